This design comes from an exercise in tuning for small area and a short achievable clock period on the open sky130 flow, not from production work. Where RTL was checked, it was by simulation tests only, not by an equivalence proof against the original. The runs stand in the order in which they began. Some may have run side by side, so a run need not build on the results above it, and the first need not be the original design. The series may have gaps, and a smaller design here may also do less where the tests do not look. Function not checked in runs 2 to 9, 14 to 18, 27, 29, 31, 32, 34, 35, 38, 41, 42, 44 and 47 to 49: the RTL went through the layout flow alone. Power and IR drop assume default switching activity.

==> design/flow/config.mk <==
export PLATFORM = sky130hd
export DESIGN_NAME = lab4_2
export DESIGN_NICKNAME = lab4_2
export VERILOG_FILES = /design/flow/design.v
export SDC_FILE = /design/flow/constraint.sdc
export NUM_CORES = 4
export LEC_CHECK = 0
export CAP_MARGIN = 20
export CORE_MARGIN = 2
export CORE_UTILIZATION = 40
export SLEW_MARGIN = 20
==> design/flow/design.v <==
`timescale 1ns / 1ps
module lab4_2( 
              input wire      mode,
              input wire[2:0] opCode,
              input wire[3:0] value,
              input clk,
              input reset,
              output reg[9:0] result,
              output reg cacheFull,
              output reg invalidOp,
              output reg overflow);
    reg [2:0] opcodes[0:31];
    reg [3:0] values[0:31];
    reg [9:0] p1;
    reg [9:0] p0;
    integer opcode_count;
    integer start_index;
    integer i;
    integer temp;
    always @(posedge clk or posedge reset)
    begin
        if (reset)
        begin
            temp=0;
            overflow=0;
            cacheFull=0;
            invalidOp=0;
            result=0;
            opcode_count=0;
            start_index=0;
            p1=0;
            p0=0;
            i=start_index;
        end
        else
        begin
            if(!mode)
            begin
                if(opcode_count==32)    cacheFull=1;
                else
                begin
                    if(opCode==0)
                    begin
                        invalidOp=0; 
                        opcodes[opcode_count]=3'b000;
                        values[opcode_count]=value;
                        opcode_count=opcode_count+1;
                    end
                    else if (opCode==1)
                    begin
                        invalidOp=0;
                        opcodes[opcode_count]=3'b001;
                        values[opcode_count]=value;
                        opcode_count=opcode_count+1;
                    end
                    else if (opCode==2)
                    begin
                        invalidOp=0;
                        opcodes[opcode_count]=3'b010;
                        values[opcode_count]=value;
                        opcode_count=opcode_count+1;
                    end
                    else if (opCode==4)
                    begin
                        invalidOp=0;
                        opcodes[opcode_count]=3'b100;
                        values[opcode_count]=value;
                        opcode_count=opcode_count+1;
                    end
                    else if (opCode==5)
                    begin
                        invalidOp=0;
                        opcodes[opcode_count]=3'b101;
                        values[opcode_count]=value;
                        opcode_count=opcode_count+1;
                    end
                    else if (opCode==6)
                    begin
                        invalidOp=0;
                        opcodes[opcode_count]=3'b110;
                        values[opcode_count]=value;
                        opcode_count=opcode_count+1;
                    end
                    else invalidOp=1;
                end
            end
            else if(mode && opcode_count)
            begin
                if(opcodes[i]==0)
                begin
                    if(p0+values[i]>=1024)  overflow=1;
                    else overflow=0;
                    temp=p0;
                    result=p0+values[i];
                    p0=result;
                    p1=temp;
                end
                else if (opcodes[i]==1)
                begin
                    if(p0+values[i]+p1>=1024)  overflow=1;
                    else overflow=0;
                    temp=p0;
                    result=p0+values[i]+p1;
                    p0=result;
                    p1=temp;
                end
                else if (opcodes[i]==2)
                begin
                    if(p0*p1+values[i]>=1024)  overflow=1;
                    else overflow=0;
                    temp=p0;
                    result=p0*p1+values[i];
                    p0=result;
                    p1=temp;
                end
                else if (opcodes[i]==4)
                begin
                    temp=p0;
                    overflow=0;
                    result=p0[0]+p0[1]+p0[2]+p0[3]+p0[4]+p0[5]+p0[6]+p0[7]+p0[8]+p0[9];
                    p0=result;
                    p1=temp;
                end
                else if (opcodes[i]==5)
                begin
                    temp=p0;
                    overflow=0;
                    result={p0[0],p0[1],p0[2],p0[3],p0[4],p0[5],p0[6],p0[7],p0[8],p0[9]};
                    p0=result;
                    p1=temp;
                end
                else if (opcodes[i]==6)
                begin
                    start_index=values[i];
                end
                i=i+1;
                if(i==opcode_count) i=start_index;
            end
        end
    end
endmodule
==> design/flow/constraint.sdc <==
create_clock -name core_clock -period 8.0 [get_ports {clk}]
set_input_delay 1.6000 -clock core_clock [delete_from_list [all_inputs] [get_ports {clk}]]
set_output_delay 1.6000 -clock core_clock [all_outputs]
set_load 0.01 [all_outputs]
==> design/flow/run.sh <==
#!/bin/bash
# synth_recipe.tcl (not shown) runs the flow's synth.tcl, then flattens the netlist and writes it again
# the make line also repeats each setting of config.mk as NAME=value (left out here)
make -C /OpenROAD-flow-scripts/flow DESIGN_CONFIG=/design/flow/config.mk WORK_HOME=/design/flow/orfs CLKGATE_MAP_FILE= SYNTH_SCRIPT=/design/flow/synth_recipe.tcl finish
==> impl_results.md, run 1 <==
- Critical Path End Type: register
- Cts repair resizes: 0
- Unrepaired setup endpoints after global routing: no
- Ys async rst share: 0.347
- Slew margin rel.: 0.217
- Antenna violations before repair: 1
- Layout cell share with drive strength beyond 1: 0.0845
- Met3 wire length: roughly 4100 um
- Antenna Nets Post-Route: 0
- Final setup violation count: 0
- Layout area overhead: 9.55%
- Post-synth top flop: edfxtp_1
- Hold_ws: approximately 0.48 ns
- Crit path largest cell delay: 0.58 ns
- WL final: 65600 um
- Total CTS buffers: 38
- Postcts setup bufs: 0
- Total gr overflow: 0
- Hold Crit Depth: 1
- Max Cap Viol: 0
- F_max: approximately 0.15 GHz
- CTS tree: done
- Metal-1 WL: 29000 um
- Vias in the first global route: about 16000
- Vias: 16383
- Worst hold path type: reg2reg
- CTS root buffer: clkbuf_16
- TNS Setup: 0 ns
- Number of buffers added on ports: 22
- Ant diodes: 0
- Starting Density: 0.407
- Critical Path RT: between 8 and 9 ns
- Register area share after synthesis: 0.442
- Status: no timing/DRC/antenna violations
- DPL Wire Length: about 48000 um
- DR vias/cell: 5.95
- Endpoints failing hold: 0
- Crit path cell chain: inv_1 -> ha_1 -> and3_1 -> a222oi_1 -> nand2_1 -> nor4_1 -> a31oi_1 -> ha_1 -> ha_1 -> inv_1 -> fa_1 -> inv_1 -> ha_1 -> a211oi_1 -> nor2_1 -> o21ai_0 -> o21ai_0 -> mux2_2 -> nor4_1 -> nand4_1 -> a22o_1
- CP most frequent cell: ha_1
- Syn. warnings: 3
- Worst-Margin Slew: between 1 and 1.5 ns
- Synth Net Count: 2251
- CTS Sinks: about 340
- Utilization after layout: 0.445
- Remaining DRCs: 0
- Die X: 238 um
- Clock transition at path regs: approximately 0.060 ns
- Cells after Synth: approximately 2100
- Syn_area_per_cell: ~11 sq um
- Slowest stage cell, crit path: fa_1
- TritonRoute pass-1 iters: 6
- Ports: 23
- First-pass GRT wire length: approximately 100000 um
- WS Path Type: reg2reg
- H-tree depth: 2
- CP startpoint kind: register
- GRT Total Usage: 0.232
- Post-synth EDFFs: 224
- Worst-path fanout max: 20
- Gpl congestion: roughly 0.95
- Setup Skew: 0.0238 ns
- Library cells used by synthesis: approximately 100
- Met2 WL post-DR: slightly above 30000 um
- Reg2reg setup slack: around 1.5 ns
- Layout Nets: approximately 2200
- # rows: 85
- Core region area: ~54000 sq um
- Min Tclk post-route: 6.45 ns
- Pin count of the biggest net entering global routing: 67
- Routed len/inst: roughly 24 um
- Area of the die: about 57000 sq um
- WP data arrival: 6.90 ns
- Final period util: 0.806
- # hold bufs at CTS: 0
- Die height: between 200 and 250 um
- Highest metal used: met4
- Post-Syn Area: 22000 sq um
- Slew Limit Fails: 0
- Register-to-Register Path Depth: 21
- Flops & latches, synth: about 340
- Max clock buf depth: 3
- DRT iter0 DRCs: 1687
- Clock latency (worst-skew pair): between 0.5 and 0.6 ns
[metrics by stage]
step	std cells	worst slack [ns]	area, sq um
floorplan	2058	1.99	22000
global placement	2686	1.66	22800
detailed placement	2686	1.58	22800
CTS	2755	1.55	24100
global route	2755	1.03	24100
finish	2755	1.55	24100
[cell type report]
| class | instances | area, sq um |
|---|---|---|
| Sequential cell | 343 | 9710 |
| Tap cell | 696 | 871 |
| Clock inverter | 22 | 223 |
| Multi-Input combinational cell | 1422 | 11100 |
| Timing Repair Buffer | 62 | 520 |
| Fill cell | 5040 | 30000 |
| Clock buffer | 47 | 1060 |
| Inverter | 163 | 614 |
[final timing paths]
path | startpoint | end
setup / recovery | i[0] | overflow
hold / removal | cacheFull | cacheFull
setup reg to reg | i[0] | overflow
hold reg to reg | cacheFull | cacheFull
max in group asynchronous | reset | i[4]
min in group asynchronous | reset | opcode_count[4]
[cell usage after synthesis, drive strengths merged (25+ instances only)]
master | n | area (sq um)
ha | 104 | 1300
nor3 | 29 | 145
nand2 | 162 | 608
a22oi | 27 | 203
o21a | 25 | 188
dfrtp | 119 | 2980
buf | 37 | 279
and2 | 52 | 325
xor2 | 26 | 228
xnor2 | 70 | 621
nor4 | 27 | 224
clkbuf | 93 | 349
nand3 | 56 | 285
nand4 | 29 | 206
fa | 79 | 1580
mux2 | 25 | 282
mux2i | 35 | 350
a21oi | 91 | 455
o21ai | 66 | 330
nor2 | 112 | 425
edfxtp | 224 | 6730
inv | 162 | 608
nor2b | 47 | 294
[registers in the layout (all words and copies together) (netlist names)]
name,flops
cacheFull,1
invalidOp,1
result,10
overflow,1
values,128
p1,10
opcodes,96
i,32
start_index,32
opcode_count,32
[logic make-up (layout without fill, tap and decap cells)]
kind of cell | Yosys count | after routing | share of synthesized area
XOR/XNOR | 96 | 96 | 0.0386
buffers and inverters | 293 | 294 | 0.0564
multiplexers | 60 | 60 | 0.0288
flip-flops | 343 | 343 | 0.442
adder cells (fa/ha/maj) | 184 | 184 | 0.132
AO/OA/AOI/OAI | 462 | 462 | 0.152
AND/OR/NAND/NOR | 620 | 620 | 0.151
[per-layer routing]
layer | up-vias | GRT usage
li1 | 7450 | -
met1 | 8224 | 0.328
met2 | 607 | 0.372
met3 | 102 | 0.0304
met4 | 0 | 0.0718
met5 | - | 0
[layout by cell type, fill, tap and decap left out, drive strengths merged, types with 13 or more instances in the layout]
master	instances
nor2	112
a22oi	27
a22o	14
clkdlybuf4s50	22
xor2	26
ha	104
nor4	27
nor2b	47
a32oi	15
fa	79
nand4	29
o22ai	14
nand2	162
a2111oi	17
nand3	56
clkinv	13
xnor2	70
mux2i	35
o21ai	66
o21a	25
and3	19
and4	13
a211oi	14
buf	40
a31oi	24
nor3	29
a2bb2oi	16
nand2b	13
or3	15
clkbuf	47
a21o	17
and2	52
mux2	25
inv	166
edfxtp	224
dfrtp	119
a21oi	91
[critical path, delay by kind of cell (launching register included)]
kind	cells	cell delay [ns]
flip-flops	1	0.51
buffers and inverters	3	0.22
AO/OA/AOI/OAI	6	1.82
adder cells (fa/ha/maj)	5	2.06
multiplexers	1	0.32
AND/OR/NAND/NOR	6	1.40
Power of run 1 is not shown: the default activity estimate is doubtful for this run.
==> run 2: changes to the inputs <==
==> design/flow/design.v (replaced) <==
`timescale 1ns / 1ps
module lab4_2( 
              input wire      mode,
              input wire[2:0] opCode,
              input wire[3:0] value,
              input clk,
              input reset,
              output reg[9:0] result,
              output reg cacheFull,
              output reg invalidOp,
              output reg overflow);
    reg [6:0] mem[0:31];
    reg [9:0] p1;       
    reg [5:0] cnt;      
    reg [3:0] start;    
    reg [4:0] idx;      
    reg [6:0] cur;      
    wire [2:0] cop = cur[6:4];
    wire [3:0] cv  = cur[3:0];
    wire full   = cnt[5];
    wire empty  = (cnt == 6'd0);
    wire valid  = (opCode[1:0] != 2'b11);
    wire store  = !mode && !full && valid;
    wire exec   = mode && !empty;
    wire arith  = !(cop[2] & cop[1]);
    wire [11:0] sum  = result + cv + (cop[0] ? p1 : 10'd0);
    wire [20:0] prod = result * p1 + cv;
    wire [3:0]  pop  = result[0] + result[1] + result[2] + result[3] + result[4]
                     + result[5] + result[6] + result[7] + result[8] + result[9];
    wire [9:0]  rev  = {result[0], result[1], result[2], result[3], result[4],
                        result[5], result[6], result[7], result[8], result[9]};
    reg [9:0] nres;
    reg       novf;
    always @* begin
        case ({cop[2], cop[1]})
            2'b00: begin nres = sum[9:0];  novf = |sum[11:10]; end
            2'b01: begin nres = prod[9:0]; novf = |prod[20:10]; end
            default: begin
                nres = cop[0] ? rev : {6'd0, pop};
                novf = 1'b0;
            end
        endcase
    end
    wire [3:0] nstart = (cop == 3'd6) ? cv : start;
    wire [5:0] inc    = {1'b0, idx} + 6'd1;
    wire [4:0] nidx   = exec ? ((inc == cnt) ? {1'b0, nstart} : inc[4:0]) : idx;
    always @(posedge clk) begin
        if (store)
            mem[cnt[4:0]] <= {opCode, value};
        cur <= empty ? {opCode, value} : mem[nidx];
    end
    always @(posedge clk or posedge reset) begin
        if (reset) begin
            result    <= 10'd0;
            p1        <= 10'd0;
            overflow  <= 1'b0;
            cacheFull <= 1'b0;
            invalidOp <= 1'b0;
            cnt       <= 6'd0;
            start     <= 4'd0;
            idx       <= 5'd0;
        end else begin
            if (!mode) begin
                if (full)
                    cacheFull <= 1'b1;
                else begin
                    invalidOp <= !valid;
                    if (valid) cnt <= cnt + 6'd1;
                end
            end
            idx <= nidx;
            if (exec) begin
                start <= nstart;
                if (arith) begin
                    result   <= nres;
                    p1       <= result;
                    if (!cop[2]) overflow <= novf;
                    else overflow <= 1'b0;
                end
            end
        end
    end
endmodule
==> impl_results.md, run 2 <==
- Max clock buf depth: 3
- Ports: 23
- Die height: slightly above 200 um
- Number of buffers added on ports: 22
- TNS Setup: 0 ns
- CP startpoint kind: register
- Status: no timing/DRC/antenna violations
- Largest register FFs: ~220
- WL final: 34500 um
- F_max: roughly 0.17 GHz
- Worst hold path type: reg2reg
- Final setup violation count: 0
- Setup Skew: between 0.01 and 0.015 ns
- Total CTS buffers: 29
- WS Path Type: reg2reg
- Synth top cells by count: 224 x edfxtp_1, 215 x nand2_1, 108 x inv_1
- Fill count: 3598
- Total gr overflow: 0
- Layout cell share with drive strength beyond 1: 0.0594
- Slew margin rel.: 0.343
- Register area share after synthesis: 0.502
- GRT Total Usage: 0.174
- CTS Sinks: between 200 and 300
- Post-Syn Area: 15600 sq um
- Gpl congestion: roughly 0.80
- Clock transition at path regs: 0.06 ns
- Die X: 201 um
- Syn. warnings: 1
- Layout area overhead: 9.69%
- Antenna violations before repair: 0
- Most frequent cells in the layout: 224 x edfxtp_1, 215 x nand2_1, 107 x inv_1
- Endpoints failing hold: 0
- Library cells used by synthesis: 68
- DPL Wire Length: between 20000 and 25000 um
- Largest cells by area after synthesis: edfxtp_1 43%, fa_1 10%, ha_1 7.2%, dfrtp_1 6.1%, nand2_1 5.2%
- H-tree depth: 1
- Area of the multi-input gates: roughly 7000 sq um
- Hold Crit Depth: 1
- CTS root buffer: clkbuf_16
- TritonRoute pass-1 iters: 5
- Antenna Nets Post-Route: 0
- Clock latency (worst-skew pair): roughly 0.55 ns
- CTS tree: done
- Ys async rst share: 0.141
- Core region area: a little under 40000 sq um
- Vias: between 9000 and 10000
- Most numerous cell in the Yosys netlist: edfxtp_1
- Layout Nets: 1501
- Cells after Synth: approximately 1300
- Post-synth EDFFs: between 200 and 250
- Biggest area consumer among synthesized cells: edfxtp_1
- Max Cap Viol: 0
- Routed len/inst: between 15 and 20 um
- Commonest non-fill, non-tap cell in the layout: edfxtp_1
- Synth Net Count: 1505
- Slew Limit Fails: 0
- Post-synth top flop: edfxtp_1
- Postcts setup bufs: 0
- Ant diodes: 0
- Share of the synthesized area in the top cell type: 0.432
- Worst-Margin Slew: between 0.9 and 1 ns
- First-pass GRT wire length: 55700 um
- Pin count of the biggest net entering global routing: 67
- Starting Density: 0.404
- DRT iter0 DRCs: slightly below 800
- Vias in the first global route: 9845
- # hold bufs at CTS: 0
- Final period util: 0.755
- Remaining DRCs: 0
- Register-to-Register Path Depth: 18
- Area of the die: between 40000 and 50000 sq um
- Cts repair resizes: 0
- Flops & latches, synth: 269
- DR vias/cell: about 5.3
- Unrepaired setup endpoints after global routing: no
- Critical Path End Type: register
- WP data arrival: between 6 and 7 ns
- # rows: between 70 and 80
- Worst-path fanout max: 16
- Min Tclk post-route: around 6.0 ns
- Syn_area_per_cell: ~12 sq um
- Register area: around 7800 sq um
- Critical Path RT: approximately 8.4 ns
run 2: cell types whose count changed in the layout (fill, tap and decap cells not counted), sizes merged, moves of 42 or more:
cell and change:
dfrtp -81, nor2 -57, xnor2 -48, nor2b -46, nand2 +54, nand3 -42
inv -56
run 2: worst max-delay path, stage by stage (launching register included):
cell,delay (ns)
dfrtp_1,0.70
nand2_1,0.16
fa_1,0.53
fa_1,0.52
fa_1,0.52
fa_1,0.52
fa_1,0.54
inv_1,0.04
ha_1,0.35
and3_1,0.23
a221o_1,0.29
nand2_1,0.09
nand2b_1,0.06
a41o_1,0.23
a21o_1,0.18
a21oi_1,0.27
mux2i_1,0.12
a2111oi_0,0.35
a41oi_1,0.18
run 2: area by class of cell:
type | instances | area share
clock inverter | 20 | 0.00887
inverter | 110 | 0.0245
clock buffer | 33 | 0.0434
tap | 518 | 0.0380
sequential | 269 | 0.458
timing repair buffer | 38 | 0.0199
multi-input combinational | 876 | 0.407
run 2: logic make-up after synthesis:
logic type | count (synthesis) | synth area share
AO/OA/AOI/OAI | 235 | 0.105
XOR/XNOR | 29 | 0.0163
adder cells (fa/ha/maj) | 167 | 0.172
buffers and inverters | 183 | 0.0519
flip-flops | 269 | 0.502
multiplexers | 61 | 0.0400
AND/OR/NAND/NOR | 384 | 0.112
run 2: path summary, 6_finish.rpt:
path	from	slack [ns]	end
max	result[1]	1.96	overflow
min	cacheFull	0.47	cacheFull
max reg2reg	result[1]	1.96	overflow
min reg2reg	cacheFull	0.47	cacheFull
max in group asynchronous	reset	6.13	result[8]
min in group asynchronous	reset	1.50	p1[1]
run 2: layer usage:
layer	GRT usage	vias to the layer above	wire length, um
li1	-	4685	-
met1	0.265	4911	17000
met2	0.265	218	15200
met3	0.0235	43	1710
met4	0.0328	0	588
met5	0	-	0
run 2: through the flow:
| stage | util | instances | setup WS, ns | instance area [sq um] | hold slack [ns] |
|---|---|---|---|---|---|
| final | 0.443 | 1864 | 1.96 | 17100 | 0.474 |
| after detailed placement | 0.419 | 1811 | 1.91 | 16200 | 0.458 |
| after global placement | 0.419 | 1811 | 2.10 | 16200 | 0.465 |
| after floorplan | - | 1328 | 2.30 | 15600 | 0.448 |
| after global routing | 0.443 | 1864 | 1.50 | 17100 | 0.503 |
| after CTS | 0.443 | 1864 | 1.92 | 17100 | 0.475 |
Power of run 2 is left out: the tool's default activity adds up to more than one toggle a clock period on the data nets, which glitch-free logic cannot reach.
==> run 3: changes to the inputs <==
--- a/design/flow/design.v
+++ b/design/flow/design.v
@@ -26,3 +26,19 @@
     wire [11:0] sum  = result + cv + (cop[0] ? p1 : 10'd0);
-    wire [20:0] prod = result * p1 + cv;
+    wire [13:0] plo = ({4'd0, result[0] ? p1        : 10'd0})
+                    + ({4'd0, result[1] ? p1[8:0]   :  9'd0, 1'b0})
+                    + ({4'd0, result[2] ? p1[7:0]   :  8'd0, 2'b0})
+                    + ({4'd0, result[3] ? p1[6:0]   :  7'd0, 3'b0})
+                    + ({4'd0, result[4] ? p1[5:0]   :  6'd0, 4'b0})
+                    + ({4'd0, result[5] ? p1[4:0]   :  5'd0, 5'b0})
+                    + ({4'd0, result[6] ? p1[3:0]   :  4'd0, 6'b0})
+                    + ({4'd0, result[7] ? p1[2:0]   :  3'd0, 7'b0})
+                    + ({4'd0, result[8] ? p1[1:0]   :  2'd0, 8'b0})
+                    + ({4'd0, result[9] ? p1[0]     :  1'd0, 9'b0})
+                    + cv;
+    wire [9:0] p1or = {p1[9], p1[9] | p1[8], p1[9] | p1[8] | p1[7],
+                       |p1[9:6], |p1[9:5], |p1[9:4], |p1[9:3], |p1[9:2], |p1[9:1], |p1[9:0]};
+    wire phi = (result[1] & p1or[9]) | (result[2] & p1or[8]) | (result[3] & p1or[7])
+             | (result[4] & p1or[6]) | (result[5] & p1or[5]) | (result[6] & p1or[4])
+             | (result[7] & p1or[3]) | (result[8] & p1or[2]) | (result[9] & p1or[1]);
+    wire [20:0] prod = {|plo[13:10] | phi, 10'd0, plo[9:0]};
     wire [3:0]  pop  = result[0] + result[1] + result[2] + result[3] + result[4]
@@ -36,3 +52,3 @@
             2'b00: begin nres = sum[9:0];  novf = |sum[11:10]; end
-            2'b01: begin nres = prod[9:0]; novf = |prod[20:10]; end
+            2'b01: begin nres = prod[9:0]; novf = prod[20]; end
             default: begin
==> impl_results.md, run 3 <==
- Status: no timing/DRC/antenna violations
- Largest register FFs: ~220
- Most numerous cell in the Yosys netlist: edfxtp_1
- Die height: roughly 190 um
- Endpoints failing hold: 0
- Gpl congestion: 0.862
- Register area share after synthesis: 0.561
- CTS root buffer: clkbuf_16
- Cells after Synth: 1027
- Critical Path End Type: register
- Worst hold start: cacheFull
- Post-Syn Area: roughly 14000 sq um
- GRT Total Usage: 0.171
- Library cells used by synthesis: 60
- Remaining DRCs: 0
- Vias in the first global route: between 8000 and 9000
- First-pass GRT wire length: about 47000 um
- H-tree depth: 1
- Slew margin rel.: 0.296
- CTS tree: done
- Ys async rst share: 0.141
- Share of the synthesized area in the top cell type: 0.483
- Die X: roughly 190 um
- Max clock buf depth: 3
- Worst hold path type: reg2reg
- Placed Cells: 1468
- Antenna violations before repair: 0
- Ports: 23
- Hold Crit Depth: 1
- DRT iter0 DRCs: a little over 500
- Core region area: between 30000 and 40000 sq um
- # rows: 68
- PnR worst setup slack: between 3 and 4 ns
- Worst-Margin Slew: ~1.1 ns
- Reg2reg setup slack: between 3 and 4 ns
- WP data arrival: 5.33 ns
- Cts repair resizes: 0
- Post-synth top flop: edfxtp_1
- Largest cells by area after synthesis: edfxtp_1 48%, mux2i_1 12%, fa_1 7.3%, dfrtp_1 6.8%, ha_1 4.7%
- Worst Setup SP: result[0]
- Layout cell share with drive strength beyond 1: 0.0780
- Critical Path RT: approximately 8.4 ns
- Fill count: between 3000 and 4000
- Worst Hold End: cacheFull
- Clock transition at path regs: 0.06 ns
- Synth top cells by count: 224 x edfxtp_1, 173 x mux2i_1, 69 x inv_1
- Syn_area_per_cell: between 10 and 15 sq um
- Pre-CTS setup slack: roughly 3.0 ns
- CP startpoint kind: register
- TNS Setup: 0 ns
- Synth Net Count: ~1100
- Postcts setup bufs: 0
- Setup Skew: between 0.008 and 0.009 ns
- TritonRoute pass-1 iters: 5
- Routed len/inst: approximately 20 um
- Most frequent cells in the layout: 224 x edfxtp_1, 173 x mux2i_1, 68 x inv_1
- Clock latency (worst-skew pair): 0.53 ns
- Slew Limit Fails: 0
- Register-to-Register Path Depth: 16
- Commonest non-fill, non-tap cell in the layout: edfxtp_1
- Starting Density: 0.405
- DR vias/cell: just over 5
- CTS Sinks: ~270
- Final period util: 0.619
- Biggest area consumer among synthesized cells: edfxtp_1
- Worst-path fanout max: 16
- Flops & latches, synth: 269
- # hold bufs at CTS: 0
- Area of the die: between 30000 and 40000 sq um
- Critical R2R Launch: result[0]
- Post-synth EDFFs: roughly 220
- Antenna Nets Post-Route: 0
- WS Path Type: reg2reg
- Final setup violation count: 0
- Reg-to-Reg End: overflow
- Max Cap Viol: 0
- Unrepaired setup endpoints after global routing: no
- DPL Wire Length: 20000 um
- Layout Nets: ~1200
- Pin count of the biggest net entering global routing: a little over 80
- Total CTS buffers: 28
- Final non-filler cell total: approximately 1500
- Min Tclk post-route: between 4 and 5 ns
- Ant diodes: 0
- Layout area overhead: 11.0%
- WL final: 30300 um
- F_max: between 0.2 and 0.25 GHz
- Total gr overflow: 0
- Number of buffers added on ports: 22
- Syn. warnings: 1
- Vias: 7879
-- run 3: changes by cell type after synthesis, moves of 14 or more --
cell / before / now
o21ai_1: 0 / 15
a21oi_1: 57 / 33
a211oi_1: 19 / 4
ha_1: 89 / 52
fa_1: 78 / 51
o22ai_1: 15 / 29
o21ai_0: 27 / 9
clkbuf_1: 40 / 22
a32oi_1: 28 / 0
inv_1: 108 / 69
mux2i_1: 51 / 173
nand2_1: 215 / 54
and2_1: 63 / 46
a31oi_1: 18 / 1
-- run 3: layout make-up --
type	instances	area (sq um)	share of cell area
multi-input cells	637	5610	0.362
repair buffers	36	338	0.0218
clock inverters	12	80.1	0.00518
clock buffers	39	793	0.0513
well taps	455	569	0.0368
inverters	71	267	0.0172
flip-flops and latches	269	7820	0.505
-- run 3: per-layer routing --
layer	GRT usage	share of wire
met1	0.242	0.46
met2	0.277	0.46
met3	0.0243	0.051
met4	0.0444	0.021
met5	0	0
-- run 3: critical path, cell delays in order, from the launching register on --
cell and delay (ns):
dfrtp_1 0.71, nand2_1 0.17, fa_1 0.54, fa_1 0.52
fa_1 0.52, fa_1 0.54, inv_1 0.05, fa_1 0.48
ha_1 0.23, nor3b_1 0.20, nand4_1 0.15, nor2_1 0.16
o221ai_1 0.14, nand2_1 0.10, nand2_1 0.07, a21oi_1 0.14
o41ai_1 0.08
-- run 3: how the worst max path moves through the flow --
stage	to	depth (start not counted)
after floorplan	overflow	16
after global placement	result[9]	19
after detailed placement	overflow	16
after CTS	overflow	16
after global routing	overflow	16
final	overflow	16
-- run 3: cell families (layout without fill, tap and decap cells) --
logic type | after synthesis | count (layout) | share of synthesized area
muxes | 192 | 192 | 0.140
AOI/OAI and AO/OA | 121 | 121 | 0.0566
xor gates and xnor gates | 20 | 20 | 0.0126
and+or+nand+nor | 201 | 201 | 0.0713
DFF | 269 | 269 | 0.561
adders and majority gates | 103 | 103 | 0.120
buffers and inverters | 121 | 158 | 0.0387
-- run 3: metrics by stage --
step	area [sq um]	utilization	hold slack [ns]
floorplan	13900	-	0.451
global placement	14600	0.424	0.485
detailed placement	14600	0.424	0.473
CTS	15500	0.449	0.491
global route	15500	0.449	0.510
finish	15500	0.449	0.496
Power of run 3 is not shown: the default activity estimate is doubtful for this run.
==> run 4: changes to the inputs <==
--- a/design/flow/config.mk
+++ b/design/flow/config.mk
@@ -10,2 +10,3 @@
 export CORE_UTILIZATION = 40
+export SETUP_SLACK_MARGIN = 4
 export SLEW_MARGIN = 20
==> impl_results.md, run 4 <==
- Pre-CTS setup slack: between 2 and 3 ns
- Largest register FFs: 224
- Critical Path RT: around 8.4 ns
- Core region area: around 34000 sq um
- Worst Setup SP: p1[2]
- F_max: between 0.2 and 0.25 GHz
- Die height: between 150 and 200 um
- WP data arrival: roughly 5 ns
- Area of the die: roughly 36000 sq um
- Syn_area_per_cell: 13.6 sq um
- Antenna Nets Post-Route: 0
- Min Tclk post-route: between 4 and 5 ns
- Layout cell share with drive strength beyond 1: 0.176
- Slew Limit Fails: 0
- TritonRoute pass-1 iters: 5
- Ys async rst share: 0.141
- TNS Setup: 0 ns
- CP most frequent cell: fa_1
- CTS Sinks: about 270
- Synth top cells by count: 224 x edfxtp_1, 173 x mux2i_1, 69 x inv_1
- Syn. warnings: 1
- Crit path cell chain: buf_12 -> and2_4 -> fa_1 -> inv_2 -> fa_1 -> fa_1 -> fa_1 -> inv_1 -> fa_1 -> ha_4 -> nand3b_1 -> nor4_2 -> o221ai_2 -> nand2_1 -> nand2_1 -> a21oi_2 -> o41ai_1
- Routed len/inst: about 21 um
- Vias: 8249
- Critical R2R Launch: p1[2]
- Max clock buf depth: 3
- Status: no timing/DRC/antenna violations
- Post-synth EDFFs: 224
- Slowest stage cell, crit path: fa_1
- Total gr overflow: 0
- Number of buffers added on ports: 22
- Worst-Margin Slew: roughly 0.84 ns
- Worst-path fanout max: 5
- Max Cap Viol: 0
- Final setup violation count: 0
- CP startpoint kind: register
- Gpl congestion: between 0.8 and 0.9
- Hold_ws: ~0.48 ns
- Fill count: 3048
- Library cells used by synthesis: 60
- WS Path Type: reg2reg
- DRT iter0 DRCs: 540
- Ports: 23
- Starting Density: 0.405
- Vias in the first global route: ~8400
- Worst hold path type: reg2reg
- Clock latency (worst-skew pair): 0.55 ns
- Post-synth top flop: edfxtp_1
- DR vias/cell: approximately 5.3
- PnR worst setup slack: about 3.4 ns
- Crit path largest cell delay: ~0.51 ns
- Compound-Gate Fraction of Synth Area: 0.0566
- Cells after Synth: between 1000 and 1500
- Antenna violations before repair: 2
- # rows: 68
- DPL Wire Length: around 20000 um
- Most frequent cells in the layout: 224 x edfxtp_1, 173 x mux2i_1, 64 x inv_1
- Post-Syn Area: around 14000 sq um
- Total CTS buffers: 28
- Unrepaired setup endpoints after global routing: yes
- CTS tree: done
- Final non-filler cell total: between 1500 and 2000
- WL final: between 30000 and 40000 um
- Largest family of logic cells by synthesized area: multiplexers
- First-pass GRT wire length: 50300 um
- Register area share after synthesis: 0.561
- Synth Area in Simple Gates: 0.0713
- Fraction of synthesized area in multiplexers: 0.140
- Largest cells by area after synthesis: edfxtp_1 48%, mux2i_1 12%, fa_1 7.3%, dfrtp_1 6.8%, ha_1 4.7%
- Ant diodes: 0
- Adder-cell share of the synthesized area: 0.120
- GRT Total Usage: 0.183
- H-tree depth: 1
- Die X: roughly 190 um
- Worst hold start: cacheFull
- Layout Nets: 1197
- Biggest area consumer among synthesized cells: edfxtp_1
- XOR/XNOR share of the synthesized area: 0.0126
- Flops & latches, synth: approximately 270
- Endpoints failing hold: 0
- Critical Path End Type: register
- Setup Skew: approximately 0.016 ns
- Clock transition at path regs: about 0.070 ns
- Pin count of the biggest net entering global routing: 58
- Placed Cells: between 1000 and 1500
- Slew margin rel.: 0.435
- Remaining DRCs: 0
- Commonest non-fill, non-tap cell in the layout: edfxtp_1
- Share of the synthesized area in the top cell type: 0.483
- CTS root buffer: clkbuf_16
- Synth Net Count: about 1100
- Most numerous cell in the Yosys netlist: edfxtp_1
- Layout area overhead: 16.5%
- Final period util: 0.573
run 4: layer usage:
| layer | routed length [um] | vias to the layer above | track usage |
|---|---|---|---|
| met5 | 0 | - | 0 |
| met4 | 537 | 0 | 0.0435 |
| met3 | 1530 | 34 | 0.0223 |
| met2 | 15800 | 172 | 0.304 |
| met1 | 15000 | 4209 | 0.256 |
| li1 | - | 3834 | - |
run 4: worst paths after layout:
check	end	slack, ns	cells past startpoint
max	overflow	3.41	17
min	cacheFull	0.48	1
max reg2reg	overflow	3.41	17
min reg2reg	cacheFull	0.48	1
max in group asynchronous	p1[6]	6.00	3
min in group asynchronous	result[7]	1.54	3
run 4: final cells by class:
cell class / instances / area, sq um / share of cell area
sequential: 269 / 7850 / 0.483
multi-input combinational: 637 / 5820 / 0.358
timing repair buffer: 77 / 763 / 0.0470
clock buffer: 28 / 701 / 0.0431
tap: 455 / 569 / 0.0351
clock inverter: 23 / 273 / 0.0168
inverter: 71 / 267 / 0.0164
run 4: critical path: cells and delay by family, from the launching register on:
family / cells / cell delay, ns
flops: 1 / 0.44
fa+ha+maj: 6 / 2.73
simple gates: 5 / 0.71
buf+inv: 3 / 0.23
compound gates: 3 / 0.34
run 4: what timing repair did:
item                       in CTS  in global routing
setup buffers                  25                 13
pin swaps                      15                 29
gates cloned                    1                  1
hold buffers                    0                  0
gates resized for setup        35                 37
setup endpoints to repair     236                 12
run 4: per-stage QoR:
step / cell area (sq um) / utilization
CTS: 15900 / 0.463
finish: 16200 / 0.471
global placement: 14600 / 0.425
detailed placement: 14600 / 0.425
floorplan: 14000 / -
global route: 16200 / 0.471
run 4: cell families (layout without fill, tap and decap cells):
family | after synthesis | after routing
compound gates | 121 | 121
xor+xnor | 20 | 20
fa+ha+maj | 103 | 103
buf+inv | 121 | 199
flops | 269 | 269
mux | 192 | 192
simple gates | 201 | 201
Power of run 4 is not shown: the default activity estimate is doubtful for this run.
==> run 5: changes to the inputs <==
--- a/design/flow/config.mk
+++ b/design/flow/config.mk
@@ -10,3 +10,3 @@
 export CORE_UTILIZATION = 40
-export SETUP_SLACK_MARGIN = 4
+export SETUP_SLACK_MARGIN = 2.5
 export SLEW_MARGIN = 20
==> impl_results.md, run 5 <==
- Area of the die: about 36000 sq um
- Crit path cell chain: nand2_1 -> fa_1 -> fa_1 -> fa_1 -> fa_1 -> inv_1 -> fa_1 -> ha_1 -> nor3b_1 -> nand4_1 -> nor2_1 -> o221ai_1 -> nand2_1 -> nand2_1 -> a21oi_1 -> o41ai_1
- Most numerous cell in the Yosys netlist: edfxtp_1
- Routed len/inst: 20.0 um
- Synth top cells by count: 224 x edfxtp_1, 173 x mux2i_1, 69 x inv_1
- CP bufs+invs: 1
- Register area share after synthesis: 0.561
- Library cells used by synthesis: 60
- Die X: between 150 and 200 um
- DR vias/cell: just over 5
- Gpl congestion: approximately 0.86
- Antenna violations before repair: 0
- Min Tclk post-route: ~4.9 ns
- WL final: 30300 um
- Crit path largest cell delay: 0.71 ns
- Pin count of the biggest net entering global routing: 81
- Reg-to-Reg End: overflow
- CTS root buffer: clkbuf_16
- Post-synth EDFFs: 224
- Worst-path fanout max: 16
- Critical Path RT: 8.38 ns
- WS Path Type: reg2reg
- CTS tree: done
- Vias in the first global route: roughly 8000
- Largest cells by area after synthesis: edfxtp_1 48%, mux2i_1 12%, fa_1 7.3%, dfrtp_1 6.8%, ha_1 4.7%
- Number of buffers added on ports: 22
- Postcts setup bufs: 0
- Register area: just under 8000 sq um
- Starting Density: 0.405
- TritonRoute pass-1 iters: 5
- Reg2reg setup slack: between 3 and 4 ns
- Post-synth top flop: edfxtp_1
- DRT iter0 DRCs: 509
- DPL Wire Length: ~20000 um
- Final setup violation count: 0
- Biggest area consumer among synthesized cells: edfxtp_1
- Commonest non-fill, non-tap cell in the layout: edfxtp_1
- Total gr overflow: 0
- Antenna Nets Post-Route: 0
- Delay-heaviest family, CP: adder cells
- GRT Total Usage: 0.171
- Layout cell share with drive strength beyond 1: 0.0780
- Status: no timing/DRC/antenna violations
- Slew Limit Fails: 0
- TNS Setup: 0 ns
- Syn_area_per_cell: 13.6 sq um
- Max Cap Viol: 0
- Register-to-Register Path Depth: 16
- Layout area overhead: 11.0%
- Ports: 23
- Die height: approximately 190 um
- Worst Setup SP: result[0]
- Share of the synthesized area in the top cell type: 0.483
- Worst hold path type: reg2reg
- Total CTS buffers: 28
- Ant diodes: 0
- Area of the multi-input gates: 5610 sq um
- H-tree depth: 1
- Remaining DRCs: 0
- Flops & latches, synth: 269
- # rows: 68
- Final period util: 0.619
- Levels on crit path: 16
- # hold bufs at CTS: 0
- Clock transition at path regs: approximately 0.06 ns
- Crit path to: overflow
- Slowest stage cell, crit path: dfrtp_1
- Unrepaired setup endpoints after global routing: no
- Worst-Margin Slew: between 1 and 1.5 ns
- Vias: ~7900
- Most frequent cells in the layout: 224 x edfxtp_1, 173 x mux2i_1, 68 x inv_1
- CP most frequent cell: fa_1
- Syn. warnings: 1
- CP startpoint kind: register
- WP data arrival: roughly 5.3 ns
- F_max: about 0.2 GHz
- Endpoints failing hold: 0
- Max clock buf depth: 3
- Core region area: between 30000 and 40000 sq um
- Post-Syn Area: about 14000 sq um
- Fill count: between 3000 and 4000
- Cells after Synth: about 1000
- Synth Net Count: between 1000 and 1500
- Largest register FFs: approximately 220
- CTS Sinks: about 270
- Ys async rst share: 0.141
- Layout Nets: about 1200
- Cts repair resizes: 0
- Setup Skew: between 0.008 and 0.009 ns
- Clock latency (worst-skew pair): around 0.53 ns
- Critical Path End Type: register
- Critical R2R Launch: result[0]
- Slew margin rel.: 0.296
- First-pass GRT wire length: 47200 um
[run 5: kinds of logic after synthesis]
kind of cell	after synthesis	synth area share
buffers and inverters	121	0.0387
and+or+nand+nor	201	0.0713
DFF	269	0.561
xor gates and xnor gates	20	0.0126
muxes	192	0.140
adders and majority gates	103	0.120
AOI/OAI and AO/OA	121	0.0566
[run 5: routing by layer]
metal / GRT usage / part of all wire / vias up
li1: - / - / 3748
met1: 0.242 / 0.46 / 3901
met2: 0.277 / 0.46 / 184
met3: 0.0243 / 0.051 / 46
met4: 0.0444 / 0.021 / 0
met5: 0 / 0 / -
[run 5: layout make-up]
cell class,instances,area share
Multi-Input combinational cell,637,0.362
Sequential cell,269,0.505
Clock buffer,39,0.0513
Clock inverter,12,0.00518
Tap cell,455,0.0368
Timing Repair Buffer,36,0.0218
Inverter,71,0.0172
[run 5: worst min path at each step]
stage / start / to / depth (start not counted)
after global routing: cacheFull / cacheFull / 1
after CTS: cacheFull / cacheFull / 1
final: cacheFull / cacheFull / 1
after detailed placement: cacheFull / cacheFull / 1
after floorplan: start[3] / start[3] / 2
after global placement: cacheFull / cacheFull / 1
[run 5: per-stage QoR]
| stage | hold slack [ns] | area [sq um] | utilization | setup WS (ns) | cells |
|---|---|---|---|---|---|
| CTS | 0.491 | 15500 | 0.449 | 3.02 | 1519 |
| floorplan | 0.451 | 13900 | - | 3.40 | 1027 |
| finish | 0.496 | 15500 | 0.449 | 3.05 | 1519 |
| detailed placement | 0.473 | 14600 | 0.424 | 3.05 | 1468 |
| global route | 0.510 | 15500 | 0.449 | 2.76 | 1519 |
| global placement | 0.485 | 14600 | 0.424 | 3.09 | 1468 |
[run 5: worst reg2reg max path: stages, from the launching register on]
cell,delay [ns]
dfrtp_1,0.71
nand2_1,0.17
fa_1,0.54
fa_1,0.52
fa_1,0.52
fa_1,0.54
inv_1,0.05
fa_1,0.48
ha_1,0.23
nor3b_1,0.20
nand4_1,0.15
nor2_1,0.17
o221ai_1,0.14
nand2_1,0.10
nand2_1,0.07
a21oi_1,0.14
o41ai_1,0.08
Power of run 5 is not shown: the default activity estimate is doubtful for this run.
==> run 6: changes to the inputs <==
--- a/design/flow/design.v
+++ b/design/flow/design.v
@@ -13,2 +13,3 @@
     reg [9:0] p1;       
+    reg [11:0] p1x3;    
     reg [5:0] cnt;      
@@ -26,12 +27,23 @@
     wire [11:0] sum  = result + cv + (cop[0] ? p1 : 10'd0);
-    wire [13:0] plo = ({4'd0, result[0] ? p1        : 10'd0})
-                    + ({4'd0, result[1] ? p1[8:0]   :  9'd0, 1'b0})
-                    + ({4'd0, result[2] ? p1[7:0]   :  8'd0, 2'b0})
-                    + ({4'd0, result[3] ? p1[6:0]   :  7'd0, 3'b0})
-                    + ({4'd0, result[4] ? p1[5:0]   :  6'd0, 4'b0})
-                    + ({4'd0, result[5] ? p1[4:0]   :  5'd0, 5'b0})
-                    + ({4'd0, result[6] ? p1[3:0]   :  4'd0, 6'b0})
-                    + ({4'd0, result[7] ? p1[2:0]   :  3'd0, 7'b0})
-                    + ({4'd0, result[8] ? p1[1:0]   :  2'd0, 8'b0})
-                    + ({4'd0, result[9] ? p1[0]     :  1'd0, 9'b0})
+    function [9:0] row;
+        input [1:0] d;
+        input [9:0] b;
+        input [9:0] b3;
+        case (d)
+            2'd0: row = 10'd0;
+            2'd1: row = b;
+            2'd2: row = {b[8:0], 1'b0};
+            default: row = b3;
+        endcase
+    endfunction
+    wire [9:0] r0 = row(result[1:0], p1, p1x3[9:0]);
+    wire [9:0] r1 = row(result[3:2], p1, p1x3[9:0]);
+    wire [9:0] r2 = row(result[5:4], p1, p1x3[9:0]);
+    wire [9:0] r3 = row(result[7:6], p1, p1x3[9:0]);
+    wire [9:0] r4 = row(result[9:8], p1, p1x3[9:0]);
+    wire [12:0] plo = {3'd0, r0}
+                    + {3'd0, r1[7:0], 2'd0}
+                    + {3'd0, r2[5:0], 4'd0}
+                    + {3'd0, r3[3:0], 6'd0}
+                    + {3'd0, r4[1:0], 8'd0}
                     + cv;
@@ -42,3 +54,8 @@
              | (result[7] & p1or[3]) | (result[8] & p1or[2]) | (result[9] & p1or[1]);
-    wire [20:0] prod = {|plo[13:10] | phi, 10'd0, plo[9:0]};
+    wire thi = (result[1:0] == 2'd3 && p1x3[11:10] != 2'd0)
+             | (result[3:2] == 2'd3 && p1x3[11:8]  != 4'd0)
+             | (result[5:4] == 2'd3 && p1x3[11:6]  != 6'd0)
+             | (result[7:6] == 2'd3 && p1x3[11:4]  != 8'd0)
+             | (result[9:8] == 2'd3 && p1x3[11:2]  != 10'd0);
+    wire [20:0] prod = {|plo[12:10] | phi | thi, 10'd0, plo[9:0]};
     wire [3:0]  pop  = result[0] + result[1] + result[2] + result[3] + result[4]
@@ -62,2 +79,9 @@
     wire [4:0] nidx   = exec ? ((inc == cnt) ? {1'b0, nstart} : inc[4:0]) : idx;
+    reg [6:0] rdat;
+    integer k;
+    always @* begin
+        rdat = 7'd0;
+        for (k = 0; k < 32; k = k + 1)
+            rdat = rdat | (mem[k] & {7{nidx == k}});
+    end
     always @(posedge clk) begin
@@ -65,3 +89,3 @@
             mem[cnt[4:0]] <= {opCode, value};
-        cur <= empty ? {opCode, value} : mem[nidx];
+        cur <= empty ? {opCode, value} : rdat;
     end
@@ -71,2 +95,3 @@
             p1        <= 10'd0;
+            p1x3      <= 12'd0;
             overflow  <= 1'b0;
@@ -92,2 +117,3 @@
                     p1       <= result;
+                    p1x3     <= {2'd0, result} + {1'b0, result, 1'b0};
                     if (!cop[2]) overflow <= novf;
--- a/design/flow/config.mk
+++ b/design/flow/config.mk
@@ -10,3 +10,3 @@
 export CORE_UTILIZATION = 40
-export SETUP_SLACK_MARGIN = 2.5
+export SETUP_SLACK_MARGIN = 4.5
 export SLEW_MARGIN = 20
==> impl_results.md, run 6 <==
- Clock transition at path regs: about 0.07 ns
- H-tree depth: 1
- Vias in the first global route: roughly 11000
- Min Tclk post-route: approximately 4 ns
- Synth Net Count: ~1300
- DRT iter0 DRCs: around 1400
- Worst-path fanout max: 7
- Max Cap Viol: 0
- Slowest stage cell, crit path: dfrtp_2
- CP most frequent cell: ha_4
- Syn. warnings: 1
- Met2 usage: 0.415
- Post-Syn Area: ~15000 sq um
- WP data arrival: approximately 4.6 ns
- Syn_area_per_cell: ~12 sq um
- Slew margin rel.: 0.436
- Ports: 23
- Critical Path End Type: register
- Post-synth top flop: edfxtp_1
- Ant diodes: 0
- Crit path largest cell delay: about 0.49 ns
- CP bufs+invs: 4
- Antenna Nets Post-Route: 0
- GRT Total Usage: 0.256
- TritonRoute pass-1 iters: 5
- Routed len/inst: 27.0 um
- TNS Setup: 0 ns
- Synth top cells by count: 224 x edfxtp_1, 106 x nand2_1, 94 x nor2_1
- Antenna violations before repair: 0
- Pin count of the biggest net entering global routing: 65
- Setup Skew: ~0.017 ns
- Post-synth EDFFs: about 220
- F_max: 0.243 GHz
- Largest cells by area after synthesis: edfxtp_1 46%, dfrtp_1 8.4%, ha_1 5.5%, fa_1 3.7%, nand2_1 2.7%
- Layout cell share with drive strength beyond 1: 0.313
- Commonest non-fill, non-tap cell in the layout: edfxtp_1
- Unrepaired setup endpoints after global routing: yes
- Layout area overhead: 32.2%
- Reg2reg setup slack: between 3 and 4 ns
- Library cells used by synthesis: 79
- DR vias/cell: between 6 and 7
- Gpl congestion: about 0.99
- Worst hold path type: reg2reg
- CP startpoint kind: register
- Vias: around 12000
- Max clock buf depth: 3
- Register area share after synthesis: 0.556
- Number of buffers added on ports: 22
- Cells after Synth: roughly 1200
- Status: no timing/DRC/antenna violations
- Largest register FFs: roughly 220
- Total CTS buffers: 31
- Global route hottest layer: met2
- Die height: a little under 200 um
- CTS tree: done
- Delay-heaviest family, CP: compound AO/OA/AOI/OAI gates
- Fill count: 2989
- Worst-Margin Slew: ~0.84 ns
- Met1 Usage GRT: 0.337
- Crit path cell chain: inv_4 -> ha_4 -> a221o_1 -> o21ai_2 -> fa_1 -> inv_2 -> ha_4 -> ha_4 -> inv_1 -> fa_2 -> inv_2 -> a21oi_4 -> o21bai_4 -> a21o_1 -> a21o_1 -> nor3b_2 -> a221oi_2 -> o21ai_1 -> o31ai_2
- Core region area: around 36000 sq um
- Endpoints failing hold: 0
- Final period util: 0.515
- Most numerous cell in the Yosys netlist: edfxtp_1
- Most frequent cells in the layout: 224 x edfxtp_1, 110 x buf_4, 95 x nand2_1
- Share of the synthesized area in the top cell type: 0.462
- First-pass GRT wire length: approximately 73000 um
- # rows: slightly below 70
- Final setup violation count: 0
- WL final: between 50000 and 60000 um
- WS Path Type: reg2reg
- Total gr overflow: 0
- Remaining DRCs: 0
- Starting Density: 0.407
- Die X: approximately 190 um
- Area of the die: approximately 38000 sq um
- Clock latency (worst-skew pair): slightly below 0.6 ns
- Layout Nets: about 1500
- CTS Sinks: 280
- Routing usage on met3: 0.0512
- Ys async rst share: 0.175
- Hold_ws: 0.484 ns
- Slew Limit Fails: 0
- DPL Wire Length: just over 30000 um
- Critical Path RT: ~8.5 ns
- Flops & latches, synth: between 200 and 300
- CTS root buffer: clkbuf_16
- Biggest area consumer among synthesized cells: edfxtp_1
-- run 6: layer usage --
layer	wire [um]	vias up
met5	0	-
met3	4940	194
li1	-	5016
met4	2660	0
met1	19700	5710
met2	23600	735
-- run 6: cells by family (layout without fill, tap and decap cells) --
family,after synthesis,count (layout),share of synthesized area
adders and majority gates,91,91,0.0921
DFF,280,280,0.556
muxes,43,43,0.0310
buffers and inverters,120,295,0.0347
and+or+nand+nor,345,346,0.110
xor gates and xnor gates,32,32,0.0192
AOI/OAI and AO/OA,336,336,0.157
-- run 6: final timing paths --
path                       startpoint   endpoint  cells after the start
setup reg to reg            result[0]   overflow                     19
hold reg to reg             cacheFull  cacheFull                      1
setup / recovery            result[0]   overflow                     19
min in group asynchronous       reset     cnt[5]                      3
max in group asynchronous       reset  result[9]                      3
hold / removal              cacheFull  cacheFull                      1
-- run 6: per-stage QoR --
stage | util | worst slack [ns] | instance area [sq um] | instances
after detailed placement | 0.430 | 2.32 | 15400 | 1687
after global placement | 0.430 | 2.42 | 15400 | 1686
final | 0.539 | 3.88 | 19200 | 1884
after CTS | 0.495 | 3.81 | 17700 | 1805
after global routing | 0.539 | 3.69 | 19200 | 1884
after floorplan | - | 4.15 | 14800 | 1247
-- run 6: worst register-to-register path, cell delays in order, from the launching register on --
cell      delay, ns
dfrtp_2        0.49
inv_4          0.06
ha_4           0.20
a221o_1        0.31
o21ai_2        0.07
fa_1           0.48
inv_2          0.09
ha_4           0.20
ha_4           0.28
inv_1          0.06
fa_2           0.39
inv_2          0.08
a21oi_4        0.06
o21bai_4       0.19
a21o_1         0.14
a21o_1         0.17
nor3b_2        0.07
a221oi_2       0.37
o21ai_1        0.14
o31ai_2        0.19
-- run 6: cell type report --
type | instances | area, sq um | area share
Clock buffer | 36 | 795 | 0.0413
Timing Repair inverter | 3 | 26.3 | 0.00137
Timing Repair Buffer | 184 | 1910 | 0.0990
Tap cell | 461 | 577 | 0.0300
Clock inverter | 20 | 245 | 0.0127
Inverter | 52 | 294 | 0.0153
Multi-Input combinational cell | 848 | 7290 | 0.379
Sequential cell | 280 | 8120 | 0.422
-- run 6: repair_timing --
| action | CTS | global route |
|---|---|---|
| hold buffers | 0 | 0 |
| setup buffers | 58 | 75 |
| endpoints found under the setup margin | 171 | 205 |
| gates cloned | 4 | 4 |
| pin swaps | 32 | 71 |
| resized for setup | 169 | 169 |
Power of run 6 is not shown: the default activity estimate is doubtful for this run.
==> run 7: changes to the inputs <==
--- a/design/flow/config.mk
+++ b/design/flow/config.mk
@@ -10,3 +10,2 @@
 export CORE_UTILIZATION = 40
-export SETUP_SLACK_MARGIN = 4.5
 export SLEW_MARGIN = 20
==> impl_results.md, run 7 <==
- Status: no timing/DRC/antenna violations
- Routed len/inst: between 20 and 30 um
- First-pass GRT wire length: about 70000 um
- Unrepaired setup endpoints after global routing: no
- CP startpoint kind: input pin
- Commonest non-fill, non-tap cell in the layout: edfxtp_1
- Metal-1 WL: between 15000 and 20000 um
- Final setup violation count: 0
- Post-synth EDFFs: approximately 220
- Share of the synthesized area in the top cell type: 0.462
- Critical Path RT: between 8 and 9 ns
- WL final: about 46000 um
- Library cells used by synthesis: 79
- Pin count of the biggest net entering global routing: 65
- Met2 WL post-DR: between 20000 and 25000 um
- Number of buffers added on ports: 22
- Met3 wire length: ~3500 um
- CTS root buffer: clkbuf_16
- Largest register FFs: 224
- Flops & latches, synth: 280
- Worst-Margin Slew: between 1 and 1.5 ns
- Layout area overhead: 12.1%
- DRT iter0 DRCs: around 1300
- Worst-path fanout max: 23
- Remaining DRCs: 0
- Setup Skew: around 0.014 ns
- Most numerous cell in the Yosys netlist: edfxtp_1
- Ports: 23
- Layout cell share with drive strength beyond 1: 0.0869
- Final period util: 0.702
- XOR/XNOR share of the synthesized area: 0.0192
- Utilization after layout: 0.457
- Core region area: around 36000 sq um
- Syn_area_per_cell: 11.7 sq um
- Vias in the first global route: 10467
- Endpoints failing hold: 0
- DR vias/cell: between 6 and 7
- Vias: 10664
- WS Path Type: in2reg
- CTS tree: done
- Compound-Gate Fraction of Synth Area: 0.157
- Syn. warnings: 1
- Largest family of logic cells by synthesized area: compound AO/OA/AOI/OAI gates
- Total gr overflow: 0
- CTS Sinks: 280
- TNS Setup: 0 ns
- Clock transition at path regs: ~0.060 ns
- Max Cap Viol: 0
- Slew margin rel.: 0.268
- PnR worst setup slack: ~2.4 ns
- Total CTS buffers: 31
- Synth Net Count: between 1000 and 1500
- Min Tclk post-route: 5.61 ns
- Highest metal used: met4
- Worst hold path type: reg2reg
- Postcts setup bufs: 0
- Die height: between 150 and 200 um
- Largest cells by area after synthesis: edfxtp_1 46%, dfrtp_1 8.4%, ha_1 5.5%, fa_1 3.7%, nand2_1 2.7%
- Register area share after synthesis: 0.556
- Biggest area consumer among synthesized cells: edfxtp_1
- Cts repair resizes: 0
- Layout Nets: ~1400
- Slew Limit Fails: 0
- Hold_ws: roughly 0.48 ns
- Starting Density: 0.407
- Cells after Synth: between 1000 and 1500
- Pre-CTS setup slack: approximately 1.9 ns
- Ys async rst share: 0.175
- Area of the die: around 38000 sq um
- Clock latency (worst-skew pair): just under 0.6 ns
- Post-synth top flop: edfxtp_1
- Adder-cell share of the synthesized area: 0.0921
- Die X: between 150 and 200 um
- Post-Syn Area: roughly 15000 sq um
- # hold bufs at CTS: 0
- # rows: 69
- Synth Area in Simple Gates: 0.110
- Fraction of synthesized area in multiplexers: 0.0310
- Max clock buf depth: 3
- DPL Wire Length: between 30000 and 40000 um
- H-tree depth: 1
- Gpl congestion: about 0.97
- F_max: around 0.18 GHz
- Antenna violations before repair: 1
- Most frequent cells in the layout: 224 x edfxtp_1, 105 x nand2_1, 92 x nor2_1
- WP data arrival: a little over 6 ns
- Critical Path End Type: register
- Antenna Nets Post-Route: 0
- TritonRoute pass-1 iters: 5
- GRT Total Usage: 0.247
- Synth top cells by count: 224 x edfxtp_1, 106 x nand2_1, 94 x nor2_1
-- run 7: stage by stage --
step,instances,area (sq um)
floorplan,1247,14600
global placement,1682,15200
detailed placement,1682,15200
CTS,1739,16300
global route,1739,16300
finish,1741,16300
-- run 7: area by class of cell --
cell class                      instances  area (sq um)
Tap cell                              461           577
Antenna cell                            2          5.00
Multi-Input combinational cell        847          5980
Clock inverter                         23           317
Inverter                               52           198
Fill cell                            3305         19400
Sequential cell                       280          8090
Timing Repair Buffer                   42           360
Clock buffer                           34           787
-- run 7: critical path: stages --
cell and delay, ns:
clkdlybuf4s50_1 0.59, inv_1 0.10, a21oi_1 0.78, nand2b_1 0.19, o21bai_1 0.22, and2_1 0.52, inv_2 0.57, nor2_1 0.39
a221oi_1 0.48, or2_2 0.18, a41oi_1 0.10, o32a_1 0.34
-- run 7: worst paths after layout --
check	start	to	slack, ns	depth (start not counted)
setup / recovery	mode	cur[2]	2.39	12
hold / removal	cacheFull	cacheFull	0.48	1
setup reg to reg	idx[0]	cur[2]	2.57	12
hold reg to reg	cacheFull	cacheFull	0.48	1
max in group asynchronous	reset	p1x3[9]	5.98	3
min in group asynchronous	reset	cnt[0]	1.51	3
-- run 7: per-layer routing --
| layer | up-vias | GRT usage |
|---|---|---|
| li1 | 4732 | - |
| met1 | 5312 | 0.345 |
| met2 | 520 | 0.396 |
| met3 | 100 | 0.0342 |
| met4 | 0 | 0.0845 |
| met5 | - | 0 |
-- run 7: logic make-up after synthesis --
group	count (synthesis)
buffers and inverters	120
multiplexers	43
adder cells (fa/ha/maj)	91
AND/OR/NAND/NOR	345
AO/OA/AOI/OAI	336
flip-flops	280
XOR/XNOR	32
Power of run 7 is not shown: the default activity estimate is doubtful for this run.
==> run 8: changes to the inputs <==
--- a/design/flow/design.v
+++ b/design/flow/design.v
@@ -12,17 +12,18 @@
     reg [6:0] mem[0:31];
-    reg [9:0] p1;       
+    reg [9:0]  p1;      
     reg [11:0] p1x3;    
-    reg [5:0] cnt;      
-    reg [3:0] start;    
-    reg [4:0] idx;      
-    reg [6:0] cur;      
+    reg [5:0]  cnt;     
+    reg [3:0]  start;   
+    reg [4:0]  idx;     
+    reg        last;    
+    reg [6:0]  cur;     
     wire [2:0] cop = cur[6:4];
     wire [3:0] cv  = cur[3:0];
-    wire full   = cnt[5];
-    wire empty  = (cnt == 6'd0);
-    wire valid  = (opCode[1:0] != 2'b11);
-    wire store  = !mode && !full && valid;
-    wire exec   = mode && !empty;
-    wire arith  = !(cop[2] & cop[1]);
-    wire [11:0] sum  = result + cv + (cop[0] ? p1 : 10'd0);
+    wire full  = cnt[5];
+    wire empty = (cnt == 6'd0);
+    wire valid = (opCode[1:0] != 2'b11);
+    wire store = !mode && !full && valid;
+    wire exec  = mode && !empty;
+    wire jump  = cop[2] & cop[1];
+    wire [11:0] sum = result + cv + (cop[0] ? p1 : 10'd0);
     function [9:0] row;
@@ -59,7 +60,7 @@
              | (result[9:8] == 2'd3 && p1x3[11:2]  != 10'd0);
-    wire [20:0] prod = {|plo[12:10] | phi | thi, 10'd0, plo[9:0]};
-    wire [3:0]  pop  = result[0] + result[1] + result[2] + result[3] + result[4]
-                     + result[5] + result[6] + result[7] + result[8] + result[9];
-    wire [9:0]  rev  = {result[0], result[1], result[2], result[3], result[4],
-                        result[5], result[6], result[7], result[8], result[9]};
+    wire movf = (plo[12:10] != 3'd0) | phi | thi;
+    wire [3:0] pop = result[0] + result[1] + result[2] + result[3] + result[4]
+                   + result[5] + result[6] + result[7] + result[8] + result[9];
+    wire [9:0] rev = {result[0], result[1], result[2], result[3], result[4],
+                      result[5], result[6], result[7], result[8], result[9]};
     reg [9:0] nres;
@@ -67,15 +68,12 @@
     always @* begin
-        case ({cop[2], cop[1]})
-            2'b00: begin nres = sum[9:0];  novf = |sum[11:10]; end
-            2'b01: begin nres = prod[9:0]; novf = prod[20]; end
-            default: begin
-                nres = cop[0] ? rev : {6'd0, pop};
-                novf = 1'b0;
-            end
+        case (cop[2:1])
+            2'b00:   begin nres = sum[9:0]; novf = sum[11:10] != 2'd0; end
+            2'b01:   begin nres = plo[9:0]; novf = movf; end
+            default: begin nres = cop[0] ? rev : {6'd0, pop}; novf = 1'b0; end
         endcase
     end
-    wire [3:0] nstart = (cop == 3'd6) ? cv : start;
-    wire [5:0] inc    = {1'b0, idx} + 6'd1;
-    wire [4:0] nidx   = exec ? ((inc == cnt) ? {1'b0, nstart} : inc[4:0]) : idx;
-    reg [6:0] rdat;
+    wire [3:0] nstart = jump ? cv : start;
+    wire [4:0] inc    = idx + 5'd1;
+    wire [4:0] nidx   = last ? {1'b0, nstart} : inc;    
+    reg [6:0] rdat;                                      
     integer k;
@@ -89,3 +87,6 @@
             mem[cnt[4:0]] <= {opCode, value};
-        cur <= empty ? {opCode, value} : rdat;
+        if (empty)
+            cur <= {opCode, value};
+        else if (mode)
+            cur <= rdat;
     end
@@ -102,2 +103,3 @@
             idx       <= 5'd0;
+            last      <= 1'b0;
         end else begin
@@ -108,9 +110,12 @@
                     invalidOp <= !valid;
-                    if (valid) cnt <= cnt + 6'd1;
+                    if (valid) begin
+                        cnt  <= cnt + 6'd1;
+                        last <= empty;
+                    end
                 end
-            end
-            idx <= nidx;
-            if (exec) begin
+            end else if (!empty) begin
+                idx   <= nidx;
+                last  <= ({1'b0, nidx} + 6'd1 == cnt);
                 start <= nstart;
-                if (arith) begin
+                if (!jump) begin
                     result   <= nres;
@@ -118,4 +123,3 @@
                     p1x3     <= {2'd0, result} + {1'b0, result, 1'b0};
-                    if (!cop[2]) overflow <= novf;
-                    else overflow <= 1'b0;
+                    overflow <= novf;
                 end
==> impl_results.md, run 8 <==
- Starting Density: 0.405
- H-tree depth: 1
- Library cells used by synthesis: about 70
- Min Tclk post-route: around 5.0 ns
- Max clock buf depth: 3
- Share of the synthesized area in the top cell type: 0.483
- Ant diodes: 0
- Pin count of the biggest net entering global routing: 66
- Final period util: 0.624
- Critical Path End Type: register
- Crit path cell chain: a21boi_0 -> o31ai_1 -> inv_1 -> ha_1 -> buf_4 -> and3b_1 -> ha_1 -> a221o_1 -> a21oi_1 -> nand4_1 -> or4_1 -> o32a_1
- Layout cell share with drive strength beyond 1: 0.0713
- CP bufs+invs: 2
- Biggest area consumer among synthesized cells: edfxtp_1
- Flops & latches, synth: approximately 280
- Ports: 23
- Core region area: approximately 35000 sq um
- Synth top cells by count: 231 x edfxtp_1, 94 x nand3_1, 79 x nand2_1
- DRT iter0 DRCs: between 900 and 1000
- WL final: around 41000 um
- Layout area overhead: 11.4%
- # rows: between 60 and 70
- Post-synth EDFFs: 231
- Layout Nets: approximately 1300
- Die height: between 150 and 200 um
- Slew margin rel.: 0.273
- Post-synth top flop: edfxtp_1
- Worst-path fanout max: 34
- Syn. warnings: 1
- Area of the die: 37500 sq um
- CTS root buffer: clkbuf_16
- Delay-heaviest family, CP: compound AO/OA/AOI/OAI gates
- Ys async rst share: 0.178
- # hold bufs at CTS: 0
- Crit path largest cell delay: ~0.96 ns
- DR vias/cell: about 6.0
- Highest metal used: met4
- Most frequent cells in the layout: 231 x edfxtp_1, 93 x nand3_1, 79 x nand2_1
- Metal-1 WL: around 18000 um
- Die X: 194 um
- Critical Path RT: 8.31 ns
- Final setup violation count: 0
- Placed Cells: around 1600
- Cts repair resizes: 0
- TritonRoute pass-1 iters: 6
- CTS tree: done
- Worst-Margin Slew: 1.09 ns
- Clock transition at path regs: approximately 0.060 ns
- Postcts setup bufs: 0
- WP data arrival: about 5.3 ns
- WS Path Type: reg2reg
- DPL Wire Length: 27400 um
- Largest register FFs: about 220
- Met2 WL post-DR: ~19000 um
- Slew Limit Fails: 0
- Clock latency (worst-skew pair): between 0.5 and 0.6 ns
- Slowest stage cell, crit path: edfxtp_1
- Vias: about 10000
- Remaining DRCs: 0
- Cells after Synth: between 1000 and 1500
- Unrepaired setup endpoints after global routing: no
- Register area share after synthesis: 0.570
- Final non-filler cell total: ~1700
- CTS Sinks: approximately 280
- Commonest non-fill, non-tap cell in the layout: edfxtp_1
- Synth Net Count: around 1300
- CP most frequent cell: ha_1
- F_max: 0.200 GHz
- Worst hold path type: reg2reg
- Vias in the first global route: 9849
- CP startpoint kind: register
- Antenna Nets Post-Route: 0
- Syn_area_per_cell: roughly 12 sq um
- Total gr overflow: 0
- Gpl congestion: approximately 0.89
- Max Cap Viol: 0
- TNS Setup: 0 ns
- Most numerous cell in the Yosys netlist: edfxtp_1
- Endpoints failing hold: 0
- Met3 wire length: approximately 2800 um
- Setup Skew: 0.0102 ns
- First-pass GRT wire length: 62300 um
- Total CTS buffers: 30
- Post-Syn Area: about 14000 sq um
- Status: no timing/DRC/antenna violations
- Antenna violations before repair: 0
- GRT Total Usage: 0.215
- Number of buffers added on ports: 22
- Largest cells by area after synthesis: edfxtp_1 48%, dfrtp_1 8.7%, ha_1 6.1%, fa_1 3.8%, nand3_1 3.3%
- Routed len/inst: about 24 um
run 8: cell count changes after synthesis, sizes merged, moves of 10 or more:
cell,change
nor3,-11
nor2,-31
a32oi,+14
clkbuf,+23
nand4,+10
a22oi,-11
mux2i,-19
nand2,-27
nand3,+47
buf,-22
a21oi,-28
run 8: cell type report:
| type | instances | area, sq um |
|---|---|---|
| fillers | 3207 | 19500 |
| flip-flops and latches | 281 | 8190 |
| multi-input cells | 793 | 5730 |
| clock buffers | 37 | 798 |
| well taps | 461 | 577 |
| repair buffers | 42 | 370 |
| inverters | 53 | 199 |
| clock inverters | 14 | 153 |
run 8: metrics by stage:
stage / hold WS [ns] / cell area (sq um) / setup WS [ns] / utilization
2_1_floorplan: 0.467 / 14400 / 3.50 / -
3_5_place_dp: 0.485 / 15100 / 3.02 / 0.425
5_1_grt: 0.526 / 16000 / 2.69 / 0.451
6_report: 0.508 / 16000 / 3.00 / 0.451
3_3_place_gp: 0.484 / 15000 / 2.97 / 0.424
4_1_cts: 0.508 / 16000 / 3.02 / 0.451
run 8: path summary, 6_finish.rpt:
kind	startpoint	endpoint	slack, ns	cells past startpoint
setup / recovery	cur[5]	cur[0]	3.00	12
hold / removal	start[1]	start[1]	0.51	1
setup reg to reg	cur[5]	cur[0]	3.00	12
hold reg to reg	start[1]	start[1]	0.51	1
max in group asynchronous	reset	idx[0]	5.98	3
min in group asynchronous	reset	p1x3[5]	1.54	3
run 8: cell families (layout without fill, tap and decap cells):
| family | Yosys count | after routing | synth area share |
|---|---|---|---|
| AND/OR/NAND/NOR | 355 | 355 | 0.124 |
| AO/OA/AOI/OAI | 299 | 299 | 0.147 |
| flip-flops | 281 | 281 | 0.570 |
| buffers and inverters | 122 | 146 | 0.0333 |
| adder cells (fa/ha/maj) | 97 | 97 | 0.0986 |
| XOR/XNOR | 27 | 27 | 0.0165 |
| multiplexers | 15 | 15 | 0.0109 |
run 8: per-layer routing:
layer,vias to the layer above,GRT usage
met5,-,0
met4,0,0.0560
met3,58,0.0300
met2,405,0.342
met1,4990,0.311
li1,4595,-
Power of run 8 is not shown: the default activity estimate is doubtful for this run.
==> run 9: changes to the inputs <==
--- a/design/flow/config.mk
+++ b/design/flow/config.mk
@@ -10,2 +10,3 @@
 export CORE_UTILIZATION = 40
+export CTS_BUF_LIST = sky130_fd_sc_hd__clkbuf_8
 export SLEW_MARGIN = 20
==> impl_results.md, run 9 <==
- Status: no timing/DRC/antenna violations
- Register area share after synthesis: 0.570
- Register-to-Register Path Depth: 15
- Routing usage on met3: 0.0410
- Met1 Usage GRT: 0.308
- Vias: roughly 10000
- Largest register FFs: about 220
- # hold bufs at CTS: 0
- H-tree depth: 2
- Reg2reg setup slack: ~3.0 ns
- Unrepaired setup endpoints after global routing: no
- DRT iter0 DRCs: ~900
- Worst hold path type: reg2reg
- Ports: 23
- Antenna violations before repair: 0
- Reg-to-Reg End: overflow
- Pin count of the biggest net entering global routing: 66
- Cells after Synth: 1196
- Met2 usage: 0.341
- Post-synth top flop: edfxtp_1
- Cts repair resizes: 0
- Worst-Margin Slew: around 1.1 ns
- Remaining DRCs: 0
- F_max: between 0.15 and 0.2 GHz
- WL final: around 41000 um
- Hold Crit Depth: 1
- Setup Skew: 0.0288 ns
- DPL Wire Length: 27400 um
- Commonest non-fill, non-tap cell in the layout: edfxtp_1
- WP data arrival: about 5.5 ns
- Flops & latches, synth: around 280
- Worst hold start: start[1]
- Syn_area_per_cell: 12.0 sq um
- Critical R2R Launch: result[1]
- Starting Density: 0.405
- Layout Nets: about 1300
- Critical Path End Type: register
- Routed len/inst: ~24 um
- Max clock buf depth: 3
- Clock transition at path regs: around 0.070 ns
- Min Tclk post-route: roughly 5.0 ns
- CTS Sinks: approximately 280
- Final period util: 0.631
- Worst-path fanout max: 18
- Core region area: roughly 35000 sq um
- GRT Total Usage: 0.221
- First-pass GRT wire length: roughly 63000 um
- # rows: 69
- Utilization after layout: 0.448
- Ant diodes: 0
- Endpoints failing hold: 0
- Critical Path RT: 8.46 ns
- CP startpoint kind: register
- Slew Limit Fails: 0
- Share of the synthesized area in the top cell type: 0.483
- Post-Syn Area: roughly 14000 sq um
- Total gr overflow: 0
- Ys async rst share: 0.178
- Clock latency (worst-skew pair): approximately 0.62 ns
- Worst Hold End: start[1]
- WS Path Type: reg2reg
- Layout area overhead: 10.7%
- Slew margin rel.: 0.253
- Final setup violation count: 0
- Hold_ws: approximately 0.50 ns
- Postcts setup bufs: 0
- Die X: 194 um
- Vias in the first global route: roughly 10000
- CTS tree: done
- DR vias/cell: just under 6
- Library cells used by synthesis: between 70 and 80
- Synth top cells by count: 231 x edfxtp_1, 94 x nand3_1, 79 x nand2_1
- Layout cell share with drive strength beyond 1: 0.0834
- Biggest area consumer among synthesized cells: edfxtp_1
- Gpl congestion: 0.891
- Largest cells by area after synthesis: edfxtp_1 48%, dfrtp_1 8.7%, ha_1 6.1%, fa_1 3.8%, nand3_1 3.3%
- Max Cap Viol: 0
- Syn. warnings: 1
- Antenna Nets Post-Route: 0
- Synth Net Count: between 1000 and 1500
- Most frequent cells in the layout: 231 x edfxtp_1, 93 x nand3_1, 79 x nand2_1
- TritonRoute pass-1 iters: 5
- Number of buffers added on ports: 22
- CTS root buffer: clkbuf_8
- Global route hottest layer: met2
- Area of the die: ~37000 sq um
- Post-synth EDFFs: about 230
- TNS Setup: 0 ns
- Most numerous cell in the Yosys netlist: edfxtp_1
- Total CTS buffers: 48
- Die height: a little under 200 um
==> run 9: final cells by class <==
| cell class | instances | area [sq um] |
|---|---|---|
| clock buffers | 48 | 661 |
| well taps | 461 | 577 |
| inverters | 53 | 199 |
| fillers | 3253 | 19600 |
| repair buffers | 42 | 370 |
| multi-input cells | 793 | 5730 |
| clock inverters | 30 | 181 |
| flip-flops and latches | 281 | 8190 |
==> run 9: critical path: stages, from the launching register on <==
cell	delay (ns)
dfrtp_1	0.53
ha_1	0.60
inv_1	0.22
o21ai_0	0.32
fa_1	0.49
fa_1	0.47
fa_1	0.55
inv_1	0.04
ha_1	0.34
a22oi_1	0.19
o211ai_1	0.12
a221oi_1	0.23
nand3_1	0.13
o31a_1	0.31
a221oi_1	0.23
o41ai_1	0.12
==> run 9: worst max path at each step <==
stage          slack [ns]  cells after the start          to       from
3_5_place_dp         3.02                     15    overflow  result[1]
6_report             2.95                     15    overflow  result[1]
4_1_cts              3.00                     15    overflow  result[1]
2_1_floorplan        3.50                     17    overflow  result[1]
5_1_grt              2.66                     15    overflow  result[1]
3_3_place_gp         2.97                      6  mem[23][6]  opCode[0]
==> run 9: per-layer routing <==
layer,wire length (um),up-vias,share of wire
li1,-,4629,-
met1,17800,5011,0.43
met2,18600,457,0.45
met3,3140,89,0.077
met4,1380,0,0.034
met5,0,-,0
==> run 9: cell families after synthesis <==
group | after synthesis | share of synthesized area
compound gates | 299 | 0.147
xor+xnor | 27 | 0.0165
fa+ha+maj | 97 | 0.0986
buf+inv | 122 | 0.0333
flops | 281 | 0.570
mux | 15 | 0.0109
simple gates | 355 | 0.124
==> run 9: stage by stage <==
stage,instances,area [sq um],setup slack [ns]
floorplan,1196,14400,3.50
global placement,1629,15000,2.97
detailed placement,1630,15100,3.02
CTS,1708,15900,3.00
global route,1708,15900,2.66
finish,1708,15900,2.95
Power of run 9 is not shown: the default activity estimate is doubtful for this run.
==> run 10: changes to the inputs <==
--- a/design/flow/design.v
+++ b/design/flow/design.v
@@ -16,5 +16,6 @@
     reg [3:0]  start;   
-    reg [4:0]  idx;     
+    reg [4:0]  nxt;     
     reg        last;    
     reg [6:0]  cur;     
+    reg [3:0]  tgt;     
     wire [2:0] cop = cur[6:4];
@@ -27,2 +28,6 @@
     wire jump  = cop[2] & cop[1];
+    function isjump;
+        input [6:0] e;
+        isjump = e[6] & e[5];
+    endfunction
     wire [11:0] sum = result + cv + (cop[0] ? p1 : 10'd0);
@@ -74,5 +79,4 @@
     end
-    wire [3:0] nstart = jump ? cv : start;
-    wire [4:0] inc    = idx + 5'd1;
-    wire [4:0] nidx   = last ? {1'b0, nstart} : inc;    
+    wire [4:0] nidx = last ? {1'b0, tgt} : nxt;        
+    wire [5:0] nidx1 = nidx + 6'd1;
     reg [6:0] rdat;                                      
@@ -84,2 +88,14 @@
     end
+    reg [6:0] ncur;
+    reg [3:0] nst;
+    always @* begin
+        ncur = cur;
+        nst  = start;
+        if (empty)
+            ncur = {opCode, value};
+        else if (mode) begin
+            ncur = rdat;
+            nst  = tgt;
+        end
+    end
     always @(posedge clk) begin
@@ -87,6 +103,4 @@
             mem[cnt[4:0]] <= {opCode, value};
-        if (empty)
-            cur <= {opCode, value};
-        else if (mode)
-            cur <= rdat;
+        cur <= ncur;
+        tgt <= isjump(ncur) ? ncur[3:0] : nst;
     end
@@ -102,3 +116,3 @@
             start     <= 4'd0;
-            idx       <= 5'd0;
+            nxt       <= 5'd1;
             last      <= 1'b0;
@@ -116,5 +130,5 @@
             end else if (!empty) begin
-                idx   <= nidx;
-                last  <= ({1'b0, nidx} + 6'd1 == cnt);
-                start <= nstart;
+                nxt   <= nidx1[4:0];
+                last  <= (nidx1 == cnt);
+                start <= tgt;
                 if (!jump) begin
--- a/design/flow/config.mk
+++ b/design/flow/config.mk
@@ -10,3 +10,2 @@
 export CORE_UTILIZATION = 40
-export CTS_BUF_LIST = sky130_fd_sc_hd__clkbuf_8
 export SLEW_MARGIN = 20
==> impl_results.md, run 10 <==
- Status: no timing/DRC/antenna violations
- CTS Sinks: 285
- Total gr overflow: 0
- CP startpoint kind: register
- Met2 usage: 0.396
- Postcts setup bufs: 0
- Worst-path fanout max: 16
- Number of buffers added on ports: 22
- CTS tree: done
- Ant diodes: 0
- Most frequent cells in the layout: 229 x edfxtp_1, 94 x nor2_1, 78 x nand2_1
- Global route hottest layer: met2
- Max clock buf depth: 3
- Syn. warnings: 1
- Core region area: 35700 sq um
- Routing usage on met3: 0.0448
- Synth Net Count: 1298
- Synth top cells by count: 229 x edfxtp_1, 94 x nor2_1, 78 x nand2_1
- Most numerous cell in the Yosys netlist: edfxtp_1
- DR vias/cell: ~6
- Slowest stage cell, crit path: or4b_2
- Gpl congestion: roughly 1
- Total CTS buffers: 34
- Worst hold path type: reg2reg
- Flops & latches, synth: around 290
- Endpoints failing hold: 0
- Final setup violation count: 0
- Largest register FFs: 224
- Ports: 23
- H-tree depth: 2
- Layout cell share with drive strength beyond 1: 0.0897
- WL final: around 45000 um
- Vias: approximately 10000
- Syn_area_per_cell: between 10 and 15 sq um
- F_max: 0.202 GHz
- Pin count of the biggest net entering global routing: between 60 and 70
- Slew margin rel.: 0.308
- DPL Wire Length: about 30000 um
- Post-Syn Area: 14500 sq um
- Critical Path RT: around 8.4 ns
- Vias in the first global route: between 10000 and 15000
- Biggest area consumer among synthesized cells: edfxtp_1
- # rows: around 70
- Clock latency (worst-skew pair): approximately 0.53 ns
- Antenna Nets Post-Route: 0
- Critical Path End Type: register
- Commonest non-fill, non-tap cell in the layout: edfxtp_1
- Share of the synthesized area in the top cell type: 0.475
- Setup Skew: 0.0220 ns
- Max Cap Viol: 0
- # hold bufs at CTS: 0
- GRT Total Usage: 0.239
- Layout Nets: ~1300
- WP data arrival: about 5.4 ns
- CP most frequent cell: fa_1
- Register area share after synthesis: 0.569
- Largest cells by area after synthesis: edfxtp_1 47%, dfrtp_1 8.5%, ha_1 6.0%, fa_1 3.7%, o21ai_0 2.6%
- Post-synth top flop: edfxtp_1
- Die X: just under 200 um
- Met1 Usage GRT: 0.304
- Cells after Synth: 1192
- Antenna violations before repair: 0
- Cts repair resizes: 0
- Slew Limit Fails: 0
- Crit path cell chain: ha_1 -> inv_1 -> o21ai_0 -> fa_1 -> fa_1 -> fa_1 -> inv_1 -> ha_1 -> or4b_2 -> a221oi_1 -> o21ai_0 -> a221oi_1 -> nand4_1 -> a32o_1
- Routed len/inst: between 20 and 30 um
- Library cells used by synthesis: 76
- Final period util: 0.620
- Post-synth EDFFs: 229
- Starting Density: 0.406
- Unrepaired setup endpoints after global routing: no
- Die height: about 200 um
- DRT iter0 DRCs: 996
- Area of the die: around 38000 sq um
- TNS Setup: 0 ns
- Min Tclk post-route: 4.96 ns
- Ys async rst share: 0.175
- TritonRoute pass-1 iters: 21
- WS Path Type: reg2reg
- First-pass GRT wire length: around 67000 um
- Clock transition at path regs: roughly 0.070 ns
- Layout area overhead: 11.9%
- Worst-Margin Slew: 1.04 ns
- Crit path largest cell delay: 0.67 ns
- CTS root buffer: clkbuf_16
- Remaining DRCs: 0
run 10: changes by cell type in the layout (fill, tap and decap cells not counted), sizes merged, moves of 10 or more:
cell / before / now
o22ai: 1 / 12
nor2: 65 / 94
a21oi: 38 / 52
mux2: 5 / 22
inv: 66 / 50
a22oi: 35 / 45
mux2i: 10 / 24
a32oi: 19 / 7
nand3: 94 / 30
nand4: 21 / 6
run 10: final timing paths:
check | from | cells past startpoint | slack, ns | to
setup reg to reg | result[1] | 14 | 3.04 | overflow
max in group asynchronous | reset | 3 | 5.93 | p1x3[4]
min in group asynchronous | reset | 3 | 1.58 | nxt[3]
hold reg to reg | cacheFull | 1 | 0.46 | cacheFull
setup / recovery | result[1] | 14 | 3.04 | overflow
hold / removal | cacheFull | 1 | 0.46 | cacheFull
run 10: worst max-delay path: cells and delay by family, from the launching register on:
family	cells	cell delay [ns]
adder cells (fa/ha/maj)	5	2.12
AO/OA/AOI/OAI	5	1.13
AND/OR/NAND/NOR	2	0.81
flip-flops	1	0.53
buffers and inverters	2	0.28
run 10: layout make-up:
cell class	instances	area (sq um)
clock buffer	41	887
multi-input combinational	790	5790
clock inverter	18	148
fill	3228	19400
inverter	48	180
sequential	285	8250
timing repair buffer	44	385
tap	461	577
run 10: per-stage QoR:
step	setup slack [ns]	hold slack (ns)	cells	util	instance area (sq um)
detailed placement	3.07	0.456	1628	0.425	15200
finish	3.04	0.459	1687	0.455	16200
CTS	3.08	0.468	1687	0.454	16200
floorplan	3.40	0.458	1192	-	14500
global placement	3.15	0.452	1628	0.425	15200
global route	2.62	0.497	1687	0.455	16200
run 10: kinds of logic after synthesis:
family,after synthesis,share of synthesized area
AOI/OAI and AO/OA,318,0.151
adders and majority gates,96,0.0969
muxes,46,0.0339
DFF,285,0.569
xor gates and xnor gates,23,0.0139
buffers and inverters,117,0.0323
and+or+nand+nor,307,0.103
run 10: per-layer routing:
metal  up-vias  share of wire
met5         -              0
met4         0          0.048
met3       111          0.082
met2       533           0.48
met1      4962           0.39
li1       4555              -
Power of run 10 is not shown: the default activity estimate is doubtful for this run.
==> run 11: changes to the inputs <==
--- a/design/flow/config.mk
+++ b/design/flow/config.mk
@@ -10,2 +10,3 @@
 export CORE_UTILIZATION = 40
+export SETUP_SLACK_MARGIN = 4.6
 export SLEW_MARGIN = 20
==> impl_results.md, run 11 <==
- Status: no timing/DRC/antenna violations
- WP data arrival: around 4.8 ns
- Ys async rst share: 0.175
- Register area: just over 8000 sq um
- # rows: 69
- Biggest area consumer among synthesized cells: edfxtp_1
- DR vias/cell: about 6.0
- Routing usage on met3: 0.0363
- Largest register FFs: between 200 and 250
- Worst hold path type: reg2reg
- Synth top cells by count: 229 x edfxtp_1, 94 x nor2_1, 78 x nand2_1
- Post-Syn Area: between 10000 and 15000 sq um
- CTS root buffer: clkbuf_16
- Gpl congestion: between 0.9 and 1
- Starting Density: 0.406
- Antenna violations before repair: 0
- Reg-to-Reg End: overflow
- Register area share after synthesis: 0.569
- Area of the multi-input gates: roughly 6400 sq um
- Area of the die: 37800 sq um
- Met2 usage: 0.389
- TNS Setup: 0 ns
- Largest cells by area after synthesis: edfxtp_1 47%, dfrtp_1 8.5%, ha_1 6.0%, fa_1 3.7%, o21ai_0 2.6%
- Min Tclk post-route: around 4.4 ns
- Final period util: 0.545
- Share of the synthesized area in the top cell type: 0.475
- DRT iter0 DRCs: between 1000 and 1500
- Syn_area_per_cell: 12.2 sq um
- Met1 Usage GRT: 0.317
- Worst hold start: cacheFull
- Ant diodes: 0
- Die X: 194 um
- CTS Sinks: around 290
- Pin count of the biggest net entering global routing: 67
- Total gr overflow: 0
- Most numerous cell in the Yosys netlist: edfxtp_1
- Total CTS buffers: 30
- Clock latency (worst-skew pair): between 0.6 and 0.7 ns
- Fill count: 3110
- DPL Wire Length: around 30000 um
- Worst Hold End: cacheFull
- CTS tree: done
- Layout Nets: between 1000 and 1500
- Post-synth top flop: edfxtp_1
- Vias: 10487
- Layout cell share with drive strength beyond 1: 0.216
- Endpoints failing hold: 0
- GRT Total Usage: 0.238
- Layout area overhead: 20.4%
- F_max: 0.229 GHz
- Vias in the first global route: between 10000 and 15000
- WS Path Type: reg2reg
- CP startpoint kind: register
- Slew margin rel.: 0.470
- Routed len/inst: between 20 and 30 um
- Antenna Nets Post-Route: 0
- Synth Net Count: between 1000 and 1500
- Clock transition at path regs: ~0.060 ns
- Worst-Margin Slew: a little under 0.8 ns
- Setup Skew: around 0.056 ns
- Slew Limit Fails: 0
- Post-synth EDFFs: around 230
- H-tree depth: 1
- Ports: 23
- Remaining DRCs: 0
- Cells after Synth: approximately 1200
- Hold Crit Depth: 1
- Worst Setup SP: result[0]
- Number of buffers added on ports: 22
- Max Cap Viol: 0
- Syn. warnings: 1
- Critical Path RT: 8.46 ns
- Global route hottest layer: met2
- Register-to-Register Path Depth: 15
- Reg2reg setup slack: approximately 3.6 ns
- Max clock buf depth: 3
- Library cells used by synthesis: 76
- Final setup violation count: 0
- Critical Path End Type: register
- Die height: between 150 and 200 um
- Flops & latches, synth: roughly 290
- First-pass GRT wire length: slightly below 70000 um
- Critical R2R Launch: result[0]
- Commonest non-fill, non-tap cell in the layout: edfxtp_1
- Hold_ws: about 0.46 ns
- WL final: roughly 45000 um
- Core region area: about 36000 sq um
- Utilization after layout: 0.489
- Worst-path fanout max: 5
- TritonRoute pass-1 iters: 15
- Unrepaired setup endpoints after global routing: yes
- Most frequent cells in the layout: 229 x edfxtp_1, 75 x nand2_1, 64 x nor2_1, 64 x buf_4, 60 x o21ai_0
run 11: repair_timing:
action / in CTS / in global routing
endpoints found under the setup margin: 253 / 203
resized for setup: 108 / 65
pin swaps: 19 / 16
hold buffers: 0 / 0
setup buffers: 33 / 22
run 11: layout make-up:
cell class | instances | area share
clock buffer | 35 | 0.0441
clock inverter | 21 | 0.0181
inverter | 48 | 0.0125
multi-input combinational | 790 | 0.368
sequential | 285 | 0.474
tap | 461 | 0.0331
timing repair buffer | 97 | 0.0508
run 11: cell families after synthesis:
kind of cell | count (synthesis) | synth area share
AOI/OAI and AO/OA | 318 | 0.151
and+or+nand+nor | 307 | 0.103
DFF | 285 | 0.569
buffers and inverters | 117 | 0.0323
adders and majority gates | 96 | 0.0969
muxes | 46 | 0.0339
xor gates and xnor gates | 23 | 0.0139
run 11: through the flow:
stage / area, sq um / cells / setup slack [ns]
floorplan: 14600 / 1192 / 3.77
global placement: 15200 / 1626 / 3.26
detailed placement: 15200 / 1626 / 3.14
CTS: 17000 / 1715 / 3.65
global route: 17500 / 1737 / 3.49
finish: 17500 / 1737 / 3.64
run 11: critical path, stage by stage, from the launching register on:
cell and delay [ns]:
dfrtp_2 0.46, buf_4 0.17, ha_4 0.18, a221o_1 0.29
o21ai_2 0.08, fa_1 0.47, fa_1 0.46, fa_1 0.49
inv_1 0.04, ha_1 0.18, or4b_4 0.53, a221oi_4 0.23
o21ai_1 0.11, a221oi_1 0.22, nand4_1 0.12, a32o_1 0.24
run 11: worst max-delay path by stage:
stage	endpoint	slack, ns
2_1_floorplan	overflow	3.77
3_3_place_gp	mem[23][2]	3.26
3_5_place_dp	mem[23][0]	3.14
4_1_cts	overflow	3.65
5_1_grt	overflow	3.49
6_report	overflow	3.64
run 11: routing by layer:
metal  vias to the layer above  routed length (um)
met1                      5219               18300
met4                         0                2150
li1                       4657                   -
met3                       120                3270
met2                       491               21700
met5                         -                   0
Power of run 11 is not shown: the default activity estimate is doubtful for this run.
==> run 12: changes to the inputs <==
--- a/design/flow/config.mk
+++ b/design/flow/config.mk
@@ -10,3 +10,3 @@
 export CORE_UTILIZATION = 40
-export SETUP_SLACK_MARGIN = 4.6
+export SETUP_SLACK_MARGIN = 4.0
 export SLEW_MARGIN = 20
==> impl_results.md, run 12 <==
- Worst hold path type: reg2reg
- Clock transition at path regs: ~0.06 ns
- Flops & latches, synth: about 290
- Library cells used by synthesis: 76
- # hold bufs at CTS: 0
- Antenna Nets Post-Route: 0
- Critical R2R Launch: result[3]
- Final setup violation count: 0
- Synth top cells by count: 229 x edfxtp_1, 94 x nor2_1, 78 x nand2_1
- DR vias/cell: slightly above 6
- Endpoints failing hold: 0
- Post-Syn Area: approximately 14000 sq um
- F_max: 0.232 GHz
- WS Path Type: reg2reg
- Reg-to-Reg End: overflow
- Routed len/inst: roughly 26 um
- CTS root buffer: clkbuf_16
- Layout area overhead: 16.9%
- DRT iter0 DRCs: 1179
- DPL Wire Length: between 20000 and 30000 um
- Worst Setup SP: result[3]
- Final period util: 0.538
- H-tree depth: 2
- Number of buffers added on ports: 22
- GRT Total Usage: 0.235
- Ant diodes: 0
- TNS Setup: 0 ns
- Most frequent cells in the layout: 229 x edfxtp_1, 92 x nor2_1, 78 x nand2_1
- Setup Skew: between 0.03 and 0.04 ns
- Layout cell share with drive strength beyond 1: 0.161
- Most numerous cell in the Yosys netlist: edfxtp_1
- Remaining DRCs: 0
- Pin count of the biggest net entering global routing: 67
- CP startpoint kind: register
- WP data arrival: about 4.7 ns
- Total gr overflow: 0
- Worst hold start: cacheFull
- Status: no timing/DRC/antenna violations
- Core region area: between 30000 and 40000 sq um
- Critical Path RT: between 8 and 9 ns
- Hold Crit Depth: 1
- Ports: 23
- Syn. warnings: 1
- Worst Hold End: cacheFull
- CTS Sinks: 285
- Max Cap Viol: 0
- Die height: between 150 and 200 um
- Starting Density: 0.406
- Slew margin rel.: 0.352
- Vias in the first global route: between 10000 and 15000
- Gpl congestion: slightly below 1
- Largest register FFs: 224
- Antenna violations before repair: 0
- Register area share after synthesis: 0.569
- Max clock buf depth: 3
- Synth Net Count: between 1000 and 1500
- Fill count: 3156
- Biggest area consumer among synthesized cells: edfxtp_1
- Clock latency (worst-skew pair): between 0.5 and 0.6 ns
- Die X: 194 um
- Layout Nets: 1338
- # rows: 69
- Min Tclk post-route: about 4.3 ns
- Ys async rst share: 0.175
- First-pass GRT wire length: between 60000 and 70000 um
- WL final: about 45000 um
- Post-synth top flop: edfxtp_1
- TritonRoute pass-1 iters: 9
- Vias: roughly 10000
- Unrepaired setup endpoints after global routing: yes
- Post-synth EDFFs: 229
- Slew Limit Fails: 0
- Register-to-Register Path Depth: 16
- Worst-path fanout max: 7
- CTS tree: done
- Cells after Synth: roughly 1200
- Share of the synthesized area in the top cell type: 0.475
- Reg2reg setup slack: between 3 and 4 ns
- Commonest non-fill, non-tap cell in the layout: edfxtp_1
- Total CTS buffers: 34
- Critical Path End Type: register
- Worst-Margin Slew: just under 1 ns
- Area of the die: between 30000 and 40000 sq um
- Syn_area_per_cell: around 12 sq um
- Largest cells by area after synthesis: edfxtp_1 47%, dfrtp_1 8.5%, ha_1 6.0%, fa_1 3.7%, o21ai_0 2.6%
==> run 12: cell counts after synthesis <==
Identical to the previous run, type by type.
==> run 12: worst max-delay path: stages (launching register included) <==
cell	delay (ns)
dfrtp_2	0.46
buf_4	0.17
ha_4	0.18
a22oi_1	0.18
nor2_1	0.07
a21oi_2	0.14
fa_1	0.44
fa_1	0.48
fa_1	0.50
inv_1	0.04
ha_1	0.18
or4b_4	0.51
a221oi_2	0.18
o21ai_1	0.12
a221oi_2	0.19
nand4_1	0.12
a32o_1	0.22
==> run 12: layout make-up <==
type | instances | area, sq um | area share
clock buffers | 39 | 891 | 0.0526
clock inverters | 22 | 251 | 0.0149
inverters | 48 | 199 | 0.0117
multi-input cells | 790 | 6130 | 0.362
flip-flops and latches | 285 | 8260 | 0.488
well taps | 461 | 577 | 0.0341
repair buffers | 73 | 626 | 0.0369
==> run 12: layer usage <==
layer / vias up / GRT usage / wire (um)
met5: - / 0 / 0
met4: 0 / 0.138 / 3020
met3: 159 / 0.0390 / 3510
met2: 575 / 0.369 / 20700
met1: 5094 / 0.309 / 17800
li1: 4614 / - / -
==> run 12: cell families (layout without fill, tap and decap cells) <==
family,Yosys count,count (layout),synth area share
compound gates,318,318,0.151
xor+xnor,23,23,0.0139
fa+ha+maj,96,96,0.0969
buf+inv,117,182,0.0323
flops,285,285,0.569
mux,46,46,0.0339
simple gates,307,307,0.103
==> run 12: metrics by stage <==
step                      hold WS, ns  setup WS [ns]  utilization  std cells  cell area, sq um
final                           0.464           3.69        0.475       1718             16900
after global placement          0.459           3.15        0.426       1628             15200
after detailed placement        0.464           3.12        0.426       1628             15200
after floorplan                 0.458           3.77            -       1192             14500
after global routing            0.506           3.52        0.475       1718             16900
after CTS                       0.476           3.67        0.463       1703             16500
==> run 12: worst max-delay path by stage <==
stage	cells after the start	slack, ns	to
2_1_floorplan	16	3.77	overflow
3_3_place_gp	6	3.15	mem[29][1]
3_5_place_dp	6	3.12	mem[23][0]
4_1_cts	16	3.67	overflow
5_1_grt	16	3.52	overflow
6_report	16	3.69	overflow
==> run 12: timing repair <==
item	CTS	global route
gates resized for setup	20	62
hold endpoints to repair	0	0
setup endpoints to repair	224	186
pin swaps	0	18
cloned	0	0
setup buffers	14	15
Power of run 12 is not shown: the default activity estimate is doubtful for this run.
==> run 13: changes to the inputs <==
--- a/design/flow/config.mk
+++ b/design/flow/config.mk
@@ -10,3 +10,3 @@
 export CORE_UTILIZATION = 40
-export SETUP_SLACK_MARGIN = 4.0
+export SETUP_SLACK_MARGIN = 3.5
 export SLEW_MARGIN = 20
==> impl_results.md, run 13 <==
- F_max: between 0.2 and 0.25 GHz
- Starting Density: 0.406
- Max clock buf depth: 3
- Flops & latches, synth: 285
- Critical R2R Launch: result[0]
- Largest cells by area after synthesis: edfxtp_1 47%, dfrtp_1 8.5%, ha_1 6.0%, fa_1 3.7%, o21ai_0 2.6%
- TNS Setup: 0 ns
- Pin count of the biggest net entering global routing: between 60 and 70
- Worst hold start: cacheFull
- Syn_area_per_cell: ~12 sq um
- Vias: between 10000 and 15000
- TritonRoute pass-1 iters: 20
- Layout Nets: 1327
- Worst-path fanout max: 6
- Critical Path End Type: register
- Final setup violation count: 0
- DR vias/cell: between 6 and 7
- Fill count: approximately 3300
- Total gr overflow: 0
- CTS tree: done
- Die X: 194 um
- Slew Limit Fails: 0
- # rows: 69
- Area of the die: 37800 sq um
- Ant diodes: 0
- Critical Path RT: about 8.5 ns
- Number of buffers added on ports: 22
- DRT iter0 DRCs: roughly 1400
- CP most frequent cell: fa_1
- GRT Total Usage: 0.234
- Final instance area: 16600 sq um
- Final period util: 0.545
- Largest family of logic cells by synthesized area: compound AO/OA/AOI/OAI gates
- Setup Skew: 0.0306 ns
- CP bufs+invs: 2
- Post-synth EDFFs: roughly 230
- Placed cell area: approximately 15000 sq um
- Worst Setup SP: result[0]
- Antenna violations before repair: 0
- First-pass GRT wire length: approximately 67000 um
- Routed len/inst: roughly 26 um
- Gpl congestion: ~1.0
- DPL Wire Length: 30000 um
- Crit path largest cell delay: 0.52 ns
- Biggest area consumer among synthesized cells: edfxtp_1
- Most numerous cell in the Yosys netlist: edfxtp_1
- Total CTS buffers: 31
- Largest register FFs: ~220
- Layout area overhead: 14.9%
- Delay-heaviest family, CP: adder cells
- Syn. warnings: 1
- Compound-Gate Fraction of Synth Area: 0.151
- H-tree depth: 1
- Antenna Nets Post-Route: 0
- Register area share after synthesis: 0.569
- CTS Sinks: between 200 and 300
- Max Cap Viol: 0
- CP startpoint kind: register
- Endpoints failing hold: 0
- WS Path Type: reg2reg
- Fraction of synthesized area in multiplexers: 0.0339
- Layout cell share with drive strength beyond 1: 0.133
- Core region area: about 36000 sq um
- Metal-1 WL: ~18000 um
- Synth top cells by count: 229 x edfxtp_1, 94 x nor2_1, 78 x nand2_1
- WL final: between 40000 and 50000 um
- Synth Area in Simple Gates: 0.103
- Post-synth top flop: edfxtp_1
- Slowest stage cell, crit path: or4b_4
- Worst-Margin Slew: about 1.1 ns
- Post-Syn Area: approximately 14000 sq um
- Share of the synthesized area in the top cell type: 0.475
- Unrepaired setup endpoints after global routing: no
- Met3 wire length: 3610 um
- Crit path cell chain: buf_4 -> ha_4 -> a221o_1 -> o21ai_1 -> fa_1 -> fa_1 -> fa_1 -> inv_1 -> ha_1 -> or4b_4 -> a221oi_2 -> o21ai_1 -> a221oi_1 -> nand4_1 -> a32o_1
- Status: no timing/DRC/antenna violations
- Commonest non-fill, non-tap cell in the layout: edfxtp_1
- Vias in the first global route: ~10000
- Most frequent cells in the layout: 229 x edfxtp_1, 94 x nor2_1, 78 x nand2_1
- Ports: 23
- WP data arrival: between 4 and 5 ns
- Library cells used by synthesis: 76
- Met2 WL post-DR: ~21000 um
- Slew margin rel.: 0.293
- CTS root buffer: clkbuf_16
- XOR/XNOR share of the synthesized area: 0.0139
- Min Tclk post-route: between 4 and 5 ns
- Worst hold path type: reg2reg
- Die height: ~200 um
- Remaining DRCs: 0
- Clock latency (worst-skew pair): around 0.60 ns
- Ys async rst share: 0.175
- Synth Net Count: about 1300
- Adder-cell share of the synthesized area: 0.0969
- Highest metal used: met4
- Cells after Synth: approximately 1200
- Clock transition at path regs: approximately 0.07 ns
run 13: logic make-up (layout without fill, tap and decap cells):
logic type      Yosys count  in the layout
flops                   285            285
compound gates          318            318
buf+inv                 117            171
xor+xnor                 23             23
simple gates            307            307
fa+ha+maj                96             96
mux                      46             46
run 13: through the flow:
step / instances / util / setup slack [ns] / hold WS (ns)
after floorplan: 1192 / - / 3.51 / 0.458
after global placement: 1629 / 0.426 / 3.17 / 0.462
after detailed placement: 1629 / 0.426 / 3.02 / 0.464
after CTS: 1696 / 0.463 / 3.52 / 0.478
after global routing: 1707 / 0.467 / 3.51 / 0.500
final: 1707 / 0.467 / 3.64 / 0.468
run 13: path summary, 6_finish.rpt:
kind / endpoint / slack, ns / cells past startpoint
worst max-delay path: overflow / 3.64 / 15
worst min-delay path: cacheFull / 0.47 / 1
worst min register to register: cacheFull / 0.47 / 1
worst max register to register: overflow / 3.64 / 15
max in group asynchronous: last / 5.94 / 3
min in group asynchronous: invalidOp / 1.53 / 3
run 13: what timing repair did:
item                                    in CTS  in global routing
pin swaps                                    2                  7
resized for setup                           23                 16
setup buffers                                9                 11
endpoints found under the setup margin       1                 11
hold buffers                                 0                  0
run 13: final cells by class:
cell class	count	area, sq um	share of cell area
clock buffer	31	776	0.0466
clock inverter	27	395	0.0237
inverter	48	190	0.0114
multi-input combinational	790	5910	0.355
sequential	285	8260	0.496
tap	461	577	0.0346
timing repair buffer	65	542	0.0325
run 13: routing by layer:
layer  vias to the layer above  global-route usage
met2                       531               0.375
li1                       4595                   -
met5                         -                   0
met4                         0               0.105
met1                      5126               0.318
met3                       111              0.0337
Power of run 13 is not shown: the default activity estimate is doubtful for this run.
==> run 14: changes to the inputs <==
--- a/design/flow/design.v
+++ b/design/flow/design.v
@@ -49,8 +49,29 @@
     wire [9:0] r4 = row(result[9:8], p1, p1x3[9:0]);
-    wire [12:0] plo = {3'd0, r0}
-                    + {3'd0, r1[7:0], 2'd0}
-                    + {3'd0, r2[5:0], 4'd0}
-                    + {3'd0, r3[3:0], 6'd0}
-                    + {3'd0, r4[1:0], 8'd0}
-                    + cv;
+    function [1:0] fa;
+        input a, b, c;
+        fa = {(a & b) | (a & c) | (b & c), a ^ b ^ c};
+    endfunction
+    function [1:0] ha;
+        input a, b;
+        ha = {a & b, a ^ b};
+    endfunction
+    wire t1, t2, t3, t4, t5, t6, t7, t8, t9, t10, t11, t12, t13, t14, t15, t16, t17, t18, t19, t20, t21, t22, t23, t24, t25, t26, t27, t28;
+    assign {t2, t1} = ha(r0[8], r1[6]);
+    assign {t4, t3} = fa(r0[9], r1[7], r2[5]);
+    assign {t6, t5} = ha(r0[6], r1[4]);
+    assign {t8, t7} = fa(r0[7], r1[5], r2[3]);
+    assign {t10, t9} = fa(t1, r2[4], r3[2]);
+    assign {t12, t11} = fa(t3, r3[3], r4[1]);
+    assign {t14, t13} = ha(cv[2], r0[2]);
+    assign {t16, t15} = fa(cv[3], r0[3], r1[1]);
+    assign {t18, t17} = fa(r0[4], r1[2], r2[0]);
+    assign {t20, t19} = fa(r0[5], r1[3], r2[1]);
+    assign {t22, t21} = fa(t5, r2[2], r3[0]);
+    assign {t24, t23} = fa(t7, r3[1], t6);
+    assign {t26, t25} = fa(t9, r4[0], t8);
+    assign {t28, t27} = fa(t11, t2, t10);
+    wire [9:0] mx = {t27, t25, t23, t21, t19, t17, t15, t13, cv[1], cv[0]};
+    wire [9:0] my = {t26, t24, t22, t20, t18, t16, t14, r1[0], r0[1], r0[0]};
+    wire mcout = t4 | t12 | t28;
+    wire [10:0] plo = mx + my;
     wire [9:0] p1or = {p1[9], p1[9] | p1[8], p1[9] | p1[8] | p1[7],
@@ -65,3 +86,3 @@
              | (result[9:8] == 2'd3 && p1x3[11:2]  != 10'd0);
-    wire movf = (plo[12:10] != 3'd0) | phi | thi;
+    wire movf = plo[10] | mcout | phi | thi;
     wire [3:0] pop = result[0] + result[1] + result[2] + result[3] + result[4]
--- a/design/flow/config.mk
+++ b/design/flow/config.mk
@@ -10,2 +10,4 @@
 export CORE_UTILIZATION = 40
+export CTS_CLUSTER_DIAMETER = 150
+export CTS_CLUSTER_SIZE = 25
 export SETUP_SLACK_MARGIN = 3.5
==> impl_results.md, run 14 <==
- Status: no timing/DRC/antenna violations
- H-tree depth: 1
- Synth Net Count: about 1300
- Most numerous cell in the Yosys netlist: edfxtp_1
- CTS tree: done
- F_max: approximately 0.23 GHz
- Biggest area consumer among synthesized cells: edfxtp_1
- Ys async rst share: 0.175
- Most frequent cells in the layout: 229 x edfxtp_1, 91 x nand2_1, 85 x o21ai_0
- Die height: 193 um
- Remaining DRCs: 0
- Number of buffers added on ports: 22
- Routed len/inst: 25.1 um
- Final non-filler cell total: between 1500 and 2000
- Pin count of the biggest net entering global routing: 57
- WS Path Type: reg2reg
- # hold bufs at CTS: 0
- Setup Skew: between 0.02 and 0.03 ns
- Commonest non-fill, non-tap cell in the layout: edfxtp_1
- Ant diodes: 0
- TritonRoute pass-1 iters: 5
- Register area share after synthesis: 0.576
- Clock transition at path regs: between 0.1 and 0.15 ns
- WL final: between 40000 and 50000 um
- Post-Syn Area: 14300 sq um
- Slew Limit Fails: 0
- Synth top cells by count: 229 x edfxtp_1, 91 x nand2_1, 88 x o21ai_0
- Max clock buf depth: 3
- WP data arrival: about 4.7 ns
- Vias in the first global route: 9511
- TNS Setup: 0 ns
- Clock latency (worst-skew pair): around 0.52 ns
- Placed Cells: approximately 1600
- CTS root buffer: clkbuf_16
- Flops & latches, synth: 285
- Vias: between 9000 and 10000
- Total gr overflow: 0
- Final period util: 0.538
- Post-synth top flop: edfxtp_1
- Starting Density: 0.405
- DPL Wire Length: 28700 um
- Ports: 23
- Min Tclk post-route: approximately 4.3 ns
- Layout area overhead: 9.11%
- Antenna Nets Post-Route: 0
- Area of the die: between 30000 and 40000 sq um
- Slew margin rel.: 0.323
- Cells after Synth: ~1200
- DRT iter0 DRCs: 1228
- Placed cell area: 15000 sq um
- Library cells used by synthesis: between 70 and 80
- Max Cap Viol: 0
- Syn. warnings: 1
- Unrepaired setup endpoints after global routing: yes
- Total CTS buffers: 15
- Final instance area: 15600 sq um
- GRT Total Usage: 0.221
- Post-synth EDFFs: about 230
- Antenna violations before repair: 0
- Core region area: about 35000 sq um
- Worst hold path type: reg2reg
- # rows: ~70
- Share of the synthesized area in the top cell type: 0.480
- CTS Sinks: 285
- Endpoints failing hold: 0
- DR vias/cell: about 6.0
- Largest cells by area after synthesis: edfxtp_1 48%, dfrtp_1 8.6%, ha_1 5.2%, fa_1 3.4%, o21ai_0 3.1%
- Die X: slightly below 200 um
- Largest register FFs: approximately 220
- First-pass GRT wire length: roughly 63000 um
- Fill count: 3275
- Worst-Margin Slew: 1.01 ns
- Critical Path End Type: register
- Final setup violation count: 0
- Layout cell share with drive strength beyond 1: 0.0908
- Worst-path fanout max: 6
- Critical Path RT: between 8 and 9 ns
- Gpl congestion: about 0.94
- Syn_area_per_cell: 12.1 sq um
- Layout Nets: ~1300
- CP startpoint kind: register
-- run 14: path summary, 6_finish.rpt --
path                            slack [ns]         to       from  cells past startpoint
worst max-delay path                  3.70   overflow  result[4]                     17
worst max register to register        3.70   overflow  result[4]                     17
min in group asynchronous             1.56  result[9]      reset                      3
worst min-delay path                  0.50     nxt[0]     nxt[0]                      2
max in group asynchronous             5.90       last      reset                      3
worst min register to register        0.50     nxt[0]     nxt[0]                      2
-- run 14: cells by family after synthesis --
kind of cell | share of synthesized area
multiplexers | 0.0299
XOR/XNOR | 0.0196
buffers and inverters | 0.0345
AO/OA/AOI/OAI | 0.154
AND/OR/NAND/NOR | 0.101
flip-flops | 0.576
adder cells (fa/ha/maj) | 0.0860
-- run 14: final cells by class --
class	instances	area, sq um	share of cell area
flip-flops and latches	285	8260	0.529
multi-input cells	781	5680	0.363
well taps	461	577	0.0369
repair buffers	57	483	0.0309
clock buffers	24	409	0.0262
inverters	51	194	0.0124
clock inverters	2	25.0	0.00160
-- run 14: critical path, cell delays in order, from the launching register on --
cell and delay (ns):
dfrtp_2 0.47, inv_2 0.11, ha_4 0.19, a22oi_1 0.19, o21ai_1 0.12, fa_1 0.50, fa_1 0.49, inv_1 0.05
fa_1 0.48, inv_1 0.05, ha_1 0.32, a211o_1 0.32, a21oi_1 0.10, o21ai_0 0.09, a221oi_1 0.26, nand3_1 0.12
a311oi_1 0.22, o41ai_1 0.10
-- run 14: routing by layer --
metal  share of wire  vias to the layer above  wire length [um]  track usage
li1                -                     4471                 -            -
met3           0.080                       65              3360       0.0307
met4           0.025                        0              1050       0.0548
met2            0.44                      464             18500        0.340
met1            0.45                     4905             18800        0.330
met5               0                        -                 0            0
-- run 14: per-stage QoR --
stage / hold WS [ns] / setup slack (ns) / util
2_1_floorplan: 0.458 / 3.61 / -
6_report: 0.496 / 3.70 / 0.442
3_5_place_dp: 0.478 / 3.12 / 0.423
4_1_cts: 0.493 / 3.46 / 0.437
3_3_place_gp: 0.485 / 3.17 / 0.423
5_1_grt: 0.536 / 3.49 / 0.442
-- run 14: what timing repair did --
item,in CTS,in global routing
endpoints found under the setup margin,3,9
buffers inserted,0,13
pin swaps,0,2
resized for setup,16,21
hold endpoints to repair,0,0
Power of run 14 is not shown: the default activity estimate is doubtful for this run.
==> run 15: changes to the inputs <==
--- a/design/flow/config.mk
+++ b/design/flow/config.mk
@@ -10,3 +10,3 @@
 export CORE_UTILIZATION = 40
-export CTS_CLUSTER_DIAMETER = 150
+export CTS_CLUSTER_DIAMETER = 70
 export CTS_CLUSTER_SIZE = 25
==> impl_results.md, run 15 <==
- Commonest non-fill, non-tap cell in the layout: edfxtp_1
- Total gr overflow: 0
- Synth top cells by count: 229 x edfxtp_1, 91 x nand2_1, 88 x o21ai_0
- Synth Net Count: ~1300
- CP bufs+invs: 3
- Crit path cell chain: inv_4 -> ha_4 -> a22oi_1 -> o21ai_1 -> fa_1 -> fa_1 -> inv_1 -> fa_1 -> inv_1 -> ha_1 -> a211o_1 -> a21oi_1 -> o21ai_0 -> a221oi_1 -> nand3_1 -> a311oi_1 -> o41ai_1
- Ant diodes: 0
- Largest register FFs: roughly 220
- Largest cells by area after synthesis: edfxtp_1 48%, dfrtp_1 8.6%, ha_1 5.2%, fa_1 3.4%, o21ai_0 3.1%
- Endpoints failing hold: 0
- Area of the multi-input gates: 5700 sq um
- Vias in the first global route: approximately 9600
- Total CTS buffers: 22
- Number of buffers added on ports: 22
- TNS Setup: 0 ns
- TritonRoute pass-1 iters: 7
- # rows: a little under 70
- Final setup violation count: 0
- Post-Syn Area: between 10000 and 15000 sq um
- Library cells used by synthesis: 75
- Layout area overhead: 11.9%
- Gpl congestion: 0.937
- H-tree depth: 1
- Critical Path RT: about 8.4 ns
- Slew margin rel.: 0.330
- Syn_area_per_cell: ~12 sq um
- Synth Area in Simple Gates: 0.101
- DRT iter0 DRCs: about 1200
- CP most frequent cell: fa_1
- Antenna Nets Post-Route: 0
- Delay-heaviest family, CP: adder cells
- # hold bufs at CTS: 0
- Remaining DRCs: 0
- Routed len/inst: approximately 25 um
- CTS Sinks: 285
- Antenna violations before repair: 1
- Share of the synthesized area in the top cell type: 0.480
- Ports: 23
- Compound-Gate Fraction of Synth Area: 0.154
- Clock latency (worst-skew pair): around 0.57 ns
- Hold_ws: 0.494 ns
- Worst-path fanout max: 6
- CP startpoint kind: register
- DPL Wire Length: between 20000 and 30000 um
- DR vias/cell: 5.91
- WP data arrival: around 4.7 ns
- Pin count of the biggest net entering global routing: 57
- GRT Total Usage: 0.223
- Slowest stage cell, crit path: fa_1
- CTS tree: done
- Max Cap Viol: 0
- Die height: a little under 200 um
- Layout Nets: about 1300
- Post-synth top flop: edfxtp_1
- Biggest area consumer among synthesized cells: edfxtp_1
- Most frequent cells in the layout: 229 x edfxtp_1, 91 x nand2_1, 85 x o21ai_0
- Die X: about 190 um
- Final period util: 0.544
- Cells after Synth: between 1000 and 1500
- Register area share after synthesis: 0.576
- Final non-filler cell total: around 1700
- Register area: 8260 sq um
- Status: no timing/DRC/antenna violations
- Vias: just under 10000
- Starting Density: 0.405
- Setup Skew: roughly 0.042 ns
- Flops & latches, synth: around 290
- Max clock buf depth: 3
- WS Path Type: reg2reg
- Adder-cell share of the synthesized area: 0.0860
- Most numerous cell in the Yosys netlist: edfxtp_1
- CTS root buffer: clkbuf_16
- Syn. warnings: 1
- Slew Limit Fails: 0
- Worst-Margin Slew: about 1.0 ns
- Fraction of synthesized area in multiplexers: 0.0299
- Critical Path End Type: register
- Unrepaired setup endpoints after global routing: yes
- WL final: ~42000 um
- Ys async rst share: 0.175
- XOR/XNOR share of the synthesized area: 0.0196
- Post-synth EDFFs: about 230
- Largest family of logic cells by synthesized area: compound AO/OA/AOI/OAI gates
- Crit path largest cell delay: roughly 0.5 ns
- Layout cell share with drive strength beyond 1: 0.109
- Core region area: between 30000 and 40000 sq um
- Clock transition at path regs: roughly 0.09 ns
- Fill count: 3247
- Placed Cells: 1622
- Area of the die: 37300 sq um
- First-pass GRT wire length: roughly 63000 um
- F_max: 0.230 GHz
- Worst hold path type: reg2reg
- Min Tclk post-route: 4.35 ns
## run 15: cell counts after synthesis
Identical to the previous run, type by type.
## run 15: per-layer routing
metal  vias to the layer above  track usage  share of wire
met1                      4875        0.321           0.44
met5                         -            0        0.00033
met2                       453        0.333           0.44
met4                         2       0.0735          0.031
li1                       4508            -              -
met3                        72       0.0507          0.092
## run 15: metrics by stage
stage          worst slack (ns)  cell area [sq um]  utilization
3_3_place_gp               3.17              15000        0.423
4_1_cts                    3.47              15800        0.447
6_report                   3.65              16000        0.453
2_1_floorplan              3.61              14300            -
3_5_place_dp               3.12              15000        0.423
5_1_grt                    3.47              16000        0.453
## run 15: final cells by class
class,count,share of cell area
Clock buffer,22,0.0343
Clock inverter,18,0.0159
Inverter,51,0.0123
Multi-Input combinational cell,781,0.355
Sequential cell,285,0.515
Tap cell,461,0.0360
Timing Repair Buffer,58,0.0306
## run 15: tightest hold or removal path: cells and delay by family, from the launching register on
family          cells  cell delay [ns]
flops               1             0.38
compound gates      1             0.07
simple gates        1             0.04
## run 15: cell families (layout without fill, tap and decap cells)
logic type,count (synthesis),count (layout)
AOI/OAI and AO/OA,323,323
xor gates and xnor gates,32,32
adders and majority gates,84,84
buffers and inverters,121,149
DFF,285,285
muxes,39,39
and+or+nand+nor,303,303
## run 15: timing repair
action / CTS / global route
setup buffers: 0 / 14
endpoints found under the setup margin: 3 / 3
pin swaps: 0 / 2
hold endpoints to repair: 0 / 0
gates resized for setup: 18 / 21
## run 15: final timing paths
check / cells past startpoint / slack, ns / to / startpoint
worst max-delay path: 17 / 3.65 / overflow / result[4]
worst min-delay path: 2 / 0.49 / nxt[0] / nxt[0]
worst max register to register: 17 / 3.65 / overflow / result[4]
worst min register to register: 2 / 0.49 / nxt[0] / nxt[0]
max in group asynchronous: 3 / 5.93 / last / reset
min in group asynchronous: 3 / 1.54 / result[4] / reset
Power of run 15 is not shown: the default activity estimate is doubtful for this run.
==> run 16: changes to the inputs <==
--- a/design/flow/config.mk
+++ b/design/flow/config.mk
@@ -10,4 +10,4 @@
 export CORE_UTILIZATION = 40
-export CTS_CLUSTER_DIAMETER = 70
-export CTS_CLUSTER_SIZE = 25
+export CTS_CLUSTER_DIAMETER = 150
+export CTS_CLUSTER_SIZE = 20
 export SETUP_SLACK_MARGIN = 3.5
==> impl_results.md, run 16 <==
- DPL Wire Length: 28700 um
- Total gr overflow: 0
- WS Path Type: reg2reg
- Clock transition at path regs: about 0.090 ns
- Syn. warnings: 1
- Ports: 23
- Layout Nets: about 1300
- Synth Area in Simple Gates: 0.101
- WL final: roughly 42000 um
- Final instance area: 15700 sq um
- Starting Density: 0.405
- Fill count: 3259
- Worst hold path type: reg2reg
- Pin count of the biggest net entering global routing: between 50 and 60
- Adder-cell share of the synthesized area: 0.0860
- Clock latency (worst-skew pair): around 0.53 ns
- Library cells used by synthesis: 75
- Die height: around 190 um
- Routed len/inst: 25.1 um
- Utilization after layout: 0.444
- Worst-Margin Slew: between 1 and 1.5 ns
- Post-Syn Area: about 14000 sq um
- Antenna violations before repair: 2
- TritonRoute pass-1 iters: 5
- XOR/XNOR share of the synthesized area: 0.0196
- Largest register FFs: ~220
- Final period util: 0.540
- Synth Net Count: about 1300
- Critical R2R Launch: result[5]
- Syn_area_per_cell: around 12 sq um
- Register area share after synthesis: 0.576
- Largest cells by area after synthesis: edfxtp_1 48%, dfrtp_1 8.6%, ha_1 5.2%, fa_1 3.4%, o21ai_0 3.1%
- Final setup violation count: 0
- Worst Setup SP: result[5]
- Final non-filler cell total: ~1700
- Core region area: 35400 sq um
- Placed cell area: 15000 sq um
- CTS Sinks: 285
- Layout cell share with drive strength beyond 1: 0.0950
- Fraction of synthesized area in multiplexers: 0.0299
- Gpl congestion: around 0.94
- CTS tree: done
- Max Cap Viol: 0
- Most numerous cell in the Yosys netlist: edfxtp_1
- Layout area overhead: 9.60%
- Commonest non-fill, non-tap cell in the layout: edfxtp_1
- DR vias/cell: around 5.9
- Slew Limit Fails: 0
- Total CTS buffers: 18
- TNS Setup: 0 ns
- Slew margin rel.: 0.317
- Number of buffers added on ports: 22
- WP data arrival: 4.70 ns
- Biggest area consumer among synthesized cells: edfxtp_1
- Ys async rst share: 0.175
- Largest family of logic cells by synthesized area: compound AO/OA/AOI/OAI gates
- Ant diodes: 0
- Flops & latches, synth: 285
- Synth top cells by count: 229 x edfxtp_1, 91 x nand2_1, 88 x o21ai_0
- Most frequent cells in the layout: 229 x edfxtp_1, 91 x nand2_1, 85 x o21ai_0
- Setup Skew: approximately 0.032 ns
- GRT Total Usage: 0.221
- Worst hold start: nxt[0]
- Placed Cells: around 1600
- Share of the synthesized area in the top cell type: 0.480
- CTS root buffer: clkbuf_16
- Die X: about 190 um
- CP startpoint kind: register
- Max clock buf depth: 3
- Vias: between 9000 and 10000
- Status: no timing/DRC/antenna violations
- Antenna Nets Post-Route: 0
- First-pass GRT wire length: ~63000 um
- Remaining DRCs: 0
- Vias in the first global route: about 9500
- Endpoints failing hold: 0
- Cells after Synth: approximately 1200
- Min Tclk post-route: 4.32 ns
- Compound-Gate Fraction of Synth Area: 0.154
- Area of the die: between 30000 and 40000 sq um
- Post-synth top flop: edfxtp_1
- Critical Path RT: between 8 and 9 ns
- Critical Path End Type: register
- DRT iter0 DRCs: about 1100
- # rows: a little under 70
- F_max: about 0.23 GHz
- Worst-path fanout max: 5
- Unrepaired setup endpoints after global routing: no
- H-tree depth: 1
- Post-synth EDFFs: approximately 230
-- run 16: cell counts after synthesis --
Identical to the previous run, type by type.
-- run 16: metal layers --
layer,wire length [um],track usage,vias to the layer above
met2,18300,0.332,449
met3,3780,0.0472,74
met4,1370,0.0715,2
met5,14,0,-
met1,18300,0.319,4874
li1,-,-,4476
-- run 16: path summary, 6_finish.rpt --
path                             end  slack [ns]  cells past startpoint
max                         overflow        3.68                     17
min                           nxt[0]        0.49                      2
max reg2reg                 overflow        3.68                     17
min reg2reg                   nxt[0]        0.49                      2
max in group asynchronous       last        5.87                      3
min in group asynchronous  result[9]        1.55                      3
-- run 16: layout make-up --
class | count | area [sq um] | area share
multi-input cells | 781 | 5670 | 0.361
repair buffers | 58 | 490 | 0.0312
inverters | 51 | 194 | 0.0124
flip-flops and latches | 285 | 8260 | 0.526
well taps | 461 | 577 | 0.0367
clock inverters | 2 | 32.5 | 0.00207
clock buffers | 23 | 469 | 0.0299
-- run 16: through the flow --
step	setup WS [ns]	hold slack [ns]
3_3_place_gp	3.17	0.485
5_1_grt	3.49	0.534
3_5_place_dp	3.12	0.478
6_report	3.68	0.495
2_1_floorplan	3.61	0.458
4_1_cts	3.47	0.491
-- run 16: logic make-up after synthesis --
family / after synthesis
flip-flops: 285
adder cells (fa/ha/maj): 84
buffers and inverters: 121
multiplexers: 39
XOR/XNOR: 32
AO/OA/AOI/OAI: 323
AND/OR/NAND/NOR: 303
-- run 16: what timing repair did --
| action | CTS | global route |
|---|---|---|
| gates resized for setup | 17 | 20 |
| pin swaps | 0 | 2 |
| hold buffers | 0 | 0 |
| setup endpoints to repair | 3 | 9 |
| setup buffers | 0 | 14 |
-- run 16: critical path, stage by stage (launching register included) --
cell and delay, ns:
dfrtp_2 0.44, buf_4 0.15, ha_4 0.17, a22oi_1 0.19, o21ai_1 0.12, fa_1 0.50, fa_1 0.49, inv_1 0.05
fa_1 0.48, inv_1 0.05, ha_1 0.32, a211o_1 0.31, a21oi_1 0.10, o21ai_0 0.09, a221oi_1 0.26, nand3_1 0.12
a311oi_1 0.22, o41ai_1 0.10
Power of run 16 is not shown: the default activity estimate is doubtful for this run.
==> run 17: changes to the inputs <==
--- a/design/flow/config.mk
+++ b/design/flow/config.mk
@@ -9,3 +9,3 @@
 export CORE_MARGIN = 2
-export CORE_UTILIZATION = 40
+export CORE_UTILIZATION = 55
 export CTS_CLUSTER_DIAMETER = 150
==> impl_results.md, run 17 <==
- Status: no timing/DRC/antenna violations
- Critical Path End Type: register
- Starting Density: 0.554
- Library cells used by synthesis: 75
- Vias: slightly above 10000
- Worst hold path type: reg2reg
- Ys async rst share: 0.175
- Reg2reg setup slack: 3.61 ns
- DR vias/cell: roughly 6.5
- Synth Net Count: 1281
- Final setup violation count: 0
- Register area share after synthesis: 0.576
- Pre-CTS setup slack: 3.20 ns
- Slew Limit Fails: 0
- Fill count: 2129
- Synth top cells by count: 229 x edfxtp_1, 91 x nand2_1, 88 x o21ai_0
- Post-synth EDFFs: between 200 and 250
- Flops & latches, synth: 285
- Area of the die: 27400 sq um
- Clock transition at path regs: 0.09 ns
- CTS root buffer: clkbuf_16
- Post-synth top flop: edfxtp_1
- PnR worst setup slack: approximately 3.6 ns
- F_max: 0.228 GHz
- Worst-path fanout max: 17
- H-tree depth: 1
- Largest cells by area after synthesis: edfxtp_1 48%, dfrtp_1 8.6%, ha_1 5.2%, fa_1 3.4%, o21ai_0 3.1%
- TritonRoute pass-1 iters: 6
- Die height: ~170 um
- Largest register FFs: 224
- Biggest area consumer among synthesized cells: edfxtp_1
- Setup Skew: 0.0251 ns
- Commonest non-fill, non-tap cell in the layout: edfxtp_1
- WP data arrival: 4.68 ns
- WL final: 43800 um
- CP startpoint kind: register
- Ant diodes: 0
- Cells after Synth: roughly 1200
- Routed len/inst: between 20 and 30 um
- Most frequent cells in the layout: 229 x edfxtp_1, 91 x nand2_1, 85 x o21ai_0
- Core region area: 25800 sq um
- Post-Syn Area: around 14000 sq um
- # hold bufs at CTS: 0
- Ports: 23
- Gpl congestion: just over 0.9
- Total CTS buffers: 18
- Endpoints failing hold: 0
- Total gr overflow: 0
- Share of the synthesized area in the top cell type: 0.480
- Antenna Nets Post-Route: 0
- Max Cap Viol: 0
- Critical Path RT: 8.29 ns
- CTS tree: done
- Number of buffers added on ports: 22
- DRT iter0 DRCs: between 1000 and 1500
- Remaining DRCs: 0
- Antenna violations before repair: 0
- Die X: 165 um
- WS Path Type: reg2reg
- Clock latency (worst-skew pair): between 0.5 and 0.6 ns
- Unrepaired setup endpoints after global routing: yes
- Worst-Margin Slew: 1.09 ns
- TNS Setup: 0 ns
- Slew margin rel.: 0.273
- Min Tclk post-route: 4.39 ns
- Syn_area_per_cell: roughly 12 sq um
- Vias in the first global route: a little under 10000
- # rows: 59
- Pin count of the biggest net entering global routing: 57
- Max clock buf depth: 3
- CTS Sinks: between 200 and 300
- Layout Nets: between 1000 and 1500
- GRT Total Usage: 0.326
- Layout area overhead: 8.91%
- Layout cell share with drive strength beyond 1: 0.0934
- Syn. warnings: 1
- First-pass GRT wire length: between 60000 and 70000 um
- DPL Wire Length: ~30000 um
- Most numerous cell in the Yosys netlist: edfxtp_1
- Final period util: 0.549
==> run 17: changes by cell type in the layout (fill, tap and decap cells not counted), sizes merged <==
cell and delta:
buf +3, clkbuf +8, clkinv -1
==> run 17: layout make-up <==
| class | count | area, sq um | share of cell area |
|---|---|---|---|
| Tap cell | 335 | 419 | 0.0269 |
| Clock buffer | 31 | 520 | 0.0334 |
| Timing Repair Buffer | 61 | 513 | 0.0329 |
| Sequential cell | 285 | 8260 | 0.529 |
| Clock inverter | 1 | 16.3 | 0.00104 |
| Multi-Input combinational cell | 781 | 5680 | 0.364 |
| Inverter | 51 | 194 | 0.0124 |
==> run 17: metal layers <==
layer / vias to the layer above / wire length [um] / part of all wire / track usage
met5: - / 0 / 0 / 0
met4: 0 / 2260 / 0.051 / 0.136
li1: 4499 / - / - / -
met1: 4983 / 16800 / 0.38 / 0.414
met2: 505 / 21600 / 0.49 / 0.563
met3: 120 / 3140 / 0.072 / 0.0450
==> run 17: kinds of logic after synthesis <==
group                      Yosys count  synth area share
and+or+nand+nor                    303             0.101
AOI/OAI and AO/OA                  323             0.154
muxes                               39            0.0299
DFF                                285             0.576
buffers and inverters              121            0.0345
adders and majority gates           84            0.0860
xor gates and xnor gates            32            0.0196
==> run 17: stage by stage <==
stage / util / instances / instance area (sq um) / hold WS [ns]
after detailed placement: 0.574 / 1495 / 14800 / 0.477
after global placement: 0.574 / 1495 / 14800 / 0.475
after CTS: 0.595 / 1527 / 15400 / 0.495
final: 0.604 / 1545 / 15600 / 0.498
after floorplan: - / 1187 / 14300 / 0.458
after global routing: 0.604 / 1545 / 15600 / 0.513
==> run 17: what timing repair did <==
item                       4_1_cts  5_1_grt
resized for setup               12       22
setup endpoints to repair        3        2
buffers inserted                 0       18
==> run 17: worst paths after layout <==
kind / startpoint / to / cells after the start
worst max register to register: last / tgt[3] / 12
max in group asynchronous: reset / result[3] / 3
worst max-delay path: last / tgt[3] / 12
worst min register to register: nxt[0] / nxt[0] / 2
min in group asynchronous: reset / p1x3[2] / 3
worst min-delay path: nxt[0] / nxt[0] / 2
==> run 17: critical path, cell delays in order, from the launching register on <==
cell	delay, ns
dfrtp_2	0.57
mux2i_1	0.41
inv_1	0.16
ha_1	0.21
buf_4	0.21
and2_1	0.18
ha_1	0.32
a22oi_1	0.62
nand2_1	0.12
a211oi_1	0.57
o2111ai_1	0.26
a2bb2oi_1	0.23
mux2_4	0.27
Power of run 17 is not shown: the default activity estimate is doubtful for this run.
==> run 18: changes to the inputs <==
==> design/flow/flow/run.sh (new file) <==
#!/bin/bash
# Standard layout, with the port buffers made from the smallest buffer cell.
set -e
export BUFFER_PORTS_ARGS="-buffer_cell sky130_fd_sc_hd__buf_1"
cat standard.sh > standard_sh_copy.txt
bash standard.sh > standard.log 2>&1
==> design/flow/standard.sh (new file) <==
#!/bin/bash
# synth_recipe.tcl (not shown) runs the flow's synth.tcl, then flattens the netlist and writes it again
# the make line also repeats each setting of config.mk as NAME=value (left out here)
make -C /OpenROAD-flow-scripts/flow DESIGN_CONFIG=/design/flow/config.mk WORK_HOME=/design/flow/orfs CLKGATE_MAP_FILE= SYNTH_SCRIPT=/design/flow/synth_recipe.tcl "${@:-finish}"
--- a/design/flow/config.mk
+++ b/design/flow/config.mk
@@ -9,3 +9,3 @@
 export CORE_MARGIN = 2
-export CORE_UTILIZATION = 55
+export CORE_UTILIZATION = 40
 export CTS_CLUSTER_DIAMETER = 150
removed: design/flow/run.sh
==> impl_results.md, run 18 <==
- Status: no timing/DRC/antenna violations
- CTS root buffer: clkbuf_16
- TritonRoute pass-1 iters: 6
- Area of the die: 37300 sq um
- Antenna Nets Post-Route: 0
- Ant diodes: 0
- Total CTS buffers: 18
- WS Path Type: reg2reg
- Placed cell area: 14900 sq um
- CTS tree: done
- Final period util: 0.538
- Metal-1 WL: 18400 um
- Ys async rst share: 0.175
- Compound-Gate Fraction of Synth Area: 0.154
- Setup Skew: approximately 0.053 ns
- Synth Area in Simple Gates: 0.101
- Layout Nets: 1296
- Biggest area consumer among synthesized cells: edfxtp_1
- Met2 WL post-DR: ~19000 um
- Syn. warnings: 1
- Largest cells by area after synthesis: edfxtp_1 48%, dfrtp_1 8.6%, ha_1 5.2%, fa_1 3.4%, o21ai_0 3.1%
- Largest register FFs: about 220
- Post-synth EDFFs: 229
- Routed len/inst: ~25 um
- CP startpoint kind: register
- Largest family of logic cells by synthesized area: compound AO/OA/AOI/OAI gates
- Most numerous cell in the Yosys netlist: edfxtp_1
- Final instance area: between 15000 and 20000 sq um
- Starting Density: 0.405
- DR vias/cell: between 6 and 7
- Critical Path End Type: register
- XOR/XNOR share of the synthesized area: 0.0196
- Adder-cell share of the synthesized area: 0.0860
- Share of the synthesized area in the top cell type: 0.480
- Synth top cells by count: 229 x edfxtp_1, 91 x nand2_1, 88 x o21ai_0
- # rows: around 70
- Final setup violation count: 0
- Commonest non-fill, non-tap cell in the layout: edfxtp_1
- DRT iter0 DRCs: 1010
- Number of buffers added on ports: 22
- # hold bufs at CTS: 0
- WL final: between 40000 and 50000 um
- Most frequent cells in the layout: 229 x edfxtp_1, 91 x nand2_1, 85 x o21ai_0
- Total gr overflow: 0
- WP data arrival: approximately 4.6 ns
- Layout area overhead: 9.53%
- Fraction of synthesized area in multiplexers: 0.0299
- Critical Path RT: 8.29 ns
- PnR worst setup slack: approximately 3.7 ns
- Highest metal used: met4
- Layout cell share with drive strength beyond 1: 0.102
- Endpoints failing hold: 0
- Vias: about 10000
- Library cells used by synthesis: 75
- Register area share after synthesis: 0.576
- F_max: about 0.23 GHz
- Ports: 23
- Slew margin rel.: 0.326
- Clock transition at path regs: approximately 0.08 ns
- Antenna violations before repair: 0
- Slew Limit Fails: 0
- Clock latency (worst-skew pair): around 0.55 ns
- Met3 wire length: about 3600 um
- Vias in the first global route: slightly below 10000
- Syn_area_per_cell: about 12 sq um
- Remaining DRCs: 0
- First-pass GRT wire length: approximately 64000 um
- Post-Syn Area: 14300 sq um
- Worst hold path type: reg2reg
- Max Cap Viol: 0
- GRT Total Usage: 0.222
- TNS Setup: 0 ns
- Worst-path fanout max: 17
- Cells after Synth: 1187
- Pin count of the biggest net entering global routing: 57
- Pre-CTS setup slack: 3.26 ns
- Min Tclk post-route: 4.30 ns
- Post-synth top flop: edfxtp_1
- CTS Sinks: ~290
- Max clock buf depth: 3
- Gpl congestion: 0.935
- Reg2reg setup slack: 3.70 ns
- Die X: around 190 um
- H-tree depth: 1
- Core region area: 35400 sq um
- Synth Net Count: 1281
- Worst-Margin Slew: around 1 ns
- DPL Wire Length: 28700 um
- Unrepaired setup endpoints after global routing: no
- Die height: 193 um
- Flops & latches, synth: 285
[run 18: cell counts after synthesis]
No cell type changed its count.
[run 18: logic make-up after synthesis]
| logic type | Yosys count |
|---|---|
| compound gates | 323 |
| buf+inv | 121 |
| flops | 285 |
| simple gates | 303 |
| fa+ha+maj | 84 |
| xor+xnor | 32 |
| mux | 39 |
[run 18: worst max-delay path: stages (launching register included)]
cell	delay (ns)
dfrtp_2	0.56
mux2i_1	0.44
inv_1	0.15
ha_1	0.44
and2_1	0.27
ha_1	0.28
a221o_1	0.42
nor4_1	0.52
o2111a_1	0.36
a211oi_2	0.10
and2b_4	0.21
or2_1	0.28
[run 18: metrics by stage]
| step | hold WS (ns) | instances | util |
|---|---|---|---|
| 2_1_floorplan | 0.458 | 1187 | - |
| 3_3_place_gp | 0.477 | 1623 | 0.420 |
| 3_5_place_dp | 0.490 | 1623 | 0.420 |
| 4_1_cts | 0.513 | 1655 | 0.437 |
| 5_1_grt | 0.536 | 1675 | 0.443 |
| 6_report | 0.498 | 1675 | 0.443 |
[run 18: layout make-up]
class | instances | area [sq um]
Tap cell | 461 | 577
Timing Repair Buffer | 65 | 407
Sequential cell | 285 | 8260
Inverter | 51 | 198
Clock inverter | 2 | 46.3
Multi-Input combinational cell | 781 | 5710
Clock buffer | 30 | 495
Fill cell | 3228 | 19700
[run 18: path summary, 6_finish.rpt]
path,from,endpoint,cells after the start
max reg2reg,last,tgt[2],11
max in group asynchronous,reset,result[1],3
min reg2reg,cacheFull,cacheFull,1
min,cacheFull,cacheFull,1
max,last,tgt[2],11
min in group asynchronous,reset,p1x3[10],3
[run 18: repair_timing]
| action | 4_1_cts | 5_1_grt |
|---|---|---|
| resized for setup | 21 | 18 |
| pin swaps | 0 | 2 |
| endpoints found under the setup margin | 1 | 10 |
| buffers inserted | 0 | 20 |
[run 18: metal layers]
metal | GRT usage | up-vias
li1 | - | 4500
met1 | 0.326 | 4980
met2 | 0.346 | 504
met3 | 0.0345 | 78
met4 | 0.0534 | 0
met5 | 0 | -
Power of run 18 is not shown: the default activity estimate is doubtful for this run.
==> run 19: changes to the inputs <==
--- a/design/flow/design.v
+++ b/design/flow/design.v
@@ -76,13 +76,20 @@
     wire [10:0] plo = mx + my;
-    wire [9:0] p1or = {p1[9], p1[9] | p1[8], p1[9] | p1[8] | p1[7],
-                       |p1[9:6], |p1[9:5], |p1[9:4], |p1[9:3], |p1[9:2], |p1[9:1], |p1[9:0]};
-    wire phi = (result[1] & p1or[9]) | (result[2] & p1or[8]) | (result[3] & p1or[7])
-             | (result[4] & p1or[6]) | (result[5] & p1or[5]) | (result[6] & p1or[4])
-             | (result[7] & p1or[3]) | (result[8] & p1or[2]) | (result[9] & p1or[1]);
-    wire thi = (result[1:0] == 2'd3 && p1x3[11:10] != 2'd0)
-             | (result[3:2] == 2'd3 && p1x3[11:8]  != 4'd0)
-             | (result[5:4] == 2'd3 && p1x3[11:6]  != 6'd0)
-             | (result[7:6] == 2'd3 && p1x3[11:4]  != 8'd0)
-             | (result[9:8] == 2'd3 && p1x3[11:2]  != 10'd0);
-    wire movf = plo[10] | mcout | phi | thi;
+    function rowhi;
+        input [1:0]  d;
+        input        ge1;    
+        input        ge2;    
+        input        ge3;    
+        case (d)
+            2'd0: rowhi = 1'b0;
+            2'd1: rowhi = ge1;
+            2'd2: rowhi = ge2;
+            default: rowhi = ge3;
+        endcase
+    endfunction
+    wire mhi = rowhi(result[1:0], 1'b0,        p1[9],       |p1x3[11:10])
+             | rowhi(result[3:2], |p1[9:8],    |p1[9:7],    |p1x3[11:8])
+             | rowhi(result[5:4], |p1[9:6],    |p1[9:5],    |p1x3[11:6])
+             | rowhi(result[7:6], |p1[9:4],    |p1[9:3],    |p1x3[11:4])
+             | rowhi(result[9:8], |p1[9:2],    |p1[9:1],    |p1x3[11:2]);
+    wire movf = plo[10] | mcout | mhi;
     wire [3:0] pop = result[0] + result[1] + result[2] + result[3] + result[4]
==> design/flow/run.sh (new file) <==
#!/bin/bash
# synth_recipe.tcl (not shown) runs the flow's synth.tcl, then flattens the netlist and writes it again
# the make line also repeats each setting of config.mk as NAME=value (left out here)
make -C /OpenROAD-flow-scripts/flow DESIGN_CONFIG=/design/flow/config.mk WORK_HOME=/design/flow/orfs CLKGATE_MAP_FILE= SYNTH_SCRIPT=/design/flow/synth_recipe.tcl finish
removed: design/flow/flow/run.sh
removed: design/flow/standard.sh
==> impl_results.md, run 19 <==
- Max Cap Viol: 0
- Ys async rst share: 0.175
- Crit path cell chain: mux2i_1 -> nor2_2 -> and2_1 -> ha_1 -> a22o_1 -> a31oi_1 -> nand4_1 -> a2111oi_2 -> a22oi_1 -> nand3_2 -> mux2_2
- Status: no timing/DRC/antenna violations
- F_max: 0.230 GHz
- Register-to-Register Path Depth: 11
- WP data arrival: 4.64 ns
- CTS tree: done
- Cells after Synth: between 1000 and 1500
- Vias in the first global route: ~10000
- Slew margin rel.: 0.386
- Hold_ws: between 0.4 and 0.5 ns
- Clock latency (worst-skew pair): ~0.55 ns
- Met3 wire length: between 3000 and 4000 um
- TNS Setup: 0 ns
- Area of the multi-input gates: around 5900 sq um
- Register area: around 8300 sq um
- Final setup violation count: 0
- Critical Path RT: a little over 8 ns
- Met2 WL post-DR: between 20000 and 25000 um
- Worst-Margin Slew: just over 0.9 ns
- Synth Net Count: 1338
- Setup Skew: between 0.03 and 0.04 ns
- Endpoints failing hold: 0
- WS Path Type: reg2reg
- Highest metal used: met4
- Worst Hold End: nxt[0]
- Layout Nets: approximately 1300
- DRT iter0 DRCs: around 1300
- Register area share after synthesis: 0.565
- Post-synth EDFFs: 229
- Flops & latches, synth: 285
- H-tree depth: 1
- Hold Crit Depth: 2
- Most numerous cell in the Yosys netlist: edfxtp_1
- Crit path largest cell delay: between 0.6 and 0.7 ns
- Library cells used by synthesis: 80
- Slew Limit Fails: 0
- Antenna Nets Post-Route: 0
- Largest cells by area after synthesis: edfxtp_1 47%, dfrtp_1 8.4%, ha_1 5.4%, fa_1 3.3%, o21ai_0 2.7%
- Total CTS buffers: 18
- Die height: 195 um
- Post-synth top flop: edfxtp_1
- Final non-filler cell total: around 1700
- Placed Cells: about 1700
- Pin count of the biggest net entering global routing: roughly 60
- Critical R2R Launch: last
- Share of the synthesized area in the top cell type: 0.471
- Total gr overflow: 0
- Max clock buf depth: 3
- Clock transition at path regs: approximately 0.090 ns
- Area of the die: about 38000 sq um
- Largest register FFs: between 200 and 250
- Most frequent cells in the layout: 229 x edfxtp_1, 99 x nand2_1, 76 x o21ai_0
- Remaining DRCs: 0
- Min Tclk post-route: 4.36 ns
- Antenna violations before repair: 0
- Unrepaired setup endpoints after global routing: no
- Layout area overhead: 9.15%
- Slowest stage cell, crit path: mux2i_1
- Ant diodes: 0
- Ports: 23
- CTS Sinks: 285
- # rows: 70
- Syn_area_per_cell: approximately 12 sq um
- # hold bufs at CTS: 0
- Worst hold start: nxt[0]
- Biggest area consumer among synthesized cells: edfxtp_1
- Commonest non-fill, non-tap cell in the layout: edfxtp_1
- Critical Path End Type: register
- Final period util: 0.544
- Placed cell area: 15200 sq um
- DR vias/cell: between 6 and 7
- Reg-to-Reg End: tgt[0]
- DPL Wire Length: between 30000 and 40000 um
- Synth top cells by count: 229 x edfxtp_1, 99 x nand2_1, 88 x nor2_1
- Starting Density: 0.403
- Fill count: 3430
- Number of buffers added on ports: 22
- WL final: 44400 um
- TritonRoute pass-1 iters: 6
- Post-Syn Area: around 15000 sq um
- Die X: approximately 200 um
- Routed len/inst: between 20 and 30 um
- CP startpoint kind: register
- Vias: between 10000 and 15000
- Reg2reg setup slack: 3.64 ns
- Worst hold path type: reg2reg
- First-pass GRT wire length: about 66000 um
- Layout cell share with drive strength beyond 1: 0.0950
- CTS root buffer: clkbuf_16
- Final instance area: between 15000 and 20000 sq um
- Worst-path fanout max: 21
- GRT Total Usage: 0.232
- Gpl congestion: 1.03
- Metal-1 WL: 18500 um
- Syn. warnings: 1
- Core region area: approximately 36000 sq um
-- run 19: changes by cell type after synthesis, sizes merged, moves of 5 or more --
cell / change
buf: +5
o2111ai: +6
a22o: -6
mux2i: -12
a21oi: +6
a2111oi: +5
nor2: +11
o21ai: -9
nand2: +8
-- run 19: what timing repair did --
action | in CTS | in global routing
resized for setup | 20 | 30
pin swaps | 0 | 0
setup buffers | 0 | 7
endpoints found under the setup margin | 44 | 223
-- run 19: final cells by class --
cell class | instances | area share
inverters | 55 | 0.0129
clock inverters | 2 | 0.00290
repair buffers | 48 | 0.0262
multi-input cells | 822 | 0.372
clock buffers | 30 | 0.0311
well taps | 468 | 0.0367
flip-flops and latches | 285 | 0.518
-- run 19: metal layers --
layer | vias up | GRT usage
li1 | 4655 | -
met1 | 5127 | 0.321
met2 | 510 | 0.385
met3 | 74 | 0.0212
met4 | 0 | 0.0749
met5 | - | 0
-- run 19: worst max path at each step --
| stage | startpoint | endpoint | slack, ns | cells past startpoint |
|---|---|---|---|---|
| 6_report | last | tgt[0] | 3.64 | 11 |
| 5_1_grt | result[2] | overflow | 3.51 | 15 |
| 4_1_cts | opCode[1] | mem[25][3] | 3.46 | 5 |
| 3_5_place_dp | opCode[1] | mem[25][1] | 2.91 | 5 |
| 3_3_place_gp | last | tgt[3] | 3.01 | 12 |
| 2_1_floorplan | result[1] | overflow | 3.78 | 17 |
-- run 19: per-stage QoR --
step / worst slack, ns / util
floorplan: 3.78 / -
global placement: 3.01 / 0.420
detailed placement: 2.91 / 0.420
CTS: 3.46 / 0.436
global route: 3.51 / 0.440
finish: 3.64 / 0.440
-- run 19: kinds of logic after synthesis --
group | count (synthesis) | synth area share
compound gates | 342 | 0.162
xor+xnor | 31 | 0.0186
fa+ha+maj | 87 | 0.0868
buf+inv | 134 | 0.0372
flops | 285 | 0.565
mux | 30 | 0.0221
simple gates | 332 | 0.109
-- run 19: worst max-delay path: cells and delay by family (launching register included) --
kind | cells | cell delay (ns)
and+or+nand+nor | 4 | 0.96
AOI/OAI and AO/OA | 4 | 1.22
adders and majority gates | 1 | 0.26
muxes | 2 | 1.01
DFF | 1 | 0.64
Power of run 19 is not shown: the default activity estimate is doubtful for this run.
==> run 20: changes to the inputs <==
--- a/design/flow/config.mk
+++ b/design/flow/config.mk
@@ -12,3 +12,3 @@
 export CTS_CLUSTER_SIZE = 20
-export SETUP_SLACK_MARGIN = 3.5
+export SETUP_SLACK_MARGIN = 3.8
 export SLEW_MARGIN = 20
==> impl_results.md, run 20 <==
- Status: no timing/DRC/antenna violations
- Area of the multi-input gates: 5980 sq um
- Slowest stage cell, crit path: dfrtp_4
- Layout area overhead: 10.1%
- Syn_area_per_cell: around 12 sq um
- Library cells used by synthesis: 80
- CP startpoint kind: register
- Synth top cells by count: 229 x edfxtp_1, 99 x nand2_1, 88 x nor2_1
- Gpl congestion: between 0.9 and 1
- TritonRoute pass-1 iters: 8
- Share of the synthesized area in the top cell type: 0.471
- Worst Setup SP: last
- # rows: 70
- Total gr overflow: 0
- Most numerous cell in the Yosys netlist: edfxtp_1
- DRT iter0 DRCs: roughly 1100
- Flops & latches, synth: ~290
- Utilization after layout: 0.444
- Unrepaired setup endpoints after global routing: yes
- Met3 wire length: 3250 um
- Critical R2R Launch: last
- Worst hold path type: reg2reg
- Max Cap Viol: 0
- Synth Net Count: between 1000 and 1500
- Register area: a little over 8000 sq um
- Register-to-Register Path Depth: 12
- Critical Path RT: around 8.3 ns
- Slew Limit Fails: 0
- WP data arrival: 4.40 ns
- Total CTS buffers: 18
- WS Path Type: reg2reg
- Most frequent cells in the layout: 229 x edfxtp_1, 99 x nand2_1, 82 x nor2_1
- Metal-1 WL: ~19000 um
- Reg2reg setup slack: a little under 4 ns
- Syn. warnings: 1
- Met2 WL post-DR: ~21000 um
- DR vias/cell: around 6.1
- Layout Nets: 1339
- Final period util: 0.514
- Remaining DRCs: 0
- Ys async rst share: 0.175
- Area of the die: roughly 38000 sq um
- Final instance area: around 16000 sq um
- CTS root buffer: clkbuf_16
- Slew margin rel.: 0.330
- Crit path largest cell delay: about 0.57 ns
- Vias: between 10000 and 15000
- Largest register FFs: around 220
- Core region area: ~36000 sq um
- Biggest area consumer among synthesized cells: edfxtp_1
- Ant diodes: 0
- Final setup violation count: 0
- Die height: between 150 and 200 um
- Reg-to-Reg End: tgt[3]
- Layout cell share with drive strength beyond 1: 0.102
- Worst-path fanout max: 16
- Max clock buf depth: 3
- Starting Density: 0.403
- DPL Wire Length: between 30000 and 40000 um
- Pin count of the biggest net entering global routing: 61
- Endpoints failing hold: 0
- Ports: 23
- Vias in the first global route: 10222
- Die X: 195 um
- Post-Syn Area: ~15000 sq um
- Antenna violations before repair: 0
- CTS Sinks: about 290
- Setup Skew: ~0.039 ns
- Commonest non-fill, non-tap cell in the layout: edfxtp_1
- Placed cell area: approximately 15000 sq um
- Crit path to: tgt[3]
- WL final: 45000 um
- GRT Total Usage: 0.234
- Routed len/inst: roughly 26 um
- Cells after Synth: 1241
- Highest metal used: met4
- Clock transition at path regs: 0.10 ns
- Clock latency (worst-skew pair): about 0.53 ns
- F_max: ~0.24 GHz
- Worst-Margin Slew: slightly below 1 ns
- Post-synth EDFFs: about 230
- Register area share after synthesis: 0.565
- Antenna Nets Post-Route: 0
- TNS Setup: 0 ns
- Largest cells by area after synthesis: edfxtp_1 47%, dfrtp_1 8.4%, ha_1 5.4%, fa_1 3.3%, o21ai_0 2.7%
- Critical Path End Type: register
- Post-synth top flop: edfxtp_1
- Crit path cell chain: mux2i_4 -> inv_1 -> ha_2 -> and2_1 -> ha_1 -> a22o_1 -> a31oi_1 -> nand4_1 -> a2111oi_2 -> a22oi_1 -> nand3_2 -> mux2_2
- Min Tclk post-route: ~4 ns
- First-pass GRT wire length: just under 70000 um
- H-tree depth: 1
- Fill count: 3350
- Number of buffers added on ports: 22
- CTS tree: done
run 20: critical path: cells and delay by family, from the launching register on:
kind                       cells  cell delay [ns]
AOI/OAI and AO/OA              4             1.30
muxes                          2             0.69
and+or+nand+nor                3             0.61
adders and majority gates      2             0.59
DFF                            1             0.57
buffers and inverters          1             0.11
run 20: worst min-delay path by stage:
| stage | from | endpoint | depth (start not counted) | slack (ns) |
|---|---|---|---|---|
| 6_report | cacheFull | cacheFull | 1 | 0.49 |
| 5_1_grt | start[3] | start[3] | 1 | 0.54 |
| 3_3_place_gp | start[2] | start[2] | 1 | 0.49 |
| 4_1_cts | cacheFull | cacheFull | 1 | 0.50 |
| 3_5_place_dp | cacheFull | cacheFull | 1 | 0.48 |
| 2_1_floorplan | nxt[0] | nxt[0] | 2 | 0.46 |
run 20: metrics by stage:
stage	std cells	hold slack [ns]	setup WS [ns]
finish	1722	0.490	3.89
global route	1722	0.541	3.74
CTS	1715	0.498	3.81
detailed placement	1671	0.475	2.90
global placement	1671	0.488	2.96
floorplan	1241	0.458	3.81
run 20: kinds of logic after synthesis:
logic type	count (synthesis)	share of synthesized area
XOR/XNOR	31	0.0186
AO/OA/AOI/OAI	342	0.162
flip-flops	285	0.565
buffers and inverters	134	0.0372
adder cells (fa/ha/maj)	87	0.0868
AND/OR/NAND/NOR	332	0.109
multiplexers	30	0.0221
run 20: cell type report:
class,instances,share of cell area
Multi-Input combinational cell,822,0.372
Clock buffer,31,0.0324
Tap cell,468,0.0364
Sequential cell,285,0.514
Inverter,55,0.0131
Timing Repair Buffer,60,0.0314
Clock inverter,1,0.00101
run 20: per-layer routing:
metal / track usage / vias up
met5: 0 / -
met3: 0.0283 / 110
li1: - / 4676
met4: 0.0803 / 0
met1: 0.321 / 5217
met2: 0.388 / 493
run 20: what timing repair did:
action | in CTS | in global routing
gates resized for setup | 32 | 22
endpoints found under the setup margin | 21 | 229
pin swaps | 0 | 1
gates cloned | 0 | 0
buffers inserted | 12 | 7
hold buffers | 0 | 0
Power of run 20 is not shown: the default activity estimate is doubtful for this run.
==> run 21: changes to the inputs <==
--- a/design/flow/config.mk
+++ b/design/flow/config.mk
@@ -12,3 +12,3 @@
 export CTS_CLUSTER_SIZE = 20
-export SETUP_SLACK_MARGIN = 3.8
+export SETUP_SLACK_MARGIN = 4.4
 export SLEW_MARGIN = 20
==> impl_results.md, run 21 <==
- Status: no timing/DRC/antenna violations
- Layout area overhead: 14.3%
- Share of the synthesized area in the top cell type: 0.471
- DR vias/cell: slightly above 6
- Antenna violations before repair: 0
- Library cells used by synthesis: 80
- Worst-path fanout max: 4
- Post-Syn Area: between 10000 and 15000 sq um
- CP startpoint kind: register
- Final setup violation count: 0
- Ys async rst share: 0.175
- Fill count: 3320
- Vias: roughly 11000
- Setup Skew: ~0.026 ns
- Critical Path RT: roughly 8.4 ns
- Critical Path End Type: register
- Register area share after synthesis: 0.565
- Largest register FFs: 224
- Routed len/inst: between 20 and 30 um
- Pin count of the biggest net entering global routing: just over 60
- WP data arrival: roughly 4.5 ns
- CTS root buffer: clkbuf_16
- Critical R2R Launch: result[4]
- Commonest non-fill, non-tap cell in the layout: edfxtp_1
- Syn. warnings: 1
- # hold bufs at CTS: 0
- TritonRoute pass-1 iters: 7
- GRT Total Usage: 0.232
- Ant diodes: 0
- Cells after Synth: 1241
- CTS Sinks: between 200 and 300
- Total gr overflow: 0
- Die height: between 150 and 200 um
- Starting Density: 0.403
- Reg2reg setup slack: just under 4 ns
- Endpoints failing hold: 0
- DPL Wire Length: approximately 30000 um
- Area of the multi-input gates: between 6000 and 7000 sq um
- Worst hold path type: reg2reg
- H-tree depth: 1
- Biggest area consumer among synthesized cells: edfxtp_1
- Largest cells by area after synthesis: edfxtp_1 47%, dfrtp_1 8.4%, ha_1 5.4%, fa_1 3.3%, o21ai_0 2.7%
- Total CTS buffers: 18
- Max clock buf depth: 3
- Gpl congestion: approximately 1
- Area of the die: roughly 38000 sq um
- Number of buffers added on ports: 22
- Worst Setup SP: result[4]
- Placed cell area: about 15000 sq um
- Layout cell share with drive strength beyond 1: 0.171
- F_max: 0.248 GHz
- WL final: approximately 45000 um
- Final period util: 0.505
- CTS tree: done
- Flops & latches, synth: 285
- Clock latency (worst-skew pair): ~0.56 ns
- First-pass GRT wire length: 66300 um
- Most numerous cell in the Yosys netlist: edfxtp_1
- Remaining DRCs: 0
- Register area: 8270 sq um
- Post-synth EDFFs: between 200 and 250
- Reg-to-Reg End: overflow
- DRT iter0 DRCs: 1267
- Max Cap Viol: 0
- Syn_area_per_cell: 11.8 sq um
- Clock transition at path regs: 0.09 ns
- Hold_ws: about 0.47 ns
- Final instance area: between 15000 and 20000 sq um
- # rows: 70
- Register-to-Register Path Depth: 16
- Slew margin rel.: 0.281
- Worst Hold End: cacheFull
- Unrepaired setup endpoints after global routing: yes
- Worst hold start: cacheFull
- Synth Net Count: between 1000 and 1500
- Most frequent cells in the layout: 229 x edfxtp_1, 95 x nand2_1, 73 x o21ai_0
- Min Tclk post-route: 4.04 ns
- Post-synth top flop: edfxtp_1
- WS Path Type: reg2reg
- Layout Nets: 1359
- Worst-Margin Slew: around 1.1 ns
- Vias in the first global route: between 10000 and 15000
- Hold Crit Depth: 1
- Ports: 23
- Core region area: 36300 sq um
- Antenna Nets Post-Route: 0
- Synth top cells by count: 229 x edfxtp_1, 99 x nand2_1, 88 x nor2_1
- TNS Setup: 0 ns
- Die X: between 150 and 200 um
- Slew Limit Fails: 0
-- run 21: routing by layer --
layer,global-route usage,share of wire
met5,0,0
met2,0.358,0.45
met4,0.0588,0.027
met1,0.338,0.43
met3,0.0435,0.090
-- run 21: worst max-delay path, cell delays in order (launching register included) --
cell and delay (ns):
dfrtp_2 0.45, buf_12 0.15, ha_4 0.16, a22oi_2 0.19, o21ai_2 0.09, fa_1 0.51, fa_1 0.49, inv_1 0.05
fa_1 0.49, inv_2 0.05, ha_4 0.15, nor4b_4 0.21, nand3_2 0.14, nor4_2 0.27, o2111ai_1 0.19, a21o_1 0.21
o22a_1 0.15
-- run 21: cells by family after synthesis --
kind of cell	after synthesis	synth area share
buffers and inverters	134	0.0372
xor gates and xnor gates	31	0.0186
DFF	285	0.565
and+or+nand+nor	332	0.109
AOI/OAI and AO/OA	342	0.162
muxes	30	0.0221
adders and majority gates	87	0.0868
-- run 21: repair_timing --
item                                    in CTS  in global routing
endpoints found under the hold margin        0                  0
cloned                                       0                  1
gates resized for setup                     99                 30
endpoints found under the setup margin     239                232
buffers inserted                            27                 11
pin swaps                                   12                 16
-- run 21: worst max path at each step --
stage                           to  slack (ns)  cells after the start
after global placement      tgt[0]        3.26                     11
after detailed placement    tgt[2]        3.13                     12
after floorplan           overflow        4.27                     17
final                     overflow        3.96                     16
after CTS                 overflow        4.04                     16
after global routing      overflow        3.76                     16
-- run 21: cell type report --
| type | instances | area share |
|---|---|---|
| Clock inverter | 2 | 0.00277 |
| Clock buffer | 30 | 0.0299 |
| Sequential cell | 285 | 0.495 |
| Timing Repair Buffer | 80 | 0.0434 |
| Tap cell | 468 | 0.0351 |
| Multi-Input combinational cell | 822 | 0.381 |
| Inverter | 55 | 0.0130 |
-- run 21: through the flow --
stage | worst slack (ns) | util | std cells
final | 3.96 | 0.461 | 1742
after detailed placement | 3.13 | 0.422 | 1671
after global placement | 3.26 | 0.422 | 1671
after floorplan | 4.27 | - | 1241
after CTS | 4.04 | 0.454 | 1730
after global routing | 3.76 | 0.461 | 1742
Power of run 21 is not shown: the default activity estimate is doubtful for this run.
==> run 22: changes to the inputs <==
--- a/design/flow/config.mk
+++ b/design/flow/config.mk
@@ -12,3 +12,3 @@
 export CTS_CLUSTER_SIZE = 20
-export SETUP_SLACK_MARGIN = 4.4
+export SETUP_SLACK_MARGIN = 4.1
 export SLEW_MARGIN = 20
==> impl_results.md, run 22 <==
- Hold Crit Depth: 1
- TNS Setup: 0 ns
- Ant diodes: 0
- Gpl congestion: a little under 1
- Number of buffers added on ports: 22
- Register area: 8270 sq um
- Starting Density: 0.403
- Worst-path fanout max: 7
- Max clock buf depth: 3
- Vias in the first global route: approximately 10000
- Post-synth top flop: edfxtp_1
- CTS Sinks: roughly 290
- TritonRoute pass-1 iters: 9
- Fraction of synthesized area in multiplexers: 0.0221
- Synth Net Count: approximately 1300
- Largest family of logic cells by synthesized area: compound AO/OA/AOI/OAI gates
- XOR/XNOR share of the synthesized area: 0.0186
- Pin count of the biggest net entering global routing: between 60 and 70
- Synth Area in Simple Gates: 0.109
- Slew margin rel.: 0.391
- Commonest non-fill, non-tap cell in the layout: edfxtp_1
- Clock transition at path regs: about 0.090 ns
- DRT iter0 DRCs: around 1400
- Post-Syn Area: 14600 sq um
- WS Path Type: reg2reg
- Flops & latches, synth: roughly 290
- F_max: 0.245 GHz
- Final instance area: 16400 sq um
- Share of the synthesized area in the top cell type: 0.471
- Biggest area consumer among synthesized cells: edfxtp_1
- # rows: 70
- CTS root buffer: clkbuf_16
- Remaining DRCs: 0
- First-pass GRT wire length: between 60000 and 70000 um
- Area of the die: approximately 38000 sq um
- Adder-cell share of the synthesized area: 0.0868
- Vias: 10534
- Most numerous cell in the Yosys netlist: edfxtp_1
- Library cells used by synthesis: 80
- WL final: 45600 um
- Post-synth EDFFs: approximately 230
- Utilization after layout: 0.451
- Total gr overflow: 0
- Clock latency (worst-skew pair): approximately 0.54 ns
- CTS tree: done
- Largest register FFs: 224
- Max Cap Viol: 0
- DPL Wire Length: between 30000 and 40000 um
- WP data arrival: around 4.5 ns
- Syn. warnings: 1
- Layout Nets: 1346
- Worst hold path type: reg2reg
- Worst-Margin Slew: around 0.9 ns
- H-tree depth: 1
- Fill count: roughly 3400
- CP startpoint kind: register
- Min Tclk post-route: 4.08 ns
- Pre-CTS setup slack: around 3.0 ns
- Compound-Gate Fraction of Synth Area: 0.162
- Critical Path RT: between 8 and 9 ns
- DR vias/cell: slightly above 6
- Status: no timing/DRC/antenna violations
- Die height: 195 um
- Layout cell share with drive strength beyond 1: 0.141
- Cells after Synth: between 1000 and 1500
- Die X: around 200 um
- PnR worst setup slack: between 3 and 4 ns
- Antenna Nets Post-Route: 0
- Total CTS buffers: 18
- Core region area: approximately 36000 sq um
- Placed cell area: roughly 15000 sq um
- Final period util: 0.510
- Register area share after synthesis: 0.565
- Largest cells by area after synthesis: edfxtp_1 47%, dfrtp_1 8.4%, ha_1 5.4%, fa_1 3.3%, o21ai_0 2.7%
- # hold bufs at CTS: 0
- Slew Limit Fails: 0
- Area of the multi-input gates: slightly above 6000 sq um
- GRT Total Usage: 0.238
- Unrepaired setup endpoints after global routing: yes
- Critical Path End Type: register
- Ports: 23
- Syn_area_per_cell: 11.8 sq um
- Endpoints failing hold: 0
- Setup Skew: around 0.027 ns
- Most frequent cells in the layout: 229 x edfxtp_1, 96 x nand2_1, 73 x o21ai_0
- Synth top cells by count: 229 x edfxtp_1, 99 x nand2_1, 88 x nor2_1
- Routed len/inst: roughly 26 um
- Final setup violation count: 0
- Layout area overhead: 12.0%
- Antenna violations before repair: 0
- Ys async rst share: 0.175
- Register-to-Register Path Depth: 16
## run 22: cell types whose count changed in the layout (fill, tap and decap cells not counted), sizes merged
cell,before,now
buf,57,44
clkdlybuf4s50,21,22
dlygate4sd2,1,0
## run 22: worst max-delay path: stages, from the launching register on
cell	delay, ns
dfrtp_2	0.46
buf_4	0.16
ha_4	0.18
a22oi_1	0.14
o21ai_1	0.12
fa_1	0.50
fa_1	0.53
inv_1	0.05
fa_1	0.51
inv_2	0.05
ha_4	0.15
nor4b_4	0.21
nand3_2	0.14
nor4_4	0.22
o2111ai_1	0.15
a21o_1	0.22
o22a_1	0.16
## run 22: layout make-up
cell class | instances | area share
multi-input combinational | 822 | 0.378
tap | 468 | 0.0358
clock buffer | 30 | 0.0303
sequential | 285 | 0.505
clock inverter | 2 | 0.00283
timing repair buffer | 67 | 0.0352
inverter | 55 | 0.0132
## run 22: cells by family after synthesis
kind of cell	Yosys count
AOI/OAI and AO/OA	342
xor gates and xnor gates	31
adders and majority gates	87
buffers and inverters	134
DFF	285
muxes	30
and+or+nand+nor	332
## run 22: per-stage QoR
step | hold slack, ns | instances
after global placement | 0.489 | 1670
after detailed placement | 0.490 | 1670
final | 0.514 | 1729
after global routing | 0.540 | 1729
after floorplan | 0.458 | 1241
after CTS | 0.515 | 1721
## run 22: routing by layer
metal | wire (um) | global-route usage | vias to the layer above
li1 | - | - | 4701
met1 | 18800 | 0.332 | 5136
met2 | 21000 | 0.384 | 579
met3 | 3780 | 0.0278 | 118
met4 | 1970 | 0.0868 | 0
met5 | 0 | 0 | -
## run 22: what timing repair did
item,4_1_cts,5_1_grt
setup endpoints to repair,224,224
resized for setup,50,51
pin swaps,2,13
buffers inserted,19,8
## run 22: final timing paths
| path | start | end | slack (ns) |
|---|---|---|---|
| max in group asynchronous | reset | last | 5.87 |
| hold reg to reg | start[1] | start[1] | 0.51 |
| setup / recovery | result[5] | overflow | 3.92 |
| hold / removal | start[1] | start[1] | 0.51 |
| min in group asynchronous | reset | result[8] | 1.57 |
| setup reg to reg | result[5] | overflow | 3.92 |
Power of run 22 is not shown: the default activity estimate is doubtful for this run.
==> run 23: changes to the inputs <==
--- a/design/flow/config.mk
+++ b/design/flow/config.mk
@@ -10,4 +10,5 @@
 export CORE_UTILIZATION = 40
-export CTS_CLUSTER_DIAMETER = 150
-export CTS_CLUSTER_SIZE = 20
+export CTS_BUF_LIST = sky130_fd_sc_hd__clkbuf_8
+export CTS_CLUSTER_DIAMETER = 100
+export CTS_CLUSTER_SIZE = 14
 export SETUP_SLACK_MARGIN = 4.1
==> impl_results.md, run 23 <==
- Antenna violations before repair: 0
- CTS Sinks: about 290
- Commonest non-fill, non-tap cell in the layout: edfxtp_1
- Unrepaired setup endpoints after global routing: yes
- Ports: 23
- Syn. warnings: 1
- # hold bufs at CTS: 0
- Register-to-Register Path Depth: 16
- Layout cell share with drive strength beyond 1: 0.147
- Synth Net Count: 1338
- WP data arrival: between 4 and 5 ns
- Placed cell area: ~15000 sq um
- Clock transition at path regs: ~0.1 ns
- F_max: 0.246 GHz
- TNS Setup: 0 ns
- Flops & latches, synth: 285
- Number of buffers added on ports: 22
- Most frequent cells in the layout: 229 x edfxtp_1, 97 x nand2_1, 74 x o21ai_0
- CTS tree: done
- Crit path largest cell delay: roughly 0.53 ns
- Largest register FFs: approximately 220
- Endpoints failing hold: 0
- Layout Nets: 1361
- Die height: between 150 and 200 um
- DPL Wire Length: approximately 31000 um
- Register area share after synthesis: 0.565
- Max clock buf depth: 3
- Remaining DRCs: 0
- Antenna Nets Post-Route: 0
- DRT iter0 DRCs: between 1000 and 1500
- Critical Path RT: approximately 8.5 ns
- WS Path Type: reg2reg
- Most numerous cell in the Yosys netlist: edfxtp_1
- Pin count of the biggest net entering global routing: around 60
- Worst hold path type: reg2reg
- Area of the die: about 38000 sq um
- GRT Total Usage: 0.241
- Max Cap Viol: 0
- Status: no timing/DRC/antenna violations
- First-pass GRT wire length: ~68000 um
- Share of the synthesized area in the top cell type: 0.471
- CP startpoint kind: register
- DR vias/cell: about 6.2
- Worst-path fanout max: 6
- Min Tclk post-route: between 4 and 5 ns
- CP bufs+invs: 3
- Vias in the first global route: a little over 10000
- Vias: 10723
- Library cells used by synthesis: 80
- Clock latency (worst-skew pair): roughly 0.6 ns
- WL final: 46300 um
- Total gr overflow: 0
- CTS root buffer: clkbuf_8
- Post-synth top flop: edfxtp_1
- Setup Skew: just under 0.03 ns
- Slew margin rel.: 0.392
- Biggest area consumer among synthesized cells: edfxtp_1
- TritonRoute pass-1 iters: 5
- Syn_area_per_cell: 11.8 sq um
- Final setup violation count: 0
- Starting Density: 0.403
- Gpl congestion: around 0.97
- Critical Path End Type: register
- Ant diodes: 0
- Routed len/inst: between 20 and 30 um
- Crit path cell chain: buf_12 -> ha_4 -> a22oi_2 -> o21ai_2 -> fa_1 -> fa_1 -> inv_1 -> fa_1 -> inv_2 -> ha_4 -> nor4b_4 -> nand3_2 -> nor4_4 -> o2111ai_1 -> a21o_1 -> o22a_1
- Hold Crit Depth: 1
- Cells after Synth: ~1200
- Core region area: around 36000 sq um
- Die X: a little under 200 um
- Worst-Margin Slew: 0.910 ns
- Ys async rst share: 0.175
- # rows: 70
- Slowest stage cell, crit path: fa_1
- Post-Syn Area: around 15000 sq um
- Post-synth EDFFs: about 230
- CP most frequent cell: fa_1
- H-tree depth: 1
- Final period util: 0.507
- Synth top cells by count: 229 x edfxtp_1, 99 x nand2_1, 88 x nor2_1
- Total CTS buffers: 24
- Levels on crit path: 16
- Final instance area: 16300 sq um
- Largest cells by area after synthesis: edfxtp_1 47%, dfrtp_1 8.4%, ha_1 5.4%, fa_1 3.3%, o21ai_0 2.7%
- Delay-heaviest family, CP: adder cells
- Layout area overhead: 11.5%
- Slew Limit Fails: 0
## run 23: cell families (layout without fill, tap and decap cells)
group | count (synthesis) | in the layout | share of synthesized area
flops | 285 | 285 | 0.565
buf+inv | 134 | 164 | 0.0372
mux | 30 | 30 | 0.0221
xor+xnor | 31 | 31 | 0.0186
compound gates | 342 | 342 | 0.162
simple gates | 332 | 332 | 0.109
fa+ha+maj | 87 | 87 | 0.0868
## run 23: path summary, 6_finish.rpt
path,startpoint,end,slack [ns]
hold / removal,start[1],start[1],0.51
hold reg to reg,start[1],start[1],0.51
setup / recovery,result[3],overflow,3.94
max in group asynchronous,reset,last,5.97
min in group asynchronous,reset,result[8],1.48
setup reg to reg,result[3],overflow,3.94
## run 23: metrics by stage
stage | std cells | util | hold WS [ns] | setup WS, ns
floorplan | 1241 | - | 0.458 | 4.13
global placement | 1670 | 0.420 | 0.489 | 3.08
finish | 1739 | 0.449 | 0.512 | 3.94
CTS | 1730 | 0.443 | 0.512 | 4.02
detailed placement | 1670 | 0.420 | 0.490 | 2.96
global route | 1739 | 0.449 | 0.537 | 3.85
## run 23: worst reg2reg max path, delay by kind of cell (launching register included)
kind	cells	cell delay [ns]
DFF	1	0.46
buffers and inverters	3	0.24
adders and majority gates	5	1.87
AOI/OAI and AO/OA	5	0.78
and+or+nand+nor	3	0.58
## run 23: final cells by class
cell class / instances / area, sq um
clock inverters: 9 / 51.3
fillers: 3351 / 20000
repair buffers: 76 / 658
clock buffers: 24 / 330
well taps: 468 / 586
multi-input cells: 822 / 6190
flip-flops and latches: 285 / 8270
inverters: 55 / 214
## run 23: what timing repair did
action                                  4_1_cts  5_1_grt
pin swaps                                     2       12
endpoints found under the setup margin       93      231
resized for setup                            50       46
setup buffers                                27        9
## run 23: routing by layer
layer,track usage,wire length (um),share of wire,vias to the layer above
met3,0.0361,3800,0.082,128
met2,0.388,21300,0.46,584
met1,0.331,19000,0.41,5293
met5,0,0,0,-
met4,0.0902,2140,0.046,0
li1,-,-,-,4718
Power of run 23 is not shown: the default activity estimate is doubtful for this run.
==> run 24: changes to the inputs <==
--- a/design/flow/config.mk
+++ b/design/flow/config.mk
@@ -10,5 +10,5 @@
 export CORE_UTILIZATION = 40
-export CTS_BUF_LIST = sky130_fd_sc_hd__clkbuf_8
-export CTS_CLUSTER_DIAMETER = 100
-export CTS_CLUSTER_SIZE = 14
+export CTS_BUF_LIST = sky130_fd_sc_hd__clkbuf_4
+export CTS_CLUSTER_DIAMETER = 80
+export CTS_CLUSTER_SIZE = 8
 export SETUP_SLACK_MARGIN = 4.1
==> impl_results.md, run 24 <==
- CP startpoint kind: register
- Commonest non-fill, non-tap cell in the layout: edfxtp_1
- Critical R2R Launch: result[2]
- Die X: between 150 and 200 um
- CTS Sinks: ~290
- Share of the synthesized area in the top cell type: 0.471
- Critical Path End Type: register
- CTS root buffer: clkbuf_4
- Number of buffers added on ports: 22
- Worst Hold End: start[1]
- Worst hold path type: reg2reg
- Most frequent cells in the layout: 229 x edfxtp_1, 99 x nand2_1, 72 x o21ai_0, 72 x nor2_1, 63 x clkbuf_4
- CP most frequent cell: fa_1
- H-tree depth: 2
- TritonRoute pass-1 iters: 6
- Flops & latches, synth: between 200 and 300
- Total gr overflow: 0
- Slew margin rel.: 0.401
- PnR worst setup slack: 3.99 ns
- Core region area: approximately 36000 sq um
- Final setup violation count: 0
- DRT iter0 DRCs: ~1400
- Worst-Margin Slew: 0.887 ns
- Biggest area consumer among synthesized cells: edfxtp_1
- Starting Density: 0.403
- Total CTS buffers: 42
- Cells after Synth: between 1000 and 1500
- Post-synth EDFFs: 229
- Layout cell share with drive strength beyond 1: 0.177
- Post-Syn Area: ~15000 sq um
- Clock latency (worst-skew pair): ~0.75 ns
- Reg-to-Reg End: overflow
- Global route hottest layer: met2
- Ys async rst share: 0.175
- Layout Nets: ~1400
- Worst-path fanout max: 4
- Routing usage on met3: 0.0432
- F_max: between 0.2 and 0.25 GHz
- Antenna Nets Post-Route: 0
- Clock transition at path regs: around 0.10 ns
- Antenna violations before repair: 1
- TNS Setup: 0 ns
- WS Path Type: reg2reg
- # hold bufs at CTS: 0
- Library cells used by synthesis: 80
- # rows: 70
- DR vias/cell: 6.08
- DPL Wire Length: ~31000 um
- Synth top cells by count: 229 x edfxtp_1, 99 x nand2_1, 88 x nor2_1
- Post-synth top flop: edfxtp_1
- Pin count of the biggest net entering global routing: between 60 and 70
- Remaining DRCs: 0
- Reg2reg setup slack: 3.99 ns
- Register area share after synthesis: 0.565
- Worst hold start: start[1]
- Area of the die: around 38000 sq um
- Pre-CTS setup slack: between 2 and 3 ns
- Hold Crit Depth: 1
- Most numerous cell in the Yosys netlist: edfxtp_1
- WP data arrival: around 4.6 ns
- Met1 Usage GRT: 0.329
- Ports: 23
- WL final: 46400 um
- Slew Limit Fails: 0
- Largest cells by area after synthesis: edfxtp_1 47%, dfrtp_1 8.4%, ha_1 5.4%, fa_1 3.3%, o21ai_0 2.7%
- Met2 usage: 0.392
- Vias in the first global route: between 10000 and 15000
- Gpl congestion: slightly below 1
- Vias: approximately 11000
- Max Cap Viol: 0
- Status: no timing/DRC/antenna violations
- Register-to-Register Path Depth: 16
- Routed len/inst: approximately 26 um
- Synth Net Count: about 1300
- First-pass GRT wire length: 68900 um
- Min Tclk post-route: 4.01 ns
- Max clock buf depth: 3
- Slowest stage cell, crit path: fa_1
- GRT Total Usage: 0.243
- Critical Path RT: around 8.6 ns
- Setup Skew: 0.119 ns
- Unrepaired setup endpoints after global routing: yes
- Layout area overhead: 13.1%
- Die height: roughly 200 um
- Syn_area_per_cell: between 10 and 15 sq um
- Endpoints failing hold: 0
- Crit path largest cell delay: approximately 0.53 ns
- CTS tree: done
- Crit path cell chain: buf_6 -> ha_4 -> a22oi_2 -> o21ai_2 -> fa_1 -> fa_1 -> inv_1 -> fa_1 -> inv_2 -> ha_4 -> nor4b_4 -> nand3_2 -> nor4_4 -> o2111ai_1 -> a21o_1 -> o22a_1
- Syn. warnings: 1
- Largest register FFs: about 220
- Final period util: 0.502
-- run 24: logic make-up (layout without fill, tap and decap cells) --
family	after synthesis	in the layout	share of synthesized area
multiplexers	30	30	0.0221
XOR/XNOR	31	31	0.0186
adder cells (fa/ha/maj)	87	87	0.0868
other	0	1	0
AO/OA/AOI/OAI	342	342	0.162
flip-flops	285	285	0.565
buffers and inverters	134	199	0.0372
AND/OR/NAND/NOR	332	332	0.109
-- run 24: area by class of cell --
cell class,count,area (sq um)
Sequential cell,285,8270
Multi-Input combinational cell,822,6230
Antenna cell,1,2.50
Clock inverter,6,111
Tap cell,468,586
Clock buffer,63,473
Fill cell,3364,19700
Timing Repair Buffer,75,642
Inverter,55,216
-- run 24: worst max-delay path: cells and delay by family, from the launching register on --
family | cells | cell delay, ns
adders and majority gates | 5 | 1.85
AOI/OAI and AO/OA | 5 | 0.81
and+or+nand+nor | 3 | 0.57
DFF | 1 | 0.45
buffers and inverters | 3 | 0.23
-- run 24: worst max path at each step --
| stage | from | endpoint | slack (ns) | cells after the start |
|---|---|---|---|---|
| floorplan | result[2] | overflow | 4.13 | 17 |
| global placement | last | tgt[0] | 3.08 | 12 |
| detailed placement | last | tgt[0] | 2.96 | 12 |
| CTS | result[5] | overflow | 4.03 | 16 |
| global route | result[3] | overflow | 3.86 | 16 |
| finish | result[2] | overflow | 3.99 | 16 |
-- run 24: routing by layer --
metal,wire (um),vias to the layer above
li1,-,4783
met1,18900,5320
met2,21600,556
met3,3940,134
met4,1910,0
met5,0,-
-- run 24: metrics by stage --
stage | instances | instance area, sq um | hold slack [ns] | util
floorplan | 1241 | 14600 | 0.458 | -
global placement | 1670 | 15200 | 0.489 | 0.420
detailed placement | 1670 | 15200 | 0.490 | 0.420
CTS | 1767 | 16300 | 0.513 | 0.448
global route | 1775 | 16500 | 0.537 | 0.456
finish | 1775 | 16500 | 0.512 | 0.456
-- run 24: what timing repair did --
| action | 4_1_cts | 5_1_grt |
|---|---|---|
| buffers inserted | 28 | 7 |
| setup endpoints to repair | 16 | 225 |
| gates resized for setup | 48 | 55 |
| pin swaps | 2 | 11 |
Power of run 24 is not shown: the default activity estimate is doubtful for this run.
==> run 25: changes to the inputs <==
--- a/design/flow/design.v
+++ b/design/flow/design.v
@@ -116,19 +116,15 @@
     end
-    reg [6:0] ncur;
-    reg [3:0] nst;
-    always @* begin
-        ncur = cur;
-        nst  = start;
-        if (empty)
-            ncur = {opCode, value};
-        else if (mode) begin
-            ncur = rdat;
-            nst  = tgt;
-        end
-    end
+    wire [6:0] wc = {opCode, value};
+    wire [3:0] tw = isjump(wc)   ? value      : start;    
+    wire [3:0] te = isjump(rdat) ? rdat[3:0]  : tgt;      
     always @(posedge clk) begin
         if (store)
-            mem[cnt[4:0]] <= {opCode, value};
-        cur <= ncur;
-        tgt <= isjump(ncur) ? ncur[3:0] : nst;
+            mem[cnt[4:0]] <= wc;
+        if (empty) begin
+            cur <= wc;
+            tgt <= tw;
+        end else if (mode) begin
+            cur <= rdat;
+            tgt <= te;
+        end
     end
--- a/design/flow/config.mk
+++ b/design/flow/config.mk
@@ -10,6 +10,5 @@
 export CORE_UTILIZATION = 40
-export CTS_BUF_LIST = sky130_fd_sc_hd__clkbuf_4
-export CTS_CLUSTER_DIAMETER = 80
-export CTS_CLUSTER_SIZE = 8
-export SETUP_SLACK_MARGIN = 4.1
+export CTS_CLUSTER_DIAMETER = 150
+export CTS_CLUSTER_SIZE = 20
+export SETUP_SLACK_MARGIN = 4.4
 export SLEW_MARGIN = 20
==> impl_results.md, run 25 <==
- Crit path cell chain: buf_12 -> ha_4 -> a22oi_2 -> o21ai_2 -> fa_1 -> fa_1 -> inv_1 -> fa_1 -> inv_1 -> ha_2 -> nor4b_2 -> nand2_1 -> a2111oi_2 -> nand2_1 -> nor4_4 -> o22ai_1
- Die height: 196 um
- Core region area: between 30000 and 40000 sq um
- Layout area overhead: 13.5%
- Most numerous cell in the Yosys netlist: edfxtp_1
- Remaining DRCs: 0
- Utilization after layout: 0.458
- First-pass GRT wire length: slightly below 70000 um
- Ports: 23
- Clock transition at path regs: 0.09 ns
- Layout Nets: between 1000 and 1500
- F_max: between 0.2 and 0.3 GHz
- Worst-Margin Slew: between 0.9 and 1 ns
- WS Path Type: reg2reg
- Worst-path fanout max: 5
- Vias: approximately 11000
- CP bufs+invs: 3
- Total gr overflow: 0
- Delay-heaviest family, CP: adder cells
- Status: no timing/DRC/antenna violations
- CTS tree: done
- WP data arrival: roughly 4.3 ns
- DR vias/cell: 6.18
- Final non-filler cell total: between 1500 and 2000
- CP startpoint kind: register
- Post-synth EDFFs: approximately 240
- Syn_area_per_cell: approximately 12 sq um
- Register area share after synthesis: 0.565
- Total CTS buffers: 18
- GRT Total Usage: 0.240
- Max Cap Viol: 0
- TritonRoute pass-1 iters: 6
- Fill count: around 3300
- Cells after Synth: ~1200
- Slew margin rel.: 0.389
- Hold Crit Depth: 2
- Gpl congestion: approximately 0.98
- Starting Density: 0.403
- Routed len/inst: 26.2 um
- Critical Path End Type: register
- Share of the synthesized area in the top cell type: 0.480
- Min Tclk post-route: roughly 3.9 ns
- Pin count of the biggest net entering global routing: 54
- Levels on crit path: 16
- CP most frequent cell: fa_1
- Flops & latches, synth: about 290
- TNS Setup: 0 ns
- Final period util: 0.487
- Ys async rst share: 0.175
- Antenna violations before repair: 2
- H-tree depth: 1
- Commonest non-fill, non-tap cell in the layout: edfxtp_1
- CTS root buffer: clkbuf_16
- Largest register FFs: roughly 220
- Endpoints failing hold: 0
- Max clock buf depth: 3
- Number of buffers added on ports: 22
- CTS Sinks: between 200 and 300
- Setup Skew: 0.0454 ns
- Placed Cells: 1671
- DPL Wire Length: 31300 um
- WL final: around 46000 um
- Largest cells by area after synthesis: edfxtp_1 48%, dfrtp_1 8.3%, ha_1 5.4%, fa_1 3.3%, o21ai_0 2.9%
- Slowest stage cell, crit path: fa_1
- Unrepaired setup endpoints after global routing: yes
- Post-Syn Area: about 15000 sq um
- Most frequent cells in the layout: 235 x edfxtp_1, 101 x nand2_1, 76 x o21ai_0
- Synth Net Count: roughly 1300
- Library cells used by synthesis: between 70 and 80
- Crit path largest cell delay: between 0.4 and 0.5 ns
- Post-synth top flop: edfxtp_1
- Slew Limit Fails: 0
- Biggest area consumer among synthesized cells: edfxtp_1
- Critical Path RT: about 8.4 ns
- Vias in the first global route: 10341
- Die X: 196 um
- Worst hold path type: reg2reg
- Layout cell share with drive strength beyond 1: 0.156
- Clock latency (worst-skew pair): approximately 0.53 ns
- # rows: 70
- Syn. warnings: 1
- Antenna Nets Post-Route: 0
- Area of the die: about 38000 sq um
- Final setup violation count: 0
- DRT iter0 DRCs: 1188
- Synth top cells by count: 235 x edfxtp_1, 103 x nand2_1, 84 x o21ai_0
- Register-to-Register Path Depth: 16
==> run 25: per-layer routing <==
layer  GRT usage  part of all wire  up-vias
met3      0.0631              0.11      112
met5           0           0.00024        -
met1       0.345              0.42     5335
met4      0.0783             0.038        2
met2       0.353              0.43      607
li1            -                 -     4760
==> run 25: cell families after synthesis <==
group,synth area share
and+or+nand+nor,0.126
adders and majority gates,0.0863
buffers and inverters,0.0347
DFF,0.565
xor gates and xnor gates,0.0143
muxes,0.0243
AOI/OAI and AO/OA,0.150
==> run 25: worst paths after layout <==
kind	startpoint	end	slack, ns
setup / recovery	result[1]	overflow	4.10
hold / removal	start[3]	start[3]	0.49
setup reg to reg	result[1]	overflow	4.10
hold reg to reg	start[3]	start[3]	0.49
min in group asynchronous	reset	p1x3[7]	1.57
max in group asynchronous	reset	last	5.90
==> run 25: final cells by class <==
cell class | count | area, sq um | share of cell area
diodes | 1 | 2.50 | 0.000150
clock buffers | 30 | 495 | 0.0297
clock inverters | 2 | 32.5 | 0.00195
inverters | 52 | 204 | 0.0122
multi-input cells | 827 | 6310 | 0.378
flip-flops and latches | 285 | 8330 | 0.499
well taps | 468 | 586 | 0.0351
repair buffers | 85 | 733 | 0.0439
==> run 25: worst min-delay path: stages, from the launching register on <==
cell and delay, ns:
dfrtp_1 0.35, nand2_1 0.05, nand2_1 0.05
==> run 25: stage by stage <==
step / hold WS, ns / area, sq um / worst slack [ns]
detailed placement: 0.465 / 15400 / 3.22
CTS: 0.489 / 16400 / 4.11
global route: 0.514 / 16700 / 3.90
finish: 0.488 / 16700 / 4.10
floorplan: 0.440 / 14800 / 4.21
global placement: 0.458 / 15400 / 3.24
==> run 25: timing repair <==
item                                    in CTS  in global routing
endpoints found under the setup margin     245                101
gates resized for setup                     44                 51
pin swaps                                    8                 13
hold buffers                                 0                  0
buffers inserted                            35                 11
Power of run 25 is not shown: the default activity estimate is doubtful for this run.
==> run 26: changes to the inputs <==
--- a/design/flow/config.mk
+++ b/design/flow/config.mk
@@ -12,3 +12,3 @@
 export CTS_CLUSTER_SIZE = 20
-export SETUP_SLACK_MARGIN = 4.4
+export SETUP_SLACK_MARGIN = 4.7
 export SLEW_MARGIN = 20
==> impl_results.md, run 26 <==
- Slew Limit Fails: 0
- Area of the die: ~38000 sq um
- Register-to-Register Path Depth: 16
- Total CTS buffers: 18
- Critical Path RT: 8.39 ns
- Syn_area_per_cell: ~12 sq um
- Largest cells by area after synthesis: edfxtp_1 48%, dfrtp_1 8.3%, ha_1 5.4%, fa_1 3.3%, o21ai_0 2.9%
- Worst-path fanout max: 5
- # hold bufs at CTS: 0
- Slew margin rel.: 0.360
- Library cells used by synthesis: 78
- Status: no timing/DRC/antenna violations
- Layout cell share with drive strength beyond 1: 0.227
- CP startpoint kind: register
- Min Tclk post-route: around 3.7 ns
- Final setup violation count: 0
- Max clock buf depth: 3
- Post-synth top flop: edfxtp_1
- CP bufs+invs: 3
- Vias in the first global route: 10433
- CTS tree: done
- Worst hold path type: reg2reg
- Clock latency (worst-skew pair): roughly 0.53 ns
- CTS root buffer: clkbuf_16
- Routed len/inst: 26.7 um
- Clock transition at path regs: 0.10 ns
- DPL Wire Length: between 30000 and 40000 um
- F_max: 0.269 GHz
- Die height: about 200 um
- Starting Density: 0.403
- Endpoints failing hold: 0
- Max Cap Viol: 0
- TritonRoute pass-1 iters: 6
- WP data arrival: just over 4 ns
- Hold Crit Depth: 2
- Commonest non-fill, non-tap cell in the layout: edfxtp_1
- Layout area overhead: 19.8%
- GRT Total Usage: 0.241
- Delay-heaviest family, CP: adder cells
- Final period util: 0.465
- Most frequent cells in the layout: 235 x edfxtp_1, 98 x nand2_1, 71 x buf_4
- Number of buffers added on ports: 22
- H-tree depth: 1
- Gpl congestion: 0.956
- Unrepaired setup endpoints after global routing: yes
- Die X: ~200 um
- Core region area: between 30000 and 40000 sq um
- Worst-Margin Slew: ~0.95 ns
- Pin count of the biggest net entering global routing: 54
- Area of the multi-input gates: 6850 sq um
- Biggest area consumer among synthesized cells: edfxtp_1
- Flops & latches, synth: about 290
- Cells after Synth: around 1200
- WL final: roughly 48000 um
- Setup Skew: around 0.049 ns
- DRT iter0 DRCs: between 1500 and 2000
- CP most frequent cell: fa_1
- First-pass GRT wire length: 69200 um
- Critical Path End Type: register
- Remaining DRCs: 0
- Levels on crit path: 16
- Ports: 23
- Post-synth EDFFs: around 240
- Syn. warnings: 1
- Largest register FFs: around 220
- Layout Nets: 1396
- Crit path largest cell delay: 0.51 ns
- # rows: 70
- Ant diodes: 0
- Share of the synthesized area in the top cell type: 0.480
- Most numerous cell in the Yosys netlist: edfxtp_1
- Antenna Nets Post-Route: 0
- Synth top cells by count: 235 x edfxtp_1, 103 x nand2_1, 84 x o21ai_0
- Crit path cell chain: inv_4 -> ha_4 -> a22oi_2 -> o21ai_2 -> fa_1 -> fa_1 -> inv_1 -> fa_1 -> inv_2 -> ha_4 -> nor4b_2 -> nand2_1 -> a2111oi_2 -> nand2_1 -> nor4_2 -> o22ai_1
- Antenna violations before repair: 1
- Fill count: approximately 3200
- TNS Setup: 0 ns
- Register area share after synthesis: 0.565
- Slowest stage cell, crit path: fa_1
- CTS Sinks: 285
- WS Path Type: reg2reg
- Synth Net Count: around 1300
- Post-Syn Area: between 10000 and 15000 sq um
- Register area: about 8300 sq um
- Vias: about 11000
- Total gr overflow: 0
- Ys async rst share: 0.175
- DR vias/cell: about 6.3
## run 26: cell count changes in the layout (fill, tap and decap cells not counted), sizes merged
cell and delta:
clkbuf +2, clkinvlp -1, inv +1, clkdlybuf4s50 -6, dlymetal6s2s +5, diode -1
dlygate4sd2 +1, buf +28
## run 26: final timing paths
| path | from | to | slack, ns |
|---|---|---|---|
| max reg2reg | result[1] | overflow | 4.28 |
| min | start[3] | start[3] | 0.50 |
| max in group asynchronous | reset | nxt[4] | 5.88 |
| min in group asynchronous | reset | p1[6] | 1.58 |
| min reg2reg | start[3] | start[3] | 0.50 |
| max | result[1] | overflow | 4.28 |
## run 26: per-stage QoR
stage               hold slack [ns]  std cells  utilization  setup WS (ns)  instance area [sq um]
floorplan                     0.440       1239            -           4.22                  15000
global placement              0.471       1673        0.426           3.66                  15500
detailed placement            0.466       1673        0.426           3.75                  15500
CTS                           0.486       1744        0.463           4.29                  16900
global route                  0.517       1779        0.483           4.22                  17600
finish                        0.496       1779        0.483           4.28                  17600
## run 26: metal layers
metal  vias to the layer above  track usage  routed length [um]
met3                        82       0.0514                5570
met1                      5533        0.359               20100
met4                         0       0.0600                1130
met2                       691        0.360               20800
met5                         -            0                   0
li1                       4845            -                   -
## run 26: tightest hold or removal path: stages (launching register included)
cell and delay, ns:
dfrtp_1 0.36, nand2_1 0.05, nand2_1 0.06
## run 26: layout make-up
| class | instances | area share |
|---|---|---|
| flip-flops and latches | 285 | 0.473 |
| multi-input cells | 827 | 0.389 |
| well taps | 468 | 0.0333 |
| repair buffers | 115 | 0.0629 |
| inverters | 52 | 0.0119 |
| clock buffers | 30 | 0.0281 |
| clock inverters | 2 | 0.00185 |
## run 26: logic make-up after synthesis
| group | synth area share |
|---|---|
| flip-flops | 0.565 |
| buffers and inverters | 0.0347 |
| AO/OA/AOI/OAI | 0.150 |
| multiplexers | 0.0243 |
| XOR/XNOR | 0.0143 |
| adder cells (fa/ha/maj) | 0.0863 |
| AND/OR/NAND/NOR | 0.126 |
## run 26: timing repair
action,CTS,global route
pin swaps,28,44
gates cloned,1,2
endpoints found under the setup margin,236,248
resized for setup,131,105
buffers inserted,38,33
Power of run 26 is not shown: the default activity estimate is doubtful for this run.
==> run 27: changes to the inputs <==
--- a/design/flow/design.v
+++ b/design/flow/design.v
@@ -114,3 +114,3 @@
         for (k = 0; k < 32; k = k + 1)
-            rdat = rdat | (mem[k] & {7{nidx == k}});
+            rdat = rdat | (mem[k] & {7{last ? (tgt == k) : (nxt == k)}});
     end
--- a/design/flow/config.mk
+++ b/design/flow/config.mk
@@ -10,5 +10,6 @@
 export CORE_UTILIZATION = 40
-export CTS_CLUSTER_DIAMETER = 150
-export CTS_CLUSTER_SIZE = 20
-export SETUP_SLACK_MARGIN = 4.7
+export CTS_BUF_LIST = sky130_fd_sc_hd__clkbuf_8
+export CTS_CLUSTER_DIAMETER = 100
+export CTS_CLUSTER_SIZE = 14
+export SETUP_SLACK_MARGIN = 4.1
 export SLEW_MARGIN = 20
==> impl_results.md, run 27 <==
- WP data arrival: around 4.6 ns
- # rows: 70
- Final period util: 0.514
- Max Cap Viol: 0
- Layout area overhead: 9.45%
- Critical Path RT: ~8.5 ns
- Setup Skew: 0.0382 ns
- Crit path cell chain: buf_6 -> ha_4 -> a22oi_2 -> o21ai_2 -> fa_1 -> fa_1 -> inv_1 -> fa_1 -> inv_1 -> ha_1 -> or4b_4 -> a211oi_2 -> nand4_1 -> o41ai_2 -> o211ai_1
- TritonRoute pass-1 iters: 7
- Number of buffers added on ports: 22
- Syn. warnings: 1
- Cells after Synth: between 1000 and 1500
- Largest cells by area after synthesis: edfxtp_1 47%, dfrtp_1 8.2%, ha_1 5.3%, fa_1 3.2%, o21ai_0 2.9%
- Layout cell share with drive strength beyond 1: 0.119
- Most frequent cells in the layout: 235 x edfxtp_1, 93 x nand2_1, 83 x o21ai_0
- Min Tclk post-route: 4.12 ns
- Die height: roughly 200 um
- Flops & latches, synth: ~290
- Unrepaired setup endpoints after global routing: yes
- Register area: 8320 sq um
- Area of the multi-input gates: between 6000 and 7000 sq um
- Antenna violations before repair: 0
- Worst-path fanout max: 5
- Slew margin rel.: 0.508
- Critical Path End Type: register
- Worst-Margin Slew: ~0.74 ns
- Gpl congestion: 0.921
- Worst hold path type: reg2reg
- Most numerous cell in the Yosys netlist: edfxtp_1
- WL final: 43600 um
- DPL Wire Length: between 20000 and 30000 um
- Ys async rst share: 0.175
- Slowest stage cell, crit path: fa_1
- Synth Net Count: roughly 1300
- Starting Density: 0.406
- Remaining DRCs: 0
- Final setup violation count: 0
- Biggest area consumer among synthesized cells: edfxtp_1
- Area of the die: 38800 sq um
- F_max: roughly 0.24 GHz
- Core region area: approximately 37000 sq um
- CTS Sinks: roughly 290
- Post-Syn Area: around 15000 sq um
- Ant diodes: 0
- Syn_area_per_cell: 12.1 sq um
- H-tree depth: 1
- Pin count of the biggest net entering global routing: 61
- Share of the synthesized area in the top cell type: 0.474
- Register-to-Register Path Depth: 15
- GRT Total Usage: 0.225
- Final non-filler cell total: around 1700
- Max clock buf depth: 3
- CP startpoint kind: register
- Slew Limit Fails: 0
- Commonest non-fill, non-tap cell in the layout: edfxtp_1
- Clock latency (worst-skew pair): between 0.6 and 0.7 ns
- Largest register FFs: around 220
- Post-synth top flop: edfxtp_1
- Ports: 23
- Clock transition at path regs: between 0.1 and 0.15 ns
- Placed Cells: around 1700
- Post-synth EDFFs: 235
- Antenna Nets Post-Route: 0
- Routed len/inst: approximately 25 um
- Vias: around 10000
- CP most frequent cell: fa_1
- Crit path largest cell delay: 0.50 ns
- Register area share after synthesis: 0.558
- Library cells used by synthesis: roughly 80
- TNS Setup: 0 ns
- Fill count: 3379
- Die X: a little under 200 um
- CTS tree: done
- DRT iter0 DRCs: roughly 1200
- Status: no timing/DRC/antenna violations
- WS Path Type: reg2reg
- # hold bufs at CTS: 0
- Hold_ws: around 0.47 ns
- Endpoints failing hold: 0
- Total CTS buffers: 24
- Vias in the first global route: between 9000 and 10000
- Hold Crit Depth: 1
- Total gr overflow: 0
- First-pass GRT wire length: between 60000 and 70000 um
- Synth top cells by count: 235 x edfxtp_1, 93 x nand2_1, 87 x o21ai_0
- Layout Nets: between 1000 and 1500
- CTS root buffer: clkbuf_8
- DR vias/cell: between 6 and 7
==> run 27: cell types whose count changed in the layout (fill, tap and decap cells not counted), moves of 15 or more <==
cell / before / now
nor2_4: 28 / 0
nor2_1: 48 / 63
o21ai_0: 65 / 83
clkbuf_8: 0 / 25
inv_1: 38 / 55
a22oi_1: 27 / 42
clkbuf_16: 20 / 0
buf_4: 71 / 40
==> run 27: critical path: cells and delay by family (launching register included) <==
family,cells,cell delay (ns)
and+or+nand+nor,2,0.61
DFF,1,0.48
adders and majority gates,5,1.80
AOI/OAI and AO/OA,5,0.85
buffers and inverters,3,0.23
==> run 27: area by class of cell <==
| type | count | share of cell area |
|---|---|---|
| clock buffers | 25 | 0.0211 |
| clock inverters | 19 | 0.00546 |
| inverters | 45 | 0.0105 |
| multi-input cells | 819 | 0.382 |
| flip-flops and latches | 285 | 0.511 |
| well taps | 468 | 0.0360 |
| repair buffers | 64 | 0.0339 |
==> run 27: path summary, 6_finish.rpt <==
check / from / to / slack, ns
setup / recovery: result[5] / overflow / 3.88
hold / removal: cacheFull / cacheFull / 0.47
setup reg to reg: result[5] / overflow / 3.88
hold reg to reg: cacheFull / cacheFull / 0.47
max in group asynchronous: reset / result[0] / 5.95
min in group asynchronous: reset / p1x3[4] / 1.47
==> run 27: kinds of logic after synthesis <==
kind of cell / Yosys count / share of synthesized area
compound gates: 333 / 0.158
buf+inv: 122 / 0.0374
fa+ha+maj: 87 / 0.0853
flops: 285 / 0.558
simple gates: 328 / 0.114
xor+xnor: 32 / 0.0188
mux: 39 / 0.0283
==> run 27: through the flow <==
| stage | setup slack [ns] | cell area, sq um | utilization |
|---|---|---|---|
| after floorplan | 4.02 | 15000 | - |
| after detailed placement | 3.69 | 15500 | 0.424 |
| after global placement | 3.76 | 15500 | 0.424 |
| after CTS | 3.97 | 16100 | 0.440 |
| final | 3.88 | 16300 | 0.445 |
| after global routing | 3.72 | 16300 | 0.445 |
==> run 27: repair_timing <==
action / CTS / global route
cloned: 0 / 0
pin swaps: 2 / 10
gates resized for setup: 14 / 20
setup endpoints to repair: 9 / 11
endpoints found under the hold margin: 0 / 0
buffers inserted: 11 / 10
==> run 27: layer usage <==
metal,GRT usage,vias up,part of all wire
met1,0.325,5179,0.44
met4,0.0579,0,0.026
met3,0.0402,76,0.090
met2,0.351,534,0.45
met5,0,-,0
li1,-,4699,-
Power of run 27 is not shown: the default activity estimate is doubtful for this run.
==> run 28: changes to the inputs <==
--- a/design/flow/design.v
+++ b/design/flow/design.v
@@ -114,3 +114,3 @@
         for (k = 0; k < 32; k = k + 1)
-            rdat = rdat | (mem[k] & {7{last ? (tgt == k) : (nxt == k)}});
+            rdat = rdat | (mem[k] & {7{nidx == k}});
     end
==> impl_results.md, run 28 <==
- Status: no timing/DRC/antenna violations
- Unrepaired setup endpoints after global routing: yes
- Reg2reg setup slack: around 4.1 ns
- Area of the die: about 38000 sq um
- Starting Density: 0.403
- Total CTS buffers: 24
- Slew margin rel.: 0.351
- Most frequent cells in the layout: 235 x edfxtp_1, 102 x nand2_1, 80 x o21ai_0
- Worst hold path type: reg2reg
- Critical Path RT: between 8 and 9 ns
- Layout cell share with drive strength beyond 1: 0.122
- Final setup violation count: 0
- Biggest area consumer among synthesized cells: edfxtp_1
- Max Cap Viol: 0
- Max clock buf depth: 3
- Antenna Nets Post-Route: 0
- Total gr overflow: 0
- Setup Skew: about 0.048 ns
- CTS root buffer: clkbuf_8
- Ports: 23
- WS Path Type: reg2reg
- TritonRoute pass-1 iters: 6
- Post-synth EDFFs: 235
- Syn_area_per_cell: between 10 and 15 sq um
- Post-synth top flop: edfxtp_1
- Die height: slightly below 200 um
- WL final: 46000 um
- Worst hold start: start[0]
- GRT Total Usage: 0.240
- Most numerous cell in the Yosys netlist: edfxtp_1
- Min Tclk post-route: 3.93 ns
- Post-Syn Area: 14700 sq um
- Worst-path fanout max: 4
- WP data arrival: roughly 4.4 ns
- Flops & latches, synth: 285
- CTS tree: done
- Largest cells by area after synthesis: edfxtp_1 48%, dfrtp_1 8.3%, ha_1 5.4%, fa_1 3.3%, o21ai_0 2.9%
- Gpl congestion: 0.981
- Register-to-Register Path Depth: 16
- Layout Nets: between 1000 and 1500
- # hold bufs at CTS: 0
- CP startpoint kind: register
- PnR worst setup slack: 4.07 ns
- Register area share after synthesis: 0.565
- Layout area overhead: 11.2%
- Worst Hold End: start[0]
- Worst-Margin Slew: 0.966 ns
- H-tree depth: 1
- Core region area: approximately 36000 sq um
- Number of buffers added on ports: 22
- DRT iter0 DRCs: 1620
- Clock transition at path regs: 0.11 ns
- Endpoints failing hold: 0
- Ant diodes: 0
- Clock latency (worst-skew pair): around 0.61 ns
- DPL Wire Length: roughly 32000 um
- Largest register FFs: 224
- CTS Sinks: between 200 and 300
- Final period util: 0.491
- Ys async rst share: 0.175
- Library cells used by synthesis: between 70 and 80
- Commonest non-fill, non-tap cell in the layout: edfxtp_1
- Pin count of the biggest net entering global routing: 54
- Slew Limit Fails: 0
- Share of the synthesized area in the top cell type: 0.480
- Cells after Synth: 1239
- Die X: 196 um
- TNS Setup: 0 ns
- Vias: between 10000 and 15000
- Critical R2R Launch: result[0]
- # rows: 70
- F_max: between 0.2 and 0.3 GHz
- Synth Net Count: 1336
- Synth top cells by count: 235 x edfxtp_1, 103 x nand2_1, 84 x o21ai_0
- First-pass GRT wire length: 68800 um
- Routed len/inst: around 26 um
- Syn. warnings: 1
- Critical Path End Type: register
- Antenna violations before repair: 0
- Pre-CTS setup slack: between 3 and 4 ns
- Vias in the first global route: between 10000 and 15000
- Reg-to-Reg End: overflow
- Hold Crit Depth: 2
- Remaining DRCs: 0
- DR vias/cell: about 6.2
-- run 28: timing repair --
| action | 4_1_cts | 5_1_grt |
|---|---|---|
| buffers inserted | 26 | 12 |
| endpoints found under the setup margin | 17 | 10 |
| pin swaps | 12 | 7 |
| resized for setup | 51 | 15 |
-- run 28: through the flow --
stage | cell area (sq um) | hold slack [ns] | instances | util
2_1_floorplan | 14700 | 0.440 | 1239 | -
3_5_place_dp | 15300 | 0.470 | 1672 | 0.421
6_report | 16400 | 0.494 | 1754 | 0.449
5_1_grt | 16400 | 0.526 | 1754 | 0.449
4_1_cts | 16200 | 0.494 | 1742 | 0.444
3_3_place_gp | 15300 | 0.458 | 1672 | 0.421
-- run 28: critical path: stages (launching register included) --
cell and delay [ns]:
dfrtp_2 0.46, buf_6 0.14, ha_4 0.17, a22oi_2 0.18
o21ai_2 0.09, fa_1 0.49, fa_1 0.49, inv_1 0.05
fa_1 0.47, inv_1 0.04, ha_2 0.18, nor4b_4 0.28
nand2_2 0.10, a2111oi_4 0.21, nand2_1 0.14, nor4_4 0.22
o22ai_1 0.11
-- run 28: kinds of logic after synthesis --
logic type,after synthesis,share of synthesized area
buffers and inverters,127,0.0347
adder cells (fa/ha/maj),87,0.0863
AO/OA/AOI/OAI,316,0.150
flip-flops,285,0.565
XOR/XNOR,24,0.0143
multiplexers,34,0.0243
AND/OR/NAND/NOR,366,0.126
-- run 28: how the worst max path moves through the flow --
stage,to,slack (ns),cells past startpoint,from
6_report,overflow,4.07,16,result[0]
4_1_cts,overflow,4.01,16,result[0]
3_5_place_dp,overflow,3.36,16,result[4]
2_1_floorplan,overflow,4.09,17,result[3]
3_3_place_gp,overflow,3.36,15,result[1]
5_1_grt,overflow,3.92,16,result[0]
-- run 28: layer usage --
metal  track usage  part of all wire  vias up
met3        0.0598              0.12       88
met5             0                 0        -
met2         0.356              0.43      705
met4        0.0553             0.028        0
met1         0.356              0.43     5288
li1              -                 -     4762
-- run 28: cell type report --
type,count,area [sq um]
fillers,3366,20100
clock inverters,20,85.1
clock buffers,24,330
multi-input cells,827,6150
repair buffers,78,668
inverters,52,206
well taps,468,586
flip-flops and latches,285,8330
Power of run 28 is not shown: the default activity estimate is doubtful for this run.
==> run 29: changes to the inputs <==
--- a/design/flow/design.v
+++ b/design/flow/design.v
@@ -11,3 +11,4 @@
               output reg overflow);
-    reg [6:0] mem[0:31];
+    reg [5:0]   mem[0:31];
+    reg [31:14] memx;
     reg [9:0]  p1;      
@@ -109,9 +110,20 @@
     wire [5:0] nidx1 = nidx + 6'd1;
-    reg [6:0] rdat;                                      
+    reg [5:0] rd;                                        
+    reg       rxs;                                       
     integer k;
     always @* begin
-        rdat = 7'd0;
+        rd  = 6'd0;
+        rxs = 1'b0;
         for (k = 0; k < 32; k = k + 1)
-            rdat = rdat | (mem[k] & {7{nidx == k}});
+            rd = rd | (mem[k] & {6{last ? (tgt == k) : (nxt == k)}});
+        for (k = 14; k < 32; k = k + 1)
+            rxs = rxs | (memx[k] & (last ? (tgt == k) : (nxt == k)));
     end
+    wire       below14 = last ? (tgt < 4'd14) : (nxt < 5'd14);
+    wire       rx      = below14 ? (rd[5:1] == 5'b11111) : rxs;
+    wire [6:0] rdat = rx ? {2'b10, rd[0], rd[3:0]}
+                         : {rd[5] & rd[4], rd[5:4] == 2'b11 ? 2'b10 : rd[5:4], rd[3:0]};
+    wire       wx    = opCode[2] & ~opCode[1];
+    wire [6:0] wcode = {wx, opCode[2] ? 2'b11 : opCode[1:0],
+                        wx ? {3'b111, opCode[0]} : value};
     wire [6:0] wc = {opCode, value};
@@ -120,4 +132,7 @@
     always @(posedge clk) begin
-        if (store)
-            mem[cnt[4:0]] <= wc;
+        if (store) begin
+            mem[cnt[4:0]] <= wcode[5:0];
+            if (cnt[4:0] >= 5'd14)
+                memx[cnt[4:0]] <= wcode[6];
+        end
         if (empty) begin
==> impl_results.md, run 29 <==
- Status: no timing/DRC/antenna violations
- DPL Wire Length: 29800 um
- # hold bufs at CTS: 0
- Endpoints failing hold: 0
- Worst hold start: cacheFull
- Antenna violations before repair: 0
- WP data arrival: about 4.3 ns
- Clock latency (worst-skew pair): 0.60 ns
- Routed len/inst: roughly 24 um
- Largest register FFs: 192
- Post-synth top flop: edfxtp_1
- CP startpoint kind: register
- GRT Total Usage: 0.225
- Slowest stage cell, crit path: fa_1
- Hold Crit Depth: 1
- Slew margin rel.: 0.326
- Starting Density: 0.403
- Routing usage on met3: 0.0313
- Most numerous cell in the Yosys netlist: edfxtp_1
- Commonest non-fill, non-tap cell in the layout: edfxtp_1
- CP most frequent cell: fa_1
- Layout Nets: around 1400
- Syn. warnings: 1
- CP bufs+invs: 3
- Fill count: approximately 3300
- Met2 usage: 0.384
- Most frequent cells in the layout: 221 x edfxtp_1, 101 x nand2_1, 82 x nor2_1
- Pre-CTS setup slack: between 3 and 4 ns
- Post-synth EDFFs: ~220
- DRT iter0 DRCs: ~1100
- Global route hottest layer: met2
- Layout area overhead: 11.2%
- Largest cells by area after synthesis: edfxtp_1 45%, dfrtp_1 8.4%, ha_1 6.1%, fa_1 3.3%, nand2_1 2.6%
- Register-to-Register Path Depth: 16
- Min Tclk post-route: ~3.8 ns
- Reg-to-Reg End: overflow
- TNS Setup: 0 ns
- Vias in the first global route: around 10000
- First-pass GRT wire length: about 66000 um
- Crit path cell chain: buf_6 -> ha_4 -> a22oi_2 -> o21ai_2 -> fa_1 -> fa_1 -> inv_2 -> fa_1 -> inv_2 -> ha_4 -> a21oi_2 -> nand3_1 -> nor4_1 -> o311ai_1 -> a31oi_1 -> o41ai_1
- Max clock buf depth: 3
- Gpl congestion: 0.888
- Die height: a little under 200 um
- Synth top cells by count: 221 x edfxtp_1, 102 x nand2_1, 83 x nor2_1
- Worst hold path type: reg2reg
- WS Path Type: reg2reg
- PnR worst setup slack: just over 4 ns
- Library cells used by synthesis: between 80 and 90
- Cells after Synth: 1250
- TritonRoute pass-1 iters: 6
- Crit path largest cell delay: about 0.5 ns
- F_max: 0.260 GHz
- Area of the multi-input gates: ~6500 sq um
- Delay-heaviest family, CP: adder cells
- Layout cell share with drive strength beyond 1: 0.136
- Remaining DRCs: 0
- # rows: 70
- Core region area: around 36000 sq um
- H-tree depth: 1
- Final setup violation count: 0
- CTS Sinks: ~270
- Total CTS buffers: 23
- Flops & latches, synth: between 200 and 300
- Die X: between 150 and 200 um
- Pin count of the biggest net entering global routing: between 50 and 60
- Final instance area: between 15000 and 20000 sq um
- Critical Path RT: 8.46 ns
- Final period util: 0.480
- Worst-Margin Slew: a little over 1 ns
- Post-Syn Area: roughly 15000 sq um
- Ys async rst share: 0.185
- Critical Path End Type: register
- Total gr overflow: 0
- Vias: around 11000
- Met1 Usage GRT: 0.294
- Register area share after synthesis: 0.538
- Area of the die: between 30000 and 40000 sq um
- Slew Limit Fails: 0
- Number of buffers added on ports: 22
- Ports: 23
- Antenna Nets Post-Route: 0
- Reg2reg setup slack: 4.16 ns
- CTS root buffer: clkbuf_8
- Max Cap Viol: 0
- Syn_area_per_cell: about 12 sq um
- Biggest area consumer among synthesized cells: edfxtp_1
- Synth Net Count: ~1400
- Register area: approximately 7900 sq um
- Share of the synthesized area in the top cell type: 0.453
- Unrepaired setup endpoints after global routing: yes
- Utilization after layout: 0.449
- Critical R2R Launch: result[5]
- DR vias/cell: roughly 6
- Placed cell area: 15300 sq um
- Clock transition at path regs: about 0.10 ns
- Setup Skew: around 0.023 ns
- Worst Hold End: cacheFull
- Worst-path fanout max: 4
- WL final: between 40000 and 50000 um
- CTS tree: done
## run 29: cell count changes after synthesis, sizes merged, moves of 9 or more
cell     before  now
clkbuf       59   42
o21ai        85   69
nor3          7   22
edfxtp      235  221
mux2         11   25
mux2i        23   12
a221oi        4   13
a22oi        40   49
a32oi         8   17
buf          16   25
o2111ai      11    2
xnor2        17   26
## run 29: routing by layer
layer / share of wire / up-vias
met2: 0.48 / 467
met4: 0.038 / 0
met3: 0.063 / 101
met5: 0 / -
met1: 0.42 / 5288
li1: - / 4815
## run 29: worst max path at each step
stage               startpoint        to  depth (start not counted)
floorplan            result[2]  overflow                         17
global placement          last    tgt[0]                         13
detailed placement        last    tgt[1]                         13
CTS                  result[5]  overflow                         16
global route         result[5]  overflow                         16
finish               result[5]  overflow                         16
## run 29: logic make-up after synthesis
logic type	Yosys count	synth area share
buffers and inverters	118	0.0332
flip-flops	271	0.538
multiplexers	37	0.0282
adder cells (fa/ha/maj)	95	0.0934
AND/OR/NAND/NOR	387	0.136
XOR/XNOR	38	0.0232
AO/OA/AOI/OAI	304	0.148
## run 29: stage by stage
| step | cells | hold WS, ns |
|---|---|---|
| 6_report | 1773 | 0.467 |
| 2_1_floorplan | 1250 | 0.472 |
| 3_3_place_gp | 1683 | 0.448 |
| 3_5_place_dp | 1683 | 0.456 |
| 5_1_grt | 1772 | 0.495 |
| 4_1_cts | 1754 | 0.477 |
## run 29: worst reg2reg max path, cell delays in order (launching register included)
cell	delay, ns
dfrtp_2	0.47
buf_6	0.14
ha_4	0.15
a22oi_2	0.16
o21ai_2	0.10
fa_1	0.51
fa_1	0.51
inv_2	0.04
fa_1	0.51
inv_2	0.05
ha_4	0.21
a21oi_2	0.11
nand3_1	0.09
nor4_1	0.23
o311ai_1	0.14
a31oi_1	0.19
o41ai_1	0.09
## run 29: final cells by class
class | instances | area share
repair buffers | 79 | 0.0407
well taps | 468 | 0.0359
clock inverters | 19 | 0.00506
inverters | 51 | 0.0124
multi-input cells | 861 | 0.401
clock buffers | 23 | 0.0194
flip-flops and latches | 271 | 0.485
diodes | 1 | 0.000153
## run 29: what timing repair did
action,in CTS,in global routing
pin swaps,15,13
resized for setup,48,19
buffers inserted,29,18
setup endpoints to repair,32,24
Power of run 29 is not shown: the default activity estimate is doubtful for this run.
==> run 30: changes to the inputs <==
--- a/design/flow/design.v
+++ b/design/flow/design.v
@@ -11,4 +11,3 @@
               output reg overflow);
-    reg [5:0]   mem[0:31];
-    reg [31:14] memx;
+    reg [6:0] mem[0:31];
     reg [9:0]  p1;      
@@ -110,20 +109,9 @@
     wire [5:0] nidx1 = nidx + 6'd1;
-    reg [5:0] rd;                                        
-    reg       rxs;                                       
+    reg [6:0] rdat;                                      
     integer k;
     always @* begin
-        rd  = 6'd0;
-        rxs = 1'b0;
+        rdat = 7'd0;
         for (k = 0; k < 32; k = k + 1)
-            rd = rd | (mem[k] & {6{last ? (tgt == k) : (nxt == k)}});
-        for (k = 14; k < 32; k = k + 1)
-            rxs = rxs | (memx[k] & (last ? (tgt == k) : (nxt == k)));
+            rdat = rdat | (mem[k] & {7{nidx == k}});
     end
-    wire       below14 = last ? (tgt < 4'd14) : (nxt < 5'd14);
-    wire       rx      = below14 ? (rd[5:1] == 5'b11111) : rxs;
-    wire [6:0] rdat = rx ? {2'b10, rd[0], rd[3:0]}
-                         : {rd[5] & rd[4], rd[5:4] == 2'b11 ? 2'b10 : rd[5:4], rd[3:0]};
-    wire       wx    = opCode[2] & ~opCode[1];
-    wire [6:0] wcode = {wx, opCode[2] ? 2'b11 : opCode[1:0],
-                        wx ? {3'b111, opCode[0]} : value};
     wire [6:0] wc = {opCode, value};
@@ -132,7 +120,4 @@
     always @(posedge clk) begin
-        if (store) begin
-            mem[cnt[4:0]] <= wcode[5:0];
-            if (cnt[4:0] >= 5'd14)
-                memx[cnt[4:0]] <= wcode[6];
-        end
+        if (store)
+            mem[cnt[4:0]] <= wc;
         if (empty) begin
--- a/design/flow/config.mk
+++ b/design/flow/config.mk
@@ -10,5 +10,4 @@
 export CORE_UTILIZATION = 40
-export CTS_BUF_LIST = sky130_fd_sc_hd__clkbuf_8
-export CTS_CLUSTER_DIAMETER = 100
-export CTS_CLUSTER_SIZE = 14
+export CTS_CLUSTER_DIAMETER = 150
+export CTS_CLUSTER_SIZE = 20
 export SETUP_SLACK_MARGIN = 4.1
==> impl_results.md, run 30 <==
- Remaining DRCs: 0
- Layout area overhead: 11.9%
- Library cells used by synthesis: 78
- Biggest area consumer among synthesized cells: edfxtp_1
- Clock transition at path regs: around 0.1 ns
- Worst hold start: start[0]
- Synth top cells by count: 235 x edfxtp_1, 103 x nand2_1, 84 x o21ai_0
- Critical Path RT: between 8 and 9 ns
- WP data arrival: about 4.3 ns
- Final setup violation count: 0
- Critical R2R Launch: result[1]
- Post-synth EDFFs: 235
- Most frequent cells in the layout: 235 x edfxtp_1, 102 x nand2_1, 81 x o21ai_0
- # rows: 70
- Post-Syn Area: ~15000 sq um
- Syn. warnings: 1
- Setup Skew: between 0.015 and 0.02 ns
- Reg-to-Reg End: overflow
- Largest register FFs: 224
- DRT iter0 DRCs: 1700
- Worst Hold End: start[0]
- WS Path Type: reg2reg
- Adder-cell share of the synthesized area: 0.0863
- Worst hold path type: reg2reg
- Total gr overflow: 0
- Compound-Gate Fraction of Synth Area: 0.150
- Max clock buf depth: 3
- Layout cell share with drive strength beyond 1: 0.115
- Total CTS buffers: 18
- Slew Limit Fails: 0
- Largest cells by area after synthesis: edfxtp_1 48%, dfrtp_1 8.3%, ha_1 5.4%, fa_1 3.3%, o21ai_0 2.9%
- DR vias/cell: between 6 and 7
- Slew margin rel.: 0.367
- Syn_area_per_cell: roughly 12 sq um
- Gpl congestion: 0.981
- H-tree depth: 1
- Post-synth top flop: edfxtp_1
- Area of the die: 38300 sq um
- Pin count of the biggest net entering global routing: 54
- F_max: roughly 0.26 GHz
- Worst Setup SP: result[1]
- Min Tclk post-route: about 3.9 ns
- Fraction of synthesized area in multiplexers: 0.0243
- Flops & latches, synth: roughly 290
- Critical Path End Type: register
- Ports: 23
- Vias: ~11000
- DPL Wire Length: roughly 32000 um
- CTS Sinks: around 290
- GRT Total Usage: 0.240
- Die X: around 200 um
- Antenna violations before repair: 1
- Final period util: 0.487
- Ys async rst share: 0.175
- Register-to-Register Path Depth: 17
- First-pass GRT wire length: ~69000 um
- WL final: 46100 um
- Reg2reg setup slack: around 4.1 ns
- Worst-path fanout max: 5
- Largest family of logic cells by synthesized area: compound AO/OA/AOI/OAI gates
- XOR/XNOR share of the synthesized area: 0.0143
- Synth Area in Simple Gates: 0.126
- Endpoints failing hold: 0
- Max Cap Viol: 0
- Share of the synthesized area in the top cell type: 0.480
- CP startpoint kind: register
- Number of buffers added on ports: 22
- Hold Crit Depth: 2
- TritonRoute pass-1 iters: 6
- Cells after Synth: between 1000 and 1500
- Commonest non-fill, non-tap cell in the layout: edfxtp_1
- Ant diodes: 0
- Synth Net Count: 1336
- Antenna Nets Post-Route: 0
- Starting Density: 0.403
- CTS root buffer: clkbuf_16
- Worst-Margin Slew: roughly 0.94 ns
- Status: no timing/DRC/antenna violations
- Die height: 196 um
- Routed len/inst: between 20 and 30 um
- Clock latency (worst-skew pair): ~0.52 ns
- Core region area: roughly 36000 sq um
- Register area share after synthesis: 0.565
- CTS tree: done
- Vias in the first global route: around 10000
- Most numerous cell in the Yosys netlist: edfxtp_1
- Unrepaired setup endpoints after global routing: yes
- TNS Setup: 0 ns
- Layout Nets: 1355
==> run 30: layout make-up <==
cell class / count / area (sq um)
Fill cell: 3335 / 20000
Sequential cell: 285 / 8330
Multi-Input combinational cell: 827 / 6150
Timing Repair Buffer: 74 / 634
Tap cell: 468 / 586
Clock buffer: 31 / 520
Inverter: 52 / 206
Clock inverter: 1 / 16.3
==> run 30: worst max-delay path by stage <==
stage | to | depth (start not counted)
finish | overflow | 17
CTS | overflow | 16
detailed placement | overflow | 16
floorplan | overflow | 17
global route | overflow | 16
global placement | overflow | 15
==> run 30: critical path, stage by stage, from the launching register on <==
cell	delay (ns)
dfrtp_2	0.43
buf_4	0.15
inv_4	0.09
ha_4	0.16
a22oi_2	0.08
o21ai_2	0.15
fa_1	0.45
fa_1	0.49
inv_1	0.05
fa_1	0.47
inv_1	0.04
ha_2	0.18
nor4b_4	0.29
nand2_2	0.09
a2111oi_4	0.21
nand2_1	0.14
nor4_4	0.20
o22ai_1	0.10
==> run 30: per-stage QoR <==
| step | utilization | cell area, sq um | cells | hold WS [ns] | setup WS, ns |
|---|---|---|---|---|---|
| floorplan | - | 14700 | 1239 | 0.440 | 4.09 |
| global placement | 0.421 | 15300 | 1672 | 0.458 | 3.36 |
| detailed placement | 0.421 | 15300 | 1672 | 0.470 | 3.36 |
| CTS | 0.448 | 16300 | 1732 | 0.493 | 4.00 |
| global route | 0.451 | 16400 | 1738 | 0.525 | 3.93 |
| finish | 0.451 | 16400 | 1738 | 0.493 | 4.11 |
==> run 30: logic make-up after synthesis <==
logic type                 after synthesis
muxes                                   34
and+or+nand+nor                        366
DFF                                    285
xor gates and xnor gates                24
AOI/OAI and AO/OA                      316
adders and majority gates               87
buffers and inverters                  127
==> run 30: layer usage <==
metal	vias up	share of wire	GRT usage
li1	4731	-	-
met1	5294	0.44	0.360
met2	620	0.43	0.353
met3	106	0.11	0.0562
met4	2	0.030	0.0586
met5	-	0.00020	0
==> run 30: what timing repair did <==
| item | CTS | global route |
|---|---|---|
| hold buffers | 0 | 0 |
| endpoints found under the setup margin | 17 | 10 |
| pin swaps | 12 | 11 |
| gates resized for setup | 50 | 16 |
| buffers inserted | 28 | 6 |
| endpoints found under the hold margin | 0 | 0 |
Power of run 30 is not shown: the default activity estimate is doubtful for this run.
==> run 31: changes to the inputs <==
--- a/design/flow/design.v
+++ b/design/flow/design.v
@@ -11,3 +11,4 @@
               output reg overflow);
-    reg [6:0] mem[0:31];
+    reg [5:0]   mem[0:31];
+    reg [31:14] memx;
     reg [9:0]  p1;      
@@ -109,9 +110,20 @@
     wire [5:0] nidx1 = nidx + 6'd1;
-    reg [6:0] rdat;                                      
+    reg [5:0] rd;                                        
+    reg       rxs;                                       
     integer k;
     always @* begin
-        rdat = 7'd0;
+        rd  = 6'd0;
+        rxs = 1'b0;
         for (k = 0; k < 32; k = k + 1)
-            rdat = rdat | (mem[k] & {7{nidx == k}});
+            rd = rd | (mem[k] & {6{last ? (tgt == k) : (nxt == k)}});
+        for (k = 14; k < 32; k = k + 1)
+            rxs = rxs | (memx[k] & (last ? (tgt == k) : (nxt == k)));
     end
+    wire       below14 = last ? (tgt < 4'd14) : (nxt < 5'd14);
+    wire       rx      = below14 ? (rd[5:1] == 5'b11111) : rxs;
+    wire [6:0] rdat = rx ? {2'b10, rd[0], rd[3:0]}
+                         : {rd[5] & rd[4], rd[5:4] == 2'b11 ? 2'b10 : rd[5:4], rd[3:0]};
+    wire       wx    = opCode[2] & ~opCode[1];
+    wire [6:0] wcode = {wx, opCode[2] ? 2'b11 : opCode[1:0],
+                        wx ? {3'b111, opCode[0]} : value};
     wire [6:0] wc = {opCode, value};
@@ -120,4 +132,7 @@
     always @(posedge clk) begin
-        if (store)
-            mem[cnt[4:0]] <= wc;
+        if (store) begin
+            mem[cnt[4:0]] <= wcode[5:0];
+            if (cnt[4:0] >= 5'd14)
+                memx[cnt[4:0]] <= wcode[6];
+        end
         if (empty) begin
--- a/design/flow/config.mk
+++ b/design/flow/config.mk
@@ -10,5 +10,6 @@
 export CORE_UTILIZATION = 40
-export CTS_CLUSTER_DIAMETER = 150
-export CTS_CLUSTER_SIZE = 20
-export SETUP_SLACK_MARGIN = 4.1
+export CTS_BUF_LIST = sky130_fd_sc_hd__clkbuf_8
+export CTS_CLUSTER_DIAMETER = 100
+export CTS_CLUSTER_SIZE = 14
+export SETUP_SLACK_MARGIN = 4.4
 export SLEW_MARGIN = 20
==> impl_results.md, run 31 <==
- Status: no timing/DRC/antenna violations
- Worst-path fanout max: 5
- TNS Setup: 0 ns
- Share of the synthesized area in the top cell type: 0.453
- Remaining DRCs: 0
- CTS Sinks: 271
- Critical R2R Launch: cnt[1]
- Ys async rst share: 0.185
- Clock transition at path regs: 0.11 ns
- Setup Skew: 0.0268 ns
- Total CTS buffers: 23
- Worst-Margin Slew: between 0.8 and 0.9 ns
- CP bufs+invs: 3
- Critical Path RT: roughly 8.3 ns
- Number of buffers added on ports: 22
- Max clock buf depth: 3
- Area of the die: about 38000 sq um
- Die height: 195 um
- Register area share after synthesis: 0.538
- Utilization after layout: 0.461
- Starting Density: 0.403
- CP startpoint kind: register
- Synth Net Count: approximately 1400
- Levels on crit path: 14
- Ports: 23
- Worst hold path type: reg2reg
- Die X: ~200 um
- Fill count: ~3300
- Cells after Synth: around 1300
- Routed len/inst: 24.7 um
- Endpoints failing hold: 0
- Flops & latches, synth: between 200 and 300
- Most numerous cell in the Yosys netlist: edfxtp_1
- Synth top cells by count: 221 x edfxtp_1, 102 x nand2_1, 83 x nor2_1
- Max Cap Viol: 0
- Post-synth EDFFs: roughly 220
- Critical Path End Type: register
- First-pass GRT wire length: around 66000 um
- Antenna violations before repair: 0
- Delay-heaviest family, CP: simple AND/OR/NAND/NOR gates
- Syn_area_per_cell: approximately 12 sq um
- Core region area: 36300 sq um
- Clock latency (worst-skew pair): 0.58 ns
- GRT Total Usage: 0.227
- Most frequent cells in the layout: 221 x edfxtp_1, 95 x nand2_1, 71 x nor2_1
- Slew Limit Fails: 0
- DPL Wire Length: roughly 30000 um
- Crit path largest cell delay: between 0.5 and 0.6 ns
- # rows: 70
- WP data arrival: roughly 4 ns
- Min Tclk post-route: approximately 3.7 ns
- Unrepaired setup endpoints after global routing: yes
- Layout cell share with drive strength beyond 1: 0.186
- WS Path Type: reg2reg
- Commonest non-fill, non-tap cell in the layout: edfxtp_1
- Post-Syn Area: roughly 15000 sq um
- Layout Nets: around 1400
- Reg2reg setup slack: approximately 4.3 ns
- TritonRoute pass-1 iters: 8
- Total gr overflow: 0
- Final period util: 0.468
- Largest cells by area after synthesis: edfxtp_1 45%, dfrtp_1 8.4%, ha_1 6.1%, fa_1 3.3%, nand2_1 2.6%
- Worst Setup SP: cnt[1]
- Ant diodes: 0
- Gpl congestion: 0.929
- Pin count of the biggest net entering global routing: 57
- Largest register FFs: between 150 and 200
- CTS tree: done
- Register-to-Register Path Depth: 14
- Vias: ~11000
- WL final: 44100 um
- DR vias/cell: a little over 6
- Antenna Nets Post-Route: 0
- Biggest area consumer among synthesized cells: edfxtp_1
- Crit path to: memx[26]
- Layout area overhead: 14.3%
- Library cells used by synthesis: roughly 90
- Post-synth top flop: edfxtp_1
- Crit path cell chain: buf_12 -> ha_4 -> nor2b_4 -> and3_4 -> ha_4 -> or4b_4 -> nor4_4 -> o21bai_2 -> buf_4 -> buf_6 -> nor4_4 -> nand2_2 -> nor2_2 -> mux2_1
- F_max: around 0.27 GHz
- H-tree depth: 1
- Final setup violation count: 0
- DRT iter0 DRCs: about 1200
- Slowest stage cell, crit path: or4b_4
- Vias in the first global route: roughly 11000
- Syn. warnings: 1
- Slew margin rel.: 0.407
- CTS root buffer: clkbuf_8
- Reg-to-Reg End: memx[26]
## run 31: cell count changes in the layout (fill, tap and decap cells not counted), moves of 13 or more
cell | previous run | this run
clkbuf_16 | 19 | 0
o21ai_0 | 81 | 53
clkbuf_8 | 0 | 23
o21ai_1 | 1 | 14
edfxtp_1 | 235 | 221
buf_4 | 48 | 63
## run 31: cell type report
type	count	area, sq um	area share
Clock buffer	23	317	0.0189
Timing Repair Buffer	91	763	0.0455
Clock inverter	19	82.6	0.00493
Inverter	51	213	0.0127
Multi-Input combinational cell	861	6880	0.411
Tap cell	468	586	0.0349
Sequential cell	271	7920	0.472
## run 31: per-layer routing
layer / wire (um) / track usage / up-vias
met4: 1420 / 0.0744 / 0
met2: 21800 / 0.395 / 438
li1: - / - / 4837
met1: 18100 / 0.294 / 5423
met3: 2770 / 0.0307 / 100
met5: 0 / 0 / -
## run 31: logic make-up (layout without fill, tap and decap cells)
kind of cell / Yosys count / count (layout) / synth area share
compound gates: 304 / 304 / 0.148
xor+xnor: 38 / 38 / 0.0232
fa+ha+maj: 95 / 95 / 0.0934
buf+inv: 118 / 184 / 0.0332
flops: 271 / 271 / 0.538
mux: 37 / 37 / 0.0282
simple gates: 387 / 387 / 0.136
## run 31: worst register-to-register path, stage by stage, from the launching register on
cell and delay, ns:
dfrtp_2 0.51, buf_12 0.16, ha_4 0.15, nor2b_4 0.12, and3_4 0.21, ha_4 0.27
or4b_4 0.55, nor4_4 0.28, o21bai_2 0.12, buf_4 0.15, buf_6 0.11, nor4_4 0.23
nand2_2 0.14, nor2_2 0.17, mux2_1 0.32
## run 31: per-stage QoR
stage | instances | hold WS, ns | setup WS, ns | area, sq um
floorplan | 1250 | 0.472 | 4.24 | 14800
global placement | 1686 | 0.447 | 3.71 | 15400
detailed placement | 1686 | 0.450 | 3.66 | 15400
CTS | 1774 | 0.472 | 4.26 | 16400
global route | 1784 | 0.490 | 4.04 | 16800
finish | 1784 | 0.472 | 4.26 | 16800
## run 31: worst min-delay path by stage
stage,start,endpoint,slack (ns),cells after the start
floorplan,p1x3[8],p1x3[8],0.47,2
global placement,cacheFull,cacheFull,0.45,1
detailed placement,cacheFull,cacheFull,0.45,1
CTS,cacheFull,cacheFull,0.47,1
global route,cacheFull,cacheFull,0.49,1
finish,cacheFull,cacheFull,0.47,1
## run 31: repair_timing
action	CTS	global route
setup buffers	46	10
hold buffers	0	0
setup endpoints to repair	36	64
pin swaps	20	21
resized for setup	62	75
Power of run 31 is not shown: the default activity estimate is doubtful for this run.
==> run 32: changes to the inputs <==
--- a/design/flow/config.mk
+++ b/design/flow/config.mk
@@ -13,3 +13,4 @@
 export CTS_CLUSTER_SIZE = 14
-export SETUP_SLACK_MARGIN = 4.4
+export PLACE_DENSITY = 0.75
+export SETUP_SLACK_MARGIN = 4.1
 export SLEW_MARGIN = 20
==> impl_results.md, run 32 <==
- Clock latency (worst-skew pair): between 0.6 and 0.7 ns
- Vias in the first global route: approximately 11000
- Setup Skew: 0.0541 ns
- Layout cell share with drive strength beyond 1: 0.159
- Vias: ~11000
- Synth top cells by count: 221 x edfxtp_1, 102 x nand2_1, 83 x nor2_1
- Worst-Margin Slew: around 1.1 ns
- Worst hold start: cacheFull
- Die height: roughly 200 um
- Utilization after layout: 0.454
- Critical Path End Type: register
- Antenna Nets Post-Route: 0
- DR vias/cell: approximately 6.2
- TritonRoute pass-1 iters: 9
- # rows: 70
- Flops & latches, synth: ~270
- Register area: approximately 7900 sq um
- Synth Net Count: ~1400
- Register area share after synthesis: 0.538
- DPL Wire Length: 29200 um
- Area of the die: 38200 sq um
- Slew Limit Fails: 0
- DRT iter0 DRCs: 1379
- Worst-path fanout max: 5
- Most frequent cells in the layout: 221 x edfxtp_1, 101 x nand2_1, 81 x nor2_1
- Hold Crit Depth: 1
- Post-synth EDFFs: roughly 220
- CTS root buffer: clkbuf_8
- Critical R2R Launch: result[4]
- Total CTS buffers: 23
- Critical Path RT: 8.44 ns
- Core region area: ~36000 sq um
- GRT Total Usage: 0.221
- Final setup violation count: 0
- Syn_area_per_cell: 11.7 sq um
- Library cells used by synthesis: between 80 and 90
- CP startpoint kind: register
- Area of the multi-input gates: roughly 6700 sq um
- Final period util: 0.489
- Largest register FFs: about 190
- Remaining DRCs: 0
- Most numerous cell in the Yosys netlist: edfxtp_1
- Max Cap Viol: 0
- Starting Density: 0.403
- Post-synth top flop: edfxtp_1
- Commonest non-fill, non-tap cell in the layout: edfxtp_1
- Fill count: 3218
- Share of the synthesized area in the top cell type: 0.453
- Routed len/inst: 24.1 um
- Cells after Synth: around 1300
- Slew margin rel.: 0.264
- Antenna violations before repair: 0
- Ports: 23
- Worst hold path type: reg2reg
- H-tree depth: 1
- Number of buffers added on ports: 22
- Post-Syn Area: 14700 sq um
- Worst Hold End: cacheFull
- Status: no timing/DRC/antenna violations
- Die X: just under 200 um
- Syn. warnings: 1
- Ant diodes: 0
- WP data arrival: about 4.4 ns
- WS Path Type: reg2reg
- Endpoints failing hold: 0
- Total gr overflow: 0
- TNS Setup: 0 ns
- Reg-to-Reg End: overflow
- Register-to-Register Path Depth: 16
- Hold_ws: between 0.4 and 0.5 ns
- Pin count of the biggest net entering global routing: 57
- CTS Sinks: around 270
- Clock transition at path regs: 0.10 ns
- Layout area overhead: 12.5%
- F_max: 0.255 GHz
- Unrepaired setup endpoints after global routing: yes
- Min Tclk post-route: between 3 and 4 ns
- Largest cells by area after synthesis: edfxtp_1 45%, dfrtp_1 8.4%, ha_1 6.1%, fa_1 3.3%, nand2_1 2.6%
- WL final: about 43000 um
- Gpl congestion: between 0.9 and 1
- Biggest area consumer among synthesized cells: edfxtp_1
- Max clock buf depth: 3
- CTS tree: done
- Final instance area: around 16000 sq um
- First-pass GRT wire length: about 65000 um
- Placed cell area: between 15000 and 20000 sq um
- Layout Nets: between 1000 and 1500
- Reg2reg setup slack: about 4 ns
- Ys async rst share: 0.185
run 32: cell counts after synthesis:
Identical to the previous run, type by type.
run 32: per-stage QoR:
step / cells / worst slack, ns
2_1_floorplan: 1250 / 4.10
5_1_grt: 1782 / 3.98
3_5_place_dp: 1681 / 3.56
6_report: 1782 / 4.08
3_3_place_gp: 1681 / 3.53
4_1_cts: 1757 / 4.10
run 32: logic make-up (layout without fill, tap and decap cells):
logic type / count (synthesis) / count (layout) / synth area share
compound gates: 304 / 304 / 0.148
xor+xnor: 38 / 38 / 0.0232
fa+ha+maj: 95 / 95 / 0.0934
buf+inv: 118 / 182 / 0.0332
flops: 271 / 271 / 0.538
mux: 37 / 37 / 0.0282
simple gates: 387 / 387 / 0.136
run 32: timing repair:
action | CTS | global route
hold buffers | 0 | 0
pin swaps | 15 | 20
buffers inserted | 34 | 25
gates resized for setup | 56 | 45
endpoints found under the setup margin | 33 | 27
run 32: final cells by class:
| class | count | area share |
|---|---|---|
| Clock buffer | 23 | 0.0192 |
| Tap cell | 468 | 0.0355 |
| Sequential cell | 271 | 0.480 |
| Timing Repair Buffer | 89 | 0.0447 |
| Clock inverter | 19 | 0.00523 |
| Inverter | 51 | 0.0124 |
| Multi-Input combinational cell | 861 | 0.403 |
run 32: worst max-delay path by stage:
stage	from	end	slack, ns	cells after the start
final	result[4]	overflow	4.08	16
after floorplan	result[2]	overflow	4.10	17
after global placement	opCode[2]	mem[22][0]	3.53	3
after detailed placement	last	tgt[1]	3.56	12
after CTS	result[1]	overflow	4.10	16
after global routing	result[5]	overflow	3.98	16
run 32: routing by layer:
metal  track usage  share of wire  vias up
li1              -              -     4842
met1         0.305           0.41     5486
met2         0.349           0.45      622
met3        0.0485           0.10      104
met4        0.0701          0.030        0
met5             0              0        -
run 32: critical path, stage by stage (launching register included):
cell      delay (ns)
dfrtp_2         0.51
inv_4           0.07
ha_4            0.17
a22oi_2         0.13
o21ai_2         0.08
fa_1            0.52
fa_1            0.56
inv_2           0.04
fa_1            0.48
inv_2           0.05
ha_4            0.21
a21oi_2         0.12
nand3_2         0.09
nor4_2          0.24
o311ai_2        0.17
a31oi_2         0.25
o41ai_2         0.09
Power of run 32 is not shown: the default activity estimate is doubtful for this run.
==> run 33: changes to the inputs <==
--- a/design/flow/design.v
+++ b/design/flow/design.v
@@ -108,4 +108,6 @@
     end
-    wire [4:0] nidx = last ? {1'b0, tgt} : nxt;        
-    wire [5:0] nidx1 = nidx + 6'd1;
+    wire [5:0] tgt1  = tgt + 6'd1;
+    wire [5:0] nxt1  = nxt + 6'd1;
+    wire [4:0] nidx1 = last ? tgt1[4:0] : nxt1[4:0];
+    wire       nlast = last ? (tgt1 == cnt) : (nxt1 == cnt);
     reg [5:0] rd;                                        
@@ -132,7 +134,7 @@
     always @(posedge clk) begin
-        if (store) begin
+        if (store)
             mem[cnt[4:0]] <= wcode[5:0];
-            if (cnt[4:0] >= 5'd14)
-                memx[cnt[4:0]] <= wcode[6];
-        end
+        for (k = 14; k < 32; k = k + 1)
+            if (store && cnt[4:0] == k)
+                memx[k] <= wcode[6];
         if (empty) begin
@@ -169,4 +171,4 @@
             end else if (!empty) begin
-                nxt   <= nidx1[4:0];
-                last  <= (nidx1 == cnt);
+                nxt   <= nidx1;
+                last  <= nlast;
                 start <= tgt;
--- a/design/flow/config.mk
+++ b/design/flow/config.mk
@@ -13,3 +13,2 @@
 export CTS_CLUSTER_SIZE = 14
-export PLACE_DENSITY = 0.75
 export SETUP_SLACK_MARGIN = 4.1
==> impl_results.md, run 33 <==
- Crit path largest cell delay: 0.60 ns
- DRT iter0 DRCs: ~1500
- Ys async rst share: 0.185
- Slew margin rel.: 0.365
- Placed Cells: approximately 1600
- Largest family of logic cells by synthesized area: compound AO/OA/AOI/OAI gates
- Total gr overflow: 0
- # rows: between 60 and 70
- Endpoints failing hold: 0
- Clock latency (worst-skew pair): approximately 0.6 ns
- CTS tree: done
- Worst-path fanout max: 14
- Worst hold path type: reg2reg
- Area of the multi-input gates: ~6100 sq um
- Vias: between 10000 and 15000
- Largest cells by area after synthesis: edfxtp_1 46%, dfrtp_1 8.6%, ha_1 5.9%, fa_1 3.4%, o21ai_0 2.8%
- Number of buffers added on ports: 22
- Core region area: 35400 sq um
- DR vias/cell: slightly above 6
- H-tree depth: 1
- Compound-Gate Fraction of Synth Area: 0.145
- CP startpoint kind: input pin
- Synth top cells by count: 221 x edfxtp_1, 105 x nor2_1, 81 x o21ai_0
- Area of the die: between 30000 and 40000 sq um
- Flops & latches, synth: about 270
- Slew Limit Fails: 0
- Worst Hold End: start[1]
- TNS Setup: 0 ns
- WS Path Type: in2reg
- Antenna Nets Post-Route: 0
- Clock transition at path regs: 0.10 ns
- Fraction of synthesized area in multiplexers: 0.0188
- GRT Total Usage: 0.224
- Reg-to-Reg End: overflow
- Die X: roughly 190 um
- WP data arrival: 4.16 ns
- Most numerous cell in the Yosys netlist: edfxtp_1
- Total CTS buffers: 23
- Routed len/inst: about 25 um
- Status: no timing/DRC/antenna violations
- DPL Wire Length: 28800 um
- XOR/XNOR share of the synthesized area: 0.0196
- Final period util: 0.491
- Cells after Synth: around 1200
- Critical Path RT: around 8.2 ns
- CTS Sinks: roughly 270
- Fill count: roughly 3300
- Layout area overhead: 8.47%
- Die height: between 150 and 200 um
- Critical Path End Type: register
- Layout cell share with drive strength beyond 1: 0.0922
- Starting Density: 0.403
- Share of the synthesized area in the top cell type: 0.465
- Final setup violation count: 0
- Hold Crit Depth: 2
- Largest register FFs: 192
- Adder-cell share of the synthesized area: 0.0924
- Final non-filler cell total: about 1700
- Pin count of the biggest net entering global routing: between 50 and 60
- Register area: 7900 sq um
- Library cells used by synthesis: 75
- TritonRoute pass-1 iters: 8
- Delay-heaviest family, CP: simple AND/OR/NAND/NOR gates
- CP bufs+invs: 1
- Max Cap Viol: 0
- Slowest stage cell, crit path: nand2_1
- Min Tclk post-route: approximately 3.9 ns
- First-pass GRT wire length: 61900 um
- Register area share after synthesis: 0.552
- Synth Net Count: roughly 1300
- Post-synth EDFFs: 221
- Remaining DRCs: 0
- Crit path cell chain: clkdlybuf4s50_1 -> a21oi_1 -> nor2b_2 -> nand2_1 -> nor2_1
- Synth Area in Simple Gates: 0.135
- Max clock buf depth: 3
- Layout Nets: roughly 1300
- Syn_area_per_cell: approximately 12 sq um
- Worst-Margin Slew: about 0.95 ns
- Most frequent cells in the layout: 221 x edfxtp_1, 99 x nor2_1, 79 x o21ai_0
- Biggest area consumer among synthesized cells: edfxtp_1
- Vias in the first global route: just under 10000
- Reg2reg setup slack: between 4 and 5 ns
- Setup Skew: ~0.036 ns
- Worst hold start: start[1]
- Ant diodes: 0
- Unrepaired setup endpoints after global routing: yes
- WL final: roughly 42000 um
- Hold_ws: approximately 0.5 ns
- Gpl congestion: around 0.93
- Post-synth top flop: edfxtp_1
- Antenna violations before repair: 0
- Ports: 23
- Critical R2R Launch: result[5]
- Post-Syn Area: ~14000 sq um
- Commonest non-fill, non-tap cell in the layout: edfxtp_1
- CTS root buffer: clkbuf_8
- Register-to-Register Path Depth: 14
- Syn. warnings: 1
- F_max: roughly 0.25 GHz
## run 33: cell count changes after synthesis, moves of 13 or more
cell / delta
a21oi_1: +13
clkbuf_1: +13
mux2_1: -17
nand2_1: -23
nand3_1: +14
nor2_1: +22
o21ai_0: +17
## run 33: layout make-up
cell class	count	share of cell area
clock inverters	9	0.00299
inverters	53	0.0128
repair buffers	45	0.0252
multi-input cells	835	0.391
clock buffers	23	0.0204
flip-flops and latches	271	0.510
well taps	461	0.0372
## run 33: cells by family after synthesis
| group | after synthesis |
|---|---|
| and+or+nand+nor | 384 |
| AOI/OAI and AO/OA | 305 |
| DFF | 271 |
| buffers and inverters | 130 |
| adders and majority gates | 91 |
| xor gates and xnor gates | 32 |
| muxes | 23 |
## run 33: worst max-delay path by stage
stage / from / to / depth (start not counted)
floorplan: result[1] / overflow / 15
global placement: mode / mem[29][5] / 5
detailed placement: mode / mem[1][5] / 5
CTS: result[4] / overflow / 14
global route: mode / mem[19][5] / 5
finish: mode / mem[3][5] / 5
## run 33: metal layers
layer | vias to the layer above | GRT usage | part of all wire
li1 | 4604 | - | -
met5 | - | 0 | 0
met4 | 0 | 0.0737 | 0.038
met1 | 5157 | 0.308 | 0.42
met2 | 489 | 0.362 | 0.47
met3 | 95 | 0.0378 | 0.075
## run 33: repair_timing
action	in CTS	in global routing
setup buffers	0	16
hold buffers	0	0
setup endpoints to repair	204	156
pin swaps	0	2
gates resized for setup	20	26
## run 33: worst register-to-register path, delay by kind of cell, from the launching register on
kind	cells	cell delay, ns
flops	1	0.46
buf+inv	1	0.08
fa+ha+maj	5	1.94
compound gates	5	0.87
simple gates	3	0.46
## run 33: stage by stage
stage           util  worst slack, ns  cell area [sq um]
6_report       0.438             4.07              15500
5_1_grt        0.438             3.91              15500
4_1_cts        0.431             3.80              15300
3_5_place_dp   0.419             3.18              14800
3_3_place_gp   0.419             3.19              14800
2_1_floorplan      -             4.15              14300
Power of run 33 is not shown: the default activity estimate is doubtful for this run.
==> run 34: changes to the inputs <==
--- a/design/flow/design.v
+++ b/design/flow/design.v
@@ -16,3 +16,2 @@
     reg [5:0]  cnt;     
-    reg [3:0]  start;   
     reg [4:0]  nxt;     
@@ -131,3 +130,3 @@
     wire [6:0] wc = {opCode, value};
-    wire [3:0] tw = isjump(wc)   ? value      : start;    
+    wire [3:0] tw = isjump(wc)   ? value      : 4'd0;     
     wire [3:0] te = isjump(rdat) ? rdat[3:0]  : tgt;      
@@ -156,3 +155,2 @@
             cnt       <= 6'd0;
-            start     <= 4'd0;
             nxt       <= 5'd1;
@@ -173,3 +171,2 @@
                 last  <= nlast;
-                start <= tgt;
                 if (!jump) begin
==> impl_results.md, run 34 <==
- Status: no timing/DRC/antenna violations
- TritonRoute pass-1 iters: 5
- H-tree depth: 1
- Total CTS buffers: 23
- Critical Path End Type: register
- Area of the multi-input gates: 5990 sq um
- Register-to-Register Path Depth: 15
- Biggest area consumer among synthesized cells: edfxtp_1
- First-pass GRT wire length: 61300 um
- Worst hold path type: reg2reg
- Layout cell share with drive strength beyond 1: 0.124
- CTS tree: done
- Die X: 192 um
- Min Tclk post-route: 4.02 ns
- Commonest non-fill, non-tap cell in the layout: edfxtp_1
- Critical R2R Launch: result[3]
- Most frequent cells in the layout: 221 x edfxtp_1, 100 x nor2_1, 94 x nand2_1
- Post-synth EDFFs: ~220
- Area of the die: about 37000 sq um
- Worst-Margin Slew: 1.01 ns
- Die height: between 150 and 200 um
- CTS Sinks: between 200 and 300
- Layout Nets: 1316
- Setup Skew: 0.0309 ns
- Register area: roughly 7800 sq um
- Max clock buf depth: 3
- Largest cells by area after synthesis: edfxtp_1 47%, dfrtp_1 8.0%, ha_1 5.9%, a22oi_1 3.8%, fa_1 3.4%
- Ant diodes: 0
- Slew Limit Fails: 0
- # hold bufs at CTS: 0
- Flops & latches, synth: roughly 270
- TNS Setup: 0 ns
- Reg2reg setup slack: 3.98 ns
- Hold Crit Depth: 1
- Post-synth top flop: edfxtp_1
- GRT Total Usage: 0.223
- WL final: 40800 um
- Unrepaired setup endpoints after global routing: yes
- DR vias/cell: just under 6
- Clock latency (worst-skew pair): about 0.60 ns
- CTS root buffer: clkbuf_8
- Layout area overhead: 9.85%
- Critical Path RT: 8.44 ns
- Antenna Nets Post-Route: 0
- WP data arrival: 4.46 ns
- Largest register FFs: ~190
- DRT iter0 DRCs: about 1200
- Register area share after synthesis: 0.552
- Worst Hold End: cacheFull
- Gpl congestion: 0.856
- Worst hold start: cacheFull
- Pin count of the biggest net entering global routing: 52
- Fill count: ~3100
- Share of the synthesized area in the top cell type: 0.470
- Remaining DRCs: 0
- Core region area: ~35000 sq um
- Ys async rst share: 0.172
- Starting Density: 0.407
- Cells after Synth: 1188
- Endpoints failing hold: 0
- Slew margin rel.: 0.326
- Syn. warnings: 1
- Vias in the first global route: 9705
- Syn_area_per_cell: between 10 and 15 sq um
- Max Cap Viol: 0
- Vias: 9965
- CP startpoint kind: register
- Total gr overflow: 0
- Reg-to-Reg End: overflow
- Routed len/inst: between 20 and 25 um
- DPL Wire Length: about 28000 um
- Synth top cells by count: 221 x edfxtp_1, 100 x nor2_1, 95 x nand2_1
- Final setup violation count: 0
- Final period util: 0.503
- Ports: 23
- F_max: approximately 0.25 GHz
- Antenna violations before repair: 1
- WS Path Type: reg2reg
- Synth Net Count: between 1000 and 1500
- Number of buffers added on ports: 22
- Worst-path fanout max: 9
- Clock transition at path regs: 0.10 ns
- Library cells used by synthesis: 89
- Most numerous cell in the Yosys netlist: edfxtp_1
- Post-Syn Area: approximately 14000 sq um
- # rows: between 60 and 70
[run 34: changes by cell type after synthesis, moves of 6 or more]
cell / previous run / this run
nand3_1: 59 / 24
a22oi_1: 43 / 72
nand2_1: 79 / 95
clkbuf_1: 55 / 43
o21ai_0: 81 / 69
a32oi_1: 17 / 8
a221oi_1: 9 / 3
buf_2: 17 / 11
xor2_1: 7 / 13
[run 34: worst max-delay path, cell delays in order, from the launching register on]
cell and delay, ns:
dfrtp_2 0.42, inv_2 0.07, ha_4 0.19, a22oi_2 0.19
o21ai_1 0.10, fa_1 0.58, fa_1 0.45, fa_1 0.52
ha_4 0.18, nor4_2 0.13, nand3_1 0.14, nor3_2 0.12
o221ai_1 0.12, or4_1 0.42, o21ai_1 0.15, a31oi_1 0.09
[run 34: worst max path at each step]
stage | startpoint | end | depth (start not counted)
floorplan | result[3] | overflow | 16
global placement | result[3] | overflow | 13
detailed placement | result[3] | overflow | 13
CTS | result[5] | overflow | 15
global route | result[1] | overflow | 14
finish | result[3] | overflow | 15
[run 34: final cells by class]
cell class	instances	share of cell area
clock buffers	23	0.0204
clock inverters	9	0.00323
inverters	53	0.0131
multi-input cells	803	0.386
flip-flops and latches	267	0.504
well taps	455	0.0367
repair buffers	67	0.0366
[run 34: through the flow]
step | setup WS (ns) | hold slack (ns) | cells | utilization | cell area [sq um]
2_1_floorplan | 4.01 | 0.472 | 1188 | - | 14200
3_3_place_gp | 3.72 | 0.450 | 1608 | 0.423 | 14700
3_5_place_dp | 3.64 | 0.450 | 1608 | 0.423 | 14700
4_1_cts | 3.98 | 0.469 | 1668 | 0.443 | 15400
5_1_grt | 3.82 | 0.505 | 1677 | 0.448 | 15500
6_report | 3.98 | 0.470 | 1677 | 0.448 | 15500
[run 34: logic make-up (layout without fill, tap and decap cells)]
logic type,Yosys count,in the layout,synth area share
AOI/OAI and AO/OA,318,318,0.155
xor gates and xnor gates,35,35,0.0217
adders and majority gates,91,91,0.0935
buffers and inverters,118,152,0.0371
DFF,267,267,0.552
muxes,24,24,0.0198
and+or+nand+nor,335,335,0.121
[run 34: routing by layer]
layer  routed length, um  up-vias  track usage
met2               19600      438        0.371
li1                    -     4498            -
met5                  13        -            0
met3                2930       93       0.0334
met1               16500     4934        0.293
met4                1810        2       0.0893
[run 34: repair_timing]
| action | 4_1_cts | 5_1_grt |
|---|---|---|
| gates resized for setup | 24 | 26 |
| buffers inserted | 28 | 9 |
| endpoints found under the setup margin | 6 | 11 |
| pin swaps | 11 | 18 |
Power of run 34 is not shown: the default activity estimate is doubtful for this run.
==> run 35: changes to the inputs <==
--- a/design/flow/config.mk
+++ b/design/flow/config.mk
@@ -12,4 +12,4 @@
 export CTS_CLUSTER_DIAMETER = 100
-export CTS_CLUSTER_SIZE = 14
-export SETUP_SLACK_MARGIN = 4.1
+export CTS_CLUSTER_SIZE = 12
+export SETUP_SLACK_MARGIN = 4.4
 export SLEW_MARGIN = 20
==> impl_results.md, run 35 <==
- Post-synth top flop: edfxtp_1
- DPL Wire Length: about 28000 um
- # rows: 68
- WS Path Type: reg2reg
- First-pass GRT wire length: roughly 62000 um
- Status: no timing/DRC/antenna violations
- WL final: 41100 um
- Antenna violations before repair: 0
- Critical Path End Type: register
- Hold Crit Depth: 1
- DRT iter0 DRCs: between 1000 and 1500
- GRT Total Usage: 0.226
- Register area: approximately 8000 sq um
- CTS Sinks: around 270
- Vias: 10060
- Fill count: approximately 3100
- Ports: 23
- CP most frequent cell: fa_1
- Clock transition at path regs: about 0.10 ns
- Routing usage on met3: 0.0333
- Largest cells by area after synthesis: edfxtp_1 47%, dfrtp_1 8.0%, ha_1 5.9%, a22oi_1 3.8%, fa_1 3.4%
- Syn. warnings: 1
- Reg2reg setup slack: roughly 4 ns
- Largest register FFs: about 190
- Post-synth EDFFs: approximately 220
- Vias in the first global route: a little under 10000
- Max clock buf depth: 3
- Pre-CTS setup slack: 3.64 ns
- Final period util: 0.499
- Worst hold path type: reg2reg
- Starting Density: 0.407
- Worst Setup SP: result[1]
- Layout Nets: 1328
- Max Cap Viol: 0
- Area of the multi-input gates: between 6000 and 7000 sq um
- Reg-to-Reg End: overflow
- Slowest stage cell, crit path: fa_1
- Unrepaired setup endpoints after global routing: yes
- Total CTS buffers: 26
- Register-to-Register Path Depth: 15
- Register area share after synthesis: 0.552
- Core region area: 34600 sq um
- CTS root buffer: clkbuf_8
- Ys async rst share: 0.172
- Final setup violation count: 0
- DR vias/cell: 5.91
- Synth Net Count: between 1000 and 1500
- Placed Cells: approximately 1600
- Endpoints failing hold: 0
- Critical R2R Launch: result[1]
- Most numerous cell in the Yosys netlist: edfxtp_1
- Global route hottest layer: met2
- Clock latency (worst-skew pair): between 0.6 and 0.7 ns
- Met2 usage: 0.373
- Worst Hold End: cacheFull
- Pin count of the biggest net entering global routing: between 50 and 60
- Setup Skew: 0.0267 ns
- TNS Setup: 0 ns
- Antenna Nets Post-Route: 0
- Library cells used by synthesis: 89
- Total gr overflow: 0
- Die height: 192 um
- Commonest non-fill, non-tap cell in the layout: edfxtp_1
- # hold bufs at CTS: 0
- Most frequent cells in the layout: 221 x edfxtp_1, 94 x nand2_1, 76 x nor2_1
- Worst-path fanout max: 12
- Worst hold start: cacheFull
- Slew margin rel.: 0.304
- PnR worst setup slack: between 4 and 5 ns
- Routed len/inst: between 20 and 25 um
- Area of the die: between 30000 and 40000 sq um
- Crit path cell chain: buf_4 -> ha_4 -> nand2_1 -> o21ai_2 -> fa_1 -> fa_1 -> fa_1 -> ha_4 -> nor4_2 -> nand3_1 -> nor3_2 -> o221ai_1 -> or4_1 -> o21ai_1 -> a31oi_1
- Slew Limit Fails: 0
- WP data arrival: 4.47 ns
- Biggest area consumer among synthesized cells: edfxtp_1
- Met1 Usage GRT: 0.293
- Layout area overhead: 12.8%
- Number of buffers added on ports: 22
- Critical Path RT: about 8.5 ns
- Crit path largest cell delay: between 0.5 and 0.6 ns
- F_max: 0.250 GHz
- Flops & latches, synth: around 270
- Remaining DRCs: 0
- Gpl congestion: ~0.86
- H-tree depth: 1
- TritonRoute pass-1 iters: 6
- CTS tree: done
- Cells after Synth: about 1200
- Min Tclk post-route: 3.99 ns
- Synth top cells by count: 221 x edfxtp_1, 100 x nor2_1, 95 x nand2_1
- Syn_area_per_cell: approximately 12 sq um
- Share of the synthesized area in the top cell type: 0.470
- Die X: 192 um
- Worst-Margin Slew: slightly above 1 ns
- Final non-filler cell total: between 1500 and 2000
- Ant diodes: 0
- Hold_ws: 0.472 ns
- Post-Syn Area: about 14000 sq um
- Layout cell share with drive strength beyond 1: 0.173
- CP startpoint kind: register
==> run 35: changes by cell type in the layout (fill, tap and decap cells not counted), moves of 5 or more <==
| cell | delta |
|---|---|
| ha_1 | -5 |
| nor2_2 | +24 |
| buf_4 | +6 |
| nor2_1 | -24 |
| o21ai_0 | -5 |
| inv_1 | +13 |
==> run 35: cell type report <==
| class | instances | share of cell area |
|---|---|---|
| clock buffer | 26 | 0.0225 |
| clock inverter | 22 | 0.00629 |
| inverter | 53 | 0.0129 |
| multi-input combinational | 803 | 0.390 |
| sequential | 267 | 0.491 |
| tap | 455 | 0.0358 |
| timing repair buffer | 76 | 0.0411 |
==> run 35: what timing repair did <==
item	CTS	global route
setup endpoints to repair	14	140
pin swaps	16	22
setup buffers	32	14
gates resized for setup	41	78
hold endpoints to repair	0	0
==> run 35: worst max path at each step <==
stage	to	slack (ns)	cells after the start
floorplan	overflow	4.01	16
global placement	overflow	3.72	13
detailed placement	overflow	3.64	13
CTS	overflow	3.99	15
global route	overflow	3.86	15
finish	overflow	4.01	15
==> run 35: metrics by stage <==
stage	cell area (sq um)	util
detailed placement	14700	0.423
global route	15900	0.459
global placement	14700	0.423
floorplan	14200	-
finish	15900	0.459
CTS	15500	0.449
==> run 35: per-layer routing <==
layer | wire, um | vias to the layer above
met5 | 0 | -
met4 | 1960 | 0
met3 | 2610 | 114
met2 | 19800 | 411
met1 | 16700 | 4992
li1 | - | 4543
==> run 35: cell families after synthesis <==
group	after synthesis	share of synthesized area
simple gates	335	0.121
xor+xnor	35	0.0217
compound gates	318	0.155
fa+ha+maj	91	0.0935
flops	267	0.552
mux	24	0.0198
buf+inv	118	0.0371
==> run 35: critical path, delay by kind of cell, from the launching register on <==
family	cells	cell delay, ns
fa+ha+maj	5	1.89
simple gates	5	0.90
compound gates	4	0.42
flops	1	0.48
buf+inv	1	0.17
Power of run 35 is not shown: the default activity estimate is doubtful for this run.
==> run 36: changes to the inputs <==
--- a/design/flow/design.v
+++ b/design/flow/design.v
@@ -16,2 +16,3 @@
     reg [5:0]  cnt;     
+    reg [3:0]  start;   
     reg [4:0]  nxt;     
@@ -130,3 +131,3 @@
     wire [6:0] wc = {opCode, value};
-    wire [3:0] tw = isjump(wc)   ? value      : 4'd0;     
+    wire [3:0] tw = isjump(wc)   ? value      : start;    
     wire [3:0] te = isjump(rdat) ? rdat[3:0]  : tgt;      
@@ -155,2 +156,3 @@
             cnt       <= 6'd0;
+            start     <= 4'd0;
             nxt       <= 5'd1;
@@ -171,2 +173,3 @@
                 last  <= nlast;
+                start <= tgt;
                 if (!jump) begin
--- a/design/flow/config.mk
+++ b/design/flow/config.mk
@@ -13,3 +13,3 @@
 export CTS_CLUSTER_SIZE = 12
-export SETUP_SLACK_MARGIN = 4.4
+export SETUP_SLACK_MARGIN = 4.1
 export SLEW_MARGIN = 20
==> impl_results.md, run 36 <==
- Status: no timing/DRC/antenna violations
- Antenna violations before repair: 0
- Total CTS buffers: 26
- Commonest non-fill, non-tap cell in the layout: edfxtp_1
- Die X: just under 200 um
- Utilization after layout: 0.441
- WS Path Type: in2reg
- TritonRoute pass-1 iters: 6
- CTS tree: done
- Fill count: 3292
- Largest cells by area after synthesis: edfxtp_1 46%, dfrtp_1 8.6%, ha_1 5.9%, fa_1 3.4%, o21ai_0 2.8%
- Critical R2R Launch: result[8]
- Post-synth top flop: edfxtp_1
- Post-synth EDFFs: roughly 220
- CP startpoint kind: input pin
- DRT iter0 DRCs: 1339
- Flops & latches, synth: between 200 and 300
- CTS Sinks: about 270
- Slew margin rel.: 0.371
- Register area share after synthesis: 0.552
- Most numerous cell in the Yosys netlist: edfxtp_1
- Post-Syn Area: 14300 sq um
- Pre-CTS setup slack: about 3.2 ns
- Layout cell share with drive strength beyond 1: 0.0973
- Antenna Nets Post-Route: 0
- DPL Wire Length: between 20000 and 30000 um
- Min Tclk post-route: approximately 4 ns
- Worst hold start: start[0]
- Hold_ws: between 0.4 and 0.5 ns
- Pin count of the biggest net entering global routing: 56
- Final period util: 0.492
- Die height: slightly below 200 um
- Worst Setup SP: mode
- Ports: 23
- Synth Net Count: 1337
- Critical Path RT: 8.26 ns
- Remaining DRCs: 0
- Biggest area consumer among synthesized cells: edfxtp_1
- Endpoints failing hold: 0
- WP data arrival: about 4.2 ns
- Setup Skew: 0.0356 ns
- Worst-Margin Slew: about 0.94 ns
- Cells after Synth: roughly 1200
- Largest register FFs: 192
- Ant diodes: 0
- Final setup violation count: 0
- Total gr overflow: 0
- Share of the synthesized area in the top cell type: 0.465
- DR vias/cell: 6.06
- Library cells used by synthesis: between 70 and 80
- WL final: between 40000 and 50000 um
- Clock transition at path regs: 0.09 ns
- Layout Nets: roughly 1300
- Max clock buf depth: 3
- Slew Limit Fails: 0
- Core region area: 35400 sq um
- F_max: roughly 0.25 GHz
- Vias: ~10000
- Critical Path End Type: register
- Most frequent cells in the layout: 221 x edfxtp_1, 98 x nor2_1, 79 x o21ai_0
- Number of buffers added on ports: 22
- GRT Total Usage: 0.224
- H-tree depth: 1
- # rows: a little under 70
- # hold bufs at CTS: 0
- Clock latency (worst-skew pair): between 0.6 and 0.7 ns
- Synth top cells by count: 221 x edfxtp_1, 105 x nor2_1, 81 x o21ai_0
- Routed len/inst: about 25 um
- Worst hold path type: reg2reg
- Ys async rst share: 0.185
- Vias in the first global route: 9757
- Starting Density: 0.403
- First-pass GRT wire length: 62000 um
- Syn. warnings: 1
- Layout area overhead: 9.36%
- Gpl congestion: 0.935
- Area of the die: around 37000 sq um
- CTS root buffer: clkbuf_8
- TNS Setup: 0 ns
- Syn_area_per_cell: between 10 and 15 sq um
- Worst-path fanout max: 14
- Max Cap Viol: 0
- Unrepaired setup endpoints after global routing: yes
- PnR worst setup slack: between 4 and 5 ns
==> run 36: cell count changes in the layout (fill, tap and decap cells not counted), sizes merged, moves of 6 or more <==
cell,before,now
buf,53,24
o21ai,71,81
nand3,24,59
or2,4,10
mux2,15,7
a22oi,72,43
a32oi,8,17
and2,14,21
nand2,96,80
a221oi,3,9
xor2,13,7
==> run 36: area by class of cell <==
cell class / count / area, sq um / share of cell area
multi-input cells: 835 / 6050 / 0.388
well taps: 461 / 577 / 0.0369
clock buffers: 26 / 358 / 0.0229
clock inverters: 22 / 121 / 0.00777
repair buffers: 47 / 405 / 0.0260
inverters: 53 / 199 / 0.0127
flip-flops and latches: 271 / 7900 / 0.506
==> run 36: path summary, 6_finish.rpt <==
| check | endpoint | slack, ns | cells past startpoint |
|---|---|---|---|
| worst max register to register | overflow | 4.18 | 13 |
| max in group asynchronous | nxt[1] | 5.97 | 3 |
| worst max-delay path | mem[26][5] | 4.06 | 5 |
| worst min register to register | start[0] | 0.50 | 2 |
| worst min-delay path | start[0] | 0.50 | 2 |
| min in group asynchronous | p1x3[4] | 1.48 | 3 |
==> run 36: logic make-up after synthesis <==
kind of cell	count (synthesis)	share of synthesized area
and+or+nand+nor	384	0.135
AOI/OAI and AO/OA	305	0.145
DFF	271	0.552
buffers and inverters	130	0.0360
adders and majority gates	91	0.0924
xor gates and xnor gates	32	0.0196
muxes	23	0.0188
==> run 36: metal layers <==
layer / vias up / part of all wire / global-route usage
met1: 5215 / 0.42 / 0.305
met2: 457 / 0.47 / 0.360
met3: 91 / 0.076 / 0.0443
met4: 0 / 0.036 / 0.0746
li1: 4634 / - / -
met5: - / 0 / 0
==> run 36: timing repair <==
action,CTS,global route
setup endpoints to repair,204,156
gates resized for setup,18,31
pin swaps,0,1
buffers inserted,0,18
==> run 36: stage by stage <==
stage	std cells	cell area, sq um
6_report	1715	15600
5_1_grt	1715	15600
4_1_cts	1697	15400
3_5_place_dp	1649	14800
3_3_place_gp	1649	14800
2_1_floorplan	1236	14300
==> run 36: worst max-delay path, stage by stage <==
cell	delay, ns
clkdlybuf4s50_1	0.55
a21oi_1	0.28
nor2b_2	0.53
nand2_1	0.62
nor2_1	0.61
Power of run 36 is not shown: the default activity estimate is doubtful for this run.
==> run 37: changes to the inputs <==
--- a/design/flow/config.mk
+++ b/design/flow/config.mk
@@ -13,3 +13,3 @@
 export CTS_CLUSTER_SIZE = 12
-export SETUP_SLACK_MARGIN = 4.1
+export SETUP_SLACK_MARGIN = 3.8
 export SLEW_MARGIN = 20
==> impl_results.md, run 37 <==
- Cells after Synth: 1236
- Number of buffers added on ports: 22
- Starting Density: 0.403
- Post-synth top flop: edfxtp_1
- Vias: slightly above 10000
- Max Cap Viol: 0
- DPL Wire Length: between 20000 and 30000 um
- CTS root buffer: clkbuf_8
- Largest register FFs: between 150 and 200
- Library cells used by synthesis: 75
- Worst Setup SP: result[3]
- Max clock buf depth: 3
- Die X: approximately 190 um
- # rows: 69
- DR vias/cell: between 6 and 7
- Ant diodes: 0
- Worst-path fanout max: 9
- Setup Skew: approximately 0.036 ns
- Worst-Margin Slew: about 0.96 ns
- Biggest area consumer among synthesized cells: edfxtp_1
- Syn. warnings: 1
- Endpoints failing hold: 0
- Slew margin rel.: 0.359
- Critical Path End Type: register
- Register area share after synthesis: 0.552
- Largest cells by area after synthesis: edfxtp_1 46%, dfrtp_1 8.6%, ha_1 5.9%, fa_1 3.4%, o21ai_0 2.8%
- Worst hold path type: reg2reg
- Gpl congestion: between 0.9 and 1
- TritonRoute pass-1 iters: 6
- WS Path Type: reg2reg
- DRT iter0 DRCs: 1402
- Min Tclk post-route: approximately 4.1 ns
- Critical R2R Launch: result[3]
- Vias in the first global route: ~9800
- Worst hold start: start[1]
- GRT Total Usage: 0.224
- F_max: approximately 0.25 GHz
- Layout cell share with drive strength beyond 1: 0.0739
- Remaining DRCs: 0
- Clock transition at path regs: ~0.09 ns
- Core region area: ~35000 sq um
- CTS Sinks: between 200 and 300
- Ys async rst share: 0.185
- Post-Syn Area: 14300 sq um
- Final setup violation count: 0
- Antenna violations before repair: 0
- H-tree depth: 1
- CP startpoint kind: register
- Most numerous cell in the Yosys netlist: edfxtp_1
- Most frequent cells in the layout: 221 x edfxtp_1, 105 x nor2_1, 79 x nand2_1, 79 x o21ai_0, 71 x inv_1
- First-pass GRT wire length: ~62000 um
- Flops & latches, synth: 271
- Pin count of the biggest net entering global routing: 56
- Routed len/inst: 24.6 um
- Synth top cells by count: 221 x edfxtp_1, 105 x nor2_1, 81 x o21ai_0
- Ports: 23
- Antenna Nets Post-Route: 0
- Clock latency (worst-skew pair): 0.61 ns
- Share of the synthesized area in the top cell type: 0.465
- Post-synth EDFFs: around 220
- WL final: ~42000 um
- # hold bufs at CTS: 0
- Total gr overflow: 0
- Fill count: about 3300
- Slew Limit Fails: 0
- WP data arrival: between 4 and 5 ns
- TNS Setup: 0 ns
- Syn_area_per_cell: 11.6 sq um
- Die height: slightly below 200 um
- Unrepaired setup endpoints after global routing: no
- Total CTS buffers: 26
- Layout area overhead: 8.32%
- CTS tree: done
- Status: no timing/DRC/antenna violations
- Commonest non-fill, non-tap cell in the layout: edfxtp_1
- Final period util: 0.507
- Layout Nets: between 1000 and 1500
- Critical Path RT: approximately 8.5 ns
- Area of the die: roughly 37000 sq um
- Synth Net Count: approximately 1300
==> run 37: layer usage <==
layer | global-route usage | up-vias | part of all wire
met1 | 0.304 | 5083 | 0.42
met2 | 0.358 | 511 | 0.46
met3 | 0.0452 | 110 | 0.083
li1 | - | 4601 | -
met5 | 0 | - | 0
met4 | 0.0778 | 0 | 0.040
==> run 37: layout make-up <==
class	instances	area (sq um)	share of cell area
Sequential cell	271	7900	0.511
Multi-Input combinational cell	835	5970	0.386
Inverter	53	199	0.0129
Timing Repair Buffer	38	340	0.0220
Clock buffer	26	358	0.0231
Clock inverter	22	121	0.00785
Tap cell	461	577	0.0373
==> run 37: worst max-delay path, cell delays in order (launching register included) <==
cell	delay (ns)
dfrtp_2	0.53
inv_1	0.15
ha_4	0.22
a22oi_1	0.20
o21ai_1	0.11
fa_1	0.48
fa_1	0.53
fa_1	0.43
ha_1	0.20
nor4_1	0.25
nand4_1	0.14
nor3_1	0.17
o311ai_0	0.21
a21oi_1	0.21
a31oi_1	0.11
==> run 37: logic make-up (layout without fill, tap and decap cells) <==
logic type               after synthesis  after routing  share of synthesized area
buffers and inverters                130            139                     0.0360
multiplexers                          23             23                     0.0188
AND/OR/NAND/NOR                      384            384                      0.135
adder cells (fa/ha/maj)               91             91                     0.0924
AO/OA/AOI/OAI                        305            305                      0.145
flip-flops                           271            271                      0.552
XOR/XNOR                              32             32                     0.0196
==> run 37: path summary, 6_finish.rpt <==
kind	endpoint	slack (ns)	depth (start not counted)
worst max-delay path	overflow	3.94	14
worst min-delay path	start[1]	0.50	2
worst max register to register	overflow	3.94	14
worst min register to register	start[1]	0.50	2
max in group asynchronous	result[5]	5.98	3
min in group asynchronous	p1x3[4]	1.47	3
==> run 37: what timing repair did <==
action	in CTS	in global routing
pin swaps	0	1
endpoints found under the setup margin	2	201
resized for setup	12	13
setup buffers	0	9
==> run 37: stage by stage <==
step	worst slack, ns	instances	hold slack (ns)	util	instance area [sq um]
after detailed placement	3.18	1649	0.479	0.419	14800
after global routing	3.80	1706	0.536	0.437	15500
after CTS	3.81	1697	0.498	0.433	15300
after global placement	3.19	1649	0.469	0.419	14800
final	3.94	1706	0.495	0.437	15500
after floorplan	4.15	1236	0.450	-	14300
Power of run 37 is not shown: the default activity estimate is doubtful for this run.
==> run 38: changes to the inputs <==
--- a/design/flow/design.v
+++ b/design/flow/design.v
@@ -16,3 +16,2 @@
     reg [5:0]  cnt;     
-    reg [3:0]  start;   
     reg [4:0]  nxt;     
@@ -131,3 +130,3 @@
     wire [6:0] wc = {opCode, value};
-    wire [3:0] tw = isjump(wc)   ? value      : start;    
+    wire [3:0] tw = isjump(wc)   ? value      : 4'd0;     
     wire [3:0] te = isjump(rdat) ? rdat[3:0]  : tgt;      
@@ -156,3 +155,2 @@
             cnt       <= 6'd0;
-            start     <= 4'd0;
             nxt       <= 5'd1;
@@ -173,3 +171,2 @@
                 last  <= nlast;
-                start <= tgt;
                 if (!jump) begin
==> impl_results.md, run 38 <==
- Commonest non-fill, non-tap cell in the layout: edfxtp_1
- Largest register FFs: between 150 and 200
- Setup Skew: between 0.02 and 0.03 ns
- Cells after Synth: around 1200
- Critical Path RT: between 8 and 9 ns
- Post-synth top flop: edfxtp_1
- Starting Density: 0.407
- Worst Hold End: cacheFull
- Vias in the first global route: between 9000 and 10000
- Total gr overflow: 0
- Register area share after synthesis: 0.552
- Post-synth EDFFs: approximately 220
- CTS root buffer: clkbuf_8
- Routed len/inst: about 24 um
- Crit path cell chain: inv_1 -> ha_4 -> a22oi_1 -> o21ai_1 -> fa_1 -> fa_1 -> fa_1 -> ha_4 -> nor4_2 -> nand3_1 -> nor3_1 -> o221ai_1 -> or4_1 -> o21ai_1 -> a31oi_1
- DPL Wire Length: 28100 um
- Final non-filler cell total: around 1700
- Layout area overhead: 8.41%
- Clock latency (worst-skew pair): 0.60 ns
- Largest cells by area after synthesis: edfxtp_1 47%, dfrtp_1 8.0%, ha_1 5.9%, a22oi_1 3.8%, fa_1 3.4%
- Register area: between 7000 and 8000 sq um
- Layout Nets: roughly 1300
- Delay-heaviest family, CP: adder cells
- Antenna violations before repair: 0
- Area of the die: around 37000 sq um
- Largest family of logic cells by synthesized area: compound AO/OA/AOI/OAI gates
- Worst-Margin Slew: between 0.9 and 1 ns
- Post-Syn Area: 14100 sq um
- Core region area: 34600 sq um
- Max Cap Viol: 0
- Placed Cells: 1610
- Total CTS buffers: 26
- Slew margin rel.: 0.338
- Worst hold start: cacheFull
- Unrepaired setup endpoints after global routing: yes
- Slew Limit Fails: 0
- WP data arrival: around 4.6 ns
- Final setup violation count: 0
- Pin count of the biggest net entering global routing: 52
- Status: no timing/DRC/antenna violations
- Adder-cell share of the synthesized area: 0.0935
- Critical Path End Type: register
- Reg2reg setup slack: roughly 3.8 ns
- Slowest stage cell, crit path: fa_1
- GRT Total Usage: 0.220
- Hold Crit Depth: 1
- Fill count: ~3200
- Utilization after layout: 0.442
- Number of buffers added on ports: 22
- Die X: 192 um
- WS Path Type: reg2reg
- Fraction of synthesized area in multiplexers: 0.0198
- Syn. warnings: 1
- Synth Area in Simple Gates: 0.121
- Max clock buf depth: 3
- Flops & latches, synth: approximately 270
- F_max: 0.240 GHz
- TNS Setup: 0 ns
- Synth Net Count: between 1000 and 1500
- Most numerous cell in the Yosys netlist: edfxtp_1
- Die height: between 150 and 200 um
- Share of the synthesized area in the top cell type: 0.470
- Library cells used by synthesis: 89
- Endpoints failing hold: 0
- Crit path largest cell delay: around 0.59 ns
- Antenna Nets Post-Route: 0
- First-pass GRT wire length: 60400 um
- DRT iter0 DRCs: 1084
- Critical R2R Launch: result[5]
- WL final: between 40000 and 50000 um
- CP bufs+invs: 1
- Reg-to-Reg End: overflow
- Final period util: 0.521
- H-tree depth: 1
- CP most frequent cell: fa_1
- TritonRoute pass-1 iters: 7
- Ports: 23
- Compound-Gate Fraction of Synth Area: 0.155
- Min Tclk post-route: approximately 4.2 ns
- Syn_area_per_cell: between 10 and 15 sq um
- Worst hold path type: reg2reg
- # rows: ~70
- Clock transition at path regs: approximately 0.090 ns
- Layout cell share with drive strength beyond 1: 0.0947
- Most frequent cells in the layout: 221 x edfxtp_1, 100 x nor2_1, 95 x nand2_1
- Remaining DRCs: 0
- Synth top cells by count: 221 x edfxtp_1, 100 x nor2_1, 95 x nand2_1
- Worst-path fanout max: 7
- Gpl congestion: about 0.88
- Register-to-Register Path Depth: 15
- CTS Sinks: about 270
- DR vias/cell: 5.96
- Vias: between 9000 and 10000
- CP startpoint kind: register
- XOR/XNOR share of the synthesized area: 0.0217
- Ys async rst share: 0.172
- Ant diodes: 0
- Biggest area consumer among synthesized cells: edfxtp_1
- CTS tree: done
- Area of the multi-input gates: just under 6000 sq um
run 38: cell count changes after synthesis, sizes merged, moves of 6 or more:
cell | previous run | this run
xor2 | 7 | 13
or2 | 10 | 4
o21ai | 81 | 71
and2 | 21 | 14
mux2 | 7 | 15
a22oi | 43 | 72
a32oi | 17 | 8
nand3 | 59 | 24
clkbuf | 56 | 43
nand2 | 80 | 96
a221oi | 9 | 3
run 38: logic make-up after synthesis:
kind of cell             after synthesis
AO/OA/AOI/OAI                        318
XOR/XNOR                              35
adder cells (fa/ha/maj)               91
buffers and inverters                118
flip-flops                           267
multiplexers                          24
AND/OR/NAND/NOR                      335
run 38: final cells by class:
class / count / area share
clock inverters: 9 / 0.00352
well taps: 455 / 0.0372
multi-input cells: 803 / 0.387
clock buffers: 26 / 0.0234
inverters: 53 / 0.0131
flip-flops and latches: 267 / 0.510
repair buffers: 46 / 0.0260
run 38: worst max-delay path by stage:
stage / startpoint / to / slack, ns / cells after the start
CTS: result[2] / overflow / 3.81 / 14
global placement: result[5] / overflow / 3.59 / 15
global route: result[5] / overflow / 3.65 / 15
floorplan: result[1] / overflow / 3.81 / 16
detailed placement: result[2] / overflow / 3.53 / 15
finish: result[5] / overflow / 3.83 / 15
run 38: worst register-to-register path, delay by kind of cell (launching register included):
| kind | cells | cell delay [ns] |
|---|---|---|
| flip-flops | 1 | 0.44 |
| buffers and inverters | 1 | 0.11 |
| AND/OR/NAND/NOR | 4 | 0.85 |
| adder cells (fa/ha/maj) | 5 | 1.94 |
| AO/OA/AOI/OAI | 5 | 0.68 |
run 38: layer usage:
metal	track usage	wire length (um)
met1	0.293	16400
met2	0.365	19100
met3	0.0298	2800
met4	0.0846	1740
met5	0	0
run 38: timing repair:
| action | in CTS | in global routing |
|---|---|---|
| setup endpoints to repair | 1 | 2 |
| resized for setup | 19 | 11 |
| hold buffers | 0 | 0 |
| pin swaps | 0 | 3 |
| setup buffers | 5 | 9 |
run 38: through the flow:
stage          setup slack [ns]  cell area [sq um]  hold WS, ns
5_1_grt                    3.65              15300        0.523
4_1_cts                    3.81              15200        0.503
3_5_place_dp               3.53              14700        0.483
3_3_place_gp               3.59              14700        0.446
2_1_floorplan              3.81              14100        0.472
6_report                   3.83              15300        0.502
Power of run 38 is not shown: the default activity estimate is doubtful for this run.
==> run 39: changes to the inputs <==
--- a/design/flow/design.v
+++ b/design/flow/design.v
@@ -16,2 +16,3 @@
     reg [5:0]  cnt;     
+    reg [3:0]  start;   
     reg [4:0]  nxt;     
@@ -130,3 +131,3 @@
     wire [6:0] wc = {opCode, value};
-    wire [3:0] tw = isjump(wc)   ? value      : 4'd0;     
+    wire [3:0] tw = isjump(wc)   ? value      : start;    
     wire [3:0] te = isjump(rdat) ? rdat[3:0]  : tgt;      
@@ -155,2 +156,3 @@
             cnt       <= 6'd0;
+            start     <= 4'd0;
             nxt       <= 5'd1;
@@ -171,2 +173,3 @@
                 last  <= nlast;
+                start <= tgt;
                 if (!jump) begin
==> design/flow/flow/run.sh (new file) <==
#!/bin/bash
# The standard layout (standard.sh, unchanged synthesis), except that
# the port buffers are sky130_fd_sc_hd__buf_2 cells rather than the delay
# buffer that buffer_ports picks by default, and the resizer may swap cells
# across footprints. Full tool output goes to standard.log here; ORFS's own
# per-step logs stay under orfs/logs.
set -euo pipefail
export BUFFER_PORTS_ARGS="-buffer_cell sky130_fd_sc_hd__buf_2"
bash standard.sh MATCH_CELL_FOOTPRINT=0 finish > standard.log 2>&1
==> design/flow/standard.sh (new file) <==
#!/bin/bash
# synth_recipe.tcl (not shown) runs the flow's synth.tcl, then flattens the netlist and writes it again
# the make line also repeats each setting of config.mk as NAME=value (left out here)
make -C /OpenROAD-flow-scripts/flow DESIGN_CONFIG=/design/flow/config.mk WORK_HOME=/design/flow/orfs CLKGATE_MAP_FILE= SYNTH_SCRIPT=/design/flow/synth_recipe.tcl "${@:-finish}"
--- a/design/flow/config.mk
+++ b/design/flow/config.mk
@@ -13,3 +13,3 @@
 export CTS_CLUSTER_SIZE = 12
-export SETUP_SLACK_MARGIN = 3.8
+export SETUP_SLACK_MARGIN = 4.1
 export SLEW_MARGIN = 20
removed: design/flow/run.sh
==> impl_results.md, run 39 <==
- Largest register FFs: 192
- Register area share after synthesis: 0.552
- CTS tree: done
- Endpoints failing hold: 0
- WS Path Type: reg2reg
- Cells after Synth: ~1200
- Crit path largest cell delay: about 0.70 ns
- DR vias/cell: roughly 6.1
- Routed len/inst: between 20 and 25 um
- # rows: 69
- Biggest area consumer among synthesized cells: edfxtp_1
- Core region area: around 35000 sq um
- CP startpoint kind: register
- Clock latency (worst-skew pair): between 0.6 and 0.7 ns
- Total gr overflow: 0
- Largest family of logic cells by synthesized area: compound AO/OA/AOI/OAI gates
- CTS Sinks: roughly 270
- Ys async rst share: 0.185
- Remaining DRCs: 0
- Max Cap Viol: 0
- GRT Total Usage: 0.230
- Slew margin rel.: 0.377
- Area of the die: roughly 37000 sq um
- Layout cell share with drive strength beyond 1: 0.106
- Antenna Nets Post-Route: 0
- DPL Wire Length: about 30000 um
- Flops & latches, synth: around 270
- # hold bufs at CTS: 0
- Clock transition at path regs: around 0.090 ns
- Library cells used by synthesis: 75
- Min Tclk post-route: between 3 and 4 ns
- WP data arrival: a little over 4 ns
- Layout Nets: 1332
- Pin count of the biggest net entering global routing: 56
- Worst hold path type: reg2reg
- Gpl congestion: 0.919
- Syn_area_per_cell: 11.6 sq um
- Number of buffers added on ports: 22
- Critical Path End Type: register
- Commonest non-fill, non-tap cell in the layout: edfxtp_1
- Crit path cell chain: inv_1 -> ha_1 -> and3b_1 -> and2_0 -> a221oi_1 -> nand4_1 -> or3_1 -> nand4b_1 -> a41o_1
- Final setup violation count: 0
- Setup Skew: about 0.036 ns
- Worst-Margin Slew: approximately 0.93 ns
- Ant diodes: 0
- Vias: about 10000
- Largest cells by area after synthesis: edfxtp_1 46%, dfrtp_1 8.6%, ha_1 5.9%, fa_1 3.4%, o21ai_0 2.8%
- Synth top cells by count: 221 x edfxtp_1, 105 x nor2_1, 81 x o21ai_0
- CTS root buffer: clkbuf_8
- Unrepaired setup endpoints after global routing: yes
- Most frequent cells in the layout: 221 x edfxtp_1, 105 x nor2_1, 79 x nand2_1, 79 x o21ai_0, 59 x nand3_1
- Worst-path fanout max: 16
- Vias in the first global route: slightly below 10000
- Antenna violations before repair: 0
- Most numerous cell in the Yosys netlist: edfxtp_1
- TNS Setup: 0 ns
- Fraction of synthesized area in multiplexers: 0.0188
- Ports: 23
- Critical Path RT: slightly above 8 ns
- Post-synth EDFFs: ~220
- Total CTS buffers: 26
- H-tree depth: 1
- Post-Syn Area: roughly 14000 sq um
- Synth Net Count: between 1000 and 1500
- Die X: about 190 um
- Final period util: 0.479
- XOR/XNOR share of the synthesized area: 0.0196
- Slowest stage cell, crit path: dfstp_2
- TritonRoute pass-1 iters: 9
- Share of the synthesized area in the top cell type: 0.465
- DRT iter0 DRCs: ~1300
- WL final: 42300 um
- Layout area overhead: 7.78%
- Adder-cell share of the synthesized area: 0.0924
- Status: no timing/DRC/antenna violations
- Syn. warnings: 1
- Slew Limit Fails: 0
- Die height: ~190 um
- Max clock buf depth: 3
- Post-synth top flop: edfxtp_1
- Synth Area in Simple Gates: 0.135
- Starting Density: 0.403
- Fill count: ~3300
- Compound-Gate Fraction of Synth Area: 0.145
- First-pass GRT wire length: about 64000 um
- F_max: approximately 0.26 GHz
==> run 39: what timing repair did <==
item,CTS,global route
setup buffers,13,2
pin swaps,1,1
gates resized for setup,23,16
endpoints found under the setup margin,4,138
==> run 39: final cells by class <==
type | instances | area, sq um | area share
clock inverters | 9 | 50.0 | 0.00325
clock buffers | 26 | 358 | 0.0233
flip-flops and latches | 271 | 7900 | 0.513
repair buffers | 44 | 275 | 0.0179
multi-input cells | 835 | 6030 | 0.392
inverters | 53 | 199 | 0.0129
well taps | 461 | 577 | 0.0375
==> run 39: worst paths after layout <==
check,start,to,slack [ns],cells after the start
worst max-delay path,nxt[0],tgt[0],4.16,9
worst min-delay path,start[1],start[1],0.51,2
worst max register to register,nxt[0],tgt[0],4.16,9
worst min register to register,start[1],start[1],0.51,2
max in group asynchronous,reset,result[0],6.31,3
min in group asynchronous,reset,p1x3[11],1.15,3
==> run 39: per-stage QoR <==
stage | instances | util | worst slack (ns) | hold slack [ns] | cell area [sq um]
detailed placement | 1649 | 0.416 | 3.50 | 0.478 | 14700
global placement | 1649 | 0.416 | 3.59 | 0.474 | 14700
global route | 1699 | 0.435 | 3.98 | 0.533 | 15400
floorplan | 1236 | - | 4.15 | 0.450 | 14300
CTS | 1697 | 0.433 | 4.14 | 0.499 | 15300
finish | 1699 | 0.435 | 4.16 | 0.508 | 15400
==> run 39: layer usage <==
| layer | up-vias | track usage | part of all wire | wire length, um |
|---|---|---|---|---|
| li1 | 4602 | - | - | - |
| met1 | 5168 | 0.312 | 0.42 | 17800 |
| met2 | 482 | 0.379 | 0.47 | 19800 |
| met3 | 102 | 0.0319 | 0.069 | 2910 |
| met4 | 0 | 0.0816 | 0.043 | 1820 |
| met5 | - | 0 | 0 | 0 |
==> run 39: kinds of logic after synthesis <==
logic type,Yosys count
XOR/XNOR,32
AO/OA/AOI/OAI,305
adder cells (fa/ha/maj),91
multiplexers,23
AND/OR/NAND/NOR,384
flip-flops,271
buffers and inverters,130
==> run 39: critical path, delay by kind of cell, from the launching register on <==
family	cells	cell delay, ns
DFF	1	0.70
and+or+nand+nor	5	1.47
AOI/OAI and AO/OA	2	0.82
adders and majority gates	1	0.44
buffers and inverters	1	0.11
Power of run 39 is not shown: the default activity estimate is doubtful for this run.
==> run 40: changes to the inputs <==
==> design/flow/flow/run.sh (replaced) <==
#!/bin/bash
# The standard layout (standard.sh, unchanged synthesis), except that
# the port buffers are sky130_fd_sc_hd__buf_2 cells rather than the delay
# buffer that buffer_ports picks by default. Full tool output goes to
# standard.log here; ORFS's own per-step logs stay under orfs/logs.
set -euo pipefail
export BUFFER_PORTS_ARGS="-buffer_cell sky130_fd_sc_hd__buf_2"
bash standard.sh > standard.log 2>&1
==> impl_results.md, run 40 <==
- GRT Total Usage: 0.230
- Layout area overhead: 7.78%
- Die X: 193 um
- TNS Setup: 0 ns
- Ports: 23
- Library cells used by synthesis: 75
- Die height: between 150 and 200 um
- Vias in the first global route: about 10000
- Cells after Synth: 1236
- Critical Path End Type: register
- Ant diodes: 0
- DRT iter0 DRCs: 1287
- Status: no timing/DRC/antenna violations
- Share of the synthesized area in the top cell type: 0.465
- Remaining DRCs: 0
- Total CTS buffers: 26
- Clock transition at path regs: roughly 0.090 ns
- Post-synth EDFFs: between 200 and 250
- Core region area: 35400 sq um
- Syn. warnings: 1
- Post-synth top flop: edfxtp_1
- XOR/XNOR share of the synthesized area: 0.0196
- Syn_area_per_cell: about 12 sq um
- # rows: between 60 and 70
- Largest family of logic cells by synthesized area: compound AO/OA/AOI/OAI gates
- Slew margin rel.: 0.377
- Routed len/inst: 24.9 um
- WL final: ~42000 um
- Synth top cells by count: 221 x edfxtp_1, 105 x nor2_1, 81 x o21ai_0
- Number of buffers added on ports: 22
- Most frequent cells in the layout: 221 x edfxtp_1, 105 x nor2_1, 79 x nand2_1, 79 x o21ai_0, 59 x nand3_1
- Adder-cell share of the synthesized area: 0.0924
- Unrepaired setup endpoints after global routing: yes
- Commonest non-fill, non-tap cell in the layout: edfxtp_1
- Setup Skew: roughly 0.036 ns
- Flops & latches, synth: between 200 and 300
- Critical Path RT: 8.31 ns
- Max Cap Viol: 0
- CTS root buffer: clkbuf_8
- Synth Area in Simple Gates: 0.135
- Endpoints failing hold: 0
- Starting Density: 0.403
- Utilization after layout: 0.435
- F_max: between 0.2 and 0.3 GHz
- Vias: slightly above 10000
- TritonRoute pass-1 iters: 9
- Biggest area consumer among synthesized cells: edfxtp_1
- # hold bufs at CTS: 0
- Antenna violations before repair: 0
- Compound-Gate Fraction of Synth Area: 0.145
- Max clock buf depth: 3
- CTS Sinks: ~270
- Worst-path fanout max: 16
- WS Path Type: reg2reg
- Layout Nets: 1332
- Gpl congestion: 0.919
- Largest register FFs: around 190
- DR vias/cell: roughly 6.1
- Final setup violation count: 0
- WP data arrival: around 4.2 ns
- DPL Wire Length: ~29000 um
- Slew Limit Fails: 0
- Fraction of synthesized area in multiplexers: 0.0188
- Worst hold path type: reg2reg
- H-tree depth: 1
- Area of the die: around 37000 sq um
- First-pass GRT wire length: ~64000 um
- Register area: roughly 8000 sq um
- CP startpoint kind: register
- Largest cells by area after synthesis: edfxtp_1 46%, dfrtp_1 8.6%, ha_1 5.9%, fa_1 3.4%, o21ai_0 2.8%
- Register area share after synthesis: 0.552
- CTS tree: done
- Post-Syn Area: 14300 sq um
- Area of the multi-input gates: 6030 sq um
- Pin count of the biggest net entering global routing: 56
- Layout cell share with drive strength beyond 1: 0.106
- Worst-Margin Slew: about 0.93 ns
- Synth Net Count: 1337
- Fill count: ~3300
- Ys async rst share: 0.185
- Most numerous cell in the Yosys netlist: edfxtp_1
- Antenna Nets Post-Route: 0
- Clock latency (worst-skew pair): slightly above 0.6 ns
- Min Tclk post-route: approximately 3.8 ns
- Total gr overflow: 0
- Final period util: 0.479
run 40: cell counts after synthesis:
Identical to the previous run, type by type.
run 40: worst paths after layout:
check / end / depth (start not counted) / slack [ns] / start
max: tgt[0] / 9 / 4.16 / nxt[0]
min in group asynchronous: p1x3[11] / 3 / 1.15 / reset
max reg2reg: tgt[0] / 9 / 4.16 / nxt[0]
max in group asynchronous: result[0] / 3 / 6.31 / reset
min reg2reg: start[1] / 2 / 0.51 / start[1]
min: start[1] / 2 / 0.51 / start[1]
run 40: critical path, cell delays in order, from the launching register on:
cell,delay (ns)
dfstp_2,0.70
inv_1,0.11
ha_1,0.44
and3b_1,0.33
and2_0,0.37
a221oi_1,0.54
nand4_1,0.20
or3_1,0.39
nand4b_1,0.18
a41o_1,0.28
run 40: cell families after synthesis:
| logic type | after synthesis |
|---|---|
| AOI/OAI and AO/OA | 305 |
| xor gates and xnor gates | 32 |
| adders and majority gates | 91 |
| buffers and inverters | 130 |
| DFF | 271 |
| muxes | 23 |
| and+or+nand+nor | 384 |
run 40: layout make-up:
cell class              instances  area share
clock buffers                  26      0.0233
clock inverters                 9     0.00325
inverters                      53      0.0129
multi-input cells             835       0.392
flip-flops and latches        271       0.513
well taps                     461      0.0375
repair buffers                 44      0.0179
run 40: metrics by stage:
| step | instance area, sq um | hold WS [ns] | worst slack (ns) | cells |
|---|---|---|---|---|
| final | 15400 | 0.508 | 4.16 | 1699 |
| after global routing | 15400 | 0.533 | 3.98 | 1699 |
| after CTS | 15300 | 0.499 | 4.14 | 1697 |
| after detailed placement | 14700 | 0.478 | 3.50 | 1649 |
| after global placement | 14700 | 0.474 | 3.59 | 1649 |
| after floorplan | 14300 | 0.450 | 4.15 | 1236 |
run 40: timing repair:
action,4_1_cts,5_1_grt
pin swaps,1,1
endpoints found under the setup margin,4,138
setup buffers,13,2
resized for setup,23,16
hold endpoints to repair,0,0
run 40: per-layer routing:
| layer | vias to the layer above | global-route usage | part of all wire |
|---|---|---|---|
| met5 | - | 0 | 0 |
| met4 | 0 | 0.0816 | 0.043 |
| met3 | 102 | 0.0319 | 0.069 |
| met2 | 482 | 0.379 | 0.47 |
| met1 | 5168 | 0.312 | 0.42 |
| li1 | 4602 | - | - |
Power of run 40 is not shown: the default activity estimate is doubtful for this run.
==> run 41: changes to the inputs <==
--- a/design/flow/design.v
+++ b/design/flow/design.v
@@ -14,5 +14,5 @@
     reg [9:0]  p1;      
-    reg [11:0] p1x3;    
+    reg [11:1] p3hi;    
+    wire [11:0] p1x3 = {p3hi, p1[0]};
     reg [5:0]  cnt;     
-    reg [3:0]  start;   
     reg [4:0]  nxt;     
@@ -131,3 +131,3 @@
     wire [6:0] wc = {opCode, value};
-    wire [3:0] tw = isjump(wc)   ? value      : start;    
+    wire [3:0] tw = isjump(wc)   ? value      : 4'd0;     
     wire [3:0] te = isjump(rdat) ? rdat[3:0]  : tgt;      
@@ -151,3 +151,3 @@
             p1        <= 10'd0;
-            p1x3      <= 12'd0;
+            p3hi      <= 11'd0;
             overflow  <= 1'b0;
@@ -156,3 +156,2 @@
             cnt       <= 6'd0;
-            start     <= 4'd0;
             nxt       <= 5'd1;
@@ -173,3 +172,2 @@
                 last  <= nlast;
-                start <= tgt;
                 if (!jump) begin
@@ -177,3 +175,3 @@
                     p1       <= result;
-                    p1x3     <= {2'd0, result} + {1'b0, result, 1'b0};
+                    p3hi     <= {1'b0, result[9:1]} + {1'b0, result};
                     overflow <= novf;
==> impl_results.md, run 41 <==
- TNS Setup: 0 ns
- Crit path cell chain: and2_1 -> fa_1 -> ha_1 -> fa_1 -> a21o_1 -> a21oi_1 -> nor2_1 -> o21a_1 -> o41a_1 -> o31ai_1 -> a211oi_1
- Hold_ws: between 0.4 and 0.5 ns
- Largest cells by area after synthesis: edfxtp_1 47%, dfrtp_1 7.9%, ha_1 5.9%, fa_1 3.4%, o21ai_0 2.4%
- Die height: around 190 um
- Antenna violations before repair: 1
- Worst-Margin Slew: about 0.99 ns
- Most numerous cell in the Yosys netlist: edfxtp_1
- Ys async rst share: 0.172
- Pwr dens: around 390 nW/um^2
- CP startpoint kind: register
- Setup Skew: around 0.059 ns
- CP most frequent cell: fa_1
- First-pass GRT wire length: about 62000 um
- Syn_area_per_cell: roughly 12 sq um
- CTS Sinks: 267
- Synth top cells by count: 221 x edfxtp_1, 90 x nor2_1, 86 x nand2_1
- Layout Nets: roughly 1300
- Share of the synthesized area in the top cell type: 0.468
- Worst hold path type: reg2reg
- Die X: between 150 and 200 um
- Worst hold start: cacheFull
- DPL Wire Length: between 20000 and 30000 um
- CTS root buffer: clkbuf_8
- Core region area: 34700 sq um
- Vias: 10219
- Syn. warnings: 1
- Total CTS buffers: 26
- Critical Path End Type: register
- Crit path largest cell delay: ~0.66 ns
- Largest register FFs: around 190
- Total gr overflow: 0
- Endpoints failing hold: 0
- DR vias/cell: ~6
- Final period util: 0.490
- Post-synth EDFFs: 221
- CTS tree: done
- Post-Syn Area: roughly 14000 sq um
- Commonest non-fill, non-tap cell in the layout: edfxtp_1
- Peak VDD IR: between 0.6 and 0.7 mV
- Critical Path RT: ~8.4 ns
- Register-to-Register Path Depth: 11
- Slew Limit Fails: 0
- Ports: 23
- Levels on crit path: 11
- # rows: 68
- Slew margin rel.: 0.338
- GRT Total Usage: 0.225
- Register area share after synthesis: 0.549
- Flops & latches, synth: approximately 270
- Min Tclk post-route: between 3 and 4 ns
- Pin count of the biggest net entering global routing: 59
- Worst Setup SP: p1[1]
- Final setup violation count: 0
- Cells after Synth: between 1000 and 1500
- Crit path to: overflow
- Routed len/inst: approximately 25 um
- Layout cell share with drive strength beyond 1: 0.131
- H-tree depth: 1
- Most frequent cells in the layout: 221 x edfxtp_1, 90 x nor2_1, 86 x nand2_1
- Max clock buf depth: 3
- Clock transition at path regs: roughly 0.090 ns
- Biggest area consumer among synthesized cells: edfxtp_1
- Unrepaired setup endpoints after global routing: yes
- CP bufs+invs: 0
- Vias in the first global route: 9580
- Reg2reg setup slack: a little over 4 ns
- Worst-path fanout max: 12
- Slowest stage cell, crit path: dfrtp_1
- Antenna Nets Post-Route: 0
- TritonRoute pass-1 iters: 5
- Starting Density: 0.409
- Post-synth top flop: edfxtp_1
- Area of the die: 37000 sq um
- # hold bufs at CTS: 0
- Number of buffers added on ports: 22
- Delay-heaviest family, CP: compound AO/OA/AOI/OAI gates
- WL final: roughly 42000 um
- DRT iter0 DRCs: 1254
- WS Path Type: reg2reg
- WP data arrival: about 4.4 ns
- F_max: ~0.26 GHz
- Synth Net Count: roughly 1300
- Layout area overhead: 9.38%
- Remaining DRCs: 0
- Critical R2R Launch: p1[1]
- Max Cap Viol: 0
- Clock latency (worst-skew pair): 0.64 ns
- Status: no timing/DRC/antenna violations
- Library cells used by synthesis: 84
- Leak: approximately 5.8 nW
- Gpl congestion: between 0.8 and 0.9
- Reg-to-Reg End: overflow
-- run 41: repair_timing --
| item | in CTS | in global routing |
|---|---|---|
| setup buffers | 15 | 3 |
| pin swaps | 4 | 3 |
| resized for setup | 29 | 24 |
| endpoints found under the setup margin | 13 | 10 |
-- run 41: how the worst min path moves through the flow --
stage                end  cells past startpoint
4_1_cts        cacheFull                      1
5_1_grt        cacheFull                      1
3_3_place_gp   cacheFull                      1
2_1_floorplan   p3hi[11]                      2
6_report       cacheFull                      1
3_5_place_dp   cacheFull                      1
-- run 41: layer usage --
layer | vias to the layer above | GRT usage | wire, um
li1 | 4568 | - | -
met1 | 5028 | 0.343 | 18900
met2 | 568 | 0.327 | 17900
met3 | 55 | 0.0506 | 4270
met4 | 0 | 0.0493 | 785
met5 | - | 0 | 0
-- run 41: area by class of cell --
type	instances	area, sq um
timing repair buffer	53	343
inverter	49	191
clock inverter	21	96.3
clock buffer	27	372
sequential	267	7800
antenna	1	2.50
fill	3157	19200
tap	455	569
multi-input combinational	815	6140
-- run 41: cells by family after synthesis --
kind of cell,count (synthesis),share of synthesized area
AND/OR/NAND/NOR,363,0.133
adder cells (fa/ha/maj),91,0.0930
flip-flops,267,0.549
XOR/XNOR,35,0.0216
buffers and inverters,123,0.0369
multiplexers,20,0.0159
AO/OA/AOI/OAI,306,0.151
-- run 41: report_power, final --
group	total [mW]	leakage (nW)	internal [mW]	switching, mW
Sequential	1.94	2.66	1.64	0.302
Combinational	3.26	2.80	1.34	1.92
Clock	0.812	0.307	0.317	0.494
Total	6.01	5.77	3.30	2.71
-- run 41: per-stage QoR --
step / power [mW] / cell area [sq um] / util / instances / setup WS (ns)
2_1_floorplan: 4.03 / 14200 / - / 1205 / 4.16
6_report: 6.01 / 15500 / 0.447 / 1688 / 4.08
4_1_cts: 5.91 / 15400 / 0.443 / 1684 / 4.08
3_5_place_dp: 4.98 / 14700 / 0.423 / 1621 / 3.26
5_1_grt: 6.39 / 15500 / 0.447 / 1687 / 3.94
3_3_place_gp: 4.96 / 14700 / 0.423 / 1621 / 3.37
==> run 42: changes to the inputs <==
--- a/design/flow/design.v
+++ b/design/flow/design.v
@@ -14,4 +14,3 @@
     reg [9:0]  p1;      
-    reg [11:1] p3hi;    
-    wire [11:0] p1x3 = {p3hi, p1[0]};
+    reg [11:0] p1x3;    
     reg [5:0]  cnt;     
@@ -151,3 +150,3 @@
             p1        <= 10'd0;
-            p3hi      <= 11'd0;
+            p1x3      <= 12'd0;
             overflow  <= 1'b0;
@@ -175,3 +174,3 @@
                     p1       <= result;
-                    p3hi     <= {1'b0, result[9:1]} + {1'b0, result};
+                    p1x3     <= {2'd0, result} + {1'b0, result, 1'b0};
                     overflow <= novf;
==> impl_results.md, run 42 <==
- TNS Setup: 0 ns
- Fill count: 3120
- Largest cells by area after synthesis: edfxtp_1 47%, dfrtp_1 8.0%, ha_1 5.9%, a22oi_1 3.8%, fa_1 3.4%
- Routed len/inst: between 20 and 25 um
- Crit path cell chain: buf_4 -> ha_4 -> nand2_1 -> o21ai_1 -> fa_1 -> fa_1 -> fa_1 -> ha_4 -> nor4_4 -> nand3_1 -> nor3_2 -> o221ai_1 -> or4_1 -> o21ai_1 -> a31oi_1
- Flops & latches, synth: roughly 270
- Layout area overhead: 9.79%
- Most numerous cell in the Yosys netlist: edfxtp_1
- CTS tree: done
- Ports: 23
- Layout cell share with drive strength beyond 1: 0.147
- Post-Syn Area: between 10000 and 15000 sq um
- Largest register FFs: 192
- Clock latency (worst-skew pair): between 0.6 and 0.7 ns
- H-tree depth: 1
- Slowest stage cell, crit path: fa_1
- Final setup violation count: 0
- Critical Path End Type: register
- Library cells used by synthesis: just under 90
- Total CTS buffers: 26
- Max clock buf depth: 3
- Post-synth top flop: edfxtp_1
- CP bufs+invs: 1
- Synth Net Count: approximately 1300
- Post-synth EDFFs: 221
- Min Tclk post-route: between 3 and 4 ns
- Setup Skew: about 0.034 ns
- Syn. warnings: 1
- WL final: between 40000 and 50000 um
- DPL Wire Length: between 20000 and 30000 um
- WP data arrival: around 4.5 ns
- Cells after Synth: roughly 1200
- Slew Limit Fails: 0
- Placed cell area: roughly 15000 sq um
- Gpl congestion: about 0.86
- Worst-Margin Slew: 1.07 ns
- Biggest area consumer among synthesized cells: edfxtp_1
- Remaining DRCs: 0
- Syn_area_per_cell: about 12 sq um
- Unrepaired setup endpoints after global routing: yes
- Final instance area: 15500 sq um
- Max Cap Viol: 0
- Ant diodes: 0
- Commonest non-fill, non-tap cell in the layout: edfxtp_1
- Delay-heaviest family, CP: adder cells
- Core region area: between 30000 and 40000 sq um
- Ys async rst share: 0.172
- F_max: 0.250 GHz
- Starting Density: 0.407
- Number of buffers added on ports: 22
- Clock transition at path regs: approximately 0.11 ns
- Antenna violations before repair: 0
- Die height: between 150 and 200 um
- Worst-path fanout max: 12
- Crit path largest cell delay: 0.58 ns
- # rows: a little under 70
- GRT Total Usage: 0.223
- Utilization after layout: 0.447
- # hold bufs at CTS: 0
- DR vias/cell: about 6
- Critical Path RT: around 8.5 ns
- CTS root buffer: clkbuf_8
- Layout Nets: around 1300
- Synth top cells by count: 221 x edfxtp_1, 100 x nor2_1, 95 x nand2_1
- Endpoints failing hold: 0
- Hold_ws: 0.476 ns
- Total gr overflow: 0
- Share of the synthesized area in the top cell type: 0.470
- Slew margin rel.: 0.281
- CP most frequent cell: fa_1
- Antenna Nets Post-Route: 0
- CTS Sinks: approximately 270
- Worst hold path type: reg2reg
- Vias: between 9000 and 10000
- First-pass GRT wire length: between 60000 and 70000 um
- CP startpoint kind: register
- Register area share after synthesis: 0.552
- Vias in the first global route: 9485
- TritonRoute pass-1 iters: 5
- Area of the die: 36800 sq um
- DRT iter0 DRCs: 1200
- Most frequent cells in the layout: 221 x edfxtp_1, 100 x nor2_1, 95 x nand2_1
- Status: no timing/DRC/antenna violations
- Die X: between 150 and 200 um
- Final period util: 0.499
- WS Path Type: reg2reg
- Pin count of the biggest net entering global routing: 52
[run 42: kinds of logic after synthesis]
kind of cell,after synthesis,share of synthesized area
xor gates and xnor gates,35,0.0217
and+or+nand+nor,335,0.121
adders and majority gates,91,0.0935
AOI/OAI and AO/OA,318,0.155
muxes,24,0.0198
buffers and inverters,118,0.0371
DFF,267,0.552
[run 42: area by class of cell]
class	count	area, sq um	share of cell area
Multi-Input combinational cell	803	6030	0.389
Clock buffer	26	358	0.0231
Inverter	53	204	0.0132
Timing Repair Buffer	69	473	0.0305
Sequential cell	267	7800	0.504
Clock inverter	10	55.1	0.00355
Tap cell	455	569	0.0368
[run 42: timing repair]
| item | CTS | global route |
|---|---|---|
| resized for setup | 24 | 28 |
| buffers inserted | 23 | 13 |
| pin swaps | 9 | 16 |
| gates cloned | 0 | 0 |
| endpoints found under the setup margin | 6 | 10 |
[run 42: stage by stage]
stage | instances | setup WS [ns]
2_1_floorplan | 1188 | 4.01
3_3_place_gp | 1610 | 3.68
3_5_place_dp | 1611 | 3.70
4_1_cts | 1670 | 3.98
5_1_grt | 1683 | 3.83
6_report | 1683 | 4.01
[run 42: final timing paths]
kind / from / end / slack, ns / depth (start not counted)
min in group asynchronous: reset / p1x3[8] / 1.08 / 2
max in group asynchronous: reset / result[7] / 6.34 / 3
hold reg to reg: cacheFull / cacheFull / 0.48 / 1
hold / removal: cacheFull / cacheFull / 0.48 / 1
setup reg to reg: result[1] / overflow / 4.01 / 15
setup / recovery: result[1] / overflow / 4.01 / 15
[run 42: metal layers]
metal / vias to the layer above / wire length, um / GRT usage
li1: 4515 / - / -
met4: 0 / 1660 / 0.0784
met1: 4860 / 17100 / 0.298
met5: - / 0 / 0
met3: 86 / 2430 / 0.0272
met2: 374 / 19700 / 0.374
Power of run 42 is not shown: the default activity estimate is doubtful for this run.
==> run 43: changes to the inputs <==
--- a/design/flow/design.v
+++ b/design/flow/design.v
@@ -16,2 +16,3 @@
     reg [5:0]  cnt;     
+    reg [3:0]  start;   
     reg [4:0]  nxt;     
@@ -130,3 +131,3 @@
     wire [6:0] wc = {opCode, value};
-    wire [3:0] tw = isjump(wc)   ? value      : 4'd0;     
+    wire [3:0] tw = isjump(wc)   ? value      : start;    
     wire [3:0] te = isjump(rdat) ? rdat[3:0]  : tgt;      
@@ -155,2 +156,3 @@
             cnt       <= 6'd0;
+            start     <= 4'd0;
             nxt       <= 5'd1;
@@ -171,2 +173,3 @@
                 last  <= nlast;
+                start <= tgt;
                 if (!jump) begin
--- a/design/flow/config.mk
+++ b/design/flow/config.mk
@@ -13,3 +13,3 @@
 export CTS_CLUSTER_SIZE = 12
-export SETUP_SLACK_MARGIN = 4.1
+export SETUP_SLACK_MARGIN = 4.7
 export SLEW_MARGIN = 20
==> impl_results.md, run 43 <==
- Status: no timing/DRC/antenna violations
- Critical R2R Launch: result[2]
- TritonRoute pass-1 iters: 6
- Worst-path fanout max: 9
- Reg2reg setup slack: about 4.3 ns
- Final non-filler cell total: 1746
- Most frequent cells in the layout: 221 x edfxtp_1, 99 x nor2_1, 75 x nand2_1
- Clock latency (worst-skew pair): a little over 0.6 ns
- Ports: 23
- # hold bufs at CTS: 0
- Share of the synthesized area in the top cell type: 0.465
- Gpl congestion: 0.949
- Biggest area consumer among synthesized cells: edfxtp_1
- TNS Setup: 0 ns
- Worst-Margin Slew: ~0.96 ns
- Largest cells by area after synthesis: edfxtp_1 46%, dfrtp_1 8.6%, ha_1 5.9%, fa_1 3.4%, o21ai_0 2.8%
- Routed len/inst: between 20 and 25 um
- Final setup violation count: 0
- Number of buffers added on ports: 22
- Die X: about 190 um
- DR vias/cell: between 6 and 7
- Clock transition at path regs: 0.09 ns
- Core region area: approximately 35000 sq um
- Post-synth top flop: edfxtp_1
- Endpoints failing hold: 0
- DPL Wire Length: slightly below 30000 um
- PnR worst setup slack: between 4 and 5 ns
- Ys async rst share: 0.185
- Fraction of synthesized area in multiplexers: 0.0188
- Register-to-Register Path Depth: 14
- Register area share after synthesis: 0.552
- Cells after Synth: between 1000 and 1500
- Antenna violations before repair: 0
- Synth Area in Simple Gates: 0.135
- Pin count of the biggest net entering global routing: 56
- GRT Total Usage: 0.233
- CTS tree: done
- Layout area overhead: 12.8%
- Syn. warnings: 1
- WL final: around 43000 um
- CTS root buffer: clkbuf_8
- Layout cell share with drive strength beyond 1: 0.177
- Most numerous cell in the Yosys netlist: edfxtp_1
- Setup Skew: 0.0126 ns
- Post-synth EDFFs: roughly 220
- Min Tclk post-route: 3.71 ns
- Largest register FFs: roughly 190
- Compound-Gate Fraction of Synth Area: 0.145
- Die height: 193 um
- Synth Net Count: roughly 1300
- F_max: about 0.27 GHz
- Commonest non-fill, non-tap cell in the layout: edfxtp_1
- Hold Crit Depth: 1
- Library cells used by synthesis: 75
- Area of the die: between 30000 and 40000 sq um
- Total CTS buffers: 26
- CTS Sinks: between 200 and 300
- Final period util: 0.463
- Max clock buf depth: 3
- Vias: around 11000
- Hold_ws: roughly 0.47 ns
- Ant diodes: 0
- Pre-CTS setup slack: roughly 3.6 ns
- First-pass GRT wire length: 64300 um
- Post-Syn Area: 14300 sq um
- Antenna Nets Post-Route: 0
- Largest family of logic cells by synthesized area: compound AO/OA/AOI/OAI gates
- Synth top cells by count: 221 x edfxtp_1, 105 x nor2_1, 81 x o21ai_0
- Crit path to: overflow
- Critical Path RT: 8.48 ns
- Flops & latches, synth: between 200 and 300
- H-tree depth: 1
- Worst hold path type: reg2reg
- Placed Cells: 1652
- XOR/XNOR share of the synthesized area: 0.0196
- CP startpoint kind: register
- Slew margin rel.: 0.361
- # rows: 69
- Total gr overflow: 0
- Critical Path End Type: register
- WS Path Type: reg2reg
- WP data arrival: approximately 4.2 ns
- Adder-cell share of the synthesized area: 0.0924
- Syn_area_per_cell: approximately 12 sq um
- Max Cap Viol: 0
- Reg-to-Reg End: overflow
- Slew Limit Fails: 0
- DRT iter0 DRCs: roughly 1200
- Remaining DRCs: 0
- Layout Nets: ~1400
- Vias in the first global route: approximately 10000
- Starting Density: 0.403
- Worst Setup SP: result[2]
- Unrepaired setup endpoints after global routing: yes
## run 43: cell types whose count changed after synthesis, moves of 6 or more
cell	before	now
a221oi_1	3	9
nand3_1	24	59
a32oi_1	8	17
nand2_1	95	79
o21ai_0	69	81
clkbuf_1	43	55
buf_2	11	17
xor2_1	13	7
a22oi_1	72	43
## run 43: what timing repair did
action | 4_1_cts | 5_1_grt
endpoints found under the setup margin | 224 | 141
resized for setup | 86 | 37
setup buffers | 39 | 7
pin swaps | 29 | 26
## run 43: per-layer routing
layer,vias to the layer above,wire (um),global-route usage,part of all wire
li1,4688,-,-,-
met1,5274,17700,0.305,0.41
met2,501,20600,0.390,0.47
met3,128,3040,0.0369,0.070
met4,0,2030,0.0886,0.047
met5,-,0,0,0
## run 43: through the flow
step / instance area, sq um / utilization
floorplan: 14400 / -
global route: 16100 / 0.455
CTS: 15900 / 0.449
global placement: 14800 / 0.419
finish: 16100 / 0.455
detailed placement: 14800 / 0.419
## run 43: how the worst min path moves through the flow
stage,start,to
after floorplan,start[0],start[0]
final,cacheFull,cacheFull
after CTS,cacheFull,cacheFull
after detailed placement,cacheFull,cacheFull
after global placement,cacheFull,cacheFull
after global routing,cacheFull,cacheFull
## run 43: kinds of logic (layout without fill, tap and decap cells)
kind of cell,Yosys count,in the layout
compound gates,305,305
xor+xnor,32,32
fa+ha+maj,91,91
buf+inv,130,179
flops,271,271
mux,23,23
simple gates,384,384
## run 43: area by class of cell
class                           instances  area (sq um)
Clock inverter                         22          98.8
Tap cell                              461           577
Fill cell                            3268         19300
Timing Repair Buffer                   78           564
Sequential cell                       271          7920
Multi-Input combinational cell        835          6380
Inverter                               53           208
Clock buffer                           26           358
## run 43: critical path, stage by stage (launching register included)
cell	delay (ns)
dfrtp_2	0.48
inv_2	0.14
ha_4	0.22
a22oi_2	0.08
o21ai_1	0.17
fa_1	0.45
fa_1	0.52
fa_1	0.42
ha_1	0.22
nor4_2	0.20
nand4_1	0.13
nor3_1	0.15
o311ai_1	0.16
a21oi_1	0.17
a31oi_1	0.09
Power of run 43 is not shown: the default activity estimate is doubtful for this run.
==> run 44: changes to the inputs <==
--- a/design/flow/design.v
+++ b/design/flow/design.v
@@ -14,5 +14,5 @@
     reg [9:0]  p1;      
-    reg [11:0] p1x3;    
+    reg [11:1] p3hi;    
+    wire [11:0] p1x3 = {p3hi, p1[0]};
     reg [5:0]  cnt;     
-    reg [3:0]  start;   
     reg [4:0]  nxt;     
@@ -131,3 +131,3 @@
     wire [6:0] wc = {opCode, value};
-    wire [3:0] tw = isjump(wc)   ? value      : start;    
+    wire [3:0] tw = isjump(wc)   ? value      : 4'd0;     
     wire [3:0] te = isjump(rdat) ? rdat[3:0]  : tgt;      
@@ -151,3 +151,3 @@
             p1        <= 10'd0;
-            p1x3      <= 12'd0;
+            p3hi      <= 11'd0;
             overflow  <= 1'b0;
@@ -156,3 +156,2 @@
             cnt       <= 6'd0;
-            start     <= 4'd0;
             nxt       <= 5'd1;
@@ -173,3 +172,2 @@
                 last  <= nlast;
-                start <= tgt;
                 if (!jump) begin
@@ -177,3 +175,3 @@
                     p1       <= result;
-                    p1x3     <= {2'd0, result} + {1'b0, result, 1'b0};
+                    p3hi     <= {1'b0, result[9:1]} + {1'b0, result};
                     overflow <= novf;
--- a/design/flow/config.mk
+++ b/design/flow/config.mk
@@ -13,3 +13,3 @@
 export CTS_CLUSTER_SIZE = 12
-export SETUP_SLACK_MARGIN = 4.7
+export SETUP_SLACK_MARGIN = 4.4
 export SLEW_MARGIN = 20
==> impl_results.md, run 44 <==
- Setup Skew: ~0.040 ns
- Post-Syn Area: between 10000 and 15000 sq um
- Unrepaired setup endpoints after global routing: yes
- First-pass GRT wire length: approximately 64000 um
- Utilization after layout: 0.457
- Min Tclk post-route: a little under 4 ns
- Critical Path End Type: register
- # rows: 68
- CTS root buffer: clkbuf_8
- Library cells used by synthesis: 84
- Final setup violation count: 0
- Status: no timing/DRC/antenna violations
- Pin count of the biggest net entering global routing: between 50 and 60
- Worst Hold End: cacheFull
- Met1 Usage GRT: 0.344
- H-tree depth: 1
- Post-synth top flop: edfxtp_1
- TritonRoute pass-1 iters: 5
- Most frequent cells in the layout: 221 x edfxtp_1, 88 x nor2_1, 86 x nand2_1
- Core region area: roughly 35000 sq um
- Endpoints failing hold: 0
- Remaining DRCs: 0
- Register-to-Register Path Depth: 14
- Layout cell share with drive strength beyond 1: 0.172
- Clock transition at path regs: roughly 0.11 ns
- PnR worst setup slack: around 4.1 ns
- Final instance area: approximately 16000 sq um
- DPL Wire Length: 29100 um
- Placed cell area: 14700 sq um
- Antenna Nets Post-Route: 0
- Area of the die: between 30000 and 40000 sq um
- Reg2reg setup slack: a little over 4 ns
- Design Power: between 6 and 7 mW
- Total gr overflow: 0
- Worst-Margin Slew: about 0.8 ns
- DR vias/cell: roughly 6
- Total CTS buffers: 26
- CP startpoint kind: register
- Largest cells by area after synthesis: edfxtp_1 47%, dfrtp_1 7.9%, ha_1 5.9%, fa_1 3.4%, o21ai_0 2.4%
- Post-synth EDFFs: 221
- Placed Cells: between 1500 and 2000
- Largest register FFs: ~190
- Final period util: 0.492
- Critical Path RT: roughly 8.4 ns
- CTS tree: done
- Most numerous cell in the Yosys netlist: edfxtp_1
- Die height: 192 um
- Share of the synthesized area in the top cell type: 0.468
- WL final: approximately 42000 um
- # hold bufs at CTS: 0
- CTS Sinks: around 270
- Layout Nets: approximately 1300
- Vias in the first global route: 10042
- WP data arrival: 4.37 ns
- Routed len/inst: around 25 um
- Routing usage on met3: 0.0404
- Ant diodes: 0
- Commonest non-fill, non-tap cell in the layout: edfxtp_1
- Pre-CTS setup slack: approximately 3.3 ns
- Flops & latches, synth: approximately 270
- GRT Total Usage: 0.233
- Syn_area_per_cell: approximately 12 sq um
- WS Path Type: reg2reg
- Die X: 192 um
- Layout area overhead: 11.9%
- Gpl congestion: 0.866
- Vias: around 10000
- DRT iter0 DRCs: approximately 1100
- Biggest area consumer among synthesized cells: edfxtp_1
- Slew margin rel.: 0.460
- Slew Limit Fails: 0
- Antenna violations before repair: 0
- Register area share after synthesis: 0.549
- Starting Density: 0.409
- Critical R2R Launch: result[2]
- Hold Crit Depth: 1
- Leak: ~6 nW
- Syn. warnings: 1
- Ports: 23
- Peak VDD IR: 0.561 mV
- Reg-to-Reg End: overflow
- Hold_ws: 0.466 ns
- Worst hold start: cacheFull
- Max clock buf depth: 3
- Met2 usage: 0.351
- Worst hold path type: reg2reg
- Global route hottest layer: met2
- Clock latency (worst-skew pair): slightly above 0.6 ns
- Worst-path fanout max: 4
- Number of buffers added on ports: 22
- Synth top cells by count: 221 x edfxtp_1, 90 x nor2_1, 86 x nand2_1
- Cells after Synth: roughly 1200
- Final non-filler cell total: 1705
- Ys async rst share: 0.172
- F_max: about 0.25 GHz
- Max Cap Viol: 0
- Pwr dens: 404 nW/um^2
- Synth Net Count: around 1300
- TNS Setup: 0 ns
==> run 44: changes by cell type in the layout (fill, tap and decap cells not counted), sizes merged, moves of 10 or more <==
cell   before  now
nand3      59   45
nor2      105   90
and3       14   31
o21ai      81   71
==> run 44: area by class of cell <==
| cell class | count | area [sq um] |
|---|---|---|
| Fill cell | 3178 | 18800 |
| Sequential cell | 267 | 7810 |
| Multi-Input combinational cell | 815 | 6300 |
| Tap cell | 455 | 569 |
| Timing Repair Buffer | 71 | 514 |
| Clock buffer | 26 | 358 |
| Inverter | 49 | 194 |
| Clock inverter | 22 | 124 |
==> run 44: critical path, cell delays in order, from the launching register on <==
cell and delay (ns):
dfrtp_2 0.45, buf_6 0.13, ha_4 0.17, a22oi_2 0.17
o21ai_2 0.09, fa_1 0.52, fa_1 0.45, fa_1 0.54
ha_4 0.22, a2111oi_4 0.29, nand4_1 0.17, nor4_2 0.19
o311ai_1 0.15, a31oi_1 0.16, a211oi_1 0.06
==> run 44: logic make-up (layout without fill, tap and decap cells) <==
logic type / Yosys count / in the layout / synth area share
flip-flops: 267 / 267 / 0.549
multiplexers: 20 / 20 / 0.0159
buffers and inverters: 123 / 168 / 0.0369
XOR/XNOR: 35 / 35 / 0.0216
adder cells (fa/ha/maj): 91 / 91 / 0.0930
AND/OR/NAND/NOR: 363 / 363 / 0.133
AO/OA/AOI/OAI: 306 / 306 / 0.151
==> run 44: worst max-delay path by stage <==
stage                     startpoint  endpoint  slack, ns  cells past startpoint
final                      result[2]  overflow       4.06                     14
after global routing       result[2]  overflow       3.91                     14
after CTS                  result[2]  overflow       4.01                     14
after detailed placement      nxt[1]    tgt[3]       3.34                      9
after global placement        nxt[1]    tgt[3]       3.39                      9
after floorplan            result[1]  overflow       4.19                     15
==> run 44: timing repair <==
item	in CTS	in global routing
setup buffers	24	11
resized for setup	59	40
endpoints found under the setup margin	17	22
pin swaps	14	14
hold endpoints to repair	0	0
cloned	0	0
==> run 44: where the power goes <==
group | total, mW | internal, mW | switching [mW]
clock network | 0.828 | 0.340 | 0.488
logic | 3.66 | 1.59 | 2.08
registers | 1.92 | 1.64 | 0.281
total | 6.41 | 3.57 | 2.84
==> run 44: metal layers <==
metal  vias to the layer above  part of all wire
met3                        71             0.087
met5                         -                 0
met2                       470              0.44
met1                      5137              0.45
li1                       4604                 -
met4                         0             0.025
==> run 45: changes to the inputs <==
--- a/design/flow/design.v
+++ b/design/flow/design.v
@@ -14,5 +14,5 @@
     reg [9:0]  p1;      
-    reg [11:1] p3hi;    
-    wire [11:0] p1x3 = {p3hi, p1[0]};
+    reg [11:0] p1x3;    
     reg [5:0]  cnt;     
+    reg [3:0]  start;   
     reg [4:0]  nxt;     
@@ -131,3 +131,3 @@
     wire [6:0] wc = {opCode, value};
-    wire [3:0] tw = isjump(wc)   ? value      : 4'd0;     
+    wire [3:0] tw = isjump(wc)   ? value      : start;    
     wire [3:0] te = isjump(rdat) ? rdat[3:0]  : tgt;      
@@ -151,3 +151,3 @@
             p1        <= 10'd0;
-            p3hi      <= 11'd0;
+            p1x3      <= 12'd0;
             overflow  <= 1'b0;
@@ -156,2 +156,3 @@
             cnt       <= 6'd0;
+            start     <= 4'd0;
             nxt       <= 5'd1;
@@ -172,2 +173,3 @@
                 last  <= nlast;
+                start <= tgt;
                 if (!jump) begin
@@ -175,3 +177,3 @@
                     p1       <= result;
-                    p3hi     <= {1'b0, result[9:1]} + {1'b0, result};
+                    p1x3     <= {2'd0, result} + {1'b0, result, 1'b0};
                     overflow <= novf;
==> impl_results.md, run 45 <==
- Slowest stage cell, crit path: fa_1
- Post-Syn Area: around 14000 sq um
- Max clock buf depth: 3
- Synth Net Count: about 1300
- Starting Density: 0.403
- Ports: 23
- Syn_area_per_cell: around 12 sq um
- Pin count of the biggest net entering global routing: between 50 and 60
- Slew margin rel.: 0.350
- CP startpoint kind: register
- CTS tree: done
- Worst hold start: start[0]
- Worst hold path type: reg2reg
- Register-to-Register Path Depth: 14
- Endpoints failing hold: 0
- DRT iter0 DRCs: approximately 1400
- First-pass GRT wire length: around 64000 um
- Area of the die: around 37000 sq um
- Setup Skew: ~0.036 ns
- Levels on crit path: 14
- Crit path largest cell delay: approximately 0.56 ns
- Largest cells by area after synthesis: edfxtp_1 46%, dfrtp_1 8.6%, ha_1 5.9%, fa_1 3.4%, o21ai_0 2.8%
- DR vias/cell: 6.06
- Layout cell share with drive strength beyond 1: 0.154
- Routed len/inst: between 20 and 25 um
- WL final: 42900 um
- Worst Hold End: start[0]
- Remaining DRCs: 0
- WP data arrival: around 4.2 ns
- F_max: approximately 0.27 GHz
- Vias: 10539
- Min Tclk post-route: ~3.7 ns
- Worst-path fanout max: 6
- Clock latency (worst-skew pair): 0.62 ns
- Status: no timing/DRC/antenna violations
- Slew Limit Fails: 0
- Critical Path End Type: register
- Core region area: 35400 sq um
- TNS Setup: 0 ns
- Total gr overflow: 0
- Die height: 193 um
- Vias in the first global route: 10066
- Commonest non-fill, non-tap cell in the layout: edfxtp_1
- Cells after Synth: 1236
- Number of buffers added on ports: 22
- Antenna violations before repair: 0
- Critical R2R Launch: result[5]
- Final period util: 0.463
- Post-synth EDFFs: about 220
- Final setup violation count: 0
- Total CTS buffers: 26
- Post-synth top flop: edfxtp_1
- Max Cap Viol: 0
- Antenna Nets Post-Route: 0
- Ys async rst share: 0.185
- GRT Total Usage: 0.229
- Worst-Margin Slew: between 0.9 and 1 ns
- Flops & latches, synth: roughly 270
- Crit path cell chain: buf_4 -> ha_4 -> a22oi_2 -> o21ai_2 -> fa_1 -> fa_1 -> fa_1 -> ha_1 -> nor4_2 -> nand4_1 -> nor3_2 -> o311ai_2 -> a21oi_1 -> a31oi_1
- Gpl congestion: 0.971
- CP most frequent cell: fa_1
- Most numerous cell in the Yosys netlist: edfxtp_1
- CTS root buffer: clkbuf_8
- CTS Sinks: 271
- Unrepaired setup endpoints after global routing: yes
- Register area share after synthesis: 0.552
- Layout area overhead: 11.2%
- # hold bufs at CTS: 0
- # rows: 69
- Layout Nets: around 1400
- Clock transition at path regs: roughly 0.11 ns
- Share of the synthesized area in the top cell type: 0.465
- Syn. warnings: 1
- Library cells used by synthesis: 75
- Hold Crit Depth: 2
- DPL Wire Length: between 20000 and 30000 um
- Most frequent cells in the layout: 221 x edfxtp_1, 101 x nor2_1, 76 x nand2_1
- Biggest area consumer among synthesized cells: edfxtp_1
- Critical Path RT: between 8 and 9 ns
- CP bufs+invs: 1
- Reg2reg setup slack: approximately 4.3 ns
- TritonRoute pass-1 iters: 9
- Delay-heaviest family, CP: adder cells
- Die X: 193 um
- Ant diodes: 0
- H-tree depth: 1
- Synth top cells by count: 221 x edfxtp_1, 105 x nor2_1, 81 x o21ai_0
- Reg-to-Reg End: overflow
- Largest register FFs: approximately 190
- WS Path Type: reg2reg
## run 45: changes by cell type after synthesis, moves of 6 or more
cell | before | now
a31oi_1 | 12 | 6
a22o_1 | 1 | 8
nand3_1 | 45 | 59
clkbuf_1 | 46 | 55
o21ai_0 | 68 | 81
nand2_1 | 86 | 79
nor2_1 | 90 | 105
buf_2 | 23 | 17
and3_1 | 31 | 14
## run 45: logic make-up after synthesis
family / synth area share
buffers and inverters: 0.0360
DFF: 0.552
AOI/OAI and AO/OA: 0.145
xor gates and xnor gates: 0.0196
muxes: 0.0188
and+or+nand+nor: 0.135
adders and majority gates: 0.0924
## run 45: worst max path at each step
stage | slack (ns) | startpoint | end
2_1_floorplan | 4.40 | result[1] | overflow
3_3_place_gp | 3.59 | mode | mem[9][0]
3_5_place_dp | 3.49 | mode | mem[9][5]
4_1_cts | 4.16 | result[3] | overflow
5_1_grt | 4.10 | result[5] | overflow
6_report | 4.30 | result[5] | overflow
## run 45: tightest hold or removal path, delay by kind of cell (launching register included)
kind | cells | cell delay (ns)
AO/OA/AOI/OAI | 1 | 0.06
flip-flops | 1 | 0.36
AND/OR/NAND/NOR | 1 | 0.05
## run 45: area by class of cell
cell class / instances / area [sq um]
timing repair buffer: 70 / 480
fill: 3292 / 19500
multi-input combinational: 835 / 6260
inverter: 53 / 201
sequential: 271 / 7910
clock inverter: 22 / 98.8
tap: 461 / 577
clock buffer: 26 / 358
## run 45: repair_timing
action	CTS	global route
resized for setup	42	54
setup buffers	18	23
pin swaps	2	13
endpoints found under the setup margin	206	35
gates cloned	0	0
hold endpoints to repair	0	0
## run 45: metrics by stage
stage / utilization / area, sq um / hold WS, ns / instances / setup WS (ns)
global route: 0.449 / 15900 / 0.536 / 1738 / 4.10
detailed placement: 0.416 / 14700 / 0.477 / 1649 / 3.49
finish: 0.449 / 15900 / 0.502 / 1738 / 4.30
floorplan: - / 14300 / 0.450 / 1236 / 4.40
CTS: 0.438 / 15500 / 0.497 / 1715 / 4.16
global placement: 0.416 / 14700 / 0.467 / 1649 / 3.59
## run 45: layer usage
layer,track usage,vias to the layer above,share of wire
met3,0.0319,110,0.076
met2,0.381,530,0.47
met4,0.0688,0,0.039
met5,0,-,0
li1,-,4668,-
met1,0.314,5231,0.41
Power of run 45 is not shown: the default activity estimate is doubtful for this run.
==> run 46: changes to the inputs <==
--- a/design/flow/config.mk
+++ b/design/flow/config.mk
@@ -9,3 +9,3 @@
 export CORE_MARGIN = 2
-export CORE_UTILIZATION = 40
+export CORE_UTILIZATION = 50
 export CTS_BUF_LIST = sky130_fd_sc_hd__clkbuf_8
==> impl_results.md, run 46 <==
- Status: no timing/DRC/antenna violations
- # rows: 61
- Fill count: about 2400
- Min Tclk post-route: between 3 and 4 ns
- Gpl congestion: 0.967
- Max Cap Viol: 0
- Placed Cells: around 1600
- Hold Crit Depth: 1
- Max clock buf depth: 3
- Number of buffers added on ports: 22
- Vias in the first global route: around 10000
- Synth top cells by count: 221 x edfxtp_1, 105 x nor2_1, 81 x o21ai_0
- Library cells used by synthesis: 75
- Post-Syn Area: approximately 14000 sq um
- Largest register FFs: approximately 190
- TNS Setup: 0 ns
- CTS Sinks: ~270
- Syn. warnings: 1
- CTS root buffer: clkbuf_8
- Starting Density: 0.511
- Cells after Synth: roughly 1200
- F_max: 0.263 GHz
- Clock transition at path regs: about 0.10 ns
- CP startpoint kind: register
- Critical Path RT: 8.46 ns
- Remaining DRCs: 0
- Ys async rst share: 0.185
- WL final: about 44000 um
- Die height: 173 um
- Post-synth top flop: edfxtp_1
- H-tree depth: 1
- Antenna Nets Post-Route: 0
- Routed len/inst: 26.7 um
- DRT iter0 DRCs: roughly 1600
- Ports: 23
- First-pass GRT wire length: ~66000 um
- Clock latency (worst-skew pair): around 0.6 ns
- Final non-filler cell total: approximately 1600
- Final setup violation count: 0
- Antenna violations before repair: 0
- Share of the synthesized area in the top cell type: 0.465
- Endpoints failing hold: 0
- Worst-path fanout max: 5
- DR vias/cell: ~6.5
- Worst-Margin Slew: between 0.9 and 1 ns
- WP data arrival: 4.26 ns
- Area of the die: ~30000 sq um
- Worst hold path type: reg2reg
- Syn_area_per_cell: ~12 sq um
- Pre-CTS setup slack: ~3.6 ns
- Synth Net Count: around 1300
- Vias: approximately 11000
- Slew Limit Fails: 0
- WS Path Type: reg2reg
- Register-to-Register Path Depth: 14
- Register area share after synthesis: 0.552
- Core region area: approximately 28000 sq um
- Hold_ws: roughly 0.46 ns
- Total CTS buffers: 26
- GRT Total Usage: 0.291
- Biggest area consumer among synthesized cells: edfxtp_1
- # hold bufs at CTS: 0
- DPL Wire Length: a little under 30000 um
- Most numerous cell in the Yosys netlist: edfxtp_1
- TritonRoute pass-1 iters: 6
- CTS tree: done
- Critical Path End Type: register
- Layout area overhead: 9.86%
- PnR worst setup slack: approximately 4.2 ns
- Slew margin rel.: 0.341
- Layout Nets: between 1000 and 1500
- Post-synth EDFFs: 221
- Flops & latches, synth: roughly 270
- Setup Skew: roughly 0.024 ns
- Ant diodes: 0
- Total gr overflow: 0
- Final period util: 0.475
- Most frequent cells in the layout: 221 x edfxtp_1, 104 x nor2_1, 77 x nand2_1
- Die X: 173 um
- Layout cell share with drive strength beyond 1: 0.145
- Largest cells by area after synthesis: edfxtp_1 46%, dfrtp_1 8.6%, ha_1 5.9%, fa_1 3.4%, o21ai_0 2.8%
- Commonest non-fill, non-tap cell in the layout: edfxtp_1
- Pin count of the biggest net entering global routing: between 50 and 60
- Unrepaired setup endpoints after global routing: yes
-- run 46: cell counts after synthesis --
No cell type changed its count.
-- run 46: layout make-up --
class	instances	area, sq um	area share
clock buffers	26	358	0.0228
clock inverters	22	97.6	0.00622
inverters	53	204	0.0130
multi-input cells	835	6210	0.396
flip-flops and latches	271	7910	0.504
well taps	378	473	0.0302
repair buffers	62	432	0.0275
-- run 46: what timing repair did --
item,in CTS,in global routing
setup endpoints to repair,200,17
resized for setup,46,41
setup buffers,25,7
pin swaps,7,18
-- run 46: cell families (layout without fill, tap and decap cells) --
logic type,Yosys count,in the layout,share of synthesized area
mux,23,23,0.0188
simple gates,384,384,0.135
xor+xnor,32,32,0.0196
compound gates,305,305,0.145
buf+inv,130,163,0.0360
flops,271,271,0.552
fa+ha+maj,91,91,0.0924
-- run 46: worst max-delay path, stage by stage (launching register included) --
cell and delay (ns):
dfrtp_2 0.47, buf_12 0.15, ha_4 0.18, a22oi_2 0.15
o21ai_2 0.08, fa_1 0.48, fa_1 0.52, fa_1 0.43
ha_1 0.21, nor4_1 0.26, nand4_1 0.16, nor3_2 0.16
o311ai_2 0.16, a21oi_1 0.15, a31oi_1 0.09
-- run 46: metal layers --
| layer | GRT usage | wire [um] | up-vias |
|---|---|---|---|
| li1 | - | - | 4669 |
| met1 | 0.441 | 19100 | 5271 |
| met2 | 0.396 | 18200 | 639 |
| met3 | 0.101 | 5410 | 84 |
| met4 | 0.0720 | 1060 | 2 |
| met5 | 0 | 89 | - |
-- run 46: path summary, 6_finish.rpt --
path | start | endpoint | slack, ns
max | result[1] | overflow | 4.20
min | cacheFull | cacheFull | 0.46
max reg2reg | result[1] | overflow | 4.20
min reg2reg | cacheFull | cacheFull | 0.46
max in group asynchronous | reset | last | 6.27
min in group asynchronous | reset | p1x3[7] | 1.15
-- run 46: stage by stage --
stage,cell area (sq um),utilization
after floorplan,14300,-
after global placement,14600,0.524
after detailed placement,14600,0.524
after CTS,15500,0.554
after global routing,15700,0.562
final,15700,0.562
Power of run 46 is not shown: the default activity estimate is doubtful for this run.
==> run 47: changes to the inputs <==
--- a/design/flow/design.v
+++ b/design/flow/design.v
@@ -16,3 +16,2 @@
     reg [5:0]  cnt;     
-    reg [3:0]  start;   
     reg [4:0]  nxt;     
@@ -131,3 +130,3 @@
     wire [6:0] wc = {opCode, value};
-    wire [3:0] tw = isjump(wc)   ? value      : start;    
+    wire [3:0] tw = isjump(wc)   ? value      : 4'd0;     
     wire [3:0] te = isjump(rdat) ? rdat[3:0]  : tgt;      
@@ -156,3 +155,2 @@
             cnt       <= 6'd0;
-            start     <= 4'd0;
             nxt       <= 5'd1;
@@ -173,3 +171,2 @@
                 last  <= nlast;
-                start <= tgt;
                 if (!jump) begin
--- a/design/flow/config.mk
+++ b/design/flow/config.mk
@@ -9,3 +9,3 @@
 export CORE_MARGIN = 2
-export CORE_UTILIZATION = 50
+export CORE_UTILIZATION = 40
 export CTS_BUF_LIST = sky130_fd_sc_hd__clkbuf_8
==> impl_results.md, run 47 <==
- Status: no timing/DRC/antenna violations
- Setup Skew: about 0.032 ns
- Endpoints failing hold: 0
- Synth Net Count: around 1300
- Biggest area consumer among synthesized cells: edfxtp_1
- # hold bufs at CTS: 0
- Final period util: 0.502
- Starting Density: 0.407
- Ports: 23
- Commonest non-fill, non-tap cell in the layout: edfxtp_1
- TNS Setup: 0 ns
- Core region area: between 30000 and 40000 sq um
- H-tree depth: 1
- CP startpoint kind: register
- Layout cell share with drive strength beyond 1: 0.189
- Total CTS buffers: 26
- Pre-CTS setup slack: between 3 and 4 ns
- Routed len/inst: 24.4 um
- Register area share after synthesis: 0.552
- Max clock buf depth: 3
- DPL Wire Length: roughly 28000 um
- Worst-path fanout max: 5
- Die X: between 150 and 200 um
- CTS Sinks: approximately 270
- # rows: between 60 and 70
- Library cells used by synthesis: between 80 and 90
- Vias in the first global route: approximately 9600
- Syn_area_per_cell: around 12 sq um
- Clock latency (worst-skew pair): 0.61 ns
- Share of the synthesized area in the top cell type: 0.470
- Hold Crit Depth: 1
- Slew Limit Fails: 0
- Critical R2R Launch: result[3]
- Register-to-Register Path Depth: 15
- Layout Nets: between 1000 and 1500
- Pin count of the biggest net entering global routing: 52
- WS Path Type: reg2reg
- GRT Total Usage: 0.225
- Syn. warnings: 1
- TritonRoute pass-1 iters: 6
- Post-Syn Area: approximately 14000 sq um
- Final setup violation count: 0
- Number of buffers added on ports: 22
- Most frequent cells in the layout: 221 x edfxtp_1, 96 x nor2_1, 95 x nand2_1
- Worst-Margin Slew: roughly 1.0 ns
- Layout area overhead: 12.3%
- Post-synth EDFFs: between 200 and 250
- Most numerous cell in the Yosys netlist: edfxtp_1
- Remaining DRCs: 0
- F_max: 0.249 GHz
- DRT iter0 DRCs: 1200
- WL final: slightly above 40000 um
- CTS tree: done
- Max Cap Viol: 0
- Die height: ~190 um
- WP data arrival: 4.48 ns
- Cells after Synth: 1188
- Ys async rst share: 0.172
- Total gr overflow: 0
- Largest register FFs: 192
- Vias: 10002
- Placed cell area: approximately 15000 sq um
- Gpl congestion: ~0.86
- CTS root buffer: clkbuf_8
- Worst hold path type: reg2reg
- Antenna Nets Post-Route: 0
- Reg2reg setup slack: between 3 and 4 ns
- Worst Hold End: cacheFull
- PnR worst setup slack: 3.99 ns
- Final instance area: around 16000 sq um
- Synth top cells by count: 221 x edfxtp_1, 100 x nor2_1, 95 x nand2_1
- Worst hold start: cacheFull
- Fill count: 3093
- Antenna violations before repair: 0
- Placed Cells: between 1500 and 2000
- Slew margin rel.: 0.310
- Ant diodes: 0
- Final non-filler cell total: about 1700
- Clock transition at path regs: approximately 0.11 ns
- Post-synth top flop: edfxtp_1
- DR vias/cell: roughly 6
- Largest cells by area after synthesis: edfxtp_1 47%, dfrtp_1 8.0%, ha_1 5.9%, a22oi_1 3.8%, fa_1 3.4%
- Area of the die: roughly 37000 sq um
- Critical Path RT: 8.47 ns
- Critical Path End Type: register
- Unrepaired setup endpoints after global routing: yes
- Reg-to-Reg End: overflow
- Min Tclk post-route: 4.01 ns
- Flops & latches, synth: about 270
- First-pass GRT wire length: 61300 um
==> run 47: cell count changes in the layout (fill, tap and decap cells not counted), moves of 6 or more <==
cell | previous run | this run
nand2_1 | 77 | 95
a22oi_1 | 41 | 69
nand2b_1 | 3 | 11
mux2i_1 | 13 | 7
a221oi_1 | 9 | 3
buf_4 | 35 | 56
nand3_1 | 59 | 24
nor2_1 | 104 | 96
a32oi_1 | 17 | 7
o21ai_0 | 72 | 54
inv_1 | 62 | 48
==> run 47: repair_timing <==
action / 4_1_cts / 5_1_grt
pin swaps: 29 / 26
setup endpoints to repair: 15 / 14
gates resized for setup: 70 / 41
setup buffers: 41 / 13
==> run 47: area by class of cell <==
cell class | instances | area [sq um] | share of cell area
clock buffers | 26 | 358 | 0.0226
clock inverters | 10 | 55.1 | 0.00347
inverters | 53 | 209 | 0.0132
multi-input cells | 803 | 6210 | 0.392
flip-flops and latches | 267 | 7800 | 0.492
well taps | 455 | 569 | 0.0359
repair buffers | 87 | 643 | 0.0406
==> run 47: cells by family (layout without fill, tap and decap cells) <==
family                   count (synthesis)  after routing  synth area share
adder cells (fa/ha/maj)                 91             91            0.0935
buffers and inverters                  118            176            0.0371
AO/OA/AOI/OAI                          318            318             0.155
flip-flops                             267            267             0.552
XOR/XNOR                                35             35            0.0217
AND/OR/NAND/NOR                        335            335             0.121
multiplexers                            24             24            0.0198
==> run 47: metrics by stage <==
step	utilization	hold WS, ns
after floorplan	-	0.472
after global placement	0.421	0.444
after detailed placement	0.421	0.455
after CTS	0.450	0.476
after global routing	0.458	0.506
final	0.458	0.475
==> run 47: worst max-delay path by stage <==
stage	startpoint	to	slack, ns
final	result[3]	overflow	3.99
after global routing	result[3]	overflow	3.81
after CTS	result[1]	overflow	4.00
after detailed placement	result[1]	overflow	3.70
after global placement	result[1]	overflow	3.68
after floorplan	result[3]	overflow	4.01
==> run 47: routing by layer <==
layer  GRT usage  routed length [um]  up-vias
met5           0                   0        -
met4      0.0799                1700        0
met3      0.0296                2880       90
met2       0.379               20100      471
met1       0.297               16800     4890
li1            -                   -     4551
==> run 47: critical path, stage by stage (launching register included) <==
cell,delay (ns)
dfrtp_2,0.47
inv_4,0.06
ha_4,0.18
a22oi_2,0.19
o21ai_2,0.09
fa_1,0.57
fa_1,0.45
fa_1,0.52
ha_4,0.19
nor4_4,0.13
nand3_1,0.12
nor3_2,0.12
o221ai_1,0.14
or4_1,0.41
o21ai_1,0.15
a31oi_1,0.09
Power of run 47 is not shown: the default activity estimate is doubtful for this run.
==> run 48: changes to the inputs <==
--- a/design/flow/design.v
+++ b/design/flow/design.v
@@ -16,2 +16,3 @@
     reg [5:0]  cnt;     
+    reg [3:0]  start;   
     reg [4:0]  nxt;     
@@ -93,3 +94,2 @@
              | rowhi(result[9:8], |p1[9:2],    |p1[9:1],    |p1x3[11:2]);
-    wire movf = plo[10] | mcout | mhi;
     wire [3:0] pop = result[0] + result[1] + result[2] + result[3] + result[4]
@@ -99,10 +99,15 @@
     reg [9:0] nres;
-    reg       novf;
     always @* begin
         case (cop[2:1])
-            2'b00:   begin nres = sum[9:0]; novf = sum[11:10] != 2'd0; end
-            2'b01:   begin nres = plo[9:0]; novf = movf; end
-            default: begin nres = cop[0] ? rev : {6'd0, pop}; novf = 1'b0; end
+            2'b00:   nres = sum[9:0];
+            2'b01:   nres = plo[9:0];
+            default: nres = cop[0] ? rev : {6'd0, pop};
         endcase
     end
+    wire ovf_set = exec && !jump;                  
+    wire ovf_mul = ovf_set && cop[2:1] == 2'b01;
+    wire ovf_rest = ovf_set ? ((cop[2:1] == 2'b00 && sum[11:10] != 2'd0) ||
+                               (cop[2:1] == 2'b01 && (mcout || mhi)))
+                            : overflow;
+    wire novf = ovf_rest | (ovf_mul & plo[10]);
     wire [5:0] tgt1  = tgt + 6'd1;
@@ -130,3 +135,3 @@
     wire [6:0] wc = {opCode, value};
-    wire [3:0] tw = isjump(wc)   ? value      : 4'd0;     
+    wire [3:0] tw = isjump(wc)   ? value      : start;    
     wire [3:0] te = isjump(rdat) ? rdat[3:0]  : tgt;      
@@ -155,2 +160,3 @@
             cnt       <= 6'd0;
+            start     <= 4'd0;
             nxt       <= 5'd1;
@@ -168,5 +174,8 @@
                 end
-            end else if (!empty) begin
+            end
+            overflow <= novf;
+            if (mode && !empty) begin
                 nxt   <= nidx1;
                 last  <= nlast;
+                start <= tgt;
                 if (!jump) begin
@@ -175,3 +184,2 @@
                     p1x3     <= {2'd0, result} + {1'b0, result, 1'b0};
-                    overflow <= novf;
                 end
==> impl_results.md, run 48 <==
- Crit path cell chain: inv_4 -> ha_4 -> a22oi_2 -> nor2_2 -> a21oi_2 -> fa_1 -> inv_1 -> fa_1 -> inv_1 -> fa_1 -> inv_2 -> ha_4 -> nand4b_1 -> a211oi_2 -> nand4_1 -> nor4_1 -> o21ai_1 -> a31oi_1 -> o41ai_1
- Area of the die: 36900 sq um
- TNS Setup: 0 ns
- CTS Sinks: around 270
- Share of the synthesized area in the top cell type: 0.468
- Synth top cells by count: 221 x edfxtp_1, 94 x nand2_1, 90 x nor2_1
- Delay-heaviest family, CP: adder cells
- Cells after Synth: 1211
- Unrepaired setup endpoints after global routing: yes
- Vias in the first global route: between 10000 and 15000
- Most frequent cells in the layout: 221 x edfxtp_1, 93 x nand2_1, 87 x nor2_1
- Sw Pwr: roughly 2.6 mW
- Sw Ratio: 0.427
- Total gr overflow: 0
- DPL Wire Length: around 28000 um
- WP data arrival: 4.44 ns
- CP most frequent cell: fa_1
- Clock power frac: 0.132
- Layout Nets: between 1000 and 1500
- Antenna Nets Post-Route: 0
- Crit path largest cell delay: between 0.5 and 0.6 ns
- Synth Net Count: 1312
- DRT iter0 DRCs: 1147
- # rows: 68
- Ant diodes: 0
- Flop pwr share: 0.313
- Reg2reg setup slack: 4.01 ns
- Clock transition at path regs: about 0.09 ns
- Layout cell share with drive strength beyond 1: 0.169
- CTS root buffer: clkbuf_8
- CTS tree: done
- Antenna violations before repair: 0
- Gpl congestion: between 0.9 and 1
- Layout area overhead: 12.2%
- Design Power: between 6 and 7 mW
- P_int: 3.48 mW
- Ys async rst share: 0.185
- Biggest area consumer among synthesized cells: edfxtp_1
- Max Cap Viol: 0
- Worst-path fanout max: 5
- Register area share after synthesis: 0.557
- Final period util: 0.498
- Setup Skew: between 0.02 and 0.03 ns
- Routed len/inst: 24.5 um
- Leak: between 5 and 6 nW
- Flops & latches, synth: around 270
- WL final: between 40000 and 50000 um
- Clock latency (worst-skew pair): 0.60 ns
- Largest register FFs: between 150 and 200
- Library cells used by synthesis: 80
- Worst hold path type: reg2reg
- Pin count of the biggest net entering global routing: 51
- Die X: ~190 um
- Combinational power share: 0.555
- Worst-Margin Slew: 0.806 ns
- Slew Limit Fails: 0
- Number of buffers added on ports: 22
- Final setup violation count: 0
- Post-synth EDFFs: about 220
- Most numerous cell in the Yosys netlist: edfxtp_1
- Critical Path RT: approximately 8.5 ns
- Die height: approximately 190 um
- CP bufs+invs: 4
- Remaining DRCs: 0
- Ports: 23
- First-pass GRT wire length: between 60000 and 70000 um
- Syn. warnings: 1
- Starting Density: 0.408
- DR vias/cell: 6.02
- Post-Syn Area: roughly 14000 sq um
- Post-synth top flop: edfxtp_1
- # hold bufs at CTS: 0
- WS Path Type: reg2reg
- Core region area: approximately 35000 sq um
- Slew margin rel.: 0.463
- H-tree depth: 1
- Max clock buf depth: 3
- Area of the multi-input gates: around 6100 sq um
- Fill count: 3188
- TritonRoute pass-1 iters: 9
- F_max: 0.251 GHz
- Vias: 10350
- Min Tclk post-route: 3.99 ns
- Total CTS buffers: 26
- Register area: slightly below 8000 sq um
- Syn_area_per_cell: 11.7 sq um
- Pwr dens: 382 nW/um^2
- Commonest non-fill, non-tap cell in the layout: edfxtp_1
- Slowest stage cell, crit path: fa_1
- Peak VDD IR: around 0.48 mV
- Largest cells by area after synthesis: edfxtp_1 47%, dfrtp_1 8.7%, ha_1 5.9%, fa_1 3.4%, o21ai_0 2.6%
- Endpoints failing hold: 0
- Status: no timing/DRC/antenna violations
- CP startpoint kind: register
- Critical Path End Type: register
- GRT Total Usage: 0.230
[run 48: changes by cell type in the layout (fill, tap and decap cells not counted), moves of 10 or more]
cell / before / now
nand3_1: 24 / 46
a32oi_1: 7 / 21
and3_1: 11 / 22
inv_1: 48 / 58
a22oi_1: 69 / 37
[run 48: metrics by stage]
stage	instance area, sq um	std cells	hold slack (ns)	util	worst slack [ns]
after floorplan	14300	1211	0.450	-	4.16
after global placement	14700	1620	0.469	0.424	3.68
after detailed placement	14700	1620	0.475	0.424	3.62
after CTS	15700	1711	0.497	0.454	3.98
after global routing	15900	1720	0.523	0.458	3.77
final	15900	1720	0.492	0.458	4.01
[run 48: layout make-up]
type                    instances  area share
flip-flops and latches        271       0.497
multi-input cells             809       0.385
repair buffers                 88      0.0407
well taps                     455      0.0358
clock buffers                  26      0.0225
inverters                      49      0.0125
clock inverters                22     0.00622
[run 48: worst paths after layout]
path                                start  cells past startpoint         to
worst max-delay path            result[2]                     19   overflow
worst min-delay path             p1x3[10]                      2   p1x3[10]
worst max register to register  result[2]                     19   overflow
worst min register to register   p1x3[10]                      2   p1x3[10]
max in group asynchronous           reset                      3  result[2]
min in group asynchronous           reset                      3    p1x3[9]
[run 48: worst register-to-register path: cells and delay by family (launching register included)]
kind                       cells  cell delay [ns]
buffers and inverters          4             0.24
adders and majority gates      5             1.77
DFF                            1             0.49
and+or+nand+nor                4             0.59
AOI/OAI and AO/OA              6             0.77
[run 48: power by group through the flow]
stage	Sequential [mW]	Combinational (mW)	Clock, mW
finish	1.90	3.37	0.799
global placement	1.94	2.84	0
global route	1.91	3.71	0.867
CTS	1.89	3.25	0.814
detailed placement	1.94	2.85	0
floorplan	1.79	2.15	0
[run 48: logic make-up after synthesis]
family,Yosys count,synth area share
AO/OA/AOI/OAI,305,0.149
XOR/XNOR,35,0.0216
adder cells (fa/ha/maj),91,0.0931
buffers and inverters,131,0.0364
flip-flops,271,0.557
multiplexers,22,0.0174
AND/OR/NAND/NOR,356,0.126
[run 48: routing by layer]
layer | GRT usage | wire length [um] | part of all wire | up-vias
met5 | 0 | 0 | 0 | -
met4 | 0.0816 | 1740 | 0.041 | 0
met3 | 0.0281 | 2920 | 0.069 | 107
met2 | 0.379 | 19800 | 0.47 | 454
met1 | 0.314 | 17600 | 0.42 | 5163
li1 | - | - | - | 4626
[run 48: repair_timing]
| item | 4_1_cts | 5_1_grt |
|---|---|---|
| resized for setup | 66 | 26 |
| setup buffers | 43 | 9 |
| pin swaps | 25 | 7 |
| setup endpoints to repair | 38 | 39 |
==> run 49: changes to the inputs <==
--- a/design/flow/config.mk
+++ b/design/flow/config.mk
@@ -13,3 +13,3 @@
 export CTS_CLUSTER_SIZE = 12
-export SETUP_SLACK_MARGIN = 4.4
+export SETUP_SLACK_MARGIN = 4.1
 export SLEW_MARGIN = 20
==> impl_results.md, run 49 <==
- Status: no timing/DRC/antenna violations
- Final setup violation count: 0
- CP startpoint kind: register
- Core region area: ~35000 sq um
- Gpl congestion: ~0.95
- Layout area overhead: 9.92%
- Die X: 192 um
- Delay-heaviest family, CP: adder cells
- Starting Density: 0.408
- Flops & latches, synth: around 270
- Synth top cells by count: 221 x edfxtp_1, 94 x nand2_1, 90 x nor2_1
- Leak: roughly 5.8 nW
- GRT Total Usage: 0.230
- Layout Nets: approximately 1300
- Post-synth EDFFs: ~220
- Largest register FFs: 192
- Area of the die: 36900 sq um
- Final instance area: approximately 16000 sq um
- Antenna Nets Post-Route: 0
- Antenna violations before repair: 0
- Hold_ws: around 0.50 ns
- Min Tclk post-route: between 3 and 4 ns
- Pin count of the biggest net entering global routing: 51
- Post-synth top flop: edfxtp_1
- Post-Syn Area: around 14000 sq um
- Design Power: between 5 and 6 mW
- TritonRoute pass-1 iters: 6
- Crit path cell chain: ha_2 -> a21oi_1 -> fa_1 -> inv_1 -> fa_1 -> inv_1 -> fa_1 -> inv_2 -> ha_4 -> nand4b_1 -> a211oi_2 -> nand4_1 -> nor4_1 -> o21ai_1 -> a31oi_1 -> o41ai_1
- Clock transition at path regs: approximately 0.10 ns
- Synth Net Count: 1312
- Largest cells by area after synthesis: edfxtp_1 47%, dfrtp_1 8.7%, ha_1 5.9%, fa_1 3.4%, o21ai_0 2.6%
- First-pass GRT wire length: 63200 um
- Register area share after synthesis: 0.557
- Syn_area_per_cell: around 12 sq um
- Total CTS buffers: 26
- Endpoints failing hold: 0
- F_max: between 0.2 and 0.3 GHz
- Worst-path fanout max: 13
- Unrepaired setup endpoints after global routing: yes
- Crit path largest cell delay: roughly 0.55 ns
- Pwr dens: between 300 and 400 nW/um^2
- Cells after Synth: about 1200
- CTS root buffer: clkbuf_8
- DR vias/cell: ~6
- Worst-Margin Slew: between 1 and 1.5 ns
- Vias: 10237
- Layout cell share with drive strength beyond 1: 0.133
- Critical Path RT: 8.46 ns
- Setup Skew: between 0.05 and 0.06 ns
- Total gr overflow: 0
- Clock latency (worst-skew pair): 0.63 ns
- Number of buffers added on ports: 22
- Ant diodes: 0
- Most numerous cell in the Yosys netlist: edfxtp_1
- Critical Path End Type: register
- Max clock buf depth: 3
- WS Path Type: reg2reg
- Syn. warnings: 1
- CTS tree: done
- Library cells used by synthesis: 80
- Hold Crit Depth: 2
- Register-to-Register Path Depth: 16
- Ys async rst share: 0.185
- Peak VDD IR: around 0.56 mV
- CTS Sinks: roughly 270
- # rows: 68
- Most frequent cells in the layout: 221 x edfxtp_1, 93 x nand2_1, 89 x nor2_1
- Die height: about 190 um
- Placed cell area: between 10000 and 15000 sq um
- Worst hold path type: reg2reg
- Share of the synthesized area in the top cell type: 0.468
- Max Cap Viol: 0
- Biggest area consumer among synthesized cells: edfxtp_1
- Slowest stage cell, crit path: fa_1
- CP most frequent cell: fa_1
- CP bufs+invs: 3
- Routed len/inst: 24.9 um
- TNS Setup: 0 ns
- WL final: about 42000 um
- DRT iter0 DRCs: around 1100
- Vias in the first global route: 9978
- Slew Limit Fails: 0
- Final period util: 0.494
- Remaining DRCs: 0
- Slew margin rel.: 0.269
- DPL Wire Length: approximately 29000 um
- Levels on crit path: 16
- WP data arrival: around 4.4 ns
- Commonest non-fill, non-tap cell in the layout: edfxtp_1
- H-tree depth: 1
- Ports: 23
run 49: timing repair:
action	4_1_cts	5_1_grt
hold buffers	0	0
setup endpoints to repair	9	16
buffers inserted	22	8
pin swaps	3	3
resized for setup	21	22
run 49: path summary, 6_finish.rpt:
kind	from	to	slack (ns)
max reg2reg	result[5]	overflow	4.05
min reg2reg	p1x3[11]	p1x3[11]	0.50
min in group asynchronous	reset	p1[4]	1.21
min	p1x3[11]	p1x3[11]	0.50
max	result[5]	overflow	4.05
max in group asynchronous	reset	result[2]	6.24
run 49: layer usage:
layer  wire length [um]  global-route usage
met1              17700               0.311
met2              20000               0.372
met3               2860              0.0347
met4               1740              0.0904
met5                  0                   0
run 49: worst min-delay path, cell delays in order, from the launching register on:
cell     delay (ns)
dfrtp_1        0.35
nand2_1        0.05
o21ai_0        0.06
run 49: cell type report:
class	instances	area, sq um
Clock buffer	26	358
Multi-Input combinational cell	809	5990
Inverter	49	191
Sequential cell	271	7900
Fill cell	3231	19100
Tap cell	455	569
Timing Repair Buffer	66	442
Clock inverter	22	121
run 49: kinds of logic (layout without fill, tap and decap cells):
group,count (synthesis),after routing,share of synthesized area
xor+xnor,35,35,0.0216
mux,22,22,0.0174
buf+inv,131,163,0.0364
flops,271,271,0.557
simple gates,356,356,0.126
compound gates,305,305,0.149
fa+ha+maj,91,91,0.0931
run 49: power breakdown:
part	internal, mW	switching (mW)	leakage, nW
logic	1.37	1.74	2.78
registers	1.64	0.262	2.71
clock network	0.338	0.493	0.314
total	3.35	2.50	5.80
run 49: stage by stage:
step / cells / setup WS [ns] / utilization
3_5_place_dp: 1620 / 3.66 / 0.423
3_3_place_gp: 1620 / 3.69 / 0.423
2_1_floorplan: 1211 / 4.13 / -
4_1_cts: 1690 / 4.04 / 0.445
6_report: 1698 / 4.05 / 0.449
5_1_grt: 1698 / 3.82 / 0.449
==> run 50: changes to the inputs <==
--- a/design/flow/design.v
+++ b/design/flow/design.v
@@ -94,2 +94,3 @@
              | rowhi(result[9:8], |p1[9:2],    |p1[9:1],    |p1x3[11:2]);
+    wire movf = plo[10] | mcout | mhi;
     wire [3:0] pop = result[0] + result[1] + result[2] + result[3] + result[4]
@@ -99,15 +100,10 @@
     reg [9:0] nres;
+    reg       novf;
     always @* begin
         case (cop[2:1])
-            2'b00:   nres = sum[9:0];
-            2'b01:   nres = plo[9:0];
-            default: nres = cop[0] ? rev : {6'd0, pop};
+            2'b00:   begin nres = sum[9:0]; novf = sum[11:10] != 2'd0; end
+            2'b01:   begin nres = plo[9:0]; novf = movf; end
+            default: begin nres = cop[0] ? rev : {6'd0, pop}; novf = 1'b0; end
         endcase
     end
-    wire ovf_set = exec && !jump;                  
-    wire ovf_mul = ovf_set && cop[2:1] == 2'b01;
-    wire ovf_rest = ovf_set ? ((cop[2:1] == 2'b00 && sum[11:10] != 2'd0) ||
-                               (cop[2:1] == 2'b01 && (mcout || mhi)))
-                            : overflow;
-    wire novf = ovf_rest | (ovf_mul & plo[10]);
     wire [5:0] tgt1  = tgt + 6'd1;
@@ -174,5 +170,3 @@
                 end
-            end
-            overflow <= novf;
-            if (mode && !empty) begin
+            end else if (!empty) begin
                 nxt   <= nidx1;
@@ -184,2 +178,3 @@
                     p1x3     <= {2'd0, result} + {1'b0, result, 1'b0};
+                    overflow <= novf;
                 end
--- a/design/flow/config.mk
+++ b/design/flow/config.mk
@@ -13,3 +13,4 @@
 export CTS_CLUSTER_SIZE = 12
-export SETUP_SLACK_MARGIN = 4.1
+export GPL_ROUTABILITY_DRIVEN = 0
+export SETUP_SLACK_MARGIN = 4.4
 export SLEW_MARGIN = 20
==> impl_results.md, run 50 <==
- Status: no timing/DRC/antenna violations
- Share of the synthesized area in the top cell type: 0.465
- WP data arrival: about 4.3 ns
- Ant diodes: 0
- WS Path Type: reg2reg
- Vias: approximately 10000
- Synth Net Count: 1337
- Ys async rst share: 0.185
- Area of the die: between 30000 and 40000 sq um
- Crit path cell chain: buf_6 -> ha_4 -> a22oi_2 -> o21ai_2 -> fa_1 -> fa_1 -> fa_1 -> ha_2 -> nor4_4 -> nand4_1 -> nor3_2 -> o311ai_2 -> a21oi_1 -> a31oi_1
- Post-synth top flop: edfxtp_1
- Library cells used by synthesis: 75
- Critical R2R Launch: result[5]
- Final instance area: around 16000 sq um
- Critical Path End Type: register
- Largest register FFs: approximately 190
- GRT Total Usage: 0.229
- Vias in the first global route: slightly above 10000
- Most frequent cells in the layout: 221 x edfxtp_1, 105 x nor2_1, 78 x nand2_1
- Reg-to-Reg End: overflow
- Clock transition at path regs: between 0.1 and 0.15 ns
- Layout area overhead: 10.1%
- Min Tclk post-route: about 3.8 ns
- Starting Density: 0.403
- Reg2reg setup slack: roughly 4.2 ns
- CTS Sinks: 271
- Routed len/inst: 24.7 um
- Critical Path RT: between 8 and 9 ns
- Syn_area_per_cell: 11.6 sq um
- Core region area: ~35000 sq um
- Delay-heaviest family, CP: adder cells
- Worst hold start: start[1]
- Largest cells by area after synthesis: edfxtp_1 46%, dfrtp_1 8.6%, ha_1 5.9%, fa_1 3.4%, o21ai_0 2.8%
- Worst Hold End: start[1]
- Register area share after synthesis: 0.552
- Final setup violation count: 0
- Syn. warnings: 1
- Layout cell share with drive strength beyond 1: 0.136
- Max clock buf depth: 3
- Fill count: ~3300
- Layout Nets: 1347
- Unrepaired setup endpoints after global routing: yes
- Biggest area consumer among synthesized cells: edfxtp_1
- Post-Syn Area: 14300 sq um
- Endpoints failing hold: 0
- Slew margin rel.: 0.372
- Slew Limit Fails: 0
- Ports: 23
- CP most frequent cell: fa_1
- Die height: 193 um
- DR vias/cell: between 6 and 7
- Max Cap Viol: 0
- CTS tree: done
- CTS root buffer: clkbuf_8
- Final period util: 0.476
- Worst-Margin Slew: 0.941 ns
- # rows: 69
- Clock latency (worst-skew pair): between 0.6 and 0.7 ns
- Hold Crit Depth: 2
- Die X: between 150 and 200 um
- Flops & latches, synth: about 270
- Worst-path fanout max: 6
- Post-synth EDFFs: between 200 and 250
- Cells after Synth: between 1000 and 1500
- First-pass GRT wire length: approximately 63000 um
- Worst hold path type: reg2reg
- DRT iter0 DRCs: between 1000 and 1500
- Antenna Nets Post-Route: 0
- CP startpoint kind: register
- Total gr overflow: 0
- Placed cell area: between 10000 and 15000 sq um
- F_max: roughly 0.26 GHz
- TritonRoute pass-1 iters: 6
- DPL Wire Length: a little under 30000 um
- Number of buffers added on ports: 22
- Slowest stage cell, crit path: fa_1
- Antenna violations before repair: 0
- Total CTS buffers: 26
- Synth top cells by count: 221 x edfxtp_1, 105 x nor2_1, 81 x o21ai_0
- Remaining DRCs: 0
- TNS Setup: 0 ns
- Commonest non-fill, non-tap cell in the layout: edfxtp_1
- Register-to-Register Path Depth: 14
- H-tree depth: 1
- Crit path largest cell delay: between 0.5 and 0.6 ns
- Most numerous cell in the Yosys netlist: edfxtp_1
- Pin count of the biggest net entering global routing: between 50 and 60
- Setup Skew: approximately 0.024 ns
- CP bufs+invs: 1
- WL final: 42700 um
run 50: worst max-delay path by stage:
stage | from | end | slack, ns | cells past startpoint
6_report | result[5] | overflow | 4.20 | 14
5_1_grt | result[5] | overflow | 4.03 | 14
4_1_cts | result[5] | overflow | 4.12 | 14
3_5_place_dp | mode | mem[22][4] | 3.47 | 5
3_3_place_gp | mode | mem[10][2] | 3.55 | 5
2_1_floorplan | result[1] | overflow | 4.40 | 15
run 50: cell families after synthesis:
logic type,count (synthesis),synth area share
AND/OR/NAND/NOR,384,0.135
adder cells (fa/ha/maj),91,0.0924
XOR/XNOR,32,0.0196
multiplexers,23,0.0188
flip-flops,271,0.552
AO/OA/AOI/OAI,305,0.145
buffers and inverters,130,0.0360
run 50: metrics by stage:
| stage | instances | util | hold WS [ns] | setup WS (ns) |
|---|---|---|---|---|
| after floorplan | 1236 | - | 0.450 | 4.40 |
| after global placement | 1650 | 0.416 | 0.473 | 3.55 |
| after detailed placement | 1650 | 0.416 | 0.477 | 3.47 |
| after CTS | 1714 | 0.438 | 0.497 | 4.12 |
| after global routing | 1727 | 0.444 | 0.522 | 4.03 |
| final | 1727 | 0.444 | 0.491 | 4.20 |
run 50: routing by layer:
| metal | global-route usage | share of wire |
|---|---|---|
| met5 | 0 | 0 |
| met4 | 0.0895 | 0.045 |
| met3 | 0.0443 | 0.084 |
| met2 | 0.367 | 0.46 |
| met1 | 0.307 | 0.41 |
run 50: what timing repair did:
| item | CTS | global route |
|---|---|---|
| setup buffers | 16 | 13 |
| hold endpoints to repair | 0 | 0 |
| hold buffers | 0 | 0 |
| endpoints found under the setup margin | 203 | 49 |
| resized for setup | 44 | 32 |
| pin swaps | 2 | 20 |
run 50: worst reg2reg max path, cell delays in order, from the launching register on:
cell and delay [ns]:
dfrtp_2 0.46, buf_6 0.14, ha_4 0.18, a22oi_2 0.18, o21ai_2 0.10, fa_1 0.52
fa_1 0.59, fa_1 0.43, ha_2 0.20, nor4_4 0.24, nand4_1 0.15, nor3_2 0.15
o311ai_2 0.13, a21oi_1 0.15, a31oi_1 0.09
run 50: layout make-up:
cell class | instances | area [sq um] | area share
clock buffers | 27 | 372 | 0.0236
clock inverters | 21 | 92.6 | 0.00589
inverters | 53 | 204 | 0.0130
multi-input cells | 835 | 6170 | 0.392
flip-flops and latches | 271 | 7910 | 0.503
well taps | 461 | 577 | 0.0367
repair buffers | 59 | 400 | 0.0255
Power of run 50 is not shown: the default activity estimate is doubtful for this run.
==> run 51: changes to the inputs <==
--- a/design/flow/config.mk
+++ b/design/flow/config.mk
@@ -7,3 +7,3 @@
 export LEC_CHECK = 0
-export CAP_MARGIN = 20
+export CAP_MARGIN = 5
 export CORE_MARGIN = 2
@@ -13,4 +13,3 @@
 export CTS_CLUSTER_SIZE = 12
-export GPL_ROUTABILITY_DRIVEN = 0
 export SETUP_SLACK_MARGIN = 4.4
-export SLEW_MARGIN = 20
+export SLEW_MARGIN = 5
==> impl_results.md, run 51 <==
- Vias: 10539
- Critical Path RT: ~8.5 ns
- Slowest stage cell, crit path: fa_1
- WS Path Type: reg2reg
- Max Cap Viol: 0
- Area of the multi-input gates: roughly 6300 sq um
- Library cells used by synthesis: 75
- Most frequent cells in the layout: 221 x edfxtp_1, 101 x nor2_1, 76 x nand2_1
- Worst-path fanout max: 6
- Antenna violations before repair: 0
- Ant diodes: 0
- Register-to-Register Path Depth: 14
- Pin count of the biggest net entering global routing: 56
- Critical R2R Launch: result[5]
- Fraction of synthesized area in multiplexers: 0.0188
- Endpoints failing hold: 0
- Share of the synthesized area in the top cell type: 0.465
- First-pass GRT wire length: ~64000 um
- Antenna Nets Post-Route: 0
- Synth Net Count: between 1000 and 1500
- Register area share after synthesis: 0.552
- DR vias/cell: 6.06
- Compound-Gate Fraction of Synth Area: 0.145
- CP bufs+invs: 1
- Starting Density: 0.403
- Post-synth EDFFs: roughly 220
- Cells after Synth: about 1200
- Final period util: 0.463
- Synth top cells by count: 221 x edfxtp_1, 105 x nor2_1, 81 x o21ai_0
- DRT iter0 DRCs: ~1400
- XOR/XNOR share of the synthesized area: 0.0196
- Synth Area in Simple Gates: 0.135
- Worst Setup SP: result[5]
- TNS Setup: 0 ns
- Layout cell share with drive strength beyond 1: 0.154
- GRT Total Usage: 0.229
- Biggest area consumer among synthesized cells: edfxtp_1
- Final setup violation count: 0
- CP most frequent cell: fa_1
- CTS Sinks: 271
- Layout area overhead: 11.2%
- Area of the die: between 30000 and 40000 sq um
- Gpl congestion: about 0.97
- Total gr overflow: 0
- Final non-filler cell total: 1738
- Clock latency (worst-skew pair): roughly 0.62 ns
- Critical Path End Type: register
- Worst-Margin Slew: 0.975 ns
- # rows: between 60 and 70
- Fill count: 3292
- Status: no timing/DRC/antenna violations
- Slew Limit Fails: 0
- DPL Wire Length: 29000 um
- Placed Cells: 1649
- Core region area: ~35000 sq um
- Post-Syn Area: 14300 sq um
- Layout Nets: between 1000 and 1500
- CP startpoint kind: register
- Routed len/inst: ~25 um
- Register area: roughly 7900 sq um
- Total CTS buffers: 26
- Adder-cell share of the synthesized area: 0.0924
- Min Tclk post-route: approximately 3.7 ns
- Number of buffers added on ports: 22
- TritonRoute pass-1 iters: 9
- Syn. warnings: 1
- Die X: slightly below 200 um
- WP data arrival: roughly 4.2 ns
- Levels on crit path: 14
- Largest family of logic cells by synthesized area: compound AO/OA/AOI/OAI gates
- CTS root buffer: clkbuf_8
- Largest register FFs: 192
- Ys async rst share: 0.185
- # hold bufs at CTS: 0
- Setup Skew: roughly 0.036 ns
- Unrepaired setup endpoints after global routing: yes
- Crit path cell chain: buf_4 -> ha_4 -> a22oi_2 -> o21ai_2 -> fa_1 -> fa_1 -> fa_1 -> ha_1 -> nor4_2 -> nand4_1 -> nor3_2 -> o311ai_2 -> a21oi_1 -> a31oi_1
- Post-synth top flop: edfxtp_1
- Commonest non-fill, non-tap cell in the layout: edfxtp_1
- Max clock buf depth: 3
- Flops & latches, synth: 271
- Vias in the first global route: just over 10000
- Die height: 193 um
- CTS tree: done
- Crit path to: overflow
- Clock transition at path regs: ~0.11 ns
- Largest cells by area after synthesis: edfxtp_1 46%, dfrtp_1 8.6%, ha_1 5.9%, fa_1 3.4%, o21ai_0 2.8%
- WL final: ~43000 um
- Reg2reg setup slack: roughly 4.3 ns
- H-tree depth: 1
- Reg-to-Reg End: overflow
- Crit path largest cell delay: about 0.56 ns
- Delay-heaviest family, CP: adder cells
- Most numerous cell in the Yosys netlist: edfxtp_1
- Slew margin rel.: 0.350
- F_max: 0.270 GHz
- Ports: 23
- Remaining DRCs: 0
- Syn_area_per_cell: about 12 sq um
- Worst hold path type: reg2reg
[run 51: cell counts after synthesis]
No cell type changed its count.
[run 51: through the flow]
stage,util,area (sq um),hold slack (ns),worst slack (ns)
final,0.449,15900,0.502,4.30
after detailed placement,0.416,14700,0.477,3.49
after global routing,0.449,15900,0.536,4.10
after CTS,0.438,15500,0.497,4.16
after global placement,0.416,14700,0.467,3.59
after floorplan,-,14300,0.450,4.40
[run 51: cells by family after synthesis]
logic type	after synthesis
AOI/OAI and AO/OA	305
muxes	23
adders and majority gates	91
xor gates and xnor gates	32
DFF	271
and+or+nand+nor	384
buffers and inverters	130
[run 51: worst min path at each step]
stage	slack [ns]	depth (start not counted)	endpoint	start
2_1_floorplan	0.45	2	start[0]	start[0]
3_3_place_gp	0.47	2	start[0]	start[0]
3_5_place_dp	0.48	2	start[0]	start[0]
4_1_cts	0.50	2	start[0]	start[0]
5_1_grt	0.54	1	start[2]	start[2]
6_report	0.50	2	start[0]	start[0]
[run 51: layout make-up]
| cell class | instances | area share |
|---|---|---|
| multi-input cells | 835 | 0.394 |
| flip-flops and latches | 271 | 0.498 |
| inverters | 53 | 0.0127 |
| clock inverters | 22 | 0.00623 |
| well taps | 461 | 0.0363 |
| clock buffers | 26 | 0.0225 |
| repair buffers | 70 | 0.0303 |
[run 51: per-layer routing]
| metal | wire length (um) | part of all wire | GRT usage |
|---|---|---|---|
| met1 | 17700 | 0.41 | 0.314 |
| met2 | 20200 | 0.47 | 0.381 |
| met3 | 3270 | 0.076 | 0.0319 |
| met4 | 1660 | 0.039 | 0.0688 |
| met5 | 0 | 0 | 0 |
[run 51: worst min-delay path, delay by kind of cell (launching register included)]
| family | cells | cell delay, ns |
|---|---|---|
| AOI/OAI and AO/OA | 1 | 0.06 |
| DFF | 1 | 0.36 |
| and+or+nand+nor | 1 | 0.05 |
[run 51: repair_timing]
item                                    in CTS  in global routing
pin swaps                                    2                 13
gates resized for setup                     42                 54
endpoints found under the setup margin     206                 35
buffers inserted                            18                 23
Power of run 51 is not shown: the default activity estimate is doubtful for this run.

[static timing again, ports no longer ideal]
The results above use ideal ports. As a check the final layouts listed here were re-extracted and re-timed, cells and wires unchanged.
Step 1 assumes that a clkbuf_16 drives the clock port and a buf_2 every other input.
Step 2 moves the port delays by t, midway between the first and last clock arrival at a register: inputs arrive t later, outputs are due t later. That takes back most of the time a late clock gives input paths.
a / b / c = ideal / step 1 / step 2; a / b = the first two.
| run | shift t [ns] | setup WS [ns] | clock arrival spread, ns | worst register clock-pin slew, ns | worst slew at a driven data input, ns |
|---|---|---|---|---|---|
| run 1 | 0.608 | 1.548 / 1.548 / 1.548 | 0.024 / 0.024 | 0.07 / 0.07 | 0.06 |
| run 2 | 0.589 | 1.961 / 1.961 / 1.961 | 0.014 / 0.015 | 0.06 / 0.06 | 0.03 |
| run 3 | 0.574 | 3.051 / 3.051 / 3.051 | 0.010 / 0.010 | 0.06 / 0.06 | 0.04 |
| run 4 | 0.587 | 3.413 / 3.413 / 3.413 | 0.017 / 0.017 | 0.07 / 0.07 | 0.03 |
| run 5 | 0.574 | 3.051 / 3.051 / 3.051 | 0.010 / 0.010 | 0.06 / 0.06 | 0.04 |
| run 6 | 0.629 | 3.883 / 3.883 / 3.656 | 0.018 / 0.017 | 0.07 / 0.07 | 0.06 |
| run 7 | 0.636 | 2.388 / 2.410 / 1.774 | 0.014 / 0.014 | 0.07 / 0.07 | 0.03 |
| run 8 | 0.605 | 3.005 / 3.005 / 3.005 | 0.011 / 0.011 | 0.06 / 0.06 | 0.07 |
| run 9 | 0.649 | 2.955 / 2.955 / 2.955 | 0.029 / 0.029 | 0.07 / 0.07 | 0.06 |
| run 10 | 0.577 | 3.037 / 3.037 / 2.994 | 0.023 / 0.022 | 0.07 / 0.07 | 0.03 |
| run 11 | 0.646 | 3.636 / 3.636 / 3.636 | 0.057 / 0.058 | 0.07 / 0.07 | 0.03 |
| run 12 | 0.583 | 3.693 / 3.693 / 3.480 | 0.036 / 0.036 | 0.07 / 0.07 | 0.03 |
| run 13 | 0.643 | 3.641 / 3.641 / 3.339 | 0.031 / 0.031 | 0.07 / 0.07 | 0.03 |
| run 14 | 0.565 | 3.695 / 3.695 / 3.284 | 0.035 / 0.035 | 0.12 / 0.12 | 0.03 |
| run 15 | 0.600 | 3.648 / 3.648 / 3.123 | 0.044 / 0.044 | 0.10 / 0.10 | 0.03 |
| run 16 | 0.559 | 3.684 / 3.684 / 3.188 | 0.032 / 0.033 | 0.10 / 0.10 | 0.03 |
| run 17 | 0.558 | 3.609 / 3.609 / 3.162 | 0.026 / 0.026 | 0.10 / 0.10 | 0.03 |
| run 18 | 0.577 | 3.696 / 3.696 / 3.696 | 0.060 / 0.060 | 0.10 / 0.10 | 0.03 |
| run 19 | 0.583 | 3.645 / 3.645 / 3.169 | 0.040 / 0.041 | 0.09 / 0.09 | 0.05 |
| run 20 | 0.564 | 3.890 / 3.890 / 3.434 | 0.041 / 0.041 | 0.10 / 0.10 | 0.04 |
| run 21 | 0.592 | 3.962 / 3.962 / 3.916 | 0.028 / 0.028 | 0.09 / 0.09 | 0.05 |
| run 22 | 0.575 | 3.923 / 3.923 / 3.612 | 0.032 / 0.032 | 0.10 / 0.10 | 0.08 |
| run 23 | 0.645 | 3.942 / 3.942 / 3.606 | 0.029 / 0.030 | 0.11 / 0.11 | 0.08 |
| run 24 | 0.747 | 3.986 / 3.986 / 3.261 | 0.126 / 0.126 | 0.11 / 0.11 | 0.08 |
| run 25 | 0.565 | 4.105 / 4.105 / 3.846 | 0.046 / 0.046 | 0.10 / 0.10 | 0.08 |
| run 26 | 0.567 | 4.283 / 4.283 / 3.788 | 0.053 / 0.053 | 0.10 / 0.10 | 0.06 |
| run 27 | 0.651 | 3.884 / 3.884 / 3.812 | 0.038 / 0.039 | 0.11 / 0.11 | 0.04 |
| run 28 | 0.630 | 4.071 / 4.071 / 3.790 | 0.051 / 0.050 | 0.12 / 0.12 | 0.04 |
| run 29 | 0.636 | 4.158 / 4.158 / 3.855 | 0.025 / 0.024 | 0.10 / 0.10 | 0.11 |
| run 30 | 0.562 | 4.108 / 4.108 / 3.793 | 0.021 / 0.021 | 0.10 / 0.10 | 0.04 |
| run 31 | 0.621 | 4.255 / 4.255 / 3.865 | 0.035 / 0.035 | 0.12 / 0.12 | 0.03 |
| run 32 | 0.639 | 4.084 / 4.084 / 3.761 | 0.057 / 0.057 | 0.11 / 0.11 | 0.04 |
| run 33 | 0.627 | 4.071 / 4.097 / 3.470 | 0.036 / 0.036 | 0.12 / 0.12 | 0.04 |
| run 34 | 0.632 | 3.975 / 3.975 / 3.675 | 0.031 / 0.032 | 0.11 / 0.11 | 0.03 |
| run 35 | 0.651 | 4.006 / 4.006 / 3.785 | 0.027 / 0.027 | 0.10 / 0.10 | 0.03 |
| run 36 | 0.640 | 4.062 / 4.086 / 3.446 | 0.045 / 0.044 | 0.11 / 0.11 | 0.04 |
| run 37 | 0.643 | 3.940 / 3.940 / 3.410 | 0.044 / 0.044 | 0.12 / 0.12 | 0.04 |
| run 38 | 0.625 | 3.832 / 3.832 / 3.737 | 0.041 / 0.041 | 0.10 / 0.10 | 0.05 |
| run 39 | 0.649 | 4.165 / 4.165 / 3.782 | 0.036 / 0.036 | 0.11 / 0.11 | 0.03 |
| run 40 | 0.649 | 4.165 / 4.165 / 3.782 | 0.036 / 0.036 | 0.11 / 0.11 | 0.03 |
| run 41 | 0.651 | 4.080 / 4.080 / 3.890 | 0.065 / 0.065 | 0.10 / 0.10 | 0.09 |
| run 42 | 0.639 | 4.007 / 4.007 / 4.007 | 0.038 / 0.038 | 0.11 / 0.11 | 0.03 |
| run 43 | 0.645 | 4.294 / 4.294 / 4.294 | 0.015 / 0.015 | 0.10 / 0.10 | 0.03 |
| run 44 | 0.647 | 4.060 / 4.060 / 3.921 | 0.047 / 0.047 | 0.11 / 0.11 | 0.08 |
| run 45 | 0.647 | 4.296 / 4.296 / 3.910 | 0.036 / 0.037 | 0.11 / 0.11 | 0.03 |
| run 46 | 0.645 | 4.201 / 4.201 / 3.939 | 0.029 / 0.029 | 0.10 / 0.10 | 0.03 |
| run 47 | 0.641 | 3.987 / 3.987 / 3.987 | 0.032 / 0.033 | 0.11 / 0.11 | 0.03 |
| run 48 | 0.631 | 4.012 / 4.012 / 3.864 | 0.030 / 0.030 | 0.10 / 0.10 | 0.03 |
| run 49 | 0.649 | 4.051 / 4.051 / 3.842 | 0.052 / 0.053 | 0.10 / 0.10 | 0.03 |
| run 50 | 0.665 | 4.195 / 4.195 / 3.846 | 0.024 / 0.024 | 0.11 / 0.11 | 0.03 |
| run 51 | 0.647 | 4.296 / 4.296 / 3.910 | 0.036 / 0.037 | 0.11 / 0.11 | 0.03 |
After both steps every run listed still meets setup and hold. For run 24, which loses most, drivers alone change the setup slack by 0.000 ns; drivers and shift together by -0.725 ns.
